What follows belongs to an exercise in optimizing a design on an open flow for small area, a short achievable clock period and few clock cycles; a production flow would make more cautious choices. RTL that was checked went through simulation tests only; none was proved equivalent to the original. Runs are listed by start time; runs that overlapped did not see each other's results, and the first one shown may already differ from the original design. Not every run is shown, and edits may drop behaviour that the tests do not exercise. Function not checked in runs 2 to 7, 14, 20, 30, 31, 34 and 35: the RTL went through the layout flow alone.

$ cat flow/design.v
module fp4_mul(
    input [3:0] a,
    input [3:0] b,
    output [3:0] out
);
    wire sign_a = a[3], sign_b = b[3];
    wire [1:0] exp_a = a[2:1], exp_b = b[2:1];
    wire mant_a = a[0], mant_b = b[0];
    wire sign_out = sign_a ^ sign_b;
    wire a_zero = (exp_a == 2'b00 && mant_a == 1'b0);
    wire b_zero = (exp_b == 2'b00 && mant_b == 1'b0);
    wire [2:0] exp_sum = {1'b0, exp_a} + {1'b0, exp_b};
    wire signed [3:0] exp_temp = $signed({1'b0, exp_sum}) - 4'sd1;
    wire hidden_a = (exp_a != 2'b00);
    wire hidden_b = (exp_b != 2'b00);
    wire [2:0] sig_a = {1'b0, hidden_a, mant_a};
    wire [2:0] sig_b = {1'b0, hidden_b, mant_b};
    wire [4:0] prod = sig_a * sig_b;
    wire need_norm = (prod >= 5'd8);
    wire [4:0] prod_norm = (need_norm) ? (prod >> 1) : prod;
    wire signed [3:0] exp_norm = (need_norm) ? (exp_temp + 1) : exp_temp;
    wire mant_out = (exp_norm == 0) ? prod_norm[1] : (prod_norm >= 5'd5);
    reg [3:0] output_reg;
    always @(*) begin
        if(a_zero || b_zero || exp_norm<0) begin
            output_reg = 4'b0000;
        end
        else if(exp_norm > 2'b11 || exp_norm == 2'b11 && mant_out) begin
            output_reg = {sign_out, 2'b11, 1'b1};
        end
        else begin
            output_reg = {sign_out, exp_norm[1:0], mant_out};
        end
    end
    assign out = output_reg;
endmodule
module fp4_cmul (
    input [3:0] a,
    input [3:0] b,
    input [3:0] c,
    input [3:0] d,
    output [3:0] out_real,
    output [3:0] out_imag
);
    wire [3:0] ac, bd, ad, bc;
    fp4_mul m1(.a(a), .b(c), .out(ac));
    fp4_mul m2(.a(b), .b(d), .out(bd));
    fp4_mul m3(.a(a), .b(d), .out(ad));
    fp4_mul m4(.a(b), .b(c), .out(bc));
    wire [3:0] res_real;
    wire [3:0] res_imag;
    fp4_add_sub s1(.a(ac), .b(bd), .sub(1'b1), .out(res_real));
    fp4_add_sub a1(.a(ad), .b(bc), .sub(1'b0), .out(res_imag));
    assign out_real = res_real;
    assign out_imag = res_imag;
endmodule
module fp4_add_sub(
    input [3:0] a,
    input [3:0] b,
    input sub,  
    output [3:0] out
);
    wire sign_a = a[3];
    wire [1:0] exp_a = a[2:1];
    wire mant_a = a[0];
    wire sign_b = b[3];
    wire [1:0] exp_b = b[2:1];
    wire mant_b = b[0];
    wire sign_b_eff = sub ? ~sign_b : sign_b;
    wire a_larger = (exp_a > exp_b) || 
                    ((exp_a == exp_b) && (mant_a >= mant_b));
    wire sign_l = a_larger ? sign_a : sign_b_eff;
    wire [1:0] exp_l = a_larger ? exp_a : exp_b;
    wire mant_l = a_larger ? mant_a : mant_b;
    wire sign_s = a_larger ? sign_b_eff : sign_a;
    wire [1:0] exp_s = a_larger ? exp_b : exp_a;
    wire mant_s = a_larger ? mant_b : mant_a;
    wire [1:0] exp_diff = exp_l - exp_s;
    wire hidden_l = (exp_l != 2'b00);   
    wire hidden_s = (exp_s != 2'b00);
    wire [2:0] sig_l = {1'b0, hidden_l, mant_l};
    wire [2:0] sig_s_unaligned = {1'b0, hidden_s, mant_s};
    wire [2:0] sig_s = (exp_diff == 2'd0) ? sig_s_unaligned :
                       (exp_diff == 2'd1) ? {1'b0, sig_s_unaligned[2:1]} :
                       (exp_diff == 2'd2) ? {2'b00, sig_s_unaligned[2]} :
                       3'b000;
    wire do_sub = (sign_l != sign_s);
    wire [3:0] sig_result_raw = do_sub ? 
                                (sig_l - sig_s) : 
                                (sig_l + sig_s);
    reg [1:0] exp_norm;
    reg [2:0] sig_norm;
    reg sign_out;
    always @(*) begin
        sign_out = sign_l;
        if (sig_result_raw[3]) begin
            sig_norm = {1'b0, sig_result_raw[3:2]};   
            exp_norm = exp_l + 2'd2;                   
        end
        else if (sig_result_raw[2]) begin
            sig_norm = {1'b0, sig_result_raw[2:1]};   
            exp_norm = exp_l + 2'd1;                   
        end
        else if (sig_result_raw[1]) begin
            sig_norm = {1'b0, sig_result_raw[1:0]};   
            if (exp_l == 2'b00) begin
                exp_norm = 2'b01;   
            end else begin
                exp_norm = exp_l;   
            end
        end
        else if (sig_result_raw[0]) begin
            if (exp_l == 2'b01) begin
                sig_norm = {1'b0, sig_result_raw[1:0]};   
                exp_norm = 2'b00;                          
            end else begin
                sig_norm = {sig_result_raw[0], 2'b00};    
                exp_norm = exp_l - 2'd1;
            end
        end
        else begin
            sig_norm = 3'b000;
            exp_norm = 2'b00;
            sign_out = 1'b0;   
        end
    end
    wire mant_out = sig_norm[0];
    reg [3:0] result;
    always @(*) begin
        if (sig_norm == 3'b000) begin
            result = 4'b0000;
        end
        else if (exp_norm[1] && exp_norm[0] && mant_out) begin
            result = {sign_out, 2'b11, 1'b1};
        end
        else if (exp_norm == 2'b00) begin
            result = 4'b0000;
        end
        else begin
            result = {sign_out, exp_norm, mant_out};
        end
    end
    assign out = result;
endmodule
module fp4_complex_add_sub(
    input [7:0] a,
    input [7:0] b,
    input sub,  
    output [7:0] out
);
    wire [3:0] a_real = a[7:4];
    wire [3:0] a_imag = a[3:0];
    wire [3:0] b_real = b[7:4];
    wire [3:0] b_imag = b[3:0];
    wire [3:0] out_real;
    wire [3:0] out_imag;
    fp4_add_sub adder_real (
        .a(a_real),
        .b(b_real),
        .sub(sub),
        .out(out_real)
    );
    fp4_add_sub adder_imag (
        .a(a_imag),
        .b(b_imag),
        .sub(sub),
        .out(out_imag)
    );
    assign out = {out_real, out_imag};
endmodule
module fp4_butterfly(
    input [7:0] A,
    input [7:0] B,
    input [7:0] W,
    output [7:0] X,
    output [7:0] Y
);
    wire [7:0] wb_product;
    fp4_cmul complex_mult_inst(
        .a(B[7:4]),  
        .b(B[3:0]),  
        .c(W[7:4]),  
        .d(W[3:0]),  
        .out_real(wb_product[7:4]),
        .out_imag(wb_product[3:0])
    );
    fp4_complex_add_sub add_inst(
        .a(A),
        .b(wb_product),
        .sub(1'b0),
        .out(X)
    );
    fp4_complex_add_sub sub_inst(
        .a(A),
        .b(wb_product),
        .sub(1'b1),
        .out(Y)
    );
endmodule
module twiddle_factor (
    input [2:0] idx,
    output reg [7:0] twiddle_out
);
    always @(*) begin
        case (idx)
            3'd0: twiddle_out = 8'b00100000;  
            3'd1: twiddle_out = 8'b00101001;  
            3'd2: twiddle_out = 8'b00011001;  
            3'd3: twiddle_out = 8'b00011010;  
            3'd4: twiddle_out = 8'b00000010;  
            3'd5: twiddle_out = 8'b00011010;  
            3'd6: twiddle_out = 8'b00011001;  
            default: twiddle_out = 8'b00101001;  
        endcase
    end
endmodule
module sdf_stage #(
    parameter D = 8
)(
    input wire clk,
    input wire en,
    input wire phase,
    input wire [7:0] W,
    input wire [7:0] s_in,
    output wire [7:0] s_out
);
    reg [8*D-1:0] dl;  
    wire [7:0] A = dl[8*D-1 -: 8];
    wire [7:0] X, Y;
    fp4_butterfly bf (
        .A(A),
        .B(s_in),
        .W(W),
        .X(X),
        .Y(Y)
    );
    generate
        if (D == 1) begin : g1
            always @(posedge clk)
                if (en) dl <= phase ? Y : s_in;
        end else begin : gn
            always @(posedge clk)
                if (en) dl <= {dl[8*(D-1)-1:0], phase ? Y : s_in};
        end
    endgenerate
    assign s_out = phase ? X : A;
endmodule
module fp4_fft #(
    parameter MAX_N = 32,
    parameter ADDR_WIDTH = $clog2(MAX_N)
)(
    input wire clk,
    input wire rst,
    input wire start,
    input wire [ADDR_WIDTH-1:0] N,  
    output reg done,
    output reg error,
    input wire [7:0] data_in,  
    input wire data_in_valid,  
    output reg [7:0] data_out,  
    output reg data_out_valid,  
    output reg fft_ready  
);
    reg n16, n8;
    always @(posedge clk) begin
        n16 <= (N == 5'd16);
        n8 <= (N == 5'd8);
    end
    wire [3:0] mask = n16 ? 4'hf : n8 ? 4'h7 : 4'h3;
    reg in_frame;  
    reg [3:0] c;  
    reg [1:0] fv;  
    wire start_now = data_in_valid & ~in_frame & fft_ready;
    wire adv = in_frame ? data_in_valid : 1'b1;
    wire [3:0] cur = start_now ? 4'd0 : c;
    wire last = in_frame & data_in_valid & ((c & mask) == mask);
    wire wrap = adv & ((cur & mask) == mask);
    wire in_frame_n = start_now | (in_frame & ~last);
    wire [3:0] c_n = adv ? cur + 4'd1 : c;
    wire [3:0] r = n16 ? 4'd12 : n8 ? 4'd5 : 4'd2;
    wire [3:0] cm = c & mask;
    wire out_v = (cm >= r) ? fv[0] : fv[1];
    always @(posedge clk or negedge rst) begin
        if (!rst) begin
            in_frame <= 1'b0;
            c <= 4'd0;
            fv <= 2'b00;
            fft_ready <= 1'b1;
            done <= 1'b0;
            error <= 1'b0;
            data_out_valid <= 1'b0;
        end else begin
            in_frame <= in_frame_n;
            c <= c_n;
            fft_ready <= ~in_frame_n & ((c_n & mask) == 4'd0);
            done <= last;
            error <= start & ((N == 5'd0) | ((N & (N - 5'd1)) != 5'd0));
            data_out_valid <= adv & out_v;
            if (adv) begin
                if (wrap)
                    fv <= {fv[0], in_frame};
                else if (cm == r - 4'd1)
                    fv[1] <= 1'b0;  
            end
        end
    end
    reg [7:0] in_reg, o8, o4, o2;
    wire [7:0] s8, s4, s2, s1;
    wire [3:0] l0 = c - 4'd1;
    wire [3:0] l1 = n16 ? c - 4'd10 : c - 4'd1;
    wire [3:0] l2 = n16 ? c - 4'd15 : n8 ? c - 4'd6 : c - 4'd1;
    wire [3:0] l3 = n16 ? c - 4'd2 : n8 ? c - 4'd9 : c - 4'd4;
    wire [3:0] l4 = n16 ? c - 4'd3 : n8 ? c - 4'd10 : c - 4'd5;
    wire [3:0] l5 = c - 4'd10;
    wire [2:0] k4 = n16 ? {l1[3], 2'b00} : 3'd0;
    wire [2:0] k2 = n16 ? {l2[2], l2[3], 1'b0} : n8 ? {l2[2], 2'b00} : 3'd0;
    wire [2:0] k1 = n16 ? {l3[1], l3[2], l3[3]} : n8 ? {l3[1], l3[2], 1'b0} : {l3[1], 2'b00};
    wire [7:0] w4, w2, w1;
    twiddle_factor tw4 (.idx(k4), .twiddle_out(w4));
    twiddle_factor tw2 (.idx(k2), .twiddle_out(w2));
    twiddle_factor tw1 (.idx(k1), .twiddle_out(w1));
    sdf_stage #(.D(8)) st8 (.clk(clk), .en(adv), .phase(l0[3]), .W(8'b00100000),
                            .s_in(in_reg), .s_out(s8));
    sdf_stage #(.D(4)) st4 (.clk(clk), .en(adv), .phase(l1[2]), .W(w4),
                            .s_in(n16 ? o8 : in_reg), .s_out(s4));
    sdf_stage #(.D(2)) st2 (.clk(clk), .en(adv), .phase(l2[1]), .W(w2),
                            .s_in(n16 | n8 ? o4 : in_reg), .s_out(s2));
    sdf_stage #(.D(1)) st1 (.clk(clk), .en(adv), .phase(l3[0]), .W(w1),
                            .s_in(o2), .s_out(s1));
    reg [55:0] rv1;
    reg [15:0] rv2;
    wire [7:0] tap1 = n16 ? rv1[55:48] : n8 ? rv1[23:16] : rv1[7:0];
    wire hi4 = n16 ? l4[3] : n8 ? l4[2] : l4[1];
    wire cond1 = hi4 & ~l4[0];
    wire [7:0] q1 = cond1 ? s1 : tap1;
    wire cond2 = l5[2] & ~l5[1];
    wire [7:0] q2 = cond2 ? q1 : rv2[15:8];
    wire [7:0] q = n16 ? q2 : q1;
    always @(posedge clk) begin
        if (adv) begin
            in_reg <= data_in;
            o8 <= s8;
            o4 <= s4;
            o2 <= s2;
            rv1 <= {rv1[47:0], cond1 ? tap1 : s1};
            rv2 <= {rv2[7:0], cond2 ? rv2[15:8] : q1};
            data_out <= q;
        end
    end
endmodule
$ cat flow/run.sh
#!/bin/bash
# synth_recipe.tcl (not shown) runs the flow's synth.tcl, then flattens the netlist and writes it again
# the make line also repeats each setting of config.mk as NAME=value (left out here)
make -C /OpenROAD-flow-scripts/flow DESIGN_CONFIG=/design/flow/config.mk WORK_HOME=/design/flow/orfs CLKGATE_MAP_FILE= SYNTH_SCRIPT=/design/flow/synth_recipe.tcl finish
$ cat flow/config.mk
export PLATFORM = sky130hd
export DESIGN_NAME = fp4_fft
export DESIGN_NICKNAME = fp4_fft
export VERILOG_FILES = /design/flow/design.v
export SDC_FILE = /design/flow/constraint.sdc
export NUM_CORES = 4
export LEC_CHECK = 0
export CAP_MARGIN = 20
export CORE_MARGIN = 2
export CORE_UTILIZATION = 40
export SLEW_MARGIN = 20
$ cat flow/constraint.sdc
create_clock -name core_clock -period 20.0 [get_ports {clk}]
set_input_delay 4.0000 -clock core_clock [delete_from_list [all_inputs] [get_ports {clk}]]
set_output_delay 4.0000 -clock core_clock [all_outputs]
set_load 0.01 [all_outputs]
==> impl_metrics.py, run 1 <==
metrics = {
    "run_status": {
        "outcome": "finished clean",
    },
    "drt": {
        "drt_wl_total_mm": 55.3,
        "dr.pass1.iters": 5,
        "vias_per_cell": 5.65,
        "drt_iter0_markers": 1187,
        "drtAntennaViolNets": 0,
        "routedWlPerCell_um": 17.0,
        "drc": 0,
        "num_vias": 18400,
    },
    "cells_and_area": {
        "num_antenna_cells": 0,
        "reg_top3": "st8.dl: 64 flops, rv1: 56 flops, st4.dl: 32 flops",
        "drive_gt1_frac": 0.0752,
        "largest_reg_flops": 64,
        "area_delta_synth_final_pct": 8.97,
        "nFillCells": 5373,
        "regMostFlops": "st8.dl",
        "fin_nets": 2742,
        "multi_input_area_mm2": 0.0140,
        "seq_area_mm2": 0.00728,
    },
    "clocking": {
        "cts_buffers": 30,
        "clockBufferDepth": 3,
        "clk_latency_ns": 0.63,
        "cts_root_buf": "clkbuf_16",
        "htreeDepth": 1,
        "cts_sinks": 245,
        "cts_setup_buffers": 0,
        "cts_tree": "built",
        "cts-resized-gates": 0,
        "path_clk_slew_ns": 0.06,
        "ctsHoldBuffers": 0,
    },
    "timing": {
        "final_hold_viol_count": 0,
        "setup_violations": 0,
        "clock_skew_ns": 0.0787,
        "maxSlewViolCount": 0,
        "layout_min_cycle_time_ns": 12.65,
        "fin_crit_sh": 0.633,
        "worst_slew_margin_rel": 0.338,
        "tns_ns": 0,
        "tightestPinTransition_ns": 0.993,
        "rsz0062_at_grt": "false",
        "fmax_ghz": 0.0790,
    },
    "die": {
        "fp.dieArea_mm2": 0.0581,
        "die_w_um": 241,
        "row_count": 86,
        "fp.dieH_um": 241,
        "ios": 29,
        "coreArea_mm2": 0.0553,
        "start_util": 0.406,
    },
    "critical_path": {
        "critPathKind": "reg2reg",
        "arrival_ns": 12.96,
        "worstPathMaxFanout": 38,
        "critPathMaxStageDelay_ns": 0.79,
        "path_depth": 51,
        "worst-path-buf-inv": 7,
        "cp-end-kind": "register",
        "path_delay_family": "compound AO/OA/AOI/OAI gates",
        "reg2reg_depth": 51,
        "cp-start-kind": "register",
        "slowest_stage": "dfxtp_2",
        "crit_required_ns": 20.31,
    },
    "yosys": {
        "async_flop_share": 0.0449,
        "syn_area_per_cell_um2": 9.05,
        "syn-num-nets": 2734,
        "yosys_warnings": 8,
        "synth_seq_area_share": 0.324,
        "synth_edf_count": 232,
        "ys_types": 120,
        "yosys_most_used_dff": "edfxtp_1",
        "syn_area_mm2": 0.0225,
        "synthCells": 2483,
        "ys_ff_latch": 245,
    },
    "placement": {
        "gp_congestion": 0.884,
        "port_buffers": 28,
        "hpwl_mm": 41.5,
    },
    "grt": {
        "overflow": 0,
        "grt_pass1_vias": 17700,
        "grt_max_degree": 85,
        "antenna_found_initial": 0,
        "grt_pass1_wl_mm": 89.6,
        "grt_usage": 0.188,
    },
    "run": {
        "max_cap_violations": 0,
    },
    "min_path": {
        "holdPathStages": 0,
        "hold_class": "reg2reg",
    },
}
final timing paths:
kind / start / to / slack, ns
setup / recovery: n16 / o2[0] / 7.35
hold / removal: rv1[38] / rv1[46] / 0.41
setup reg to reg: n16 / o2[0] / 7.35
hold reg to reg: rv1[38] / rv1[46] / 0.41
max in group asynchronous: rst / c[2] / 15.76
min in group asynchronous: rst / done / 3.77
per-layer routing:
metal | vias up | global-route usage | routed length, µm
li1 | 9128 | - | -
met1 | 8793 | 0.241 | 24400
met2 | 412 | 0.324 | 26500
met3 | 105 | 0.0216 | 2460
met4 | 0 | 0.0700 | 1990
met5 | - | 0 | 0
final cells by class:
type / count / share of cell area
clock buffers: 33 / 0.0311
multi-input cells: 1956 / 0.574
inverters: 212 / 0.0329
flip-flops and latches: 245 / 0.298
repair buffers: 46 / 0.0170
clock inverters: 22 / 0.00941
well taps: 748 / 0.0382
cell families (layout without fill, tap and decap cells):
family | count (synthesis) | after routing | share of synthesized area
mux | 141 | 141 | 0.0662
fa+ha+maj | 234 | 234 | 0.140
xor+xnor | 39 | 39 | 0.0222
other cells | 1 | 1 | 0.000167
simple gates | 841 | 841 | 0.185
compound gates | 700 | 700 | 0.212
flops | 245 | 245 | 0.324
buf+inv | 282 | 313 | 0.0505
layout by cell type (no fill, tap or decap), types with 14 or more instances in the layout:
cell type,n
and3_1,18
nor3b_1,24
ha_1,206
o22ai_1,30
fa_1,28
mux2_2,29
a21o_1,25
a21oi_1,152
nand3b_1,15
xnor2_1,21
nor3_1,59
inv_1,206
o211ai_1,24
nand3_1,50
or2_2,20
edfxtp_1,232
a31oi_1,27
nor2_1,242
o21ai_0,171
nand2_1,216
clkdlybuf4s50_1,28
nor2b_1,55
a211oi_1,19
nand2b_1,54
clkbuf_16,30
and2_1,21
o21a_1,16
or3_1,14
mux2i_1,102
o31ai_1,25
a22o_1,16
buf_4,18
Yosys cell counts (all sizes together), types with 8 or more instances:
library cell | instances | area (µm²)
nand2 | 218 | 833
nand3 | 51 | 260
o211a | 11 | 125
clkbuf | 47 | 176
edfxtp | 232 | 6970
o21a | 16 | 120
nand3b | 15 | 113
o221ai | 10 | 105
a21oi | 157 | 812
o22ai | 32 | 213
a211oi | 21 | 168
nor2 | 244 | 926
a211o | 10 | 87.6
and2 | 23 | 146
xor2 | 13 | 200
mux2 | 36 | 417
a221o | 8 | 80.1
a311oi | 11 | 114
nor4 | 10 | 62.6
fa | 28 | 561
or2 | 22 | 138
or3 | 16 | 110
inv | 212 | 798
and3 | 20 | 135
a22o | 17 | 158
buf | 23 | 160
nor3b | 25 | 193
o31ai | 25 | 188
o21bai | 10 | 75.1
a21boi | 14 | 128
ha | 206 | 2580
mux2i | 105 | 1070
xnor2 | 26 | 299
a22oi | 9 | 67.6
nand4 | 9 | 56.3
o211ai | 28 | 230
nor3 | 59 | 295
o21ai | 187 | 947
a31oi | 27 | 169
a21o | 25 | 188
dfrtp | 10 | 250
nand2b | 55 | 352
nor2b | 55 | 344
worst register-to-register path: cells and delay by family (launching register included):
kind / cells / cell delay, ns
AOI/OAI and AO/OA: 16 / 3.94
and+or+nand+nor: 17 / 3.11
adders and majority gates: 8 / 2.69
buffers and inverters: 7 / 1.18
DFF: 1 / 0.79
muxes: 2 / 0.46
xor gates and xnor gates: 1 / 0.18
stage by stage:
step / instance area, µm² / setup WS [ns] / hold WS, ns / util / cells
after floorplan: 22500 / 9.16 / 0.400 / - / 2483
after global placement: 23500 / 7.75 / 0.401 / 0.425 / 3207
after detailed placement: 23500 / 7.48 / 0.405 / 0.425 / 3207
after CTS: 24500 / 7.45 / 0.413 / 0.443 / 3262
after global routing: 24500 / 6.08 / 0.416 / 0.443 / 3262
final: 24500 / 7.35 / 0.407 / 0.443 / 3262
Testbench counts, summed over its fixed seeds: cycles 5,352.
Power of run 1 is not shown: default switching activity piles up to over one toggle a cycle in this logic, so the estimate is an artifact.
==> run 2: changes to the inputs <==
==> flow/design.v (replaced) <==
module fp4_mul_wr(
    input [3:0] x,
    input [1:0] wr,
    output [3:0] out
);
    wire nz = x[2:1] != 2'b00;
    wire [3:0] one = (x == 4'h8) ? 4'h0 : x;
    wire [3:0] half = {x[3] & nz, x[2:1] == 2'b11, x[2:1] == 2'b10, x[2:1] == 2'b01};
    assign out = wr[1] ? 4'h0 : wr[0] ? half : one;
endmodule
module fp4_mul_wi(
    input [3:0] x,
    input [1:0] wi,
    output [3:0] out
);
    wire nz = x[2:1] != 2'b00;
    wire [3:0] one = (x == 4'h8) ? 4'h0 : x;
    wire [3:0] half = {x[3] & nz, x[2:1] == 2'b11, x[2:1] == 2'b10, x[2:1] == 2'b01};
    wire [3:0] mhalf = {~x[3] & nz, half[2:0]};
    wire [3:0] mone = (x[2:0] == 3'b000) ? 4'h0 : {~x[3], x[2:0]};
    assign out = (wi == 2'd0) ? 4'h0 : (wi == 2'd1) ? mhalf : (wi == 2'd2) ? mone : one;
endmodule
module fp4_add(a, b, out);
  input [3:0] a;
  wire [3:0] a;
  input [3:0] b;
  wire [3:0] b;
  output [3:0] out;
  wire [3:0] out;
  wire _000_;
  wire _001_;
  wire _002_;
  wire _003_;
  wire _004_;
  wire _005_;
  wire _006_;
  wire _007_;
  wire _008_;
  wire _009_;
  wire _010_;
  wire _011_;
  wire _012_;
  wire _013_;
  wire _014_;
  wire _015_;
  wire _016_;
  wire _017_;
  wire _018_;
  wire _019_;
  wire _020_;
  wire _021_;
  wire _022_;
  wire _023_;
  wire _024_;
  wire _025_;
  wire _026_;
  wire _027_;
  wire _028_;
  wire _029_;
  wire _030_;
  wire _031_;
  wire _032_;
  wire _033_;
  wire _034_;
  wire _035_;
  wire _036_;
  wire _037_;
  wire _038_;
  wire _039_;
  wire _040_;
  wire _041_;
  wire _042_;
  wire _043_;
  wire _044_;
  wire _045_;
  wire _046_;
  wire _047_;
  wire _048_;
  wire _049_;
  wire _050_;
  wire _051_;
  wire _052_;
  wire _053_;
  wire _054_;
  wire _055_;
  wire _056_;
  wire _057_;
  wire _058_;
  wire _059_;
  wire _060_;
  wire _061_;
  wire _062_;
  wire _063_;
  wire _064_;
  wire _065_;
  wire _066_;
  wire _067_;
  wire _068_;
  wire _069_;
  wire _070_;
  wire _071_;
  wire _072_;
  wire _073_;
  wire _074_;
  wire _075_;
  wire _076_;
  wire _077_;
  wire _078_;
  wire _079_;
  wire _080_;
  wire _081_;
  wire _082_;
  wire _083_;
  wire _084_;
  wire _085_;
  wire _086_;
  wire _087_;
  wire _088_;
  wire _089_;
  wire _090_;
  wire _091_;
  wire _092_;
  wire _093_;
  wire _094_;
  wire _095_;
  wire _096_;
  wire _097_;
  wire _098_;
  wire _099_;
  wire _100_;
  wire _101_;
  wire _102_;
  wire _103_;
  wire _104_;
  wire _105_;
  wire _106_;
  wire _107_;
  wire _108_;
  wire _109_;
  wire _110_;
  wire _111_;
  wire _112_;
  wire _113_;
  wire _114_;
  wire _115_;
  wire _116_;
  wire _117_;
  wire _118_;
  wire _119_;
  wire _120_;
  wire _121_;
  wire _122_;
  wire _123_;
  wire _124_;
  wire _125_;
  wire _126_;
  wire _127_;
  wire _128_;
  wire _129_;
  wire _130_;
  wire _131_;
  wire _132_;
  wire _133_;
  wire _134_;
  wire _135_;
  wire _136_;
  wire _137_;
  wire _138_;
  wire _139_;
  wire [2:0] m;
  wire [2:0] \u_d.x ;
  wire [2:0] \u_d.y ;
  wire [2:0] \u_s.x ;
  wire [2:0] \u_s.y ;
  assign _029_ = ~b[2];
  assign _039_ = ~a[2];
  assign _050_ = _039_ & _029_;
  assign _057_ = a[1] & b[1];
  assign _058_ = ~_057_;
  assign _059_ = _058_ & _050_;
  assign _060_ = ~_059_;
  assign _061_ = ~a[3];
  assign _062_ = _061_ & b[3];
  assign _063_ = ~_062_;
  assign _064_ = ~b[3];
  assign _065_ = a[3] & _064_;
  assign _066_ = ~_065_;
  assign _067_ = _066_ & _063_;
  assign _068_ = _067_ & _060_;
  assign _069_ = ~_050_;
  assign _070_ = ~b[1];
  assign _071_ = ~a[1];
  assign _072_ = _071_ & _070_;
  assign _073_ = a[2] & b[2];
  assign _074_ = _073_ & _072_;
  assign _075_ = ~_074_;
  assign _076_ = _075_ & _069_;
  assign _077_ = ~_076_;
  assign _078_ = b[0] & a[0];
  assign _079_ = _078_ & _077_;
  assign _080_ = ~_079_;
  assign _081_ = _071_ & b[0];
  assign _082_ = ~_081_;
  assign _083_ = _070_ & a[0];
  assign _084_ = ~_083_;
  assign _085_ = _084_ & _073_;
  assign _086_ = _085_ & _082_;
  assign _087_ = ~_072_;
  assign _088_ = _087_ & _058_;
  assign _089_ = _088_ & _086_;
  assign _090_ = ~_089_;
  assign _091_ = _090_ & _080_;
  assign _092_ = _071_ & b[1];
  assign _093_ = ~a[0];
  assign _094_ = _029_ & _093_;
  assign _095_ = _094_ & _092_;
  assign _096_ = ~_095_;
  assign _097_ = a[1] & _070_;
  assign _098_ = ~b[0];
  assign _099_ = _039_ & _098_;
  assign _100_ = _099_ & _097_;
  assign _101_ = ~_100_;
  assign _102_ = _101_ & _096_;
  assign _103_ = _102_ & _091_;
  assign _104_ = ~_103_;
  assign _105_ = _104_ & _068_;
  assign _106_ = ~_105_;
  assign _107_ = ~_092_;
  assign _108_ = _107_ & _029_;
  assign _109_ = ~_097_;
  assign _110_ = _109_ & _039_;
  assign _111_ = ~_110_;
  assign _112_ = _111_ & a[0];
  assign _113_ = _112_ & _108_;
  assign _114_ = ~_113_;
  assign _115_ = ~_108_;
  assign _116_ = _110_ & b[0];
  assign _117_ = _116_ & _115_;
  assign _118_ = ~_117_;
  assign _119_ = _118_ & _114_;
  assign _120_ = _119_ & _106_;
  assign out[0] = ~_120_;
  assign _121_ = ~_102_;
  assign _122_ = _121_ & _068_;
  assign _123_ = ~_122_;
  assign _124_ = ~_078_;
  assign _125_ = _098_ & _093_;
  assign _126_ = ~_125_;
  assign _127_ = _126_ & _124_;
  assign _128_ = ~_127_;
  assign _129_ = _128_ & _057_;
  assign _130_ = ~_129_;
  assign _131_ = _087_ & _067_;
  assign _132_ = ~_131_;
  assign _133_ = _132_ & _130_;
  assign _134_ = ~_133_;
  assign _135_ = _134_ & _073_;
  assign _136_ = _135_ & _091_;
  assign _137_ = ~_136_;
  assign _138_ = ~_067_;
  assign _139_ = ~_086_;
  assign _000_ = _039_ & b[2];
  assign _001_ = ~_000_;
  assign _002_ = _071_ & a[0];
  assign _003_ = ~_002_;
  assign _004_ = _003_ & _001_;
  assign _005_ = ~_004_;
  assign _006_ = b[0] & _070_;
  assign _007_ = ~_006_;
  assign _008_ = a[2] & _029_;
  assign _009_ = ~_008_;
  assign _010_ = _009_ & _007_;
  assign _011_ = ~_010_;
  assign _012_ = _011_ & _005_;
  assign _013_ = ~_012_;
  assign _014_ = _013_ & _139_;
  assign _015_ = ~_014_;
  assign _016_ = _015_ & _138_;
  assign _017_ = ~_016_;
  assign _018_ = _057_ & _050_;
  assign _019_ = ~_018_;
  assign _020_ = ~_073_;
  assign _021_ = _020_ & _072_;
  assign _022_ = _126_ & _050_;
  assign _023_ = ~_022_;
  assign _024_ = _023_ & _021_;
  assign _025_ = ~_024_;
  assign _026_ = _025_ & _019_;
  assign _027_ = _026_ & _017_;
  assign _028_ = _027_ & _137_;
  assign out[1] = _028_ & _123_;
  assign _030_ = ~_068_;
  assign _031_ = _021_ & _127_;
  assign _032_ = ~_031_;
  assign _033_ = _032_ & _077_;
  assign _034_ = ~_033_;
  assign _035_ = _034_ & _102_;
  assign _036_ = ~_035_;
  assign _037_ = _036_ & _030_;
  assign _038_ = ~_037_;
  assign out[2] = _038_ & _137_;
  assign _040_ = ~_028_;
  assign _041_ = ~out[2];
  assign _042_ = _041_ & _040_;
  assign _043_ = ~_042_;
  assign _044_ = _109_ & b[0];
  assign _045_ = ~_044_;
  assign _046_ = _001_ & _107_;
  assign _047_ = _046_ & _045_;
  assign _048_ = ~_047_;
  assign _049_ = _048_ & _009_;
  assign _051_ = ~_049_;
  assign _052_ = _051_ & _061_;
  assign _053_ = ~_052_;
  assign _054_ = _049_ & _064_;
  assign _055_ = ~_054_;
  assign _056_ = _055_ & _053_;
  assign out[3] = _056_ & _043_;
  assign \u_s.x  = a[2:0];
  assign \u_s.y  = b[2:0];
  assign \u_d.y  = b[2:0];
  assign \u_d.x  = a[2:0];
  assign m = out[2:0];
endmodule
module fp4_addsub2(a, p, x, y);
  input [3:0] a;
  wire [3:0] a;
  input [3:0] p;
  wire [3:0] p;
  output [3:0] x;
  wire [3:0] x;
  output [3:0] y;
  wire [3:0] y;
  wire _000_;
  wire _001_;
  wire _002_;
  wire _003_;
  wire _004_;
  wire _005_;
  wire _006_;
  wire _007_;
  wire _008_;
  wire _009_;
  wire _010_;
  wire _011_;
  wire _012_;
  wire _013_;
  wire _014_;
  wire _015_;
  wire _016_;
  wire _017_;
  wire _018_;
  wire _019_;
  wire _020_;
  wire _021_;
  wire _022_;
  wire _023_;
  wire _024_;
  wire _025_;
  wire _026_;
  wire _027_;
  wire _028_;
  wire _029_;
  wire _030_;
  wire _031_;
  wire _032_;
  wire _033_;
  wire _034_;
  wire _035_;
  wire _036_;
  wire _037_;
  wire _038_;
  wire _039_;
  wire _040_;
  wire _041_;
  wire _042_;
  wire _043_;
  wire _044_;
  wire _045_;
  wire _046_;
  wire _047_;
  wire _048_;
  wire _049_;
  wire _050_;
  wire _051_;
  wire _052_;
  wire _053_;
  wire _054_;
  wire _055_;
  wire _056_;
  wire _057_;
  wire _058_;
  wire _059_;
  wire _060_;
  wire _061_;
  wire _062_;
  wire _063_;
  wire _064_;
  wire _065_;
  wire _066_;
  wire _067_;
  wire _068_;
  wire _069_;
  wire _070_;
  wire _071_;
  wire _072_;
  wire _073_;
  wire _074_;
  wire _075_;
  wire _076_;
  wire _077_;
  wire _078_;
  wire _079_;
  wire _080_;
  wire _081_;
  wire _082_;
  wire _083_;
  wire _084_;
  wire _085_;
  wire _086_;
  wire _087_;
  wire _088_;
  wire _089_;
  wire _090_;
  wire _091_;
  wire _092_;
  wire _093_;
  wire _094_;
  wire _095_;
  wire _096_;
  wire _097_;
  wire _098_;
  wire _099_;
  wire _100_;
  wire _101_;
  wire _102_;
  wire _103_;
  wire _104_;
  wire _105_;
  wire _106_;
  wire _107_;
  wire _108_;
  wire _109_;
  wire _110_;
  wire _111_;
  wire _112_;
  wire _113_;
  wire _114_;
  wire _115_;
  wire _116_;
  wire _117_;
  wire _118_;
  wire _119_;
  wire _120_;
  wire _121_;
  wire _122_;
  wire _123_;
  wire _124_;
  wire _125_;
  wire _126_;
  wire _127_;
  wire _128_;
  wire _129_;
  wire _130_;
  wire _131_;
  wire _132_;
  wire _133_;
  wire _134_;
  wire _135_;
  wire _136_;
  wire _137_;
  wire _138_;
  wire _139_;
  wire _140_;
  wire _141_;
  wire _142_;
  wire _143_;
  wire _144_;
  wire _145_;
  wire _146_;
  wire _147_;
  wire _148_;
  wire _149_;
  wire _150_;
  wire _151_;
  wire _152_;
  wire _153_;
  wire _154_;
  wire _155_;
  wire _156_;
  wire _157_;
  wire _158_;
  wire [2:0] \u_d.x ;
  wire [2:0] \u_d.y ;
  wire [2:0] \u_s.x ;
  wire [2:0] \u_s.y ;
  wire [2:0] xm;
  wire [2:0] ym;
  assign _066_ = ~p[2];
  assign _075_ = ~a[1];
  assign _079_ = _075_ & p[1];
  assign _080_ = ~_079_;
  assign _081_ = _080_ & _066_;
  assign _082_ = ~_081_;
  assign _083_ = ~a[2];
  assign _084_ = ~p[1];
  assign _085_ = a[1] & _084_;
  assign _086_ = ~_085_;
  assign _087_ = _086_ & _083_;
  assign _088_ = ~_087_;
  assign _089_ = _088_ & _082_;
  assign _090_ = ~_089_;
  assign _091_ = _088_ & a[0];
  assign _092_ = ~_091_;
  assign _093_ = _082_ & p[0];
  assign _094_ = ~_093_;
  assign _095_ = _094_ & _092_;
  assign _096_ = ~_095_;
  assign _097_ = _096_ & _090_;
  assign _098_ = ~_097_;
  assign _099_ = ~p[0];
  assign _100_ = a[2] & _066_;
  assign _101_ = ~_100_;
  assign _102_ = _083_ & _066_;
  assign _103_ = ~_102_;
  assign _104_ = a[2] & p[2];
  assign _105_ = ~_104_;
  assign _106_ = _105_ & _103_;
  assign _107_ = ~_106_;
  assign _108_ = _086_ & p[0];
  assign _109_ = ~_108_;
  assign _110_ = _109_ & _080_;
  assign _111_ = _110_ & _107_;
  assign _112_ = ~_111_;
  assign _113_ = _112_ & _101_;
  assign _114_ = _113_ & _099_;
  assign _115_ = ~_114_;
  assign _116_ = ~_113_;
  assign _117_ = ~a[0];
  assign _118_ = _086_ & p[2];
  assign _119_ = ~_118_;
  assign _120_ = _119_ & _117_;
  assign _121_ = _120_ & _116_;
  assign _122_ = ~_121_;
  assign _123_ = _122_ & _115_;
  assign _124_ = ~_123_;
  assign _125_ = _124_ & _089_;
  assign _126_ = ~_125_;
  assign _127_ = p[0] & a[0];
  assign _128_ = _075_ & _084_;
  assign _129_ = _128_ & a[2];
  assign _130_ = ~_129_;
  assign _131_ = a[1] & p[1];
  assign _132_ = _131_ & _083_;
  assign _133_ = ~_132_;
  assign _134_ = _133_ & _130_;
  assign _135_ = ~_134_;
  assign _136_ = _135_ & _127_;
  assign _137_ = ~_136_;
  assign _138_ = _137_ & _126_;
  assign _139_ = ~_138_;
  assign _140_ = ~a[3];
  assign _141_ = _140_ & p[3];
  assign _142_ = ~_141_;
  assign _143_ = ~p[3];
  assign _144_ = a[3] & _143_;
  assign _145_ = ~_144_;
  assign _146_ = _145_ & _142_;
  assign _147_ = ~_146_;
  assign _148_ = _147_ & _139_;
  assign _149_ = ~_148_;
  assign _150_ = _149_ & _098_;
  assign y[0] = ~_150_;
  assign _151_ = _125_ & _106_;
  assign _152_ = ~_151_;
  assign _153_ = _122_ & _107_;
  assign _154_ = ~_153_;
  assign _155_ = _154_ & _128_;
  assign _156_ = ~_155_;
  assign _157_ = _131_ & _107_;
  assign _158_ = ~_157_;
  assign _000_ = a[1] & a[0];
  assign _001_ = ~_000_;
  assign _002_ = p[0] & p[1];
  assign _003_ = ~_002_;
  assign _004_ = _003_ & _001_;
  assign _005_ = ~_004_;
  assign _006_ = _005_ & _104_;
  assign _007_ = ~_006_;
  assign _008_ = _007_ & _158_;
  assign _009_ = _008_ & _156_;
  assign _010_ = _009_ & _152_;
  assign _011_ = _010_ & _147_;
  assign _012_ = ~_011_;
  assign _013_ = ~_127_;
  assign _014_ = _099_ & _117_;
  assign _015_ = ~_014_;
  assign _016_ = _015_ & _013_;
  assign _017_ = _016_ & _128_;
  assign _018_ = ~_017_;
  assign _019_ = ~_128_;
  assign _020_ = _019_ & _090_;
  assign _021_ = ~_020_;
  assign _022_ = _021_ & _018_;
  assign _023_ = _022_ & _010_;
  assign _024_ = ~_023_;
  assign _025_ = ~_010_;
  assign _026_ = _086_ & _080_;
  assign _027_ = _026_ & _025_;
  assign _028_ = ~_027_;
  assign _029_ = _028_ & _024_;
  assign _030_ = _029_ & _146_;
  assign _031_ = ~_030_;
  assign _032_ = _031_ & _012_;
  assign y[1] = ~_032_;
  assign _033_ = _146_ & _139_;
  assign _034_ = ~_033_;
  assign _035_ = _034_ & _098_;
  assign x[0] = ~_035_;
  assign _036_ = _010_ & _146_;
  assign _037_ = ~_036_;
  assign _038_ = _029_ & _147_;
  assign _039_ = ~_038_;
  assign _040_ = _039_ & _037_;
  assign x[1] = ~_040_;
  assign _041_ = _018_ & _102_;
  assign _042_ = ~_041_;
  assign _043_ = _042_ & _008_;
  assign _044_ = ~_043_;
  assign _045_ = _044_ & _134_;
  assign _046_ = ~_045_;
  assign _047_ = _046_ & _147_;
  assign _048_ = ~_047_;
  assign _049_ = ~_016_;
  assign _050_ = _049_ & _157_;
  assign _051_ = ~_050_;
  assign _052_ = _128_ & _104_;
  assign _053_ = ~_052_;
  assign _054_ = _053_ & _042_;
  assign _055_ = _054_ & _051_;
  assign _056_ = _055_ & _152_;
  assign _057_ = _056_ & _146_;
  assign _058_ = ~_057_;
  assign _059_ = _058_ & _048_;
  assign y[2] = ~_059_;
  assign _060_ = _059_ & _032_;
  assign _061_ = ~_060_;
  assign _062_ = _113_ & p[3];
  assign _063_ = ~_062_;
  assign _064_ = _116_ & _140_;
  assign _065_ = ~_064_;
  assign _067_ = _065_ & _063_;
  assign y[3] = _067_ & _061_;
  assign _068_ = _046_ & _146_;
  assign _069_ = ~_068_;
  assign _070_ = _056_ & _147_;
  assign _071_ = ~_070_;
  assign _072_ = _071_ & _069_;
  assign x[2] = ~_072_;
  assign _073_ = _072_ & _040_;
  assign _074_ = ~_073_;
  assign _076_ = _113_ & _143_;
  assign _077_ = ~_076_;
  assign _078_ = _077_ & _065_;
  assign x[3] = _078_ & _074_;
  assign \u_s.y  = p[2:0];
  assign \u_s.x  = a[2:0];
  assign \u_d.y  = p[2:0];
  assign \u_d.x  = a[2:0];
  assign ym = y[2:0];
  assign xm = x[2:0];
endmodule
module fp4_butterfly(
    input [7:0] A,
    input [7:0] B,
    input [2:0] widx,
    output [7:0] X,
    output [7:0] Y
);
    wire [1:0] wr, wi;
    twiddle_factor tw (.idx(widx), .wr(wr), .wi(wi));
    wire [3:0] br_wr, bi_wi, br_wi, bi_wr;
    fp4_mul_wr m1 (.x(B[7:4]), .wr(wr), .out(br_wr));
    fp4_mul_wi m2 (.x(B[3:0]), .wi(wi), .out(bi_wi));
    fp4_mul_wi m3 (.x(B[7:4]), .wi(wi), .out(br_wi));
    fp4_mul_wr m4 (.x(B[3:0]), .wr(wr), .out(bi_wr));
    wire [3:0] p_re, p_im;
    fp4_add s1 (.a(br_wr), .b({~bi_wi[3], bi_wi[2:0]}), .out(p_re));
    fp4_add a1 (.a(br_wi), .b(bi_wr), .out(p_im));
    fp4_addsub2 xr (.a(A[7:4]), .p(p_re), .x(X[7:4]), .y(Y[7:4]));
    fp4_addsub2 xi (.a(A[3:0]), .p(p_im), .x(X[3:0]), .y(Y[3:0]));
endmodule
module fp4_butterfly_w0(
    input [7:0] A,
    input [7:0] B,
    output [7:0] X,
    output [7:0] Y
);
    wire [3:0] br = (B[7:4] == 4'h8) ? 4'h0 : B[7:4];
    wire [3:0] bi = (B[3:0] == 4'h8) ? 4'h0 : B[3:0];
    wire [3:0] p_re, p_im;
    fp4_add s1 (.a(br), .b(4'h8), .out(p_re));
    fp4_add a1 (.a(4'h0), .b(bi), .out(p_im));
    fp4_addsub2 xr (.a(A[7:4]), .p(p_re), .x(X[7:4]), .y(Y[7:4]));
    fp4_addsub2 xi (.a(A[3:0]), .p(p_im), .x(X[3:0]), .y(Y[3:0]));
endmodule
module fp4_butterfly_w08(
    input [7:0] A,
    input [7:0] B,
    input w8,
    output [7:0] X,
    output [7:0] Y
);
    wire [3:0] br = (B[7:4] == 4'h8) ? 4'h0 : B[7:4];
    wire [3:0] bi = (B[3:0] == 4'h8) ? 4'h0 : B[3:0];
    wire [3:0] re0, im0, re8, im8;
    fp4_add s0 (.a(br), .b(4'h8), .out(re0));
    fp4_add a0 (.a(4'h0), .b(bi), .out(im0));
    fp4_add s8 (.a(4'h0), .b({~bi[3], bi[2:0]}), .out(re8));
    fp4_add a8 (.a(br), .b(4'h0), .out(im8));
    wire [3:0] p_re = w8 ? re8 : re0;
    wire [3:0] p_im = w8 ? im8 : im0;
    fp4_addsub2 xr (.a(A[7:4]), .p(p_re), .x(X[7:4]), .y(Y[7:4]));
    fp4_addsub2 xi (.a(A[3:0]), .p(p_im), .x(X[3:0]), .y(Y[3:0]));
endmodule
module twiddle_factor (
    input [2:0] idx,
    output reg [1:0] wr,
    output reg [1:0] wi
);
    always @(*) begin
        case (idx)
            3'd0: begin wr = 2'd0; wi = 2'd0; end
            3'd1, 3'd7: begin wr = 2'd0; wi = 2'd1; end
            3'd2, 3'd6: begin wr = 2'd1; wi = 2'd1; end
            3'd3, 3'd5: begin wr = 2'd1; wi = 2'd2; end
            default: begin wr = 2'd2; wi = 2'd3; end
        endcase
    end
endmodule
module sdf_stage #(
    parameter D = 8
)(
    input wire clk,
    input wire en,
    input wire phase,
    input wire [7:0] s_in,
    input wire [7:0] X,
    input wire [7:0] Y,
    output wire [7:0] A,
    output wire [7:0] s_out
);
    reg [8*D-1:0] dl;  
    assign A = dl[8*D-1 -: 8];
    generate
        if (D == 1) begin : g1
            always @(posedge clk)
                if (en) dl <= phase ? Y : s_in;
        end else begin : gn
            always @(posedge clk)
                if (en) dl <= {dl[8*(D-1)-1:0], phase ? Y : s_in};
        end
    endgenerate
    assign s_out = phase ? X : A;
endmodule
module fp4_fft #(
    parameter MAX_N = 32,
    parameter ADDR_WIDTH = $clog2(MAX_N)
)(
    input wire clk,
    input wire rst,
    input wire start,
    input wire [ADDR_WIDTH-1:0] N,  
    output reg done,
    output reg error,
    input wire [7:0] data_in,  
    input wire data_in_valid,  
    output reg [7:0] data_out,  
    output reg data_out_valid,  
    output reg fft_ready  
);
    reg n16, n8;
    always @(posedge clk) begin
        n16 <= (N == 5'd16);
        n8 <= (N == 5'd8);
    end
    wire [3:0] mask = n16 ? 4'hf : n8 ? 4'h7 : 4'h3;
    reg in_frame;  
    reg [3:0] c;  
    reg [1:0] fv;  
    wire start_now = data_in_valid & ~in_frame & fft_ready;
    wire adv = in_frame ? data_in_valid : 1'b1;
    wire [3:0] cur = start_now ? 4'd0 : c;
    wire last = in_frame & data_in_valid & ((c & mask) == mask);
    wire wrap = adv & ((cur & mask) == mask);
    wire in_frame_n = start_now | (in_frame & ~last);
    wire [3:0] c_n = adv ? cur + 4'd1 : c;
    wire [3:0] r = n16 ? 4'd12 : n8 ? 4'd5 : 4'd2;
    wire [3:0] cm = c & mask;
    wire out_v = (cm >= r) ? fv[0] : fv[1];
    always @(posedge clk or negedge rst) begin
        if (!rst) begin
            in_frame <= 1'b0;
            c <= 4'd0;
            fv <= 2'b00;
            fft_ready <= 1'b1;
            done <= 1'b0;
            error <= 1'b0;
            data_out_valid <= 1'b0;
        end else begin
            in_frame <= in_frame_n;
            c <= c_n;
            fft_ready <= ~in_frame_n & ((c_n & mask) == 4'd0);
            done <= last;
            error <= start & ((N == 5'd0) | ((N & (N - 5'd1)) != 5'd0));
            data_out_valid <= adv & out_v;
            if (adv) begin
                if (wrap)
                    fv <= {fv[0], in_frame};
                else if (cm == r - 4'd1)
                    fv[1] <= 1'b0;  
            end
        end
    end
    reg [7:0] in_reg, o8, o4, o2;
    wire [7:0] s8, s4, s2, s1;
    wire [3:0] l0 = c - 4'd1;
    wire [3:0] l1 = n16 ? c - 4'd10 : c - 4'd1;
    wire [3:0] l2 = n16 ? c - 4'd15 : n8 ? c - 4'd6 : c - 4'd1;
    wire [3:0] l3 = n16 ? c - 4'd2 : n8 ? c - 4'd9 : c - 4'd4;
    wire [3:0] l4 = n16 ? c - 4'd3 : n8 ? c - 4'd10 : c - 4'd5;
    wire [3:0] l5 = c - 4'd10;
    wire [2:0] k4 = n16 ? {l1[3], 2'b00} : 3'd0;
    wire [2:0] k2 = n16 ? {l2[2], l2[3], 1'b0} : n8 ? {l2[2], 2'b00} : 3'd0;
    wire [2:0] k1 = n16 ? {l3[1], l3[2], l3[3]} : n8 ? {l3[1], l3[2], 1'b0} : {l3[1], 2'b00};
    wire [7:0] a8, a4, a2, a1, x8, y8, x4, y4, x2, y2, x1, y1;
    wire [7:0] b4 = n16 ? o8 : in_reg;
    wire [7:0] b2 = n16 | n8 ? o4 : in_reg;
    fp4_butterfly_w0 bf8 (.A(a8), .B(in_reg), .X(x8), .Y(y8));
    fp4_butterfly_w08 bf4 (.A(a4), .B(b4), .w8(k4[2]), .X(x4), .Y(y4));
    fp4_butterfly bf2 (.A(a2), .B(b2), .widx(k2), .X(x2), .Y(y2));
    fp4_butterfly bf1 (.A(a1), .B(o2), .widx(k1), .X(x1), .Y(y1));
    sdf_stage #(.D(8)) st8 (.clk(clk), .en(adv), .phase(l0[3]), .s_in(in_reg),
                            .X(x8), .Y(y8), .A(a8), .s_out(s8));
    sdf_stage #(.D(4)) st4 (.clk(clk), .en(adv), .phase(l1[2]), .s_in(b4),
                            .X(x4), .Y(y4), .A(a4), .s_out(s4));
    sdf_stage #(.D(2)) st2 (.clk(clk), .en(adv), .phase(l2[1]), .s_in(b2),
                            .X(x2), .Y(y2), .A(a2), .s_out(s2));
    sdf_stage #(.D(1)) st1 (.clk(clk), .en(adv), .phase(l3[0]), .s_in(o2),
                            .X(x1), .Y(y1), .A(a1), .s_out(s1));
    reg [55:0] rv1;
    reg [15:0] rv2;
    wire [7:0] tap1 = n16 ? rv1[55:48] : n8 ? rv1[23:16] : rv1[7:0];
    wire hi4 = n16 ? l4[3] : n8 ? l4[2] : l4[1];
    wire cond1 = hi4 & ~l4[0];
    wire [7:0] q1 = cond1 ? s1 : tap1;
    wire cond2 = l5[2] & ~l5[1];
    wire [7:0] q2 = cond2 ? q1 : rv2[15:8];
    wire [7:0] q = n16 ? q2 : q1;
    always @(posedge clk) begin
        if (adv) begin
            in_reg <= data_in;
            o8 <= s8;
            o4 <= s4;
            o2 <= s2;
            rv1 <= {rv1[47:0], cond1 ? tap1 : s1};
            rv2 <= {rv2[7:0], cond2 ? rv2[15:8] : q1};
            data_out <= q;
        end
    end
endmodule
--- a/flow/config.mk
+++ b/flow/config.mk
@@ -5,6 +5,7 @@
 export SDC_FILE = /design/flow/constraint.sdc
 export NUM_CORES = 4
 export LEC_CHECK = 0
+export ABC_AREA = 1
 export CAP_MARGIN = 20
 export CORE_MARGIN = 2
 export CORE_UTILIZATION = 40
==> run 2 against run 1 <==
- non-clock buffer count shrank 13
- wire length down 41%
- largest cell class is now flip-flops and latches
- cell area down 33%
- utilization is 0.82 points higher
- worst setup slack better by 6.4 ns
- clock skew is 0.036 ns lower
- die area is 34% lower
==> impl_metrics.py, run 2 <==
metrics = {
    "cells_and_area": {
        "fin_nets": 1814,
        "num_antenna_cells": 0,
        "largest_reg_flops": 64,
        "area_delta_synth_final_pct": 11.4,
        "reg_top3": "st8.dl: 64 flops, rv1: 56 flops, st4.dl: 32 flops",
        "nFillCells": 3479,
        "regMostFlops": "st8.dl",
        "drive_gt1_frac": 0.0868,
        "final_cell_area_mm2": 0.0165,
        "fin_cells": 2197,
        "layout_commonest_cell": "nand2_1",
        "final_cell_mix": "438 x nand2_1, 232 x edfxtp_1, 207 x inv_1",
    },
    "grt": {
        "grt_pass1_wl_mm": 53.0,
        "overflow": 0,
        "grt_max_degree": 157,
        "antenna_found_initial": 0,
        "grt_pass1_vias": 10600,
        "grt_usage": 0.169,
    },
    "timing": {
        "finalWorstSetupSlack_ns": 13.73,
        "rsz0062_at_grt": "false",
        "worst_slew_margin_rel": 0.246,
        "tightestPinTransition_ns": 1.13,
        "fmax_ghz": 0.159,
        "clock_skew_ns": 0.0426,
        "layout_min_cycle_time_ns": 6.27,
        "fin_crit_sh": 0.314,
        "maxSlewViolCount": 0,
        "final_hold_viol_count": 0,
        "setup_violations": 0,
        "tns_ns": 0,
    },
    "clocking": {
        "clockBufferDepth": 3,
        "path_clk_slew_ns": 0.06,
        "cts_buffers": 28,
        "cts_setup_buffers": 0,
        "cts_sinks": 245,
        "cts_tree": "built",
        "htreeDepth": 1,
        "ctsHoldBuffers": 0,
        "cts_root_buf": "clkbuf_16",
        "clk_latency_ns": 0.58,
        "cts-resized-gates": 0,
    },
    "yosys": {
        "synth_fa_ha_area_frac": 0.0753,
        "synth_compound_area_frac": 0.141,
        "ys_ff_latch": 245,
        "yosys_most_used_dff": "edfxtp_1",
        "async_flop_share": 0.0449,
        "synth_mux_area_frac": 0.00288,
        "yosys-top-cells-area": "edfxtp_1 47%, nand2_1 11%, ha_1 7.5%",
        "synth-simple-area-share": 0.208,
        "ys_types": 67,
        "syn_area_mm2": 0.0148,
        "synth_top_family_by_area": "simple AND/OR/NAND/NOR gates",
        "synth_edf_count": 232,
        "syn_area_per_cell_um2": 8.86,
        "synth.top_cell.area_share": 0.471,
        "syn-num-nets": 1775,
        "yosys_warnings": 6,
        "synthCells": 1669,
        "synth_xor_area_frac": 0.0105,
        "post-synth-top-count-cell": "nand2_1",
        "synth.largest_area_cell": "edfxtp_1",
        "synth_seq_area_share": 0.493,
        "synthTopCellsByCount": "438 x nand2_1, 232 x edfxtp_1, 208 x inv_1, 142 x o21ai_0, 100 x nor2_1",
    },
    "die": {
        "start_util": 0.405,
        "fp.dieH_um": 196,
        "die_w_um": 196,
        "fp.dieArea_mm2": 0.0385,
        "ios": 29,
        "row_count": 70,
        "coreArea_mm2": 0.0365,
    },
    "drt": {
        "drt_wl_total_mm": 32.6,
        "drtAntennaViolNets": 0,
        "num_vias": 11400,
        "routedWlPerCell_um": 14.9,
        "drt_iter0_markers": 793,
        "drc": 0,
        "vias_per_cell": 5.19,
        "dr.pass1.iters": 8,
    },
    "critical_path": {
        "rr_startpoint": "c[1]",
        "timing.rr.end": "data_out[3]",
        "crit_start": "data_in_valid",
        "critPathKind": "in2reg",
        "critPathCapture": "st8.dl[61]",
        "cp-end-kind": "register",
        "arrival_ns": 6.47,
        "r2r_slack_ns": 14.29,
        "worstPathMaxFanout": 156,
        "cp-start-kind": "primary input",
        "reg2reg_depth": 31,
        "crit_required_ns": 20.20,
    },
    "placement": {
        "post-place-ws_ns": 13.10,
        "dp.cells": 2146,
        "hpwl_mm": 23.6,
        "placed_area_mm2": 0.0156,
        "gp_congestion": 0.868,
        "port_buffers": 28,
    },
    "run_status": {
        "outcome": "finished clean",
    },
    "min_path": {
        "hold_start": "rv1[30]",
        "hold_class": "reg2reg",
    },
    "run": {
        "max_cap_violations": 0,
    },
}
==> run 2: final cells by class <==
class / instances / area [µm²] / area share
clock buffers: 33 / 719 / 0.0437
clock inverters: 18 / 176 / 0.0107
inverters: 237 / 900 / 0.0546
multi-input cells: 1163 / 6480 / 0.394
flip-flops and latches: 245 / 7280 / 0.442
well taps: 468 / 586 / 0.0356
repair buffers: 33 / 318 / 0.0193
==> run 2: kinds of logic (layout without fill, tap and decap cells) <==
| logic type | after synthesis | in the layout |
|---|---|---|
| AO/OA/AOI/OAI | 349 | 349 |
| XOR/XNOR | 13 | 13 |
| adder cells (fa/ha/maj) | 89 | 89 |
| buffers and inverters | 261 | 321 |
| flip-flops | 245 | 245 |
| multiplexers | 4 | 4 |
| AND/OR/NAND/NOR | 708 | 708 |
==> run 2: worst min path at each step <==
stage | cells past startpoint | end
after floorplan | 0 | rv1[16]
after global placement | 0 | rv2[12]
after detailed placement | 0 | rv1[33]
after CTS | 0 | rv1[38]
after global routing | 0 | rv1[37]
final | 0 | rv1[38]
==> run 2: worst max-delay path, cell delays in order <==
cell and delay [ns]:
clkdlybuf4s50_1 0.51, nor2_1 0.15, inv_8 0.63, buf_4 0.91
==> run 2: per-stage QoR <==
step,hold slack [ns],utilization
after global routing,0.374,0.451
final,0.385,0.451
after floorplan,0.400,-
after CTS,0.373,0.451
after detailed placement,0.405,0.426
after global placement,0.401,0.426
==> run 2: metal layers <==
layer	routed length [µm]	track usage	vias to the layer above	share of wire
met1	15900	0.236	5337	0.49
met5	0	0	-	0
met4	895	0.0530	0	0.027
met3	1580	0.0292	54	0.048
met2	14300	0.267	263	0.44
li1	-	-	5751	-
Power of run 2 is not shown: the default activity estimate is doubtful for this run.
==> run 3: changes to the inputs <==
--- a/flow/design.v
+++ b/flow/design.v
@@ -788,6 +788,7 @@
     reg in_frame;  
     reg [3:0] c;  
     reg [1:0] fv;  
+    reg en;  
     wire start_now = data_in_valid & ~in_frame & fft_ready;
     wire adv = in_frame ? data_in_valid : 1'b1;
     wire [3:0] cur = start_now ? 4'd0 : c;
@@ -807,19 +808,19 @@
             done <= 1'b0;
             error <= 1'b0;
             data_out_valid <= 1'b0;
+            en <= 1'b0;
         end else begin
+            en <= adv;
             in_frame <= in_frame_n;
             c <= c_n;
             fft_ready <= ~in_frame_n & ((c_n & mask) == 4'd0);
             done <= last;
             error <= start & ((N == 5'd0) | ((N & (N - 5'd1)) != 5'd0));
-            data_out_valid <= adv & out_v;
-            if (adv) begin
-                if (wrap)
-                    fv <= {fv[0], in_frame};
-                else if (cm == r - 4'd1)
-                    fv[1] <= 1'b0;  
-            end
+            data_out_valid <= en & out_v;
+            if (adv & wrap)
+                fv <= {fv[0], in_frame};
+            else if (en & (cm == r - 4'd1))
+                fv[1] <= 1'b0;  
         end
     end
     reg [7:0] in_reg, o8, o4, o2;
@@ -840,13 +841,13 @@
     fp4_butterfly_w08 bf4 (.A(a4), .B(b4), .w8(k4[2]), .X(x4), .Y(y4));
     fp4_butterfly bf2 (.A(a2), .B(b2), .widx(k2), .X(x2), .Y(y2));
     fp4_butterfly bf1 (.A(a1), .B(o2), .widx(k1), .X(x1), .Y(y1));
-    sdf_stage #(.D(8)) st8 (.clk(clk), .en(adv), .phase(l0[3]), .s_in(in_reg),
+    sdf_stage #(.D(8)) st8 (.clk(clk), .en(en), .phase(l0[3]), .s_in(in_reg),
                             .X(x8), .Y(y8), .A(a8), .s_out(s8));
-    sdf_stage #(.D(4)) st4 (.clk(clk), .en(adv), .phase(l1[2]), .s_in(b4),
+    sdf_stage #(.D(4)) st4 (.clk(clk), .en(en), .phase(l1[2]), .s_in(b4),
                             .X(x4), .Y(y4), .A(a4), .s_out(s4));
-    sdf_stage #(.D(2)) st2 (.clk(clk), .en(adv), .phase(l2[1]), .s_in(b2),
+    sdf_stage #(.D(2)) st2 (.clk(clk), .en(en), .phase(l2[1]), .s_in(b2),
                             .X(x2), .Y(y2), .A(a2), .s_out(s2));
-    sdf_stage #(.D(1)) st1 (.clk(clk), .en(adv), .phase(l3[0]), .s_in(o2),
+    sdf_stage #(.D(1)) st1 (.clk(clk), .en(en), .phase(l3[0]), .s_in(o2),
                             .X(x1), .Y(y1), .A(a1), .s_out(s1));
     reg [55:0] rv1;
     reg [15:0] rv2;
@@ -857,9 +858,10 @@
     wire cond2 = l5[2] & ~l5[1];
     wire [7:0] q2 = cond2 ? q1 : rv2[15:8];
     wire [7:0] q = n16 ? q2 : q1;
+    always @(posedge clk)
+        in_reg <= data_in;
     always @(posedge clk) begin
-        if (adv) begin
-            in_reg <= data_in;
+        if (en) begin
             o8 <= s8;
             o4 <= s4;
             o2 <= s2;
==> run 3 against run 2 <==
- clock skew fell by 0.030 ns
- clock-buffer cell count fell by 2
- sequential share of layout area fell by 0.95 points
- critical path depth fell by 3
- utilization rose by 0.33 points
- largest cell class unchanged
- die area rose by 1.6%
==> impl_metrics.py, run 3 <==
metrics = {
    "drt": {
        "vias_per_cell": 5.18,
        "drt_iter0_markers": 888,
        "drtAntennaViolNets": 0,
        "drc": 0,
        "num_vias": 11400,
        "dr.pass1.iters": 6,
        "routedWlPerCell_um": 15.2,
        "drt_wl_total_mm": 33.6,
    },
    "critical_path": {
        "cp-end-kind": "primary output",
        "arrival_ns": 1.61,
        "path_delay_family": "flip-flops",
        "crit_required_ns": 16.00,
        "critPathKind": "reg2out",
        "worstPathMaxFanout": 2,
        "worst-path-buf-inv": 1,
        "slowest_stage": "dfstp_2",
        "cp-start-kind": "register",
        "critPathMaxStageDelay_ns": 0.53,
        "crit_chain": "clkdlybuf4s50_1",
    },
    "grt": {
        "grt_pass1_vias": 11000,
        "grt_usage": 0.174,
        "antenna_found_initial": 0,
        "grt_max_degree": 92,
        "overflow": 0,
        "grt_pass1_wl_mm": 55.6,
    },
    "placement": {
        "port_buffers": 28,
        "post-place-ws_ns": 14.16,
        "hpwl_mm": 24.8,
        "gp_congestion": 0.902,
        "dp.cells": 2155,
    },
    "clocking": {
        "cts_buffers": 27,
        "cts_root_buf": "clkbuf_16",
        "cts_setup_buffers": 0,
        "htreeDepth": 1,
        "clk_latency_ns": 0.55,
        "path_clk_slew_ns": 0.06,
        "clockBufferDepth": 3,
        "cts-resized-gates": 0,
        "cts_tree": "built",
        "cts_sinks": 246,
        "ctsHoldBuffers": 0,
    },
    "die": {
        "die_w_um": 198,
        "fp.dieH_um": 198,
        "row_count": 70,
        "start_util": 0.408,
        "ios": 29,
        "coreArea_mm2": 0.0368,
        "fp.dieArea_mm2": 0.0391,
    },
    "cells_and_area": {
        "regMostFlops": "st8.dl",
        "largest_reg_flops": 64,
        "nFillCells": 3527,
        "fin_nets": 1822,
        "layout_commonest_cell": "nand2_1",
        "reg_top3": "st8.dl: 64 flops, rv1: 56 flops, st4.dl: 32 flops",
        "final_cell_mix": "434 x nand2_1, 224 x edfxtp_1, 190 x inv_1",
        "fin_cells": 2204,
        "drive_gt1_frac": 0.109,
        "num_antenna_cells": 0,
        "area_delta_synth_final_pct": 11.2,
    },
    "yosys": {
        "ys_ff_latch": 246,
        "ys_types": 73,
        "synthCells": 1683,
        "yosys_warnings": 6,
        "post-synth-top-count-cell": "nand2_1",
        "synth_seq_area_share": 0.481,
        "synth.largest_area_cell": "edfxtp_1",
        "syn-num-nets": 1789,
        "async_flop_share": 0.0488,
        "syn_area_per_cell_um2": 8.93,
        "yosys-top-cells-area": "edfxtp_1 45%, nand2_1 11%, ha_1 7.4%",
        "yosys_most_used_dff": "edfxtp_1",
        "syn_area_mm2": 0.0150,
        "synth.top_cell.area_share": 0.448,
        "synthTopCellsByCount": "434 x nand2_1, 224 x edfxtp_1, 190 x inv_1, 126 x o21ai_0, 91 x nand3_1",
        "synth_edf_count": 224,
    },
    "timing": {
        "maxSlewViolCount": 0,
        "finalWorstSetupSlack_ns": 14.39,
        "layout_min_cycle_time_ns": 5.61,
        "tns_ns": 0,
        "setup_violations": 0,
        "worst_slew_margin_rel": 0.342,
        "rsz0062_at_grt": "false",
        "clock_skew_ns": 0.0128,
        "fin_crit_sh": 0.280,
        "fin_hold_ws_ns": 0.414,
        "tightestPinTransition_ns": 0.987,
        "final_hold_viol_count": 0,
        "fmax_ghz": 0.178,
    },
    "min_path": {
        "hold_class": "reg2reg",
    },
    "run": {
        "max_cap_violations": 0,
    },
    "run_status": {
        "outcome": "finished clean",
    },
}
-- run 3: worst paths after layout --
kind                       cells after the start  slack (ns)  startpoint              to
setup / recovery                               1       14.39   fft_ready       fft_ready
hold reg to reg                                0        0.41  st8.dl[45]      st8.dl[53]
min in group asynchronous                      1        3.85         rst  data_out_valid
setup reg to reg                              27       14.74        c[1]           o2[3]
max in group asynchronous                      1       15.67         rst              en
hold / removal                                 0        0.41  st8.dl[45]      st8.dl[53]
-- run 3: stage by stage --
step                utilization  instance area [µm²]
floorplan                     -                15000
global placement          0.429                15800
detailed placement        0.429                15800
CTS                       0.454                16700
global route              0.454                16700
finish                    0.454                16700
-- run 3: cell families (layout without fill, tap and decap cells) --
kind of cell    Yosys count  in the layout  synth area share
simple gates            721            721             0.221
compound gates          354            354             0.142
buf+inv                 253            306            0.0666
flops                   246            246             0.481
fa+ha+maj                89             89            0.0741
xor+xnor                 14             14            0.0117
mux                       6              6           0.00408
-- run 3: metal layers --
metal	up-vias	part of all wire	GRT usage
li1	5808	-	-
met1	5339	0.46	0.229
met2	221	0.48	0.303
met3	45	0.035	0.0237
met4	0	0.021	0.0451
met5	-	0	0
-- run 3: area by class of cell --
class / instances / area (µm²) / area share
flip-flops and latches: 246 / 7230 / 0.433
multi-input cells: 1184 / 6790 / 0.407
inverters: 224 / 841 / 0.0503
clock buffers: 31 / 701 / 0.0419
well taps: 468 / 586 / 0.0351
repair buffers: 33 / 322 / 0.0192
clock inverters: 18 / 231 / 0.0139
Power of run 3 is not shown: the default activity estimate is doubtful for this run.
==> run 4: changes to the inputs <==
==> flow/flow/run.sh (new file) <==
#!/bin/bash
set -e
cp standard.sh standard_sh_copy.txt
echo "export BUFFER_PORTS_ARGS = -buffer_cell sky130_fd_sc_hd__buf_4" >> "$FLOW_CONFIG"
bash standard.sh > standard_flow.log 2>&1
==> flow/standard.sh (new file) <==
#!/bin/bash
# synth_recipe.tcl (not shown) runs the flow's synth.tcl, then flattens the netlist and writes it again
# the make line also repeats each setting of config.mk as NAME=value (left out here)
make -C /OpenROAD-flow-scripts/flow DESIGN_CONFIG=/design/flow/config.mk WORK_HOME=/design/flow/orfs CLKGATE_MAP_FILE= SYNTH_SCRIPT=/design/flow/synth_recipe.tcl "${@:-finish}"
--- a/flow/config.mk
+++ b/flow/config.mk
@@ -10,3 +10,4 @@
 export CORE_MARGIN = 2
 export CORE_UTILIZATION = 40
 export SLEW_MARGIN = 20
+export BUFFER_PORTS_ARGS = -buffer_cell sky130_fd_sc_hd__buf_4
removed: flow/run.sh
==> run 4 against run 3 <==
- synthesized cell count unchanged
- sequential cell count unchanged
- first-iteration DRC count increased by 11%
- wire length increased by 1.0%
- global-route usage increased by 0.16 points
- register-to-register slack improved by 0.07 ns
- cell count about the same
- non-clock buffer count decreased by 2
- critical path type unchanged
- highest routed layer is now met5
==> impl_metrics.py, run 4 <==
metrics = {
    "cells_and_area": {
        "final_cell_mix": "434 x nand2_1, 224 x edfxtp_1, 190 x inv_1",
        "drive_gt1_frac": 0.123,
        "area_delta_synth_final_pct": 10.6,
        "regMostFlops": "st8.dl",
        "utilization": 0.452,
        "final_cell_area_mm2": 0.0166,
        "reg_top3": "st8.dl: 64 flops, rv1: 56 flops, st4.dl: 32 flops",
        "fin_nets": 1820,
        "num_antenna_cells": 0,
        "layout_commonest_cell": "nand2_1",
        "largest_reg_flops": 64,
    },
    "min_path": {
        "whs_endpoint": "st4.dl[15]",
        "hold_start": "st4.dl[7]",
        "holdPathStages": 0,
        "hold_class": "reg2reg",
    },
    "grt": {
        "grt_usage": 0.176,
        "antenna_found_initial": 1,
        "overflow": 0,
        "grt_max_degree": 163,
        "grt_pass1_wl_mm": 55.7,
        "grt_pass1_vias": 10800,
    },
    "die": {
        "fp.dieH_um": 198,
        "row_count": 70,
        "ios": 29,
        "fp.dieArea_mm2": 0.0391,
        "start_util": 0.408,
        "coreArea_mm2": 0.0368,
        "die_w_um": 198,
    },
    "yosys": {
        "yosys_warnings": 6,
        "yosys_most_used_dff": "edfxtp_1",
        "ys_types": 73,
        "synth.top_cell.area_share": 0.448,
        "syn-num-nets": 1789,
        "ys_ff_latch": 246,
        "yosys-top-cells-area": "edfxtp_1 45%, nand2_1 11%, ha_1 7.4%",
        "syn_area_per_cell_um2": 8.93,
        "synthCells": 1683,
        "syn_area_mm2": 0.0150,
        "synth.largest_area_cell": "edfxtp_1",
        "post-synth-top-count-cell": "nand2_1",
        "synth_edf_count": 224,
        "async_flop_share": 0.0488,
        "synthTopCellsByCount": "434 x nand2_1, 224 x edfxtp_1, 190 x inv_1, 126 x o21ai_0, 91 x nand3_1",
        "synth_seq_area_share": 0.481,
    },
    "clocking": {
        "clk_latency_ns": 0.57,
        "htreeDepth": 1,
        "cts_setup_buffers": 0,
        "cts_sinks": 246,
        "path_clk_slew_ns": 0.07,
        "cts_buffers": 27,
        "clockBufferDepth": 3,
        "cts_root_buf": "clkbuf_16",
        "ctsHoldBuffers": 0,
        "cts_tree": "built",
        "cts-resized-gates": 0,
    },
    "timing": {
        "setup_violations": 0,
        "clock_skew_ns": 0.0424,
        "final_hold_viol_count": 0,
        "fin_hold_ws_ns": 0.408,
        "tightestPinTransition_ns": 0.959,
        "fin_crit_sh": 0.261,
        "fmax_ghz": 0.191,
        "rsz0062_at_grt": "false",
        "worst_slew_margin_rel": 0.361,
        "tns_ns": 0,
        "maxSlewViolCount": 0,
        "layout_min_cycle_time_ns": 5.23,
    },
    "drt": {
        "dr.pass1.iters": 5,
        "drtAntennaViolNets": 0,
        "num_vias": 11400,
        "routedWlPerCell_um": 15.4,
        "drc": 0,
        "drt_iter0_markers": 986,
        "drt_wl_total_mm": 33.9,
        "vias_per_cell": 5.18,
    },
    "critical_path": {
        "cp-end-kind": "primary output",
        "crit_required_ns": 16.00,
        "critPathKind": "reg2out",
        "crit_chain": "buf_4",
        "critPathMaxStageDelay_ns": 0.54,
        "crit_start": "fft_ready",
        "slowest_stage": "dfstp_2",
        "worstPathMaxFanout": 2,
        "timing.rr.end": "o2[3]",
        "cp-start-kind": "register",
        "worst-path-buf-inv": 1,
        "reg2reg_depth": 27,
        "r2r_slack_ns": 14.81,
        "arrival_ns": 1.23,
        "path_delay_family": "flip-flops",
        "rr_startpoint": "c[1]",
    },
    "placement": {
        "gp_congestion": 0.854,
        "port_buffers": 28,
        "placed_area_mm2": 0.0157,
        "hpwl_mm": 24.5,
    },
    "run": {
        "max_cap_violations": 0,
    },
    "run_status": {
        "outcome": "finished clean",
    },
}
## run 4: cell count changes in the layout (fill, tap and decap cells not counted), moves of 2 or more
cell,before,now
buf_4,4,30
clkbuf_1,3,6
clkdlybuf4s50_1,28,0
clkinvlp_4,2,0
## run 4: worst max-delay path by stage
stage / to / slack, ns / cells after the start
global placement: fft_ready / 14.61 / 9
floorplan: data_out_valid / 14.29 / 2
finish: fft_ready / 14.77 / 1
detailed placement: fft_ready / 14.55 / 9
global route: data_out[5] / 14.23 / 33
CTS: fft_ready / 14.73 / 1
## run 4: layout make-up
type | count | area (µm²)
Fill cell | 3493 | 20200
Sequential cell | 246 | 7230
Multi-Input combinational cell | 1184 | 6790
Inverter | 224 | 841
Clock buffer | 33 | 698
Tap cell | 468 | 586
Timing Repair Buffer | 31 | 245
Clock inverter | 16 | 218
## run 4: per-stage QoR
step	cells	setup WS (ns)
global route	2202	14.23
detailed placement	2153	14.55
floorplan	1683	14.29
global placement	2153	14.61
CTS	2202	14.73
finish	2202	14.77
## run 4: cell families (layout without fill, tap and decap cells)
group / count (synthesis) / in the layout / share of synthesized area
compound gates: 354 / 354 / 0.142
fa+ha+maj: 89 / 89 / 0.0741
flops: 246 / 246 / 0.481
simple gates: 721 / 721 / 0.221
xor+xnor: 14 / 14 / 0.0117
buf+inv: 253 / 304 / 0.0666
mux: 6 / 6 / 0.00408
## run 4: metal layers
metal / part of all wire / track usage / routed length (µm) / vias up
li1: - / - / - / 5801
met1: 0.47 / 0.239 / 15900 / 5298
met2: 0.47 / 0.295 / 15900 / 236
met5: 0.00021 / 0 / 7 / -
met3: 0.037 / 0.0247 / 1270 / 63
met4: 0.025 / 0.0479 / 852 / 2
Power of run 4 is not shown: the default activity estimate is doubtful for this run.
==> run 5: changes to the inputs <==
--- a/flow/design.v
+++ b/flow/design.v
@@ -1,24 +1,1052 @@
-module fp4_mul_wr(
-    input [3:0] x,
-    input [1:0] wr,
-    output [3:0] out
-);
-    wire nz = x[2:1] != 2'b00;
-    wire [3:0] one = (x == 4'h8) ? 4'h0 : x;
-    wire [3:0] half = {x[3] & nz, x[2:1] == 2'b11, x[2:1] == 2'b10, x[2:1] == 2'b01};
-    assign out = wr[1] ? 4'h0 : wr[0] ? half : one;
+module fp4_cmul_w(br, bi, widx, p_re, p_im);
+  input [3:0] br;
+  wire [3:0] br;
+  input [3:0] bi;
+  wire [3:0] bi;
+  input [2:0] widx;
+  wire [2:0] widx;
+  output [3:0] p_re;
+  wire [3:0] p_re;
+  output [3:0] p_im;
+  wire [3:0] p_im;
+  wire _000_;
+  wire _001_;
+  wire _002_;
+  wire _003_;
+  wire _004_;
+  wire _005_;
+  wire _006_;
+  wire _007_;
+  wire _008_;
+  wire _009_;
+  wire _010_;
+  wire _011_;
+  wire _012_;
+  wire _013_;
+  wire _014_;
+  wire _015_;
+  wire _016_;
+  wire _017_;
+  wire _018_;
+  wire _019_;
+  wire _020_;
+  wire _021_;
+  wire _022_;
+  wire _023_;
+  wire _024_;
+  wire _025_;
+  wire _026_;
+  wire _027_;
+  wire _028_;
+  wire _029_;
+  wire _030_;
+  wire _031_;
+  wire _032_;
+  wire _033_;
+  wire _034_;
+  wire _035_;
+  wire _036_;
+  wire _037_;
+  wire _038_;
+  wire _039_;
+  wire _040_;
+  wire _041_;
+  wire _042_;
+  wire _043_;
+  wire _044_;
+  wire _045_;
+  wire _046_;
+  wire _047_;
+  wire _048_;
+  wire _049_;
+  wire _050_;
+  wire _051_;
+  wire _052_;
+  wire _053_;
+  wire _054_;
+  wire _055_;
+  wire _056_;
+  wire _057_;
+  wire _058_;
+  wire _059_;
+  wire _060_;
+  wire _061_;
+  wire _062_;
+  wire _063_;
+  wire _064_;
+  wire _065_;
+  wire _066_;
+  wire _067_;
+  wire _068_;
+  wire _069_;
+  wire _070_;
+  wire _071_;
+  wire _072_;
+  wire _073_;
+  wire _074_;
+  wire _075_;
+  wire _076_;
+  wire _077_;
+  wire _078_;
+  wire _079_;
+  wire _080_;
+  wire _081_;
+  wire _082_;
+  wire _083_;
+  wire _084_;
+  wire _085_;
+  wire _086_;
+  wire _087_;
+  wire _088_;
+  wire _089_;
+  wire _090_;
+  wire _091_;
+  wire _092_;
+  wire _093_;
+  wire _094_;
+  wire _095_;
+  wire _096_;
+  wire _097_;
+  wire _098_;
+  wire _099_;
+  wire _100_;
+  wire _101_;
+  wire _102_;
+  wire _103_;
+  wire _104_;
+  wire _105_;
+  wire _106_;
+  wire _107_;
+  wire _108_;
+  wire _109_;
+  wire _110_;
+  wire _111_;
+  wire _112_;
+  wire _113_;
+  wire _114_;
+  wire _115_;
+  wire _116_;
+  wire _117_;
+  wire _118_;
+  wire _119_;
+  wire _120_;
+  wire _121_;
+  wire _122_;
+  wire _123_;
+  wire _124_;
+  wire _125_;
+  wire _126_;
+  wire _127_;
+  wire _128_;
+  wire _129_;
+  wire _130_;
+  wire _131_;
+  wire _132_;
+  wire _133_;
+  wire _134_;
+  wire _135_;
+  wire _136_;
+  wire _137_;
+  wire _138_;
+  wire _139_;
+  wire _140_;
+  wire _141_;
+  wire _142_;
+  wire _143_;
+  wire _144_;
+  wire _145_;
+  wire _146_;
+  wire _147_;
+  wire _148_;
+  wire _149_;
+  wire _150_;
+  wire _151_;
+  wire _152_;
+  wire _153_;
+  wire _154_;
+  wire _155_;
+  wire _156_;
+  wire _157_;
+  wire _158_;
+  wire _159_;
+  wire _160_;
+  wire _161_;
+  wire _162_;
+  wire _163_;
+  wire _164_;
+  wire _165_;
+  wire _166_;
+  wire _167_;
+  wire _168_;
+  wire _169_;
+  wire _170_;
+  wire _171_;
+  wire _172_;
+  wire _173_;
+  wire _174_;
+  wire _175_;
+  wire _176_;
+  wire _177_;
+  wire _178_;
+  wire _179_;
+  wire _180_;
+  wire _181_;
+  wire _182_;
+  wire _183_;
+  wire _184_;
+  wire _185_;
+  wire _186_;
+  wire _187_;
+  wire _188_;
+  wire _189_;
+  wire _190_;
+  wire _191_;
+  wire _192_;
+  wire _193_;
+  wire _194_;
+  wire _195_;
+  wire _196_;
+  wire _197_;
+  wire _198_;
+  wire _199_;
+  wire _200_;
+  wire _201_;
+  wire _202_;
+  wire _203_;
+  wire _204_;
+  wire _205_;
+  wire _206_;
+  wire _207_;
+  wire _208_;
+  wire _209_;
+  wire _210_;
+  wire _211_;
+  wire _212_;
+  wire _213_;
+  wire _214_;
+  wire _215_;
+  wire _216_;
+  wire _217_;
+  wire _218_;
+  wire _219_;
+  wire _220_;
+  wire _221_;
+  wire _222_;
+  wire _223_;
+  wire _224_;
+  wire _225_;
+  wire _226_;
+  wire _227_;
+  wire _228_;
+  wire _229_;
+  wire _230_;
+  wire _231_;
+  wire _232_;
+  wire _233_;
+  wire _234_;
+  wire _235_;
+  wire _236_;
+  wire _237_;
+  wire _238_;
+  wire _239_;
+  wire _240_;
+  wire _241_;
+  wire _242_;
+  wire _243_;
+  wire _244_;
+  wire _245_;
+  wire _246_;
+  wire _247_;
+  wire _248_;
+  wire _249_;
+  wire _250_;
+  wire _251_;
+  wire _252_;
+  wire _253_;
+  wire _254_;
+  wire _255_;
+  wire _256_;
+  wire _257_;
+  wire _258_;
+  wire _259_;
+  wire _260_;
+  wire _261_;
+  wire _262_;
+  wire _263_;
+  wire _264_;
+  wire _265_;
+  wire _266_;
+  wire _267_;
+  wire _268_;
+  wire _269_;
+  wire _270_;
+  wire _271_;
+  wire _272_;
+  wire _273_;
+  wire _274_;
+  wire _275_;
+  wire _276_;
+  wire _277_;
+  wire _278_;
+  wire _279_;
+  wire _280_;
+  wire _281_;
+  wire _282_;
+  wire _283_;
+  wire _284_;
+  wire _285_;
+  wire _286_;
+  wire _287_;
+  wire _288_;
+  wire _289_;
+  wire _290_;
+  wire _291_;
+  wire _292_;
+  wire _293_;
+  wire _294_;
+  wire _295_;
+  wire _296_;
+  wire _297_;
+  wire _298_;
+  wire _299_;
+  wire [3:0] \a1.out ;
+  wire [3:0] \a1.result ;
+  wire [2:0] \a1.sig_l ;
+  wire [2:0] \a1.sig_s ;
+  wire [2:0] \a1.sig_s_unaligned ;
+  wire \a1.sub ;
+  wire [3:0] \m1.x ;
+  wire [3:0] \m2.half ;
+  wire [3:0] \m2.mhalf ;
+  wire [3:0] \m2.x ;
+  wire [3:0] \m3.half ;
+  wire [3:0] \m3.x ;
+  wire [3:0] \m4.half ;
+  wire [3:0] \m4.x ;
+  wire [3:0] \s1.out ;
+  wire [3:0] \s1.result ;
+  wire [2:0] \s1.sig_l ;
+  wire [2:0] \s1.sig_s ;
+  wire [2:0] \s1.sig_s_unaligned ;
+  wire \s1.sub ;
+  wire [2:0] \tw.idx ;
+  assign _097_ = ~widx[2];
+  assign _108_ = widx[1] & _097_;
+  assign _119_ = _108_ & widx[0];
+  assign _130_ = ~_119_;
+  assign _141_ = ~widx[1];
+  assign _152_ = _141_ & widx[2];
+  assign _163_ = ~_152_;
+  assign _174_ = _163_ & _130_;
+  assign _183_ = ~widx[0];
+  assign _194_ = _183_ & widx[1];
+  assign _205_ = ~_194_;
+  assign _216_ = _205_ & _174_;
+  assign _226_ = _216_ & bi[1];
+  assign _233_ = ~_226_;
+  assign _234_ = _183_ & _141_;
+  assign _235_ = ~_234_;
+  assign _236_ = _235_ & bi[2];
+  assign _237_ = ~_236_;
+  assign _238_ = _237_ & _233_;
+  assign _239_ = ~_238_;
+  assign _240_ = _235_ & br[2];
+  assign _241_ = ~_240_;
+  assign _242_ = ~_174_;
+  assign _243_ = _242_ & br[1];
+  assign _244_ = ~_243_;
+  assign _245_ = _244_ & _241_;
+  assign _246_ = ~_245_;
+  assign _247_ = _246_ & _239_;
+  assign _248_ = ~_247_;
+  assign _249_ = _235_ & br[1];
+  assign _250_ = ~_249_;
+  assign _251_ = _250_ & _174_;
+  assign _252_ = ~_251_;
+  assign _253_ = _252_ & br[2];
+  assign _254_ = ~_253_;
+  assign _255_ = ~_216_;
+  assign _256_ = _235_ & bi[1];
+  assign _257_ = ~_256_;
+  assign _258_ = _257_ & _255_;
+  assign _259_ = ~_258_;
+  assign _260_ = _259_ & bi[2];
+  assign _261_ = ~_260_;
+  assign _262_ = _261_ & _254_;
+  assign _263_ = _262_ & _248_;
+  assign _264_ = ~_263_;
+  assign _265_ = ~_262_;
+  assign _266_ = _260_ & _253_;
+  assign _267_ = ~_266_;
+  assign _268_ = _267_ & _265_;
+  assign _269_ = ~_268_;
+  assign _270_ = _243_ & br[2];
+  assign _271_ = ~_270_;
+  assign _272_ = _216_ & bi[2];
+  assign _273_ = _272_ & bi[1];
+  assign _274_ = ~_273_;
+  assign _275_ = _274_ & _271_;
+  assign _276_ = _275_ & _269_;
+  assign _277_ = ~_276_;
+  assign _278_ = ~br[1];
+  assign _279_ = _278_ & _183_;
+  assign _280_ = ~_279_;
+  assign _281_ = br[1] & widx[0];
+  assign _282_ = ~_281_;
+  assign _283_ = _282_ & bi[1];
+  assign _284_ = _283_ & _280_;
+  assign _285_ = ~_284_;
+  assign _286_ = ~bi[1];
+  assign _287_ = _281_ & _286_;
+  assign _288_ = ~_287_;
+  assign _289_ = _288_ & _285_;
+  assign _290_ = _289_ & _247_;
+  assign _291_ = ~_290_;
+  assign _292_ = _242_ & br[0];
+  assign _293_ = ~_292_;
+  assign _294_ = _249_ & _245_;
+  assign _295_ = ~_294_;
+  assign _296_ = _295_ & _293_;
+  assign _297_ = ~_296_;
+  assign _298_ = _245_ & _238_;
+  assign _299_ = _216_ & bi[0];
+  assign _000_ = ~_299_;
+  assign _001_ = _000_ & _257_;
+  assign _002_ = ~_001_;
+  assign _003_ = _002_ & _298_;
+  assign _004_ = _003_ & _297_;
+  assign _005_ = ~_004_;
+  assign _006_ = _005_ & _291_;
+  assign _007_ = ~_006_;
+  assign _008_ = ~_272_;
+  assign _009_ = _254_ & _239_;
+  assign _010_ = ~_009_;
+  assign _011_ = _010_ & _008_;
+  assign _012_ = ~_011_;
+  assign _013_ = _012_ & _000_;
+  assign _014_ = ~_013_;
+  assign _015_ = ~_003_;
+  assign _016_ = _011_ & _015_;
+  assign _017_ = _016_ & _296_;
+  assign _018_ = ~_017_;
+  assign _019_ = _018_ & _014_;
+  assign _020_ = ~br[3];
+  assign _021_ = _020_ & bi[3];
+  assign _022_ = ~_021_;
+  assign _023_ = ~bi[3];
+  assign _024_ = br[3] & _023_;
+  assign _025_ = ~_024_;
+  assign _026_ = _025_ & _022_;
+  assign _027_ = ~_026_;
+  assign _028_ = _027_ & _019_;
+  assign _029_ = ~_028_;
+  assign _030_ = ~_019_;
+  assign _031_ = _026_ & _030_;
+  assign _032_ = ~_031_;
+  assign _033_ = _032_ & _029_;
+  assign _034_ = ~_033_;
+  assign _035_ = _034_ & _007_;
+  assign _036_ = ~_035_;
+  assign _037_ = _036_ & _277_;
+  assign _038_ = ~_037_;
+  assign _039_ = _038_ & _247_;
+  assign _040_ = ~_275_;
+  assign _041_ = _026_ & _040_;
+  assign _042_ = ~_041_;
+  assign _043_ = _027_ & _275_;
+  assign _044_ = ~_043_;
+  assign _045_ = _044_ & _042_;
+  assign _046_ = _045_ & _039_;
+  assign _047_ = ~_046_;
+  assign _048_ = _047_ & _264_;
+  assign _049_ = ~_048_;
+  assign _050_ = _030_ & _007_;
+  assign _051_ = ~_050_;
+  assign _052_ = _019_ & _006_;
+  assign _053_ = ~_052_;
+  assign _054_ = _053_ & _051_;
+  assign _055_ = ~_054_;
+  assign _056_ = _055_ & _298_;
+  assign _057_ = ~_056_;
+  assign _058_ = _057_ & _049_;
+  assign p_im[2] = ~_058_;
+  assign _059_ = _298_ & _262_;
+  assign _060_ = _059_ & _036_;
+  assign _061_ = ~_060_;
+  assign _062_ = _061_ & _047_;
+  assign _063_ = ~_062_;
+  assign _064_ = _063_ & _054_;
+  assign _065_ = ~_064_;
+  assign _066_ = _262_ & _247_;
+  assign _067_ = ~_066_;
+  assign _068_ = _067_ & _065_;
+  assign _069_ = _035_ & _040_;
+  assign _070_ = ~_069_;
+  assign _071_ = _037_ & _275_;
+  assign _072_ = ~_071_;
+  assign _073_ = _072_ & _070_;
+  assign p_im[1] = _073_ & _068_;
+  assign _074_ = ~_039_;
+  assign _075_ = ~_059_;
+  assign _076_ = _075_ & _055_;
+  assign p_im[0] = _076_ & _074_;
+  assign _077_ = _242_ & bi[1];
+  assign _078_ = ~_077_;
+  assign _079_ = _257_ & _174_;
+  assign _080_ = _079_ & _236_;
+  assign _081_ = ~_080_;
+  assign _082_ = _081_ & _078_;
+  assign _083_ = ~_082_;
+  assign _084_ = _216_ & br[1];
+  assign _085_ = ~_084_;
+  assign _086_ = _085_ & _241_;
+  assign _087_ = ~_086_;
+  assign _088_ = ~_079_;
+  assign _089_ = _088_ & bi[2];
+  assign _090_ = ~_089_;
+  assign _091_ = _090_ & _087_;
+  assign _092_ = ~_091_;
+  assign _093_ = _216_ & br[2];
+  assign _094_ = ~_093_;
+  assign _095_ = _094_ & _092_;
+  assign _096_ = _095_ & _083_;
+  assign _098_ = ~_096_;
+  assign _099_ = ~_095_;
+  assign _100_ = _250_ & _255_;
+  assign _101_ = ~_100_;
+  assign _102_ = _101_ & _085_;
+  assign _103_ = ~_102_;
+  assign _104_ = _103_ & _099_;
+  assign _105_ = ~_104_;
+  assign _106_ = _105_ & _098_;
+  assign _107_ = _090_ & _082_;
+  assign _109_ = _216_ & br[0];
+  assign _110_ = ~_109_;
+  assign _111_ = _086_ & _249_;
+  assign _112_ = ~_111_;
+  assign _113_ = _112_ & _110_;
+  assign _114_ = ~_113_;
+  assign _115_ = _087_ & _082_;
+  assign _116_ = ~_289_;
+  assign _117_ = _089_ & _116_;
+  assign _118_ = _117_ & _115_;
+  assign _120_ = ~_118_;
+  assign _121_ = ~_115_;
+  assign _122_ = _101_ & br[2];
+  assign _123_ = ~_122_;
+  assign _124_ = _123_ & _090_;
+  assign _125_ = _124_ & _121_;
+  assign _126_ = _125_ & _098_;
+  assign _127_ = ~_126_;
+  assign _128_ = _127_ & _120_;
+  assign _129_ = ~_128_;
+  assign _131_ = _129_ & _114_;
+  assign _132_ = _242_ & bi[0];
+  assign _133_ = ~_132_;
+  assign _134_ = _107_ & _256_;
+  assign _135_ = ~_134_;
+  assign _136_ = _135_ & _133_;
+  assign _137_ = ~_136_;
+  assign _138_ = _137_ & _131_;
+  assign _139_ = ~_138_;
+  assign _140_ = _139_ & _107_;
+  assign _142_ = ~_140_;
+  assign _143_ = _142_ & _026_;
+  assign _144_ = ~_143_;
+  assign _145_ = ~_107_;
+  assign _146_ = _087_ & _289_;
+  assign _147_ = _146_ & _145_;
+  assign _148_ = _113_ & _099_;
+  assign _149_ = ~_148_;
+  assign _150_ = ~_131_;
+  assign _151_ = _150_ & _095_;
+  assign _153_ = _151_ & _136_;
+  assign _154_ = ~_153_;
+  assign _155_ = _154_ & _149_;
+  assign _156_ = _155_ & _147_;
+  assign _157_ = ~_156_;
+  assign _158_ = ~_147_;
+  assign _159_ = ~_155_;
+  assign _160_ = _159_ & _158_;
+  assign _161_ = ~_160_;
+  assign _162_ = _161_ & _157_;
+  assign _164_ = _162_ & _139_;
+  assign _165_ = ~_164_;
+  assign _166_ = _165_ & _144_;
+  assign _167_ = ~_166_;
+  assign _168_ = _159_ & _026_;
+  assign _169_ = ~_168_;
+  assign _170_ = _169_ & _147_;
+  assign _171_ = _170_ & _167_;
+  assign _172_ = ~_171_;
+  assign _173_ = _172_ & _128_;
+  assign _175_ = ~_173_;
+  assign _176_ = _175_ & _167_;
+  assign _177_ = ~_176_;
+  assign _178_ = _177_ & _106_;
+  assign _179_ = ~_178_;
+  assign _180_ = ~_106_;
+  assign _181_ = _175_ & _180_;
+  assign _182_ = ~_181_;
+  assign p_re[1] = _182_ & _179_;
+  assign p_re[0] = _173_ & _162_;
+  assign _184_ = ~p_re[1];
+  assign _185_ = ~_124_;
+  assign _186_ = _144_ & _106_;
+  assign _187_ = ~_186_;
+  assign _188_ = _143_ & _180_;
+  assign _189_ = ~_188_;
+  assign _190_ = _189_ & _187_;
+  assign _191_ = ~_190_;
+  assign _192_ = _191_ & _175_;
+  assign _193_ = ~_192_;
+  assign _195_ = _193_ & _185_;
+  assign _196_ = ~_195_;
+  assign _197_ = _191_ & _124_;
+  assign _198_ = _197_ & _176_;
+  assign _199_ = ~_198_;
+  assign _200_ = _199_ & _196_;
+  assign _201_ = _200_ & _184_;
+  assign _202_ = ~_201_;
+  assign _203_ = ~_151_;
+  assign _204_ = _203_ & _020_;
+  assign _206_ = ~_204_;
+  assign _207_ = _235_ & _023_;
+  assign _208_ = ~_207_;
+  assign _209_ = _234_ & bi[3];
+  assign _210_ = ~_209_;
+  assign _211_ = _210_ & _208_;
+  assign _212_ = ~_211_;
+  assign _213_ = _212_ & _151_;
+  assign _214_ = ~_213_;
+  assign _215_ = _214_ & _206_;
+  assign p_re[3] = _215_ & _202_;
+  assign _217_ = ~_068_;
+  assign _218_ = _217_ & _058_;
+  assign _219_ = ~_218_;
+  assign _220_ = ~_016_;
+  assign _221_ = _220_ & _023_;
+  assign _222_ = ~_221_;
+  assign _223_ = _235_ & br[3];
+  assign _224_ = ~_223_;
+  assign _225_ = _234_ & _020_;
+  assign _227_ = ~_225_;
+  assign _228_ = _227_ & _224_;
+  assign _229_ = ~_228_;
+  assign _230_ = _229_ & _016_;
+  assign _231_ = ~_230_;
+  assign _232_ = _231_ & _222_;
+  assign p_im[3] = _232_ & _219_;
+  assign p_re[2] = ~_200_;
+  assign \s1.sub  = 1'h1;
+  assign \s1.out  = p_re;
+  assign \s1.sig_l [2] = 1'h0;
+  assign \s1.sig_s_unaligned [2] = 1'h0;
+  assign \s1.sig_s [2] = 1'h0;
+  assign \s1.result  = p_re;
+  assign \m4.x  = bi;
+  assign \m4.half [2:0] = \m2.half [2:0];
+  assign \m3.x  = br;
+  assign \m3.half [3] = 1'hx;
+  assign \a1.result  = p_im;
+  assign \a1.sig_s [2] = 1'h0;
+  assign \a1.sig_s_unaligned [2] = 1'h0;
+  assign \m2.x  = bi;
+  assign \m2.half [3] = 1'hx;
+  assign \m2.mhalf [2:0] = \m2.half [2:0];
+  assign \a1.sig_l [2] = 1'h0;
+  assign \m1.x  = br;
+  assign \tw.idx  = widx;
+  assign \a1.out  = p_im;
+  assign \a1.sub  = 1'h0;
 endmodule
-module fp4_mul_wi(
-    input [3:0] x,
-    input [1:0] wi,
-    output [3:0] out
-);
-    wire nz = x[2:1] != 2'b00;
-    wire [3:0] one = (x == 4'h8) ? 4'h0 : x;
-    wire [3:0] half = {x[3] & nz, x[2:1] == 2'b11, x[2:1] == 2'b10, x[2:1] == 2'b01};
-    wire [3:0] mhalf = {~x[3] & nz, half[2:0]};
-    wire [3:0] mone = (x[2:0] == 3'b000) ? 4'h0 : {~x[3], x[2:0]};
-    assign out = (wi == 2'd0) ? 4'h0 : (wi == 2'd1) ? mhalf : (wi == 2'd2) ? mone : one;
+module fp4_cmul_w2(br, bi, w, p_re, p_im);
+  input [3:0] br;
+  wire [3:0] br;
+  input [3:0] bi;
+  wire [3:0] bi;
+  input [1:0] w;
+  wire [1:0] w;
+  output [3:0] p_re;
+  wire [3:0] p_re;
+  output [3:0] p_im;
+  wire [3:0] p_im;
+  wire _000_;
+  wire _001_;
+  wire _002_;
+  wire _003_;
+  wire _004_;
+  wire _005_;
+  wire _006_;
+  wire _007_;
+  wire _008_;
+  wire _009_;
+  wire _010_;
+  wire _011_;
+  wire _012_;
+  wire _013_;
+  wire _014_;
+  wire _015_;
+  wire _016_;
+  wire _017_;
+  wire _018_;
+  wire _019_;
+  wire _020_;
+  wire _021_;
+  wire _022_;
+  wire _023_;
+  wire _024_;
+  wire _025_;
+  wire _026_;
+  wire _027_;
+  wire _028_;
+  wire _029_;
+  wire _030_;
+  wire _031_;
+  wire _032_;
+  wire _033_;
+  wire _034_;
+  wire _035_;
+  wire _036_;
+  wire _037_;
+  wire _038_;
+  wire _039_;
+  wire _040_;
+  wire _041_;
+  wire _042_;
+  wire _043_;
+  wire _044_;
+  wire _045_;
+  wire _046_;
+  wire _047_;
+  wire _048_;
+  wire _049_;
+  wire _050_;
+  wire _051_;
+  wire _052_;
+  wire _053_;
+  wire _054_;
+  wire _055_;
+  wire _056_;
+  wire _057_;
+  wire _058_;
+  wire _059_;
+  wire _060_;
+  wire _061_;
+  wire _062_;
+  wire _063_;
+  wire _064_;
+  wire _065_;
+  wire _066_;
+  wire _067_;
+  wire _068_;
+  wire _069_;
+  wire _070_;
+  wire _071_;
+  wire _072_;
+  wire _073_;
+  wire _074_;
+  wire _075_;
+  wire _076_;
+  wire _077_;
+  wire _078_;
+  wire _079_;
+  wire _080_;
+  wire _081_;
+  wire _082_;
+  wire _083_;
+  wire _084_;
+  wire _085_;
+  wire _086_;
+  wire _087_;
+  wire _088_;
+  wire _089_;
+  wire _090_;
+  wire _091_;
+  wire _092_;
+  wire _093_;
+  wire _094_;
+  wire _095_;
+  wire _096_;
+  wire _097_;
+  wire _098_;
+  wire _099_;
+  wire _100_;
+  wire _101_;
+  wire _102_;
+  wire _103_;
+  wire _104_;
+  wire _105_;
+  wire _106_;
+  wire _107_;
+  wire _108_;
+  wire _109_;
+  wire _110_;
+  wire _111_;
+  wire _112_;
+  wire _113_;
+  wire _114_;
+  wire _115_;
+  wire _116_;
+  wire _117_;
+  wire _118_;
+  wire _119_;
+  wire _120_;
+  wire _121_;
+  wire _122_;
+  wire _123_;
+  wire _124_;
+  wire _125_;
+  wire _126_;
+  wire _127_;
+  wire _128_;
+  wire _129_;
+  wire _130_;
+  wire _131_;
+  wire _132_;
+  wire _133_;
+  wire _134_;
+  wire _135_;
+  wire _136_;
+  wire _137_;
+  wire _138_;
+  wire _139_;
+  wire _140_;
+  wire _141_;
+  wire _142_;
+  wire _143_;
+  wire _144_;
+  wire _145_;
+  wire _146_;
+  wire _147_;
+  wire _148_;
+  wire _149_;
+  wire _150_;
+  wire _151_;
+  wire _152_;
+  wire _153_;
+  wire _154_;
+  wire _155_;
+  wire _156_;
+  wire _157_;
+  wire [3:0] \u.a1.out ;
+  wire [3:0] \u.a1.result ;
+  wire [2:0] \u.a1.sig_l ;
+  wire [2:0] \u.a1.sig_s ;
+  wire [2:0] \u.a1.sig_s_unaligned ;
+  wire \u.a1.sub ;
+  wire [3:0] \u.bi ;
+  wire [3:0] \u.br ;
+  wire [3:0] \u.m1.x ;
+  wire [3:0] \u.m2.half ;
+  wire [3:0] \u.m2.mhalf ;
+  wire [3:0] \u.m2.x ;
+  wire [3:0] \u.m3.half ;
+  wire [3:0] \u.m3.x ;
+  wire [3:0] \u.m4.half ;
+  wire [3:0] \u.m4.x ;
+  wire [3:0] \u.p_im ;
+  wire [3:0] \u.p_re ;
+  wire [3:0] \u.s1.out ;
+  wire [3:0] \u.s1.result ;
+  wire [2:0] \u.s1.sig_l ;
+  wire [2:0] \u.s1.sig_s ;
+  wire [2:0] \u.s1.sig_s_unaligned ;
+  wire \u.s1.sub ;
+  wire [2:0] \u.tw.idx ;
+  wire [2:0] \u.widx ;
+  assign _077_ = br[1] & br[2];
+  assign _078_ = ~_077_;
+  assign _079_ = bi[2] & bi[1];
+  assign _080_ = ~_079_;
+  assign _081_ = bi[2] & br[2];
+  assign _082_ = ~_081_;
+  assign _083_ = _082_ & _080_;
+  assign _084_ = _083_ & _078_;
+  assign _085_ = ~_084_;
+  assign _086_ = _085_ & w[0];
+  assign _087_ = ~_086_;
+  assign _088_ = bi[1] & br[1];
+  assign _089_ = ~_088_;
+  assign _090_ = _089_ & w[0];
+  assign _091_ = ~_090_;
+  assign _092_ = _091_ & bi[2];
+  assign _093_ = ~_092_;
+  assign _094_ = ~br[3];
+  assign _095_ = ~bi[3];
+  assign _096_ = _095_ & _094_;
+  assign _097_ = ~_096_;
+  assign _098_ = bi[3] & br[3];
+  assign _099_ = ~_098_;
+  assign _100_ = _099_ & _097_;
+  assign _101_ = ~bi[2];
+  assign _102_ = _089_ & _101_;
+  assign _103_ = ~_102_;
+  assign _104_ = _103_ & _100_;
+  assign _105_ = _104_ & _093_;
+  assign _106_ = ~_105_;
+  assign _107_ = ~br[2];
+  assign _108_ = _101_ & _107_;
+  assign _109_ = ~_108_;
+  assign _110_ = _109_ & _082_;
+  assign _111_ = ~_110_;
+  assign _112_ = _111_ & w[0];
+  assign _113_ = ~_112_;
+  assign _114_ = ~bi[1];
+  assign _115_ = ~w[0];
+  assign _116_ = ~w[1];
+  assign _117_ = _116_ & _115_;
+  assign _118_ = _117_ & _114_;
+  assign _119_ = ~_118_;
+  assign _120_ = ~br[1];
+  assign _121_ = w[1] & _115_;
+  assign _122_ = _121_ & _120_;
+  assign _123_ = ~_122_;
+  assign _124_ = _123_ & _119_;
+  assign _125_ = _124_ & _113_;
+  assign _126_ = ~_125_;
+  assign _127_ = _126_ & _106_;
+  assign _128_ = _127_ & _086_;
+  assign _129_ = ~_128_;
+  assign _130_ = _114_ & _120_;
+  assign _131_ = ~_130_;
+  assign _132_ = _131_ & _089_;
+  assign _133_ = _132_ & _112_;
+  assign _134_ = ~_133_;
+  assign _135_ = _117_ & br[0];
+  assign _136_ = ~_135_;
+  assign _137_ = _121_ & bi[0];
+  assign _138_ = ~_137_;
+  assign _139_ = _138_ & _136_;
+  assign _140_ = _139_ & _134_;
+  assign _141_ = _140_ & _129_;
+  assign _142_ = ~_141_;
+  assign _143_ = ~_100_;
+  assign _144_ = _128_ & _143_;
+  assign _145_ = ~_144_;
+  assign _146_ = ~_127_;
+  assign _147_ = _146_ & _087_;
+  assign _148_ = ~_147_;
+  assign _149_ = _148_ & _145_;
+  assign _150_ = _131_ & _091_;
+  assign _151_ = _150_ & _149_;
+  assign _152_ = ~_151_;
+  assign _153_ = ~_149_;
+  assign _154_ = ~_132_;
+  assign _155_ = _154_ & _115_;
+  assign _156_ = ~_155_;
+  assign _157_ = _156_ & _091_;
+  assign _000_ = ~_157_;
+  assign _001_ = _000_ & _153_;
+  assign _002_ = ~_001_;
+  assign _003_ = _002_ & _152_;
+  assign _004_ = _003_ & _142_;
+  assign _005_ = _004_ & _087_;
+  assign _006_ = ~_005_;
+  assign _007_ = _117_ & br[2];
+  assign _008_ = ~_007_;
+  assign _009_ = _121_ & bi[2];
+  assign _010_ = ~_009_;
+  assign _011_ = _010_ & _008_;
+  assign _012_ = _100_ & _081_;
+  assign _013_ = ~_012_;
+  assign _014_ = _013_ & _086_;
+  assign _015_ = ~_014_;
+  assign _016_ = _015_ & _011_;
+  assign _017_ = _016_ & _006_;
+  assign p_re[2] = ~_017_;
+  assign _018_ = _011_ & _004_;
+  assign _019_ = ~_018_;
+  assign _020_ = ~_003_;
+  assign _021_ = _020_ & _087_;
+  assign _022_ = ~_021_;
+  assign _023_ = _022_ & _019_;
+  assign p_re[1] = ~_023_;
+  assign _024_ = ~_140_;
+  assign p_re[0] = _019_ & _024_;
+  assign _025_ = _117_ & bi[2];
+  assign _026_ = ~_025_;
+  assign _027_ = _121_ & br[2];
+  assign _028_ = ~_027_;
+  assign _029_ = _028_ & _026_;
+  assign _030_ = _029_ & _127_;
+  assign _031_ = _117_ & bi[0];
+  assign _032_ = ~_031_;
+  assign _033_ = _121_ & br[0];
+  assign _034_ = ~_033_;
+  assign _035_ = _034_ & _032_;
+  assign _036_ = _035_ & _134_;
+  assign _037_ = _036_ & _013_;
+  assign _038_ = _037_ & _030_;
+  assign _039_ = ~_038_;
+  assign _040_ = _029_ & _153_;
+  assign _041_ = ~_040_;
+  assign p_im[2] = _041_ & _039_;
+  assign _042_ = ~_030_;
+  assign _043_ = _042_ & _149_;
+  assign _044_ = ~_043_;
+  assign p_im[1] = _044_ & _039_;
+  assign _045_ = ~_036_;
+  assign p_im[0] = _045_ & _042_;
+  assign _046_ = _023_ & _017_;
+  assign _047_ = ~_046_;
+  assign _048_ = _080_ & br[2];
+  assign _049_ = ~_048_;
+  assign _050_ = _101_ & _114_;
+  assign _051_ = ~_050_;
+  assign _052_ = _051_ & w[0];
+  assign _053_ = _052_ & _049_;
+  assign _054_ = _053_ & _095_;
+  assign _055_ = ~_054_;
+  assign _056_ = _121_ & _095_;
+  assign _057_ = ~_056_;
+  assign _058_ = ~_053_;
+  assign _059_ = ~_121_;
+  assign _060_ = _059_ & br[3];
+  assign _061_ = ~_060_;
+  assign _062_ = _061_ & _058_;
+  assign _063_ = _062_ & _057_;
+  assign _064_ = ~_063_;
+  assign _065_ = _064_ & _055_;
+  assign p_re[3] = _065_ & _047_;
+  assign _066_ = ~_117_;
+  assign _067_ = _058_ & _066_;
+  assign _068_ = ~_067_;
+  assign _069_ = _068_ & bi[3];
+  assign _070_ = ~_069_;
+  assign _071_ = _094_ & _115_;
+  assign _072_ = ~_071_;
+  assign _073_ = _072_ & _062_;
+  assign _074_ = ~_073_;
+  assign _075_ = _074_ & _070_;
+  assign _076_ = ~_075_;
+  assign p_im[3] = _076_ & _039_;
+  assign \u.s1.sig_l [2] = 1'h0;
+  assign \u.s1.sig_s_unaligned [2] = 1'h0;
+  assign \u.s1.sig_s [2] = 1'h0;
+  assign \u.m2.x  = bi;
+  assign \u.m2.half [3] = 1'hx;
+  assign \u.m2.mhalf [2:0] = \u.m2.half [2:0];
+  assign \u.s1.result  = p_re;
+  assign \u.m3.half [3] = 1'hx;
+  assign \u.m3.x  = br;
+  assign \u.s1.out  = p_re;
+  assign \u.m1.x  = br;
+  assign \u.s1.sub  = 1'h1;
+  assign \u.m4.half [2:0] = \u.m2.half [2:0];
+  assign \u.m4.x  = bi;
+  assign \u.tw.idx  = { w, 1'h0 };
+  assign \u.p_im  = p_im;
+  assign \u.p_re  = p_re;
+  assign \u.widx  = { w, 1'h0 };
+  assign \u.bi  = bi;
+  assign \u.br  = br;
+  assign \u.a1.result  = p_im;
+  assign \u.a1.sig_s [2] = 1'h0;
+  assign \u.a1.sig_s_unaligned [2] = 1'h0;
+  assign \u.a1.sig_l [2] = 1'h0;
+  assign \u.a1.out  = p_im;
+  assign \u.a1.sub  = 1'h0;
 endmodule
 module fp4_add(a, b, out);
   input [3:0] a;
@@ -677,30 +1705,39 @@
     output [7:0] X,
     output [7:0] Y
 );
-    wire [1:0] wr, wi;
-    twiddle_factor tw (.idx(widx), .wr(wr), .wi(wi));
-    wire [3:0] br_wr, bi_wi, br_wi, bi_wr;
-    fp4_mul_wr m1 (.x(B[7:4]), .wr(wr), .out(br_wr));
-    fp4_mul_wi m2 (.x(B[3:0]), .wi(wi), .out(bi_wi));
-    fp4_mul_wi m3 (.x(B[7:4]), .wi(wi), .out(br_wi));
-    fp4_mul_wr m4 (.x(B[3:0]), .wr(wr), .out(bi_wr));
     wire [3:0] p_re, p_im;
-    fp4_add s1 (.a(br_wr), .b({~bi_wi[3], bi_wi[2:0]}), .out(p_re));
-    fp4_add a1 (.a(br_wi), .b(bi_wr), .out(p_im));
+    fp4_cmul_w cm (.br(B[7:4]), .bi(B[3:0]), .widx(widx), .p_re(p_re), .p_im(p_im));
     fp4_addsub2 xr (.a(A[7:4]), .p(p_re), .x(X[7:4]), .y(Y[7:4]));
     fp4_addsub2 xi (.a(A[3:0]), .p(p_im), .x(X[3:0]), .y(Y[3:0]));
 endmodule
+module fp4_butterfly_w2(
+    input [7:0] A,
+    input [7:0] B,
+    input [1:0] w,
+    output [7:0] X,
+    output [7:0] Y
+);
+    wire [3:0] p_re, p_im;
+    fp4_cmul_w2 cm (.br(B[7:4]), .bi(B[3:0]), .w(w), .p_re(p_re), .p_im(p_im));
+    fp4_addsub2 xr (.a(A[7:4]), .p(p_re), .x(X[7:4]), .y(Y[7:4]));
+    fp4_addsub2 xi (.a(A[3:0]), .p(p_im), .x(X[3:0]), .y(Y[3:0]));
+endmodule
+module fp4_z(
+    input [3:0] x,
+    output [3:0] y
+);
+    wire sub = (x[2:1] == 2'b00);
+    assign y = {x[3] & (x[2:0] != 3'b000), x[2] | (sub & x[0]), x[1] | (sub & x[0]), x[0] & ~sub};
+endmodule
 module fp4_butterfly_w0(
     input [7:0] A,
     input [7:0] B,
     output [7:0] X,
     output [7:0] Y
 );
-    wire [3:0] br = (B[7:4] == 4'h8) ? 4'h0 : B[7:4];
-    wire [3:0] bi = (B[3:0] == 4'h8) ? 4'h0 : B[3:0];
     wire [3:0] p_re, p_im;
-    fp4_add s1 (.a(br), .b(4'h8), .out(p_re));
-    fp4_add a1 (.a(4'h0), .b(bi), .out(p_im));
+    fp4_z zr (.x(B[7:4]), .y(p_re));
+    fp4_z zi (.x(B[3:0]), .y(p_im));
     fp4_addsub2 xr (.a(A[7:4]), .p(p_re), .x(X[7:4]), .y(Y[7:4]));
     fp4_addsub2 xi (.a(A[3:0]), .p(p_im), .x(X[3:0]), .y(Y[3:0]));
 endmodule
@@ -711,33 +1748,14 @@
     output [7:0] X,
     output [7:0] Y
 );
-    wire [3:0] br = (B[7:4] == 4'h8) ? 4'h0 : B[7:4];
-    wire [3:0] bi = (B[3:0] == 4'h8) ? 4'h0 : B[3:0];
-    wire [3:0] re0, im0, re8, im8;
-    fp4_add s0 (.a(br), .b(4'h8), .out(re0));
-    fp4_add a0 (.a(4'h0), .b(bi), .out(im0));
-    fp4_add s8 (.a(4'h0), .b({~bi[3], bi[2:0]}), .out(re8));
-    fp4_add a8 (.a(br), .b(4'h0), .out(im8));
-    wire [3:0] p_re = w8 ? re8 : re0;
-    wire [3:0] p_im = w8 ? im8 : im0;
+    wire [3:0] zr, zi;
+    fp4_z u_r (.x(B[7:4]), .y(zr));
+    fp4_z u_i (.x(B[3:0]), .y(zi));
+    wire [3:0] p_re = w8 ? {zi[3] ^ (zi != 4'h0), zi[2:0]} : zr;
+    wire [3:0] p_im = w8 ? zr : zi;
     fp4_addsub2 xr (.a(A[7:4]), .p(p_re), .x(X[7:4]), .y(Y[7:4]));
     fp4_addsub2 xi (.a(A[3:0]), .p(p_im), .x(X[3:0]), .y(Y[3:0]));
 endmodule
-module twiddle_factor (
-    input [2:0] idx,
-    output reg [1:0] wr,
-    output reg [1:0] wi
-);
-    always @(*) begin
-        case (idx)
-            3'd0: begin wr = 2'd0; wi = 2'd0; end
-            3'd1, 3'd7: begin wr = 2'd0; wi = 2'd1; end
-            3'd2, 3'd6: begin wr = 2'd1; wi = 2'd1; end
-            3'd3, 3'd5: begin wr = 2'd1; wi = 2'd2; end
-            default: begin wr = 2'd2; wi = 2'd3; end
-        endcase
-    end
-endmodule
 module sdf_stage #(
     parameter D = 8
 )(
@@ -785,10 +1803,40 @@
         n8 <= (N == 5'd8);
     end
     wire [3:0] mask = n16 ? 4'hf : n8 ? 4'h7 : 4'h3;
+    function [14:0] stage_ctl;
+        input [3:0] x;
+        input m16, m8;
+        reg [3:0] l0, l1, l2, l3, l4, l5, cm, r;
+        reg hi4;
+        begin
+            l0 = x - 4'd1;
+            l1 = m16 ? x - 4'd10 : x - 4'd1;
+            l2 = m16 ? x - 4'd15 : m8 ? x - 4'd6 : x - 4'd1;
+            l3 = m16 ? x - 4'd2 : m8 ? x - 4'd9 : x - 4'd4;
+            l4 = m16 ? x - 4'd3 : m8 ? x - 4'd10 : x - 4'd5;
+            l5 = x - 4'd10;
+            hi4 = m16 ? l4[3] : m8 ? l4[2] : l4[1];
+            cm = x & (m16 ? 4'hf : m8 ? 4'h7 : 4'h3);
+            r = m16 ? 4'd12 : m8 ? 4'd5 : 4'd2;
+            stage_ctl[14] = l0[3];
+            stage_ctl[13] = l1[2];
+            stage_ctl[12] = l2[1];
+            stage_ctl[11] = l3[0];
+            stage_ctl[10] = m16 & l1[3];
+            stage_ctl[9:8] = m16 ? {l2[2], l2[3]} : m8 ? {l2[2], 1'b0} : 2'b00;
+            stage_ctl[7:5] = m16 ? {l3[1], l3[2], l3[3]} : m8 ? {l3[1], l3[2], 1'b0} : {l3[1], 2'b00};
+            stage_ctl[4] = hi4 & ~l4[0];
+            stage_ctl[3] = l5[2] & ~l5[1];
+            stage_ctl[2] = (cm >= r);
+            stage_ctl[1] = (cm == r - 4'd1);
+            stage_ctl[0] = 1'b0;
+        end
+    endfunction
     reg in_frame;  
     reg [3:0] c;  
     reg [1:0] fv;  
     reg en;  
+    reg [14:0] ctl;  
     wire start_now = data_in_valid & ~in_frame & fft_ready;
     wire adv = in_frame ? data_in_valid : 1'b1;
     wire [3:0] cur = start_now ? 4'd0 : c;
@@ -796,9 +1844,18 @@
     wire wrap = adv & ((cur & mask) == mask);
     wire in_frame_n = start_now | (in_frame & ~last);
     wire [3:0] c_n = adv ? cur + 4'd1 : c;
-    wire [3:0] r = n16 ? 4'd12 : n8 ? 4'd5 : 4'd2;
-    wire [3:0] cm = c & mask;
-    wire out_v = (cm >= r) ? fv[0] : fv[1];
+    wire p16 = (N == 5'd16);
+    wire p8 = (N == 5'd8);
+    wire [14:0] ctl_inc = stage_ctl(c + 4'd1, p16, p8);
+    wire [14:0] ctl_one = stage_ctl(4'd1, p16, p8);
+    always @(posedge clk)
+        ctl <= ~adv ? ctl : start_now ? ctl_one : ctl_inc;
+    wire ph8 = ctl[14], ph4 = ctl[13], ph2 = ctl[12], ph1 = ctl[11];
+    wire k4 = ctl[10];
+    wire [1:0] k2 = ctl[9:8];
+    wire [2:0] k1 = ctl[7:5];
+    wire cond1 = ctl[4], cond2 = ctl[3];
+    wire out_v = ctl[2] ? fv[0] : fv[1];
     always @(posedge clk or negedge rst) begin
         if (!rst) begin
             in_frame <= 1'b0;
@@ -810,52 +1867,40 @@
             data_out_valid <= 1'b0;
             en <= 1'b0;
         end else begin
-            en <= adv;
             in_frame <= in_frame_n;
             c <= c_n;
+            en <= adv;
             fft_ready <= ~in_frame_n & ((c_n & mask) == 4'd0);
             done <= last;
             error <= start & ((N == 5'd0) | ((N & (N - 5'd1)) != 5'd0));
             data_out_valid <= en & out_v;
-            if (adv & wrap)
+            if (wrap)
                 fv <= {fv[0], in_frame};
-            else if (en & (cm == r - 4'd1))
+            else if (en & ctl[1])
                 fv[1] <= 1'b0;  
         end
     end
     reg [7:0] in_reg, o8, o4, o2;
     wire [7:0] s8, s4, s2, s1;
-    wire [3:0] l0 = c - 4'd1;
-    wire [3:0] l1 = n16 ? c - 4'd10 : c - 4'd1;
-    wire [3:0] l2 = n16 ? c - 4'd15 : n8 ? c - 4'd6 : c - 4'd1;
-    wire [3:0] l3 = n16 ? c - 4'd2 : n8 ? c - 4'd9 : c - 4'd4;
-    wire [3:0] l4 = n16 ? c - 4'd3 : n8 ? c - 4'd10 : c - 4'd5;
-    wire [3:0] l5 = c - 4'd10;
-    wire [2:0] k4 = n16 ? {l1[3], 2'b00} : 3'd0;
-    wire [2:0] k2 = n16 ? {l2[2], l2[3], 1'b0} : n8 ? {l2[2], 2'b00} : 3'd0;
-    wire [2:0] k1 = n16 ? {l3[1], l3[2], l3[3]} : n8 ? {l3[1], l3[2], 1'b0} : {l3[1], 2'b00};
     wire [7:0] a8, a4, a2, a1, x8, y8, x4, y4, x2, y2, x1, y1;
     wire [7:0] b4 = n16 ? o8 : in_reg;
     wire [7:0] b2 = n16 | n8 ? o4 : in_reg;
     fp4_butterfly_w0 bf8 (.A(a8), .B(in_reg), .X(x8), .Y(y8));
-    fp4_butterfly_w08 bf4 (.A(a4), .B(b4), .w8(k4[2]), .X(x4), .Y(y4));
-    fp4_butterfly bf2 (.A(a2), .B(b2), .widx(k2), .X(x2), .Y(y2));
+    fp4_butterfly_w08 bf4 (.A(a4), .B(b4), .w8(k4), .X(x4), .Y(y4));
+    fp4_butterfly_w2 bf2 (.A(a2), .B(b2), .w(k2), .X(x2), .Y(y2));
     fp4_butterfly bf1 (.A(a1), .B(o2), .widx(k1), .X(x1), .Y(y1));
-    sdf_stage #(.D(8)) st8 (.clk(clk), .en(en), .phase(l0[3]), .s_in(in_reg),
+    sdf_stage #(.D(8)) st8 (.clk(clk), .en(en), .phase(ph8), .s_in(in_reg),
                             .X(x8), .Y(y8), .A(a8), .s_out(s8));
-    sdf_stage #(.D(4)) st4 (.clk(clk), .en(en), .phase(l1[2]), .s_in(b4),
+    sdf_stage #(.D(4)) st4 (.clk(clk), .en(en), .phase(ph4), .s_in(b4),
                             .X(x4), .Y(y4), .A(a4), .s_out(s4));
-    sdf_stage #(.D(2)) st2 (.clk(clk), .en(en), .phase(l2[1]), .s_in(b2),
+    sdf_stage #(.D(2)) st2 (.clk(clk), .en(en), .phase(ph2), .s_in(b2),
                             .X(x2), .Y(y2), .A(a2), .s_out(s2));
-    sdf_stage #(.D(1)) st1 (.clk(clk), .en(en), .phase(l3[0]), .s_in(o2),
+    sdf_stage #(.D(1)) st1 (.clk(clk), .en(en), .phase(ph1), .s_in(o2),
                             .X(x1), .Y(y1), .A(a1), .s_out(s1));
     reg [55:0] rv1;
     reg [15:0] rv2;
     wire [7:0] tap1 = n16 ? rv1[55:48] : n8 ? rv1[23:16] : rv1[7:0];
-    wire hi4 = n16 ? l4[3] : n8 ? l4[2] : l4[1];
-    wire cond1 = hi4 & ~l4[0];
     wire [7:0] q1 = cond1 ? s1 : tap1;
-    wire cond2 = l5[2] & ~l5[1];
     wire [7:0] q2 = cond2 ? q1 : rv2[15:8];
     wire [7:0] q = n16 ? q2 : q1;
     always @(posedge clk)
==> run 5 against run 4 <==
- still clean on timing, DRC and antenna
- die area fell by 4.5%
- via count down 8.0%
- sequential share of layout area rose by 4.3 points
==> impl_metrics.py, run 5 <==
metrics = {
    "run_status": {
        "outcome": "finished clean",
    },
    "critical_path": {
        "crit_required_ns": 20.33,
        "cp_common_cell": "nor2_1",
        "crit_chain": "buf_4, nor2_1, nand2_1, nor2_1, nor2_1, inv_1, ha_1, a21oi_1, a2111oi_0",
        "arrival_ns": 5.71,
        "r2r_slack_ns": 15.13,
        "slowest_stage": "nor2_1",
        "critPathKind": "in2reg",
        "worst-path-buf-inv": 2,
        "critPathMaxStageDelay_ns": 0.45,
        "cp-start-kind": "primary input",
        "worstPathMaxFanout": 9,
        "cp-end-kind": "register",
        "path_delay_family": "simple AND/OR/NAND/NOR gates",
    },
    "cells_and_area": {
        "utilization": 0.452,
        "drive_gt1_frac": 0.0965,
        "fin_cells": 2068,
        "largest_reg_flops": 64,
        "num_antenna_cells": 0,
        "final_cell_mix": "381 x nand2_1, 238 x edfxtp_1, 211 x inv_1",
        "layout_commonest_cell": "nand2_1",
        "regMostFlops": "st8.dl",
        "area_delta_synth_final_pct": 11.7,
        "reg_top3": "st8.dl: 64 flops, rv1: 56 flops, st4.dl: 32 flops",
        "fin_nets": 1680,
    },
    "yosys": {
        "synth_fa_ha_area_frac": 0.0690,
        "synth_mux_area_frac": 0.00210,
        "synth.top_cell.area_share": 0.499,
        "syn-num-nets": 1636,
        "synth_edf_count": 238,
        "yosys_warnings": 5,
        "yosys_most_used_dff": "edfxtp_1",
        "synth_seq_area_share": 0.534,
        "yosys-top-cells-area": "edfxtp_1 50%, nand2_1 10%, ha_1 6.9%",
        "synth.largest_area_cell": "edfxtp_1",
        "synth_compound_area_frac": 0.132,
        "ys_types": 60,
        "syn_area_mm2": 0.0143,
        "synth-simple-area-share": 0.181,
        "synth_top_family_by_area": "simple AND/OR/NAND/NOR gates",
        "synthCells": 1540,
        "synth_xor_area_frac": 0.0156,
        "synthTopCellsByCount": "381 x nand2_1, 238 x edfxtp_1, 211 x inv_1, 136 x o21ai_0, 92 x nor2_1",
        "ys_ff_latch": 260,
        "syn_area_per_cell_um2": 9.31,
        "async_flop_share": 0.0462,
        "post-synth-top-count-cell": "nand2_1",
    },
    "grt": {
        "antenna_found_initial": 0,
        "grt_max_degree": 77,
        "grt_pass1_vias": 9855,
        "grt_pass1_wl_mm": 49.6,
        "grt_usage": 0.160,
        "overflow": 0,
    },
    "drt": {
        "routedWlPerCell_um": 14.7,
        "dr.pass1.iters": 5,
        "drt_wl_total_mm": 30.5,
        "drtAntennaViolNets": 0,
        "drc": 0,
        "drt_iter0_markers": 686,
        "num_vias": 10500,
        "vias_per_cell": 5.07,
    },
    "clocking": {
        "cts_buffers": 29,
        "cts_sinks": 260,
        "htreeDepth": 1,
        "cts_setup_buffers": 0,
        "path_clk_slew_ns": 0.07,
        "clk_latency_ns": 0.56,
        "cts-resized-gates": 0,
        "clockBufferDepth": 3,
        "cts_tree": "built",
        "cts_root_buf": "clkbuf_16",
        "ctsHoldBuffers": 0,
    },
    "min_path": {
        "hold_class": "reg2reg",
    },
    "timing": {
        "fmax_ghz": 0.186,
        "worst_slew_margin_rel": 0.354,
        "clock_skew_ns": 0.0263,
        "tightestPinTransition_ns": 0.969,
        "maxSlewViolCount": 0,
        "finalWorstSetupSlack_ns": 14.62,
        "layout_min_cycle_time_ns": 5.38,
        "rsz0062_at_grt": "false",
        "fin_crit_sh": 0.269,
        "final_hold_viol_count": 0,
        "setup_violations": 0,
        "tns_ns": 0,
    },
    "placement": {
        "port_buffers": 28,
        "dp.cells": 2014,
        "post-place-ws_ns": 14.02,
        "gp_congestion": 0.881,
        "hpwl_mm": 21.9,
    },
    "die": {
        "ios": 29,
        "fp.dieArea_mm2": 0.0374,
        "fp.dieH_um": 193,
        "start_util": 0.405,
        "row_count": 69,
        "die_w_um": 193,
        "coreArea_mm2": 0.0354,
    },
    "run": {
        "max_cap_violations": 0,
    },
}
-- run 5: layout make-up --
class,count,area (µm²)
repair buffers,33,248
inverters,230,863
multi-input cells,1030,5720
fillers,3396,19400
clock buffers,42,795
well taps,461,577
clock inverters,12,141
flip-flops and latches,260,7650
-- run 5: worst register-to-register path, cell delays in order, from the launching register on --
cell and delay, ns:
dfxtp_1 0.74, nor2_4 0.18, o21ai_2 0.28, ha_1 0.28, or2_2 0.31, o21ai_0 0.10, o21ai_2 0.10, nor2_2 0.13
nand2_1 0.06, nand2_1 0.11, inv_1 0.07, o21ai_1 0.31, inv_1 0.08, ha_1 0.30, inv_1 0.07, a31oi_1 0.22
inv_1 0.12, o211ai_1 0.11, o21ai_1 0.13, nand3_1 0.11, nand4_1 0.15, nand2_1 0.09, o21ai_1 0.08, o21ai_1 0.22
nand2_1 0.08, o2111ai_1 0.07, o21ai_0 0.10
-- run 5: logic make-up (layout without fill, tap and decap cells) --
kind of cell | Yosys count | in the layout
AOI/OAI and AO/OA | 314 | 314
and+or+nand+nor | 611 | 611
xor gates and xnor gates | 23 | 23
buffers and inverters | 250 | 317
muxes | 3 | 3
adders and majority gates | 79 | 79
DFF | 260 | 260
-- run 5: final timing paths --
| check | startpoint | to | cells after the start |
|---|---|---|---|
| max | N[0] | ctl[2] | 9 |
| min | st2.dl[0] | st2.dl[8] | 0 |
| max reg2reg | n8 | st2.dl[3] | 26 |
| min reg2reg | st2.dl[0] | st2.dl[8] | 0 |
| max in group asynchronous | rst | fft_ready | 1 |
| min in group asynchronous | rst | error | 1 |
-- run 5: per-layer routing --
layer	routed length [µm]	vias to the layer above	GRT usage	part of all wire
met2	13500	223	0.254	0.44
met1	14700	4897	0.231	0.48
li1	-	5316	-	-
met3	1390	57	0.0199	0.046
met4	867	0	0.0486	0.028
met5	0	-	0	0
-- run 5: metrics by stage --
stage          hold WS [ns]  instance area, µm²
6_report              0.401               16000
5_1_grt               0.409               16000
4_1_cts               0.396               16000
3_5_place_dp          0.405               15100
3_3_place_gp          0.401               15100
2_1_floorplan         0.400               14300
Power of run 5 is not shown: default switching activity piles up to over one toggle a cycle in this logic, so the estimate is an artifact.
==> run 6: changes to the inputs <==
--- a/flow/design.v
+++ b/flow/design.v
@@ -1844,10 +1844,10 @@
     wire wrap = adv & ((cur & mask) == mask);
     wire in_frame_n = start_now | (in_frame & ~last);
     wire [3:0] c_n = adv ? cur + 4'd1 : c;
-    wire p16 = (N == 5'd16);
-    wire p8 = (N == 5'd8);
-    wire [14:0] ctl_inc = stage_ctl(c + 4'd1, p16, p8);
-    wire [14:0] ctl_one = stage_ctl(4'd1, p16, p8);
+    wire last_slot = ((c & mask) == mask);
+    wire wrap_next = (((c + 4'd1) & mask) == 4'd0);
+    wire [14:0] ctl_inc = stage_ctl(c + 4'd1, n16, n8);
+    wire [14:0] ctl_one = stage_ctl(4'd1, N == 5'd16, N == 5'd8);
     always @(posedge clk)
         ctl <= ~adv ? ctl : start_now ? ctl_one : ctl_inc;
     wire ph8 = ctl[14], ph4 = ctl[13], ph2 = ctl[12], ph1 = ctl[11];
@@ -1870,7 +1870,7 @@
             in_frame <= in_frame_n;
             c <= c_n;
             en <= adv;
-            fft_ready <= ~in_frame_n & ((c_n & mask) == 4'd0);
+            fft_ready <= in_frame ? (data_in_valid & last_slot) : (~(data_in_valid & fft_ready) & wrap_next);
             done <= last;
             error <= start & ((N == 5'd0) | ((N & (N - 5'd1)) != 5'd0));
             data_out_valid <= en & out_v;
==> run 6 against run 5 <==
- cell area down 0.20%
- sequential share of layout area rose by 0.097 points
- sequential cell count stayed put
- critical path depth is 2 lower
- non-clock buffer count fell by 1
- cell count fell by 0.73%
- fmax increased by 0.55%
- first-iteration DRC count grew 40%
- utilization shrank 0.092 points
- worst setup slack better by 0.029 ns
- synthesized area shrank 0.19%
==> impl_metrics.py, run 6 <==
metrics = {
    "clocking": {
        "clk_latency_ns": 0.55,
        "cts_setup_buffers": 0,
        "cts_root_buf": "clkbuf_16",
        "path_clk_slew_ns": 0.07,
        "cts_sinks": 260,
        "cts_tree": "built",
        "htreeDepth": 1,
        "cts-resized-gates": 0,
        "clockBufferDepth": 3,
        "ctsHoldBuffers": 0,
        "cts_buffers": 28,
    },
    "yosys": {
        "post-synth-top-count-cell": "nand2_1",
        "yosys_warnings": 5,
        "synth.top_cell.area_share": 0.500,
        "synthCells": 1529,
        "syn-num-nets": 1626,
        "yosys-top-cells-area": "edfxtp_1 50%, nand2_1 10%, ha_1 7.0%",
        "yosys_most_used_dff": "edfxtp_1",
        "ys_types": 62,
        "synth_seq_area_share": 0.535,
        "synth_edf_count": 238,
        "syn_area_mm2": 0.0143,
        "ys_ff_latch": 260,
        "synth.largest_area_cell": "edfxtp_1",
        "syn_area_per_cell_um2": 9.35,
        "synthTopCellsByCount": "380 x nand2_1, 238 x edfxtp_1, 210 x inv_1, 149 x o21ai_0, 82 x nor2_1",
        "async_flop_share": 0.0462,
    },
    "cells_and_area": {
        "reg_top3": "st8.dl: 64 flops, rv1: 56 flops, st4.dl: 32 flops",
        "multi_input_area_mm2": 0.00570,
        "regMostFlops": "st8.dl",
        "seq_area_mm2": 0.00765,
        "fin_nets": 1667,
        "num_antenna_cells": 0,
        "drive_gt1_frac": 0.0967,
        "nFillCells": 3350,
        "layout_commonest_cell": "nand2_1",
        "final_cell_mix": "380 x nand2_1, 238 x edfxtp_1, 210 x inv_1",
        "largest_reg_flops": 64,
        "area_delta_synth_final_pct": 11.6,
    },
    "placement": {
        "port_buffers": 28,
        "gp_congestion": 0.906,
        "hpwl_mm": 22.0,
    },
    "critical_path": {
        "critPathKind": "in2reg",
        "r2r_slack_ns": 15.12,
        "crit_start": "data_in_valid",
        "slowest_stage": "nor2_1",
        "critPathMaxStageDelay_ns": 0.59,
        "path_delay_family": "simple AND/OR/NAND/NOR gates",
        "rr_startpoint": "n16",
        "worst-path-buf-inv": 2,
        "arrival_ns": 5.64,
        "reg2reg_depth": 24,
        "cp-end-kind": "register",
        "timing.rr.end": "st2.dl[3]",
        "crit_chain": "buf_4, nand2_1, nor2_1, inv_1, or2_2, nor2_1, a21oi_1",
        "crit_required_ns": 20.29,
        "cp-start-kind": "primary input",
        "worstPathMaxFanout": 11,
        "cp_common_cell": "nor2_1",
    },
    "die": {
        "fp.dieH_um": 193,
        "start_util": 0.404,
        "die_w_um": 193,
        "row_count": 69,
        "fp.dieArea_mm2": 0.0373,
        "coreArea_mm2": 0.0354,
        "ios": 29,
    },
    "timing": {
        "setup_violations": 0,
        "worst_slew_margin_rel": 0.271,
        "final_hold_viol_count": 0,
        "tightestPinTransition_ns": 1.09,
        "fmax_ghz": 0.187,
        "layout_min_cycle_time_ns": 5.35,
        "rsz0062_at_grt": "false",
        "tns_ns": 0,
        "maxSlewViolCount": 0,
        "clock_skew_ns": 0.00984,
        "fin_crit_sh": 0.267,
    },
    "min_path": {
        "hold_start": "st8.dl[0]",
        "holdPathStages": 0,
        "whs_endpoint": "st8.dl[8]",
        "hold_class": "reg2reg",
    },
    "drt": {
        "drt_wl_total_mm": 31.4,
        "drtAntennaViolNets": 0,
        "dr.pass1.iters": 5,
        "vias_per_cell": 5.15,
        "num_vias": 10600,
        "routedWlPerCell_um": 15.3,
        "drc": 0,
        "drt_iter0_markers": 958,
    },
    "grt": {
        "grt_usage": 0.170,
        "grt_pass1_wl_mm": 50.9,
        "overflow": 0,
        "grt_max_degree": 88,
        "grt_pass1_vias": 9974,
        "antenna_found_initial": 0,
    },
    "run_status": {
        "outcome": "finished clean",
    },
    "run": {
        "max_cap_violations": 0,
    },
}
## run 6: cell types whose count changed in the layout (fill, tap and decap cells not counted), sizes merged, moves of 3 or more
cell,previous run,this run
o32ai,2,5
o21ai,177,184
o22ai,20,16
inv,227,224
a21oi,53,45
o211ai,10,7
nor2,100,87
a22o,0,4
o2111ai,4,9
xnor2,7,3
## run 6: cell families (layout without fill, tap and decap cells)
logic type	count (synthesis)	in the layout	share of synthesized area
compound gates	317	317	0.134
xor+xnor	18	18	0.0126
fa+ha+maj	80	80	0.0700
buf+inv	250	313	0.0668
flops	260	260	0.535
mux	6	6	0.00429
simple gates	598	598	0.178
## run 6: worst max-delay path by stage
stage,cells after the start,endpoint,slack (ns)
floorplan,2,data_out_valid,14.29
global placement,7,ctl[12],14.18
detailed placement,7,ctl[12],14.14
CTS,7,ctl[12],14.70
global route,9,fv[1],14.40
finish,7,ctl[12],14.65
## run 6: stage by stage
stage | hold slack (ns) | instance area (µm²) | worst slack [ns] | utilization | instances
after global routing | 0.422 | 16000 | 14.40 | 0.451 | 2053
after detailed placement | 0.405 | 15000 | 14.14 | 0.424 | 2000
final | 0.408 | 16000 | 14.65 | 0.451 | 2053
after CTS | 0.410 | 15900 | 14.70 | 0.450 | 2052
after floorplan | 0.400 | 14300 | 14.29 | - | 1529
after global placement | 0.401 | 15000 | 14.18 | 0.424 | 2000
## run 6: worst reg2reg max path, stage by stage, from the launching register on
cell and delay [ns]:
dfxtp_1 0.30, buf_4 0.24, nor2_8 0.40, nand2_1 0.10, o21ai_1 0.25, ha_1 0.30, or2_2 0.30, o21ai_1 0.08
o21ai_1 0.11, nor2_2 0.13, nand2_1 0.06, nand2_1 0.10, inv_1 0.08, o21ai_2 0.22, ha_1 0.33, o31ai_4 0.34
o211ai_1 0.17, o21ai_0 0.14, nand3_1 0.15, nand3_1 0.17, o21ai_1 0.10, o21ai_0 0.24, nand2_1 0.08, o2111ai_1 0.08
o21ai_0 0.12
## run 6: final cells by class
type                    count  area share
flip-flops and latches    260       0.479
multi-input cells        1019       0.357
inverters                 229      0.0538
clock buffers              40      0.0487
well taps                 461      0.0361
repair buffers             32      0.0163
clock inverters            12     0.00885
## run 6: routing by layer
metal	GRT usage	part of all wire	routed length [µm]	vias to the layer above
li1	-	-	-	5272
met1	0.253	0.51	15900	5050
met2	0.264	0.44	13700	223
met3	0.0179	0.041	1280	37
met4	0.0428	0.015	478	0
met5	0	0	0	-
Power of run 6 is left out for the same reason.
==> run 7: changes to the inputs <==
==> flow/flow/run.sh (replaced) <==
#!/bin/bash
set -e
echo "export BUFFER_PORTS_ARGS = -buffer_cell sky130_fd_sc_hd__buf_4" >> "$FLOW_CONFIG"
echo "export SETUP_SLACK_MARGIN = 15" >> "$FLOW_CONFIG"
bash standard.sh > standard_flow.log 2>&1
--- a/flow/config.mk
+++ b/flow/config.mk
@@ -11,3 +11,4 @@
 export CORE_UTILIZATION = 40
 export SLEW_MARGIN = 20
 export BUFFER_PORTS_ARGS = -buffer_cell sky130_fd_sc_hd__buf_4
+export SETUP_SLACK_MARGIN = 15
==> run 7 against run 6 <==
- global-route usage is essentially flat
- cell count grew 0.63%
- utilization grew 0.72 points
- clock-buffer cell count shrank 2
- die area is the same
- via count grew 0.37%
==> impl_metrics.py, run 7 <==
metrics = {
    "run_status": {
        "outcome": "finished clean",
    },
    "yosys": {
        "post-synth-top-count-cell": "nand2_1",
        "syn-num-nets": 1626,
        "synth_seq_area_share": 0.535,
        "async_flop_share": 0.0462,
        "yosys-top-cells-area": "edfxtp_1 50%, nand2_1 10%, ha_1 7.0%",
        "synth_edf_count": 238,
        "ys_ff_latch": 260,
        "synthCells": 1529,
        "yosys_most_used_dff": "edfxtp_1",
        "syn_area_mm2": 0.0143,
        "yosys_warnings": 5,
        "synthTopCellsByCount": "380 x nand2_1, 238 x edfxtp_1, 210 x inv_1, 149 x o21ai_0, 82 x nor2_1",
        "ys_types": 62,
        "synth.largest_area_cell": "edfxtp_1",
        "syn_area_per_cell_um2": 9.35,
        "synth.top_cell.area_share": 0.500,
    },
    "timing": {
        "worst_slew_margin_rel": 0.431,
        "clock_skew_ns": 0.00871,
        "maxSlewViolCount": 0,
        "tns_ns": 0,
        "fin_hold_ws_ns": 0.415,
        "layout_min_cycle_time_ns": 5.19,
        "final_hold_viol_count": 0,
        "rsz0062_at_grt": "true",
        "tightestPinTransition_ns": 0.854,
        "fin_crit_sh": 0.259,
        "setup_violations": 0,
        "fmax_ghz": 0.193,
    },
    "min_path": {
        "hold_class": "reg2reg",
    },
    "run": {
        "max_cap_violations": 0,
    },
    "critical_path": {
        "crit_chain": "buf_6",
        "arrival_ns": 1.19,
        "cp-end-kind": "primary output",
        "critPathMaxStageDelay_ns": 0.54,
        "critPathKind": "reg2out",
        "worstPathMaxFanout": 2,
        "crit_required_ns": 16.00,
        "worst-path-buf-inv": 1,
        "path_delay_family": "flip-flops",
        "slowest_stage": "dfstp_2",
        "cp-start-kind": "register",
    },
    "cells_and_area": {
        "fin_nets": 1680,
        "fin_cells": 2066,
        "drive_gt1_frac": 0.115,
        "utilization": 0.458,
        "area_delta_synth_final_pct": 13.4,
        "nFillCells": 3363,
        "largest_reg_flops": 64,
        "regMostFlops": "st8.dl",
        "seq_area_mm2": 0.00766,
        "reg_top3": "st8.dl: 64 flops, rv1: 56 flops, st4.dl: 32 flops",
        "final_cell_mix": "378 x nand2_1, 238 x edfxtp_1, 208 x inv_1",
        "layout_commonest_cell": "nand2_1",
        "multi_input_area_mm2": 0.00579,
        "num_antenna_cells": 0,
    },
    "die": {
        "coreArea_mm2": 0.0354,
        "ios": 29,
        "fp.dieH_um": 193,
        "fp.dieArea_mm2": 0.0373,
        "row_count": 69,
        "die_w_um": 193,
        "start_util": 0.404,
    },
    "drt": {
        "num_vias": 10600,
        "dr.pass1.iters": 5,
        "drtAntennaViolNets": 0,
        "drt_iter0_markers": 807,
        "routedWlPerCell_um": 15.5,
        "vias_per_cell": 5.14,
        "drt_wl_total_mm": 32.0,
        "drc": 0,
    },
    "clocking": {
        "path_clk_slew_ns": 0.06,
        "cts_root_buf": "clkbuf_16",
        "cts_tree": "built",
        "cts_sinks": 260,
        "clk_latency_ns": 0.56,
        "cts_buffers": 29,
        "htreeDepth": 1,
        "ctsHoldBuffers": 0,
        "clockBufferDepth": 3,
    },
    "grt": {
        "antenna_found_initial": 0,
        "gr-usage-met1": 0.251,
        "grt_pass1_vias": 10000,
        "use_met3": 0.0248,
        "grt_max_degree": 68,
        "grt_pass1_wl_mm": 50.7,
        "gr-usage-met2": 0.262,
        "top_usage_layer": "met2",
        "overflow": 0,
        "grt_usage": 0.170,
    },
    "placement": {
        "gp_congestion": 0.910,
        "hpwl_mm": 22.4,
        "dp.cells": 2002,
        "port_buffers": 28,
    },
}
-- run 7: cell count changes in the layout (fill, tap and decap cells not counted), sizes merged --
cell      before  now
clkinv        12   11
clkinvlp       2    7
nor2          87   89
bufinv         3    4
inv          224  223
buf           32   41
clkbuf        40   38
-- run 7: repair_timing --
action,4_1_cts,5_1_grt
setup endpoints to repair,15,33
buffers inserted,1,7
pin swaps,0,2
gates cloned,0,3
gates resized for setup,8,17
-- run 7: final cells by class --
type | count | area share
repair inverters | 1 | 0.000308
repair buffers | 41 | 0.0222
clock buffers | 38 | 0.0480
multi-input cells | 1021 | 0.357
inverters | 229 | 0.0534
flip-flops and latches | 260 | 0.472
clock inverters | 15 | 0.0116
well taps | 461 | 0.0356
-- run 7: per-stage QoR --
| step | area (µm²) | setup WS (ns) |
|---|---|---|
| 3_5_place_dp | 15100 | 14.44 |
| 5_1_grt | 16200 | 14.77 |
| 4_1_cts | 16100 | 14.78 |
| 3_3_place_gp | 15100 | 14.50 |
| 2_1_floorplan | 14400 | 14.95 |
| 6_report | 16200 | 14.81 |
-- run 7: cells by family after synthesis --
kind of cell / Yosys count / share of synthesized area
compound gates: 317 / 0.134
xor+xnor: 18 / 0.0126
fa+ha+maj: 80 / 0.0700
buf+inv: 250 / 0.0668
flops: 260 / 0.535
mux: 6 / 0.00429
simple gates: 598 / 0.178
-- run 7: worst paths after layout --
check	start	endpoint	slack [ns]	cells after the start
setup / recovery	fft_ready	fft_ready	14.81	1
min in group asynchronous	rst	c[2]	3.30	1
hold / removal	rv1[32]	rv1[40]	0.41	0
setup reg to reg	n16	st2.dl[3]	15.46	23
max in group asynchronous	rst	fft_ready	16.45	1
hold reg to reg	rv1[32]	rv1[40]	0.41	0
-- run 7: metal layers --
metal | share of wire | wire length, µm
met5 | 0 | 0
met4 | 0.021 | 667
met1 | 0.50 | 16100
met2 | 0.42 | 13600
met3 | 0.053 | 1680
Power of run 7 is left out for the same reason.
==> run 8: changes to the inputs <==
--- a/flow/design.v
+++ b/flow/design.v
@@ -1048,308 +1048,6 @@
   assign \u.a1.out  = p_im;
   assign \u.a1.sub  = 1'h0;
 endmodule
-module fp4_add(a, b, out);
-  input [3:0] a;
-  wire [3:0] a;
-  input [3:0] b;
-  wire [3:0] b;
-  output [3:0] out;
-  wire [3:0] out;
-  wire _000_;
-  wire _001_;
-  wire _002_;
-  wire _003_;
-  wire _004_;
-  wire _005_;
-  wire _006_;
-  wire _007_;
-  wire _008_;
-  wire _009_;
-  wire _010_;
-  wire _011_;
-  wire _012_;
-  wire _013_;
-  wire _014_;
-  wire _015_;
-  wire _016_;
-  wire _017_;
-  wire _018_;
-  wire _019_;
-  wire _020_;
-  wire _021_;
-  wire _022_;
-  wire _023_;
-  wire _024_;
-  wire _025_;
-  wire _026_;
-  wire _027_;
-  wire _028_;
-  wire _029_;
-  wire _030_;
-  wire _031_;
-  wire _032_;
-  wire _033_;
-  wire _034_;
-  wire _035_;
-  wire _036_;
-  wire _037_;
-  wire _038_;
-  wire _039_;
-  wire _040_;
-  wire _041_;
-  wire _042_;
-  wire _043_;
-  wire _044_;
-  wire _045_;
-  wire _046_;
-  wire _047_;
-  wire _048_;
-  wire _049_;
-  wire _050_;
-  wire _051_;
-  wire _052_;
-  wire _053_;
-  wire _054_;
-  wire _055_;
-  wire _056_;
-  wire _057_;
-  wire _058_;
-  wire _059_;
-  wire _060_;
-  wire _061_;
-  wire _062_;
-  wire _063_;
-  wire _064_;
-  wire _065_;
-  wire _066_;
-  wire _067_;
-  wire _068_;
-  wire _069_;
-  wire _070_;
-  wire _071_;
-  wire _072_;
-  wire _073_;
-  wire _074_;
-  wire _075_;
-  wire _076_;
-  wire _077_;
-  wire _078_;
-  wire _079_;
-  wire _080_;
-  wire _081_;
-  wire _082_;
-  wire _083_;
-  wire _084_;
-  wire _085_;
-  wire _086_;
-  wire _087_;
-  wire _088_;
-  wire _089_;
-  wire _090_;
-  wire _091_;
-  wire _092_;
-  wire _093_;
-  wire _094_;
-  wire _095_;
-  wire _096_;
-  wire _097_;
-  wire _098_;
-  wire _099_;
-  wire _100_;
-  wire _101_;
-  wire _102_;
-  wire _103_;
-  wire _104_;
-  wire _105_;
-  wire _106_;
-  wire _107_;
-  wire _108_;
-  wire _109_;
-  wire _110_;
-  wire _111_;
-  wire _112_;
-  wire _113_;
-  wire _114_;
-  wire _115_;
-  wire _116_;
-  wire _117_;
-  wire _118_;
-  wire _119_;
-  wire _120_;
-  wire _121_;
-  wire _122_;
-  wire _123_;
-  wire _124_;
-  wire _125_;
-  wire _126_;
-  wire _127_;
-  wire _128_;
-  wire _129_;
-  wire _130_;
-  wire _131_;
-  wire _132_;
-  wire _133_;
-  wire _134_;
-  wire _135_;
-  wire _136_;
-  wire _137_;
-  wire _138_;
-  wire _139_;
-  wire [2:0] m;
-  wire [2:0] \u_d.x ;
-  wire [2:0] \u_d.y ;
-  wire [2:0] \u_s.x ;
-  wire [2:0] \u_s.y ;
-  assign _029_ = ~b[2];
-  assign _039_ = ~a[2];
-  assign _050_ = _039_ & _029_;
-  assign _057_ = a[1] & b[1];
-  assign _058_ = ~_057_;
-  assign _059_ = _058_ & _050_;
-  assign _060_ = ~_059_;
-  assign _061_ = ~a[3];
-  assign _062_ = _061_ & b[3];
-  assign _063_ = ~_062_;
-  assign _064_ = ~b[3];
-  assign _065_ = a[3] & _064_;
-  assign _066_ = ~_065_;
-  assign _067_ = _066_ & _063_;
-  assign _068_ = _067_ & _060_;
-  assign _069_ = ~_050_;
-  assign _070_ = ~b[1];
-  assign _071_ = ~a[1];
-  assign _072_ = _071_ & _070_;
-  assign _073_ = a[2] & b[2];
-  assign _074_ = _073_ & _072_;
-  assign _075_ = ~_074_;
-  assign _076_ = _075_ & _069_;
-  assign _077_ = ~_076_;
-  assign _078_ = b[0] & a[0];
-  assign _079_ = _078_ & _077_;
-  assign _080_ = ~_079_;
-  assign _081_ = _071_ & b[0];
-  assign _082_ = ~_081_;
-  assign _083_ = _070_ & a[0];
-  assign _084_ = ~_083_;
-  assign _085_ = _084_ & _073_;
-  assign _086_ = _085_ & _082_;
-  assign _087_ = ~_072_;
-  assign _088_ = _087_ & _058_;
-  assign _089_ = _088_ & _086_;
-  assign _090_ = ~_089_;
-  assign _091_ = _090_ & _080_;
-  assign _092_ = _071_ & b[1];
-  assign _093_ = ~a[0];
-  assign _094_ = _029_ & _093_;
-  assign _095_ = _094_ & _092_;
-  assign _096_ = ~_095_;
-  assign _097_ = a[1] & _070_;
-  assign _098_ = ~b[0];
-  assign _099_ = _039_ & _098_;
-  assign _100_ = _099_ & _097_;
-  assign _101_ = ~_100_;
-  assign _102_ = _101_ & _096_;
-  assign _103_ = _102_ & _091_;
-  assign _104_ = ~_103_;
-  assign _105_ = _104_ & _068_;
-  assign _106_ = ~_105_;
-  assign _107_ = ~_092_;
-  assign _108_ = _107_ & _029_;
-  assign _109_ = ~_097_;
-  assign _110_ = _109_ & _039_;
-  assign _111_ = ~_110_;
-  assign _112_ = _111_ & a[0];
-  assign _113_ = _112_ & _108_;
-  assign _114_ = ~_113_;
-  assign _115_ = ~_108_;
-  assign _116_ = _110_ & b[0];
-  assign _117_ = _116_ & _115_;
-  assign _118_ = ~_117_;
-  assign _119_ = _118_ & _114_;
-  assign _120_ = _119_ & _106_;
-  assign out[0] = ~_120_;
-  assign _121_ = ~_102_;
-  assign _122_ = _121_ & _068_;
-  assign _123_ = ~_122_;
-  assign _124_ = ~_078_;
-  assign _125_ = _098_ & _093_;
-  assign _126_ = ~_125_;
-  assign _127_ = _126_ & _124_;
-  assign _128_ = ~_127_;
-  assign _129_ = _128_ & _057_;
-  assign _130_ = ~_129_;
-  assign _131_ = _087_ & _067_;
-  assign _132_ = ~_131_;
-  assign _133_ = _132_ & _130_;
-  assign _134_ = ~_133_;
-  assign _135_ = _134_ & _073_;
-  assign _136_ = _135_ & _091_;
-  assign _137_ = ~_136_;
-  assign _138_ = ~_067_;
-  assign _139_ = ~_086_;
-  assign _000_ = _039_ & b[2];
-  assign _001_ = ~_000_;
-  assign _002_ = _071_ & a[0];
-  assign _003_ = ~_002_;
-  assign _004_ = _003_ & _001_;
-  assign _005_ = ~_004_;
-  assign _006_ = b[0] & _070_;
-  assign _007_ = ~_006_;
-  assign _008_ = a[2] & _029_;
-  assign _009_ = ~_008_;
-  assign _010_ = _009_ & _007_;
-  assign _011_ = ~_010_;
-  assign _012_ = _011_ & _005_;
-  assign _013_ = ~_012_;
-  assign _014_ = _013_ & _139_;
-  assign _015_ = ~_014_;
-  assign _016_ = _015_ & _138_;
-  assign _017_ = ~_016_;
-  assign _018_ = _057_ & _050_;
-  assign _019_ = ~_018_;
-  assign _020_ = ~_073_;
-  assign _021_ = _020_ & _072_;
-  assign _022_ = _126_ & _050_;
-  assign _023_ = ~_022_;
-  assign _024_ = _023_ & _021_;
-  assign _025_ = ~_024_;
-  assign _026_ = _025_ & _019_;
-  assign _027_ = _026_ & _017_;
-  assign _028_ = _027_ & _137_;
-  assign out[1] = _028_ & _123_;
-  assign _030_ = ~_068_;
-  assign _031_ = _021_ & _127_;
-  assign _032_ = ~_031_;
-  assign _033_ = _032_ & _077_;
-  assign _034_ = ~_033_;
-  assign _035_ = _034_ & _102_;
-  assign _036_ = ~_035_;
-  assign _037_ = _036_ & _030_;
-  assign _038_ = ~_037_;
-  assign out[2] = _038_ & _137_;
-  assign _040_ = ~_028_;
-  assign _041_ = ~out[2];
-  assign _042_ = _041_ & _040_;
-  assign _043_ = ~_042_;
-  assign _044_ = _109_ & b[0];
-  assign _045_ = ~_044_;
-  assign _046_ = _001_ & _107_;
-  assign _047_ = _046_ & _045_;
-  assign _048_ = ~_047_;
-  assign _049_ = _048_ & _009_;
-  assign _051_ = ~_049_;
-  assign _052_ = _051_ & _061_;
-  assign _053_ = ~_052_;
-  assign _054_ = _049_ & _064_;
-  assign _055_ = ~_054_;
-  assign _056_ = _055_ & _053_;
-  assign out[3] = _056_ & _043_;
-  assign \u_s.x  = a[2:0];
-  assign \u_s.y  = b[2:0];
-  assign \u_d.y  = b[2:0];
-  assign \u_d.x  = a[2:0];
-  assign m = out[2:0];
-endmodule
 module fp4_addsub2(a, p, x, y);
   input [3:0] a;
   wire [3:0] a;
@@ -1859,9 +1557,9 @@
     always @(posedge clk or negedge rst) begin
         if (!rst) begin
             in_frame <= 1'b0;
-            c <= 4'd0;
+            c <= 4'hf;  
             fv <= 2'b00;
-            fft_ready <= 1'b1;
+            fft_ready <= 1'b0;
             done <= 1'b0;
             error <= 1'b0;
             data_out_valid <= 1'b0;
==> run 8 against run 7 <==
- first-iteration DRC count down 0.99%
- cell area about the same
- global-route usage up 0.071 points
- critical path depth unchanged
- via count down 0.35%
- synthesized area about the same
- utilization about the same
- sequential share of layout area about the same
- worst hold slack worse by 0.0015 ns
- register-to-register slack worse by 0.05 ns
- clock-buffer cell count unchanged
- largest cell class unchanged
==> impl_metrics.py, run 8 <==
metrics = {
    "run_status": {
        "outcome": "finished clean",
    },
    "grt": {
        "grt_pass1_vias": 9947,
        "grt_usage": 0.171,
        "grt_pass1_wl_mm": 50.9,
        "grt_max_degree": 67,
        "overflow": 0,
        "antenna_found_initial": 0,
    },
    "cells_and_area": {
        "utilization": 0.458,
        "final_cell_area_mm2": 0.0162,
        "final_cell_mix": "378 x nand2_1, 238 x edfxtp_1, 208 x inv_1",
        "multi_input_area_mm2": 0.00578,
        "regMostFlops": "st8.dl",
        "area_delta_synth_final_pct": 13.4,
        "layout_commonest_cell": "nand2_1",
        "fin_nets": 1680,
        "largest_reg_flops": 64,
        "drive_gt1_frac": 0.116,
        "num_antenna_cells": 0,
        "reg_top3": "st8.dl: 64 flops, rv1: 56 flops, st4.dl: 32 flops",
        "seq_area_mm2": 0.00766,
        "nFillCells": 3366,
    },
    "timing": {
        "fmax_ghz": 0.196,
        "clock_skew_ns": 0.0224,
        "tightestPinTransition_ns": 0.808,
        "layout_min_cycle_time_ns": 5.09,
        "final_hold_viol_count": 0,
        "fin_crit_sh": 0.255,
        "maxSlewViolCount": 0,
        "rsz0062_at_grt": "true",
        "tns_ns": 0,
        "setup_violations": 0,
        "worst_slew_margin_rel": 0.461,
        "fin_hold_ws_ns": 0.413,
    },
    "critical_path": {
        "slowest_stage": "edfxtp_1",
        "crit_chain": "buf_6",
        "cp-end-kind": "primary output",
        "path_delay_family": "flip-flops",
        "path_depth": 1,
        "reg2reg_depth": 23,
        "critPathMaxStageDelay_ns": 0.39,
        "arrival_ns": 1.09,
        "cp-start-kind": "register",
        "worstPathMaxFanout": 1,
        "critPathKind": "reg2out",
        "crit_required_ns": 16.00,
        "worst-path-buf-inv": 1,
    },
    "drt": {
        "num_vias": 10600,
        "drc": 0,
        "dr.pass1.iters": 4,
        "routedWlPerCell_um": 15.3,
        "drt_iter0_markers": 799,
        "drtAntennaViolNets": 0,
        "vias_per_cell": 5.12,
        "drt_wl_total_mm": 31.7,
    },
    "min_path": {
        "hold_class": "reg2reg",
        "holdPathStages": 0,
    },
    "clocking": {
        "clk_latency_ns": 0.58,
        "path_clk_slew_ns": 0.06,
        "htreeDepth": 1,
        "ctsHoldBuffers": 0,
        "cts_root_buf": "clkbuf_16",
        "cts_sinks": 260,
        "clockBufferDepth": 3,
        "cts_tree": "built",
        "cts_buffers": 30,
    },
    "yosys": {
        "ys_ff_latch": 260,
        "synthTopCellsByCount": "380 x nand2_1, 238 x edfxtp_1, 210 x inv_1, 149 x o21ai_0, 82 x nor2_1",
        "syn_area_mm2": 0.0143,
        "synth.largest_area_cell": "edfxtp_1",
        "async_flop_share": 0.0462,
        "yosys_most_used_dff": "edfxtp_1",
        "synth_edf_count": 238,
        "ys_types": 62,
        "synthCells": 1529,
        "yosys-top-cells-area": "edfxtp_1 50%, nand2_1 10%, ha_1 7.0%",
        "syn_area_per_cell_um2": 9.36,
        "post-synth-top-count-cell": "nand2_1",
        "syn-num-nets": 1626,
        "synth_seq_area_share": 0.535,
        "yosys_warnings": 5,
        "synth.top_cell.area_share": 0.500,
    },
    "placement": {
        "gp_congestion": 0.919,
        "placed_area_mm2": 0.0151,
        "hpwl_mm": 22.3,
        "port_buffers": 28,
    },
    "die": {
        "coreArea_mm2": 0.0354,
        "die_w_um": 193,
        "ios": 29,
        "fp.dieArea_mm2": 0.0373,
        "row_count": 69,
        "fp.dieH_um": 193,
        "start_util": 0.404,
    },
    "run": {
        "max_cap_violations": 0,
    },
}
-- run 8: cell count changes in the layout (fill, tap and decap cells not counted), moves of 2 or more --
cell      before  now
buf_4         28   30
buf_6         12   10
clkbuf_8       2    0
clkinv_1       6   11
clkinv_2       5    2
clkinv_4       0    2
dfrtp_1       10    6
dfstp_2        1    4
o21ai_0      147  145
o21ai_2       11   14
-- run 8: routing by layer --
| layer | share of wire | vias to the layer above | track usage |
|---|---|---|---|
| met1 | 0.50 | 5008 | 0.255 |
| met4 | 0.018 | 0 | 0.0355 |
| met5 | 0 | - | 0 |
| li1 | - | 5309 | - |
| met3 | 0.047 | 42 | 0.0239 |
| met2 | 0.44 | 225 | 0.264 |
-- run 8: through the flow --
step	std cells	worst slack, ns
finish	2068	14.91
global route	2068	14.85
CTS	2059	14.87
detailed placement	2002	14.49
global placement	2002	14.51
floorplan	1529	14.94
-- run 8: worst paths after layout --
check                            start          end  slack, ns
setup / recovery           data_out[1]  data_out[1]      14.91
hold / removal               st4.dl[0]    st4.dl[8]       0.41
setup reg to reg                   n16    st2.dl[3]      15.41
hold reg to reg              st4.dl[0]    st4.dl[8]       0.41
max in group asynchronous          rst         c[3]      16.45
min in group asynchronous          rst        error       3.28
-- run 8: area by class of cell --
cell class,count,area share
sequential,260,0.472
multi-input combinational,1020,0.356
inverter,229,0.0535
clock buffer,38,0.0481
tap,461,0.0356
timing repair buffer,41,0.0218
clock inverter,18,0.0124
timing repair inverter,1,0.000309
-- run 8: cells by family after synthesis --
| family | share of synthesized area |
|---|---|
| simple gates | 0.178 |
| compound gates | 0.134 |
| flops | 0.535 |
| buf+inv | 0.0668 |
| fa+ha+maj | 0.0700 |
| xor+xnor | 0.0126 |
| mux | 0.00429 |
-- run 8: what timing repair did --
item,4_1_cts,5_1_grt
hold endpoints to repair,0,0
setup buffers,1,7
gates resized for setup,6,19
cloned,0,2
endpoints found under the setup margin,16,39
pin swaps,0,2
Testbench counts for the RTL of run 8, summed over its fixed seeds: cycles 5,352.
Power of run 8 is left out for the same reason.
==> run 9: changes to the inputs <==
--- a/flow/config.mk
+++ b/flow/config.mk
@@ -9,6 +9,7 @@
 export CAP_MARGIN = 20
 export CORE_MARGIN = 2
 export CORE_UTILIZATION = 40
+export CTS_BUF_LIST = sky130_fd_sc_hd__clkbuf_4 sky130_fd_sc_hd__clkbuf_8
 export SLEW_MARGIN = 20
 export BUFFER_PORTS_ARGS = -buffer_cell sky130_fd_sc_hd__buf_4
 export SETUP_SLACK_MARGIN = 15
==> run 9 against run 8 <==
- die area unchanged
- cell area shrank 0.87%
- via count increased by 0.63%
- utilization down 0.40 points
- worst hold slack worse by 0.0042 ns
- synthesized cell count unchanged
- non-clock buffer count down 6
- synthesized area unchanged
- sequential share of layout area increased by 0.42 points
- global-route usage up 0.40 points
- critical path type unchanged
- critical endpoint is now fft_ready
==> impl_metrics.py, run 9 <==
metrics = {
    "grt": {
        "grt_usage": 0.175,
        "grt_pass1_vias": 10100,
        "grt_pass1_wl_mm": 51.6,
        "grt_max_degree": 67,
        "antenna_found_initial": 0,
        "overflow": 0,
    },
    "drt": {
        "drc": 0,
        "drt_iter0_markers": 818,
        "num_vias": 10700,
        "dr.pass1.iters": 6,
        "drtAntennaViolNets": 0,
        "routedWlPerCell_um": 15.3,
        "drt_wl_total_mm": 31.9,
        "vias_per_cell": 5.10,
    },
    "yosys": {
        "synth_edf_count": 238,
        "yosys_warnings": 5,
        "ys_ff_latch": 260,
        "async_flop_share": 0.0462,
        "yosys_most_used_dff": "edfxtp_1",
        "syn_area_per_cell_um2": 9.36,
        "synthTopCellsByCount": "380 x nand2_1, 238 x edfxtp_1, 210 x inv_1, 149 x o21ai_0, 82 x nor2_1",
        "syn_area_mm2": 0.0143,
        "syn-num-nets": 1626,
        "post-synth-top-count-cell": "nand2_1",
        "yosys-top-cells-area": "edfxtp_1 50%, nand2_1 10%, ha_1 7.0%",
        "ys_types": 62,
        "synth.top_cell.area_share": 0.500,
        "synthCells": 1529,
        "synth.largest_area_cell": "edfxtp_1",
        "synth_seq_area_share": 0.535,
    },
    "die": {
        "coreArea_mm2": 0.0354,
        "row_count": 69,
        "fp.dieH_um": 193,
        "fp.dieArea_mm2": 0.0373,
        "start_util": 0.404,
        "die_w_um": 193,
        "ios": 29,
    },
    "cells_and_area": {
        "multi_input_area_mm2": 0.00578,
        "regMostFlops": "st8.dl",
        "seq_area_mm2": 0.00766,
        "num_antenna_cells": 0,
        "layout_commonest_cell": "nand2_1",
        "area_delta_synth_final_pct": 12.4,
        "largest_reg_flops": 64,
        "fin_nets": 1689,
        "drive_gt1_frac": 0.128,
        "nFillCells": 3401,
        "final_cell_mix": "378 x nand2_1, 238 x edfxtp_1, 209 x inv_1",
        "reg_top3": "st8.dl: 64 flops, rv1: 56 flops, st4.dl: 32 flops",
    },
    "clocking": {
        "cts_buffers": 45,
        "path_clk_slew_ns": 0.06,
        "htreeDepth": 2,
        "clk_latency_ns": 0.60,
        "clockBufferDepth": 3,
        "ctsHoldBuffers": 0,
        "cts_sinks": 260,
        "cts_tree": "built",
        "cts_root_buf": "clkbuf_8",
    },
    "timing": {
        "tightestPinTransition_ns": 0.831,
        "final_hold_viol_count": 0,
        "maxSlewViolCount": 0,
        "setup_violations": 0,
        "tns_ns": 0,
        "fin_crit_sh": 0.255,
        "worst_slew_margin_rel": 0.446,
        "fmax_ghz": 0.196,
        "clock_skew_ns": 0.0254,
        "layout_min_cycle_time_ns": 5.11,
        "rsz0062_at_grt": "true",
    },
    "critical_path": {
        "crit_required_ns": 16.00,
        "crit_chain": "buf_6",
        "critPathMaxStageDelay_ns": 0.41,
        "critPathKind": "reg2out",
        "cp-end-kind": "primary output",
        "path_delay_family": "flip-flops",
        "slowest_stage": "dfrtp_2",
        "arrival_ns": 1.11,
        "cp-start-kind": "register",
        "worst-path-buf-inv": 1,
        "worstPathMaxFanout": 2,
    },
    "run": {
        "max_cap_violations": 0,
    },
    "run_status": {
        "outcome": "finished clean",
    },
    "placement": {
        "hpwl_mm": 22.3,
        "port_buffers": 28,
        "gp_congestion": 0.919,
    },
    "min_path": {
        "hold_class": "reg2reg",
    },
}
run 9: cell counts after synthesis:
Identical to the previous run, type by type.
run 9: final timing paths:
kind	from	to	slack, ns	depth (start not counted)
worst min register to register	st4.dl[9]	st4.dl[17]	0.41	0
worst min-delay path	st4.dl[9]	st4.dl[17]	0.41	0
min in group asynchronous	rst	error	3.27	1
worst max-delay path	fft_ready	fft_ready	14.89	1
max in group asynchronous	rst	c[3]	16.46	1
worst max register to register	n16	o4[3]	15.37	25
run 9: through the flow:
stage	instance area, µm²	std cells	worst slack [ns]	utilization	hold WS, ns
after global routing	16100	2089	14.83	0.454	0.418
final	16100	2089	14.89	0.454	0.409
after detailed placement	15100	2002	14.49	0.426	0.405
after global placement	15100	2002	14.51	0.426	0.401
after floorplan	14400	1529	14.94	-	0.400
after CTS	16000	2086	14.82	0.452	0.410
run 9: cell type report:
cell class / count / share of cell area
clock buffers: 61 / 0.0464
clock inverters: 22 / 0.00918
inverters: 229 / 0.0537
multi-input cells: 1020 / 0.359
flip-flops and latches: 260 / 0.476
well taps: 461 / 0.0359
repair buffers: 35 / 0.0191
repair inverters: 1 / 0.000311
run 9: logic make-up after synthesis:
logic type	Yosys count	synth area share
simple gates	598	0.178
fa+ha+maj	80	0.0700
compound gates	317	0.134
xor+xnor	18	0.0126
mux	6	0.00429
flops	260	0.535
buf+inv	250	0.0668
run 9: what timing repair did:
item | 4_1_cts | 5_1_grt
endpoints found under the setup margin | 14 | 38
gates resized for setup | 6 | 18
cloned | 0 | 2
buffers inserted | 1 | 1
pin swaps | 0 | 1
run 9: per-layer routing:
metal / vias to the layer above / GRT usage / routed length (µm) / share of wire
met3: 44 / 0.0282 / 1620 / 0.051
met4: 0 / 0.0545 / 588 / 0.018
li1: 5334 / - / - / -
met5: - / 0 / 0 / 0
met2: 245 / 0.264 / 13900 / 0.44
met1: 5028 / 0.256 / 15700 / 0.49
Power of run 9 is left out for the same reason.
==> run 10: changes to the inputs <==
--- a/flow/config.mk
+++ b/flow/config.mk
@@ -9,7 +9,9 @@
 export CAP_MARGIN = 20
 export CORE_MARGIN = 2
 export CORE_UTILIZATION = 40
-export CTS_BUF_LIST = sky130_fd_sc_hd__clkbuf_4 sky130_fd_sc_hd__clkbuf_8
+export CTS_BUF_LIST = sky130_fd_sc_hd__clkbuf_8
+export CTS_CLUSTER_DIAMETER = 60
+export CTS_CLUSTER_SIZE = 20
 export SLEW_MARGIN = 20
 export BUFFER_PORTS_ARGS = -buffer_cell sky130_fd_sc_hd__buf_4
 export SETUP_SLACK_MARGIN = 15
==> run 10 against run 9 <==
- critical endpoint is now data_out[1]
- synthesized area did not move
- fmax fell by 0.65%
- worst hold slack improved by 0.012 ns
==> impl_metrics.py, run 10 <==
metrics = {
    "cells_and_area": {
        "largest_reg_flops": 64,
        "fin_nets": 1668,
        "regMostFlops": "st8.dl",
        "reg_top3": "st8.dl: 64 flops, rv1: 56 flops, st4.dl: 32 flops",
        "final_cell_mix": "378 x nand2_1, 238 x edfxtp_1, 210 x inv_1",
        "drive_gt1_frac": 0.113,
        "area_delta_synth_final_pct": 10.6,
        "num_antenna_cells": 0,
        "layout_commonest_cell": "nand2_1",
    },
    "grt": {
        "grt_usage": 0.169,
        "use_met3": 0.0217,
        "antenna_found_initial": 0,
        "gr-usage-met2": 0.263,
        "gr-usage-met1": 0.253,
        "top_usage_layer": "met2",
        "grt_pass1_vias": 9936,
        "grt_pass1_wl_mm": 50.7,
        "grt_max_degree": 67,
        "overflow": 0,
    },
    "timing": {
        "final_hold_viol_count": 0,
        "fin_crit_sh": 0.257,
        "clock_skew_ns": 0.0508,
        "tightestPinTransition_ns": 0.839,
        "tns_ns": 0,
        "layout_min_cycle_time_ns": 5.14,
        "worst_slew_margin_rel": 0.441,
        "maxSlewViolCount": 0,
        "rsz0062_at_grt": "true",
        "fmax_ghz": 0.194,
        "setup_violations": 0,
    },
    "die": {
        "fp.dieArea_mm2": 0.0373,
        "ios": 29,
        "fp.dieH_um": 193,
        "coreArea_mm2": 0.0354,
        "die_w_um": 193,
        "start_util": 0.404,
        "row_count": 69,
    },
    "placement": {
        "gp_congestion": 0.919,
        "port_buffers": 28,
        "hpwl_mm": 22.3,
    },
    "yosys": {
        "synth.largest_area_cell": "edfxtp_1",
        "async_flop_share": 0.0462,
        "yosys_most_used_dff": "edfxtp_1",
        "yosys_warnings": 5,
        "yosys-top-cells-area": "edfxtp_1 50%, nand2_1 10%, ha_1 7.0%",
        "syn_area_mm2": 0.0143,
        "syn_area_per_cell_um2": 9.36,
        "ys_types": 62,
        "ys_ff_latch": 260,
        "synth.top_cell.area_share": 0.500,
        "post-synth-top-count-cell": "nand2_1",
        "synthCells": 1529,
        "synth_edf_count": 238,
        "syn-num-nets": 1626,
        "synthTopCellsByCount": "380 x nand2_1, 238 x edfxtp_1, 210 x inv_1, 149 x o21ai_0, 82 x nor2_1",
        "synth_seq_area_share": 0.535,
    },
    "critical_path": {
        "timing.rr.end": "st2.dl[3]",
        "path_delay_family": "flip-flops",
        "critPathCapture": "data_out[1]",
        "critPathMaxStageDelay_ns": 0.41,
        "critPathKind": "reg2out",
        "arrival_ns": 1.14,
        "worstPathMaxFanout": 1,
        "slowest_stage": "edfxtp_1",
        "r2r_slack_ns": 15.38,
        "cp-start-kind": "register",
        "rr_startpoint": "n16",
        "worst-path-buf-inv": 1,
        "cp-end-kind": "primary output",
        "crit_chain": "buf_6",
        "path_depth": 1,
        "crit_required_ns": 16.00,
        "reg2reg_depth": 23,
        "crit_start": "data_out[1]",
    },
    "clocking": {
        "cts_tree": "built",
        "clk_latency_ns": 0.63,
        "cts_sinks": 260,
        "clockBufferDepth": 3,
        "cts_root_buf": "clkbuf_8",
        "path_clk_slew_ns": 0.11,
        "cts_buffers": 26,
        "htreeDepth": 1,
    },
    "drt": {
        "vias_per_cell": 5.14,
        "drt_wl_total_mm": 31.1,
        "num_vias": 10500,
        "routedWlPerCell_um": 15.2,
        "drtAntennaViolNets": 0,
        "dr.pass1.iters": 5,
        "drc": 0,
        "drt_iter0_markers": 743,
    },
    "run": {
        "max_cap_violations": 0,
    },
    "run_status": {
        "outcome": "finished clean",
    },
    "min_path": {
        "hold_class": "reg2reg",
    },
}
-- run 10: final cells by class --
| cell class | count | area (µm²) |
|---|---|---|
| clock inverters | 20 | 284 |
| well taps | 461 | 577 |
| fillers | 3414 | 19600 |
| inverters | 229 | 860 |
| multi-input cells | 1020 | 5780 |
| repair buffers | 34 | 300 |
| flip-flops and latches | 260 | 7660 |
| clock buffers | 27 | 372 |
-- run 10: worst min path at each step --
| stage | start | end | slack, ns | depth (start not counted) |
|---|---|---|---|---|
| floorplan | rv1[8] | rv1[16] | 0.40 | 0 |
| global placement | rv1[41] | rv1[49] | 0.40 | 0 |
| detailed placement | rv1[32] | rv1[40] | 0.40 | 0 |
| CTS | st2.dl[4] | st2.dl[12] | 0.42 | 0 |
| global route | st4.dl[18] | st4.dl[26] | 0.43 | 0 |
| finish | st2.dl[4] | st2.dl[12] | 0.42 | 0 |
-- run 10: cells by family (layout without fill, tap and decap cells) --
family | after synthesis | count (layout) | synth area share
compound gates | 317 | 317 | 0.134
buf+inv | 250 | 310 | 0.0668
flops | 260 | 260 | 0.535
fa+ha+maj | 80 | 80 | 0.0700
simple gates | 598 | 599 | 0.178
xor+xnor | 18 | 18 | 0.0126
mux | 6 | 6 | 0.00429
-- run 10: routing by layer --
metal  routed length [µm]  up-vias  share of wire
li1                     -     5277              -
met1                15500     4998           0.50
met2                13500      228           0.43
met3                 1560       43          0.050
met4                  548        0          0.018
met5                    0        -              0
-- run 10: repair_timing --
action / CTS / global route
gates resized for setup: 6 / 17
setup endpoints to repair: 15 / 36
pin swaps: 0 / 1
hold buffers: 0 / 0
setup buffers: 1 / 0
endpoints found under the hold margin: 0 / 0
gates cloned: 0 / 1
-- run 10: per-stage QoR --
step / util / cell area [µm²] / cells / setup slack [ns] / hold WS [ns]
detailed placement: 0.426 / 15100 / 2002 / 14.49 / 0.405
CTS: 0.445 / 15800 / 2050 / 14.81 / 0.423
global route: 0.447 / 15800 / 2051 / 14.79 / 0.431
floorplan: - / 14400 / 1529 / 14.94 / 0.400
finish: 0.447 / 15800 / 2051 / 14.86 / 0.421
global placement: 0.426 / 15100 / 2002 / 14.51 / 0.401
Power of run 10 is left out for the same reason.
==> run 11: changes to the inputs <==
--- a/flow/config.mk
+++ b/flow/config.mk
@@ -9,9 +9,9 @@
 export CAP_MARGIN = 20
 export CORE_MARGIN = 2
 export CORE_UTILIZATION = 40
-export CTS_BUF_LIST = sky130_fd_sc_hd__clkbuf_8
-export CTS_CLUSTER_DIAMETER = 60
-export CTS_CLUSTER_SIZE = 20
+export CTS_BUF_LIST = sky130_fd_sc_hd__clkbuf_16
+export CTS_CLUSTER_DIAMETER = 80
+export CTS_CLUSTER_SIZE = 25
 export SLEW_MARGIN = 20
 export BUFFER_PORTS_ARGS = -buffer_cell sky130_fd_sc_hd__buf_4
 export SETUP_SLACK_MARGIN = 15
==> run 11 against run 10 <==
- synthesized area unchanged
- still clean on timing, DRC and antenna
- fmax rose by 1.7%
- synthesized cell count stayed put
- critical path depth did not move
- utilization rose by 0.14 points
- global-route usage fell by 0.19 points
- worst setup slack improved by 0.088 ns
- critical path type unchanged
- first-iteration DRC count is 22% higher
- non-clock buffer count grew 8
- die area did not move
- clock skew is 0.031 ns lower
- sequential share of layout area fell by 0.15 points
==> impl_metrics.py, run 11 <==
metrics = {
    "run_status": {
        "outcome": "finished clean",
    },
    "critical_path": {
        "critPathMaxStageDelay_ns": 0.40,
        "arrival_ns": 1.05,
        "crit_chain": "buf_6",
        "crit_required_ns": 16.00,
        "critPathKind": "reg2out",
        "slowest_stage": "edfxtp_1",
        "r2r_slack_ns": 15.44,
        "worstPathMaxFanout": 1,
        "reg2reg_depth": 26,
        "path_delay_family": "flip-flops",
        "worst-path-buf-inv": 1,
        "cp-start-kind": "register",
        "cp-end-kind": "primary output",
        "path_depth": 1,
    },
    "clocking": {
        "cts_tree": "built",
        "cts_root_buf": "clkbuf_16",
        "ctsHoldBuffers": 0,
        "cts_sinks": 260,
        "htreeDepth": 1,
        "cts_buffers": 18,
        "path_clk_slew_ns": 0.09,
        "clk_latency_ns": 0.53,
        "clockBufferDepth": 3,
    },
    "timing": {
        "tns_ns": 0,
        "layout_min_cycle_time_ns": 5.05,
        "fmax_ghz": 0.198,
        "clock_skew_ns": 0.0197,
        "maxSlewViolCount": 0,
        "setup_violations": 0,
        "fin_crit_sh": 0.253,
        "rsz0062_at_grt": "true",
        "tightestPinTransition_ns": 0.818,
        "worst_slew_margin_rel": 0.455,
        "final_hold_viol_count": 0,
    },
    "placement": {
        "gp_congestion": 0.919,
        "hpwl_mm": 22.3,
        "dp.cells": 2002,
        "port_buffers": 28,
    },
    "cells_and_area": {
        "final_cell_mix": "378 x nand2_1, 238 x edfxtp_1, 212 x inv_1",
        "num_antenna_cells": 0,
        "reg_top3": "st8.dl: 64 flops, rv1: 56 flops, st4.dl: 32 flops",
        "drive_gt1_frac": 0.109,
        "regMostFlops": "st8.dl",
        "fin_cells": 2045,
        "fin_nets": 1669,
        "largest_reg_flops": 64,
        "area_delta_synth_final_pct": 11.0,
        "layout_commonest_cell": "nand2_1",
        "nFillCells": 3392,
    },
    "grt": {
        "gr-usage-met2": 0.260,
        "grt_usage": 0.167,
        "grt_max_degree": 67,
        "gr-usage-met1": 0.253,
        "antenna_found_initial": 0,
        "overflow": 0,
        "top_usage_layer": "met2",
        "grt_pass1_wl_mm": 50.2,
        "grt_pass1_vias": 9794,
        "use_met3": 0.0172,
    },
    "yosys": {
        "syn-num-nets": 1626,
        "yosys-top-cells-area": "edfxtp_1 50%, nand2_1 10%, ha_1 7.0%",
        "synth_edf_count": 238,
        "synth.top_cell.area_share": 0.500,
        "ys_types": 62,
        "synth-simple-area-share": 0.178,
        "synth_fa_ha_area_frac": 0.0700,
        "syn_area_per_cell_um2": 9.36,
        "synth_seq_area_share": 0.535,
        "yosys_most_used_dff": "edfxtp_1",
        "synth_mux_area_frac": 0.00429,
        "syn_area_mm2": 0.0143,
        "synth_compound_area_frac": 0.134,
        "yosys_warnings": 5,
        "synth_xor_area_frac": 0.0126,
        "async_flop_share": 0.0462,
        "synthTopCellsByCount": "380 x nand2_1, 238 x edfxtp_1, 210 x inv_1, 149 x o21ai_0, 82 x nor2_1",
        "ys_ff_latch": 260,
        "post-synth-top-count-cell": "nand2_1",
        "synthCells": 1529,
        "synth_top_family_by_area": "simple AND/OR/NAND/NOR gates",
        "synth.largest_area_cell": "edfxtp_1",
    },
    "die": {
        "fp.dieH_um": 193,
        "start_util": 0.404,
        "ios": 29,
        "row_count": 69,
        "fp.dieArea_mm2": 0.0373,
        "die_w_um": 193,
        "coreArea_mm2": 0.0354,
    },
    "drt": {
        "drt_wl_total_mm": 31.1,
        "drc": 0,
        "drt_iter0_markers": 906,
        "routedWlPerCell_um": 15.2,
        "vias_per_cell": 5.12,
        "drtAntennaViolNets": 0,
        "dr.pass1.iters": 5,
        "num_vias": 10500,
    },
    "min_path": {
        "hold_class": "reg2reg",
        "holdPathStages": 0,
    },
    "run": {
        "max_cap_violations": 0,
    },
}
-- run 11: cell count changes in the layout (fill, tap and decap cells not counted), sizes merged --
| cell | before | now |
|---|---|---|
| clkbuf | 27 | 19 |
| bufinv | 1 | 0 |
| inv | 234 | 230 |
| buf | 34 | 42 |
| clkinvlp | 0 | 3 |
| clkinv | 14 | 10 |
-- run 11: cell type report --
type                    instances  area, µm²  share of cell area
inverters                     229        867              0.0546
well taps                     461        577              0.0363
clock inverters                13        156             0.00985
clock buffers                  19        475              0.0299
flip-flops and latches        260       7660               0.482
repair inverters                1       5.00            0.000315
multi-input cells            1020       5780               0.364
repair buffers                 42        360              0.0227
-- run 11: cell families after synthesis --
kind of cell               after synthesis
xor gates and xnor gates                18
adders and majority gates               80
DFF                                    260
buffers and inverters                  250
muxes                                    6
and+or+nand+nor                        598
AOI/OAI and AO/OA                      317
-- run 11: worst paths after layout --
check | startpoint | end
max | data_out[0] | data_out[0]
min | rv1[32] | rv1[40]
max reg2reg | n16 | o4[3]
min reg2reg | rv1[32] | rv1[40]
max in group asynchronous | rst | c[0]
min in group asynchronous | rst | fft_ready
-- run 11: routing by layer --
metal / vias up / part of all wire
met3: 34 / 0.047
li1: 5270 / -
met1: 4963 / 0.50
met5: - / 0
met4: 0 / 0.021
met2: 206 / 0.44
-- run 11: timing repair --
item	4_1_cts	5_1_grt
setup endpoints to repair	13	39
pin swaps	0	2
buffers inserted	1	8
gates resized for setup	7	18
gates cloned	0	2
-- run 11: metrics by stage --
stage               cell area (µm²)  hold slack [ns]   util  worst slack, ns
floorplan                     14400            0.400      -            14.94
global placement              15100            0.401  0.426            14.51
detailed placement            15100            0.405  0.426            14.49
CTS                           15700            0.419  0.445            14.92
global route                  15900            0.422  0.448            14.91
finish                        15900            0.415  0.448            14.95
Power of run 11 is left out for the same reason.
==> run 12: changes to the inputs <==
--- a/flow/design.v
+++ b/flow/design.v
@@ -1508,31 +1508,31 @@
         reg hi4;
         begin
             l0 = x - 4'd1;
-            l1 = m16 ? x - 4'd10 : x - 4'd1;
-            l2 = m16 ? x - 4'd15 : m8 ? x - 4'd6 : x - 4'd1;
-            l3 = m16 ? x - 4'd2 : m8 ? x - 4'd9 : x - 4'd4;
-            l4 = m16 ? x - 4'd3 : m8 ? x - 4'd10 : x - 4'd5;
+            l1 = x - 4'd10;
+            l2 = x - 4'd15;
+            l3 = x - 4'd2;
+            l4 = x - 4'd3;
             l5 = x - 4'd10;
             hi4 = m16 ? l4[3] : m8 ? l4[2] : l4[1];
             cm = x & (m16 ? 4'hf : m8 ? 4'h7 : 4'h3);
-            r = m16 ? 4'd12 : m8 ? 4'd5 : 4'd2;
-            stage_ctl[14] = l0[3];
-            stage_ctl[13] = l1[2];
+            r = m16 ? 4'd12 : m8 ? 4'd0 : 4'd2;
+            stage_ctl[14] = m16 & l0[3];
+            stage_ctl[13] = (m16 | m8) & l1[2];
             stage_ctl[12] = l2[1];
             stage_ctl[11] = l3[0];
             stage_ctl[10] = m16 & l1[3];
             stage_ctl[9:8] = m16 ? {l2[2], l2[3]} : m8 ? {l2[2], 1'b0} : 2'b00;
             stage_ctl[7:5] = m16 ? {l3[1], l3[2], l3[3]} : m8 ? {l3[1], l3[2], 1'b0} : {l3[1], 2'b00};
             stage_ctl[4] = hi4 & ~l4[0];
-            stage_ctl[3] = l5[2] & ~l5[1];
+            stage_ctl[3] = m16 & l5[2] & ~l5[1];
             stage_ctl[2] = (cm >= r);
-            stage_ctl[1] = (cm == r - 4'd1);
+            stage_ctl[1] = (r != 4'd0) & (cm == r - 4'd1);
             stage_ctl[0] = 1'b0;
         end
     endfunction
     reg in_frame;  
     reg [3:0] c;  
-    reg [1:0] fv;  
+    reg [5:0] fv;  
     reg en;  
     reg [14:0] ctl;  
     wire start_now = data_in_valid & ~in_frame & fft_ready;
@@ -1553,12 +1553,13 @@
     wire [1:0] k2 = ctl[9:8];
     wire [2:0] k1 = ctl[7:5];
     wire cond1 = ctl[4], cond2 = ctl[3];
-    wire out_v = ctl[2] ? fv[0] : fv[1];
+    wire out_v = n16 ? (ctl[2] ? fv[0] : fv[1]) : n8 ? fv[2] : (ctl[2] ? fv[4] : fv[5]);
+    wire [5:0] keep = n16 ? 6'b000011 : n8 ? 6'b000111 : 6'b111111;
     always @(posedge clk or negedge rst) begin
         if (!rst) begin
             in_frame <= 1'b0;
             c <= 4'hf;  
-            fv <= 2'b00;
+            fv <= 6'b000000;
             fft_ready <= 1'b0;
             done <= 1'b0;
             error <= 1'b0;
@@ -1573,16 +1574,18 @@
             error <= start & ((N == 5'd0) | ((N & (N - 5'd1)) != 5'd0));
             data_out_valid <= en & out_v;
             if (wrap)
-                fv <= {fv[0], in_frame};
-            else if (en & ctl[1])
-                fv[1] <= 1'b0;  
+                fv <= {fv[4:0], in_frame} & keep;
+            else if (en & ctl[1]) begin
+                if (n16) fv[1] <= 1'b0;
+                else fv[5] <= 1'b0;
+            end
         end
     end
     reg [7:0] in_reg, o8, o4, o2;
     wire [7:0] s8, s4, s2, s1;
     wire [7:0] a8, a4, a2, a1, x8, y8, x4, y4, x2, y2, x1, y1;
-    wire [7:0] b4 = n16 ? o8 : in_reg;
-    wire [7:0] b2 = n16 | n8 ? o4 : in_reg;
+    wire [7:0] b4 = o8;
+    wire [7:0] b2 = o4;
     fp4_butterfly_w0 bf8 (.A(a8), .B(in_reg), .X(x8), .Y(y8));
     fp4_butterfly_w08 bf4 (.A(a4), .B(b4), .w8(k4), .X(x4), .Y(y4));
     fp4_butterfly_w2 bf2 (.A(a2), .B(b2), .w(k2), .X(x2), .Y(y2));
@@ -1600,7 +1603,6 @@
     wire [7:0] tap1 = n16 ? rv1[55:48] : n8 ? rv1[23:16] : rv1[7:0];
     wire [7:0] q1 = cond1 ? s1 : tap1;
     wire [7:0] q2 = cond2 ? q1 : rv2[15:8];
-    wire [7:0] q = n16 ? q2 : q1;
     always @(posedge clk)
         in_reg <= data_in;
     always @(posedge clk) begin
@@ -1610,7 +1612,7 @@
             o2 <= s2;
             rv1 <= {rv1[47:0], cond1 ? tap1 : s1};
             rv2 <= {rv2[7:0], cond2 ? rv2[15:8] : q1};
-            data_out <= q;
+            data_out <= q2;
         end
     end
 endmodule
==> run 12 against run 11 <==
- first-iteration DRC count down 17%
- highest routed layer unchanged
- worst hold slack worse by 0.0069 ns
- sequential share of layout area up 1.7 points
==> impl_metrics.py, run 12 <==
metrics = {
    "drt": {
        "dr_wl_met2_mm": 12.7,
        "drt_iter0_markers": 756,
        "drc": 0,
        "dr.pass1.iters": 5,
        "routedWlPerCell_um": 13.8,
        "num_vias": 10100,
        "routed.top_layer": "met4",
        "drt_wl_total_mm": 27.8,
        "wl_met1_mm": 13.9,
        "vias_per_cell": 5.00,
        "drtAntennaViolNets": 0,
        "met3WireLength_um": 777,
    },
    "yosys": {
        "async_flop_share": 0.0606,
        "synth_edf_count": 238,
        "synthCells": 1517,
        "post-synth-top-count-cell": "nand2_1",
        "syn_area_mm2": 0.0142,
        "synth.top_cell.area_share": 0.504,
        "syn_area_per_cell_um2": 9.34,
        "yosys_warnings": 5,
        "yosys_most_used_dff": "edfxtp_1",
        "synth.largest_area_cell": "edfxtp_1",
        "synthTopCellsByCount": "390 x nand2_1, 238 x edfxtp_1, 215 x inv_1, 143 x o21ai_0, 91 x nor2_1",
        "ys_ff_latch": 264,
        "ys_types": 56,
        "yosys-top-cells-area": "edfxtp_1 50%, nand2_1 10%, ha_1 6.9%",
        "syn-num-nets": 1612,
        "synth_seq_area_share": 0.547,
    },
    "critical_path": {
        "cp-end-kind": "primary output",
        "cp-start-kind": "register",
        "slowest_stage": "edfxtp_1",
        "path_delay_family": "flip-flops",
        "crit_required_ns": 16.00,
        "critPathMaxStageDelay_ns": 0.39,
        "critPathKind": "reg2out",
        "crit_chain": "buf_6",
        "worst-path-buf-inv": 1,
        "arrival_ns": 1.04,
        "worstPathMaxFanout": 1,
    },
    "min_path": {
        "hold_class": "reg2reg",
    },
    "grt": {
        "grt_pass1_vias": 9559,
        "antenna_found_initial": 0,
        "grt_pass1_wl_mm": 47.0,
        "overflow": 0,
        "grt_usage": 0.154,
        "grt_max_degree": 77,
    },
    "timing": {
        "final_hold_viol_count": 0,
        "clock_skew_ns": 0.0365,
        "fin_crit_sh": 0.252,
        "worst_slew_margin_rel": 0.307,
        "fmax_ghz": 0.198,
        "tightestPinTransition_ns": 1.04,
        "setup_violations": 0,
        "rsz0062_at_grt": "true",
        "maxSlewViolCount": 0,
        "tns_ns": 0,
        "finalWorstSetupSlack_ns": 14.96,
        "layout_min_cycle_time_ns": 5.04,
    },
    "run_status": {
        "outcome": "finished clean",
    },
    "clocking": {
        "cts_tree": "built",
        "htreeDepth": 1,
        "cts_buffers": 16,
        "cts_root_buf": "clkbuf_16",
        "path_clk_slew_ns": 0.10,
        "cts_sinks": 264,
        "clk_latency_ns": 0.51,
        "clockBufferDepth": 3,
    },
    "cells_and_area": {
        "reg_top3": "st8.dl: 64 flops, rv1: 56 flops, st4.dl: 32 flops",
        "final_cell_mix": "388 x nand2_1, 238 x edfxtp_1, 218 x inv_1",
        "drive_gt1_frac": 0.0821,
        "num_antenna_cells": 0,
        "layout_commonest_cell": "nand2_1",
        "area_delta_synth_final_pct": 9.63,
        "largest_reg_flops": 64,
        "fin_nets": 1644,
        "regMostFlops": "st8.dl",
    },
    "die": {
        "start_util": 0.408,
        "fp.dieH_um": 192,
        "die_w_um": 192,
        "fp.dieArea_mm2": 0.0369,
        "row_count": 68,
        "coreArea_mm2": 0.0347,
        "ios": 29,
    },
    "run": {
        "max_cap_violations": 0,
    },
    "placement": {
        "port_buffers": 28,
        "post-place-ws_ns": 14.61,
        "gp_congestion": 0.826,
        "hpwl_mm": 20.1,
    },
}
[run 12: cell types whose count changed in the layout (fill, tap and decap cells not counted), sizes merged, moves of 4 or more]
cell    before  now
a21oi       45   50
a31oi        9    3
or2         14   10
dfrtp        8   12
nor2        88   95
clkinv      10    4
buf         42   36
nand2      401  405
o21ai      184  161
[run 12: per-layer routing]
layer,vias up,GRT usage
met5,-,0
met4,0,0.0276
met2,149,0.253
li1,5192,-
met1,4695,0.222
met3,28,0.0157
[run 12: cells by family (layout without fill, tap and decap cells)]
logic type                 Yosys count  count (layout)  share of synthesized area
DFF                                264             264                      0.547
AOI/OAI and AO/OA                  288             288                      0.117
muxes                                8               8                    0.00574
adders and majority gates           78              78                     0.0689
buffers and inverters              248             290                     0.0660
and+or+nand+nor                    611             611                      0.181
xor gates and xnor gates            20              20                     0.0134
[run 12: path summary, 6_finish.rpt]
check | from | end | slack (ns) | depth (start not counted)
min | st4.dl[20] | st4.dl[28] | 0.41 | 0
max | data_out[2] | data_out[2] | 14.96 | 1
min reg2reg | st4.dl[20] | st4.dl[28] | 0.41 | 0
max reg2reg | ctl[6] | rv2[5] | 15.61 | 37
min in group asynchronous | rst | en | 3.35 | 1
max in group asynchronous | rst | c[3] | 16.38 | 1
[run 12: worst register-to-register path, delay by kind of cell (launching register included)]
kind / cells / cell delay, ns
simple gates: 30 / 2.60
flops: 1 / 0.53
buf+inv: 4 / 0.44
compound gates: 2 / 0.36
fa+ha+maj: 1 / 0.24
[run 12: final cells by class]
class	instances	area [µm²]
clock buffers	17	425
clock inverters	11	90.1
fillers	3323	19200
inverters	226	848
multi-input cells	1005	5540
flip-flops and latches	264	7760
well taps	455	569
repair buffers	36	308
[run 12: timing repair]
action / in CTS / in global routing
buffers inserted: 1 / 2
setup endpoints to repair: 12 / 16
pin swaps: 0 / 2
hold buffers: 0 / 0
resized for setup: 7 / 6
[run 12: stage by stage]
step	util	std cells	instance area, µm²	hold WS, ns
floorplan	-	1517	14200	0.400
global placement	0.431	1983	15000	0.401
finish	0.448	2014	15500	0.408
detailed placement	0.431	1983	15000	0.405
global route	0.448	2014	15500	0.412
CTS	0.446	2012	15500	0.410
Testbench counts for the RTL of run 12, summed over its fixed seeds: cycles 5,352.
Power of run 12 is left out for the same reason.
==> run 13: changes to the inputs <==
--- a/flow/config.mk
+++ b/flow/config.mk
@@ -11,7 +11,7 @@
 export CORE_UTILIZATION = 40
 export CTS_BUF_LIST = sky130_fd_sc_hd__clkbuf_16
 export CTS_CLUSTER_DIAMETER = 80
-export CTS_CLUSTER_SIZE = 25
+export CTS_CLUSTER_SIZE = 30
 export SLEW_MARGIN = 20
 export BUFFER_PORTS_ARGS = -buffer_cell sky130_fd_sc_hd__buf_4
 export SETUP_SLACK_MARGIN = 15
==> run 13 against run 12 <==
- utilization up 0.21 points
- cell count unchanged
- cell area up 0.48%
- first-iteration DRC count down 9.8%
- sequential cell count unchanged
- worst setup slack worse by 0.025 ns
- non-clock buffer count unchanged
- still clean
- critical endpoint is now fft_ready
- die area unchanged
- register-to-register slack worse by 0.03 ns
- wire length up 0.55%
==> impl_metrics.py, run 13 <==
metrics = {
    "run_status": {
        "outcome": "finished clean",
    },
    "yosys": {
        "synthCells": 1517,
        "syn-num-nets": 1612,
        "ys_ff_latch": 264,
        "yosys_most_used_dff": "edfxtp_1",
        "post-synth-top-count-cell": "nand2_1",
        "syn_area_mm2": 0.0142,
        "yosys_warnings": 5,
        "syn_area_per_cell_um2": 9.34,
        "synthTopCellsByCount": "390 x nand2_1, 238 x edfxtp_1, 215 x inv_1, 143 x o21ai_0, 91 x nor2_1",
        "async_flop_share": 0.0606,
        "synth.largest_area_cell": "edfxtp_1",
        "yosys-top-cells-area": "edfxtp_1 50%, nand2_1 10%, ha_1 6.9%",
        "ys_types": 56,
        "synth_edf_count": 238,
        "synth.top_cell.area_share": 0.504,
        "synth_seq_area_share": 0.547,
    },
    "critical_path": {
        "critPathMaxStageDelay_ns": 0.42,
        "cp-start-kind": "register",
        "worstPathMaxFanout": 2,
        "cp-end-kind": "primary output",
        "crit_required_ns": 16.00,
        "arrival_ns": 1.07,
        "crit_chain": "buf_6",
        "crit_start": "fft_ready",
        "rr_startpoint": "ctl[6]",
        "slowest_stage": "dfrtp_2",
        "worst-path-buf-inv": 1,
        "critPathKind": "reg2out",
        "path_delay_family": "flip-flops",
    },
    "cells_and_area": {
        "layout_commonest_cell": "nand2_1",
        "num_antenna_cells": 0,
        "final_cell_area_mm2": 0.0156,
        "drive_gt1_frac": 0.0834,
        "regMostFlops": "st8.dl",
        "reg_top3": "st8.dl: 64 flops, rv1: 56 flops, st4.dl: 32 flops",
        "largest_reg_flops": 64,
        "fin_nets": 1644,
        "final_cell_mix": "388 x nand2_1, 238 x edfxtp_1, 215 x inv_1",
        "area_delta_synth_final_pct": 10.2,
    },
    "grt": {
        "grt_usage": 0.155,
        "antenna_found_initial": 0,
        "grt_pass1_wl_mm": 47.2,
        "grt_pass1_vias": 9611,
        "overflow": 0,
        "grt_max_degree": 77,
    },
    "drt": {
        "drt_wl_total_mm": 27.9,
        "vias_per_cell": 4.99,
        "drtAntennaViolNets": 0,
        "drc": 0,
        "drt_iter0_markers": 682,
        "routedWlPerCell_um": 13.9,
        "num_vias": 10100,
        "dr.pass1.iters": 5,
    },
    "die": {
        "fp.dieH_um": 192,
        "ios": 29,
        "die_w_um": 192,
        "fp.dieArea_mm2": 0.0369,
        "coreArea_mm2": 0.0347,
        "row_count": 68,
        "start_util": 0.408,
    },
    "clocking": {
        "cts_sinks": 264,
        "htreeDepth": 1,
        "cts_buffers": 16,
        "clockBufferDepth": 3,
        "clk_latency_ns": 0.52,
        "ctsHoldBuffers": 0,
        "cts_root_buf": "clkbuf_16",
        "path_clk_slew_ns": 0.10,
        "cts_tree": "built",
    },
    "timing": {
        "rsz0062_at_grt": "true",
        "setup_violations": 0,
        "finalWorstSetupSlack_ns": 14.94,
        "worst_slew_margin_rel": 0.319,
        "final_hold_viol_count": 0,
        "tightestPinTransition_ns": 1.02,
        "fin_crit_sh": 0.253,
        "fmax_ghz": 0.197,
        "maxSlewViolCount": 0,
        "tns_ns": 0,
        "layout_min_cycle_time_ns": 5.06,
        "clock_skew_ns": 0.0364,
    },
    "placement": {
        "post-place-ws_ns": 14.61,
        "placed_area_mm2": 0.0150,
        "port_buffers": 28,
        "gp_congestion": 0.826,
        "hpwl_mm": 20.1,
    },
    "run": {
        "max_cap_violations": 0,
    },
    "min_path": {
        "hold_start": "rv1[32]",
        "hold_class": "reg2reg",
    },
}
## run 13: cell types whose count changed in the layout (fill, tap and decap cells not counted), moves of 2 or more
cell	previous run	this run
inv_8	3	1
inv_1	218	215
inv_12	0	4
inv_6	2	0
## run 13: kinds of logic (layout without fill, tap and decap cells)
logic type	after synthesis	after routing	share of synthesized area
AOI/OAI and AO/OA	288	288	0.117
xor gates and xnor gates	20	20	0.0134
adders and majority gates	78	78	0.0689
buffers and inverters	248	290	0.0660
DFF	264	264	0.547
muxes	8	8	0.00574
and+or+nand+nor	611	611	0.181
## run 13: per-layer routing
metal,vias up,part of all wire,global-route usage
li1,5187,-,-
met1,4681,0.49,0.221
met2,152,0.46,0.255
met3,33,0.035,0.0190
met4,0,0.019,0.0338
met5,-,0,0
## run 13: layout make-up
type,instances,area (µm²)
Fill cell,3319,19100
Sequential cell,264,7760
Multi-Input combinational cell,1005,5530
Inverter,226,848
Tap cell,455,569
Clock buffer,16,400
Timing Repair Buffer,36,308
Clock inverter,12,196
## run 13: final timing paths
path,endpoint,slack [ns],cells after the start
max,fft_ready,14.94,1
min,rv1[40],0.42,0
max reg2reg,rv2[5],15.58,37
min reg2reg,rv1[40],0.42,0
max in group asynchronous,c[3],16.41,1
min in group asynchronous,data_out_valid,3.32,1
## run 13: repair_timing
| item | CTS | global route |
|---|---|---|
| pin swaps | 0 | 1 |
| setup endpoints to repair | 12 | 18 |
| gates cloned | 0 | 0 |
| setup buffers | 1 | 2 |
| gates resized for setup | 8 | 3 |
## run 13: worst reg2reg max path, delay by kind of cell (launching register included)
family	cells	cell delay, ns
buffers and inverters	7	0.65
adders and majority gates	1	0.24
and+or+nand+nor	26	2.20
AOI/OAI and AO/OA	3	0.54
DFF	1	0.54
## run 13: per-stage QoR
stage	cells	utilization	hold WS, ns
2_1_floorplan	1517	-	0.400
3_3_place_gp	1983	0.431	0.401
3_5_place_dp	1983	0.431	0.405
4_1_cts	2012	0.449	0.420
5_1_grt	2014	0.450	0.424
6_report	2014	0.450	0.421
Power of run 13 is left out for the same reason.
==> run 14: changes to the inputs <==
--- a/flow/design.v
+++ b/flow/design.v
@@ -1508,14 +1508,14 @@
         reg hi4;
         begin
             l0 = x - 4'd1;
-            l1 = x - 4'd10;
-            l2 = x - 4'd15;
-            l3 = x - 4'd2;
-            l4 = x - 4'd3;
-            l5 = x - 4'd10;
+            l1 = x - 4'd9;
+            l2 = x - 4'd14;
+            l3 = x - 4'd0;
+            l4 = x - 4'd1;
+            l5 = x - 4'd8;
             hi4 = m16 ? l4[3] : m8 ? l4[2] : l4[1];
             cm = x & (m16 ? 4'hf : m8 ? 4'h7 : 4'h3);
-            r = m16 ? 4'd12 : m8 ? 4'd0 : 4'd2;
+            r = m16 ? 4'd10 : m8 ? 4'd6 : 4'd0;
             stage_ctl[14] = m16 & l0[3];
             stage_ctl[13] = (m16 | m8) & l1[2];
             stage_ctl[12] = l2[1];
@@ -1526,13 +1526,13 @@
             stage_ctl[4] = hi4 & ~l4[0];
             stage_ctl[3] = m16 & l5[2] & ~l5[1];
             stage_ctl[2] = (cm >= r);
-            stage_ctl[1] = (r != 4'd0) & (cm == r - 4'd1);
+            stage_ctl[1] = (cm == ((r - 4'd1) & (m16 ? 4'hf : m8 ? 4'h7 : 4'h3)));
             stage_ctl[0] = 1'b0;
         end
     endfunction
     reg in_frame;  
     reg [3:0] c;  
-    reg [5:0] fv;  
+    reg [4:0] fv;  
     reg en;  
     reg [14:0] ctl;  
     wire start_now = data_in_valid & ~in_frame & fft_ready;
@@ -1553,13 +1553,13 @@
     wire [1:0] k2 = ctl[9:8];
     wire [2:0] k1 = ctl[7:5];
     wire cond1 = ctl[4], cond2 = ctl[3];
-    wire out_v = n16 ? (ctl[2] ? fv[0] : fv[1]) : n8 ? fv[2] : (ctl[2] ? fv[4] : fv[5]);
-    wire [5:0] keep = n16 ? 6'b000011 : n8 ? 6'b000111 : 6'b111111;
+    wire out_v = n16 ? (ctl[2] ? fv[0] : fv[1]) : n8 ? (ctl[2] ? fv[1] : fv[2]) : fv[4];
+    wire [4:0] keep = n16 ? 5'b00011 : n8 ? 5'b00111 : 5'b11111;
     always @(posedge clk or negedge rst) begin
         if (!rst) begin
             in_frame <= 1'b0;
             c <= 4'hf;  
-            fv <= 6'b000000;
+            fv <= 5'b00000;
             fft_ready <= 1'b0;
             done <= 1'b0;
             error <= 1'b0;
@@ -1574,29 +1574,29 @@
             error <= start & ((N == 5'd0) | ((N & (N - 5'd1)) != 5'd0));
             data_out_valid <= en & out_v;
             if (wrap)
-                fv <= {fv[4:0], in_frame} & keep;
+                fv <= {fv[3:0], in_frame} & keep;
             else if (en & ctl[1]) begin
                 if (n16) fv[1] <= 1'b0;
-                else fv[5] <= 1'b0;
+                else if (n8) fv[2] <= 1'b0;
             end
         end
     end
-    reg [7:0] in_reg, o8, o4, o2;
+    reg [7:0] in_reg, o4;
     wire [7:0] s8, s4, s2, s1;
     wire [7:0] a8, a4, a2, a1, x8, y8, x4, y4, x2, y2, x1, y1;
-    wire [7:0] b4 = o8;
+    wire [7:0] b4 = s8;
     wire [7:0] b2 = o4;
     fp4_butterfly_w0 bf8 (.A(a8), .B(in_reg), .X(x8), .Y(y8));
     fp4_butterfly_w08 bf4 (.A(a4), .B(b4), .w8(k4), .X(x4), .Y(y4));
     fp4_butterfly_w2 bf2 (.A(a2), .B(b2), .w(k2), .X(x2), .Y(y2));
-    fp4_butterfly bf1 (.A(a1), .B(o2), .widx(k1), .X(x1), .Y(y1));
+    fp4_butterfly bf1 (.A(a1), .B(s2), .widx(k1), .X(x1), .Y(y1));
     sdf_stage #(.D(8)) st8 (.clk(clk), .en(en), .phase(ph8), .s_in(in_reg),
                             .X(x8), .Y(y8), .A(a8), .s_out(s8));
     sdf_stage #(.D(4)) st4 (.clk(clk), .en(en), .phase(ph4), .s_in(b4),
                             .X(x4), .Y(y4), .A(a4), .s_out(s4));
     sdf_stage #(.D(2)) st2 (.clk(clk), .en(en), .phase(ph2), .s_in(b2),
                             .X(x2), .Y(y2), .A(a2), .s_out(s2));
-    sdf_stage #(.D(1)) st1 (.clk(clk), .en(en), .phase(ph1), .s_in(o2),
+    sdf_stage #(.D(1)) st1 (.clk(clk), .en(en), .phase(ph1), .s_in(s2),
                             .X(x1), .Y(y1), .A(a1), .s_out(s1));
     reg [55:0] rv1;
     reg [15:0] rv2;
@@ -1607,9 +1607,7 @@
         in_reg <= data_in;
     always @(posedge clk) begin
         if (en) begin
-            o8 <= s8;
             o4 <= s4;
-            o2 <= s2;
             rv1 <= {rv1[47:0], cond1 ? tap1 : s1};
             rv2 <= {rv2[7:0], cond2 ? rv2[15:8] : q1};
             data_out <= q2;
--- a/flow/config.mk
+++ b/flow/config.mk
@@ -11,7 +11,7 @@
 export CORE_UTILIZATION = 40
 export CTS_BUF_LIST = sky130_fd_sc_hd__clkbuf_16
 export CTS_CLUSTER_DIAMETER = 80
-export CTS_CLUSTER_SIZE = 30
+export CTS_CLUSTER_SIZE = 25
 export SLEW_MARGIN = 20
 export BUFFER_PORTS_ARGS = -buffer_cell sky130_fd_sc_hd__buf_4
 export SETUP_SLACK_MARGIN = 15
==> run 14 against run 13 <==
- still clean on timing, DRC and antenna
- via count grew 8.7%
- utilization up 6.7 points
- worst hold slack got worse by 0.0095 ns
- non-clock buffer count up 156
- die area shrank 3.5%
- sequential cell count fell by 17
- synthesized cell count is 1.6% lower
- worst setup slack got worse by 1.1 ns
- clock skew decreased by 0.017 ns
- register-to-register slack worse by 1.8 ns
- critical path type is now reg2reg
==> impl_metrics.py, run 14 <==
metrics = {
    "run_status": {
        "outcome": "finished clean",
    },
    "grt": {
        "antenna_found_initial": 0,
        "gr-usage-met2": 0.280,
        "top_usage_layer": "met2",
        "use_met3": 0.0148,
        "grt_max_degree": 90,
        "grt_pass1_vias": 10300,
        "gr-usage-met1": 0.245,
        "overflow": 0,
        "grt_pass1_wl_mm": 50.8,
        "grt_usage": 0.171,
    },
    "yosys": {
        "synth.top_cell.area_share": 0.488,
        "syn_area_mm2": 0.0137,
        "ys_types": 59,
        "yosys_warnings": 5,
        "yosys_most_used_dff": "edfxtp_1",
        "yosys-top-cells-area": "edfxtp_1 49%, nand2_1 10%, ha_1 7.0%",
        "syn_area_per_cell_um2": 9.16,
        "synth_seq_area_share": 0.530,
        "synth.largest_area_cell": "edfxtp_1",
        "synthTopCellsByCount": "381 x nand2_1, 222 x edfxtp_1, 211 x inv_1, 146 x o21ai_0, 82 x nor2_1",
        "async_flop_share": 0.0607,
        "post-synth-top-count-cell": "nand2_1",
        "syn-num-nets": 1586,
        "ys_ff_latch": 247,
        "synthCells": 1493,
        "synth_edf_count": 222,
    },
    "critical_path": {
        "path_delay_family": "simple AND/OR/NAND/NOR gates",
        "arrival_ns": 6.43,
        "worst-path-buf-inv": 4,
        "crit_required_ns": 20.22,
        "critPathMaxStageDelay_ns": 0.45,
        "slowest_stage": "edfxtp_1",
        "cp-end-kind": "register",
        "cp-start-kind": "register",
        "path_depth": 51,
        "critPathKind": "reg2reg",
        "reg2reg_depth": 51,
        "worstPathMaxFanout": 5,
    },
    "clocking": {
        "cts_tree": "built",
        "path_clk_slew_ns": 0.10,
        "cts_buffers": 14,
        "clk_latency_ns": 0.49,
        "cts_sinks": 247,
        "ctsHoldBuffers": 0,
        "cts_root_buf": "clkbuf_16",
        "clockBufferDepth": 3,
        "htreeDepth": 1,
    },
    "cells_and_area": {
        "area_delta_synth_final_pct": 27.0,
        "multi_input_area_mm2": 0.00667,
        "final_cell_mix": "323 x nand2_1, 222 x edfxtp_1, 186 x inv_1",
        "nFillCells": 2951,
        "final_cell_area_mm2": 0.0174,
        "seq_area_mm2": 0.00726,
        "drive_gt1_frac": 0.305,
        "fin_nets": 1774,
        "num_antenna_cells": 0,
        "reg_top3": "st8.dl: 64 flops, rv1: 56 flops, st4.dl: 32 flops",
        "regMostFlops": "st8.dl",
        "utilization": 0.517,
        "layout_commonest_cell": "nand2_1",
        "largest_reg_flops": 64,
    },
    "placement": {
        "hpwl_mm": 20.3,
        "port_buffers": 28,
        "placed_area_mm2": 0.0147,
        "gp_congestion": 0.911,
    },
    "drt": {
        "drc": 0,
        "num_vias": 10900,
        "vias_per_cell": 5.12,
        "routedWlPerCell_um": 15.3,
        "drt_wl_total_mm": 32.6,
        "drtAntennaViolNets": 0,
        "drt_iter0_markers": 838,
        "dr.pass1.iters": 5,
    },
    "die": {
        "fp.dieArea_mm2": 0.0357,
        "start_util": 0.407,
        "coreArea_mm2": 0.0336,
        "ios": 29,
        "row_count": 67,
        "die_w_um": 189,
        "fp.dieH_um": 189,
    },
    "timing": {
        "fmax_ghz": 0.161,
        "layout_min_cycle_time_ns": 6.21,
        "fin_crit_sh": 0.311,
        "tns_ns": 0,
        "worst_slew_margin_rel": 0.341,
        "final_hold_viol_count": 0,
        "maxSlewViolCount": 0,
        "tightestPinTransition_ns": 0.978,
        "setup_violations": 0,
        "clock_skew_ns": 0.0190,
        "rsz0062_at_grt": "true",
    },
    "min_path": {
        "hold_class": "reg2reg",
        "holdPathStages": 0,
    },
    "run": {
        "max_cap_violations": 0,
    },
}
[run 14: cell count changes in the layout (fill, tap and decap cells not counted), sizes merged, moves of 4 or more]
cell / delta
nand4: +5
o31ai: -4
o22ai: -7
o21ai: +10
buf: +156
nand3: +9
nor2: -9
xnor2: -4
edfxtp: -16
[run 14: what timing repair did]
| action | in CTS | in global routing |
|---|---|---|
| pin swaps | 85 | 87 |
| buffers inserted | 123 | 38 |
| gates resized for setup | 133 | 172 |
| setup endpoints to repair | 60 | 65 |
[run 14: area by class of cell]
type,instances,share of cell area
Sequential cell,247,0.418
Multi-Input combinational cell,999,0.384
Timing Repair Buffer,192,0.0916
Inverter,227,0.0496
Tap cell,448,0.0323
Clock buffer,15,0.0216
Clock inverter,8,0.00281
[run 14: worst paths after layout]
path | startpoint | endpoint | slack [ns]
worst max-delay path | o4[5] | rv2[6] | 13.79
worst min-delay path | st8.dl[32] | st8.dl[40] | 0.41
worst max register to register | o4[5] | rv2[6] | 13.79
worst min register to register | st8.dl[32] | st8.dl[40] | 0.41
max in group asynchronous | rst | c[3] | 16.41
min in group asynchronous | rst | en | 3.35
[run 14: cell families (layout without fill, tap and decap cells)]
| kind of cell | after synthesis | after routing | synth area share |
|---|---|---|---|
| buf+inv | 247 | 442 | 0.0687 |
| xor+xnor | 15 | 15 | 0.0113 |
| fa+ha+maj | 76 | 76 | 0.0696 |
| compound gates | 295 | 295 | 0.126 |
| simple gates | 609 | 609 | 0.191 |
| mux | 4 | 4 | 0.00293 |
| flops | 247 | 247 | 0.530 |
[run 14: metrics by stage]
step	setup slack [ns]	hold slack, ns	cells
floorplan	14.56	0.400	1493
global placement	13.74	0.400	1952
detailed placement	13.59	0.405	1952
CTS	14.04	0.408	2098
global route	13.38	0.413	2136
finish	13.79	0.411	2136
[run 14: metal layers]
| metal | wire, µm | vias to the layer above |
|---|---|---|
| li1 | - | 5423 |
| met1 | 15500 | 5176 |
| met2 | 15200 | 253 |
| met3 | 1050 | 78 |
| met4 | 823 | 0 |
| met5 | 0 | - |
[run 14: worst register-to-register path: cells and delay by family (launching register included)]
family | cells | cell delay, ns
buffers and inverters | 4 | 0.34
flip-flops | 1 | 0.45
AND/OR/NAND/NOR | 39 | 3.85
adder cells (fa/ha/maj) | 3 | 0.68
AO/OA/AOI/OAI | 5 | 0.61
Power of run 14 is left out for the same reason.
==> run 15: changes to the inputs <==
--- a/flow/design.v
+++ b/flow/design.v
@@ -1510,12 +1510,12 @@
             l0 = x - 4'd1;
             l1 = x - 4'd9;
             l2 = x - 4'd14;
-            l3 = x - 4'd0;
-            l4 = x - 4'd1;
-            l5 = x - 4'd8;
+            l3 = x - 4'd1;
+            l4 = x - 4'd2;
+            l5 = x - 4'd9;
             hi4 = m16 ? l4[3] : m8 ? l4[2] : l4[1];
             cm = x & (m16 ? 4'hf : m8 ? 4'h7 : 4'h3);
-            r = m16 ? 4'd10 : m8 ? 4'd6 : 4'd0;
+            r = m16 ? 4'd11 : m8 ? 4'd7 : 4'd1;
             stage_ctl[14] = m16 & l0[3];
             stage_ctl[13] = (m16 | m8) & l1[2];
             stage_ctl[12] = l2[1];
@@ -1526,13 +1526,13 @@
             stage_ctl[4] = hi4 & ~l4[0];
             stage_ctl[3] = m16 & l5[2] & ~l5[1];
             stage_ctl[2] = (cm >= r);
-            stage_ctl[1] = (cm == ((r - 4'd1) & (m16 ? 4'hf : m8 ? 4'h7 : 4'h3)));
+            stage_ctl[1] = (cm == r - 4'd1);
             stage_ctl[0] = 1'b0;
         end
     endfunction
     reg in_frame;  
     reg [3:0] c;  
-    reg [4:0] fv;  
+    reg [5:0] fv;  
     reg en;  
     reg [14:0] ctl;  
     wire start_now = data_in_valid & ~in_frame & fft_ready;
@@ -1553,13 +1553,13 @@
     wire [1:0] k2 = ctl[9:8];
     wire [2:0] k1 = ctl[7:5];
     wire cond1 = ctl[4], cond2 = ctl[3];
-    wire out_v = n16 ? (ctl[2] ? fv[0] : fv[1]) : n8 ? (ctl[2] ? fv[1] : fv[2]) : fv[4];
-    wire [4:0] keep = n16 ? 5'b00011 : n8 ? 5'b00111 : 5'b11111;
+    wire out_v = n16 ? (ctl[2] ? fv[0] : fv[1]) : n8 ? (ctl[2] ? fv[1] : fv[2]) : (ctl[2] ? fv[4] : fv[5]);
+    wire [5:0] keep = n16 ? 6'b000011 : n8 ? 6'b000111 : 6'b111111;
     always @(posedge clk or negedge rst) begin
         if (!rst) begin
             in_frame <= 1'b0;
             c <= 4'hf;  
-            fv <= 5'b00000;
+            fv <= 6'b000000;
             fft_ready <= 1'b0;
             done <= 1'b0;
             error <= 1'b0;
@@ -1574,14 +1574,15 @@
             error <= start & ((N == 5'd0) | ((N & (N - 5'd1)) != 5'd0));
             data_out_valid <= en & out_v;
             if (wrap)
-                fv <= {fv[3:0], in_frame} & keep;
+                fv <= {fv[4:0], in_frame} & keep;
             else if (en & ctl[1]) begin
                 if (n16) fv[1] <= 1'b0;
                 else if (n8) fv[2] <= 1'b0;
+                else fv[5] <= 1'b0;
             end
         end
     end
-    reg [7:0] in_reg, o4;
+    reg [7:0] in_reg, o4, o2;
     wire [7:0] s8, s4, s2, s1;
     wire [7:0] a8, a4, a2, a1, x8, y8, x4, y4, x2, y2, x1, y1;
     wire [7:0] b4 = s8;
@@ -1589,14 +1590,14 @@
     fp4_butterfly_w0 bf8 (.A(a8), .B(in_reg), .X(x8), .Y(y8));
     fp4_butterfly_w08 bf4 (.A(a4), .B(b4), .w8(k4), .X(x4), .Y(y4));
     fp4_butterfly_w2 bf2 (.A(a2), .B(b2), .w(k2), .X(x2), .Y(y2));
-    fp4_butterfly bf1 (.A(a1), .B(s2), .widx(k1), .X(x1), .Y(y1));
+    fp4_butterfly bf1 (.A(a1), .B(o2), .widx(k1), .X(x1), .Y(y1));
     sdf_stage #(.D(8)) st8 (.clk(clk), .en(en), .phase(ph8), .s_in(in_reg),
                             .X(x8), .Y(y8), .A(a8), .s_out(s8));
     sdf_stage #(.D(4)) st4 (.clk(clk), .en(en), .phase(ph4), .s_in(b4),
                             .X(x4), .Y(y4), .A(a4), .s_out(s4));
     sdf_stage #(.D(2)) st2 (.clk(clk), .en(en), .phase(ph2), .s_in(b2),
                             .X(x2), .Y(y2), .A(a2), .s_out(s2));
-    sdf_stage #(.D(1)) st1 (.clk(clk), .en(en), .phase(ph1), .s_in(s2),
+    sdf_stage #(.D(1)) st1 (.clk(clk), .en(en), .phase(ph1), .s_in(o2),
                             .X(x1), .Y(y1), .A(a1), .s_out(s1));
     reg [55:0] rv1;
     reg [15:0] rv2;
@@ -1608,6 +1609,7 @@
     always @(posedge clk) begin
         if (en) begin
             o4 <= s4;
+            o2 <= s2;
             rv1 <= {rv1[47:0], cond1 ? tap1 : s1};
             rv2 <= {rv2[7:0], cond2 ? rv2[15:8] : q1};
             data_out <= q2;
==> run 15 against run 14 <==
- register-to-register slack improved by 1.7 ns
- via count is 6.5% lower
- synthesized area is 2.0% higher
- non-clock buffer count decreased by 151
- synthesized cell count rose by 0.87%
- clock-buffer cell count increased by 2
- die area increased by 1.9%
- clock skew is 0.0011 ns higher
- largest cell class unchanged
==> impl_metrics.py, run 15 <==
metrics = {
    "yosys": {
        "synth.top_cell.area_share": 0.493,
        "synth.largest_area_cell": "edfxtp_1",
        "ys_types": 60,
        "synthTopCellsByCount": "421 x nand2_1, 229 x edfxtp_1, 209 x inv_1, 110 x o21ai_0, 87 x nand3_1",
        "synthCells": 1506,
        "synth_seq_area_share": 0.537,
        "syn-num-nets": 1598,
        "syn_area_per_cell_um2": 9.26,
        "yosys-top-cells-area": "edfxtp_1 49%, nand2_1 11%, ha_1 6.7%",
        "post-synth-top-count-cell": "nand2_1",
        "ys_ff_latch": 255,
        "syn_area_mm2": 0.0139,
        "yosys_warnings": 5,
        "async_flop_share": 0.0627,
        "yosys_most_used_dff": "edfxtp_1",
        "synth_edf_count": 229,
    },
    "clocking": {
        "htreeDepth": 1,
        "clockBufferDepth": 3,
        "cts_tree": "built",
        "cts_buffers": 17,
        "path_clk_slew_ns": 0.09,
        "ctsHoldBuffers": 0,
        "cts_root_buf": "clkbuf_16",
        "cts_sinks": 255,
        "clk_latency_ns": 0.51,
    },
    "cells_and_area": {
        "final_cell_area_mm2": 0.0154,
        "num_antenna_cells": 0,
        "nFillCells": 3273,
        "final_cell_mix": "420 x nand2_1, 229 x edfxtp_1, 207 x inv_1",
        "area_delta_synth_final_pct": 10.7,
        "reg_top3": "st8.dl: 64 flops, rv1: 56 flops, st4.dl: 32 flops",
        "regMostFlops": "st8.dl",
        "drive_gt1_frac": 0.0938,
        "layout_commonest_cell": "nand2_1",
        "fin_nets": 1639,
        "largest_reg_flops": 64,
    },
    "timing": {
        "clock_skew_ns": 0.0201,
        "worst_slew_margin_rel": 0.243,
        "setup_violations": 0,
        "layout_min_cycle_time_ns": 5.05,
        "tightestPinTransition_ns": 1.13,
        "final_hold_viol_count": 0,
        "maxSlewViolCount": 0,
        "fin_crit_sh": 0.252,
        "fmax_ghz": 0.198,
        "tns_ns": 0,
        "fin_hold_ws_ns": 0.412,
        "rsz0062_at_grt": "true",
    },
    "critical_path": {
        "worst-path-buf-inv": 1,
        "path_delay_family": "flip-flops",
        "worstPathMaxFanout": 2,
        "arrival_ns": 1.05,
        "critPathKind": "reg2out",
        "slowest_stage": "dfrtp_2",
        "cp-end-kind": "primary output",
        "crit_required_ns": 16.00,
        "crit_chain": "buf_6",
        "critPathMaxStageDelay_ns": 0.42,
        "cp-start-kind": "register",
    },
    "grt": {
        "overflow": 0,
        "grt_pass1_vias": 9645,
        "grt_max_degree": 90,
        "grt_pass1_wl_mm": 47.7,
        "antenna_found_initial": 0,
        "grt_usage": 0.159,
    },
    "die": {
        "fp.dieArea_mm2": 0.0364,
        "coreArea_mm2": 0.0345,
        "fp.dieH_um": 191,
        "die_w_um": 191,
        "ios": 29,
        "start_util": 0.405,
        "row_count": 68,
    },
    "drt": {
        "routedWlPerCell_um": 14.1,
        "drc": 0,
        "drt_wl_total_mm": 28.4,
        "drt_iter0_markers": 714,
        "drtAntennaViolNets": 0,
        "num_vias": 10200,
        "dr.pass1.iters": 5,
        "vias_per_cell": 5.08,
    },
    "run_status": {
        "outcome": "finished clean",
    },
    "min_path": {
        "hold_class": "reg2reg",
    },
    "run": {
        "max_cap_violations": 0,
    },
    "placement": {
        "hpwl_mm": 20.1,
        "port_buffers": 28,
        "placed_area_mm2": 0.0147,
        "gp_congestion": 0.886,
    },
}
## run 15: metrics by stage
stage	cells	utilization	setup WS, ns
final	2012	0.448	14.95
after global routing	2012	0.448	14.90
after CTS	2004	0.444	14.91
after detailed placement	1972	0.427	14.72
after global placement	1972	0.427	14.75
after floorplan	1506	-	14.99
## run 15: per-layer routing
layer  share of wire  track usage  wire length [µm]
met1            0.50        0.234             14300
met2            0.44        0.249             12500
met3           0.042       0.0195              1200
met4           0.015       0.0355               428
met5               0            0                 0
## run 15: repair_timing
action	CTS	global route
cloned	1	0
hold endpoints to repair	0	0
setup buffers	2	8
endpoints found under the setup margin	24	39
resized for setup	12	15
pin swaps	0	1
## run 15: cell families (layout without fill, tap and decap cells)
group                      after synthesis  in the layout  share of synthesized area
AOI/OAI and AO/OA                      266            266                      0.117
xor gates and xnor gates                21             21                     0.0148
adders and majority gates               75             75                     0.0673
buffers and inverters                  237            288                     0.0643
DFF                                    255            255                      0.537
muxes                                    6              6                    0.00431
and+or+nand+nor                        646            646                      0.195
## run 15: path summary, 6_finish.rpt
check / to / slack (ns) / cells past startpoint / start
max in group asynchronous: c[2] / 16.40 / 1 / rst
setup / recovery: fft_ready / 14.95 / 1 / fft_ready
setup reg to reg: st4.dl[3] / 15.45 / 30 / in_reg[5]
hold / removal: st4.dl[10] / 0.41 / 0 / st4.dl[2]
hold reg to reg: st4.dl[10] / 0.41 / 0 / st4.dl[2]
min in group asynchronous: error / 3.34 / 1 / rst
## run 15: final cells by class
class	count	area, µm²	share of cell area
clock inverters	12	118	0.00762
multi-input cells	1014	5650	0.366
inverters	217	818	0.0530
repair buffers	41	357	0.0231
well taps	455	569	0.0369
flip-flops and latches	255	7490	0.485
clock buffers	17	425	0.0276
repair inverters	1	5.00	0.000324
Testbench counts for the RTL of run 15, summed over its fixed seeds: cycles 5,344.
Power of run 15 is left out for the same reason.
==> run 16: changes to the inputs <==
==> flow/flow/run.sh (replaced) <==
#!/bin/bash


set -e
echo "export BUFFER_PORTS_ARGS = -buffer_cell sky130_fd_sc_hd__buf_4" >> "$FLOW_CONFIG"
bash standard.sh > standard_flow.log 2>&1
--- a/flow/config.mk
+++ b/flow/config.mk
@@ -14,4 +14,3 @@
 export CTS_CLUSTER_SIZE = 25
 export SLEW_MARGIN = 20
 export BUFFER_PORTS_ARGS = -buffer_cell sky130_fd_sc_hd__buf_4
-export SETUP_SLACK_MARGIN = 15
==> run 16 against run 15 <==
- still clean on timing, DRC and antenna
- non-clock buffer count fell by 10
- die area stayed put
- first-iteration DRC count increased by 2.2%
- wire length down 0.47%
- synthesized cell count unchanged
- critical path depth rose by 10
- worst setup slack worse by 0.12 ns
- clock skew down 0.0035 ns
- register-to-register slack got worse by 0.61 ns
- fmax fell by 2.3%
- critical path type is now in2reg
- critical endpoint is now fv[5]
- largest cell class unchanged
- highest routed layer unchanged
==> impl_metrics.py, run 16 <==
metrics = {
    "yosys": {
        "ys_ff_latch": 255,
        "synth_xor_area_frac": 0.0148,
        "yosys_warnings": 5,
        "synth.largest_area_cell": "edfxtp_1",
        "yosys-top-cells-area": "edfxtp_1 49%, nand2_1 11%, ha_1 6.7%",
        "synth_mux_area_frac": 0.00431,
        "yosys_most_used_dff": "edfxtp_1",
        "synth_fa_ha_area_frac": 0.0673,
        "synth-simple-area-share": 0.195,
        "synth_seq_area_share": 0.537,
        "synthCells": 1506,
        "synth.top_cell.area_share": 0.493,
        "ys_types": 60,
        "synth_edf_count": 229,
        "synth_compound_area_frac": 0.117,
        "async_flop_share": 0.0627,
        "synthTopCellsByCount": "421 x nand2_1, 229 x edfxtp_1, 209 x inv_1, 110 x o21ai_0, 87 x nand3_1",
        "syn_area_mm2": 0.0139,
        "syn-num-nets": 1598,
        "post-synth-top-count-cell": "nand2_1",
        "syn_area_per_cell_um2": 9.26,
        "synth_top_family_by_area": "simple AND/OR/NAND/NOR gates",
    },
    "drt": {
        "drtAntennaViolNets": 0,
        "drt_wl_total_mm": 28.2,
        "drt_iter0_markers": 730,
        "num_vias": 10100,
        "dr.pass1.iters": 6,
        "routedWlPerCell_um": 14.1,
        "drc": 0,
        "vias_per_cell": 5.07,
    },
    "placement": {
        "port_buffers": 28,
        "hpwl_mm": 20.1,
        "gp_congestion": 0.871,
        "post-place-ws_ns": 14.30,
    },
    "grt": {
        "antenna_found_initial": 0,
        "grt_pass1_vias": 9605,
        "grt_max_degree": 92,
        "grt_pass1_wl_mm": 47.5,
        "overflow": 0,
        "grt_usage": 0.159,
    },
    "clocking": {
        "clk_latency_ns": 0.51,
        "cts_tree": "built",
        "ctsHoldBuffers": 0,
        "cts_sinks": 255,
        "cts_root_buf": "clkbuf_16",
        "clockBufferDepth": 3,
        "htreeDepth": 1,
        "cts-resized-gates": 0,
        "cts_setup_buffers": 0,
        "path_clk_slew_ns": 0.10,
        "cts_buffers": 16,
    },
    "timing": {
        "setup_violations": 0,
        "final_hold_viol_count": 0,
        "tightestPinTransition_ns": 1.07,
        "fin_crit_sh": 0.258,
        "tns_ns": 0,
        "clock_skew_ns": 0.0166,
        "fmax_ghz": 0.194,
        "worst_slew_margin_rel": 0.285,
        "layout_min_cycle_time_ns": 5.17,
        "maxSlewViolCount": 0,
        "rsz0062_at_grt": "false",
        "finalWorstSetupSlack_ns": 14.83,
        "fin_hold_ws_ns": 0.414,
    },
    "die": {
        "die_w_um": 191,
        "fp.dieArea_mm2": 0.0364,
        "fp.dieH_um": 191,
        "row_count": 68,
        "start_util": 0.405,
        "ios": 29,
        "coreArea_mm2": 0.0345,
    },
    "cells_and_area": {
        "area_delta_synth_final_pct": 9.14,
        "drive_gt1_frac": 0.0751,
        "largest_reg_flops": 64,
        "num_antenna_cells": 0,
        "utilization": 0.442,
        "fin_nets": 1627,
        "final_cell_mix": "421 x nand2_1, 229 x edfxtp_1, 213 x inv_1",
        "layout_commonest_cell": "nand2_1",
        "regMostFlops": "st8.dl",
        "reg_top3": "st8.dl: 64 flops, rv1: 56 flops, st4.dl: 32 flops",
    },
    "critical_path": {
        "critPathKind": "in2reg",
        "worstPathMaxFanout": 8,
        "arrival_ns": 5.56,
        "cp-start-kind": "primary input",
        "cp-end-kind": "register",
        "crit_required_ns": 20.39,
    },
    "run": {
        "max_cap_violations": 0,
    },
    "run_status": {
        "outcome": "finished clean",
    },
    "min_path": {
        "hold_class": "reg2reg",
    },
}
[run 16: cell types whose count changed in the layout (fill, tap and decap cells not counted), sizes merged]
cell	previous run	this run
buf	41	31
inv	225	224
bufinv	0	1
clkinvlp	2	0
[run 16: cell families (layout without fill, tap and decap cells)]
logic type	after synthesis	after routing
XOR/XNOR	21	21
flip-flops	255	255
multiplexers	6	6
buffers and inverters	237	276
AO/OA/AOI/OAI	266	266
AND/OR/NAND/NOR	646	646
adder cells (fa/ha/maj)	75	75
[run 16: per-layer routing]
layer / GRT usage / up-vias / wire, µm
li1: - / 5135 / -
met1: 0.234 / 4749 / 14200
met2: 0.250 / 221 / 12200
met3: 0.0173 / 35 / 1310
met4: 0.0376 / 0 / 510
met5: 0 / - / 0
[run 16: worst paths after layout]
path | startpoint | to | slack, ns | depth (start not counted)
min in group asynchronous | rst | fft_ready | 3.34 | 1
worst min register to register | rv1[45] | rv1[53] | 0.41 | 0
worst max-delay path | data_in_valid | fv[5] | 14.83 | 11
worst min-delay path | rv1[45] | rv1[53] | 0.41 | 0
max in group asynchronous | rst | c[2] | 16.40 | 1
worst max register to register | ctl[14] | data_out[5] | 14.84 | 35
[run 16: worst max-delay path, cell delays in order]
cell and delay, ns:
buf_4 0.12, nand2_1 0.07, nor2_1 0.11, inv_1 0.23, nand2_1 0.16, nand2_1 0.09
nand3_1 0.07, nor2_1 0.34, inv_1 0.16, o211ai_1 0.11, o21ai_0 0.11
[run 16: cell type report]
class                   count  area (µm²)
multi-input cells        1014        5560
clock buffers              17         425
well taps                 455         569
inverters                 217         815
repair buffers             31         236
clock inverters            11         120
fillers                  3313       19200
flip-flops and latches    255        7490
[run 16: metrics by stage]
step / cells / cell area [µm²]
4_1_cts: 2000 / 15200
6_report: 2000 / 15200
3_5_place_dp: 1972 / 14700
3_3_place_gp: 1972 / 14700
5_1_grt: 2000 / 15200
2_1_floorplan: 1506 / 13900
Power of run 16 is left out for the same reason.
==> run 17: changes to the inputs <==
==> flow/flow/run.sh (replaced) <==
#!/bin/bash
set -e
rm -rf scripts_mod
cp -r "$FLOW_HOME/scripts" scripts_mod
printf 'strash\ndch -f\nmap -a\nstrash\ndch -f\nmap -a\ntopo\nstime -c\n' > scripts_mod/abc_area.script
echo "export BUFFER_PORTS_ARGS = -buffer_cell sky130_fd_sc_hd__buf_4" >> "$FLOW_CONFIG"
echo "export SETUP_SLACK_MARGIN = 15" >> "$FLOW_CONFIG"
export SCRIPTS_DIR="$PWD/scripts_mod"
bash standard.sh > standard_flow.log 2>&1
--- a/flow/config.mk
+++ b/flow/config.mk
@@ -14,3 +14,4 @@
 export CTS_CLUSTER_SIZE = 25
 export SLEW_MARGIN = 20
 export BUFFER_PORTS_ARGS = -buffer_cell sky130_fd_sc_hd__buf_4
+export SETUP_SLACK_MARGIN = 15
==> run 17 against run 16 <==
- sequential share of layout area shrank 4.4 points
- register-to-register slack lost 0.25 ns
- first-iteration DRC count shrank 12%
- non-clock buffer count grew 128
- utilization grew 7.3 points
- clock skew grew 0.0042 ns
- synthesized area shrank 5.2%
- critical path type is now reg2reg
- highest routed layer unchanged
- global-route usage grew 1.3 points
- clock-buffer cell count is the same
- wire length grew 9.6%
==> impl_metrics.py, run 17 <==
metrics = {
    "drt": {
        "drtAntennaViolNets": 0,
        "dr.pass1.iters": 5,
        "drc": 0,
        "vias_per_cell": 5.22,
        "routedWlPerCell_um": 15.6,
        "drt_wl_total_mm": 31.0,
        "num_vias": 10300,
        "drt_iter0_markers": 645,
    },
    "yosys": {
        "synth.top_cell.area_share": 0.520,
        "yosys_most_used_dff": "edfxtp_1",
        "synthTopCellsByCount": "287 x nand2_1, 229 x edfxtp_1, 182 x clkinv_1, 182 x o21ai_0, 104 x nor2_1",
        "synth.largest_area_cell": "edfxtp_1",
        "yosys_warnings": 5,
        "syn_area_mm2": 0.0132,
        "synthCells": 1355,
        "ys_ff_latch": 255,
        "syn_area_per_cell_um2": 9.76,
        "ys_types": 41,
        "synth_seq_area_share": 0.566,
        "synth_edf_count": 229,
        "syn-num-nets": 1447,
        "post-synth-top-count-cell": "nand2_1",
        "yosys-top-cells-area": "edfxtp_1 52%, nand2_1 8.1%, ha_1 7.1%",
        "async_flop_share": 0.0627,
    },
    "timing": {
        "fin_hold_ws_ns": 0.419,
        "tns_ns": 0,
        "setup_violations": 0,
        "final_hold_viol_count": 0,
        "fin_crit_sh": 0.270,
        "clock_skew_ns": 0.0208,
        "tightestPinTransition_ns": 1.00,
        "worst_slew_margin_rel": 0.333,
        "finalWorstSetupSlack_ns": 14.59,
        "fmax_ghz": 0.185,
        "layout_min_cycle_time_ns": 5.41,
        "maxSlewViolCount": 0,
        "rsz0062_at_grt": "true",
    },
    "critical_path": {
        "timing.rr.end": "rv2[7]",
        "arrival_ns": 5.66,
        "worstPathMaxFanout": 8,
        "critPathCapture": "rv2[7]",
        "cp-end-kind": "register",
        "slowest_stage": "edfxtp_1",
        "crit_required_ns": 20.25,
        "critPathMaxStageDelay_ns": 0.50,
        "rr_startpoint": "ctl[6]",
        "critPathKind": "reg2reg",
        "cp-start-kind": "register",
        "cp_common_cell": "nand2_2",
        "r2r_slack_ns": 14.59,
        "crit_start": "ctl[6]",
        "reg2reg_depth": 36,
    },
    "grt": {
        "antenna_found_initial": 0,
        "grt_max_degree": 90,
        "overflow": 0,
        "grt_usage": 0.172,
        "grt_pass1_wl_mm": 48.3,
        "grt_pass1_vias": 9836,
    },
    "clocking": {
        "path_clk_slew_ns": 0.10,
        "clk_latency_ns": 0.52,
        "clockBufferDepth": 3,
        "htreeDepth": 1,
        "cts_buffers": 16,
        "cts_sinks": 255,
        "cts_tree": "built",
        "cts_root_buf": "clkbuf_16",
    },
    "cells_and_area": {
        "drive_gt1_frac": 0.277,
        "num_antenna_cells": 0,
        "largest_reg_flops": 64,
        "fin_cells": 1983,
        "fin_nets": 1624,
        "layout_commonest_cell": "nand2_1",
        "reg_top3": "st8.dl: 64 flops, rv1: 56 flops, st4.dl: 32 flops",
        "regMostFlops": "st8.dl",
        "final_cell_mix": "257 x nand2_1, 229 x edfxtp_1, 139 x buf_4",
        "area_delta_synth_final_pct": 26.8,
    },
    "min_path": {
        "hold_class": "reg2reg",
    },
    "placement": {
        "gp_congestion": 0.855,
        "hpwl_mm": 19.3,
        "dp.cells": 1826,
        "post-place-ws_ns": 13.84,
        "port_buffers": 28,
    },
    "die": {
        "ios": 29,
        "coreArea_mm2": 0.0325,
        "fp.dieH_um": 186,
        "fp.dieArea_mm2": 0.0345,
        "die_w_um": 186,
        "start_util": 0.406,
        "row_count": 66,
    },
    "run_status": {
        "outcome": "finished clean",
    },
    "run": {
        "max_cap_violations": 0,
    },
}
## run 17: changes by cell type in the layout (fill, tap and decap cells not counted), moves of 20 or more
cell	change
buf_4	+109
inv_1	-211
ha_1	-20
nand2_1	-164
nand3_1	-62
clkinv_1	+132
## run 17: metal layers
metal,vias to the layer above,share of wire,wire [µm],track usage
met5,-,0,0,0
met4,0,0.029,901,0.0583
met3,65,0.037,1160,0.0229
met2,241,0.49,15300,0.292
met1,4899,0.44,13600,0.226
li1,5137,-,-,-
## run 17: cells by family after synthesis
kind of cell	after synthesis	synth area share
flip-flops	255	0.566
adder cells (fa/ha/maj)	75	0.0710
AO/OA/AOI/OAI	365	0.160
AND/OR/NAND/NOR	457	0.138
XOR/XNOR	19	0.0126
buffers and inverters	184	0.0522
## run 17: how the worst min path moves through the flow
stage / startpoint / to / depth (start not counted)
global placement: st2.dl[6] / st2.dl[14] / 0
detailed placement: st2.dl[2] / st2.dl[10] / 0
floorplan: rv1[8] / rv1[16] / 0
global route: st8.dl[16] / st8.dl[24] / 0
finish: st2.dl[1] / st2.dl[9] / 0
CTS: st8.dl[16] / st8.dl[24] / 0
## run 17: what timing repair did
action	CTS	global route
gates cloned	2	0
hold buffers	0	0
pin swaps	57	82
endpoints found under the setup margin	61	69
gates resized for setup	140	168
buffers inserted	74	53
## run 17: cell type report
cell class                      instances  area, µm²
Sequential cell                       255       7510
Clock inverter                         10        118
Tap cell                              442        553
Timing Repair inverter                  1       5.00
Fill cell                            2920      15800
Inverter                              182        748
Timing Repair Buffer                  159       1290
Clock buffer                           17        425
Multi-Input combinational cell        917       6100
## run 17: worst max-delay path, delay by kind of cell (launching register included)
family / cells / cell delay (ns)
AOI/OAI and AO/OA: 17 / 2.76
and+or+nand+nor: 11 / 0.95
adders and majority gates: 1 / 0.29
xor gates and xnor gates: 1 / 0.19
DFF: 1 / 0.50
buffers and inverters: 6 / 0.47
## run 17: per-stage QoR
step | utilization | area, µm²
2_1_floorplan | - | 13400
3_3_place_gp | 0.437 | 14200
3_5_place_dp | 0.437 | 14200
4_1_cts | 0.486 | 15800
5_1_grt | 0.515 | 16800
6_report | 0.515 | 16800
Power of run 17 is left out for the same reason.
==> run 18: changes to the inputs <==
==> flow/flow/run.sh (replaced) <==
#!/bin/bash
set -e
rm -rf scripts_mod
cp -r "$FLOW_HOME/scripts" scripts_mod
printf 'strash\ndch -f\nmap -a\nstrash\ndch -f\nmap -a\ntopo\nstime -c\nbuffer -c\nupsize -c\ndnsize -c\n' > scripts_mod/abc_area.script
echo "export BUFFER_PORTS_ARGS = -buffer_cell sky130_fd_sc_hd__buf_4" >> "$FLOW_CONFIG"
echo "export SETUP_SLACK_MARGIN = 15" >> "$FLOW_CONFIG"
export SCRIPTS_DIR="$PWD/scripts_mod"
bash standard.sh > standard_flow.log 2>&1
==> run 18 against run 17 <==
- largest cell class unchanged
- global-route usage decreased by 1.5 points
- highest routed layer unchanged
- critical path type unchanged
- non-clock buffer count decreased by 51
- critical path depth decreased by 1
- synthesized cell count is 1.5% higher
- still clean
- die area rose by 1.6%
==> impl_metrics.py, run 18 <==
metrics = {
    "run_status": {
        "outcome": "finished clean",
    },
    "yosys": {
        "synthTopCellsByCount": "283 x nand2_1, 229 x edfxtp_1, 172 x inv_1, 161 x o21ai_0, 97 x nor2_1",
        "synthCells": 1375,
        "ys_ff_latch": 255,
        "synth.largest_area_cell": "edfxtp_1",
        "synth_seq_area_share": 0.557,
        "syn_area_per_cell_um2": 9.77,
        "yosys_most_used_dff": "edfxtp_1",
        "async_flop_share": 0.0627,
        "post-synth-top-count-cell": "nand2_1",
        "synth_edf_count": 229,
        "syn-num-nets": 1467,
        "ys_types": 60,
        "yosys_warnings": 5,
        "yosys-top-cells-area": "edfxtp_1 51%, nand2_1 7.9%, ha_1 7.0%",
        "syn_area_mm2": 0.0134,
        "synth.top_cell.area_share": 0.512,
    },
    "critical_path": {
        "worstPathMaxFanout": 5,
        "critPathKind": "reg2reg",
        "path_delay_family": "compound AO/OA/AOI/OAI gates",
        "cp-end-kind": "register",
        "critPathMaxStageDelay_ns": 0.52,
        "worst-path-buf-inv": 4,
        "arrival_ns": 5.30,
        "cp-start-kind": "register",
        "slowest_stage": "edfxtp_1",
        "crit_required_ns": 20.25,
    },
    "drt": {
        "routedWlPerCell_um": 15.0,
        "drt_wl_total_mm": 29.0,
        "vias_per_cell": 5.19,
        "drtAntennaViolNets": 0,
        "num_vias": 10000,
        "drc": 0,
        "dr.pass1.iters": 6,
        "drt_iter0_markers": 810,
    },
    "clocking": {
        "path_clk_slew_ns": 0.10,
        "ctsHoldBuffers": 0,
        "cts_tree": "built",
        "cts_sinks": 255,
        "cts_root_buf": "clkbuf_16",
        "clockBufferDepth": 3,
        "cts_buffers": 15,
        "clk_latency_ns": 0.51,
        "htreeDepth": 1,
    },
    "die": {
        "die_w_um": 187,
        "row_count": 67,
        "ios": 29,
        "start_util": 0.404,
        "fp.dieH_um": 187,
        "fp.dieArea_mm2": 0.0351,
        "coreArea_mm2": 0.0333,
    },
    "timing": {
        "worst_slew_margin_rel": 0.340,
        "fin_hold_ws_ns": 0.423,
        "clock_skew_ns": 0.0262,
        "layout_min_cycle_time_ns": 5.05,
        "fin_crit_sh": 0.253,
        "setup_violations": 0,
        "tightestPinTransition_ns": 0.991,
        "fmax_ghz": 0.198,
        "tns_ns": 0,
        "maxSlewViolCount": 0,
        "final_hold_viol_count": 0,
        "rsz0062_at_grt": "true",
    },
    "grt": {
        "gr-usage-met1": 0.214,
        "overflow": 0,
        "use_met3": 0.0189,
        "gr-usage-met2": 0.269,
        "grt_usage": 0.157,
        "antenna_found_initial": 0,
        "grt_pass1_vias": 9259,
        "grt_max_degree": 91,
        "grt_pass1_wl_mm": 46.1,
        "top_usage_layer": "met2",
    },
    "placement": {
        "gp_congestion": 0.904,
        "hpwl_mm": 19.3,
        "port_buffers": 28,
    },
    "cells_and_area": {
        "num_antenna_cells": 0,
        "drive_gt1_frac": 0.227,
        "layout_commonest_cell": "nand2_1",
        "area_delta_synth_final_pct": 19.8,
        "largest_reg_flops": 64,
        "reg_top3": "st8.dl: 64 flops, rv1: 56 flops, st4.dl: 32 flops",
        "regMostFlops": "st8.dl",
        "fin_nets": 1571,
        "final_cell_mix": "266 x nand2_1, 229 x edfxtp_1, 150 x inv_1",
    },
    "min_path": {
        "hold_class": "reg2reg",
    },
    "run": {
        "max_cap_violations": 0,
    },
}
run 18: changes by cell type after synthesis, sizes merged:
cell,change
clkinv,-181
inv,+181
clkbuf,+20
and2b,-1
nor2b,+1
run 18: routing by layer:
metal | share of wire | vias up
met5 | 0 | -
met4 | 0.022 | 0
met2 | 0.49 | 218
met1 | 0.46 | 4791
li1 | - | 4984
met3 | 0.036 | 42
run 18: worst reg2reg max path: cells and delay by family, from the launching register on:
family | cells | cell delay [ns]
compound gates | 16 | 2.37
xor+xnor | 1 | 0.16
fa+ha+maj | 1 | 0.28
buf+inv | 4 | 0.26
flops | 1 | 0.52
simple gates | 13 | 1.23
run 18: final timing paths:
kind	startpoint	to	slack, ns	cells after the start
min in group asynchronous	rst	done	3.34	1
setup / recovery	ctl[14]	data_out[7]	14.95	35
hold reg to reg	st2.dl[6]	st2.dl[14]	0.42	0
max in group asynchronous	rst	c[3]	16.40	1
setup reg to reg	ctl[14]	data_out[7]	14.95	35
hold / removal	st2.dl[6]	st2.dl[14]	0.42	0
run 18: cell families (layout without fill, tap and decap cells):
| family | after synthesis | after routing | share of synthesized area |
|---|---|---|---|
| DFF | 255 | 255 | 0.557 |
| xor gates and xnor gates | 19 | 19 | 0.0129 |
| adders and majority gates | 75 | 75 | 0.0699 |
| and+or+nand+nor | 457 | 458 | 0.139 |
| AOI/OAI and AO/OA | 365 | 365 | 0.165 |
| buffers and inverters | 204 | 315 | 0.0570 |
run 18: cell type report:
type	count	area, µm²
clock buffers	15	375
fillers	3009	17200
flip-flops and latches	255	7510
clock inverters	10	98.8
multi-input cells	917	5990
inverters	182	688
well taps	448	561
repair buffers	108	863
run 18: timing repair:
item,in CTS,in global routing
pin swaps,29,66
endpoints found under the setup margin,64,64
setup buffers,29,46
hold endpoints to repair,0,0
cloned,0,1
resized for setup,81,150
run 18: per-stage QoR:
stage               instance area, µm²  instances   util  setup WS [ns]
detailed placement               14200       1834  0.427          14.21
finish                           16100       1935  0.483          14.95
floorplan                        13500       1375      -          14.83
global placement                 14200       1834  0.427          14.27
global route                     16100       1935  0.483          14.54
CTS                              15200       1888  0.457          14.93
Power of run 18 is left out for the same reason.
==> run 19: changes to the inputs <==
--- a/flow/design.v
+++ b/flow/design.v
@@ -1604,15 +1604,16 @@
     wire [7:0] tap1 = n16 ? rv1[55:48] : n8 ? rv1[23:16] : rv1[7:0];
     wire [7:0] q1 = cond1 ? s1 : tap1;
     wire [7:0] q2 = cond2 ? q1 : rv2[15:8];
-    always @(posedge clk)
+    always @(posedge clk) begin
         in_reg <= data_in;
+        data_out <= q2;
+    end
     always @(posedge clk) begin
         if (en) begin
             o4 <= s4;
             o2 <= s2;
             rv1 <= {rv1[47:0], cond1 ? tap1 : s1};
             rv2 <= {rv2[7:0], cond2 ? rv2[15:8] : q1};
-            data_out <= q2;
         end
     end
 endmodule
==> flow/flow/run.sh (replaced) <==
#!/bin/bash
set -e
echo "export BUFFER_PORTS_ARGS = -buffer_cell sky130_fd_sc_hd__buf_4" >> "$FLOW_CONFIG"
echo "export SETUP_SLACK_MARGIN = 15" >> "$FLOW_CONFIG"
bash standard.sh > standard_flow.log 2>&1
==> run 19 against run 18 <==
- utilization fell by 3.9 points
- sequential share of layout area is 1.8 points higher
- via count increased by 1.4%
- wire length is 2.2% lower
- synthesized area grew 3.2%
- first-iteration DRC count rose by 1.9%
- critical path type is now reg2out
- critical endpoint is now fft_ready
==> impl_metrics.py, run 19 <==
metrics = {
    "run_status": {
        "outcome": "finished clean",
    },
    "cells_and_area": {
        "seq_area_mm2": 0.00741,
        "nFillCells": 3319,
        "num_antenna_cells": 0,
        "fin_nets": 1635,
        "final_cell_area_mm2": 0.0153,
        "area_delta_synth_final_pct": 10.3,
        "largest_reg_flops": 64,
        "multi_input_area_mm2": 0.00563,
        "final_cell_mix": "420 x nand2_1, 221 x edfxtp_1, 208 x inv_1",
        "reg_top3": "st8.dl: 64 flops, rv1: 56 flops, st4.dl: 32 flops",
        "regMostFlops": "st8.dl",
        "layout_commonest_cell": "nand2_1",
        "drive_gt1_frac": 0.0921,
    },
    "run": {
        "max_cap_violations": 0,
    },
    "clocking": {
        "clk_latency_ns": 0.52,
        "cts_tree": "built",
        "path_clk_slew_ns": 0.09,
        "htreeDepth": 1,
        "cts_root_buf": "clkbuf_16",
        "cts_sinks": 255,
        "cts_buffers": 16,
        "clockBufferDepth": 3,
        "ctsHoldBuffers": 0,
    },
    "yosys": {
        "synthCells": 1506,
        "synth_seq_area_share": 0.534,
        "syn_area_mm2": 0.0139,
        "synth.largest_area_cell": "edfxtp_1",
        "synth_edf_count": 221,
        "syn_area_per_cell_um2": 9.20,
        "yosys-top-cells-area": "edfxtp_1 48%, nand2_1 11%, ha_1 6.8%",
        "async_flop_share": 0.0627,
        "syn-num-nets": 1598,
        "synth.top_cell.area_share": 0.479,
        "post-synth-top-count-cell": "nand2_1",
        "yosys_warnings": 5,
        "ys_ff_latch": 255,
        "synthTopCellsByCount": "421 x nand2_1, 221 x edfxtp_1, 209 x inv_1, 110 x o21ai_0, 87 x nand3_1",
        "yosys_most_used_dff": "edfxtp_1",
        "ys_types": 60,
    },
    "drt": {
        "dr.pass1.iters": 5,
        "num_vias": 10200,
        "drt_wl_total_mm": 28.4,
        "drtAntennaViolNets": 0,
        "routedWlPerCell_um": 14.1,
        "drt_iter0_markers": 825,
        "vias_per_cell": 5.07,
        "drc": 0,
    },
    "grt": {
        "grt_pass1_vias": 9733,
        "overflow": 0,
        "antenna_found_initial": 0,
        "grt_usage": 0.159,
        "grt_pass1_wl_mm": 47.6,
        "grt_max_degree": 82,
    },
    "timing": {
        "fmax_ghz": 0.198,
        "maxSlewViolCount": 0,
        "clock_skew_ns": 0.0290,
        "layout_min_cycle_time_ns": 5.04,
        "tns_ns": 0,
        "tightestPinTransition_ns": 1.03,
        "final_hold_viol_count": 0,
        "rsz0062_at_grt": "true",
        "finalWorstSetupSlack_ns": 14.96,
        "worst_slew_margin_rel": 0.313,
        "fin_crit_sh": 0.252,
        "setup_violations": 0,
    },
    "critical_path": {
        "slowest_stage": "dfrtp_2",
        "cp-start-kind": "register",
        "crit_chain": "buf_6",
        "worstPathMaxFanout": 2,
        "reg2reg_depth": 30,
        "worst-path-buf-inv": 1,
        "critPathMaxStageDelay_ns": 0.42,
        "arrival_ns": 1.04,
        "timing.rr.end": "st4.dl[3]",
        "crit_required_ns": 16.00,
        "path_delay_family": "flip-flops",
        "r2r_slack_ns": 15.40,
        "rr_startpoint": "in_reg[5]",
        "cp-end-kind": "primary output",
        "critPathKind": "reg2out",
    },
    "placement": {
        "gp_congestion": 0.877,
        "post-place-ws_ns": 14.69,
        "port_buffers": 28,
        "placed_area_mm2": 0.0146,
        "hpwl_mm": 20.3,
    },
    "die": {
        "coreArea_mm2": 0.0344,
        "row_count": 68,
        "ios": 29,
        "start_util": 0.403,
        "die_w_um": 190,
        "fp.dieH_um": 190,
        "fp.dieArea_mm2": 0.0362,
    },
    "min_path": {
        "hold_start": "st4.dl[22]",
        "hold_class": "reg2reg",
        "holdPathStages": 0,
        "whs_endpoint": "st4.dl[30]",
    },
}
[run 19: cell type report]
type | count | area share
Timing Repair inverter | 1 | 0.000327
Tap cell | 455 | 0.0372
Timing Repair Buffer | 38 | 0.0199
Multi-Input combinational cell | 1014 | 0.368
Clock buffer | 17 | 0.0278
Inverter | 217 | 0.0535
Sequential cell | 255 | 0.485
Clock inverter | 11 | 0.00802
[run 19: per-layer routing]
layer	global-route usage	up-vias	part of all wire
met3	0.0177	30	0.042
met4	0.0340	0	0.015
met2	0.252	206	0.44
li1	-	5145	-
met5	0	-	0
met1	0.234	4790	0.50
[run 19: how the worst max path moves through the flow]
stage | endpoint | cells past startpoint | start | slack (ns)
3_5_place_dp | fv[5] | 11 | data_in_valid | 14.69
3_3_place_gp | fv[5] | 10 | data_in_valid | 14.74
5_1_grt | fft_ready | 1 | fft_ready | 14.92
6_report | fft_ready | 1 | fft_ready | 14.96
2_1_floorplan | fv[5] | 9 | data_in_valid | 14.99
4_1_cts | fft_ready | 1 | fft_ready | 14.93
[run 19: repair_timing]
item                                    CTS  global route
endpoints found under the setup margin    8            27
pin swaps                                 0             1
resized for setup                         5            12
setup buffers                             2             4
gates cloned                              1             0
[run 19: metrics by stage]
step,hold slack [ns],std cells,utilization
6_report,0.414,2008,0.445
3_5_place_dp,0.405,1973,0.426
3_3_place_gp,0.400,1973,0.426
4_1_cts,0.418,2004,0.443
2_1_floorplan,0.400,1506,-
5_1_grt,0.429,2008,0.445
[run 19: cells by family (layout without fill, tap and decap cells)]
family | count (synthesis) | in the layout | synth area share
AND/OR/NAND/NOR | 646 | 646 | 0.196
AO/OA/AOI/OAI | 266 | 266 | 0.118
flip-flops | 255 | 255 | 0.534
buffers and inverters | 237 | 284 | 0.0646
adder cells (fa/ha/maj) | 75 | 75 | 0.0677
XOR/XNOR | 21 | 21 | 0.0149
multiplexers | 6 | 6 | 0.00433
Testbench counts for the RTL of run 19, summed over its fixed seeds: cycles 5,344.
Power of run 19 is left out for the same reason.
==> run 20: changes to the inputs <==
--- a/flow/design.v
+++ b/flow/design.v
@@ -1535,7 +1535,8 @@
     reg [5:0] fv;  
     reg en;  
     reg [14:0] ctl;  
-    wire start_now = data_in_valid & ~in_frame & fft_ready;
+    reg rdy;  
+    wire start_now = data_in_valid & ~in_frame & rdy;
     wire adv = in_frame ? data_in_valid : 1'b1;
     wire [3:0] cur = start_now ? 4'd0 : c;
     wire last = in_frame & data_in_valid & ((c & mask) == mask);
@@ -1544,6 +1545,7 @@
     wire [3:0] c_n = adv ? cur + 4'd1 : c;
     wire last_slot = ((c & mask) == mask);
     wire wrap_next = (((c + 4'd1) & mask) == 4'd0);
+    wire rdy_n = in_frame ? (data_in_valid & last_slot) : (~(data_in_valid & rdy) & wrap_next);
     wire [14:0] ctl_inc = stage_ctl(c + 4'd1, n16, n8);
     wire [14:0] ctl_one = stage_ctl(4'd1, N == 5'd16, N == 5'd8);
     always @(posedge clk)
@@ -1561,18 +1563,14 @@
             c <= 4'hf;  
             fv <= 6'b000000;
             fft_ready <= 1'b0;
-            done <= 1'b0;
-            error <= 1'b0;
-            data_out_valid <= 1'b0;
+            rdy <= 1'b0;
             en <= 1'b0;
         end else begin
             in_frame <= in_frame_n;
             c <= c_n;
             en <= adv;
-            fft_ready <= in_frame ? (data_in_valid & last_slot) : (~(data_in_valid & fft_ready) & wrap_next);
-            done <= last;
-            error <= start & ((N == 5'd0) | ((N & (N - 5'd1)) != 5'd0));
-            data_out_valid <= en & out_v;
+            fft_ready <= rdy_n;  
+            rdy <= rdy_n;
             if (wrap)
                 fv <= {fv[4:0], in_frame} & keep;
             else if (en & ctl[1]) begin
@@ -1609,6 +1607,11 @@
         data_out <= q2;
     end
     always @(posedge clk) begin
+        done <= last;
+        error <= start & ((N == 5'd0) | ((N & (N - 5'd1)) != 5'd0));
+        data_out_valid <= en & out_v;
+    end
+    always @(posedge clk) begin
         if (en) begin
             o4 <= s4;
             o2 <= s2;
==> run 20 against run 19 <==
- still clean
- non-clock buffer count increased by 2
- worst setup slack got worse by 0.017 ns
- worst hold slack improved by 0.00097 ns
- cell area decreased by 0.26%
- via count decreased by 0.40%
- synthesized area decreased by 0.18%
- utilization about the same
- sequential cell count unchanged
- clock-buffer cell count unchanged
- first-iteration DRC count decreased by 2.7%
- fmax decreased by 0.33%
- synthesized cell count decreased by 0.33%
- critical endpoint unchanged
==> impl_metrics.py, run 20 <==
metrics = {
    "clocking": {
        "htreeDepth": 1,
        "cts_sinks": 255,
        "cts_buffers": 16,
        "cts_tree": "built",
        "path_clk_slew_ns": 0.10,
        "cts_root_buf": "clkbuf_16",
        "ctsHoldBuffers": 0,
        "clk_latency_ns": 0.51,
        "clockBufferDepth": 3,
    },
    "grt": {
        "overflow": 0,
        "grt_pass1_vias": 9683,
        "antenna_found_initial": 0,
        "grt_max_degree": 80,
        "grt_pass1_wl_mm": 48.2,
        "grt_usage": 0.161,
    },
    "cells_and_area": {
        "final_cell_mix": "413 x nand2_1, 221 x edfxtp_1, 208 x inv_1",
        "fin_cells": 2003,
        "layout_commonest_cell": "nand2_1",
        "reg_top3": "st8.dl: 64 flops, rv1: 56 flops, st4.dl: 32 flops",
        "area_delta_synth_final_pct": 10.2,
        "drive_gt1_frac": 0.0937,
        "regMostFlops": "st8.dl",
        "num_antenna_cells": 0,
        "fin_nets": 1630,
        "largest_reg_flops": 64,
    },
    "drt": {
        "routed.top_layer": "met4",
        "drt_wl_total_mm": 28.6,
        "met3WireLength_mm": 1.08,
        "routedWlPerCell_um": 14.3,
        "drc": 0,
        "dr_wl_met2_mm": 12.4,
        "drtAntennaViolNets": 0,
        "drt_iter0_markers": 803,
        "dr.pass1.iters": 5,
        "num_vias": 10100,
        "wl_met1_mm": 14.7,
        "vias_per_cell": 5.06,
    },
    "timing": {
        "maxSlewViolCount": 0,
        "fmax_ghz": 0.198,
        "final_hold_viol_count": 0,
        "worst_slew_margin_rel": 0.268,
        "rsz0062_at_grt": "true",
        "clock_skew_ns": 0.0190,
        "tightestPinTransition_ns": 1.09,
        "layout_min_cycle_time_ns": 5.06,
        "fin_hold_ws_ns": 0.415,
        "setup_violations": 0,
        "tns_ns": 0,
        "fin_crit_sh": 0.253,
    },
    "yosys": {
        "yosys_most_used_dff": "edfxtp_1",
        "synth.largest_area_cell": "edfxtp_1",
        "yosys_warnings": 5,
        "syn_area_mm2": 0.0138,
        "ys_types": 59,
        "synth_fa_ha_area_frac": 0.0678,
        "yosys-top-cells-area": "edfxtp_1 48%, nand2_1 11%, ha_1 6.8%",
        "synth-simple-area-share": 0.194,
        "synth_edf_count": 221,
        "synth_top_family_by_area": "simple AND/OR/NAND/NOR gates",
        "syn-num-nets": 1593,
        "synthTopCellsByCount": "415 x nand2_1, 221 x edfxtp_1, 207 x inv_1, 110 x o21ai_0, 86 x nand3_1",
        "synth_compound_area_frac": 0.119,
        "synth.top_cell.area_share": 0.480,
        "synth_xor_area_frac": 0.0156,
        "syn_area_per_cell_um2": 9.22,
        "synth_seq_area_share": 0.534,
        "post-synth-top-count-cell": "nand2_1",
        "synthCells": 1501,
        "synth_mux_area_frac": 0.00434,
        "async_flop_share": 0.0510,
        "ys_ff_latch": 255,
    },
    "placement": {
        "port_buffers": 28,
        "hpwl_mm": 20.2,
        "dp.cells": 1965,
        "gp_congestion": 0.871,
    },
    "die": {
        "die_w_um": 190,
        "ios": 29,
        "start_util": 0.403,
        "coreArea_mm2": 0.0343,
        "fp.dieArea_mm2": 0.0361,
        "fp.dieH_um": 190,
        "row_count": 68,
    },
    "run_status": {
        "outcome": "finished clean",
    },
    "run": {
        "max_cap_violations": 0,
    },
    "critical_path": {
        "critPathMaxStageDelay_ns": 0.43,
        "cp-start-kind": "register",
        "slowest_stage": "dfrtp_2",
        "crit_chain": "buf_6",
        "worst-path-buf-inv": 1,
        "arrival_ns": 1.06,
        "crit_required_ns": 16.00,
        "path_delay_family": "flip-flops",
        "r2r_slack_ns": 15.54,
        "critPathKind": "reg2out",
        "worstPathMaxFanout": 2,
        "cp-end-kind": "primary output",
    },
    "min_path": {
        "hold_class": "reg2reg",
    },
}
run 20: cell count changes after synthesis, moves of 2 or more:
cell / previous run / this run
buf_2: 5 / 7
dfrtp_1: 12 / 9
dfxtp_1: 18 / 21
inv_1: 209 / 207
nand2_1: 421 / 415
nor2_1: 84 / 81
nor3_1: 4 / 7
o21ai_2: 8 / 10
xnor2_1: 4 / 6
run 20: area by class of cell:
class | instances | area, µm²
Clock buffer | 17 | 425
Tap cell | 455 | 569
Timing Repair inverter | 1 | 5.00
Clock inverter | 11 | 95.1
Sequential cell | 255 | 7390
Inverter | 216 | 815
Multi-Input combinational cell | 1008 | 5640
Timing Repair Buffer | 40 | 304
Fill cell | 3270 | 19000
run 20: cells by family after synthesis:
logic type | Yosys count
buf+inv | 238
compound gates | 267
mux | 6
fa+ha+maj | 75
xor+xnor | 22
flops | 255
simple gates | 638
run 20: path summary, 6_finish.rpt:
path                               to  cells past startpoint      start
max in group asynchronous        c[2]                      1        rst
max reg2reg                 st4.dl[3]                     28  in_reg[5]
max                         fft_ready                      1  fft_ready
min                        st8.dl[15]                      0  st8.dl[7]
min in group asynchronous   fft_ready                      1        rst
min reg2reg                st8.dl[15]                      0  st8.dl[7]
run 20: stage by stage:
step,util,area (µm²),worst slack (ns)
5_1_grt,0.445,15200,14.90
3_3_place_gp,0.426,14600,14.64
3_5_place_dp,0.426,14600,14.63
6_report,0.445,15200,14.94
2_1_floorplan,-,13900,14.95
4_1_cts,0.441,15100,14.91
run 20: per-layer routing:
metal,GRT usage,vias to the layer above
met5,0,-
met4,0.0331,0
met3,0.0175,29
met2,0.250,195
met1,0.244,4764
li1,-,5142
run 20: timing repair:
action | CTS | global route
endpoints found under the setup margin | 10 | 30
gates resized for setup | 2 | 14
endpoints found under the hold margin | 0 | 0
setup buffers | 2 | 7
pin swaps | 0 | 1
gates cloned | 1 | 0
Power of run 20 is left out for the same reason.
==> run 21: changes to the inputs <==
--- a/flow/design.v
+++ b/flow/design.v
@@ -1535,8 +1535,7 @@
     reg [5:0] fv;  
     reg en;  
     reg [14:0] ctl;  
-    reg rdy;  
-    wire start_now = data_in_valid & ~in_frame & rdy;
+    wire start_now = data_in_valid & ~in_frame & fft_ready;
     wire adv = in_frame ? data_in_valid : 1'b1;
     wire [3:0] cur = start_now ? 4'd0 : c;
     wire last = in_frame & data_in_valid & ((c & mask) == mask);
@@ -1545,7 +1544,6 @@
     wire [3:0] c_n = adv ? cur + 4'd1 : c;
     wire last_slot = ((c & mask) == mask);
     wire wrap_next = (((c + 4'd1) & mask) == 4'd0);
-    wire rdy_n = in_frame ? (data_in_valid & last_slot) : (~(data_in_valid & rdy) & wrap_next);
     wire [14:0] ctl_inc = stage_ctl(c + 4'd1, n16, n8);
     wire [14:0] ctl_one = stage_ctl(4'd1, N == 5'd16, N == 5'd8);
     always @(posedge clk)
@@ -1562,15 +1560,11 @@
             in_frame <= 1'b0;
             c <= 4'hf;  
             fv <= 6'b000000;
-            fft_ready <= 1'b0;
-            rdy <= 1'b0;
             en <= 1'b0;
         end else begin
             in_frame <= in_frame_n;
             c <= c_n;
             en <= adv;
-            fft_ready <= rdy_n;  
-            rdy <= rdy_n;
             if (wrap)
                 fv <= {fv[4:0], in_frame} & keep;
             else if (en & ctl[1]) begin
@@ -1607,6 +1601,7 @@
         data_out <= q2;
     end
     always @(posedge clk) begin
+        fft_ready <= in_frame ? (data_in_valid & last_slot) : (~(data_in_valid & fft_ready) & wrap_next);
         done <= last;
         error <= start & ((N == 5'd0) | ((N & (N - 5'd1)) != 5'd0));
         data_out_valid <= en & out_v;
==> run 21 against run 20 <==
- sequential share of layout area is 0.12 points higher
- critical path type unchanged
- utilization shrank 0.11 points
- worst setup slack improved by 0.088 ns
- cell count up 0.35%
- first-iteration DRC count down 20%
- register-to-register slack improved by 0.03 ns
- fmax grew 1.8%
- clock skew up 0.010 ns
- global-route usage is 0.32 points lower
- critical path depth did not move
==> impl_metrics.py, run 21 <==
metrics = {
    "clocking": {
        "clockBufferDepth": 3,
        "clk_latency_ns": 0.51,
        "ctsHoldBuffers": 0,
        "cts_buffers": 15,
        "cts_root_buf": "clkbuf_16",
        "path_clk_slew_ns": 0.10,
        "cts_tree": "built",
        "htreeDepth": 1,
        "cts_sinks": 255,
    },
    "yosys": {
        "syn_area_per_cell_um2": 9.19,
        "yosys_most_used_dff": "edfxtp_1",
        "yosys-top-cells-area": "edfxtp_1 48%, nand2_1 11%, ha_1 6.8%",
        "synthCells": 1506,
        "synthTopCellsByCount": "421 x nand2_1, 221 x edfxtp_1, 209 x inv_1, 110 x o21ai_0, 87 x nand3_1",
        "synth_seq_area_share": 0.533,
        "yosys_warnings": 5,
        "ys_types": 60,
        "async_flop_share": 0.0471,
        "syn-num-nets": 1598,
        "synth_edf_count": 221,
        "synth.largest_area_cell": "edfxtp_1",
        "ys_ff_latch": 255,
        "synth.top_cell.area_share": 0.480,
        "post-synth-top-count-cell": "nand2_1",
        "syn_area_mm2": 0.0138,
    },
    "critical_path": {
        "path_delay_family": "flip-flops",
        "crit_required_ns": 16.00,
        "crit_chain": "buf_6",
        "r2r_slack_ns": 15.57,
        "cp-end-kind": "primary output",
        "worst-path-buf-inv": 1,
        "reg2reg_depth": 30,
        "crit_start": "fft_ready",
        "arrival_ns": 0.97,
        "path_depth": 1,
        "cp-start-kind": "register",
        "critPathCapture": "fft_ready",
        "rr_startpoint": "in_reg[5]",
        "slowest_stage": "dfxtp_4",
        "worstPathMaxFanout": 2,
        "critPathKind": "reg2out",
        "timing.rr.end": "st4.dl[3]",
        "critPathMaxStageDelay_ns": 0.35,
    },
    "die": {
        "fp.dieArea_mm2": 0.0361,
        "start_util": 0.404,
        "ios": 29,
        "coreArea_mm2": 0.0343,
        "die_w_um": 190,
        "row_count": 68,
        "fp.dieH_um": 190,
    },
    "timing": {
        "worst_slew_margin_rel": 0.265,
        "fmax_ghz": 0.201,
        "rsz0062_at_grt": "true",
        "clock_skew_ns": 0.0291,
        "setup_violations": 0,
        "layout_min_cycle_time_ns": 4.97,
        "fin_crit_sh": 0.249,
        "tightestPinTransition_ns": 1.10,
        "final_hold_viol_count": 0,
        "fin_hold_ws_ns": 0.412,
        "tns_ns": 0,
        "maxSlewViolCount": 0,
    },
    "cells_and_area": {
        "fin_nets": 1638,
        "largest_reg_flops": 64,
        "reg_top3": "st8.dl: 64 flops, rv1: 56 flops, st4.dl: 32 flops",
        "drive_gt1_frac": 0.0920,
        "layout_commonest_cell": "nand2_1",
        "regMostFlops": "st8.dl",
        "final_cell_mix": "420 x nand2_1, 221 x edfxtp_1, 208 x inv_1",
        "area_delta_synth_final_pct": 9.88,
        "num_antenna_cells": 0,
    },
    "grt": {
        "grt_max_degree": 83,
        "grt_pass1_wl_mm": 47.1,
        "antenna_found_initial": 0,
        "grt_usage": 0.158,
        "grt_pass1_vias": 9518,
        "overflow": 0,
    },
    "drt": {
        "drtAntennaViolNets": 0,
        "drt_iter0_markers": 645,
        "num_vias": 10000,
        "routedWlPerCell_um": 14.1,
        "dr.pass1.iters": 5,
        "drc": 0,
        "drt_wl_total_mm": 28.4,
        "vias_per_cell": 4.98,
    },
    "run_status": {
        "outcome": "finished clean",
    },
    "min_path": {
        "hold_class": "reg2reg",
        "holdPathStages": 0,
    },
    "run": {
        "max_cap_violations": 0,
    },
    "placement": {
        "gp_congestion": 0.854,
        "port_buffers": 28,
        "hpwl_mm": 20.3,
    },
}
run 21: cell count changes after synthesis, sizes merged, moves of 2 or more:
cell	previous run	this run
nand2	428	435
buf	8	6
nor2	87	90
xnor2	6	4
nor3	7	4
run 21: worst min path at each step:
stage / to / slack, ns / from
after global routing: st8.dl[63] / 0.42 / st8.dl[55]
after global placement: st2.dl[11] / 0.40 / st2.dl[3]
final: st8.dl[51] / 0.41 / st8.dl[43]
after floorplan: rv1[16] / 0.40 / rv1[8]
after detailed placement: rv1[17] / 0.40 / rv1[9]
after CTS: st8.dl[21] / 0.41 / st8.dl[13]
run 21: stage by stage:
step | area [µm²] | util | cells | setup WS, ns
after detailed placement | 14600 | 0.426 | 1972 | 14.71
after global routing | 15200 | 0.444 | 2010 | 15.00
after global placement | 14600 | 0.426 | 1972 | 14.75
final | 15200 | 0.444 | 2010 | 15.03
after CTS | 15100 | 0.440 | 2000 | 15.00
after floorplan | 13900 | - | 1506 | 14.99
run 21: cell type report:
type                    count  area, µm²
fillers                  3281      19100
flip-flops and latches    255       7390
multi-input cells        1014       5630
inverters                 217        818
well taps                 455        569
clock buffers              15        375
repair buffers             42        330
clock inverters            11       82.6
repair inverters            1       5.00
run 21: per-layer routing:
metal  GRT usage  routed length, µm  up-vias
li1            -                  -     5164
met1       0.227              14200     4644
met2       0.253              12600      167
met3      0.0186               1020       36
met4      0.0423                600        0
met5           0                  0        -
run 21: timing repair:
item,in CTS,in global routing
pin swaps,0,2
resized for setup,6,12
setup endpoints to repair,25,41
gates cloned,0,1
endpoints found under the hold margin,0,0
setup buffers,2,9
run 21: logic make-up (layout without fill, tap and decap cells):
group           Yosys count  in the layout  share of synthesized area
simple gates            646            646                      0.197
compound gates          266            266                      0.118
flops                   255            255                      0.533
buf+inv                 237            286                     0.0647
fa+ha+maj                75             75                     0.0678
xor+xnor                 21             21                     0.0149
mux                       6              6                    0.00434
Testbench counts for the RTL of run 21, summed over its fixed seeds: cycles 5,344.
Power of run 21 is left out for the same reason.
==> run 22: changes to the inputs <==
--- a/flow/design.v
+++ b/flow/design.v
@@ -822,13 +822,6 @@
   wire _148_;
   wire _149_;
   wire _150_;
-  wire _151_;
-  wire _152_;
-  wire _153_;
-  wire _154_;
-  wire _155_;
-  wire _156_;
-  wire _157_;
   wire [3:0] \u.a1.out ;
   wire [3:0] \u.a1.result ;
   wire [2:0] \u.a1.sig_l ;
@@ -855,172 +848,165 @@
   wire \u.s1.sub ;
   wire [2:0] \u.tw.idx ;
   wire [2:0] \u.widx ;
-  assign _077_ = br[1] & br[2];
-  assign _078_ = ~_077_;
-  assign _079_ = bi[2] & bi[1];
-  assign _080_ = ~_079_;
-  assign _081_ = bi[2] & br[2];
-  assign _082_ = ~_081_;
-  assign _083_ = _082_ & _080_;
-  assign _084_ = _083_ & _078_;
-  assign _085_ = ~_084_;
-  assign _086_ = _085_ & w[0];
-  assign _087_ = ~_086_;
-  assign _088_ = bi[1] & br[1];
-  assign _089_ = ~_088_;
-  assign _090_ = _089_ & w[0];
-  assign _091_ = ~_090_;
-  assign _092_ = _091_ & bi[2];
-  assign _093_ = ~_092_;
-  assign _094_ = ~br[3];
-  assign _095_ = ~bi[3];
-  assign _096_ = _095_ & _094_;
-  assign _097_ = ~_096_;
-  assign _098_ = bi[3] & br[3];
-  assign _099_ = ~_098_;
-  assign _100_ = _099_ & _097_;
-  assign _101_ = ~bi[2];
-  assign _102_ = _089_ & _101_;
-  assign _103_ = ~_102_;
-  assign _104_ = _103_ & _100_;
-  assign _105_ = _104_ & _093_;
-  assign _106_ = ~_105_;
-  assign _107_ = ~br[2];
-  assign _108_ = _101_ & _107_;
-  assign _109_ = ~_108_;
-  assign _110_ = _109_ & _082_;
-  assign _111_ = ~_110_;
-  assign _112_ = _111_ & w[0];
-  assign _113_ = ~_112_;
-  assign _114_ = ~bi[1];
-  assign _115_ = ~w[0];
-  assign _116_ = ~w[1];
-  assign _117_ = _116_ & _115_;
-  assign _118_ = _117_ & _114_;
-  assign _119_ = ~_118_;
-  assign _120_ = ~br[1];
-  assign _121_ = w[1] & _115_;
-  assign _122_ = _121_ & _120_;
-  assign _123_ = ~_122_;
-  assign _124_ = _123_ & _119_;
-  assign _125_ = _124_ & _113_;
-  assign _126_ = ~_125_;
-  assign _127_ = _126_ & _106_;
-  assign _128_ = _127_ & _086_;
-  assign _129_ = ~_128_;
-  assign _130_ = _114_ & _120_;
-  assign _131_ = ~_130_;
-  assign _132_ = _131_ & _089_;
-  assign _133_ = _132_ & _112_;
+  assign _072_ = ~bi[2];
+  assign _073_ = _072_ & br[2];
+  assign _074_ = br[1] & w[0];
+  assign _075_ = _074_ & _073_;
+  assign _076_ = ~_075_;
+  assign _077_ = ~br[2];
+  assign _078_ = bi[2] & _077_;
+  assign _079_ = bi[1] & w[0];
+  assign _080_ = _079_ & _078_;
+  assign _081_ = ~_080_;
+  assign _082_ = _081_ & _076_;
+  assign _083_ = ~w[0];
+  assign _084_ = ~w[1];
+  assign _085_ = _084_ & _083_;
+  assign _086_ = ~_085_;
+  assign _087_ = _086_ & _072_;
+  assign _088_ = ~_087_;
+  assign _089_ = w[1] & _083_;
+  assign _090_ = ~_089_;
+  assign _091_ = _090_ & _077_;
+  assign _092_ = ~_091_;
+  assign _093_ = _092_ & _088_;
+  assign _094_ = ~_093_;
+  assign _095_ = _094_ & _082_;
+  assign _096_ = ~_095_;
+  assign _097_ = ~_073_;
+  assign _098_ = ~_078_;
+  assign _099_ = _098_ & _097_;
+  assign _100_ = ~bi[3];
+  assign _101_ = _100_ & br[3];
+  assign _102_ = ~_101_;
+  assign _103_ = ~br[3];
+  assign _104_ = bi[3] & _103_;
+  assign _105_ = ~_104_;
+  assign _106_ = _105_ & _102_;
+  assign _107_ = ~_106_;
+  assign _108_ = _107_ & _099_;
+  assign _109_ = _108_ & w[0];
+  assign _110_ = ~_109_;
+  assign _111_ = _110_ & _096_;
+  assign _112_ = ~_111_;
+  assign _113_ = ~_108_;
+  assign _114_ = _113_ & w[0];
+  assign _115_ = bi[1] & br[1];
+  assign _116_ = ~_115_;
+  assign _117_ = _116_ & _099_;
+  assign _118_ = ~_117_;
+  assign _119_ = _118_ & _114_;
+  assign _120_ = ~_119_;
+  assign _121_ = _085_ & br[1];
+  assign _122_ = ~_121_;
+  assign _123_ = _089_ & bi[1];
+  assign _124_ = ~_123_;
+  assign _125_ = _124_ & _122_;
+  assign _126_ = _125_ & _120_;
+  assign _127_ = ~_074_;
+  assign _128_ = ~_079_;
+  assign _129_ = _128_ & _127_;
+  assign _130_ = ~_129_;
+  assign _131_ = _130_ & _117_;
+  assign _132_ = ~_131_;
+  assign _133_ = _085_ & br[0];
   assign _134_ = ~_133_;
-  assign _135_ = _117_ & br[0];
+  assign _135_ = _089_ & bi[0];
   assign _136_ = ~_135_;
-  assign _137_ = _121_ & bi[0];
-  assign _138_ = ~_137_;
-  assign _139_ = _138_ & _136_;
-  assign _140_ = _139_ & _134_;
-  assign _141_ = _140_ & _129_;
+  assign _137_ = _136_ & _134_;
+  assign _138_ = _137_ & _132_;
+  assign _139_ = ~_138_;
+  assign _140_ = _139_ & _095_;
+  assign _141_ = _140_ & _126_;
   assign _142_ = ~_141_;
-  assign _143_ = ~_100_;
-  assign _144_ = _128_ & _143_;
+  assign _143_ = _142_ & _112_;
+  assign p_re[2] = ~_143_;
+  assign _144_ = _139_ & _112_;
   assign _145_ = ~_144_;
-  assign _146_ = ~_127_;
-  assign _147_ = _146_ & _087_;
+  assign _146_ = ~_126_;
+  assign _147_ = _146_ & _082_;
   assign _148_ = ~_147_;
   assign _149_ = _148_ & _145_;
-  assign _150_ = _131_ & _091_;
-  assign _151_ = _150_ & _149_;
-  assign _152_ = ~_151_;
-  assign _153_ = ~_149_;
-  assign _154_ = ~_132_;
-  assign _155_ = _154_ & _115_;
-  assign _156_ = ~_155_;
-  assign _157_ = _156_ & _091_;
-  assign _000_ = ~_157_;
-  assign _001_ = _000_ & _153_;
-  assign _002_ = ~_001_;
-  assign _003_ = _002_ & _152_;
-  assign _004_ = _003_ & _142_;
-  assign _005_ = _004_ & _087_;
-  assign _006_ = ~_005_;
-  assign _007_ = _117_ & br[2];
+  assign p_re[1] = ~_149_;
+  assign _150_ = _126_ & _112_;
+  assign _000_ = ~_150_;
+  assign p_re[0] = _000_ & _139_;
+  assign _001_ = ~_114_;
+  assign _002_ = _072_ & _084_;
+  assign _003_ = ~_002_;
+  assign _004_ = _077_ & w[1];
+  assign _005_ = ~_004_;
+  assign _006_ = _005_ & _003_;
+  assign _007_ = _006_ & _001_;
   assign _008_ = ~_007_;
-  assign _009_ = _121_ & bi[2];
-  assign _010_ = ~_009_;
-  assign _011_ = _010_ & _008_;
-  assign _012_ = _100_ & _081_;
+  assign _009_ = _008_ & _082_;
+  assign _010_ = _089_ & br[0];
+  assign _011_ = ~_010_;
+  assign _012_ = _085_ & bi[0];
   assign _013_ = ~_012_;
-  assign _014_ = _013_ & _086_;
-  assign _015_ = ~_014_;
-  assign _016_ = _015_ & _011_;
-  assign _017_ = _016_ & _006_;
-  assign p_re[2] = ~_017_;
-  assign _018_ = _011_ & _004_;
+  assign _014_ = _013_ & _011_;
+  assign _015_ = _014_ & _132_;
+  assign _016_ = ~_015_;
+  assign _017_ = ~br[1];
+  assign _018_ = _086_ & _017_;
   assign _019_ = ~_018_;
-  assign _020_ = ~_003_;
-  assign _021_ = _020_ & _087_;
+  assign _020_ = ~bi[1];
+  assign _021_ = _090_ & _020_;
   assign _022_ = ~_021_;
   assign _023_ = _022_ & _019_;
-  assign p_re[1] = ~_023_;
-  assign _024_ = ~_140_;
-  assign p_re[0] = _019_ & _024_;
-  assign _025_ = _117_ & bi[2];
+  assign _024_ = ~_023_;
+  assign _025_ = bi[2] & br[2];
   assign _026_ = ~_025_;
-  assign _027_ = _121_ & br[2];
-  assign _028_ = ~_027_;
-  assign _029_ = _028_ & _026_;
-  assign _030_ = _029_ & _127_;
-  assign _031_ = _117_ & bi[0];
-  assign _032_ = ~_031_;
-  assign _033_ = _121_ & br[0];
-  assign _034_ = ~_033_;
-  assign _035_ = _034_ & _032_;
-  assign _036_ = _035_ & _134_;
-  assign _037_ = _036_ & _013_;
-  assign _038_ = _037_ & _030_;
+  assign _027_ = _026_ & _024_;
+  assign _028_ = _027_ & _016_;
+  assign _029_ = ~_028_;
+  assign _030_ = _029_ & _009_;
+  assign p_im[2] = ~_030_;
+  assign _031_ = ~_099_;
+  assign _032_ = _031_ & w[0];
+  assign _033_ = ~_032_;
+  assign _034_ = _033_ & _015_;
+  assign _035_ = ~_034_;
+  assign _036_ = _035_ & _009_;
+  assign _037_ = ~_036_;
+  assign _038_ = _023_ & _001_;
   assign _039_ = ~_038_;
-  assign _040_ = _029_ & _153_;
-  assign _041_ = ~_040_;
-  assign p_im[2] = _041_ & _039_;
-  assign _042_ = ~_030_;
-  assign _043_ = _042_ & _149_;
+  assign _040_ = _039_ & _037_;
+  assign p_im[1] = ~_040_;
+  assign _041_ = _024_ & _009_;
+  assign _042_ = ~_041_;
+  assign p_im[0] = _042_ & _016_;
+  assign _043_ = _033_ & _128_;
   assign _044_ = ~_043_;
-  assign p_im[1] = _044_ & _039_;
-  assign _045_ = ~_036_;
-  assign p_im[0] = _045_ & _042_;
-  assign _046_ = _023_ & _017_;
-  assign _047_ = ~_046_;
-  assign _048_ = _080_ & br[2];
-  assign _049_ = ~_048_;
-  assign _050_ = _101_ & _114_;
-  assign _051_ = ~_050_;
-  assign _052_ = _051_ & w[0];
-  assign _053_ = _052_ & _049_;
-  assign _054_ = _053_ & _095_;
-  assign _055_ = ~_054_;
-  assign _056_ = _121_ & _095_;
-  assign _057_ = ~_056_;
-  assign _058_ = ~_053_;
-  assign _059_ = ~_121_;
-  assign _060_ = _059_ & br[3];
+  assign _045_ = _044_ & _097_;
+  assign _046_ = ~_045_;
+  assign _047_ = _046_ & _103_;
+  assign _048_ = ~_047_;
+  assign _049_ = _048_ & _090_;
+  assign _050_ = ~_049_;
+  assign _051_ = _089_ & _100_;
+  assign _052_ = ~_051_;
+  assign _053_ = _052_ & _050_;
+  assign _054_ = ~_053_;
+  assign _055_ = _045_ & _100_;
+  assign _056_ = ~_055_;
+  assign _057_ = _150_ & _138_;
+  assign _058_ = ~_057_;
+  assign _059_ = _058_ & _056_;
+  assign p_re[3] = _059_ & _054_;
+  assign _060_ = _046_ & _086_;
   assign _061_ = ~_060_;
-  assign _062_ = _061_ & _058_;
-  assign _063_ = _062_ & _057_;
-  assign _064_ = ~_063_;
-  assign _065_ = _064_ & _055_;
-  assign p_re[3] = _065_ & _047_;
-  assign _066_ = ~_117_;
-  assign _067_ = _058_ & _066_;
-  assign _068_ = ~_067_;
-  assign _069_ = _068_ & bi[3];
-  assign _070_ = ~_069_;
-  assign _071_ = _094_ & _115_;
-  assign _072_ = ~_071_;
-  assign _073_ = _072_ & _062_;
-  assign _074_ = ~_073_;
-  assign _075_ = _074_ & _070_;
-  assign _076_ = ~_075_;
-  assign p_im[3] = _076_ & _039_;
+  assign _062_ = _061_ & bi[3];
+  assign _063_ = ~_062_;
+  assign _064_ = _103_ & _083_;
+  assign _065_ = ~_064_;
+  assign _066_ = _065_ & _050_;
+  assign _067_ = ~_066_;
+  assign _068_ = _067_ & _063_;
+  assign _069_ = ~_068_;
+  assign _070_ = _040_ & _009_;
+  assign _071_ = ~_070_;
+  assign p_im[3] = _071_ & _069_;
   assign \u.s1.sig_l [2] = 1'h0;
   assign \u.s1.sig_s_unaligned [2] = 1'h0;
   assign \u.s1.sig_s [2] = 1'h0;
@@ -1210,185 +1196,173 @@
   wire _150_;
   wire _151_;
   wire _152_;
-  wire _153_;
-  wire _154_;
-  wire _155_;
-  wire _156_;
-  wire _157_;
-  wire _158_;
   wire [2:0] \u_d.x ;
   wire [2:0] \u_d.y ;
   wire [2:0] \u_s.x ;
   wire [2:0] \u_s.y ;
   wire [2:0] xm;
   wire [2:0] ym;
-  assign _066_ = ~p[2];
+  assign _064_ = ~a[0];
+  assign _072_ = a[1] & p[1];
+  assign _073_ = ~_072_;
+  assign _074_ = ~p[1];
   assign _075_ = ~a[1];
-  assign _079_ = _075_ & p[1];
-  assign _080_ = ~_079_;
-  assign _081_ = _080_ & _066_;
-  assign _082_ = ~_081_;
-  assign _083_ = ~a[2];
-  assign _084_ = ~p[1];
-  assign _085_ = a[1] & _084_;
+  assign _076_ = _075_ & _074_;
+  assign _077_ = ~_076_;
+  assign _078_ = _077_ & _073_;
+  assign _079_ = ~_078_;
+  assign _080_ = _079_ & a[2];
+  assign _081_ = ~_080_;
+  assign _082_ = ~p[2];
+  assign _083_ = a[1] & _082_;
+  assign _084_ = ~_083_;
+  assign _085_ = _084_ & _081_;
   assign _086_ = ~_085_;
-  assign _087_ = _086_ & _083_;
+  assign _087_ = _086_ & _064_;
   assign _088_ = ~_087_;
-  assign _089_ = _088_ & _082_;
-  assign _090_ = ~_089_;
-  assign _091_ = _088_ & a[0];
-  assign _092_ = ~_091_;
-  assign _093_ = _082_ & p[0];
-  assign _094_ = ~_093_;
-  assign _095_ = _094_ & _092_;
-  assign _096_ = ~_095_;
-  assign _097_ = _096_ & _090_;
-  assign _098_ = ~_097_;
-  assign _099_ = ~p[0];
-  assign _100_ = a[2] & _066_;
-  assign _101_ = ~_100_;
-  assign _102_ = _083_ & _066_;
-  assign _103_ = ~_102_;
-  assign _104_ = a[2] & p[2];
-  assign _105_ = ~_104_;
-  assign _106_ = _105_ & _103_;
-  assign _107_ = ~_106_;
-  assign _108_ = _086_ & p[0];
+  assign _089_ = ~p[0];
+  assign _090_ = _089_ & _074_;
+  assign _091_ = ~_090_;
+  assign _092_ = _074_ & _082_;
+  assign _093_ = ~_092_;
+  assign _094_ = _093_ & _091_;
+  assign _095_ = ~_094_;
+  assign _096_ = a[2] & _082_;
+  assign _097_ = ~_096_;
+  assign _098_ = _097_ & _075_;
+  assign _099_ = _098_ & _095_;
+  assign _100_ = ~_099_;
+  assign _101_ = p[0] & p[1];
+  assign _102_ = ~_101_;
+  assign _103_ = a[1] & a[0];
+  assign _104_ = ~_103_;
+  assign _105_ = _104_ & _102_;
+  assign _106_ = ~_105_;
+  assign _107_ = a[2] & p[2];
+  assign _108_ = _107_ & _106_;
   assign _109_ = ~_108_;
-  assign _110_ = _109_ & _080_;
-  assign _111_ = _110_ & _107_;
-  assign _112_ = ~_111_;
-  assign _113_ = _112_ & _101_;
-  assign _114_ = _113_ & _099_;
-  assign _115_ = ~_114_;
-  assign _116_ = ~_113_;
-  assign _117_ = ~a[0];
-  assign _118_ = _086_ & p[2];
-  assign _119_ = ~_118_;
-  assign _120_ = _119_ & _117_;
-  assign _121_ = _120_ & _116_;
-  assign _122_ = ~_121_;
-  assign _123_ = _122_ & _115_;
-  assign _124_ = ~_123_;
-  assign _125_ = _124_ & _089_;
-  assign _126_ = ~_125_;
-  assign _127_ = p[0] & a[0];
-  assign _128_ = _075_ & _084_;
-  assign _129_ = _128_ & a[2];
+  assign _110_ = ~a[2];
+  assign _111_ = _110_ & p[1];
+  assign _112_ = _111_ & _089_;
+  assign _113_ = ~_112_;
+  assign _114_ = _113_ & _109_;
+  assign _115_ = _114_ & _100_;
+  assign _116_ = _115_ & _088_;
+  assign _117_ = _091_ & _110_;
+  assign _118_ = ~_117_;
+  assign _119_ = a[0] & _082_;
+  assign _120_ = ~_119_;
+  assign _121_ = ~_107_;
+  assign _122_ = _121_ & _084_;
+  assign _123_ = _122_ & _120_;
+  assign _124_ = _123_ & _118_;
+  assign _125_ = ~_124_;
+  assign _126_ = _110_ & _082_;
+  assign _127_ = ~_126_;
+  assign _128_ = _127_ & _121_;
+  assign _129_ = _127_ & _072_;
   assign _130_ = ~_129_;
-  assign _131_ = a[1] & p[1];
-  assign _132_ = _131_ & _083_;
-  assign _133_ = ~_132_;
+  assign _131_ = _110_ & _075_;
+  assign _132_ = ~_131_;
+  assign _133_ = _132_ & _093_;
   assign _134_ = _133_ & _130_;
-  assign _135_ = ~_134_;
-  assign _136_ = _135_ & _127_;
+  assign _135_ = _134_ & _128_;
+  assign _136_ = _135_ & _125_;
   assign _137_ = ~_136_;
-  assign _138_ = _137_ & _126_;
-  assign _139_ = ~_138_;
+  assign _138_ = _137_ & _116_;
+  assign _139_ = ~p[3];
   assign _140_ = ~a[3];
-  assign _141_ = _140_ & p[3];
+  assign _141_ = _140_ & _139_;
   assign _142_ = ~_141_;
-  assign _143_ = ~p[3];
-  assign _144_ = a[3] & _143_;
-  assign _145_ = ~_144_;
-  assign _146_ = _145_ & _142_;
-  assign _147_ = ~_146_;
-  assign _148_ = _147_ & _139_;
-  assign _149_ = ~_148_;
-  assign _150_ = _149_ & _098_;
-  assign y[0] = ~_150_;
-  assign _151_ = _125_ & _106_;
-  assign _152_ = ~_151_;
-  assign _153_ = _122_ & _107_;
-  assign _154_ = ~_153_;
-  assign _155_ = _154_ & _128_;
-  assign _156_ = ~_155_;
-  assign _157_ = _131_ & _107_;
-  assign _158_ = ~_157_;
-  assign _000_ = a[1] & a[0];
-  assign _001_ = ~_000_;
-  assign _002_ = p[0] & p[1];
-  assign _003_ = ~_002_;
-  assign _004_ = _003_ & _001_;
-  assign _005_ = ~_004_;
-  assign _006_ = _005_ & _104_;
-  assign _007_ = ~_006_;
-  assign _008_ = _007_ & _158_;
-  assign _009_ = _008_ & _156_;
-  assign _010_ = _009_ & _152_;
-  assign _011_ = _010_ & _147_;
+  assign _143_ = a[3] & p[3];
+  assign _144_ = ~_143_;
+  assign _145_ = _144_ & _142_;
+  assign _146_ = ~_145_;
+  assign _147_ = _146_ & _134_;
+  assign _148_ = ~_147_;
+  assign y[0] = _148_ & _138_;
+  assign _149_ = ~_128_;
+  assign _150_ = _149_ & _073_;
+  assign _151_ = ~_150_;
+  assign _152_ = _128_ & _077_;
+  assign _000_ = ~_152_;
+  assign _001_ = _000_ & _151_;
+  assign _002_ = ~_001_;
+  assign _003_ = _125_ & _109_;
+  assign _004_ = _003_ & _002_;
+  assign _005_ = _004_ & _145_;
+  assign _006_ = ~_005_;
+  assign _007_ = _116_ & _107_;
+  assign _008_ = ~_007_;
+  assign _009_ = p[0] & a[0];
+  assign _010_ = ~_009_;
+  assign _011_ = _089_ & _064_;
   assign _012_ = ~_011_;
-  assign _013_ = ~_127_;
-  assign _014_ = _099_ & _117_;
-  assign _015_ = ~_014_;
-  assign _016_ = _015_ & _013_;
-  assign _017_ = _016_ & _128_;
-  assign _018_ = ~_017_;
-  assign _019_ = ~_128_;
-  assign _020_ = _019_ & _090_;
-  assign _021_ = ~_020_;
-  assign _022_ = _021_ & _018_;
-  assign _023_ = _022_ & _010_;
-  assign _024_ = ~_023_;
-  assign _025_ = ~_010_;
-  assign _026_ = _086_ & _080_;
-  assign _027_ = _026_ & _025_;
+  assign _013_ = _012_ & _010_;
+  assign _014_ = ~_013_;
+  assign _015_ = _149_ & _079_;
+  assign _016_ = _015_ & _014_;
+  assign _017_ = ~_016_;
+  assign _018_ = _017_ & _002_;
+  assign _019_ = _018_ & _137_;
+  assign _020_ = _019_ & _008_;
+  assign _021_ = _020_ & _146_;
+  assign _022_ = ~_021_;
+  assign _023_ = _022_ & _006_;
+  assign y[1] = ~_023_;
+  assign _024_ = _145_ & _134_;
+  assign _025_ = ~_024_;
+  assign x[0] = _025_ & _138_;
+  assign _026_ = ~_004_;
+  assign _027_ = _026_ & _146_;
   assign _028_ = ~_027_;
-  assign _029_ = _028_ & _024_;
-  assign _030_ = _029_ & _146_;
+  assign _029_ = ~_020_;
+  assign _030_ = _029_ & _145_;
   assign _031_ = ~_030_;
-  assign _032_ = _031_ & _012_;
-  assign y[1] = ~_032_;
-  assign _033_ = _146_ & _139_;
-  assign _034_ = ~_033_;
-  assign _035_ = _034_ & _098_;
-  assign x[0] = ~_035_;
-  assign _036_ = _010_ & _146_;
+  assign x[1] = _031_ & _028_;
+  assign _032_ = _127_ & _125_;
+  assign _033_ = ~_032_;
+  assign _034_ = _033_ & _077_;
+  assign _035_ = ~_034_;
+  assign _036_ = _107_ & _076_;
   assign _037_ = ~_036_;
-  assign _038_ = _029_ & _147_;
-  assign _039_ = ~_038_;
-  assign _040_ = _039_ & _037_;
-  assign x[1] = ~_040_;
-  assign _041_ = _018_ & _102_;
+  assign _038_ = _037_ & _017_;
+  assign _039_ = _038_ & _035_;
+  assign _040_ = ~_039_;
+  assign _041_ = _040_ & _025_;
   assign _042_ = ~_041_;
-  assign _043_ = _042_ & _008_;
+  assign _043_ = _145_ & _108_;
   assign _044_ = ~_043_;
-  assign _045_ = _044_ & _134_;
-  assign _046_ = ~_045_;
-  assign _047_ = _046_ & _147_;
-  assign _048_ = ~_047_;
-  assign _049_ = ~_016_;
-  assign _050_ = _049_ & _157_;
-  assign _051_ = ~_050_;
-  assign _052_ = _128_ & _104_;
-  assign _053_ = ~_052_;
-  assign _054_ = _053_ & _042_;
-  assign _055_ = _054_ & _051_;
-  assign _056_ = _055_ & _152_;
-  assign _057_ = _056_ & _146_;
+  assign y[2] = _044_ & _042_;
+  assign _045_ = ~y[2];
+  assign _046_ = _045_ & _023_;
+  assign _047_ = ~_046_;
+  assign _048_ = _091_ & _075_;
+  assign _049_ = ~_048_;
+  assign _050_ = _149_ & _102_;
+  assign _051_ = _050_ & _049_;
+  assign _052_ = ~_051_;
+  assign _053_ = _052_ & _097_;
+  assign _054_ = ~_053_;
+  assign _055_ = _054_ & _140_;
+  assign _056_ = ~_055_;
+  assign _057_ = _053_ & p[3];
   assign _058_ = ~_057_;
-  assign _059_ = _058_ & _048_;
-  assign y[2] = ~_059_;
-  assign _060_ = _059_ & _032_;
+  assign _059_ = _058_ & _056_;
+  assign y[3] = _059_ & _047_;
+  assign _060_ = _040_ & _148_;
   assign _061_ = ~_060_;
-  assign _062_ = _113_ & p[3];
+  assign _062_ = _146_ & _108_;
   assign _063_ = ~_062_;
-  assign _064_ = _116_ & _140_;
-  assign _065_ = ~_064_;
-  assign _067_ = _065_ & _063_;
-  assign y[3] = _067_ & _061_;
-  assign _068_ = _046_ & _146_;
-  assign _069_ = ~_068_;
-  assign _070_ = _056_ & _147_;
-  assign _071_ = ~_070_;
-  assign _072_ = _071_ & _069_;
-  assign x[2] = ~_072_;
-  assign _073_ = _072_ & _040_;
-  assign _074_ = ~_073_;
-  assign _076_ = _113_ & _143_;
-  assign _077_ = ~_076_;
-  assign _078_ = _077_ & _065_;
-  assign x[3] = _078_ & _074_;
+  assign x[2] = _063_ & _061_;
+  assign _065_ = ~x[1];
+  assign _066_ = ~x[2];
+  assign _067_ = _066_ & _065_;
+  assign _068_ = ~_067_;
+  assign _069_ = _053_ & _139_;
+  assign _070_ = ~_069_;
+  assign _071_ = _070_ & _056_;
+  assign x[3] = _071_ & _068_;
   assign \u_s.y  = p[2:0];
   assign \u_s.x  = a[2:0];
   assign \u_d.y  = p[2:0];
==> flow/flow/run.sh (replaced) <==
#!/bin/bash
set -e
echo "export BUFFER_PORTS_ARGS = -buffer_cell sky130_fd_sc_hd__buf_4" >> "$FLOW_CONFIG"
echo "export SETUP_SLACK_MARGIN = 15.2" >> "$FLOW_CONFIG"
bash standard.sh > standard_flow.log 2>&1
--- a/flow/config.mk
+++ b/flow/config.mk
@@ -14,4 +14,4 @@
 export CTS_CLUSTER_SIZE = 25
 export SLEW_MARGIN = 20
 export BUFFER_PORTS_ARGS = -buffer_cell sky130_fd_sc_hd__buf_4
-export SETUP_SLACK_MARGIN = 15
+export SETUP_SLACK_MARGIN = 15.2
==> run 22 against run 21 <==
- utilization is 0.28 points higher
- die area fell by 0.87%
- largest cell class unchanged
- critical path type unchanged
- fmax increased by 0.49%
- synthesized area decreased by 0.89%
- cell area fell by 1.3%
- clock skew fell by 0.012 ns
- synthesized cell count down 1.6%
- wire length down 3.0%
==> impl_metrics.py, run 22 <==
metrics = {
    "critical_path": {
        "rr_startpoint": "ctl[5]",
        "cp-start-kind": "register",
        "cp-end-kind": "primary output",
        "arrival_ns": 0.95,
        "slowest_stage": "dfxtp_4",
        "critPathMaxStageDelay_ns": 0.35,
        "critPathKind": "reg2out",
        "timing.rr.end": "rv2[1]",
        "crit_required_ns": 16.00,
        "worstPathMaxFanout": 2,
        "path_depth": 1,
        "r2r_slack_ns": 15.72,
        "worst-path-buf-inv": 1,
        "reg2reg_depth": 24,
        "path_delay_family": "flip-flops",
        "crit_chain": "buf_6",
    },
    "clocking": {
        "ctsHoldBuffers": 0,
        "cts_tree": "built",
        "cts_sinks": 255,
        "clk_latency_ns": 0.49,
        "clockBufferDepth": 3,
        "cts_buffers": 15,
        "cts_root_buf": "clkbuf_16",
        "path_clk_slew_ns": 0.10,
        "htreeDepth": 1,
    },
    "die": {
        "fp.dieH_um": 189,
        "die_w_um": 189,
        "start_util": 0.408,
        "row_count": 67,
        "coreArea_mm2": 0.0336,
        "ios": 29,
        "fp.dieArea_mm2": 0.0358,
    },
    "cells_and_area": {
        "final_cell_area_mm2": 0.0150,
        "regMostFlops": "st8.dl",
        "layout_commonest_cell": "nand2_1",
        "drive_gt1_frac": 0.120,
        "final_cell_mix": "364 x nand2_1, 221 x edfxtp_1, 186 x inv_1",
        "largest_reg_flops": 64,
        "area_delta_synth_final_pct": 9.37,
        "reg_top3": "st8.dl: 64 flops, rv1: 56 flops, st4.dl: 32 flops",
        "fin_nets": 1585,
        "nFillCells": 3179,
        "num_antenna_cells": 0,
    },
    "grt": {
        "antenna_found_initial": 0,
        "grt_usage": 0.154,
        "grt_pass1_vias": 9304,
        "grt_max_degree": 74,
        "overflow": 0,
        "grt_pass1_wl_mm": 45.6,
    },
    "yosys": {
        "synth_seq_area_share": 0.538,
        "ys_types": 67,
        "synth.top_cell.area_share": 0.484,
        "synthCells": 1482,
        "yosys_most_used_dff": "edfxtp_1",
        "synth_edf_count": 221,
        "synthTopCellsByCount": "366 x nand2_1, 221 x edfxtp_1, 184 x inv_1, 106 x nor2_1, 106 x o21ai_0",
        "yosys-top-cells-area": "edfxtp_1 48%, nand2_1 10%, inv_1 5.0%",
        "syn_area_mm2": 0.0137,
        "yosys_warnings": 5,
        "syn_area_per_cell_um2": 9.26,
        "synth.largest_area_cell": "edfxtp_1",
        "post-synth-top-count-cell": "nand2_1",
        "ys_ff_latch": 255,
        "syn-num-nets": 1550,
        "async_flop_share": 0.0471,
    },
    "drt": {
        "drt_wl_total_mm": 27.6,
        "vias_per_cell": 5.01,
        "num_vias": 9888,
        "routedWlPerCell_um": 14.0,
        "drtAntennaViolNets": 0,
        "drc": 0,
        "drt_iter0_markers": 625,
        "dr.pass1.iters": 5,
    },
    "timing": {
        "clock_skew_ns": 0.0170,
        "fmax_ghz": 0.202,
        "fin_hold_ws_ns": 0.411,
        "final_hold_viol_count": 0,
        "layout_min_cycle_time_ns": 4.95,
        "fin_crit_sh": 0.247,
        "rsz0062_at_grt": "true",
        "finalWorstSetupSlack_ns": 15.05,
        "setup_violations": 0,
        "maxSlewViolCount": 0,
        "tightestPinTransition_ns": 0.905,
        "worst_slew_margin_rel": 0.395,
        "tns_ns": 0,
    },
    "min_path": {
        "whs_endpoint": "st4.dl[14]",
        "hold_class": "reg2reg",
        "holdPathStages": 0,
        "hold_start": "st4.dl[6]",
    },
    "run_status": {
        "outcome": "finished clean",
    },
    "run": {
        "max_cap_violations": 0,
    },
    "placement": {
        "hpwl_mm": 19.6,
        "port_buffers": 28,
        "gp_congestion": 0.867,
        "placed_area_mm2": 0.0144,
        "post-place-ws_ns": 14.58,
    },
}
==> run 22: worst reg2reg max path, stage by stage (launching register included) <==
cell	delay (ns)
edfxtp_1	0.34
buf_4	0.35
clkinvlp_4	0.25
nand2_2	0.13
nand3_4	0.12
nor2_1	0.19
a31oi_1	0.07
ha_1	0.30
or2_2	0.30
nand2_2	0.08
nand3b_2	0.09
nand2_2	0.09
nand2_4	0.07
inv_4	0.09
ha_1	0.27
or2_2	0.31
nor3_1	0.25
or2_0	0.17
a21oi_2	0.05
nand3_2	0.09
nand3_1	0.08
o21ai_2	0.12
nand2_1	0.10
nand3_1	0.09
nand2_1	0.06
==> run 22: timing repair <==
action / CTS / global route
buffers inserted: 3 / 3
cloned: 0 / 0
pin swaps: 1 / 2
resized for setup: 20 / 7
hold endpoints to repair: 0 / 0
setup endpoints to repair: 15 / 20
==> run 22: worst max-delay path by stage <==
stage | from | end | slack (ns)
global route | fft_ready | fft_ready | 15.01
global placement | data_in_valid | fv[5] | 14.67
detailed placement | data_in_valid | fv[3] | 14.58
finish | fft_ready | fft_ready | 15.05
CTS | fft_ready | fft_ready | 15.03
floorplan | data_in_valid | fv[1] | 14.96
==> run 22: logic make-up (layout without fill, tap and decap cells) <==
family	count (synthesis)	after routing	synth area share
adders and majority gates	51	51	0.0465
AOI/OAI and AO/OA	291	291	0.126
xor gates and xnor gates	17	17	0.0122
DFF	255	255	0.538
muxes	2	2	0.00146
buffers and inverters	224	266	0.0654
and+or+nand+nor	642	642	0.210
==> run 22: area by class of cell <==
class | count | area (µm²) | area share
flip-flops and latches | 255 | 7400 | 0.493
inverters | 204 | 774 | 0.0516
clock inverters | 9 | 70.1 | 0.00467
repair buffers | 38 | 330 | 0.0220
well taps | 448 | 561 | 0.0374
multi-input cells | 1003 | 5490 | 0.366
clock buffers | 15 | 375 | 0.0250
==> run 22: metal layers <==
metal  GRT usage  vias to the layer above  wire length [µm]
met5           0                        -                 0
met4      0.0424                        0               682
met3      0.0178                       39               825
met2       0.258                      139             12800
met1       0.212                     4604             13300
li1            -                     5106                 -
==> run 22: metrics by stage <==
step | cells | util
final | 1972 | 0.446
after global routing | 1972 | 0.446
after CTS | 1969 | 0.445
after detailed placement | 1942 | 0.429
after global placement | 1942 | 0.429
after floorplan | 1482 | -
Testbench counts for the RTL of run 22, summed over its fixed seeds: cycles 5,344.
Power of run 22 is left out for the same reason.
==> run 23: changes to the inputs <==
==> flow/flow/run.sh (replaced) <==
#!/bin/bash
set -e
echo "export BUFFER_PORTS_ARGS = -buffer_cell sky130_fd_sc_hd__buf_4" >> "$FLOW_CONFIG"
echo "export SETUP_SLACK_MARGIN = 15" >> "$FLOW_CONFIG"
bash standard.sh > standard_flow.log 2>&1
--- a/flow/config.mk
+++ b/flow/config.mk
@@ -14,4 +14,4 @@
 export CTS_CLUSTER_SIZE = 25
 export SLEW_MARGIN = 20
 export BUFFER_PORTS_ARGS = -buffer_cell sky130_fd_sc_hd__buf_4
-export SETUP_SLACK_MARGIN = 15.2
+export SETUP_SLACK_MARGIN = 15
==> run 23 against run 22 <==
- clock skew up 0.0069 ns
- critical path type unchanged
- wire length is 0.87% higher
- worst setup slack got worse by 0.021 ns
- sequential share of layout area rose by 0.21 points
- highest routed layer unchanged
- critical endpoint unchanged
- fmax decreased by 0.43%
==> impl_metrics.py, run 23 <==
metrics = {
    "critical_path": {
        "timing.rr.end": "rv1[7]",
        "path_delay_family": "flip-flops",
        "worstPathMaxFanout": 2,
        "arrival_ns": 0.97,
        "critPathKind": "reg2out",
        "crit_chain": "buf_6",
        "slowest_stage": "dfxtp_4",
        "worst-path-buf-inv": 1,
        "rr_startpoint": "ctl[5]",
        "cp-end-kind": "primary output",
        "critPathMaxStageDelay_ns": 0.36,
        "reg2reg_depth": 29,
        "cp-start-kind": "register",
        "r2r_slack_ns": 15.65,
        "crit_required_ns": 16.00,
    },
    "cells_and_area": {
        "nFillCells": 3197,
        "area_delta_synth_final_pct": 8.73,
        "regMostFlops": "st8.dl",
        "num_antenna_cells": 0,
        "drive_gt1_frac": 0.109,
        "fin_nets": 1581,
        "reg_top3": "st8.dl: 64 flops, rv1: 56 flops, st4.dl: 32 flops",
        "largest_reg_flops": 64,
        "layout_commonest_cell": "nand2_1",
        "final_cell_mix": "364 x nand2_1, 221 x edfxtp_1, 188 x inv_1",
    },
    "timing": {
        "tightestPinTransition_ns": 0.979,
        "rsz0062_at_grt": "false",
        "setup_violations": 0,
        "clock_skew_ns": 0.0239,
        "maxSlewViolCount": 0,
        "worst_slew_margin_rel": 0.348,
        "layout_min_cycle_time_ns": 4.97,
        "fmax_ghz": 0.201,
        "fin_crit_sh": 0.248,
        "tns_ns": 0,
        "final_hold_viol_count": 0,
    },
    "min_path": {
        "hold_start": "st8.dl[32]",
        "hold_class": "reg2reg",
        "whs_endpoint": "st8.dl[40]",
        "holdPathStages": 0,
    },
    "yosys": {
        "ys_ff_latch": 255,
        "synth_top_family_by_area": "simple AND/OR/NAND/NOR gates",
        "synth_fa_ha_area_frac": 0.0465,
        "post-synth-top-count-cell": "nand2_1",
        "synth-simple-area-share": 0.210,
        "synthCells": 1482,
        "synth.largest_area_cell": "edfxtp_1",
        "synth_edf_count": 221,
        "ys_types": 67,
        "yosys_most_used_dff": "edfxtp_1",
        "synth_xor_area_frac": 0.0122,
        "synth.top_cell.area_share": 0.484,
        "synth_seq_area_share": 0.538,
        "synthTopCellsByCount": "366 x nand2_1, 221 x edfxtp_1, 184 x inv_1, 106 x nor2_1, 106 x o21ai_0",
        "synth_compound_area_frac": 0.126,
        "yosys_warnings": 5,
        "syn-num-nets": 1550,
        "syn_area_per_cell_um2": 9.26,
        "synth_mux_area_frac": 0.00146,
        "syn_area_mm2": 0.0137,
        "yosys-top-cells-area": "edfxtp_1 48%, nand2_1 10%, inv_1 5.0%",
        "async_flop_share": 0.0471,
    },
    "clocking": {
        "clockBufferDepth": 3,
        "clk_latency_ns": 0.49,
        "path_clk_slew_ns": 0.10,
        "cts_buffers": 15,
        "cts_root_buf": "clkbuf_16",
        "htreeDepth": 1,
        "cts_tree": "built",
        "cts_sinks": 255,
    },
    "placement": {
        "hpwl_mm": 19.7,
        "gp_congestion": 0.877,
        "port_buffers": 28,
    },
    "drt": {
        "dr.pass1.iters": 6,
        "drtAntennaViolNets": 0,
        "routedWlPerCell_um": 14.1,
        "num_vias": 10000,
        "drt_wl_total_mm": 27.8,
        "vias_per_cell": 5.09,
        "drc": 0,
        "drt_iter0_markers": 574,
    },
    "run_status": {
        "outcome": "finished clean",
    },
    "grt": {
        "grt_pass1_vias": 9565,
        "grt_max_degree": 80,
        "grt_pass1_wl_mm": 46.8,
        "grt_usage": 0.157,
        "overflow": 0,
        "antenna_found_initial": 0,
    },
    "die": {
        "fp.dieH_um": 189,
        "coreArea_mm2": 0.0336,
        "ios": 29,
        "fp.dieArea_mm2": 0.0358,
        "start_util": 0.408,
        "die_w_um": 189,
        "row_count": 67,
    },
    "run": {
        "max_cap_violations": 0,
    },
}
run 23: worst max-delay path by stage:
stage / startpoint / end / slack, ns / cells after the start
global route: fft_ready / fft_ready / 15.00 / 1
detailed placement: data_in_valid / fv[3] / 14.63 / 6
finish: fft_ready / fft_ready / 15.03 / 1
global placement: data_in_valid / fv[1] / 14.66 / 7
floorplan: data_in_valid / fv[1] / 14.96 / 9
CTS: fft_ready / fft_ready / 15.02 / 1
run 23: final cells by class:
type / count / area, µm² / area share
Timing Repair Buffer: 34 / 259 / 0.0174
Clock buffer: 15 / 375 / 0.0252
Tap cell: 448 / 561 / 0.0376
Inverter: 204 / 771 / 0.0517
Multi-Input combinational cell: 1003 / 5480 / 0.367
Sequential cell: 255 / 7390 / 0.495
Clock inverter: 10 / 78.8 / 0.00529
run 23: cell families after synthesis:
family	after synthesis
buffers and inverters	224
AOI/OAI and AO/OA	291
adders and majority gates	51
and+or+nand+nor	642
DFF	255
muxes	2
xor gates and xnor gates	17
run 23: what timing repair did:
item | 4_1_cts | 5_1_grt
buffers inserted | 1 | 0
gates resized for setup | 3 | 0
endpoints found under the setup margin | 1 | 0
hold buffers | 0 | 0
run 23: per-stage QoR:
step | instance area, µm² | utilization | hold slack (ns) | setup slack [ns] | cells
after floorplan | 13800 | - | 0.400 | 14.96 | 1482
after global placement | 14400 | 0.430 | 0.401 | 14.66 | 1943
after detailed placement | 14400 | 0.430 | 0.405 | 14.63 | 1943
after CTS | 14900 | 0.444 | 0.412 | 15.02 | 1969
after global routing | 14900 | 0.444 | 0.415 | 15.00 | 1969
final | 14900 | 0.444 | 0.419 | 15.03 | 1969
run 23: worst reg2reg max path: cells and delay by family, from the launching register on:
kind	cells	cell delay, ns
and+or+nand+nor	20	2.13
buffers and inverters	4	0.77
AOI/OAI and AO/OA	3	0.48
DFF	1	0.33
adders and majority gates	1	0.32
xor gates and xnor gates	1	0.20
run 23: per-layer routing:
metal,wire (µm),vias up,part of all wire,track usage
met5,0,-,0,0
met2,13200,202,0.47,0.266
met1,13100,4690,0.47,0.214
li1,-,5100,-,-
met3,981,34,0.035,0.0180
met4,539,0,0.019,0.0379
Power of run 23 is left out for the same reason.
==> run 24: changes to the inputs <==
--- a/flow/config.mk
+++ b/flow/config.mk
@@ -5,7 +5,6 @@
 export SDC_FILE = /design/flow/constraint.sdc
 export NUM_CORES = 4
 export LEC_CHECK = 0
-export ABC_AREA = 1
 export CAP_MARGIN = 20
 export CORE_MARGIN = 2
 export CORE_UTILIZATION = 40
==> run 24 against run 23 <==
- highest routed layer unchanged
- worst setup slack worse by 0.011 ns
- clock skew increased by 0.019 ns
- global-route usage up 0.75 points
- worst hold slack worse by 0.0068 ns
- critical endpoint is now data_out[3]
- via count rose by 11%
- still clean on timing, DRC and antenna
==> impl_metrics.py, run 24 <==
metrics = {
    "cells_and_area": {
        "drive_gt1_frac": 0.137,
        "fin_nets": 1505,
        "final_cell_area_mm2": 0.0166,
        "layout_commonest_cell": "edfxtp_1",
        "nFillCells": 3380,
        "reg_top3": "st8.dl: 64 flops, rv1: 56 flops, st4.dl: 32 flops",
        "final_cell_mix": "221 x edfxtp_1, 107 x nor2_1, 100 x nand2_1",
        "area_delta_synth_final_pct": 11.1,
        "num_antenna_cells": 0,
        "regMostFlops": "st8.dl",
        "largest_reg_flops": 64,
    },
    "critical_path": {
        "crit_required_ns": 16.00,
        "worst-path-buf-inv": 1,
        "cp-end-kind": "primary output",
        "critPathKind": "reg2out",
        "crit_start": "data_out[3]",
        "slowest_stage": "dfxtp_2",
        "timing.rr.end": "rv2[4]",
        "path_depth": 1,
        "arrival_ns": 0.98,
        "rr_startpoint": "o2[5]",
        "critPathCapture": "data_out[3]",
        "reg2reg_depth": 16,
        "r2r_slack_ns": 15.28,
        "critPathMaxStageDelay_ns": 0.33,
        "worstPathMaxFanout": 1,
        "path_delay_family": "flip-flops",
        "crit_chain": "buf_6",
        "cp-start-kind": "register",
    },
    "min_path": {
        "hold_class": "reg2reg",
    },
    "yosys": {
        "synth.top_cell.area_share": 0.445,
        "synth_edf_count": 221,
        "yosys_warnings": 5,
        "synth.largest_area_cell": "edfxtp_1",
        "synth_seq_area_share": 0.495,
        "yosys_most_used_dff": "edfxtp_1",
        "post-synth-top-count-cell": "edfxtp_1",
        "synthCells": 1407,
        "async_flop_share": 0.0471,
        "syn_area_per_cell_um2": 10.6,
        "syn_area_mm2": 0.0149,
        "synthTopCellsByCount": "221 x edfxtp_1, 108 x nor2_1, 101 x nand2_1, 80 x inv_1, 70 x a21oi_1",
        "ys_ff_latch": 255,
        "ys_types": 101,
        "syn-num-nets": 1475,
        "yosys-top-cells-area": "edfxtp_1 45%, ha_1 4.3%, dfxtp_1 3.0%",
    },
    "drt": {
        "dr.pass1.iters": 5,
        "vias_per_cell": 5.78,
        "drtAntennaViolNets": 0,
        "drc": 0,
        "drt_wl_total_mm": 32.5,
        "routedWlPerCell_um": 16.9,
        "drt_iter0_markers": 859,
        "num_vias": 11100,
    },
    "run": {
        "max_cap_violations": 0,
    },
    "placement": {
        "post-place-ws_ns": 14.13,
        "port_buffers": 28,
        "gp_congestion": 0.859,
        "hpwl_mm": 22.2,
        "placed_area_mm2": 0.0156,
    },
    "timing": {
        "finalWorstSetupSlack_ns": 15.02,
        "tns_ns": 0,
        "worst_slew_margin_rel": 0.293,
        "clock_skew_ns": 0.0428,
        "final_hold_viol_count": 0,
        "fin_crit_sh": 0.249,
        "fin_hold_ws_ns": 0.412,
        "fmax_ghz": 0.201,
        "layout_min_cycle_time_ns": 4.98,
        "setup_violations": 0,
        "tightestPinTransition_ns": 1.06,
        "maxSlewViolCount": 0,
        "rsz0062_at_grt": "true",
    },
    "clocking": {
        "htreeDepth": 1,
        "cts_buffers": 18,
        "clockBufferDepth": 3,
        "path_clk_slew_ns": 0.09,
        "clk_latency_ns": 0.54,
        "ctsHoldBuffers": 0,
        "cts_tree": "built",
        "cts_sinks": 255,
        "cts_root_buf": "clkbuf_16",
    },
    "run_status": {
        "outcome": "finished clean",
    },
    "grt": {
        "grt_max_degree": 86,
        "grt_usage": 0.164,
        "overflow": 0,
        "antenna_found_initial": 0,
        "grt_pass1_wl_mm": 52.8,
        "grt_pass1_vias": 10300,
    },
    "die": {
        "ios": 29,
        "die_w_um": 197,
        "fp.dieH_um": 197,
        "fp.dieArea_mm2": 0.0388,
        "row_count": 70,
        "start_util": 0.406,
        "coreArea_mm2": 0.0367,
    },
}
run 24: routing by layer:
layer,track usage,up-vias,share of wire
met3,0.0207,42,0.042
li1,-,5457,-
met1,0.238,5347,0.49
met2,0.261,243,0.45
met5,0,-,0
met4,0.0412,0,0.017
run 24: cell families (layout without fill, tap and decap cells):
group                      after synthesis  in the layout  share of synthesized area
buffers and inverters                  136            177                     0.0369
muxes                                   67             67                     0.0482
and+or+nand+nor                        422            422                      0.143
AOI/OAI and AO/OA                      435            436                      0.210
xor gates and xnor gates                36             36                     0.0211
DFF                                    255            255                      0.495
adders and majority gates               56             56                     0.0462
run 24: layout make-up:
type / instances / area (µm²) / area share
Sequential cell: 255 / 7400 / 0.447
Multi-Input combinational cell: 1017 / 7100 / 0.429
Tap cell: 468 / 586 / 0.0354
Timing Repair Buffer: 62 / 532 / 0.0321
Clock buffer: 18 / 450 / 0.0272
Inverter: 83 / 314 / 0.0190
Clock inverter: 14 / 173 / 0.0104
run 24: worst min-delay path by stage:
stage | end | startpoint | depth (start not counted) | slack (ns)
floorplan | rv1[16] | rv1[8] | 0 | 0.40
global placement | st4.dl[8] | st4.dl[0] | 0 | 0.40
detailed placement | st4.dl[20] | st4.dl[12] | 0 | 0.40
CTS | rv1[20] | rv1[12] | 0 | 0.42
global route | rv1[52] | rv1[44] | 0 | 0.42
finish | rv1[52] | rv1[44] | 0 | 0.41
run 24: repair_timing:
item / in CTS / in global routing
gates cloned: 0 / 1
setup buffers: 2 / 25
endpoints found under the setup margin: 18 / 39
pin swaps: 0 / 4
resized for setup: 21 / 27
run 24: through the flow:
step	instances	util
after floorplan	1407	-
after global placement	1856	0.424
after detailed placement	1856	0.424
after CTS	1890	0.443
after global routing	1917	0.451
final	1917	0.451
Power of run 24 is left out for the same reason.
==> run 25: changes to the inputs <==
--- a/flow/config.mk
+++ b/flow/config.mk
@@ -5,9 +5,10 @@
 export SDC_FILE = /design/flow/constraint.sdc
 export NUM_CORES = 4
 export LEC_CHECK = 0
+export ABC_AREA = 1
 export CAP_MARGIN = 20
 export CORE_MARGIN = 2
-export CORE_UTILIZATION = 40
+export CORE_UTILIZATION = 60
 export CTS_BUF_LIST = sky130_fd_sc_hd__clkbuf_16
 export CTS_CLUSTER_DIAMETER = 80
 export CTS_CLUSTER_SIZE = 25
==> run 25 against run 24 <==
- clock-buffer cell count decreased by 1
- sequential cell count stayed put
- non-clock buffer count decreased by 28
- via count is 10% lower
- synthesized cell count grew 5.3%
- die area down 38%
- critical endpoint is now fft_ready
- largest cell class unchanged
- highest routed layer unchanged
==> impl_metrics.py, run 25 <==
metrics = {
    "run_status": {
        "outcome": "finished clean",
    },
    "timing": {
        "clock_skew_ns": 0.0233,
        "setup_violations": 0,
        "worst_slew_margin_rel": 0.309,
        "finalWorstSetupSlack_ns": 15.02,
        "fmax_ghz": 0.201,
        "tns_ns": 0,
        "final_hold_viol_count": 0,
        "layout_min_cycle_time_ns": 4.98,
        "rsz0062_at_grt": "true",
        "fin_crit_sh": 0.249,
        "maxSlewViolCount": 0,
        "tightestPinTransition_ns": 1.04,
    },
    "yosys": {
        "synthCells": 1482,
        "yosys-top-cells-area": "edfxtp_1 48%, nand2_1 10%, inv_1 5.0%",
        "syn-num-nets": 1550,
        "post-synth-top-count-cell": "nand2_1",
        "synth.top_cell.area_share": 0.484,
        "synth.largest_area_cell": "edfxtp_1",
        "syn_area_mm2": 0.0137,
        "synthTopCellsByCount": "366 x nand2_1, 221 x edfxtp_1, 184 x inv_1, 106 x nor2_1, 106 x o21ai_0",
        "yosys_most_used_dff": "edfxtp_1",
        "syn_area_per_cell_um2": 9.26,
        "synth_seq_area_share": 0.538,
        "ys_ff_latch": 255,
        "synth_edf_count": 221,
        "yosys_warnings": 5,
        "async_flop_share": 0.0471,
        "ys_types": 67,
    },
    "drt": {
        "vias_per_cell": 5.50,
        "routed.top_layer": "met4",
        "routedWlPerCell_um": 14.9,
        "drtAntennaViolNets": 0,
        "num_vias": 9945,
        "drt_iter0_markers": 815,
        "drc": 0,
        "dr_wl_met2_mm": 11.8,
        "wl_met1_mm": 13.4,
        "met3WireLength_mm": 1.31,
        "dr.pass1.iters": 5,
        "drt_wl_total_mm": 27.0,
    },
    "die": {
        "fp.dieH_um": 155,
        "coreArea_mm2": 0.0226,
        "ios": 29,
        "row_count": 55,
        "start_util": 0.608,
        "fp.dieArea_mm2": 0.0241,
        "die_w_um": 155,
    },
    "min_path": {
        "hold_class": "reg2reg",
        "hold_start": "st4.dl[7]",
    },
    "clocking": {
        "cts_tree": "built",
        "ctsHoldBuffers": 0,
        "path_clk_slew_ns": 0.10,
        "cts_buffers": 16,
        "cts_root_buf": "clkbuf_16",
        "htreeDepth": 1,
        "cts_sinks": 255,
        "clockBufferDepth": 3,
        "clk_latency_ns": 0.50,
    },
    "critical_path": {
        "arrival_ns": 0.98,
        "slowest_stage": "dfxtp_4",
        "cp-start-kind": "register",
        "crit_required_ns": 16.00,
        "crit_start": "fft_ready",
        "cp-end-kind": "primary output",
        "path_delay_family": "flip-flops",
        "rr_startpoint": "ctl[5]",
        "worstPathMaxFanout": 2,
        "critPathKind": "reg2out",
        "critPathMaxStageDelay_ns": 0.36,
        "worst-path-buf-inv": 1,
        "crit_chain": "buf_6",
    },
    "cells_and_area": {
        "layout_commonest_cell": "nand2_1",
        "fin_nets": 1582,
        "area_delta_synth_final_pct": 7.78,
        "regMostFlops": "st8.dl",
        "final_cell_mix": "364 x nand2_1, 221 x edfxtp_1, 188 x inv_1",
        "num_antenna_cells": 0,
        "nFillCells": 1843,
        "largest_reg_flops": 64,
        "reg_top3": "st8.dl: 64 flops, rv1: 56 flops, st4.dl: 32 flops",
        "drive_gt1_frac": 0.112,
    },
    "grt": {
        "grt_usage": 0.227,
        "antenna_found_initial": 0,
        "grt_pass1_wl_mm": 44.6,
        "grt_max_degree": 87,
        "grt_pass1_vias": 9215,
        "overflow": 0,
    },
    "placement": {
        "hpwl_mm": 19.4,
        "gp_congestion": 0.942,
        "port_buffers": 28,
        "post-place-ws_ns": 14.65,
    },
    "run": {
        "max_cap_violations": 0,
    },
}
-- run 25: timing repair --
item	CTS	global route
buffers inserted	1	0
gates resized for setup	3	0
endpoints found under the hold margin	0	0
endpoints found under the setup margin	1	1
-- run 25: final timing paths --
kind / to / slack [ns] / depth (start not counted)
setup / recovery: fft_ready / 15.02 / 1
hold / removal: st4.dl[15] / 0.41 / 0
setup reg to reg: rv2[1] / 15.62 / 24
hold reg to reg: st4.dl[15] / 0.41 / 0
max in group asynchronous: c[1] / 16.43 / 1
min in group asynchronous: fv[1] / 3.32 / 1
-- run 25: kinds of logic (layout without fill, tap and decap cells) --
kind of cell | after synthesis | in the layout | synth area share
muxes | 2 | 2 | 0.00146
xor gates and xnor gates | 17 | 17 | 0.0122
buffers and inverters | 224 | 266 | 0.0654
DFF | 255 | 255 | 0.538
and+or+nand+nor | 642 | 642 | 0.210
AOI/OAI and AO/OA | 291 | 291 | 0.126
adders and majority gates | 51 | 51 | 0.0465
-- run 25: per-layer routing --
metal  GRT usage  vias up
li1            -     5098
met1       0.339     4583
met2       0.355      229
met3      0.0326       35
met4      0.0572        0
met5           0        -
-- run 25: worst register-to-register path: stages (launching register included) --
cell,delay [ns]
edfxtp_1,0.34
buf_4,0.32
inv_1,0.27
nand2_2,0.15
nand3_4,0.13
nor2_1,0.21
a31oi_1,0.08
ha_1,0.31
or2_2,0.31
nand2_2,0.09
nand3b_2,0.09
nand2_1,0.09
nand2_2,0.09
nand3b_4,0.13
ha_1,0.25
or2_2,0.27
nor3_1,0.25
or2_0,0.17
a21oi_2,0.05
nand3_2,0.09
nand3_1,0.08
o21ai_2,0.12
nand2_1,0.10
nand3_1,0.09
nand2_1,0.06
-- run 25: layout make-up --
type | count | area, µm² | area share
sequential | 255 | 7390 | 0.500
multi-input combinational | 1003 | 5480 | 0.371
inverter | 204 | 771 | 0.0521
clock buffer | 17 | 425 | 0.0288
tap | 285 | 357 | 0.0241
timing repair buffer | 34 | 259 | 0.0175
clock inverter | 11 | 103 | 0.00694
-- run 25: per-stage QoR --
| step | instances | hold slack, ns | area, µm² | util |
|---|---|---|---|---|
| 3_5_place_dp | 1780 | 0.405 | 14200 | 0.631 |
| 3_3_place_gp | 1780 | 0.400 | 14200 | 0.631 |
| 2_1_floorplan | 1482 | 0.400 | 13800 | - |
| 4_1_cts | 1809 | 0.420 | 14800 | 0.655 |
| 6_report | 1809 | 0.411 | 14800 | 0.655 |
| 5_1_grt | 1809 | 0.420 | 14800 | 0.655 |
Power of run 25 is left out for the same reason.
==> run 26: changes to the inputs <==
--- a/flow/config.mk
+++ b/flow/config.mk
@@ -8,8 +8,8 @@
 export ABC_AREA = 1
 export CAP_MARGIN = 20
 export CORE_MARGIN = 2
-export CORE_UTILIZATION = 60
-export CTS_BUF_LIST = sky130_fd_sc_hd__clkbuf_16
+export CORE_UTILIZATION = 40
+export CTS_BUF_LIST = sky130_fd_sc_hd__clkbuf_8 sky130_fd_sc_hd__clkbuf_16
 export CTS_CLUSTER_DIAMETER = 80
 export CTS_CLUSTER_SIZE = 25
 export SLEW_MARGIN = 20
==> run 26 against run 25 <==
- still clean on timing, DRC and antenna
- register-to-register slack gained 0.04 ns
- sequential cell count is the same
- clock-buffer cell count shrank 1
- synthesized area is the same
- die area grew 49%
- fmax grew 0.18%
- wire length grew 2.8%
- sequential share of layout area shrank 0.47 points
- cell count grew 8.8%
- first-iteration DRC count shrank 29%
- cell area grew 0.95%
- worst hold slack gained 0.0080 ns
- critical path type unchanged
- critical endpoint unchanged
==> impl_metrics.py, run 26 <==
metrics = {
    "timing": {
        "finalWorstSetupSlack_ns": 15.03,
        "clock_skew_ns": 0.0233,
        "tightestPinTransition_ns": 0.970,
        "fin_crit_sh": 0.248,
        "tns_ns": 0,
        "maxSlewViolCount": 0,
        "rsz0062_at_grt": "false",
        "fmax_ghz": 0.201,
        "setup_violations": 0,
        "layout_min_cycle_time_ns": 4.97,
        "final_hold_viol_count": 0,
        "worst_slew_margin_rel": 0.354,
    },
    "yosys": {
        "synth.largest_area_cell": "edfxtp_1",
        "ys_types": 67,
        "syn_area_per_cell_um2": 9.26,
        "synth_edf_count": 221,
        "synth.top_cell.area_share": 0.484,
        "yosys_warnings": 5,
        "syn-num-nets": 1550,
        "post-synth-top-count-cell": "nand2_1",
        "syn_area_mm2": 0.0137,
        "ys_ff_latch": 255,
        "async_flop_share": 0.0471,
        "yosys-top-cells-area": "edfxtp_1 48%, nand2_1 10%, inv_1 5.0%",
        "synthCells": 1482,
        "synth_seq_area_share": 0.538,
        "yosys_most_used_dff": "edfxtp_1",
        "synthTopCellsByCount": "366 x nand2_1, 221 x edfxtp_1, 184 x inv_1, 106 x nor2_1, 106 x o21ai_0",
    },
    "critical_path": {
        "critPathKind": "reg2out",
        "cp-start-kind": "register",
        "crit_chain": "buf_6",
        "critPathMaxStageDelay_ns": 0.36,
        "worst-path-buf-inv": 1,
        "arrival_ns": 0.97,
        "slowest_stage": "dfxtp_4",
        "path_delay_family": "flip-flops",
        "crit_required_ns": 16.00,
        "worstPathMaxFanout": 2,
        "cp-end-kind": "primary output",
    },
    "clocking": {
        "cts_sinks": 255,
        "ctsHoldBuffers": 0,
        "cts_root_buf": "clkbuf_16",
        "path_clk_slew_ns": 0.10,
        "htreeDepth": 1,
        "clk_latency_ns": 0.49,
        "cts_buffers": 15,
        "clockBufferDepth": 3,
        "cts_tree": "built",
    },
    "drt": {
        "drt_wl_total_mm": 27.8,
        "vias_per_cell": 5.09,
        "num_vias": 10000,
        "drtAntennaViolNets": 0,
        "drc": 0,
        "dr.pass1.iters": 5,
        "routedWlPerCell_um": 14.1,
        "drt_iter0_markers": 577,
    },
    "cells_and_area": {
        "final_cell_mix": "364 x nand2_1, 221 x edfxtp_1, 188 x inv_1",
        "largest_reg_flops": 64,
        "regMostFlops": "st8.dl",
        "layout_commonest_cell": "nand2_1",
        "num_antenna_cells": 0,
        "final_cell_area_mm2": 0.0149,
        "fin_nets": 1581,
        "nFillCells": 3194,
        "drive_gt1_frac": 0.110,
        "reg_top3": "st8.dl: 64 flops, rv1: 56 flops, st4.dl: 32 flops",
        "area_delta_synth_final_pct": 8.80,
    },
    "placement": {
        "gp_congestion": 0.877,
        "post-place-ws_ns": 14.63,
        "placed_area_mm2": 0.0144,
        "port_buffers": 28,
        "hpwl_mm": 19.7,
    },
    "die": {
        "fp.dieArea_mm2": 0.0358,
        "start_util": 0.408,
        "row_count": 67,
        "die_w_um": 189,
        "fp.dieH_um": 189,
        "coreArea_mm2": 0.0336,
        "ios": 29,
    },
    "grt": {
        "grt_pass1_vias": 9555,
        "grt_pass1_wl_mm": 46.8,
        "grt_max_degree": 80,
        "antenna_found_initial": 0,
        "grt_usage": 0.156,
        "overflow": 0,
    },
    "run": {
        "max_cap_violations": 0,
    },
    "min_path": {
        "hold_class": "reg2reg",
    },
    "run_status": {
        "outcome": "finished clean",
    },
}
## run 26: cell counts after synthesis
No cell type changed its count.
## run 26: metrics by stage
step	instances	utilization	hold WS (ns)
global placement	1943	0.430	0.401
finish	1969	0.444	0.419
global route	1969	0.444	0.415
detailed placement	1943	0.430	0.405
floorplan	1482	-	0.400
CTS	1969	0.444	0.412
## run 26: layout make-up
type | count | area [µm²] | share of cell area
sequential | 255 | 7390 | 0.495
multi-input combinational | 1003 | 5480 | 0.367
inverter | 204 | 771 | 0.0516
tap | 448 | 561 | 0.0376
clock buffer | 16 | 389 | 0.0261
timing repair buffer | 34 | 259 | 0.0174
clock inverter | 9 | 75.1 | 0.00503
## run 26: cells by family (layout without fill, tap and decap cells)
| family | count (synthesis) | in the layout | share of synthesized area |
|---|---|---|---|
| AND/OR/NAND/NOR | 642 | 642 | 0.210 |
| AO/OA/AOI/OAI | 291 | 291 | 0.126 |
| flip-flops | 255 | 255 | 0.538 |
| buffers and inverters | 224 | 263 | 0.0654 |
| adder cells (fa/ha/maj) | 51 | 51 | 0.0465 |
| XOR/XNOR | 17 | 17 | 0.0122 |
| multiplexers | 2 | 2 | 0.00146 |
## run 26: timing repair
action                     CTS  global route
resized for setup            3             0
setup endpoints to repair    1             0
setup buffers                1             0
## run 26: path summary, 6_finish.rpt
kind,from,end,slack [ns],depth (start not counted)
max in group asynchronous,rst,c[2],16.43,1
hold reg to reg,st8.dl[32],st8.dl[40],0.42,0
setup reg to reg,ctl[5],rv1[7],15.66,29
min in group asynchronous,rst,en,3.33,1
setup / recovery,fft_ready,fft_ready,15.03,1
hold / removal,st8.dl[32],st8.dl[40],0.42,0
## run 26: routing by layer
| layer | routed length (µm) | vias to the layer above | share of wire | GRT usage |
|---|---|---|---|---|
| met3 | 994 | 34 | 0.036 | 0.0180 |
| met4 | 539 | 0 | 0.019 | 0.0379 |
| met5 | 0 | - | 0 | 0 |
| met2 | 13100 | 206 | 0.47 | 0.265 |
| met1 | 13100 | 4677 | 0.47 | 0.214 |
| li1 | - | 5100 | - | - |
Power of run 26 is left out for the same reason.
==> run 27: changes to the inputs <==
--- a/flow/config.mk
+++ b/flow/config.mk
@@ -9,9 +9,9 @@
 export CAP_MARGIN = 20
 export CORE_MARGIN = 2
 export CORE_UTILIZATION = 40
-export CTS_BUF_LIST = sky130_fd_sc_hd__clkbuf_8 sky130_fd_sc_hd__clkbuf_16
-export CTS_CLUSTER_DIAMETER = 80
-export CTS_CLUSTER_SIZE = 25
+export CTS_BUF_LIST = sky130_fd_sc_hd__clkbuf_16
+export CTS_CLUSTER_DIAMETER = 60
+export CTS_CLUSTER_SIZE = 30
 export SLEW_MARGIN = 20
 export BUFFER_PORTS_ARGS = -buffer_cell sky130_fd_sc_hd__buf_4
 export SETUP_SLACK_MARGIN = 15
==> run 27 against run 26 <==
- non-clock buffer count is the same
- sequential cell count stayed put
- worst setup slack got worse by 0.028 ns
- critical endpoint unchanged
- cell area is 2.7% higher
- utilization rose by 1.2 points
- first-iteration DRC count up 4.3%
- wire length is 0.75% higher
- sequential share of layout area shrank 1.2 points
- clock-buffer cell count up 7
- largest cell class unchanged
- synthesized area unchanged
- register-to-register slack about the same
- critical path depth did not move
==> impl_metrics.py, run 27 <==
metrics = {
    "run_status": {
        "outcome": "finished clean",
    },
    "critical_path": {
        "timing.rr.end": "rv2[7]",
        "crit_required_ns": 16.00,
        "arrival_ns": 1.00,
        "reg2reg_depth": 29,
        "path_depth": 1,
        "crit_start": "fft_ready",
        "rr_startpoint": "ctl[5]",
        "path_delay_family": "flip-flops",
        "critPathCapture": "fft_ready",
        "critPathMaxStageDelay_ns": 0.35,
        "r2r_slack_ns": 15.65,
        "slowest_stage": "dfxtp_4",
        "worst-path-buf-inv": 1,
        "critPathKind": "reg2out",
        "cp-end-kind": "primary output",
        "crit_chain": "buf_6",
        "cp-start-kind": "register",
        "worstPathMaxFanout": 2,
    },
    "drt": {
        "vias_per_cell": 5.07,
        "drc": 0,
        "dr.pass1.iters": 5,
        "num_vias": 10100,
        "drtAntennaViolNets": 0,
        "drt_wl_total_mm": 28.0,
        "routedWlPerCell_um": 14.1,
        "drt_iter0_markers": 602,
    },
    "cells_and_area": {
        "reg_top3": "st8.dl: 64 flops, rv1: 56 flops, st4.dl: 32 flops",
        "fin_nets": 1589,
        "largest_reg_flops": 64,
        "drive_gt1_frac": 0.126,
        "final_cell_mix": "364 x nand2_1, 221 x edfxtp_1, 185 x inv_1",
        "regMostFlops": "st8.dl",
        "layout_commonest_cell": "nand2_1",
        "area_delta_synth_final_pct": 11.7,
        "num_antenna_cells": 0,
    },
    "yosys": {
        "ys_ff_latch": 255,
        "yosys_warnings": 5,
        "synth.top_cell.area_share": 0.484,
        "async_flop_share": 0.0471,
        "syn_area_mm2": 0.0137,
        "yosys-top-cells-area": "edfxtp_1 48%, nand2_1 10%, inv_1 5.0%",
        "syn-num-nets": 1550,
        "synth_seq_area_share": 0.538,
        "syn_area_per_cell_um2": 9.26,
        "synth.largest_area_cell": "edfxtp_1",
        "post-synth-top-count-cell": "nand2_1",
        "synthCells": 1482,
        "ys_types": 67,
        "yosys_most_used_dff": "edfxtp_1",
        "synth_edf_count": 221,
        "synthTopCellsByCount": "366 x nand2_1, 221 x edfxtp_1, 184 x inv_1, 106 x nor2_1, 106 x o21ai_0",
    },
    "grt": {
        "grt_pass1_wl_mm": 47.2,
        "overflow": 0,
        "grt_pass1_vias": 9625,
        "grt_max_degree": 80,
        "grt_usage": 0.158,
        "antenna_found_initial": 0,
    },
    "die": {
        "fp.dieArea_mm2": 0.0358,
        "start_util": 0.408,
        "coreArea_mm2": 0.0336,
        "die_w_um": 189,
        "fp.dieH_um": 189,
        "row_count": 67,
        "ios": 29,
    },
    "clocking": {
        "cts_buffers": 23,
        "htreeDepth": 1,
        "ctsHoldBuffers": 0,
        "cts_sinks": 255,
        "path_clk_slew_ns": 0.08,
        "cts_tree": "built",
        "clk_latency_ns": 0.54,
        "cts_root_buf": "clkbuf_16",
        "clockBufferDepth": 3,
    },
    "placement": {
        "port_buffers": 28,
        "hpwl_mm": 19.7,
        "gp_congestion": 0.877,
    },
    "min_path": {
        "hold_class": "reg2reg",
    },
    "timing": {
        "clock_skew_ns": 0.0157,
        "worst_slew_margin_rel": 0.345,
        "rsz0062_at_grt": "true",
        "setup_violations": 0,
        "tightestPinTransition_ns": 0.982,
        "tns_ns": 0,
        "fin_crit_sh": 0.250,
        "final_hold_viol_count": 0,
        "layout_min_cycle_time_ns": 5.00,
        "fmax_ghz": 0.200,
        "maxSlewViolCount": 0,
    },
    "run": {
        "max_cap_violations": 0,
    },
}
-- run 27: repair_timing --
item	4_1_cts	5_1_grt
setup buffers	1	0
endpoints found under the setup margin	5	11
endpoints found under the hold margin	0	0
gates resized for setup	9	12
-- run 27: cell families (layout without fill, tap and decap cells) --
logic type	after synthesis	count (layout)	synth area share
AND/OR/NAND/NOR	642	642	0.210
flip-flops	255	255	0.538
AO/OA/AOI/OAI	291	291	0.126
adder cells (fa/ha/maj)	51	51	0.0465
multiplexers	2	2	0.00146
buffers and inverters	224	280	0.0654
XOR/XNOR	17	17	0.0122
-- run 27: metal layers --
metal  wire length (µm)  global-route usage  vias to the layer above
met5                  0                   0                        -
met2              13300               0.267                      196
li1                   -                   -                     5133
met4                505              0.0376                        0
met1              13200               0.216                     4708
met3                963              0.0228                       38
-- run 27: layout make-up --
cell class | count | area [µm²]
timing repair buffer | 34 | 297
multi-input combinational | 1003 | 5480
sequential | 255 | 7400
inverter | 204 | 771
tap | 448 | 561
clock buffer | 23 | 576
fill | 3149 | 18300
clock inverter | 19 | 241
-- run 27: through the flow --
stage | hold WS (ns) | worst slack [ns] | instance area (µm²) | cells | util
6_report | 0.406 | 15.00 | 15300 | 1986 | 0.456
5_1_grt | 0.415 | 14.97 | 15300 | 1986 | 0.456
4_1_cts | 0.407 | 14.98 | 15300 | 1986 | 0.455
3_5_place_dp | 0.405 | 14.63 | 14400 | 1943 | 0.430
3_3_place_gp | 0.401 | 14.66 | 14400 | 1943 | 0.430
2_1_floorplan | 0.400 | 14.96 | 13800 | 1482 | -
-- run 27: worst min-delay path by stage --
| stage | startpoint | to | slack (ns) | cells past startpoint |
|---|---|---|---|---|
| 2_1_floorplan | rv1[8] | rv1[16] | 0.40 | 0 |
| 3_3_place_gp | rv1[40] | rv1[48] | 0.40 | 0 |
| 3_5_place_dp | rv1[38] | rv1[46] | 0.40 | 0 |
| 4_1_cts | st8.dl[47] | st8.dl[55] | 0.41 | 0 |
| 5_1_grt | st8.dl[47] | st8.dl[55] | 0.42 | 0 |
| 6_report | st8.dl[47] | st8.dl[55] | 0.41 | 0 |
Power of run 27 is left out for the same reason.
==> run 28: changes to the inputs <==
--- a/flow/design.v
+++ b/flow/design.v
@@ -1527,7 +1527,10 @@
     wire [1:0] k2 = ctl[9:8];
     wire [2:0] k1 = ctl[7:5];
     wire cond1 = ctl[4], cond2 = ctl[3];
-    wire out_v = n16 ? (ctl[2] ? fv[0] : fv[1]) : n8 ? (ctl[2] ? fv[1] : fv[2]) : (ctl[2] ? fv[4] : fv[5]);
+    wire [3:0] cm = c & mask;
+    wire near = n16 ? (cm >= 4'd11) : n8 ? (cm == 4'd7) : (cm != 4'd0);
+    wire far_last = n16 ? (cm == 4'd10) : n8 ? (cm == 4'd6) : (cm == 4'd0);
+    wire out_v = n16 ? (near ? fv[0] : fv[1]) : n8 ? (near ? fv[1] : fv[2]) : (near ? fv[4] : fv[5]);
     wire [5:0] keep = n16 ? 6'b000011 : n8 ? 6'b000111 : 6'b111111;
     always @(posedge clk or negedge rst) begin
         if (!rst) begin
@@ -1541,7 +1544,7 @@
             en <= adv;
             if (wrap)
                 fv <= {fv[4:0], in_frame} & keep;
-            else if (en & ctl[1]) begin
+            else if (en & far_last) begin
                 if (n16) fv[1] <= 1'b0;
                 else if (n8) fv[2] <= 1'b0;
                 else fv[5] <= 1'b0;
--- a/flow/config.mk
+++ b/flow/config.mk
@@ -10,8 +10,8 @@
 export CORE_MARGIN = 2
 export CORE_UTILIZATION = 40
 export CTS_BUF_LIST = sky130_fd_sc_hd__clkbuf_16
-export CTS_CLUSTER_DIAMETER = 60
-export CTS_CLUSTER_SIZE = 30
+export CTS_CLUSTER_DIAMETER = 80
+export CTS_CLUSTER_SIZE = 25
 export SLEW_MARGIN = 20
 export BUFFER_PORTS_ARGS = -buffer_cell sky130_fd_sc_hd__buf_4
 export SETUP_SLACK_MARGIN = 15
==> run 28 against run 27 <==
- register-to-register slack worse by 0.04 ns
- utilization down 1.5 points
- clock skew up 0.0018 ns
- cell area down 4.0%
- non-clock buffer count up 1
- fmax up 0.76%
- critical path depth unchanged
- worst setup slack better by 0.038 ns
- critical endpoint unchanged
- largest cell class unchanged
- highest routed layer unchanged
==> impl_metrics.py, run 28 <==
metrics = {
    "run_status": {
        "outcome": "finished clean",
    },
    "cells_and_area": {
        "area_delta_synth_final_pct": 9.39,
        "utilization": 0.441,
        "drive_gt1_frac": 0.0900,
        "fin_nets": 1584,
        "final_cell_mix": "408 x nand2_1, 219 x edfxtp_1, 188 x inv_1",
        "reg_top3": "st8.dl: 64 flops, rv1: 56 flops, st4.dl: 32 flops",
        "layout_commonest_cell": "nand2_1",
        "regMostFlops": "st8.dl",
        "largest_reg_flops": 64,
        "num_antenna_cells": 0,
    },
    "grt": {
        "gr-usage-met1": 0.219,
        "use_met3": 0.0193,
        "grt_max_degree": 73,
        "antenna_found_initial": 0,
        "grt_pass1_wl_mm": 45.5,
        "top_usage_layer": "met2",
        "grt_pass1_vias": 9381,
        "grt_usage": 0.155,
        "gr-usage-met2": 0.258,
        "overflow": 0,
    },
    "yosys": {
        "synthCells": 1482,
        "synth_seq_area_share": 0.544,
        "synth.top_cell.area_share": 0.489,
        "post-synth-top-count-cell": "nand2_1",
        "yosys_warnings": 5,
        "ys_ff_latch": 253,
        "synth.largest_area_cell": "edfxtp_1",
        "synthTopCellsByCount": "411 x nand2_1, 219 x edfxtp_1, 188 x inv_1, 111 x o21ai_0, 93 x nor2_1",
        "yosys_most_used_dff": "edfxtp_1",
        "async_flop_share": 0.0474,
        "syn_area_mm2": 0.0135,
        "syn_area_per_cell_um2": 9.08,
        "syn-num-nets": 1551,
        "yosys-top-cells-area": "edfxtp_1 49%, nand2_1 11%, inv_1 5.2%",
        "ys_types": 65,
        "synth_edf_count": 219,
    },
    "drt": {
        "drtAntennaViolNets": 0,
        "drt_wl_total_mm": 27.2,
        "drc": 0,
        "num_vias": 9936,
        "drt_iter0_markers": 680,
        "routedWlPerCell_um": 13.8,
        "dr.pass1.iters": 5,
        "vias_per_cell": 5.04,
    },
    "die": {
        "coreArea_mm2": 0.0334,
        "fp.dieH_um": 187,
        "fp.dieArea_mm2": 0.0351,
        "ios": 29,
        "start_util": 0.403,
        "die_w_um": 187,
        "row_count": 67,
    },
    "critical_path": {
        "arrival_ns": 0.96,
        "cp-end-kind": "primary output",
        "crit_chain": "buf_6",
        "worstPathMaxFanout": 2,
        "critPathMaxStageDelay_ns": 0.36,
        "crit_required_ns": 16.00,
        "slowest_stage": "dfxtp_4",
        "cp-start-kind": "register",
        "critPathKind": "reg2out",
        "path_delay_family": "flip-flops",
        "worst-path-buf-inv": 1,
    },
    "timing": {
        "clock_skew_ns": 0.0175,
        "tns_ns": 0,
        "setup_violations": 0,
        "layout_min_cycle_time_ns": 4.96,
        "maxSlewViolCount": 0,
        "fmax_ghz": 0.202,
        "worst_slew_margin_rel": 0.392,
        "tightestPinTransition_ns": 0.913,
        "fin_crit_sh": 0.248,
        "final_hold_viol_count": 0,
        "rsz0062_at_grt": "false",
    },
    "clocking": {
        "cts_buffers": 15,
        "cts_root_buf": "clkbuf_16",
        "clockBufferDepth": 3,
        "clk_latency_ns": 0.50,
        "cts_sinks": 253,
        "cts_tree": "built",
        "path_clk_slew_ns": 0.10,
        "htreeDepth": 1,
    },
    "run": {
        "max_cap_violations": 0,
    },
    "placement": {
        "port_buffers": 28,
        "hpwl_mm": 19.3,
        "gp_congestion": 0.863,
    },
    "min_path": {
        "hold_class": "reg2reg",
    },
}
[run 28: worst reg2reg max path: cells and delay by family, from the launching register on]
family                   cells  cell delay, ns
AND/OR/NAND/NOR             25            2.37
buffers and inverters        6            0.84
flip-flops                   1            0.37
adder cells (fa/ha/maj)      1            0.27
AO/OA/AOI/OAI                2            0.30
[run 28: through the flow]
| stage | hold WS, ns | instances | instance area [µm²] | setup slack, ns |
|---|---|---|---|---|
| final | 0.410 | 1971 | 14700 | 15.04 |
| after CTS | 0.416 | 1971 | 14700 | 15.01 |
| after detailed placement | 0.405 | 1945 | 14200 | 14.61 |
| after floorplan | 0.400 | 1482 | 13500 | 14.88 |
| after global placement | 0.400 | 1945 | 14200 | 14.59 |
| after global routing | 0.420 | 1971 | 14700 | 15.00 |
[run 28: worst paths after layout]
path,start,endpoint,slack (ns),cells after the start
max,fft_ready,fft_ready,15.04,1
max reg2reg,ctl[5],rv2[7],15.61,34
min,st4.dl[18],st4.dl[26],0.41,0
max in group asynchronous,rst,c[2],16.44,1
min in group asynchronous,rst,en,3.32,1
min reg2reg,st4.dl[18],st4.dl[26],0.41,0
[run 28: kinds of logic (layout without fill, tap and decap cells)]
group	after synthesis	in the layout	synth area share
xor gates and xnor gates	17	17	0.0125
DFF	253	253	0.544
AOI/OAI and AO/OA	282	282	0.123
muxes	1	1	0.000744
adders and majority gates	52	52	0.0484
buffers and inverters	221	262	0.0625
and+or+nand+nor	656	656	0.209
[run 28: what timing repair did]
action | in CTS | in global routing
setup endpoints to repair | 1 | 0
buffers inserted | 1 | 0
hold buffers | 0 | 0
resized for setup | 3 | 0
[run 28: cell type report]
class                           instances  area (µm²)
Sequential cell                       253        7330
Clock buffer                           15         375
Clock inverter                         10        95.1
Multi-Input combinational cell       1008        5330
Timing Repair Buffer                   35         267
Tap cell                              448         561
Inverter                              202         759
Fill cell                            3246       18600
[run 28: metal layers]
metal	part of all wire	wire length, µm	vias up
met1	0.48	13200	4639
met2	0.46	12500	187
met4	0.016	437	0
met3	0.040	1090	29
met5	0	0	-
li1	-	-	5081
Testbench counts for the RTL of run 28, summed over its fixed seeds: cycles 5,344.
Power of run 28 is left out for the same reason.
==> run 29: changes to the inputs <==
--- a/flow/design.v
+++ b/flow/design.v
@@ -1522,7 +1522,8 @@
     wire [14:0] ctl_one = stage_ctl(4'd1, N == 5'd16, N == 5'd8);
     always @(posedge clk)
         ctl <= ~adv ? ctl : start_now ? ctl_one : ctl_inc;
-    wire ph8 = ctl[14], ph4 = ctl[13], ph2 = ctl[12], ph1 = ctl[11];
+    wire ph8 = ctl[14], ph4 = ctl[13];
+    wire ph2 = ~c[1], ph1 = ~c[0];
     wire k4 = ctl[10];
     wire [1:0] k2 = ctl[9:8];
     wire [2:0] k1 = ctl[7:5];
==> run 29 against run 28 <==
- synthesized area down 0.76%
- worst setup slack worse by 0.074 ns
- via count up 0.34%
- wire length up 1.3%
- cell count down 0.25%
- fmax down 1.5%
==> impl_metrics.py, run 29 <==
metrics = {
    "run_status": {
        "outcome": "finished clean",
    },
    "critical_path": {
        "crit_chain": "buf_8, nand2_8, nor2_4, nor2_1, ha_2, nand2_2, nor2_4, nand2_4, inv_4, nor2_4, inv_2, o21ai_2, o21bai_4, a31oi_2, a21oi_1",
        "timing.rr.end": "rv1[7]",
        "r2r_slack_ns": 15.56,
        "slowest_stage": "ha_2",
        "critPathMaxStageDelay_ns": 0.20,
        "rr_startpoint": "ctl[5]",
        "crit_required_ns": 20.39,
        "cp-end-kind": "register",
        "cp-start-kind": "primary input",
        "critPathKind": "in2reg",
        "reg2reg_depth": 34,
        "cp_common_cell": "nor2_4",
        "worst-path-buf-inv": 3,
        "path_delay_family": "simple AND/OR/NAND/NOR gates",
        "worstPathMaxFanout": 4,
        "arrival_ns": 5.42,
    },
    "min_path": {
        "holdPathStages": 0,
        "hold_class": "reg2reg",
        "hold_start": "st4.dl[10]",
        "whs_endpoint": "st4.dl[18]",
    },
    "drt": {
        "drtAntennaViolNets": 0,
        "drt_wl_total_mm": 27.5,
        "num_vias": 9970,
        "drc": 0,
        "routedWlPerCell_um": 14.0,
        "dr.pass1.iters": 5,
        "drt_iter0_markers": 702,
        "vias_per_cell": 5.07,
    },
    "cells_and_area": {
        "drive_gt1_frac": 0.0919,
        "area_delta_synth_final_pct": 10.9,
        "reg_top3": "st8.dl: 64 flops, rv1: 56 flops, st4.dl: 32 flops",
        "final_cell_mix": "397 x nand2_1, 217 x edfxtp_1, 194 x inv_1",
        "regMostFlops": "st8.dl",
        "largest_reg_flops": 64,
        "layout_commonest_cell": "nand2_1",
        "num_antenna_cells": 0,
        "seq_area_mm2": 0.00727,
        "multi_input_area_mm2": 0.00532,
        "nFillCells": 3191,
        "fin_nets": 1583,
    },
    "die": {
        "row_count": 66,
        "fp.dieH_um": 187,
        "coreArea_mm2": 0.0327,
        "fp.dieArea_mm2": 0.0349,
        "die_w_um": 187,
        "start_util": 0.408,
        "ios": 29,
    },
    "timing": {
        "final_hold_viol_count": 0,
        "layout_min_cycle_time_ns": 5.03,
        "tightestPinTransition_ns": 0.967,
        "rsz0062_at_grt": "true",
        "tns_ns": 0,
        "clock_skew_ns": 0.0229,
        "fin_crit_sh": 0.252,
        "setup_violations": 0,
        "maxSlewViolCount": 0,
        "worst_slew_margin_rel": 0.355,
        "fmax_ghz": 0.199,
    },
    "grt": {
        "overflow": 0,
        "grt_max_degree": 91,
        "grt_pass1_wl_mm": 45.9,
        "antenna_found_initial": 0,
        "grt_usage": 0.156,
        "grt_pass1_vias": 9423,
    },
    "yosys": {
        "synth.largest_area_cell": "edfxtp_1",
        "ys_types": 58,
        "yosys_warnings": 5,
        "ys_ff_latch": 251,
        "synth.top_cell.area_share": 0.488,
        "synth_seq_area_share": 0.544,
        "synth_edf_count": 217,
        "yosys_most_used_dff": "edfxtp_1",
        "yosys-top-cells-area": "edfxtp_1 49%, nand2_1 11%, inv_1 5.5%",
        "syn-num-nets": 1543,
        "post-synth-top-count-cell": "nand2_1",
        "synthCells": 1474,
        "syn_area_mm2": 0.0134,
        "syn_area_per_cell_um2": 9.06,
        "synthTopCellsByCount": "400 x nand2_1, 217 x edfxtp_1, 195 x inv_1, 125 x o21ai_0, 92 x nor2_1",
        "async_flop_share": 0.0478,
    },
    "clocking": {
        "clockBufferDepth": 3,
        "path_clk_slew_ns": 0.10,
        "clk_latency_ns": 0.50,
        "cts_tree": "built",
        "cts_root_buf": "clkbuf_16",
        "htreeDepth": 1,
        "cts_buffers": 16,
        "cts_sinks": 251,
    },
    "placement": {
        "hpwl_mm": 19.6,
        "port_buffers": 28,
        "gp_congestion": 0.842,
    },
    "run": {
        "max_cap_violations": 0,
    },
}
==> run 29: cell type report <==
| cell class | instances | share of cell area |
|---|---|---|
| repair buffers | 43 | 0.0228 |
| well taps | 442 | 0.0374 |
| inverters | 204 | 0.0519 |
| multi-input cells | 998 | 0.360 |
| clock buffers | 17 | 0.0287 |
| clock inverters | 11 | 0.00837 |
| flip-flops and latches | 251 | 0.491 |
==> run 29: layer usage <==
layer,global-route usage,up-vias,routed length [µm]
met5,0,-,0
met2,0.273,158,13200
li1,-,5082,-
met4,0.0400,0,607
met3,0.0173,35,814
met1,0.208,4695,12900
==> run 29: kinds of logic (layout without fill, tap and decap cells) <==
kind of cell,count (synthesis),in the layout,synth area share
AND/OR/NAND/NOR,636,636,0.203
adder cells (fa/ha/maj),53,53,0.0495
AO/OA/AOI/OAI,291,291,0.127
multiplexers,3,3,0.00234
buffers and inverters,225,275,0.0636
XOR/XNOR,15,15,0.0104
flip-flops,251,251,0.544
==> run 29: how the worst max path moves through the flow <==
stage                        startpoint     to  depth (start not counted)
after global routing      data_in_valid  fv[2]                         15
after global placement    data_in_valid  fv[2]                         15
after CTS                 data_in_valid  fv[2]                         15
after detailed placement  data_in_valid  fv[2]                         15
after floorplan           data_in_valid  fv[2]                         14
final                     data_in_valid  fv[2]                         15
==> run 29: worst register-to-register path, delay by kind of cell (launching register included) <==
| kind | cells | cell delay [ns] |
|---|---|---|
| buffers and inverters | 6 | 0.87 |
| adders and majority gates | 1 | 0.26 |
| AOI/OAI and AO/OA | 3 | 0.41 |
| DFF | 1 | 0.36 |
| and+or+nand+nor | 24 | 2.26 |
==> run 29: metrics by stage <==
stage / worst slack [ns] / std cells / cell area [µm²] / hold WS [ns] / utilization
global placement: 14.26 / 1928 / 14100 / 0.400 / 0.432
global route: 14.86 / 1966 / 14800 / 0.431 / 0.453
CTS: 14.98 / 1965 / 14800 / 0.423 / 0.452
detailed placement: 14.22 / 1928 / 14100 / 0.405 / 0.432
floorplan: 14.59 / 1474 / 13400 / 0.400 / -
finish: 14.97 / 1966 / 14800 / 0.419 / 0.453
==> run 29: what timing repair did <==
item	4_1_cts	5_1_grt
hold buffers	0	0
setup buffers	9	1
pin swaps	7	1
cloned	0	0
endpoints found under the hold margin	0	0
resized for setup	10	6
endpoints found under the setup margin	4	4
Testbench counts for the RTL of run 29, summed over its fixed seeds: cycles 5,344.
Power of run 29 is left out for the same reason.
==> run 30: changes to the inputs <==
--- a/flow/design.v
+++ b/flow/design.v
@@ -1475,40 +1475,10 @@
         n8 <= (N == 5'd8);
     end
     wire [3:0] mask = n16 ? 4'hf : n8 ? 4'h7 : 4'h3;
-    function [14:0] stage_ctl;
-        input [3:0] x;
-        input m16, m8;
-        reg [3:0] l0, l1, l2, l3, l4, l5, cm, r;
-        reg hi4;
-        begin
-            l0 = x - 4'd1;
-            l1 = x - 4'd9;
-            l2 = x - 4'd14;
-            l3 = x - 4'd1;
-            l4 = x - 4'd2;
-            l5 = x - 4'd9;
-            hi4 = m16 ? l4[3] : m8 ? l4[2] : l4[1];
-            cm = x & (m16 ? 4'hf : m8 ? 4'h7 : 4'h3);
-            r = m16 ? 4'd11 : m8 ? 4'd7 : 4'd1;
-            stage_ctl[14] = m16 & l0[3];
-            stage_ctl[13] = (m16 | m8) & l1[2];
-            stage_ctl[12] = l2[1];
-            stage_ctl[11] = l3[0];
-            stage_ctl[10] = m16 & l1[3];
-            stage_ctl[9:8] = m16 ? {l2[2], l2[3]} : m8 ? {l2[2], 1'b0} : 2'b00;
-            stage_ctl[7:5] = m16 ? {l3[1], l3[2], l3[3]} : m8 ? {l3[1], l3[2], 1'b0} : {l3[1], 2'b00};
-            stage_ctl[4] = hi4 & ~l4[0];
-            stage_ctl[3] = m16 & l5[2] & ~l5[1];
-            stage_ctl[2] = (cm >= r);
-            stage_ctl[1] = (cm == r - 4'd1);
-            stage_ctl[0] = 1'b0;
-        end
-    endfunction
     reg in_frame;  
     reg [3:0] c;  
     reg [5:0] fv;  
     reg en;  
-    reg [14:0] ctl;  
     wire start_now = data_in_valid & ~in_frame & fft_ready;
     wire adv = in_frame ? data_in_valid : 1'b1;
     wire [3:0] cur = start_now ? 4'd0 : c;
@@ -1518,16 +1488,19 @@
     wire [3:0] c_n = adv ? cur + 4'd1 : c;
     wire last_slot = ((c & mask) == mask);
     wire wrap_next = (((c + 4'd1) & mask) == 4'd0);
-    wire [14:0] ctl_inc = stage_ctl(c + 4'd1, n16, n8);
-    wire [14:0] ctl_one = stage_ctl(4'd1, N == 5'd16, N == 5'd8);
-    always @(posedge clk)
-        ctl <= ~adv ? ctl : start_now ? ctl_one : ctl_inc;
-    wire ph8 = ctl[14], ph4 = ctl[13];
+    wire c20 = (c[2:0] != 3'd0);
+    wire l1b3 = c[3] ^ ~c20, l1b2 = c[2] ^ ~(c[1] | c[0]), l1b1 = ~(c[1] ^ c[0]);
+    wire l9b3 = c[3] ^ c20, l9b2 = ~(c[2] ^ (c[1] | c[0]));
+    wire ph8 = n16 & l1b3;
+    wire ph4 = (n16 | n8) & l9b2;
     wire ph2 = ~c[1], ph1 = ~c[0];
-    wire k4 = ctl[10];
-    wire [1:0] k2 = ctl[9:8];
-    wire [2:0] k1 = ctl[7:5];
-    wire cond1 = ctl[4], cond2 = ctl[3];
+    wire k4 = n16 & l9b3;
+    wire [2:0] k1 = n16 ? {l1b1, l1b2, l1b3} : n8 ? {l1b1, l1b2, 1'b0} : {l1b1, 2'b00};
+    wire l2b2 = c[2] ^ c[1], l2b3 = c[3] ^ (c[2] & c[1]);
+    wire [1:0] k2 = n16 ? {l2b2, l2b3} : n8 ? {l2b2, 1'b0} : 2'b00;
+    wire hi4 = n16 ? ~(c[3] ^ (c[2] | c[1])) : n8 ? ~(c[2] ^ c[1]) : ~c[1];
+    wire cond1 = hi4 & ~c[0];
+    wire cond2 = n16 & ~(c[2] ^ (c[1] | c[0])) & (c[1] ^ c[0]);
     wire [3:0] cm = c & mask;
     wire near = n16 ? (cm >= 4'd11) : n8 ? (cm == 4'd7) : (cm != 4'd0);
     wire far_last = n16 ? (cm == 4'd10) : n8 ? (cm == 4'd6) : (cm == 4'd0);
==> run 30 against run 29 <==
- cell area grew 0.97%
- cell count decreased by 0.20%
- critical path depth is 2 lower
- synthesized cell count decreased by 2.0%
- wire length is 3.6% higher
- clock skew increased by 0.0019 ns
- global-route usage increased by 0.86 points
- via count rose by 0.79%
- sequential share of layout area decreased by 2.2 points
- sequential cell count fell by 9
- fmax grew 0.15%
- critical path type unchanged
==> impl_metrics.py, run 30 <==
metrics = {
    "run_status": {
        "outcome": "finished clean",
    },
    "cells_and_area": {
        "nFillCells": 3035,
        "area_delta_synth_final_pct": 14.6,
        "drive_gt1_frac": 0.136,
        "seq_area_mm2": 0.00701,
        "fin_nets": 1580,
        "largest_reg_flops": 64,
        "regMostFlops": "st8.dl",
        "final_cell_mix": "387 x nand2_1, 208 x edfxtp_1, 171 x inv_1",
        "multi_input_area_mm2": 0.00557,
        "num_antenna_cells": 0,
        "reg_top3": "st8.dl: 64 flops, rv1: 56 flops, st4.dl: 32 flops",
        "layout_commonest_cell": "nand2_1",
        "utilization": 0.463,
    },
    "critical_path": {
        "arrival_ns": 5.41,
        "cp-end-kind": "register",
        "cp-start-kind": "primary input",
        "rr_startpoint": "c[0]",
        "reg2reg_depth": 39,
        "timing.rr.end": "rv1[7]",
        "critPathKind": "in2reg",
        "critPathMaxStageDelay_ns": 0.22,
        "crit_chain": "buf_8, nand2_8, nor2_4, nor2_4, ha_4, nand2_4, o21ai_4, nand2_2, inv_2, a31oi_4, o21bai_4, a31oi_1, a21oi_1",
        "worstPathMaxFanout": 4,
        "cp_common_cell": "nor2_4",
        "r2r_slack_ns": 15.27,
        "crit_required_ns": 20.38,
        "slowest_stage": "o21bai_4",
    },
    "clocking": {
        "cts_tree": "built",
        "clockBufferDepth": 3,
        "cts_sinks": 242,
        "cts_root_buf": "clkbuf_16",
        "clk_latency_ns": 0.50,
        "cts_buffers": 15,
        "path_clk_slew_ns": 0.10,
        "htreeDepth": 1,
        "ctsHoldBuffers": 0,
    },
    "die": {
        "fp.dieArea_mm2": 0.0341,
        "start_util": 0.404,
        "coreArea_mm2": 0.0323,
        "die_w_um": 185,
        "row_count": 66,
        "fp.dieH_um": 185,
        "ios": 29,
    },
    "yosys": {
        "syn_area_mm2": 0.0130,
        "ys_ff_latch": 242,
        "yosys_warnings": 5,
        "synthTopCellsByCount": "404 x nand2_1, 208 x edfxtp_1, 173 x inv_1, 116 x o21ai_0, 75 x nor2_1",
        "post-synth-top-count-cell": "nand2_1",
        "syn-num-nets": 1513,
        "async_flop_share": 0.0496,
        "synthCells": 1444,
        "yosys_most_used_dff": "edfxtp_1",
        "synth_edf_count": 208,
        "synth.largest_area_cell": "edfxtp_1",
        "synth.top_cell.area_share": 0.479,
        "ys_types": 60,
        "yosys-top-cells-area": "edfxtp_1 48%, nand2_1 12%, ha_1 5.0%",
        "syn_area_per_cell_um2": 9.03,
        "synth_seq_area_share": 0.536,
    },
    "timing": {
        "maxSlewViolCount": 0,
        "setup_violations": 0,
        "final_hold_viol_count": 0,
        "tns_ns": 0,
        "tightestPinTransition_ns": 1.03,
        "fin_hold_ws_ns": 0.411,
        "worst_slew_margin_rel": 0.311,
        "fmax_ghz": 0.199,
        "clock_skew_ns": 0.0248,
        "layout_min_cycle_time_ns": 5.03,
        "fin_crit_sh": 0.251,
        "rsz0062_at_grt": "true",
    },
    "drt": {
        "drt_wl_total_mm": 28.5,
        "drt_iter0_markers": 835,
        "met3WireLength_mm": 1.14,
        "wl_met1_mm": 13.0,
        "drtAntennaViolNets": 0,
        "num_vias": 10000,
        "routed.top_layer": "met4",
        "routedWlPerCell_um": 14.5,
        "drc": 0,
        "vias_per_cell": 5.12,
        "dr.pass1.iters": 5,
        "dr_wl_met2_mm": 13.6,
    },
    "placement": {
        "port_buffers": 28,
        "hpwl_mm": 19.6,
        "gp_congestion": 0.876,
    },
    "min_path": {
        "whs_endpoint": "st8.dl[51]",
        "hold_start": "st8.dl[43]",
        "hold_class": "reg2reg",
        "holdPathStages": 0,
    },
    "grt": {
        "overflow": 0,
        "grt_pass1_vias": 9350,
        "grt_max_degree": 83,
        "antenna_found_initial": 0,
        "grt_usage": 0.165,
        "grt_pass1_wl_mm": 46.0,
    },
    "run": {
        "max_cap_violations": 0,
    },
}
[run 30: worst max-delay path, delay by kind of cell]
family	cells	cell delay (ns)
simple gates	5	0.37
fa+ha+maj	1	0.18
buf+inv	2	0.21
compound gates	5	0.64
[run 30: cells by family after synthesis]
family	Yosys count	synth area share
and+or+nand+nor	620	0.205
AOI/OAI and AO/OA	300	0.132
DFF	242	0.536
buffers and inverters	212	0.0628
adders and majority gates	53	0.0506
xor gates and xnor gates	16	0.0122
muxes	1	0.000863
[run 30: cell type report]
class                   instances  share of cell area
clock inverters                10             0.00586
well taps                     442              0.0370
flip-flops and latches        242               0.469
clock buffers                  16              0.0268
repair buffers                 70              0.0389
inverters                     191              0.0498
multi-input cells             991               0.373
[run 30: routing by layer]
layer  vias to the layer above  GRT usage
li1                       5064          -
met1                      4687      0.222
met2                       251      0.285
met3                        47     0.0194
met4                         0     0.0403
met5                         -          0
[run 30: what timing repair did]
action | CTS | global route
gates cloned | 0 | 2
resized for setup | 28 | 58
pin swaps | 8 | 30
setup buffers | 14 | 23
endpoints found under the setup margin | 56 | 41
[run 30: metrics by stage]
| step | cells | area (µm²) | setup WS [ns] |
|---|---|---|---|
| after floorplan | 1444 | 13100 | 14.53 |
| final | 1962 | 14900 | 14.97 |
| after CTS | 1937 | 14500 | 14.99 |
| after global routing | 1962 | 14900 | 14.89 |
| after detailed placement | 1897 | 13800 | 13.93 |
| after global placement | 1897 | 13800 | 14.12 |
[run 30: worst max path at each step]
stage                     cells past startpoint        end           from  slack [ns]
final                                        13      fv[2]  data_in_valid       14.97
after global routing                         39     rv1[7]           c[0]       14.89
after CTS                                     1  fft_ready      fft_ready       14.99
after detailed placement                     37     rv2[7]           c[1]       13.93
after global placement                       37     rv2[7]           c[1]       14.12
after floorplan                              12      fv[2]  data_in_valid       14.53
Power of run 30 is left out for the same reason.
==> run 31: changes to the inputs <==
==> flow/flow/run.sh (replaced) <==
#!/bin/bash
set -e
echo "export BUFFER_PORTS_ARGS = -buffer_cell sky130_fd_sc_hd__buf_4" >> "$FLOW_CONFIG"
echo "export SETUP_SLACK_MARGIN = 14.8" >> "$FLOW_CONFIG"
bash standard.sh > standard_flow.log 2>&1
--- a/flow/config.mk
+++ b/flow/config.mk
@@ -14,4 +14,4 @@
 export CTS_CLUSTER_SIZE = 25
 export SLEW_MARGIN = 20
 export BUFFER_PORTS_ARGS = -buffer_cell sky130_fd_sc_hd__buf_4
-export SETUP_SLACK_MARGIN = 15
+export SETUP_SLACK_MARGIN = 14.8
==> run 31 against run 30 <==
- cell area fell by 2.2%
- die area did not move
- largest cell class unchanged
- synthesized area stayed put
==> impl_metrics.py, run 31 <==
metrics = {
    "run_status": {
        "outcome": "finished clean",
    },
    "die": {
        "fp.dieArea_mm2": 0.0341,
        "die_w_um": 185,
        "coreArea_mm2": 0.0323,
        "row_count": 66,
        "start_util": 0.404,
        "fp.dieH_um": 185,
        "ios": 29,
    },
    "cells_and_area": {
        "final_cell_mix": "393 x nand2_1, 208 x edfxtp_1, 174 x inv_1",
        "area_delta_synth_final_pct": 12.0,
        "regMostFlops": "st8.dl",
        "fin_nets": 1560,
        "seq_area_mm2": 0.00700,
        "drive_gt1_frac": 0.110,
        "nFillCells": 3098,
        "reg_top3": "st8.dl: 64 flops, rv1: 56 flops, st4.dl: 32 flops",
        "num_antenna_cells": 0,
        "layout_commonest_cell": "nand2_1",
        "multi_input_area_mm2": 0.00543,
        "largest_reg_flops": 64,
    },
    "yosys": {
        "syn_area_mm2": 0.0130,
        "synth_mux_area_frac": 0.000863,
        "synth_edf_count": 208,
        "synthTopCellsByCount": "404 x nand2_1, 208 x edfxtp_1, 173 x inv_1, 116 x o21ai_0, 75 x nor2_1",
        "async_flop_share": 0.0496,
        "synth.largest_area_cell": "edfxtp_1",
        "yosys_most_used_dff": "edfxtp_1",
        "synth_xor_area_frac": 0.0122,
        "syn_area_per_cell_um2": 9.03,
        "synth_seq_area_share": 0.536,
        "synth_top_family_by_area": "simple AND/OR/NAND/NOR gates",
        "post-synth-top-count-cell": "nand2_1",
        "yosys-top-cells-area": "edfxtp_1 48%, nand2_1 12%, ha_1 5.0%",
        "syn-num-nets": 1513,
        "ys_types": 60,
        "synth_fa_ha_area_frac": 0.0506,
        "synthCells": 1444,
        "ys_ff_latch": 242,
        "yosys_warnings": 5,
        "synth_compound_area_frac": 0.132,
        "synth-simple-area-share": 0.205,
        "synth.top_cell.area_share": 0.479,
    },
    "drt": {
        "dr.pass1.iters": 7,
        "drt_iter0_markers": 820,
        "vias_per_cell": 5.09,
        "drt_wl_total_mm": 27.9,
        "routedWlPerCell_um": 14.4,
        "drtAntennaViolNets": 0,
        "num_vias": 9887,
        "drc": 0,
    },
    "placement": {
        "hpwl_mm": 19.6,
        "port_buffers": 28,
        "gp_congestion": 0.876,
    },
    "grt": {
        "grt_usage": 0.164,
        "overflow": 0,
        "grt_pass1_wl_mm": 45.5,
        "grt_max_degree": 83,
        "antenna_found_initial": 0,
        "grt_pass1_vias": 9273,
    },
    "clocking": {
        "cts_tree": "built",
        "clockBufferDepth": 3,
        "cts_sinks": 242,
        "path_clk_slew_ns": 0.10,
        "cts_root_buf": "clkbuf_16",
        "clk_latency_ns": 0.50,
        "htreeDepth": 1,
        "cts_buffers": 15,
    },
    "timing": {
        "clock_skew_ns": 0.0238,
        "fin_hold_ws_ns": 0.412,
        "worst_slew_margin_rel": 0.306,
        "fin_crit_sh": 0.258,
        "setup_violations": 0,
        "rsz0062_at_grt": "false",
        "tns_ns": 0,
        "fmax_ghz": 0.194,
        "layout_min_cycle_time_ns": 5.15,
        "maxSlewViolCount": 0,
        "final_hold_viol_count": 0,
        "tightestPinTransition_ns": 1.04,
    },
    "critical_path": {
        "crit_required_ns": 16.00,
        "cp-start-kind": "register",
        "worstPathMaxFanout": 2,
        "worst-path-buf-inv": 1,
        "cp-end-kind": "primary output",
        "critPathKind": "reg2out",
        "slowest_stage": "dfxtp_1",
        "arrival_ns": 1.15,
        "critPathMaxStageDelay_ns": 0.45,
        "r2r_slack_ns": 15.17,
        "path_delay_family": "flip-flops",
        "crit_chain": "buf_4",
    },
    "run": {
        "max_cap_violations": 0,
    },
    "min_path": {
        "hold_class": "reg2reg",
    },
}
==> run 31: cells by family (layout without fill, tap and decap cells) <==
logic type                 after synthesis  in the layout
xor gates and xnor gates                16             16
muxes                                    1              1
DFF                                    242            242
buffers and inverters                  212            267
adders and majority gates               53             53
AOI/OAI and AO/OA                      300            300
and+or+nand+nor                        620            621
==> run 31: cell type report <==
type | count | area share
inverters | 191 | 0.0503
flip-flops and latches | 242 | 0.479
repair buffers | 50 | 0.0277
clock inverters | 10 | 0.00599
well taps | 442 | 0.0378
clock buffers | 16 | 0.0274
multi-input cells | 991 | 0.372
==> run 31: per-stage QoR <==
stage / setup WS (ns) / cells / utilization / cell area (µm²)
floorplan: 14.53 / 1444 / - / 13100
global placement: 14.12 / 1897 / 0.427 / 13800
detailed placement: 13.93 / 1897 / 0.427 / 13800
CTS: 14.80 / 1930 / 0.445 / 14400
global route: 14.74 / 1942 / 0.453 / 14600
finish: 14.85 / 1942 / 0.453 / 14600
==> run 31: routing by layer <==
layer | up-vias | share of wire | global-route usage
li1 | 5028 | - | -
met1 | 4590 | 0.45 | 0.221
met2 | 225 | 0.47 | 0.278
met3 | 44 | 0.047 | 0.0196
met4 | 0 | 0.024 | 0.0445
met5 | - | 0 | 0
==> run 31: path summary, 6_finish.rpt <==
check / startpoint / to / cells past startpoint
setup reg to reg: c[0] / rv2[4] / 35
max in group asynchronous: rst / c[3] / 1
min in group asynchronous: rst / fv[4] / 1
hold / removal: st8.dl[43] / st8.dl[51] / 0
setup / recovery: fft_ready / fft_ready / 1
hold reg to reg: st8.dl[43] / st8.dl[51] / 0
==> run 31: repair_timing <==
| item | CTS | global route |
|---|---|---|
| setup endpoints to repair | 48 | 30 |
| setup buffers | 7 | 10 |
| pin swaps | 2 | 14 |
| gates resized for setup | 9 | 33 |
| gates cloned | 0 | 1 |
| hold buffers | 0 | 0 |
Power of run 31 is left out for the same reason.
==> run 32: changes to the inputs <==
--- a/flow/design.v
+++ b/flow/design.v
@@ -1475,10 +1475,40 @@
         n8 <= (N == 5'd8);
     end
     wire [3:0] mask = n16 ? 4'hf : n8 ? 4'h7 : 4'h3;
+    function [14:0] stage_ctl;
+        input [3:0] x;
+        input m16, m8;
+        reg [3:0] l0, l1, l2, l3, l4, l5, cm, r;
+        reg hi4;
+        begin
+            l0 = x - 4'd1;
+            l1 = x - 4'd9;
+            l2 = x - 4'd14;
+            l3 = x - 4'd1;
+            l4 = x - 4'd2;
+            l5 = x - 4'd9;
+            hi4 = m16 ? l4[3] : m8 ? l4[2] : l4[1];
+            cm = x & (m16 ? 4'hf : m8 ? 4'h7 : 4'h3);
+            r = m16 ? 4'd11 : m8 ? 4'd7 : 4'd1;
+            stage_ctl[14] = m16 & l0[3];
+            stage_ctl[13] = (m16 | m8) & l1[2];
+            stage_ctl[12] = l2[1];
+            stage_ctl[11] = l3[0];
+            stage_ctl[10] = m16 & l1[3];
+            stage_ctl[9:8] = m16 ? {l2[2], l2[3]} : m8 ? {l2[2], 1'b0} : 2'b00;
+            stage_ctl[7:5] = m16 ? {l3[1], l3[2], l3[3]} : m8 ? {l3[1], l3[2], 1'b0} : {l3[1], 2'b00};
+            stage_ctl[4] = hi4 & ~l4[0];
+            stage_ctl[3] = m16 & l5[2] & ~l5[1];
+            stage_ctl[2] = (cm >= r);
+            stage_ctl[1] = (cm == r - 4'd1);
+            stage_ctl[0] = 1'b0;
+        end
+    endfunction
     reg in_frame;  
     reg [3:0] c;  
     reg [5:0] fv;  
     reg en;  
+    reg [14:0] ctl;  
     wire start_now = data_in_valid & ~in_frame & fft_ready;
     wire adv = in_frame ? data_in_valid : 1'b1;
     wire [3:0] cur = start_now ? 4'd0 : c;
@@ -1488,14 +1518,14 @@
     wire [3:0] c_n = adv ? cur + 4'd1 : c;
     wire last_slot = ((c & mask) == mask);
     wire wrap_next = (((c + 4'd1) & mask) == 4'd0);
-    wire c20 = (c[2:0] != 3'd0);
-    wire l1b3 = c[3] ^ ~c20, l1b2 = c[2] ^ ~(c[1] | c[0]), l1b1 = ~(c[1] ^ c[0]);
-    wire l9b3 = c[3] ^ c20, l9b2 = ~(c[2] ^ (c[1] | c[0]));
-    wire ph8 = n16 & l1b3;
-    wire ph4 = (n16 | n8) & l9b2;
+    wire [14:0] ctl_inc = stage_ctl(c + 4'd1, n16, n8);
+    wire [14:0] ctl_one = stage_ctl(4'd1, N == 5'd16, N == 5'd8);
+    always @(posedge clk)
+        ctl <= ~adv ? ctl : start_now ? ctl_one : ctl_inc;
+    wire ph8 = ctl[14], ph4 = ctl[13];
     wire ph2 = ~c[1], ph1 = ~c[0];
-    wire k4 = n16 & l9b3;
-    wire [2:0] k1 = n16 ? {l1b1, l1b2, l1b3} : n8 ? {l1b1, l1b2, 1'b0} : {l1b1, 2'b00};
+    wire k4 = ctl[10];
+    wire [2:0] k1 = ctl[7:5];
     wire l2b2 = c[2] ^ c[1], l2b3 = c[3] ^ (c[2] & c[1]);
     wire [1:0] k2 = n16 ? {l2b2, l2b3} : n8 ? {l2b2, 1'b0} : 2'b00;
     wire hi4 = n16 ? ~(c[3] ^ (c[2] | c[1])) : n8 ? ~(c[2] ^ c[1]) : ~c[1];
==> flow/flow/run.sh (replaced) <==
#!/bin/bash
set -e
echo "export BUFFER_PORTS_ARGS = -buffer_cell sky130_fd_sc_hd__buf_4" >> "$FLOW_CONFIG"
echo "export SETUP_SLACK_MARGIN = 15" >> "$FLOW_CONFIG"
bash standard.sh > standard_flow.log 2>&1
--- a/flow/config.mk
+++ b/flow/config.mk
@@ -14,4 +14,4 @@
 export CTS_CLUSTER_SIZE = 25
 export SLEW_MARGIN = 20
 export BUFFER_PORTS_ARGS = -buffer_cell sky130_fd_sc_hd__buf_4
-export SETUP_SLACK_MARGIN = 14.8
+export SETUP_SLACK_MARGIN = 15
==> run 32 against run 31 <==
- clock-buffer cell count up 1
- cell count up 0.57%
- sequential cell count up 5
- largest cell class unchanged
==> impl_metrics.py, run 32 <==
metrics = {
    "yosys": {
        "synth_edf_count": 213,
        "synth_top_family_by_area": "simple AND/OR/NAND/NOR gates",
        "ys_ff_latch": 247,
        "yosys_most_used_dff": "edfxtp_1",
        "synthTopCellsByCount": "386 x nand2_1, 213 x edfxtp_1, 177 x inv_1, 116 x o21ai_0, 86 x nor2_1",
        "yosys_warnings": 5,
        "synth.top_cell.area_share": 0.481,
        "synth_xor_area_frac": 0.0120,
        "synthCells": 1469,
        "synth_seq_area_share": 0.538,
        "synth-simple-area-share": 0.207,
        "async_flop_share": 0.0486,
        "post-synth-top-count-cell": "nand2_1",
        "ys_types": 62,
        "synth_fa_ha_area_frac": 0.0488,
        "syn_area_mm2": 0.0133,
        "syn-num-nets": 1537,
        "yosys-top-cells-area": "edfxtp_1 48%, nand2_1 11%, inv_1 5.0%",
        "syn_area_per_cell_um2": 9.04,
        "synth.largest_area_cell": "edfxtp_1",
        "synth_compound_area_frac": 0.129,
        "synth_mux_area_frac": 0.00151,
    },
    "clocking": {
        "cts_tree": "built",
        "path_clk_slew_ns": 0.09,
        "clockBufferDepth": 3,
        "clk_latency_ns": 0.51,
        "cts_buffers": 17,
        "htreeDepth": 1,
        "cts_sinks": 247,
        "cts_root_buf": "clkbuf_16",
        "ctsHoldBuffers": 0,
    },
    "timing": {
        "worst_slew_margin_rel": 0.422,
        "fin_crit_sh": 0.248,
        "tightestPinTransition_ns": 0.867,
        "tns_ns": 0,
        "rsz0062_at_grt": "true",
        "clock_skew_ns": 0.0204,
        "maxSlewViolCount": 0,
        "final_hold_viol_count": 0,
        "layout_min_cycle_time_ns": 4.96,
        "setup_violations": 0,
        "fmax_ghz": 0.202,
        "fin_hold_ws_ns": 0.417,
    },
    "min_path": {
        "hold_class": "reg2reg",
        "holdPathStages": 0,
        "hold_start": "st8.dl[52]",
        "whs_endpoint": "st8.dl[60]",
    },
    "drt": {
        "vias_per_cell": 5.08,
        "routedWlPerCell_um": 14.0,
        "drt_wl_total_mm": 27.3,
        "dr.pass1.iters": 5,
        "drtAntennaViolNets": 0,
        "met3WireLength_um": 975,
        "routed.top_layer": "met4",
        "wl_met1_mm": 12.8,
        "drt_iter0_markers": 629,
        "dr_wl_met2_mm": 12.8,
        "drc": 0,
        "num_vias": 9915,
    },
    "critical_path": {
        "crit_chain": "buf_6",
        "critPathKind": "reg2out",
        "cp-start-kind": "register",
        "critPathMaxStageDelay_ns": 0.35,
        "arrival_ns": 0.96,
        "timing.rr.end": "o2[3]",
        "crit_required_ns": 16.00,
        "worst-path-buf-inv": 1,
        "slowest_stage": "dfxtp_4",
        "path_delay_family": "flip-flops",
        "reg2reg_depth": 21,
        "rr_startpoint": "c[1]",
        "worstPathMaxFanout": 2,
        "r2r_slack_ns": 15.53,
        "cp-end-kind": "primary output",
    },
    "grt": {
        "antenna_found_initial": 0,
        "grt_pass1_vias": 9407,
        "grt_max_degree": 163,
        "grt_pass1_wl_mm": 45.2,
        "grt_usage": 0.160,
        "overflow": 0,
    },
    "run": {
        "max_cap_violations": 0,
    },
    "placement": {
        "port_buffers": 28,
        "dp.cells": 1916,
        "placed_area_mm2": 0.0140,
        "gp_congestion": 0.870,
        "hpwl_mm": 19.3,
    },
    "cells_and_area": {
        "largest_reg_flops": 64,
        "final_cell_mix": "384 x nand2_1, 213 x edfxtp_1, 180 x inv_1",
        "fin_cells": 1953,
        "drive_gt1_frac": 0.0979,
        "num_antenna_cells": 0,
        "layout_commonest_cell": "nand2_1",
        "final_cell_area_mm2": 0.0147,
        "regMostFlops": "st8.dl",
        "fin_nets": 1569,
        "area_delta_synth_final_pct": 10.5,
        "reg_top3": "st8.dl: 64 flops, rv1: 56 flops, st4.dl: 32 flops",
    },
    "die": {
        "die_w_um": 186,
        "start_util": 0.407,
        "fp.dieArea_mm2": 0.0347,
        "ios": 29,
        "coreArea_mm2": 0.0326,
        "fp.dieH_um": 186,
        "row_count": 66,
    },
    "run_status": {
        "outcome": "finished clean",
    },
}
## run 32: changes by cell type in the layout (fill, tap and decap cells not counted), moves of 6 or more
cell,previous run,this run
nand2_1,393,384
inv_1,174,180
nor3_1,6,15
nor2_1,71,82
buf_4,47,34
nand2_2,18,26
## run 32: kinds of logic (layout without fill, tap and decap cells)
group / after synthesis / after routing
XOR/XNOR: 16 / 16
buffers and inverters: 221 / 263
AND/OR/NAND/NOR: 634 / 634
adder cells (fa/ha/maj): 52 / 52
flip-flops: 247 / 247
AO/OA/AOI/OAI: 297 / 297
multiplexers: 2 / 2
## run 32: area by class of cell
class	count	area, µm²
timing repair buffer	37	298
sequential	247	7150
clock inverter	12	164
inverter	196	742
clock buffer	17	425
multi-input combinational	1001	5340
fill	3110	17900
tap	442	553
timing repair inverter	1	5.00
## run 32: how the worst max path moves through the flow
stage | start | to | slack, ns | cells after the start
4_1_cts | fft_ready | fft_ready | 15.02 | 1
3_5_place_dp | data_in_valid | fv[2] | 14.53 | 11
3_3_place_gp | data_in_valid | fv[5] | 14.56 | 12
5_1_grt | data_in_valid | fv[5] | 14.97 | 12
2_1_floorplan | data_in_valid | fv[2] | 14.75 | 10
6_report | fft_ready | fft_ready | 15.04 | 1
## run 32: metal layers
metal  global-route usage  vias up
li1                     -     5071
met3               0.0212       46
met1                0.212     4619
met2                0.275      179
met5                    0        -
met4               0.0463        0
## run 32: stage by stage
stage	util	worst slack [ns]
2_1_floorplan	-	14.75
3_3_place_gp	0.430	14.56
3_5_place_dp	0.430	14.53
4_1_cts	0.448	15.02
5_1_grt	0.450	14.97
6_report	0.450	15.04
## run 32: what timing repair did
action / 4_1_cts / 5_1_grt
setup endpoints to repair: 1 / 25
cloned: 0 / 1
resized for setup: 3 / 2
pin swaps: 0 / 1
setup buffers: 1 / 6
Testbench counts for the RTL of run 32, summed over its fixed seeds: cycles 5,344.
Power of run 32 is left out for the same reason.
==> run 33: changes to the inputs <==
--- a/flow/design.v
+++ b/flow/design.v
@@ -1513,10 +1513,10 @@
     wire adv = in_frame ? data_in_valid : 1'b1;
     wire [3:0] cur = start_now ? 4'd0 : c;
     wire last = in_frame & data_in_valid & ((c & mask) == mask);
-    wire wrap = adv & ((cur & mask) == mask);
+    wire last_slot = ((c & mask) == mask);
+    wire wrap = last_slot & (in_frame ? data_in_valid : ~(data_in_valid & fft_ready));
     wire in_frame_n = start_now | (in_frame & ~last);
     wire [3:0] c_n = adv ? cur + 4'd1 : c;
-    wire last_slot = ((c & mask) == mask);
     wire wrap_next = (((c + 4'd1) & mask) == 4'd0);
     wire [14:0] ctl_inc = stage_ctl(c + 4'd1, n16, n8);
     wire [14:0] ctl_one = stage_ctl(4'd1, N == 5'd16, N == 5'd8);
==> run 33 against run 32 <==
- still clean
- sequential share of layout area increased by 0.94 points
- utilization down 0.74 points
- wire length decreased by 0.33%
- worst hold slack lost 0.0020 ns
- clock-buffer cell count fell by 2
- via count down 1.2%
- non-clock buffer count shrank 2
- clock skew fell by 0.0052 ns
- cell count fell by 0.97%
- critical path type unchanged
- highest routed layer unchanged
==> impl_metrics.py, run 33 <==
metrics = {
    "cells_and_area": {
        "layout_commonest_cell": "nand2_1",
        "largest_reg_flops": 64,
        "final_cell_mix": "364 x nand2_1, 213 x edfxtp_1, 194 x inv_1",
        "fin_nets": 1552,
        "num_antenna_cells": 0,
        "regMostFlops": "st8.dl",
        "reg_top3": "st8.dl: 64 flops, rv1: 56 flops, st4.dl: 32 flops",
        "drive_gt1_frac": 0.0878,
        "nFillCells": 3197,
        "area_delta_synth_final_pct": 8.82,
    },
    "grt": {
        "grt_pass1_wl_mm": 44.4,
        "grt_max_degree": 75,
        "antenna_found_initial": 0,
        "overflow": 0,
        "grt_usage": 0.157,
        "grt_pass1_vias": 9203,
    },
    "drt": {
        "drt_iter0_markers": 740,
        "num_vias": 9792,
        "drt_wl_total_mm": 27.2,
        "vias_per_cell": 5.06,
        "dr.pass1.iters": 5,
        "drc": 0,
        "routedWlPerCell_um": 14.1,
        "drtAntennaViolNets": 0,
    },
    "yosys": {
        "syn-num-nets": 1525,
        "synth_edf_count": 213,
        "ys_ff_latch": 247,
        "synth-simple-area-share": 0.202,
        "yosys_warnings": 5,
        "synth_seq_area_share": 0.540,
        "yosys_most_used_dff": "edfxtp_1",
        "post-synth-top-count-cell": "nand2_1",
        "synthTopCellsByCount": "364 x nand2_1, 213 x edfxtp_1, 191 x inv_1, 132 x o21ai_0, 87 x nand3_1",
        "synth.largest_area_cell": "edfxtp_1",
        "synth_fa_ha_area_frac": 0.0490,
        "syn_area_per_cell_um2": 9.08,
        "synth_xor_area_frac": 0.0120,
        "synth_mux_area_frac": 0.000756,
        "async_flop_share": 0.0486,
        "synth_compound_area_frac": 0.131,
        "synth_top_family_by_area": "simple AND/OR/NAND/NOR gates",
        "syn_area_mm2": 0.0132,
        "ys_types": 59,
        "synth.top_cell.area_share": 0.483,
        "yosys-top-cells-area": "edfxtp_1 48%, nand2_1 10%, inv_1 5.4%",
        "synthCells": 1457,
    },
    "critical_path": {
        "critPathKind": "reg2out",
        "path_delay_family": "flip-flops",
        "critPathMaxStageDelay_ns": 0.34,
        "cp-start-kind": "register",
        "slowest_stage": "dfxtp_2",
        "crit_required_ns": 16.00,
        "crit_chain": "buf_4",
        "cp-end-kind": "primary output",
        "worst-path-buf-inv": 1,
        "worstPathMaxFanout": 3,
        "arrival_ns": 0.96,
    },
    "clocking": {
        "cts_buffers": 14,
        "clk_latency_ns": 0.49,
        "cts_tree": "built",
        "htreeDepth": 1,
        "path_clk_slew_ns": 0.10,
        "cts_root_buf": "clkbuf_16",
        "clockBufferDepth": 3,
        "cts_sinks": 247,
        "ctsHoldBuffers": 0,
    },
    "min_path": {
        "hold_class": "reg2reg",
    },
    "die": {
        "ios": 29,
        "fp.dieArea_mm2": 0.0346,
        "coreArea_mm2": 0.0325,
        "fp.dieH_um": 186,
        "die_w_um": 186,
        "start_util": 0.407,
        "row_count": 66,
    },
    "timing": {
        "final_hold_viol_count": 0,
        "layout_min_cycle_time_ns": 4.96,
        "worst_slew_margin_rel": 0.363,
        "tightestPinTransition_ns": 0.955,
        "setup_violations": 0,
        "fin_crit_sh": 0.248,
        "maxSlewViolCount": 0,
        "fmax_ghz": 0.202,
        "fin_hold_ws_ns": 0.415,
        "tns_ns": 0,
        "clock_skew_ns": 0.0153,
        "rsz0062_at_grt": "false",
    },
    "run_status": {
        "outcome": "finished clean",
    },
    "placement": {
        "gp_congestion": 0.912,
        "port_buffers": 28,
        "hpwl_mm": 19.3,
    },
    "run": {
        "max_cap_violations": 0,
    },
}
[run 33: changes by cell type after synthesis, moves of 4 or more]
cell     before  now
nand3_1      72   87
a31oi_1       8    4
nor3_1       15    9
o22ai_1      20   15
nor2_1       86   74
inv_1       177  191
nand2_1     386  364
or2_2         3    7
o21ai_0     116  132
o21ai_1      29   23
[run 33: worst paths after layout]
path                            start    endpoint  slack, ns  depth (start not counted)
hold / removal             st4.dl[10]  st4.dl[18]       0.42                          0
setup reg to reg                 c[1]   st2.dl[7]      15.55                         23
min in group asynchronous         rst       fv[5]       3.33                          1
hold reg to reg            st4.dl[10]  st4.dl[18]       0.42                          0
max in group asynchronous         rst        c[3]      16.44                          1
setup / recovery            fft_ready   fft_ready      15.04                          1
[run 33: cell type report]
cell class	instances	area (µm²)	share of cell area
Tap cell	442	553	0.0384
Timing Repair Buffer	35	263	0.0182
Clock inverter	9	53.8	0.00374
Timing Repair inverter	1	5.00	0.000348
Clock buffer	15	375	0.0261
Multi-Input combinational cell	981	5230	0.363
Inverter	204	769	0.0534
Sequential cell	247	7150	0.497
[run 33: cells by family (layout without fill, tap and decap cells)]
logic type	count (synthesis)	in the layout
adder cells (fa/ha/maj)	52	52
buffers and inverters	229	264
AO/OA/AOI/OAI	300	300
flip-flops	247	247
XOR/XNOR	16	16
AND/OR/NAND/NOR	612	612
multiplexers	1	1
[run 33: per-layer routing]
layer,up-vias,share of wire,global-route usage
met1,4560,0.47,0.211
met3,38,0.034,0.0196
met2,183,0.47,0.269
li1,5011,-,-
met4,0,0.023,0.0419
met5,-,0,0
[run 33: through the flow]
step	instance area [µm²]	std cells	utilization	worst slack [ns]
finish	14400	1934	0.443	15.04
detailed placement	13900	1907	0.429	14.73
CTS	14400	1931	0.442	15.02
floorplan	13200	1457	-	15.05
global route	14400	1934	0.443	15.00
global placement	13900	1907	0.429	14.74
[run 33: timing repair]
action / CTS / global route
endpoints found under the setup margin: 1 / 8
setup buffers: 0 / 2
gates cloned: 0 / 1
resized for setup: 1 / 2
Testbench counts for the RTL of run 33, summed over its fixed seeds: cycles 5,344.
Power of run 33 is left out for the same reason.
==> run 34: changes to the inputs <==
--- a/flow/design.v
+++ b/flow/design.v
@@ -1511,12 +1511,12 @@
     reg [14:0] ctl;  
     wire start_now = data_in_valid & ~in_frame & fft_ready;
     wire adv = in_frame ? data_in_valid : 1'b1;
-    wire [3:0] cur = start_now ? 4'd0 : c;
     wire last = in_frame & data_in_valid & ((c & mask) == mask);
     wire last_slot = ((c & mask) == mask);
     wire wrap = last_slot & (in_frame ? data_in_valid : ~(data_in_valid & fft_ready));
-    wire in_frame_n = start_now | (in_frame & ~last);
-    wire [3:0] c_n = adv ? cur + 4'd1 : c;
+    wire in_frame_n = in_frame ? ~(data_in_valid & last_slot) : (data_in_valid & fft_ready);
+    wire [3:0] c_inc = c + 4'd1;
+    wire [3:0] c_n = start_now ? 4'd1 : adv ? c_inc : c;
     wire wrap_next = (((c + 4'd1) & mask) == 4'd0);
     wire [14:0] ctl_inc = stage_ctl(c + 4'd1, n16, n8);
     wire [14:0] ctl_one = stage_ctl(4'd1, N == 5'd16, N == 5'd8);
==> run 34 against run 33 <==
- cell area up 0.47%
- critical endpoint unchanged
- die area up 0.29%
- critical path type unchanged
- first-iteration DRC count up 13%
- utilization up 0.095 points
- still clean on timing, DRC and antenna
- via count up 0.95%
- critical path depth unchanged
- clock skew up 0.0095 ns
- sequential cell count unchanged
==> impl_metrics.py, run 34 <==
metrics = {
    "placement": {
        "gp_congestion": 0.877,
        "post-place-ws_ns": 14.73,
        "hpwl_mm": 19.3,
        "port_buffers": 28,
        "dp.cells": 1893,
    },
    "drt": {
        "num_vias": 9885,
        "drtAntennaViolNets": 0,
        "drt_wl_total_mm": 27.4,
        "drt_iter0_markers": 839,
        "dr.pass1.iters": 6,
        "routedWlPerCell_um": 14.3,
        "drc": 0,
        "vias_per_cell": 5.15,
    },
    "critical_path": {
        "path_delay_family": "flip-flops",
        "critPathMaxStageDelay_ns": 0.37,
        "slowest_stage": "dfxtp_2",
        "crit_required_ns": 16.00,
        "crit_chain": "buf_6",
        "cp-end-kind": "primary output",
        "critPathKind": "reg2out",
        "worstPathMaxFanout": 3,
        "arrival_ns": 0.97,
        "path_depth": 1,
        "worst-path-buf-inv": 1,
        "reg2reg_depth": 23,
        "cp-start-kind": "register",
    },
    "timing": {
        "worst_slew_margin_rel": 0.319,
        "layout_min_cycle_time_ns": 4.97,
        "tns_ns": 0,
        "maxSlewViolCount": 0,
        "final_hold_viol_count": 0,
        "clock_skew_ns": 0.0248,
        "finalWorstSetupSlack_ns": 15.03,
        "fin_crit_sh": 0.248,
        "fmax_ghz": 0.201,
        "rsz0062_at_grt": "false",
        "tightestPinTransition_ns": 1.02,
        "setup_violations": 0,
    },
    "cells_and_area": {
        "layout_commonest_cell": "nand2_1",
        "fin_cells": 1918,
        "reg_top3": "st8.dl: 64 flops, rv1: 56 flops, st4.dl: 32 flops",
        "seq_area_mm2": 0.00715,
        "multi_input_area_mm2": 0.00532,
        "regMostFlops": "st8.dl",
        "num_antenna_cells": 0,
        "area_delta_synth_final_pct": 9.01,
        "final_cell_mix": "360 x nand2_1, 213 x edfxtp_1, 177 x inv_1",
        "drive_gt1_frac": 0.107,
        "nFillCells": 3153,
        "fin_nets": 1535,
        "largest_reg_flops": 64,
    },
    "die": {
        "die_w_um": 186,
        "start_util": 0.407,
        "coreArea_mm2": 0.0326,
        "fp.dieH_um": 186,
        "row_count": 66,
        "ios": 29,
        "fp.dieArea_mm2": 0.0347,
    },
    "grt": {
        "grt_pass1_wl_mm": 45.6,
        "antenna_found_initial": 0,
        "grt_pass1_vias": 9538,
        "grt_usage": 0.161,
        "overflow": 0,
        "grt_max_degree": 74,
    },
    "yosys": {
        "synth.largest_area_cell": "edfxtp_1",
        "synth.top_cell.area_share": 0.482,
        "yosys_warnings": 5,
        "syn_area_per_cell_um2": 9.21,
        "synthTopCellsByCount": "362 x nand2_1, 213 x edfxtp_1, 175 x inv_1, 107 x o21ai_0, 79 x nand3_1",
        "post-synth-top-count-cell": "nand2_1",
        "synth_edf_count": 213,
        "async_flop_share": 0.0486,
        "yosys-top-cells-area": "edfxtp_1 48%, nand2_1 10%, inv_1 4.9%",
        "yosys_most_used_dff": "edfxtp_1",
        "synth_seq_area_share": 0.538,
        "syn-num-nets": 1508,
        "ys_types": 61,
        "syn_area_mm2": 0.0133,
        "synthCells": 1441,
        "ys_ff_latch": 247,
    },
    "min_path": {
        "hold_class": "reg2reg",
        "holdPathStages": 0,
    },
    "run": {
        "max_cap_violations": 0,
    },
    "clocking": {
        "clk_latency_ns": 0.50,
        "clockBufferDepth": 3,
        "cts_buffers": 14,
        "cts_tree": "built",
        "path_clk_slew_ns": 0.11,
        "cts_root_buf": "clkbuf_16",
        "cts_sinks": 247,
        "htreeDepth": 1,
    },
    "run_status": {
        "outcome": "finished clean",
    },
}
## run 34: final cells by class
class,instances,area share
inverters,195,0.0510
well taps,442,0.0382
repair inverters,1,0.000346
flip-flops and latches,247,0.494
clock buffers,15,0.0259
multi-input cells,976,0.367
repair buffers,33,0.0174
clock inverters,9,0.00562
## run 34: layer usage
| layer | GRT usage | up-vias | share of wire |
|---|---|---|---|
| met4 | 0.0397 | 0 | 0.021 |
| met1 | 0.213 | 4630 | 0.46 |
| li1 | - | 4987 | - |
| met2 | 0.282 | 224 | 0.48 |
| met5 | 0 | - | 0 |
| met3 | 0.0183 | 44 | 0.039 |
## run 34: cell families (layout without fill, tap and decap cells)
kind of cell	Yosys count	in the layout	share of synthesized area
mux	3	3	0.00236
simple gates	603	603	0.202
xor+xnor	14	14	0.0107
fa+ha+maj	51	51	0.0479
flops	247	247	0.538
compound gates	305	305	0.137
buf+inv	218	253	0.0622
## run 34: what timing repair did
action / 4_1_cts / 5_1_grt
hold buffers: 0 / 0
endpoints found under the setup margin: 1 / 3
gates resized for setup: 1 / 2
hold endpoints to repair: 0 / 0
gates cloned: 0 / 1
setup buffers: 0 / 0
## run 34: worst register-to-register path, delay by kind of cell (launching register included)
family	cells	cell delay, ns
DFF	1	0.75
buffers and inverters	9	1.00
adders and majority gates	2	0.71
and+or+nand+nor	8	1.10
AOI/OAI and AO/OA	4	0.61
## run 34: worst paths after layout
path | end | startpoint | slack, ns
min reg2reg | st4.dl[19] | st4.dl[11] | 0.41
max | fft_ready | fft_ready | 15.03
max in group asynchronous | c[2] | rst | 16.43
max reg2reg | o2[7] | c[1] | 15.57
min | st4.dl[19] | st4.dl[11] | 0.41
min in group asynchronous | fv[3] | rst | 3.33
## run 34: metrics by stage
step	hold WS, ns	area, µm²	util
2_1_floorplan	0.400	13300	-
3_3_place_gp	0.400	14000	0.429
3_5_place_dp	0.405	14000	0.429
4_1_cts	0.409	14500	0.443
5_1_grt	0.416	14500	0.444
6_report	0.410	14500	0.444
Power of run 34 is left out for the same reason.
==> run 35: changes to the inputs <==
--- a/flow/design.v
+++ b/flow/design.v
@@ -1475,57 +1475,27 @@
         n8 <= (N == 5'd8);
     end
     wire [3:0] mask = n16 ? 4'hf : n8 ? 4'h7 : 4'h3;
-    function [14:0] stage_ctl;
-        input [3:0] x;
-        input m16, m8;
-        reg [3:0] l0, l1, l2, l3, l4, l5, cm, r;
-        reg hi4;
-        begin
-            l0 = x - 4'd1;
-            l1 = x - 4'd9;
-            l2 = x - 4'd14;
-            l3 = x - 4'd1;
-            l4 = x - 4'd2;
-            l5 = x - 4'd9;
-            hi4 = m16 ? l4[3] : m8 ? l4[2] : l4[1];
-            cm = x & (m16 ? 4'hf : m8 ? 4'h7 : 4'h3);
-            r = m16 ? 4'd11 : m8 ? 4'd7 : 4'd1;
-            stage_ctl[14] = m16 & l0[3];
-            stage_ctl[13] = (m16 | m8) & l1[2];
-            stage_ctl[12] = l2[1];
-            stage_ctl[11] = l3[0];
-            stage_ctl[10] = m16 & l1[3];
-            stage_ctl[9:8] = m16 ? {l2[2], l2[3]} : m8 ? {l2[2], 1'b0} : 2'b00;
-            stage_ctl[7:5] = m16 ? {l3[1], l3[2], l3[3]} : m8 ? {l3[1], l3[2], 1'b0} : {l3[1], 2'b00};
-            stage_ctl[4] = hi4 & ~l4[0];
-            stage_ctl[3] = m16 & l5[2] & ~l5[1];
-            stage_ctl[2] = (cm >= r);
-            stage_ctl[1] = (cm == r - 4'd1);
-            stage_ctl[0] = 1'b0;
-        end
-    endfunction
     reg in_frame;  
     reg [3:0] c;  
     reg [5:0] fv;  
     reg en;  
-    reg [14:0] ctl;  
     wire start_now = data_in_valid & ~in_frame & fft_ready;
     wire adv = in_frame ? data_in_valid : 1'b1;
+    wire [3:0] cur = start_now ? 4'd0 : c;
     wire last = in_frame & data_in_valid & ((c & mask) == mask);
     wire last_slot = ((c & mask) == mask);
     wire wrap = last_slot & (in_frame ? data_in_valid : ~(data_in_valid & fft_ready));
-    wire in_frame_n = in_frame ? ~(data_in_valid & last_slot) : (data_in_valid & fft_ready);
-    wire [3:0] c_inc = c + 4'd1;
-    wire [3:0] c_n = start_now ? 4'd1 : adv ? c_inc : c;
+    wire in_frame_n = start_now | (in_frame & ~last);
+    wire [3:0] c_n = adv ? cur + 4'd1 : c;
     wire wrap_next = (((c + 4'd1) & mask) == 4'd0);
-    wire [14:0] ctl_inc = stage_ctl(c + 4'd1, n16, n8);
-    wire [14:0] ctl_one = stage_ctl(4'd1, N == 5'd16, N == 5'd8);
-    always @(posedge clk)
-        ctl <= ~adv ? ctl : start_now ? ctl_one : ctl_inc;
-    wire ph8 = ctl[14], ph4 = ctl[13];
+    wire c20 = (c[2:0] != 3'd0);
+    wire l1b3 = c[3] ^ ~c20, l1b2 = c[2] ^ ~(c[1] | c[0]), l1b1 = ~(c[1] ^ c[0]);
+    wire l9b3 = c[3] ^ c20, l9b2 = ~(c[2] ^ (c[1] | c[0]));
+    wire ph8 = n16 & l1b3;
+    wire ph4 = (n16 | n8) & l9b2;
     wire ph2 = ~c[1], ph1 = ~c[0];
-    wire k4 = ctl[10];
-    wire [2:0] k1 = ctl[7:5];
+    wire k4 = n16 & l9b3;
+    wire [2:0] k1 = n16 ? {l1b1, l1b2, l1b3} : n8 ? {l1b1, l1b2, 1'b0} : {l1b1, 2'b00};
     wire l2b2 = c[2] ^ c[1], l2b3 = c[3] ^ (c[2] & c[1]);
     wire [1:0] k2 = n16 ? {l2b2, l2b3} : n8 ? {l2b2, 1'b0} : 2'b00;
     wire hi4 = n16 ? ~(c[3] ^ (c[2] | c[1])) : n8 ? ~(c[2] ^ c[1]) : ~c[1];
==> run 35 against run 34 <==
- worst setup slack improved by 0.0014 ns
- first-iteration DRC count shrank 10%
- worst hold slack better by 0.0068 ns
- cell area increased by 1.5%
- sequential share of layout area fell by 1.7 points
- utilization up 0.87 points
- fmax about the same
- critical path depth is the same
- register-to-register slack got worse by 0.28 ns
- clock-buffer cell count did not move
- synthesized area shrank 1.0%
- wire length rose by 1.1%
==> impl_metrics.py, run 35 <==
metrics = {
    "run_status": {
        "outcome": "finished clean",
    },
    "yosys": {
        "yosys-top-cells-area": "edfxtp_1 48%, nand2_1 10%, ha_1 5.0%",
        "ys_types": 71,
        "yosys_warnings": 5,
        "synthCells": 1424,
        "syn_area_mm2": 0.0131,
        "post-synth-top-count-cell": "nand2_1",
        "async_flop_share": 0.0496,
        "synth_edf_count": 208,
        "synthTopCellsByCount": "360 x nand2_1, 208 x edfxtp_1, 166 x inv_1, 101 x o21ai_0, 87 x nor2_1",
        "syn_area_per_cell_um2": 9.22,
        "synth.largest_area_cell": "edfxtp_1",
        "syn-num-nets": 1493,
        "yosys_most_used_dff": "edfxtp_1",
        "synth_seq_area_share": 0.532,
        "synth.top_cell.area_share": 0.476,
        "ys_ff_latch": 242,
    },
    "critical_path": {
        "slowest_stage": "dfxtp_2",
        "crit_chain": "buf_6",
        "worstPathMaxFanout": 2,
        "cp-end-kind": "primary output",
        "critPathMaxStageDelay_ns": 0.34,
        "crit_required_ns": 16.00,
        "critPathKind": "reg2out",
        "arrival_ns": 0.97,
        "path_delay_family": "flip-flops",
        "cp-start-kind": "register",
        "worst-path-buf-inv": 1,
    },
    "grt": {
        "overflow": 0,
        "grt_pass1_vias": 9253,
        "grt_max_degree": 82,
        "antenna_found_initial": 0,
        "grt_usage": 0.160,
        "grt_pass1_wl_mm": 44.8,
    },
    "die": {
        "die_w_um": 185,
        "ios": 29,
        "coreArea_mm2": 0.0325,
        "fp.dieH_um": 185,
        "fp.dieArea_mm2": 0.0343,
        "start_util": 0.405,
        "row_count": 66,
    },
    "timing": {
        "maxSlewViolCount": 0,
        "setup_violations": 0,
        "clock_skew_ns": 0.0308,
        "tns_ns": 0,
        "rsz0062_at_grt": "true",
        "fin_crit_sh": 0.248,
        "tightestPinTransition_ns": 1.02,
        "fmax_ghz": 0.201,
        "worst_slew_margin_rel": 0.323,
        "layout_min_cycle_time_ns": 4.97,
        "finalWorstSetupSlack_ns": 15.03,
        "final_hold_viol_count": 0,
    },
    "clocking": {
        "clk_latency_ns": 0.51,
        "cts_tree": "built",
        "cts_buffers": 15,
        "cts_root_buf": "clkbuf_16",
        "htreeDepth": 1,
        "cts_sinks": 242,
        "path_clk_slew_ns": 0.09,
        "clockBufferDepth": 3,
    },
    "drt": {
        "drc": 0,
        "vias_per_cell": 5.13,
        "drt_iter0_markers": 752,
        "routedWlPerCell_um": 14.4,
        "dr.pass1.iters": 5,
        "num_vias": 9878,
        "drtAntennaViolNets": 0,
        "drt_wl_total_mm": 27.7,
    },
    "cells_and_area": {
        "num_antenna_cells": 0,
        "fin_nets": 1543,
        "layout_commonest_cell": "nand2_1",
        "final_cell_mix": "354 x nand2_1, 208 x edfxtp_1, 166 x inv_1",
        "reg_top3": "st8.dl: 64 flops, rv1: 56 flops, st4.dl: 32 flops",
        "drive_gt1_frac": 0.131,
        "largest_reg_flops": 64,
        "regMostFlops": "st8.dl",
        "area_delta_synth_final_pct": 11.8,
        "nFillCells": 3035,
    },
    "placement": {
        "gp_congestion": 0.893,
        "hpwl_mm": 19.2,
        "port_buffers": 28,
        "post-place-ws_ns": 14.07,
    },
    "run": {
        "max_cap_violations": 0,
    },
    "min_path": {
        "hold_class": "reg2reg",
    },
}
==> run 35: changes by cell type in the layout (fill, tap and decap cells not counted), moves of 6 or more <==
cell     before  now
buf_4        32   49
nand3_1      79   64
inv_1       177  166
nor2_1       69   85
nand2_1     360  354
nand3_2       6   13
inv_2        21   14
o21ai_0     107   99
==> run 35: worst paths after layout <==
kind                       startpoint         to  slack [ns]  depth (start not counted)
max                         fft_ready  fft_ready       15.03                          1
min in group asynchronous         rst      fv[5]        3.31                          1
max reg2reg                      c[0]     rv2[4]       15.29                         38
min reg2reg                   rv1[29]    rv1[37]        0.42                          0
max in group asynchronous         rst       c[2]       16.46                          1
min                           rv1[29]    rv1[37]        0.42                          0
==> run 35: area by class of cell <==
type                       instances  area (µm²)  area share
clock buffer                      15         375      0.0256
clock inverter                    11         121     0.00827
inverter                         183         704      0.0480
multi-input combinational        977        5490       0.374
sequential                       242        7000       0.477
tap                              442         553      0.0377
timing repair buffer              53         422      0.0287
timing repair inverter             2        10.0    0.000682
==> run 35: per-stage QoR <==
stage | cells | hold WS (ns) | instance area (µm²) | util
3_3_place_gp | 1875 | 0.401 | 13800 | 0.426
5_1_grt | 1925 | 0.412 | 14700 | 0.452
4_1_cts | 1910 | 0.413 | 14400 | 0.445
6_report | 1925 | 0.417 | 14700 | 0.452
3_5_place_dp | 1875 | 0.405 | 13800 | 0.426
2_1_floorplan | 1424 | 0.400 | 13100 | -
==> run 35: layer usage <==
metal  vias up  track usage  wire length, µm
met3        36       0.0208             1200
met5         -            0                0
li1       4981            -                -
met2       229        0.272            13100
met4         0       0.0429              573
met1      4632        0.217            12800
==> run 35: kinds of logic after synthesis <==
group / after synthesis / share of synthesized area
AOI/OAI and AO/OA: 299 / 0.135
muxes: 4 / 0.00314
buffers and inverters: 205 / 0.0600
and+or+nand+nor: 602 / 0.204
xor gates and xnor gates: 19 / 0.0152
adders and majority gates: 53 / 0.0503
DFF: 242 / 0.532
==> run 35: repair_timing <==
item,CTS,global route
endpoints found under the setup margin,44,39
pin swaps,2,18
setup buffers,8,14
hold buffers,0,0
resized for setup,9,33
gates cloned,1,1
Power of run 35 is left out for the same reason.

[port drivers added, routing unchanged]
How much do the figures lean on ideal ports? The routed layouts below were timed once more, with nothing changed but the port constraints. Step 1 (the two cells are an assumption about what drives the block):
set clk [get_ports {clk}]
set_driving_cell -lib_cell sky130_fd_sc_hd__clkbuf_16 $clk
set_driving_cell -lib_cell sky130_fd_sc_hd__buf_2 [delete_from_list [all_inputs] $clk]
Step 2 also shifts input and output timing later by t, the mid clock arrival at the registers, as if the neighbouring blocks saw the same clock. Slacks: no drivers / after step 1 / after step 2; pairs: no drivers / after step 1.
run | t, ns | slack for setup (ns) | clock arrival spread, ns | worst register clock-pin slew, ns
run 1 | 0.645 | 7.347 / 7.347 / 7.347 | 0.079 / 0.079 | 0.07 / 0.07
run 2 | 0.612 | 13.730 / 13.751 / 13.139 | 0.046 / 0.046 | 0.06 / 0.06
run 3 | 0.593 | 14.393 / 14.343 / 14.114 | 0.015 / 0.015 | 0.07 / 0.07
run 4 | 0.599 | 14.770 / 14.718 / 14.539 | 0.042 / 0.042 | 0.07 / 0.07
run 5 | 0.589 | 14.623 / 14.645 / 14.056 | 0.027 / 0.027 | 0.07 / 0.07
run 6 | 0.594 | 14.652 / 14.664 / 14.070 | 0.011 / 0.010 | 0.07 / 0.07
run 7 | 0.601 | 14.813 / 14.763 / 14.495 | 0.009 / 0.009 | 0.07 / 0.07
run 8 | 0.621 | 14.907 / 14.857 / 14.495 | 0.023 / 0.022 | 0.06 / 0.06
run 9 | 0.635 | 14.892 / 14.844 / 14.471 | 0.026 / 0.026 | 0.07 / 0.07
run 10 | 0.653 | 14.858 / 14.810 / 14.489 | 0.054 / 0.053 | 0.11 / 0.11
run 11 | 0.568 | 14.946 / 14.894 / 14.565 | 0.024 / 0.023 | 0.10 / 0.10
run 12 | 0.539 | 14.961 / 14.914 / 14.633 | 0.037 / 0.038 | 0.10 / 0.10
run 13 | 0.554 | 14.935 / 14.887 / 14.625 | 0.038 / 0.037 | 0.11 / 0.11
run 14 | 0.529 | 13.786 / 13.786 / 13.786 | 0.021 / 0.020 | 0.10 / 0.10
run 15 | 0.552 | 14.954 / 14.901 / 14.719 | 0.021 / 0.021 | 0.10 / 0.10
run 16 | 0.550 | 14.834 / 14.839 / 14.310 | 0.017 / 0.017 | 0.10 / 0.10
run 17 | 0.558 | 14.590 / 14.590 / 14.553 | 0.021 / 0.021 | 0.10 / 0.10
run 18 | 0.546 | 14.948 / 14.904 / 14.552 | 0.027 / 0.027 | 0.10 / 0.10
run 19 | 0.553 | 14.957 / 14.905 / 14.686 | 0.030 / 0.030 | 0.10 / 0.10
run 20 | 0.550 | 14.940 / 14.891 / 14.692 | 0.020 / 0.020 | 0.10 / 0.10
run 21 | 0.543 | 15.028 / 14.982 / 14.724 | 0.038 / 0.038 | 0.11 / 0.11
run 22 | 0.536 | 15.053 / 15.003 / 14.752 | 0.017 / 0.018 | 0.10 / 0.10
run 23 | 0.534 | 15.031 / 14.981 / 14.630 | 0.025 / 0.025 | 0.10 / 0.10
run 24 | 0.569 | 15.020 / 14.968 / 14.537 | 0.044 / 0.044 | 0.09 / 0.09
run 25 | 0.542 | 15.022 / 14.973 / 14.672 | 0.025 / 0.024 | 0.10 / 0.10
run 26 | 0.534 | 15.031 / 14.981 / 14.631 | 0.024 / 0.025 | 0.10 / 0.10
run 27 | 0.581 | 15.003 / 14.953 / 14.618 | 0.016 / 0.016 | 0.08 / 0.08
run 28 | 0.538 | 15.040 / 14.991 / 14.589 | 0.018 / 0.017 | 0.10 / 0.10
run 29 | 0.539 | 14.966 / 14.979 / 14.440 | 0.024 / 0.024 | 0.10 / 0.10
run 30 | 0.546 | 14.974 / 14.965 / 14.421 | 0.034 / 0.034 | 0.10 / 0.10
run 31 | 0.548 | 14.848 / 14.798 / 14.330 | 0.034 / 0.034 | 0.10 / 0.10
run 32 | 0.548 | 15.040 / 14.989 / 14.551 | 0.020 / 0.021 | 0.10 / 0.10
run 33 | 0.536 | 15.040 / 14.988 / 14.724 | 0.017 / 0.017 | 0.10 / 0.10
run 34 | 0.536 | 15.033 / 14.985 / 14.723 | 0.025 / 0.025 | 0.11 / 0.11
run 35 | 0.549 | 15.034 / 14.986 / 14.702 | 0.033 / 0.033 | 0.10 / 0.10
After both steps setup and hold are still met in every run listed. The setup slack of run 2, which loses most, moves by +0.021 ns with the drivers and by -0.591 ns with both steps.
